Context: an optimization exercise on an open-source flow, tuned for small area and a short achievable clock period. The choices shown serve that exercise and are no tape-out recipe. At most, simulation tests tie the RTL to the original design; equivalence was not proved. Order is by start time. A run may have started before the one above it ended, and the first run may already hold edits. Some runs may be left out. An edit can pass the tests and still lose a function that they never use. The RTL of runs 4 to 8, 13 to 16, 18, 21 to 24, 33, 34, 40, 43 and 44 was laid out without a check of its function. The clock port is modelled as an ideal driver, which makes a skipped or thinned clock tree look cheaper than it is; a real chip needs a root buffer or a tree. Power and IR drop assume default switching activity.

## design.v

```verilog
 module ADDER_TREE#(parameter DATA_IN_WIDTH = 8,DATA_OUT_WIDTH = 16)
							(clk,rst_n,ena,data_in1,data_in2,data_out,done,	pipe
							);
 input clk,rst_n,ena;
 input [DATA_IN_WIDTH - 1:0] data_in1,data_in2;
 output [DATA_OUT_WIDTH:0] data_out;
 output done;
 reg signed done;
 reg signed [DATA_OUT_WIDTH:0] data_out;
output [6:0] pipe;
reg signed [6:0] pipe;
wire data_in2_b0,data_in2_b1,data_in2_b2,data_in2_b3,data_in2_b4,data_in2_b5,data_in2_b6,data_in2_b7;
wire [DATA_IN_WIDTH - 1:0] M_wire0,M_wire1,M_wire2,M_wire3,M_wire4,M_wire5,M_wire6,M_wire7;
reg signed  [DATA_IN_WIDTH - 1:0] M_reg0,M_reg1,M_reg2,M_reg3,M_reg4,M_reg5,M_reg6,M_reg7;
reg signed  [DATA_IN_WIDTH:0] M_reg_ls1_0,M_reg_ls1_1,M_reg_ls1_2,M_reg_ls1_3,M_reg_ls1_4,M_reg_ls1_5,M_reg_ls1_6,M_reg_ls1_7;
reg signed  [DATA_IN_WIDTH + 1:0] Adder_reg1_0,Adder_reg1_1,Adder_reg1_2,Adder_reg1_3;
reg signed  [DATA_IN_WIDTH + 3:0] Adder_reg1_ls2_0,Adder_reg1_ls2_1,Adder_reg1_ls2_2,Adder_reg1_ls2_3,Adder_reg2_0,Adder_reg2_1;
reg signed  [DATA_IN_WIDTH + DATA_IN_WIDTH - 1:0] Adder_reg2_ls4_0,Adder_reg2_ls4_1;
reg signed  [DATA_IN_WIDTH + DATA_IN_WIDTH - 1:0] Adder_reg3_1;
assign data_in2_b0 = data_in2[0];
assign data_in2_b1 = data_in2[1];
assign data_in2_b2 = data_in2[2];
assign data_in2_b3 = data_in2[3];
assign data_in2_b4 = data_in2[4];
assign data_in2_b5 = data_in2[5];
assign data_in2_b6 = data_in2[6];
assign data_in2_b7 = data_in2[7];
assign M_wire0 = data_in2_b0 ? data_in1 : 0;
assign M_wire1 = data_in2_b1 ? data_in1 : 0;
assign M_wire2 = data_in2_b2 ? data_in1 : 0;
assign M_wire3 = data_in2_b3 ? data_in1 : 0;
assign M_wire4 = data_in2_b4 ? data_in1 : 0;
assign M_wire5 = data_in2_b5 ? data_in1 : 0;
assign M_wire6 = data_in2_b6 ? data_in1 : 0;
assign M_wire7 = data_in2_b7 ? data_in1 : 0;
always @(posedge clk or negedge rst_n)
  begin
    if(!rst_n)
	   begin
		   M_reg0 <= 0;
			M_reg1 <= 0;
			M_reg2 <= 0;
			M_reg3 <= 0;
			M_reg4 <= 0;
			M_reg5 <= 0;
			M_reg6 <= 0;
			M_reg7 <= 0;
			pipe[0] <= 0;
		end
	 else
	   begin
		  if(ena)
		    begin
			   M_reg0 <= M_wire0;
				M_reg1 <= M_wire1;
				M_reg2 <= M_wire2;
				M_reg3 <= M_wire3;
				M_reg4 <= M_wire4;
				M_reg5 <= M_wire5;
				M_reg6 <= M_wire6;
				M_reg7 <= M_wire7;
				pipe[0] <= 1;
			 end
		end
  end
always @(posedge clk or negedge rst_n)
  begin
    if(!rst_n)
	   begin
		   M_reg_ls1_0 <= 0;
			M_reg_ls1_1 <= 0;
			M_reg_ls1_2 <= 0;
			M_reg_ls1_3 <= 0;
			M_reg_ls1_4 <= 0;
			M_reg_ls1_5 <= 0;
			M_reg_ls1_6 <= 0;
			M_reg_ls1_7 <= 0;
			pipe[1] <= 0;
		end
	 else
	   begin
		  if(pipe[0])
		    begin
			   M_reg_ls1_0 <= M_reg0;
				M_reg_ls1_1 <= {M_reg1[7:0],1'b0};
				M_reg_ls1_2 <= M_reg2;
				M_reg_ls1_3 <= {M_reg3[7:0],1'b0};
				M_reg_ls1_4 <= M_reg4;
				M_reg_ls1_5 <= {M_reg5[7:0],1'b0};
				M_reg_ls1_6 <= M_reg6;
				M_reg_ls1_7 <= {M_reg7[7:0],1'b0};
				pipe[1] <= 1;
			 end
		end
  end
always @(posedge clk or negedge rst_n)
  begin
    if(!rst_n)
	   begin
		   Adder_reg1_0 <= 0;
			Adder_reg1_1 <= 0;
			Adder_reg1_2 <= 0;
			Adder_reg1_3 <= 0;
			pipe[2] <= 0;
		end
	 else
	   begin
		  if(pipe[1])
		    begin
			   Adder_reg1_0 <= M_reg_ls1_0 + M_reg_ls1_1;
				Adder_reg1_1 <= M_reg_ls1_2 + M_reg_ls1_3;
				Adder_reg1_2 <= M_reg_ls1_4 + M_reg_ls1_5;
				Adder_reg1_3 <= M_reg_ls1_6 + M_reg_ls1_7;
				pipe[2] <= 1;
			 end
		end
  end
always @(posedge clk or negedge rst_n)
  begin
    if(!rst_n)
	   begin
		   Adder_reg1_ls2_0 <= 0;
			Adder_reg1_ls2_1 <= 0;
			Adder_reg1_ls2_2 <= 0;
			Adder_reg1_ls2_3 <= 0;
			pipe[3] <= 0;
		end
	 else
	   begin
		  if(pipe[2])
		    begin
			   Adder_reg1_ls2_0 <= Adder_reg1_0;
				Adder_reg1_ls2_1 <= {Adder_reg1_1[9:0],2'b0};
				Adder_reg1_ls2_2 <= Adder_reg1_2;
				Adder_reg1_ls2_3 <= {Adder_reg1_3[9:0],2'b0};
				pipe[3] <= 1;
			 end
		end
  end
 always @(posedge clk or negedge rst_n)
  begin
    if(!rst_n)
	   begin
		   Adder_reg2_0 <= 0;
			Adder_reg2_1 <= 0;
			pipe[4] <= 0;
		end
	 else
	   begin
		  if(pipe[3])
		    begin
			   Adder_reg2_0 <= Adder_reg1_ls2_0 + Adder_reg1_ls2_1;
				Adder_reg2_1 <= Adder_reg1_ls2_2 + Adder_reg1_ls2_3;
				pipe[4] <= 1;
			 end
		end
  end
  always @(posedge clk or negedge rst_n)
  begin
    if(!rst_n)
	   begin
		   Adder_reg2_ls4_0 <= 0;
		   Adder_reg2_ls4_1 <= 0;
			pipe[5] <= 0;
		end
	 else
	   begin
		  if(pipe[4])
		    begin
				Adder_reg2_ls4_0 <= Adder_reg2_0;
				Adder_reg2_ls4_1 <= {Adder_reg2_1[11:0],4'b0};
				pipe[5] <= 1;
			 end
		end
  end
 always @(posedge clk or negedge rst_n)
  begin
    if(!rst_n)
	   begin
		   Adder_reg3_1 <= 0;
			pipe[6] <= 0;
		end
	 else
	   begin
		  if(pipe[5])
		    begin
			   Adder_reg3_1 <= Adder_reg2_ls4_0 + Adder_reg2_ls4_1;
				pipe[6] <= 1;
			 end
		end
  end
always @(posedge clk or negedge rst_n)
  begin
    if(!rst_n)
	   begin
		  data_out <= 0;
		  done <= 0; 
		end
	 else
	   begin
		  if(pipe[6])
		    begin
			  data_out <= Adder_reg3_1;
			  done <= 1'b1;
			 end
		end
  end
 endmodule 
```

## constraint.sdc

```tcl
create_clock -name core_clock -period 4.0 [get_ports {clk}]
set_input_delay 0.8000 -clock core_clock [delete_from_list [all_inputs] [get_ports {clk}]]
set_output_delay 0.8000 -clock core_clock [all_outputs]
set_load 0.01 [all_outputs]
```

## config.mk

```make
export PLATFORM = sky130hd
export DESIGN_NAME = ADDER_TREE
export DESIGN_NICKNAME = ADDER_TREE
export VERILOG_FILES = /design/flow/design.v
export SDC_FILE = /design/flow/constraint.sdc
export NUM_CORES = 4
export LEC_CHECK = 0
export CAP_MARGIN = 20
export CORE_MARGIN = 2
export CORE_UTILIZATION = 40
export SLEW_MARGIN = 20
```

## run.sh

```bash
#!/bin/bash
# synth_recipe.tcl (not shown) runs the flow's synth.tcl, then flattens the netlist and writes it again
# the make line also repeats each setting of config.mk as NAME=value (left out here)
make -C /OpenROAD-flow-scripts/flow DESIGN_CONFIG=/design/flow/config.mk WORK_HOME=/design/flow/orfs CLKGATE_MAP_FILE= SYNTH_SCRIPT=/design/flow/synth_recipe.tcl finish
```

==> flow_summary.html, run 1 <==
<table>
<tr><th>Metric</th><th>Value</th></tr>
<tr><th colspan="2">Yosys</th></tr>
<tr><td>Post-synthesis average cell area</td><td>12.0 sq um</td></tr>
<tr><td>Syn nets</td><td>1211</td></tr>
<tr><td>Post-Syn Instances</td><td>1124</td></tr>
<tr><td>Warning count from the yosys run</td><td>1</td></tr>
<tr><td>Count of flip-flops with a built-in enable after synthesis</td><td>0</td></tr>
<tr><td>Share of flip-flops with an asynchronous set or reset</td><td>100%</td></tr>
<tr><td>Primary flip-flop cell chosen by synthesis mapping</td><td>sky130_fd_sc_hd__dfrtp_1</td></tr>
<tr><td>Synth Register Bits</td><td>296</td></tr>
<tr><td>Portion of the post-synthesis area used by sequential elements</td><td>54.8%</td></tr>
<tr><td>Combined area of all synthesized cells</td><td>0.0135 sq mm</td></tr>
<tr><td>Synth cell types</td><td>50</td></tr>
<tr><th colspan="2">Clock network</th></tr>
<tr><td>CTS sink cnt</td><td>296</td></tr>
<tr><td>Total clock buffers created by CTS</td><td>34</td></tr>
<tr><td>Hold bufs inserted after CTS</td><td>0</td></tr>
<tr><td>Post-CTS setup buffers</td><td>0</td></tr>
<tr><td>Buffer type at the clock tree root</td><td>sky130_fd_sc_hd__clkbuf_16</td></tr>
<tr><td>Clock Pin Slew Worst Setup and Hold Paths</td><td>60 ps</td></tr>
<tr><td>TritonCTS clock tree</td><td>done</td></tr>
<tr><td>Maximum root-to-sink buffer count</td><td>3</td></tr>
<tr><td>Post-cts sizing count</td><td>0</td></tr>
<tr><td>Number of H-tree levels</td><td>2</td></tr>
<tr><td>Clock latency on the worst-skew pair</td><td>510 ps</td></tr>
<tr><th colspan="2">Drt</th></tr>
<tr><td>Final routed DRC violation total</td><td>0</td></tr>
<tr><td>Via count</td><td>8130</td></tr>
<tr><td>Final wirelength</td><td>25000 um</td></tr>
<tr><td>Average wire length per cell after detail routing</td><td>15.4 um</td></tr>
<tr><td>Number of optimization iterations in the first detailed-route pass</td><td>6</td></tr>
<tr><td>Per-cell via count in the routed design</td><td>5.01</td></tr>
<tr><td>Number of routed nets with antenna violations</td><td>0</td></tr>
<tr><td>Iteration-0 DRC Markers</td><td>351</td></tr>
<tr><th colspan="2">Finish</th></tr>
<tr><td>Final std cell area, no fill</td><td>0.0155 sq mm</td></tr>
<tr><td>Number of nets in the layout</td><td>1239</td></tr>
<tr><td>N_diodes</td><td>0</td></tr>
<tr><td>Post-Layout Cell Count</td><td>1624</td></tr>
<tr><td>Share of layout cells above drive strength 1</td><td>24.1%</td></tr>
<tr><td>Fill cell count</td><td>3048</td></tr>
<tr><td>Post-synthesis to final-layout area growth</td><td>14.6%</td></tr>
<tr><td>Core Util, Final</td><td>46.3%</td></tr>
<tr><th colspan="2">Floorplanning</th></tr>
<tr><td>Chip Width</td><td>188 um</td></tr>
<tr><td>Placement Rows</td><td>67</td></tr>
<tr><td>Initial Utilization</td><td>40.4%</td></tr>
<tr><td>Die boundary height</td><td>188 um</td></tr>
<tr><td>Top-Level Pins</td><td>44</td></tr>
<tr><td>Area enclosed by the die boundary</td><td>0.0353 sq mm</td></tr>
<tr><td>Area of the core</td><td>0.0334 sq mm</td></tr>
<tr><th colspan="2">Timing</th></tr>
<tr><td>Max Clock Skew</td><td>14.2 ps</td></tr>
<tr><td>Finish-stage setup viols</td><td>0</td></tr>
<tr><td>Final critical delay including setup and external delays</td><td>3020 ps</td></tr>
<tr><td>Final critical-path share of the clock period</td><td>75.6%</td></tr>
<tr><td>Measured slew at the worst slew-check pin</td><td>1020 ps</td></tr>
<tr><td>Setup repair after global routing missed its margin</td><td>no</td></tr>
<tr><td>Max Clk Rate</td><td>0.331 GHz</td></tr>
<tr><td>Final max-slew violation count</td><td>0</td></tr>
<tr><td>Slew headroom</td><td>32.2%</td></tr>
<tr><td>Final sum of negative setup slack</td><td>0 ps</td></tr>
<tr><td>Hold violation count in the final report</td><td>0</td></tr>
<tr><th colspan="2">Placed design</th></tr>
<tr><td>Port Buffers</td><td>43</td></tr>
<tr><td>Half-perimeter wire length of the detailed placement result</td><td>16900 um</td></tr>
<tr><td>Final Wtd Congestion</td><td>0.773</td></tr>
<tr><td>Cell count after placement</td><td>1564</td></tr>
<tr><td>Placed Area</td><td>0.0144 sq mm</td></tr>
<tr><th colspan="2">Setup path</th></tr>
<tr><td>Critical register-to-register path startpoint</td><td>M_reg_ls1_4[1]</td></tr>
<tr><td>Data arrival time at the worst-slack endpoint</td><td>2220 ps</td></tr>
<tr><td>Worst setup EP type</td><td>primary output</td></tr>
<tr><td>Worst setup path start</td><td>pipe[4]</td></tr>
<tr><td>Total buffers and inverters traversed by the critical path</td><td>1</td></tr>
<tr><td>Cell family with most CP delay</td><td>flip-flops</td></tr>
<tr><td>Worst setup path category</td><td>reg2out</td></tr>
<tr><td>Worst path cell trace</td><td>clkdlybuf4s50_1</td></tr>
<tr><td>Biggest cell delay along the critical path</td><td>1010 ps</td></tr>
<tr><td>Slowest stage cell, crit path</td><td>sky130_fd_sc_hd__dfrtp_1</td></tr>
<tr><td>Critical path launch point type</td><td>flop</td></tr>
<tr><td>Required time at the endpoint of the critical path</td><td>3200 ps</td></tr>
<tr><td>Critical path fanouts, max</td><td>27</td></tr>
<tr><th colspan="2">Power</th></tr>
<tr><td>Total power density per cell area</td><td>604 mW/mm^2</td></tr>
<tr><td>Tot Pwr</td><td>9.36 mW</td></tr>
<tr><td>Worst IR Drop VDD</td><td>0.350 mV</td></tr>
<tr><td>Static Leakage</td><td>7.06 nW</td></tr>
<tr><th colspan="2">GRT</th></tr>
<tr><td>First-pass GRT wire length</td><td>42900 um</td></tr>
<tr><td>Initial antenna violation count</td><td>0</td></tr>
<tr><td>Vias in the first global route</td><td>8303</td></tr>
<tr><td>All-Layer GR Usage</td><td>14.7%</td></tr>
<tr><td>Congestion Overflow GR</td><td>0</td></tr>
<tr><td>Pin count of the biggest net entering global routing</td><td>96</td></tr>
<tr><th colspan="2">Status</th></tr>
<tr><td>Run status</td><td>no timing/DRC/antenna violations</td></tr>
<tr><th colspan="2">Run</th></tr>
<tr><td>Reported max-cap violation count</td><td>0</td></tr>
<tr><th colspan="2">Hold path</th></tr>
<tr><td>Hold Path Class</td><td>in2async</td></tr>
</table>
cell type report:
| type | count | area, sq um | area share, % |
|---|---|---|---|
| multi-input cells | 690 | 5570 | 36.0 |
| well taps | 448 | 561 | 3.62 |
| flip-flops and latches | 296 | 7410 | 47.8 |
| inverters | 78 | 293 | 1.89 |
| clock buffers | 49 | 1010 | 6.51 |
| clock inverters | 11 | 123 | 0.791 |
| repair buffers | 52 | 526 | 3.39 |
cells in the mapped netlist, drive strengths merged, types with 9 or more instances:
master / n / area share [%]
xnor2: 24 / 1.6
nor2b: 13 / 0.60
mux2: 188 / 16
buf: 22 / 0.77
o21ai: 103 / 3.8
nor2: 39 / 1.1
o31ai: 9 / 0.54
nand2: 27 / 0.75
a21o: 16 / 0.89
a21oi: 39 / 1.5
nor3: 10 / 0.37
inv: 78 / 2.2
ha: 61 / 5.6
nand3: 67 / 2.5
dfrtp: 296 / 55
clkbuf: 38 / 1.1
a31oi: 9 / 0.46
a211oi: 14 / 0.93
flip-flops by register name (all words and copies together), names as in the netlist, 10 cells and up:
name and flops:
Adder_reg2_1 12, Adder_reg1_3 10, Adder_reg1_2 10, Adder_reg1_ls2_0 10, Adder_reg3_1 16, Adder_reg1_ls2_2 10
Adder_reg1_ls2_1 10, Adder_reg2_ls4_0 12, Adder_reg1_ls2_3 10, Adder_reg2_0 12, data_out 16, Adder_reg2_ls4_1 12
Adder_reg1_0 10, Adder_reg1_1 10
stage by stage:
step / hold slack [ps] / setup WS (ps)
2_1_floorplan: 443 / 1930
3_3_place_gp: 456 / 1470
3_5_place_dp: 466 / 1470
4_1_cts: 336 / 931
5_1_grt: 362 / 844
6_report: 289 / 976
metal layers:
layer,track usage (%),routed length (um)
met1,21.6,12800
met2,22.3,10800
met3,2.70,957
met4,4.30,495
met5,0,0
kinds of logic (layout without fill, tap and decap cells):
group                      Yosys count  in the layout  share of synthesized area, %
DFF                                296            296                          54.8
AOI/OAI and AO/OA                  216            216                          9.94
muxes                              188            188                          15.7
and+or+nand+nor                    186            186                          6.85
buffers and inverters              138            190                          3.99
adders and majority gates           68             68                          6.68
xor gates and xnor gates            32             32                          2.07
path summary, 6_finish.rpt:
check	endpoint	slack [ps]	cells past startpoint
setup / recovery	pipe[4]	980	1
hold / removal	Adder_reg2_ls4_0[1]	290	1
setup reg to reg	Adder_reg1_2[7]	1760	7
hold reg to reg	done	470	1
max in group asynchronous	pipe[0]	2820	2
min in group core_clock	done	470	1
cell usage in the layout, fill, tap and decap left out, types with 4 or more instances in the layout:
master	Yosys	routed
sky130_fd_sc_hd__a21o_1	16	16
sky130_fd_sc_hd__a211oi_2	4	4
sky130_fd_sc_hd__o31ai_1	8	8
sky130_fd_sc_hd__clkbuf_16	0	35
sky130_fd_sc_hd__o21a_1	6	6
sky130_fd_sc_hd__clkbuf_8	0	8
sky130_fd_sc_hd__nand2_1	27	27
sky130_fd_sc_hd__buf_4	1	8
sky130_fd_sc_hd__nor2_1	39	39
sky130_fd_sc_hd__clkdlybuf4s50_1	0	41
sky130_fd_sc_hd__nor3b_1	4	4
sky130_fd_sc_hd__fa_1	7	7
sky130_fd_sc_hd__a31oi_1	8	8
sky130_fd_sc_hd__xnor2_1	24	24
sky130_fd_sc_hd__nor2b_1	13	13
sky130_fd_sc_hd__nand3_1	67	67
sky130_fd_sc_hd__a211oi_1	10	10
sky130_fd_sc_hd__nand2b_1	4	4
sky130_fd_sc_hd__nor3_1	10	10
sky130_fd_sc_hd__mux2_2	187	187
sky130_fd_sc_hd__or2_2	8	8
sky130_fd_sc_hd__ha_1	61	61
sky130_fd_sc_hd__xor2_1	8	8
sky130_fd_sc_hd__dfrtp_1	296	293
sky130_fd_sc_hd__clkinvlp_4	0	4
sky130_fd_sc_hd__inv_1	78	78
sky130_fd_sc_hd__a21oi_1	37	37
sky130_fd_sc_hd__o21ai_0	99	99
sky130_fd_sc_hd__a31o_2	4	4
sky130_fd_sc_hd__clkbuf_1	38	6
power breakdown:
group          internal [mW]  switching (mW)
clock                   1.89            1.22
sequential              3.62           0.362
combinational           1.20            1.08
total                   6.71            2.66
==> run 2, diff against run 1 <==
==> design.v (replaced) <==
module ADDER_TREE #(parameter DATA_IN_WIDTH = 8, DATA_OUT_WIDTH = 16)
  (clk, rst_n, ena, data_in1, data_in2, data_out, done, pipe);
  input clk, rst_n, ena;
  input [DATA_IN_WIDTH - 1:0] data_in1, data_in2;
  output [DATA_OUT_WIDTH:0] data_out;
  output done;
  output [6:0] pipe;
  reg        done;
  reg [6:0]  pipe;
  reg [7:0]  a1, b1;
  reg [7:0]  a2;
  reg [3:0]  bh2;
  reg [11:0] x2;
  reg [15:0] p3, p4, p5, p6, p7;
  reg [15:0] p8;
  wire [11:0] x = {{4{a1[7]}}, a1} * {8'b0, b1[3:0]};
  wire [11:0] y = {{4{a2[7]}}, a2} * {8'b0, bh2};
  wire [15:0] p = {{4{x2[11]}}, x2} + {y, 4'b0};
  always @(posedge clk) begin
    if (ena) begin
      a1 <= data_in1;
      b1 <= data_in2;
    end
    a2  <= a1;
    bh2 <= b1[7:4];
    x2  <= x;
    p3  <= p;
    p4  <= p3;
    p5  <= p4;
    p6  <= p5;
    p7  <= p6;
  end
  always @(posedge clk or negedge rst_n) begin
    if (!rst_n) begin
      pipe <= 7'b0;
      done <= 1'b0;
      p8   <= 16'b0;
    end else begin
      pipe <= {pipe[5:0], pipe[0] | ena};
      done <= pipe[6];
      p8   <= pipe[6] ? p7 : 16'b0;
    end
  end
  assign data_out = {p8[15], p8};
endmodule
==> run 2 against run 1 <==
Power fell by 36%. Core utilization rose by 5.1 points. Combinational power fell by 5%. Setup slack got worse by 910 ps. Clock skew fell by 8.2 ps. Flip-flop and latch count fell by 152. Clock power fell by 46%. First-iteration DRC count fell by 69%. Still clean. Global-route usage fell by 2.1 points. Critical endpoint is now p3[15]. Wire length fell by 64%.
==> flow_summary.html, run 2 <==
<table>
<tr><th>Metric</th><th>Value</th></tr>
<tr><th colspan="2">Status</th></tr>
<tr><td>Run status</td><td>no timing/DRC/antenna violations</td></tr>
<tr><th colspan="2">Floorplanning</th></tr>
<tr><td>Initial Utilization</td><td>41.2%</td></tr>
<tr><td>Area enclosed by the die boundary</td><td>0.0161 sq mm</td></tr>
<tr><td>Chip Width</td><td>127 um</td></tr>
<tr><td>Die boundary height</td><td>127 um</td></tr>
<tr><td>Top-Level Pins</td><td>44</td></tr>
<tr><th colspan="2">Clock network</th></tr>
<tr><td>Hold bufs inserted after CTS</td><td>0</td></tr>
<tr><td>Clock Pin Slew Worst Setup and Hold Paths</td><td>60 ps</td></tr>
<tr><td>Buffer type at the clock tree root</td><td>sky130_fd_sc_hd__clkbuf_16</td></tr>
<tr><td>TritonCTS clock tree</td><td>done</td></tr>
<tr><th colspan="2">Yosys</th></tr>
<tr><td>Count of flip-flops with a built-in enable after synthesis</td><td>16</td></tr>
<tr><td>Warning count from the yosys run</td><td>1</td></tr>
<tr><td>Combined area of all synthesized cells</td><td>0.00603 sq mm</td></tr>
<tr><td>Cell type with the highest aggregate area in the netlist</td><td>sky130_fd_sc_hd__dfxtp_1</td></tr>
<tr><td>Proportion of netlist area held by the largest area contributor</td><td>34.5%</td></tr>
<tr><td>Portion of the post-synthesis area used by sequential elements</td><td>52.4%</td></tr>
<tr><td>Syn nets</td><td>608</td></tr>
<tr><td>Top-count cell post-synth</td><td>sky130_fd_sc_hd__dfxtp_1</td></tr>
<tr><th colspan="2">Setup path</th></tr>
<tr><td>Biggest cell delay along the critical path</td><td>510 ps</td></tr>
<tr><td>Critical path fanouts, max</td><td>8</td></tr>
<tr><td>Data arrival time at the worst-slack endpoint</td><td>4220 ps</td></tr>
<tr><td>Critical path launch point type</td><td>flop</td></tr>
<tr><td>Worst setup path category</td><td>reg2reg</td></tr>
<tr><td>Slowest stage cell, crit path</td><td>sky130_fd_sc_hd__fa_1</td></tr>
<tr><td>Cell family with most CP delay</td><td>adder cells</td></tr>
<tr><td>Required time at the endpoint of the critical path</td><td>4290 ps</td></tr>
<tr><th colspan="2">Drt</th></tr>
<tr><td>Final wirelength</td><td>8910 um</td></tr>
<tr><td>Number of routed nets with antenna violations</td><td>0</td></tr>
<tr><td>Iteration-0 DRC Markers</td><td>109</td></tr>
<tr><th colspan="2">GRT</th></tr>
<tr><td>Pin count of the biggest net entering global routing</td><td>25</td></tr>
<tr><td>Congestion Overflow GR</td><td>0</td></tr>
<tr><td>Initial antenna violation count</td><td>0</td></tr>
<tr><td>Vias in the first global route</td><td>3558</td></tr>
<tr><td>All-Layer GR Usage</td><td>12.6%</td></tr>
<tr><th colspan="2">Timing</th></tr>
<tr><td>Measured slew at the worst slew-check pin</td><td>792 ps</td></tr>
<tr><td>Max Clk Rate</td><td>0.254 GHz</td></tr>
<tr><td>Worst Slack Setup Final</td><td>68.7 ps</td></tr>
<tr><td>Finish-stage setup viols</td><td>0</td></tr>
<tr><td>Final critical-path share of the clock period</td><td>98.3%</td></tr>
<tr><th colspan="2">Placed design</th></tr>
<tr><td>Half-perimeter wire length of the detailed placement result</td><td>6700 um</td></tr>
<tr><td>Port Buffers</td><td>43</td></tr>
<tr><th colspan="2">Power</th></tr>
<tr><td>Static Leakage</td><td>3.36 nW</td></tr>
<tr><td>Net switching component of the power</td><td>1.76 mW</td></tr>
<tr><th colspan="2">Finish</th></tr>
<tr><td>Share of layout cells above drive strength 1</td><td>12.4%</td></tr>
<tr><td>Fill cell count</td><td>1275</td></tr>
<tr><td>Most common cell after layout, fill and taps aside</td><td>sky130_fd_sc_hd__dfxtp_1</td></tr>
<tr><td>Number of nets in the layout</td><td>681</td></tr>
<tr><th colspan="2">Hold path</th></tr>
<tr><td>Hold Path Class</td><td>reg2reg</td></tr>
<tr><th colspan="2">Run</th></tr>
<tr><td>Reported max-cap violation count</td><td>0</td></tr>
</table>
-- run 2: power groups by stage --
stage	clock, mW	combinational (mW)	sequential, mW
finish	1.67	2.16	2.15
global route	1.80	2.42	2.21
CTS	1.72	2.10	2.16
detailed placement	0	1.99	2.19
global placement	0	1.95	2.17
floorplan	0	1.45	2.18
-- run 2: per-stage QoR --
step	util [%]	hold slack [ps]	cells	instance area [sq um]	total power, mW
3_5_place_dp	46.0	312	730	6730	4.18
6_report	51.4	319	772	7530	5.98
5_1_grt	51.4	320	772	7530	6.43
2_1_floorplan	-	310	502	6060	3.63
4_1_cts	51.1	320	768	7480	5.98
3_3_place_gp	46.0	310	730	6730	4.12
-- run 2: cells by family (layout without fill, tap and decap cells) --
group / after synthesis / count (layout) / synth area share (%)
XOR/XNOR: 31 / 31 / 4.73
buffers and inverters: 68 / 154 / 4.29
adder cells (fa/ha/maj): 87 / 87 / 22.2
AO/OA/AOI/OAI: 47 / 47 / 5.35
AND/OR/NAND/NOR: 124 / 124 / 10.9
multiplexers: 1 / 1 / 0.166
flip-flops: 144 / 144 / 52.4
-- run 2: final timing paths --
| check | startpoint | end | slack [ps] | cells past startpoint |
|---|---|---|---|---|
| worst max-delay path | bh2[2] | p3[15] | 70 | 18 |
| min in group asynchronous | rst_n | p8[0] | 350 | 1 |
| worst min register to register | p6[1] | p7[1] | 320 | 0 |
| worst max register to register | bh2[2] | p3[15] | 70 | 18 |
| max in group asynchronous | rst_n | pipe[0] | 3300 | 1 |
| worst min-delay path | p6[1] | p7[1] | 320 | 0 |
-- run 2: area by class of cell --
class                      count  area, sq um  share of cell area (%)
clock inverter                13          198                    2.63
timing repair buffer          56          523                    6.94
inverter                      66          248                    3.29
clock buffer                  19          443                    5.88
tap                          184          230                    3.06
multi-input combinational    290         2720                    36.1
sequential                   144         3170                    42.1
-- run 2: metal layers --
metal / share of wire, % / up-vias / GRT usage, %
met5: 0 / - / 0
met4: 2.9 / 0 / 5.82
met3: 4.3 / 25 / 5.06
met2: 49 / 68 / 20.8
met1: 44 / 1614 / 14.5
li1: - / 1753 / -
-- run 2: repair_timing --
action | CTS | global route
gates resized for setup | 15 | 7
setup buffers | 6 | 4
setup endpoints to repair | 2 | 2
pin swaps | 22 | 20
==> run 3, diff against run 2 <==
--- a/config.mk
+++ b/config.mk
@@ -6,6 +6,9 @@
 export NUM_CORES = 4
 export LEC_CHECK = 0
+export ABC_CLOCK_PERIOD_IN_PS = 2000
 export CAP_MARGIN = 20
 export CORE_MARGIN = 2
 export CORE_UTILIZATION = 40
+export CTS_BUF_LIST = sky130_fd_sc_hd__clkbuf_4 sky130_fd_sc_hd__clkbuf_8
+export SETUP_SLACK_MARGIN = 1.5
 export SLEW_MARGIN = 20
==> run 3 against run 2 <==
Now fails the layout checks on setup timing. Count of clock-buffer cells in the layout fell by 1. Clock power shrank 34%. Critical path depth unchanged. Clock skew about the same. Synthesized area stayed put. Die area unchanged.
==> flow_summary.html, run 3 <==
<table>
<tr><th>Metric</th><th>Value</th></tr>
<tr><th colspan="2">Clock network</th></tr>
<tr><td>Clock latency on the worst-skew pair</td><td>440 ps</td></tr>
<tr><td>Maximum root-to-sink buffer count</td><td>2</td></tr>
<tr><td>Clock Pin Slew Worst Setup and Hold Paths</td><td>80 ps</td></tr>
<tr><td>Total clock buffers created by CTS</td><td>17</td></tr>
<tr><td>Hold bufs inserted after CTS</td><td>0</td></tr>
<tr><td>TritonCTS clock tree</td><td>done</td></tr>
<tr><th colspan="2">Placed design</th></tr>
<tr><td>Half-perimeter wire length of the detailed placement result</td><td>6730 um</td></tr>
<tr><td>Port Buffers</td><td>43</td></tr>
<tr><th colspan="2">Status</th></tr>
<tr><td>Layout violations</td><td>setup timing</td></tr>
<tr><td>Run status</td><td>complete, but fails checks</td></tr>
<tr><th colspan="2">GRT</th></tr>
<tr><td>Congestion Overflow GR</td><td>0</td></tr>
<tr><td>All-Layer GR Usage</td><td>12.5%</td></tr>
<tr><th colspan="2">Drt</th></tr>
<tr><td>Final routed DRC violation total</td><td>0</td></tr>
<tr><td>Via count</td><td>3580</td></tr>
<tr><td>Number of routed nets with antenna violations</td><td>0</td></tr>
<tr><td>Average wire length per cell after detail routing</td><td>12.1 um</td></tr>
<tr><td>Number of optimization iterations in the first detailed-route pass</td><td>4</td></tr>
<tr><th colspan="2">Floorplanning</th></tr>
<tr><td>Placement Rows</td><td>44</td></tr>
<tr><td>Die boundary height</td><td>127 um</td></tr>
<tr><td>Initial Utilization</td><td>41.2%</td></tr>
<tr><th colspan="2">Timing</th></tr>
<tr><td>Setup repair after global routing missed its margin</td><td>yes</td></tr>
<tr><td>Finish-stage setup viols</td><td>1</td></tr>
<tr><td>Max Clock Skew</td><td>5.57 ps</td></tr>
<tr><td>Measured slew at the worst slew-check pin</td><td>770 ps</td></tr>
<tr><td>Max Clk Rate</td><td>0.249 GHz</td></tr>
<tr><td>Final critical-path share of the clock period</td><td>100%</td></tr>
<tr><td>Final max-slew violation count</td><td>0</td></tr>
<tr><td>Worst Slack Setup Final</td><td>-14.8 ps</td></tr>
<tr><td>Final critical delay including setup and external delays</td><td>4010 ps</td></tr>
<tr><th colspan="2">Yosys</th></tr>
<tr><td>Syn nets</td><td>608</td></tr>
<tr><td>Combined area of all synthesized cells</td><td>0.00603 sq mm</td></tr>
<tr><td>Primary flip-flop cell chosen by synthesis mapping</td><td>sky130_fd_sc_hd__dfxtp_1</td></tr>
<tr><td>Warning count from the yosys run</td><td>1</td></tr>
<tr><td>Post-synthesis average cell area</td><td>12.0 sq um</td></tr>
<tr><td>Post-synthesis share of cell area spent on full adders, half adders and majority gates</td><td>22.2%</td></tr>
<tr><td>Area contributors post-synth</td><td>sky130_fd_sc_hd__dfxtp_1 (35%), sky130_fd_sc_hd__ha_1 (11%), sky130_fd_sc_hd__fa_1 (11%)</td></tr>
<tr><td>Synth cell types</td><td>39</td></tr>
<tr><td>Top cells by count, synth</td><td>sky130_fd_sc_hd__dfxtp_1 (104), sky130_fd_sc_hd__inv_1 (66), sky130_fd_sc_hd__and2_1 (64), sky130_fd_sc_hd__ha_1 (54), sky130_fd_sc_hd__fa_1 (33)</td></tr>
<tr><td>Multiplexer share of the synthesized area</td><td>0.166%</td></tr>
<tr><td>Combinational family with the most area after synthesis</td><td>adder cells</td></tr>
<tr><th colspan="2">Run</th></tr>
<tr><td>Reported max-cap violation count</td><td>0</td></tr>
<tr><th colspan="2">Power</th></tr>
<tr><td>Static Leakage</td><td>3.43 nW</td></tr>
<tr><td>Tot Pwr</td><td>5.89 mW</td></tr>
<tr><th colspan="2">Setup path</th></tr>
<tr><td>Data arrival time at the worst-slack endpoint</td><td>4330 ps</td></tr>
<tr><td>Critical path launch point type</td><td>flop</td></tr>
<tr><td>Worst setup path start</td><td>bh2[2]</td></tr>
<tr><th colspan="2">Finish</th></tr>
<tr><td>Most common cell after layout, fill and taps aside</td><td>sky130_fd_sc_hd__dfxtp_1</td></tr>
<tr><td>Leading cell types in the layout, fill and taps excluded</td><td>sky130_fd_sc_hd__dfxtp_1 (102), sky130_fd_sc_hd__inv_1 (55), sky130_fd_sc_hd__and2_1 (54)</td></tr>
<tr><td>Core Util, Final</td><td>53.7%</td></tr>
</table>
[run 3: critical path: stages, from the launching register on]
cell and delay (ps):
sky130_fd_sc_hd__dfxtp_4 370, sky130_fd_sc_hd__and2_4 150, sky130_fd_sc_hd__ha_4 250, sky130_fd_sc_hd__inv_2 30, sky130_fd_sc_hd__fa_1 450, sky130_fd_sc_hd__fa_1 520
sky130_fd_sc_hd__inv_2 50, sky130_fd_sc_hd__ha_4 220, sky130_fd_sc_hd__a21o_1 190, sky130_fd_sc_hd__a21oi_2 170, sky130_fd_sc_hd__o21ai_2 90, sky130_fd_sc_hd__nor2_1 110
sky130_fd_sc_hd__xnor2_1 90, sky130_fd_sc_hd__ha_1 320, sky130_fd_sc_hd__nand2_1 70, sky130_fd_sc_hd__a211oi_2 220, sky130_fd_sc_hd__o41ai_2 120, sky130_fd_sc_hd__a32oi_1 230
sky130_fd_sc_hd__xnor3_1 250
[run 3: report_power, final]
group | internal [mW] | switching (mW)
Combinational | 1.41 | 1.22
Sequential | 2.01 | 0.144
Clock | 0.528 | 0.576
Total | 3.95 | 1.94
[run 3: final cells by class]
| class | instances | area, sq um |
|---|---|---|
| fillers | 1269 | 6780 |
| flip-flops and latches | 144 | 3170 |
| multi-input cells | 290 | 3080 |
| repair buffers | 81 | 744 |
| clock buffers | 18 | 248 |
| inverters | 66 | 248 |
| well taps | 184 | 230 |
| clock inverters | 14 | 150 |
[run 3: repair_timing]
action / CTS / global route
resized for setup: 25 / 49
pin swaps: 24 / 36
hold endpoints to repair: 0 / 0
setup buffers: 19 / 18
setup endpoints to repair: 18 / 17
[run 3: how the worst min path moves through the flow]
| stage | endpoint | cells after the start | slack (ps) | start |
|---|---|---|---|---|
| finish | p8[7] | 1 | 320 | rst_n |
| global route | p6[9] | 0 | 320 | p5[9] |
| CTS | p6[4] | 0 | 330 | p5[4] |
| detailed placement | p4[13] | 0 | 310 | p3[13] |
| global placement | p5[8] | 0 | 310 | p4[8] |
| floorplan | p3[0] | 0 | 310 | x2[0] |
[run 3: per-stage QoR]
stage | instances | worst slack, ps | TNS (ps) | instance area, sq um | hold WS [ps]
after floorplan | 502 | 165 | 0 | 6190 | 310
after global routing | 797 | -172 | -294 | 7870 | 321
after detailed placement | 728 | -13.5 | -13.5 | 6840 | 312
final | 797 | -14.8 | -14.8 | 7870 | 318
after global placement | 728 | 74.4 | 0 | 6840 | 310
after CTS | 779 | 39.8 | 0 | 7480 | 326
[run 3: layer usage]
layer / part of all wire (%) / up-vias / wire length (um) / track usage [%]
met5: 0 / - / 0 / 0
met4: 1.5 / 0 / 144 / 4.27
met3: 4.2 / 12 / 407 / 4.56
met2: 50 / 68 / 4830 / 21.7
met1: 44 / 1696 / 4230 / 14.2
li1: - / 1804 / - / -
==> run 4, diff against run 3 <==
==> design.v (replaced) <==
module ADDER_TREE #(parameter DATA_IN_WIDTH = 8, DATA_OUT_WIDTH = 16)
  (clk, rst_n, ena, data_in1, data_in2, data_out, done, pipe);
  input clk, rst_n, ena;
  input [DATA_IN_WIDTH - 1:0] data_in1, data_in2;
  output [DATA_OUT_WIDTH:0] data_out;
  output done;
  output [6:0] pipe;
  reg        done;
  reg [6:0]  pipe;
  reg [7:0]  a1, b1;
  always @(posedge clk)
    if (ena) begin
      a1 <= data_in1;
      b1 <= data_in2;
    end
  wire [9:0] s2 = {{2{a1[7] & b1[0]}}, a1 & {8{b1[0]}}}
      + {{1{a1[7] & b1[1]}}, a1 & {8{b1[1]}}, 1'b0};
  reg  [9:0] x2;
  reg  [7:0] a2;
  reg  [7:2] b2;
  always @(posedge clk) begin
    x2 <= s2;
    a2 <= a1;
    b2 <= b1[7:2];
  end
  wire [11:0] s3 = {{2{x2[9]}}, x2}
      + {{2{a2[7] & b2[2]}}, a2 & {8{b2[2]}}, 2'b0}
      + {{1{a2[7] & b2[3]}}, a2 & {8{b2[3]}}, 3'b0};
  reg  [11:0] x3;
  reg  [7:0] a3;
  reg  [7:4] b3;
  always @(posedge clk) begin
    x3 <= s3;
    a3 <= a2;
    b3 <= b2[7:4];
  end
  wire [13:0] s4 = {{2{x3[11]}}, x3}
      + {{2{a3[7] & b3[4]}}, a3 & {8{b3[4]}}, 4'b0}
      + {{1{a3[7] & b3[5]}}, a3 & {8{b3[5]}}, 5'b0};
  reg  [13:0] x4;
  reg  [7:0] a4;
  reg  [7:6] b4;
  always @(posedge clk) begin
    x4 <= s4;
    a4 <= a3;
    b4 <= b3[7:6];
  end
  wire [15:0] s5 = {{2{x4[13]}}, x4}
      + {{2{a4[7] & b4[6]}}, a4 & {8{b4[6]}}, 6'b0}
      + {{1{a4[7] & b4[7]}}, a4 & {8{b4[7]}}, 7'b0};
  reg  [15:0] x5;
  always @(posedge clk) begin
    x5 <= s5;
  end
  reg  [15:0] x6;
  always @(posedge clk) x6 <= x5;
  reg  [15:0] x7;
  always @(posedge clk) x7 <= x6;
  reg [15:0] p8;
  always @(posedge clk or negedge rst_n) begin
    if (!rst_n) begin
      pipe <= 7'b0;
      done <= 1'b0;
      p8   <= 16'b0;
    end else begin
      pipe <= {pipe[5:0], pipe[0] | ena};
      done <= pipe[6];
      p8   <= x7 & {16{pipe[6]}};
    end
  end
  assign data_out = {p8[15], p8};
endmodule
==> run 4 against run 3 <==
Now clean on timing, DRC and antenna. Sequential power increased by 6%. Synthesized area decreased by 2.4%. Wire length decreased by 12%. Highest routed layer unchanged. Global-route usage decreased by 0.56 points.
==> flow_summary.html, run 4 <==
<table>
<tr><th>Metric</th><th>Value</th></tr>
<tr><th colspan="2">Placed design</th></tr>
<tr><td>Final Wtd Congestion</td><td>0.806</td></tr>
<tr><td>DP Worst Slack</td><td>1390 ps</td></tr>
<tr><td>Half-perimeter wire length of the detailed placement result</td><td>6400 um</td></tr>
<tr><td>Port Buffers</td><td>43</td></tr>
<tr><th colspan="2">Timing</th></tr>
<tr><td>Setup repair after global routing missed its margin</td><td>yes</td></tr>
<tr><td>Final sum of negative setup slack</td><td>0 ps</td></tr>
<tr><td>Final critical-path share of the clock period</td><td>59.2%</td></tr>
<tr><td>Final max-slew violation count</td><td>0</td></tr>
<tr><td>Final critical delay including setup and external delays</td><td>2370 ps</td></tr>
<tr><td>Measured slew at the worst slew-check pin</td><td>833 ps</td></tr>
<tr><td>Hold violation count in the final report</td><td>0</td></tr>
<tr><td>Max Clock Skew</td><td>9.35 ps</td></tr>
<tr><td>Worst Slack Setup Final</td><td>1630 ps</td></tr>
<tr><td>Finish-stage setup viols</td><td>0</td></tr>
<tr><td>Slew headroom</td><td>44.3%</td></tr>
<tr><th colspan="2">Finish</th></tr>
<tr><td>Leading cell types in the layout, fill and taps excluded</td><td>sky130_fd_sc_hd__dfxtp_1 (114), sky130_fd_sc_hd__and2_1 (74), sky130_fd_sc_hd__clkdlybuf4s50_1 (42)</td></tr>
<tr><td>Post-synthesis to final-layout area growth</td><td>19.1%</td></tr>
<tr><td>Share of layout cells above drive strength 1</td><td>9.56%</td></tr>
<tr><td>Combined area of the multi-input logic cells</td><td>0.00235 sq mm</td></tr>
<tr><td>Final std cell area, no fill</td><td>0.00701 sq mm</td></tr>
<tr><td>N_diodes</td><td>0</td></tr>
<tr><td>Fill cell count</td><td>1298</td></tr>
<tr><td>Number of nets in the layout</td><td>592</td></tr>
<tr><th colspan="2">Clock network</th></tr>
<tr><td>Number of H-tree levels</td><td>4</td></tr>
<tr><td>TritonCTS clock tree</td><td>done</td></tr>
<tr><td>CTS sink cnt</td><td>160</td></tr>
<tr><td>Maximum root-to-sink buffer count</td><td>2</td></tr>
<tr><td>Buffer type at the clock tree root</td><td>sky130_fd_sc_hd__clkbuf_8</td></tr>
<tr><td>Clock Pin Slew Worst Setup and Hold Paths</td><td>80 ps</td></tr>
<tr><td>Hold bufs inserted after CTS</td><td>0</td></tr>
<tr><th colspan="2">Setup path</th></tr>
<tr><td>Biggest cell delay along the critical path</td><td>500 ps</td></tr>
<tr><td>Critical path launch point type</td><td>flop</td></tr>
<tr><td>Data arrival time at the worst-slack endpoint</td><td>2740 ps</td></tr>
<tr><td>Required time at the endpoint of the critical path</td><td>4370 ps</td></tr>
<tr><td>Depth of the worst register-to-register path</td><td>9</td></tr>
<tr><td>Cell family with most CP delay</td><td>adder cells</td></tr>
<tr><td>Worst-case register-to-register setup slack</td><td>1630 ps</td></tr>
<tr><td>Crit path depth</td><td>9</td></tr>
<tr><td>Total buffers and inverters traversed by the critical path</td><td>1</td></tr>
<tr><td>Crit Reg-Reg Endpoint</td><td>x4[13]</td></tr>
<tr><td>Slowest stage cell, crit path</td><td>sky130_fd_sc_hd__fa_1</td></tr>
<tr><th colspan="2">Yosys</th></tr>
<tr><td>Combined area of all synthesized cells</td><td>0.00589 sq mm</td></tr>
<tr><td>Proportion of netlist area held by the largest area contributor</td><td>40.8%</td></tr>
<tr><td>Portion of the post-synthesis area used by sequential elements</td><td>59.2%</td></tr>
<tr><td>Count of flip-flops with a built-in enable after synthesis</td><td>16</td></tr>
<tr><td>Synth cell types</td><td>41</td></tr>
<tr><td>Top cells by count, synth</td><td>sky130_fd_sc_hd__dfxtp_1 (120), sky130_fd_sc_hd__and2_1 (74), sky130_fd_sc_hd__ha_1 (35), sky130_fd_sc_hd__fa_1 (28), sky130_fd_sc_hd__dfrtp_1 (24)</td></tr>
<tr><td>Primary flip-flop cell chosen by synthesis mapping</td><td>sky130_fd_sc_hd__dfxtp_1</td></tr>
<tr><td>Share of flip-flops with an asynchronous set or reset</td><td>15.0%</td></tr>
<tr><td>Synth Register Bits</td><td>160</td></tr>
<tr><td>Post-Syn Instances</td><td>449</td></tr>
<tr><td>Cell type with the highest aggregate area in the netlist</td><td>sky130_fd_sc_hd__dfxtp_1</td></tr>
<tr><td>Syn nets</td><td>531</td></tr>
<tr><th colspan="2">GRT</th></tr>
<tr><td>Vias in the first global route</td><td>3464</td></tr>
<tr><td>First-pass GRT wire length</td><td>14800 um</td></tr>
<tr><td>Initial antenna violation count</td><td>0</td></tr>
<tr><td>Congestion Overflow GR</td><td>0</td></tr>
<tr><td>Pin count of the biggest net entering global routing</td><td>25</td></tr>
<tr><th colspan="2">Floorplanning</th></tr>
<tr><td>Area of the core</td><td>0.0145 sq mm</td></tr>
<tr><td>Placement Rows</td><td>44</td></tr>
<tr><td>Die boundary height</td><td>125 um</td></tr>
<tr><td>Chip Width</td><td>125 um</td></tr>
<tr><th colspan="2">Status</th></tr>
<tr><td>Run status</td><td>no timing/DRC/antenna violations</td></tr>
<tr><th colspan="2">Drt</th></tr>
<tr><td>Number of routed nets with antenna violations</td><td>0</td></tr>
<tr><td>Number of optimization iterations in the first detailed-route pass</td><td>4</td></tr>
<tr><td>Iteration-0 DRC Markers</td><td>149</td></tr>
<tr><td>Final wirelength</td><td>8460 um</td></tr>
<tr><td>Final routed DRC violation total</td><td>0</td></tr>
<tr><th colspan="2">Hold path</th></tr>
<tr><td>Hold Path Class</td><td>in2async</td></tr>
<tr><th colspan="2">Run</th></tr>
<tr><td>Reported max-cap violation count</td><td>0</td></tr>
<tr><th colspan="2">Power</th></tr>
<tr><td>Total power density per cell area</td><td>732 mW/mm^2</td></tr>
</table>
[run 4: changes by cell type in the layout (fill, tap and decap cells not counted), moves of 9 or more]
cell / change
sky130_fd_sc_hd__inv_1: -40
sky130_fd_sc_hd__buf_4: -28
sky130_fd_sc_hd__and2_1: +20
sky130_fd_sc_hd__ha_4: -19
sky130_fd_sc_hd__a21oi_1: +14
sky130_fd_sc_hd__dfxtp_1: +12
sky130_fd_sc_hd__inv_2: -11
sky130_fd_sc_hd__and2_4: -10
sky130_fd_sc_hd__nor2_1: -10
sky130_fd_sc_hd__buf_6: -9
[run 4: what timing repair did]
item / 4_1_cts / 5_1_grt
resized for setup: 7 / 8
buffers inserted: 0 / 1
endpoints found under the setup margin: 5 / 7
pin swaps: 0 / 3
[run 4: final cells by class]
| class | count | share of cell area, % |
|---|---|---|
| timing repair buffer | 44 | 6.18 |
| multi-input combinational | 272 | 33.5 |
| clock buffer | 19 | 3.73 |
| inverter | 15 | 0.803 |
| sequential | 160 | 49.9 |
| clock inverter | 13 | 2.61 |
| tap | 184 | 3.28 |
[run 4: cells by family (layout without fill, tap and decap cells)]
family	after synthesis	in the layout	share of synthesized area, %
AOI/OAI and AO/OA	58	58	6.70
muxes	3	3	0.510
xor gates and xnor gates	23	23	3.42
buffers and inverters	17	91	1.15
and+or+nand+nor	125	125	12.1
DFF	160	160	59.2
adders and majority gates	63	63	17.0
[run 4: power breakdown]
group	switching (mW)	internal, mW
Sequential	0.161	2.12
Combinational	0.792	0.797
Clock	0.548	0.715
Total	1.50	3.63
[run 4: layer usage]
layer | part of all wire, % | vias to the layer above | GRT usage, %
li1 | - | 1637 | -
met3 | 4.5 | 14 | 4.58
met4 | 1.9 | 0 | 5.75
met2 | 53 | 62 | 21.2
met5 | 0 | - | 0
met1 | 41 | 1596 | 12.2
[run 4: worst max-delay path by stage]
stage,startpoint,to
2_1_floorplan,b2[2],x3[9]
3_3_place_gp,b4[6],x5[13]
3_5_place_dp,b2[2],x3[9]
4_1_cts,b2[2],x3[9]
5_1_grt,b3[4],x4[13]
6_report,b3[4],x4[13]
[run 4: stage by stage]
stage	total power, mW	instances	hold slack (ps)
2_1_floorplan	3.44	449	310
4_1_cts	5.19	706	325
3_3_place_gp	3.84	674	310
6_report	5.13	707	327
5_1_grt	5.52	707	330
3_5_place_dp	3.89	674	312
==> run 5, diff against run 4 <==
==> design.v (replaced) <==
module ADDER_TREE #(parameter DATA_IN_WIDTH = 8, DATA_OUT_WIDTH = 16)
  (clk, rst_n, ena, data_in1, data_in2, data_out, done, pipe);
  input clk, rst_n, ena;
  input [DATA_IN_WIDTH - 1:0] data_in1, data_in2;
  output [DATA_OUT_WIDTH:0] data_out;
  output done;
  output [6:0] pipe;
  reg        done;
  reg [6:0]  pipe;
  function [8:0] bpp;
    input [7:0] a;
    input [2:0] bits;    
    reg one, two;
    begin
      one = bits[1] ^ bits[0];
      two = (bits[2] & ~bits[1] & ~bits[0]) | (~bits[2] & bits[1] & bits[0]);
      bpp = (({9{one}} & {a[7], a}) | ({9{two}} & {a, 1'b0})) ^ {9{bits[2]}};
    end
  endfunction
  reg [7:0] a1, b1;
  always @(posedge clk)
    if (ena) begin
      a1 <= data_in1;
      b1 <= data_in2;
    end
  wire [8:0]  pp0 = bpp(a1, {b1[1:0], 1'b0});
  wire [8:0]  pp1 = bpp(a1, b1[3:1]);
  wire [11:0] s2  = {{3{pp0[8]}}, pp0} + {{1{pp1[8]}}, pp1, 1'b0, b1[1]};
  reg  [11:0] x2;
  reg  [7:0]  a2;
  reg  [7:3]  b2;
  always @(posedge clk) begin
    x2 <= s2;
    a2 <= a1;
    b2 <= b1[7:3];
  end
  wire [8:0]  pp2 = bpp(a2, b2[5:3]);
  wire [13:0] s3  = {{2{x2[11]}}, x2} + {{{1{pp2[8]}}, pp2, 1'b0, b2[3]}, 2'b0};
  reg  [13:0] x3;
  reg  [7:0]  a3;
  reg  [7:5]  b3;
  always @(posedge clk) begin
    x3 <= s3;
    a3 <= a2;
    b3 <= b2[7:5];
  end
  wire [8:0]  pp3 = bpp(a3, b3[7:5]);
  wire [15:0] s4  = {{2{x3[13]}}, x3} + {{{1{pp3[8]}}, pp3, 1'b0, b3[5]}, 4'b0};
  reg  [15:0] x4;
  reg  [7:0]  a4;
  reg         b4;
  always @(posedge clk) begin
    x4 <= s4;
    a4 <= a3;
    b4 <= b3[7];
  end
  wire [15:0] s5 = x4 + {a4 & {8{b4}}, 1'b0, b4, 6'b0};
  reg  [15:0] x5, x6, x7;
  always @(posedge clk) begin
    x5 <= s5;
    x6 <= x5;
    x7 <= x6;
  end
  reg [15:0] p8;
  always @(posedge clk or negedge rst_n) begin
    if (!rst_n) begin
      pipe <= 7'b0;
      done <= 1'b0;
      p8   <= 16'b0;
    end else begin
      pipe <= {pipe[5:0], pipe[0] | ena};
      done <= pipe[6];
      p8   <= x7 & {16{pipe[6]}};
    end
  end
  assign data_out = {p8[15], p8};
endmodule
--- a/config.mk
+++ b/config.mk
@@ -6,9 +6,7 @@
 export NUM_CORES = 4
 export LEC_CHECK = 0
-export ABC_CLOCK_PERIOD_IN_PS = 2000
 export CAP_MARGIN = 20
 export CORE_MARGIN = 2
 export CORE_UTILIZATION = 40
 export CTS_BUF_LIST = sky130_fd_sc_hd__clkbuf_4 sky130_fd_sc_hd__clkbuf_8
-export SETUP_SLACK_MARGIN = 1.5
 export SLEW_MARGIN = 20
==> run 5 against run 4 <==
First-iteration DRC count up 98%. Flip-flop and latch count grew 3. Still clean. Setup slack lost 640 ps. Maximum frequency is 21% lower. Cell count up 31%. Non-clock buffer count is 1 higher. Global-route usage rose by 2.2 points. Power is 7.0% higher. Sequential share of layout area shrank 4.2 points. Critical endpoint is now x2[10].
==> flow_summary.html, run 5 <==
<table>
<tr><th>Metric</th><th>Value</th></tr>
<tr><th colspan="2">Drt</th></tr>
<tr><td>Final routed DRC violation total</td><td>0</td></tr>
<tr><td>Via count</td><td>4676</td></tr>
<tr><td>Number of optimization iterations in the first detailed-route pass</td><td>4</td></tr>
<tr><td>Number of routed nets with antenna violations</td><td>0</td></tr>
<tr><td>Average wire length per cell after detail routing</td><td>12.9 um</td></tr>
<tr><th colspan="2">Yosys</th></tr>
<tr><td>Portion of the post-synthesis area used by sequential elements</td><td>52.4%</td></tr>
<tr><td>Synth cell types</td><td>56</td></tr>
<tr><td>Top cells by count, synth</td><td>sky130_fd_sc_hd__dfxtp_1 (123), sky130_fd_sc_hd__nand2_1 (71), sky130_fd_sc_hd__a21oi_1 (53), sky130_fd_sc_hd__o21ai_0 (48), sky130_fd_sc_hd__ha_1 (42)</td></tr>
<tr><td>Warning count from the yosys run</td><td>1</td></tr>
<tr><td>Cell type with the highest aggregate area in the netlist</td><td>sky130_fd_sc_hd__dfxtp_1</td></tr>
<tr><td>Combined area of all synthesized cells</td><td>0.00677 sq mm</td></tr>
<tr><td>Top-count cell post-synth</td><td>sky130_fd_sc_hd__dfxtp_1</td></tr>
<tr><td>Share of flip-flops with an asynchronous set or reset</td><td>14.7%</td></tr>
<tr><td>Synth Register Bits</td><td>163</td></tr>
<tr><th colspan="2">Finish</th></tr>
<tr><td>Post-synthesis to final-layout area growth</td><td>14.6%</td></tr>
<tr><td>Share of layout cells above drive strength 1</td><td>7.08%</td></tr>
<tr><td>Most common cell after layout, fill and taps aside</td><td>sky130_fd_sc_hd__dfxtp_1</td></tr>
<tr><td>Number of nets in the layout</td><td>754</td></tr>
<tr><th colspan="2">Status</th></tr>
<tr><td>Run status</td><td>no timing/DRC/antenna violations</td></tr>
<tr><th colspan="2">Setup path</th></tr>
<tr><td>Worst setup EP type</td><td>flop</td></tr>
<tr><td>Worst-case register-to-register setup slack</td><td>990 ps</td></tr>
<tr><td>Critical path launch point type</td><td>flop</td></tr>
<tr><td>Data arrival time at the worst-slack endpoint</td><td>3320 ps</td></tr>
<tr><th colspan="2">Clock network</th></tr>
<tr><td>TritonCTS clock tree</td><td>done</td></tr>
<tr><td>Post-cts sizing count</td><td>0</td></tr>
<tr><td>CTS sink cnt</td><td>163</td></tr>
<tr><td>Buffer type at the clock tree root</td><td>sky130_fd_sc_hd__clkbuf_8</td></tr>
<tr><td>Post-CTS setup buffers</td><td>0</td></tr>
<tr><th colspan="2">Power</th></tr>
<tr><td>Net switching share of the total power</td><td>31.7%</td></tr>
<tr><td>Cell-internal power</td><td>3.75 mW</td></tr>
<tr><td>Static Leakage</td><td>3.18 nW</td></tr>
<tr><td>Sequential group share of total power</td><td>44.9%</td></tr>
<tr><td>Total power density per cell area</td><td>708 mW/mm^2</td></tr>
<tr><th colspan="2">Timing</th></tr>
<tr><td>Slew headroom</td><td>29.4%</td></tr>
<tr><td>Final critical-path share of the clock period</td><td>75.2%</td></tr>
<tr><td>Final sum of negative setup slack</td><td>0 ps</td></tr>
<tr><td>Finish-stage setup viols</td><td>0</td></tr>
<tr><td>Final critical delay including setup and external delays</td><td>3010 ps</td></tr>
<tr><td>Hold violation count in the final report</td><td>0</td></tr>
<tr><th colspan="2">Floorplanning</th></tr>
<tr><td>Initial Utilization</td><td>40.8%</td></tr>
<tr><td>Area of the core</td><td>0.0166 sq mm</td></tr>
<tr><th colspan="2">Hold path</th></tr>
<tr><td>Hold Path Class</td><td>in2async</td></tr>
<tr><th colspan="2">Placed design</th></tr>
<tr><td>Final Wtd Congestion</td><td>0.794</td></tr>
<tr><td>Port Buffers</td><td>43</td></tr>
<tr><th colspan="2">GRT</th></tr>
<tr><td>All-Layer GR Usage</td><td>14.1%</td></tr>
<tr><td>Initial antenna violation count</td><td>0</td></tr>
<tr><td>Vias in the first global route</td><td>4393</td></tr>
<tr><td>First-pass GRT wire length</td><td>20300 um</td></tr>
<tr><th colspan="2">Run</th></tr>
<tr><td>Reported max-cap violation count</td><td>0</td></tr>
</table>
==> run 5: logic make-up after synthesis <==
logic type	Yosys count	synth area share [%]
flops	163	52.4
mux	1	0.148
simple gates	161	10.8
compound gates	179	16.5
buf+inv	47	2.90
xor+xnor	47	6.08
fa+ha+maj	65	11.2
==> run 5: final cells by class <==
type | count | area (sq um) | share of cell area, %
clock buffer | 19 | 255 | 3.29
clock inverter | 13 | 160 | 2.07
inverter | 13 | 48.8 | 0.630
multi-input combinational | 453 | 3030 | 39.0
sequential | 163 | 3540 | 45.7
tap | 220 | 275 | 3.55
timing repair buffer | 45 | 440 | 5.68
==> run 5: critical path, stage by stage (launching register included) <==
cell and delay [ps]:
sky130_fd_sc_hd__edfxtp_1 660, sky130_fd_sc_hd__buf_4 340, sky130_fd_sc_hd__maj3_1 360, sky130_fd_sc_hd__o22ai_1 150, sky130_fd_sc_hd__a21oi_1 60, sky130_fd_sc_hd__ha_1 400, sky130_fd_sc_hd__a21o_1 220, sky130_fd_sc_hd__a21o_1 200
sky130_fd_sc_hd__a221oi_1 320, sky130_fd_sc_hd__o311ai_1 150
==> run 5: power by group through the flow <==
stage / clock [mW] / combinational [mW] / sequential (mW)
after floorplan: 0 / 1.37 / 2.44
after global placement: 0 / 1.75 / 2.49
after detailed placement: 0 / 1.80 / 2.51
after CTS: 1.28 / 1.81 / 2.48
after global routing: 1.34 / 2.03 / 2.54
final: 1.22 / 1.80 / 2.47
==> run 5: path summary, 6_finish.rpt <==
kind,from,endpoint,cells after the start
max,b1[1],x2[10],9
min,rst_n,p8[2],1
max reg2reg,b1[1],x2[10],9
min reg2reg,x6[3],x7[3],0
max in group asynchronous,rst_n,p8[11],1
min in group core_clock,x6[3],x7[3],0
==> run 5: metrics by stage <==
step / setup slack, ps / total power, mW / hold WS, ps / instance area, sq um / cells
2_1_floorplan: 1510 / 3.81 / 310 / 6770 / 663
3_3_place_gp: 1090 / 4.25 / 310 / 7340 / 894
3_5_place_dp: 1030 / 4.31 / 312 / 7340 / 894
4_1_cts: 998 / 5.56 / 329 / 7750 / 926
5_1_grt: 753 / 5.91 / 323 / 7750 / 926
6_report: 993 / 5.49 / 325 / 7750 / 926
==> run 5: layer usage <==
metal,up-vias,part of all wire [%],global-route usage (%),wire length (um)
li1,2381,-,-,-
met1,2179,44,16.3,5220
met2,93,50,24.9,6040
met3,23,3.7,3.40,446
met4,0,2.3,6.26,274
met5,-,0,0,0
==> run 6, diff against run 5 <==
==> flow/run.sh (new file) <==
#!/bin/bash
# The standard layout (standard.sh), with plain buffers on the ports instead
# of the delay cells buffer_ports picks by default.
set -euo pipefail
export BUFFER_PORTS_ARGS="-buffer_cell sky130_fd_sc_hd__buf_2"
bash standard.sh > standard_make.log 2>&1
==> standard.sh (new file) <==
#!/bin/bash
# synth_recipe.tcl (not shown) runs the flow's synth.tcl, then flattens the netlist and writes it again
# the make line also repeats each setting of config.mk as NAME=value (left out here)
make -C /OpenROAD-flow-scripts/flow DESIGN_CONFIG=/design/flow/config.mk WORK_HOME=/design/flow/orfs CLKGATE_MAP_FILE= SYNTH_SCRIPT=/design/flow/synth_recipe.tcl "${@:-finish}"
removed: run.sh
==> run 6 against run 5 <==
Sequential share of layout area rose by 1.4 points. Non-clock buffer count decreased by 1. Synthesized area is the same. Still clean. Largest cell class unchanged. Clock power about the same. Synthesized cell count unchanged. Power is 2.3% lower. Count of clock-buffer cells in the layout down 1. Clock skew down 3.0 ps.
==> flow_summary.html, run 6 <==
<table>
<tr><th>Metric</th><th>Value</th></tr>
<tr><th colspan="2">Status</th></tr>
<tr><td>Run status</td><td>no timing/DRC/antenna violations</td></tr>
<tr><th colspan="2">Yosys</th></tr>
<tr><td>Top-count cell post-synth</td><td>sky130_fd_sc_hd__dfxtp_1</td></tr>
<tr><td>Count of flip-flops with a built-in enable after synthesis</td><td>16</td></tr>
<tr><td>Proportion of netlist area held by the largest area contributor</td><td>36.4%</td></tr>
<tr><td>Portion of the post-synthesis area used by sequential elements</td><td>52.4%</td></tr>
<tr><td>Cell type with the highest aggregate area in the netlist</td><td>sky130_fd_sc_hd__dfxtp_1</td></tr>
<tr><td>Share of flip-flops with an asynchronous set or reset</td><td>14.7%</td></tr>
<tr><td>Area contributors post-synth</td><td>sky130_fd_sc_hd__dfxtp_1 (36%), sky130_fd_sc_hd__dfrtp_1 (8.9%), sky130_fd_sc_hd__ha_1 (7.8%)</td></tr>
<tr><td>Combined area of all synthesized cells</td><td>0.00677 sq mm</td></tr>
<tr><td>Primary flip-flop cell chosen by synthesis mapping</td><td>sky130_fd_sc_hd__dfxtp_1</td></tr>
<tr><td>Warning count from the yosys run</td><td>1</td></tr>
<tr><th colspan="2">Finish</th></tr>
<tr><td>Most common cell after layout, fill and taps aside</td><td>sky130_fd_sc_hd__dfxtp_1</td></tr>
<tr><td>Number of nets in the layout</td><td>753</td></tr>
<tr><td>Fill cell count</td><td>1581</td></tr>
<tr><td>Core Util, Final</td><td>45.4%</td></tr>
<tr><th colspan="2">Placed design</th></tr>
<tr><td>Half-perimeter wire length of the detailed placement result</td><td>8480 um</td></tr>
<tr><td>Final Wtd Congestion</td><td>0.788</td></tr>
<tr><th colspan="2">Drt</th></tr>
<tr><td>Final wirelength</td><td>11700 um</td></tr>
<tr><td>Via count</td><td>4648</td></tr>
<tr><td>WL met2</td><td>5830 um</td></tr>
<tr><td>M1 WL</td><td>5250 um</td></tr>
<tr><th colspan="2">Timing</th></tr>
<tr><td>Measured slew at the worst slew-check pin</td><td>1070 ps</td></tr>
<tr><td>Final sum of negative setup slack</td><td>0 ps</td></tr>
<tr><td>Hold slack final</td><td>306 ps</td></tr>
<tr><td>Hold violation count in the final report</td><td>0</td></tr>
<tr><td>Worst Slack Setup Final</td><td>867 ps</td></tr>
<tr><td>Slew headroom</td><td>28.8%</td></tr>
<tr><td>Finish-stage setup viols</td><td>0</td></tr>
<tr><th colspan="2">Setup path</th></tr>
<tr><td>Worst path cell trace</td><td>buf_4 -&gt; xnor2_1 -&gt; a21oi_1 -&gt; ha_1 -&gt; a211o_1 -&gt; a21oi_2 -&gt; nor2b_1 -&gt; o41a_1 -&gt; xor2_1</td></tr>
<tr><td>Biggest cell delay along the critical path</td><td>960 ps</td></tr>
<tr><td>Slowest stage cell, crit path</td><td>sky130_fd_sc_hd__edfxtp_1</td></tr>
<tr><td>Critical path launch point type</td><td>flop</td></tr>
<tr><td>Worst setup path category</td><td>reg2reg</td></tr>
<tr><td>Data arrival time at the worst-slack endpoint</td><td>3460 ps</td></tr>
<tr><td>Total buffers and inverters traversed by the critical path</td><td>1</td></tr>
<tr><th colspan="2">Clock network</th></tr>
<tr><td>Total clock buffers created by CTS</td><td>17</td></tr>
<tr><td>Post-cts sizing count</td><td>0</td></tr>
<tr><td>CTS sink cnt</td><td>163</td></tr>
<tr><td>Hold bufs inserted after CTS</td><td>0</td></tr>
<tr><th colspan="2">GRT</th></tr>
<tr><td>Pin count of the biggest net entering global routing</td><td>39</td></tr>
<tr><td>First-pass GRT wire length</td><td>20400 um</td></tr>
<tr><td>Vias in the first global route</td><td>4468</td></tr>
<tr><th colspan="2">Power</th></tr>
<tr><td>Static Leakage</td><td>3.15 nW</td></tr>
<tr><td>Cell-internal power</td><td>3.64 mW</td></tr>
<tr><th colspan="2">Floorplanning</th></tr>
<tr><td>Area of the core</td><td>0.0166 sq mm</td></tr>
<tr><td>Top-Level Pins</td><td>44</td></tr>
<tr><td>Die boundary height</td><td>134 um</td></tr>
<tr><td>Placement Rows</td><td>47</td></tr>
<tr><th colspan="2">Run</th></tr>
<tr><td>Reported max-cap violation count</td><td>0</td></tr>
</table>
run 6: changes by cell type in the layout (fill, tap and decap cells not counted):
cell                              previous run  this run
sky130_fd_sc_hd__buf_4                       2         1
sky130_fd_sc_hd__clkinv_2                    0         1
sky130_fd_sc_hd__clkinv_4                    1         2
sky130_fd_sc_hd__clkdlybuf4s50_1            42         0
sky130_fd_sc_hd__inv_6                       5         4
sky130_fd_sc_hd__clkbuf_8                   18        17
sky130_fd_sc_hd__buf_2                       1        43
run 6: logic make-up (layout without fill, tap and decap cells):
family / count (synthesis) / count (layout) / share of synthesized area [%]
simple gates: 161 / 161 / 10.8
mux: 1 / 1 / 0.148
flops: 163 / 163 / 52.4
compound gates: 179 / 179 / 16.5
fa+ha+maj: 65 / 65 / 11.2
xor+xnor: 47 / 47 / 6.08
buf+inv: 47 / 89 / 2.90
run 6: final timing paths:
check	startpoint	end	slack, ps	cells after the start
max in group asynchronous	rst_n	p8[15]	3350	1
hold reg to reg	x6[2]	x7[2]	320	0
hold / removal	rst_n	p8[2]	310	1
min in group core_clock	x6[2]	x7[2]	320	0
setup / recovery	b1[1]	x2[8]	870	9
setup reg to reg	b1[1]	x2[8]	870	9
run 6: final cells by class:
type / instances / area (sq um) / share of cell area, %
flip-flops and latches: 163 / 3540 / 47.1
clock buffers: 18 / 241 / 3.21
repair buffers: 44 / 223 / 2.96
inverters: 13 / 48.8 / 0.648
well taps: 220 / 275 / 3.66
clock inverters: 14 / 165 / 2.19
multi-input cells: 453 / 3030 / 40.2
run 6: power by group through the flow:
stage / clock network (mW) / logic, mW / registers [mW]
CTS: 1.27 / 1.70 / 2.46
detailed placement: 0 / 1.69 / 2.50
global route: 1.34 / 1.93 / 2.53
global placement: 0 / 1.66 / 2.49
floorplan: 0 / 1.37 / 2.44
finish: 1.21 / 1.69 / 2.46
run 6: metrics by stage:
step,cell area [sq um],cells
2_1_floorplan,6770,663
3_3_place_gp,7120,893
3_5_place_dp,7120,893
4_1_cts,7520,925
5_1_grt,7520,925
6_report,7520,925
run 6: layer usage:
| metal | vias to the layer above | GRT usage [%] |
|---|---|---|
| met5 | - | 0 |
| li1 | 2383 | - |
| met1 | 2162 | 16.5 |
| met4 | 0 | 5.50 |
| met3 | 12 | 4.57 |
| met2 | 91 | 24.4 |
==> run 7, diff against run 6 <==
--- a/config.mk
+++ b/config.mk
@@ -6,4 +6,5 @@
 export NUM_CORES = 4
 export LEC_CHECK = 0
+export ABC_CLOCK_PERIOD_IN_PS = 1500
 export CAP_MARGIN = 20
 export CORE_MARGIN = 2
==> run 7 against run 6 <==
Power did not move. Via count did not move. First-iteration DRC count did not move. Largest cell class unchanged. Combinational power barely moved. Critical path type unchanged. Synthesized cell count did not move. Clock skew did not move. Sequential share of layout area did not move. Setup slack did not move. Critical path depth did not move. Non-clock buffer count did not move. Flip-flop and latch count did not move.
==> flow_summary.html, run 7 <==
<table>
<tr><th>Metric</th><th>Value</th></tr>
<tr><th colspan="2">Clock network</th></tr>
<tr><td>TritonCTS clock tree</td><td>done</td></tr>
<tr><td>Maximum root-to-sink buffer count</td><td>2</td></tr>
<tr><td>Total clock buffers created by CTS</td><td>17</td></tr>
<tr><td>Number of H-tree levels</td><td>4</td></tr>
<tr><td>Clock latency on the worst-skew pair</td><td>450 ps</td></tr>
<tr><td>Post-cts sizing count</td><td>0</td></tr>
<tr><td>Clock Pin Slew Worst Setup and Hold Paths</td><td>90 ps</td></tr>
<tr><td>Post-CTS setup buffers</td><td>0</td></tr>
<tr><th colspan="2">Finish</th></tr>
<tr><td>Number of nets in the layout</td><td>753</td></tr>
<tr><td>Share of layout cells above drive strength 1</td><td>12.9%</td></tr>
<tr><td>Post-synthesis to final-layout area growth</td><td>11.2%</td></tr>
<tr><td>Leading cell types in the layout, fill and taps excluded</td><td>sky130_fd_sc_hd__dfxtp_1 (122), sky130_fd_sc_hd__nand2_1 (71), sky130_fd_sc_hd__a21oi_1 (53)</td></tr>
<tr><td>Fill cell count</td><td>1581</td></tr>
<tr><td>N_diodes</td><td>0</td></tr>
<tr><td>Core Util, Final</td><td>45.4%</td></tr>
<tr><th colspan="2">Yosys</th></tr>
<tr><td>Top-count cell post-synth</td><td>sky130_fd_sc_hd__dfxtp_1</td></tr>
<tr><td>Post-synthesis average cell area</td><td>10.2 sq um</td></tr>
<tr><td>Proportion of netlist area held by the largest area contributor</td><td>36.4%</td></tr>
<tr><td>Top cells by count, synth</td><td>sky130_fd_sc_hd__dfxtp_1 (123), sky130_fd_sc_hd__nand2_1 (71), sky130_fd_sc_hd__a21oi_1 (53), sky130_fd_sc_hd__o21ai_0 (48), sky130_fd_sc_hd__ha_1 (42)</td></tr>
<tr><td>Portion of the post-synthesis area used by sequential elements</td><td>52.4%</td></tr>
<tr><td>Post-synthesis share of cell area spent on full adders, half adders and majority gates</td><td>11.2%</td></tr>
<tr><td>Combined area of all synthesized cells</td><td>0.00677 sq mm</td></tr>
<tr><td>Syn nets</td><td>724</td></tr>
<tr><td>Post-Syn Instances</td><td>663</td></tr>
<tr><td>Count of flip-flops with a built-in enable after synthesis</td><td>16</td></tr>
<tr><td>Primary flip-flop cell chosen by synthesis mapping</td><td>sky130_fd_sc_hd__dfxtp_1</td></tr>
<tr><td>Combinational family with the most area after synthesis</td><td>compound AO/OA/AOI/OAI gates</td></tr>
<tr><th colspan="2">Setup path</th></tr>
<tr><td>Worst setup path category</td><td>reg2reg</td></tr>
<tr><td>Worst setup EP type</td><td>flop</td></tr>
<tr><td>Slowest stage cell, crit path</td><td>sky130_fd_sc_hd__edfxtp_1</td></tr>
<tr><td>Required time at the endpoint of the critical path</td><td>4330 ps</td></tr>
<tr><td>Data arrival time at the worst-slack endpoint</td><td>3460 ps</td></tr>
<tr><td>Worst path cell trace</td><td>buf_4 -&gt; xnor2_1 -&gt; a21oi_1 -&gt; ha_1 -&gt; a211o_1 -&gt; a21oi_2 -&gt; nor2b_1 -&gt; o41a_1 -&gt; xor2_1</td></tr>
<tr><td>Depth of the worst register-to-register path</td><td>9</td></tr>
<tr><td>Critical register-to-register path startpoint</td><td>b1[1]</td></tr>
<tr><td>Crit Reg-Reg Endpoint</td><td>x2[8]</td></tr>
<tr><td>Critical path launch point type</td><td>flop</td></tr>
<tr><td>Worst-case register-to-register setup slack</td><td>870 ps</td></tr>
<tr><th colspan="2">Drt</th></tr>
<tr><td>Number of optimization iterations in the first detailed-route pass</td><td>5</td></tr>
<tr><td>Final routed DRC violation total</td><td>0</td></tr>
<tr><td>Via count</td><td>4648</td></tr>
<tr><td>Average wire length per cell after detail routing</td><td>12.7 um</td></tr>
<tr><td>Iteration-0 DRC Markers</td><td>196</td></tr>
<tr><td>Number of routed nets with antenna violations</td><td>0</td></tr>
<tr><td>Per-cell via count in the routed design</td><td>5.02</td></tr>
<tr><th colspan="2">GRT</th></tr>
<tr><td>Pin count of the biggest net entering global routing</td><td>39</td></tr>
<tr><td>All-Layer GR Usage</td><td>14.2%</td></tr>
<tr><td>Vias in the first global route</td><td>4468</td></tr>
<tr><td>Congestion Overflow GR</td><td>0</td></tr>
<tr><th colspan="2">Run</th></tr>
<tr><td>Reported max-cap violation count</td><td>0</td></tr>
<tr><th colspan="2">Timing</th></tr>
<tr><td>Finish-stage setup viols</td><td>0</td></tr>
<tr><td>Max Clk Rate</td><td>0.319 GHz</td></tr>
<tr><td>Final sum of negative setup slack</td><td>0 ps</td></tr>
<tr><td>Measured slew at the worst slew-check pin</td><td>1070 ps</td></tr>
<tr><td>Max Clock Skew</td><td>13.9 ps</td></tr>
<tr><td>Final max-slew violation count</td><td>0</td></tr>
<tr><td>Final critical delay including setup and external delays</td><td>3130 ps</td></tr>
<tr><td>Hold violation count in the final report</td><td>0</td></tr>
<tr><td>Slew headroom</td><td>28.8%</td></tr>
<tr><td>Setup repair after global routing missed its margin</td><td>no</td></tr>
<tr><th colspan="2">Floorplanning</th></tr>
<tr><td>Area enclosed by the die boundary</td><td>0.0180 sq mm</td></tr>
<tr><td>Initial Utilization</td><td>40.8%</td></tr>
<tr><td>Die boundary height</td><td>134 um</td></tr>
<tr><td>Area of the core</td><td>0.0166 sq mm</td></tr>
<tr><td>Top-Level Pins</td><td>44</td></tr>
<tr><td>Placement Rows</td><td>47</td></tr>
<tr><th colspan="2">Placed design</th></tr>
<tr><td>Port Buffers</td><td>43</td></tr>
<tr><td>Final Wtd Congestion</td><td>0.788</td></tr>
<tr><td>Half-perimeter wire length of the detailed placement result</td><td>8480 um</td></tr>
<tr><th colspan="2">Power</th></tr>
<tr><td>Total power density per cell area</td><td>713 mW/mm^2</td></tr>
<tr><th colspan="2">Status</th></tr>
<tr><td>Run status</td><td>no timing/DRC/antenna violations</td></tr>
</table>
==> run 7: layout make-up <==
type	instances	area [sq um]	share of cell area (%)
clock inverter	14	165	2.19
sequential	163	3540	47.1
tap	220	275	3.66
timing repair buffer	44	223	2.96
inverter	13	48.8	0.648
clock buffer	18	241	3.21
multi-input combinational	453	3030	40.2
==> run 7: worst max-delay path by stage <==
stage / end / slack [ps] / cells after the start
global route: x2[8] / 700 / 9
CTS: x2[8] / 900 / 9
global placement: x2[8] / 1030 / 9
detailed placement: x2[8] / 930 / 9
floorplan: x2[8] / 1510 / 10
finish: x2[8] / 870 / 9
==> run 7: metal layers <==
layer  up-vias  share of wire (%)  GRT usage, %
met3        12                4.2          4.57
li1       2383                  -             -
met2        91                 50          24.4
met4         0                1.4          5.50
met1      2162                 45          16.5
met5         -                  0             0
==> run 7: through the flow <==
step | hold WS (ps) | worst slack (ps) | instance area (sq um)
finish | 306 | 867 | 7520
global route | 297 | 696 | 7520
CTS | 291 | 899 | 7520
detailed placement | 312 | 931 | 7120
global placement | 309 | 1030 | 7120
floorplan | 310 | 1510 | 6770
==> run 7: where the power goes <==
group / total (mW) / internal (mW) / switching (mW) / leakage (nW)
clock: 1.21 / 0.583 / 0.631 / 0.208
combinational: 1.69 / 0.822 / 0.870 / 1.49
sequential: 2.46 / 2.23 / 0.223 / 1.45
==> run 7: logic make-up (layout without fill, tap and decap cells) <==
group / after synthesis / after routing
AOI/OAI and AO/OA: 179 / 179
muxes: 1 / 1
xor gates and xnor gates: 47 / 47
DFF: 163 / 163
and+or+nand+nor: 161 / 161
buffers and inverters: 47 / 89
adders and majority gates: 65 / 65
==> run 7: worst max-delay path: cells and delay by family (launching register included) <==
family	cells	cell delay, ps
DFF	1	960
buffers and inverters	1	360
adders and majority gates	1	400
AOI/OAI and AO/OA	4	920
and+or+nand+nor	1	70
xor gates and xnor gates	2	310
==> run 8, diff against run 7 <==
--- a/config.mk
+++ b/config.mk
@@ -11,3 +11,4 @@
 export CORE_UTILIZATION = 40
 export CTS_BUF_LIST = sky130_fd_sc_hd__clkbuf_4 sky130_fd_sc_hd__clkbuf_8
+export SETUP_SLACK_MARGIN = 2.2
 export SLEW_MARGIN = 20
==> run 8 against run 7 <==
Still clean. Clock skew up 1.3 ps. Flip-flop and latch count unchanged. Clock power down 8%. Combinational power up 58%. Register-to-register slack better by 610 ps. Critical endpoint unchanged. Highest routed layer unchanged.
==> flow_summary.html, run 8 <==
<table>
<tr><th>Metric</th><th>Value</th></tr>
<tr><th colspan="2">Status</th></tr>
<tr><td>Run status</td><td>no timing/DRC/antenna violations</td></tr>
<tr><th colspan="2">Placed design</th></tr>
<tr><td>Half-perimeter wire length of the detailed placement result</td><td>8560 um</td></tr>
<tr><td>Port Buffers</td><td>43</td></tr>
<tr><td>Final Wtd Congestion</td><td>0.779</td></tr>
<tr><td>Cell count after placement</td><td>895</td></tr>
<tr><th colspan="2">Finish</th></tr>
<tr><td>Number of nets in the layout</td><td>843</td></tr>
<tr><td>Leading cell types in the layout, fill and taps excluded</td><td>sky130_fd_sc_hd__dfxtp_1 (116), sky130_fd_sc_hd__nand2_1 (69), sky130_fd_sc_hd__buf_4 (69)</td></tr>
<tr><th colspan="2">Setup path</th></tr>
<tr><td>Slowest stage cell, crit path</td><td>sky130_fd_sc_hd__edfxtp_1</td></tr>
<tr><td>Biggest cell delay along the critical path</td><td>460 ps</td></tr>
<tr><td>Worst-case register-to-register setup slack</td><td>1480 ps</td></tr>
<tr><td>Critical register-to-register path startpoint</td><td>b1[1]</td></tr>
<tr><td>Worst path cell trace</td><td>buf_4 -&gt; xor2_2 -&gt; nand2_1 -&gt; xnor2_1 -&gt; ha_1 -&gt; a211o_1 -&gt; a21oi_2 -&gt; nor2b_1 -&gt; o41a_1 -&gt; xor2_1</td></tr>
<tr><th colspan="2">Clock network</th></tr>
<tr><td>Hold bufs inserted after CTS</td><td>0</td></tr>
<tr><td>Clock latency on the worst-skew pair</td><td>450 ps</td></tr>
<tr><td>TritonCTS clock tree</td><td>done</td></tr>
<tr><th colspan="2">Power</th></tr>
<tr><td>Clock group share of total power</td><td>17.7%</td></tr>
<tr><td>Net switching component of the power</td><td>2.09 mW</td></tr>
<tr><td>Worst IR Drop VDD</td><td>0.314 mV</td></tr>
<tr><td>Static Leakage</td><td>3.70 nW</td></tr>
<tr><th colspan="2">Timing</th></tr>
<tr><td>Measured slew at the worst slew-check pin</td><td>516 ps</td></tr>
<tr><td>Final sum of negative setup slack</td><td>0 ps</td></tr>
<tr><td>Max Clock Skew</td><td>15.2 ps</td></tr>
<tr><td>Hold violation count in the final report</td><td>0</td></tr>
<tr><td>Final max-slew violation count</td><td>0</td></tr>
<tr><td>Slew headroom</td><td>65.6%</td></tr>
<tr><td>Finish-stage setup viols</td><td>0</td></tr>
<tr><th colspan="2">Drt</th></tr>
<tr><td>Average wire length per cell after detail routing</td><td>14.3 um</td></tr>
<tr><td>Iteration-0 DRC Markers</td><td>195</td></tr>
<tr><td>Per-cell via count in the routed design</td><td>5.03</td></tr>
<tr><th colspan="2">GRT</th></tr>
<tr><td>First-pass GRT wire length</td><td>23100 um</td></tr>
<tr><td>Pin count of the biggest net entering global routing</td><td>25</td></tr>
<tr><td>Vias in the first global route</td><td>5051</td></tr>
<tr><td>All-Layer GR Usage</td><td>16.2%</td></tr>
<tr><th colspan="2">Yosys</th></tr>
<tr><td>Combinational family with the most area after synthesis</td><td>compound AO/OA/AOI/OAI gates</td></tr>
<tr><td>Cell type with the highest aggregate area in the netlist</td><td>sky130_fd_sc_hd__dfxtp_1</td></tr>
<tr><td>Synth Register Bits</td><td>163</td></tr>
<tr><td>Synth cell types</td><td>56</td></tr>
<tr><td>Warning count from the yosys run</td><td>1</td></tr>
<tr><td>Top cells by count, synth</td><td>sky130_fd_sc_hd__dfxtp_1 (123), sky130_fd_sc_hd__nand2_1 (71), sky130_fd_sc_hd__a21oi_1 (53), sky130_fd_sc_hd__o21ai_0 (48), sky130_fd_sc_hd__ha_1 (42)</td></tr>
<tr><td>Share of flip-flops with an asynchronous set or reset</td><td>14.7%</td></tr>
<tr><td>Portion of the post-synthesis area used by sequential elements</td><td>52.4%</td></tr>
<tr><td>Post-Syn Instances</td><td>663</td></tr>
<tr><td>Combined area of all synthesized cells</td><td>0.00677 sq mm</td></tr>
<tr><td>Post-synthesis share of cell area spent on xor and xnor gates</td><td>6.08%</td></tr>
<tr><td>Multiplexer share of the synthesized area</td><td>0.148%</td></tr>
<tr><th colspan="2">Floorplanning</th></tr>
<tr><td>Initial Utilization</td><td>40.8%</td></tr>
<tr><td>Chip Width</td><td>134 um</td></tr>
<tr><td>Die boundary height</td><td>134 um</td></tr>
<tr><th colspan="2">Run</th></tr>
<tr><td>Reported max-cap violation count</td><td>0</td></tr>
</table>
-- run 8: cell counts after synthesis --
No cell type changed its count.
-- run 8: power by group through the flow --
stage | sequential, mW | combinational, mW | clock, mW
floorplan | 2.44 | 1.50 | 0
global placement | 2.49 | 1.76 | 0
detailed placement | 2.50 | 1.81 | 0
CTS | 2.45 | 2.35 | 1.15
global route | 2.52 | 2.91 | 1.22
finish | 2.45 | 2.67 | 1.11
-- run 8: repair_timing --
item / in CTS / in global routing
gates resized for setup: 85 / 53
buffers inserted: 68 / 19
pin swaps: 52 / 42
endpoints found under the hold margin: 0 / 0
setup endpoints to repair: 41 / 55
cloned: 1 / 0
-- run 8: worst max path at each step --
stage	from	to	slack [ps]	cells past startpoint
CTS	b1[1]	x2[8]	1550	10
global route	b1[1]	x2[8]	1410	10
global placement	b1[2]	x2[8]	1100	9
floorplan	b1[1]	x2[10]	1630	10
finish	b1[1]	x2[8]	1480	10
detailed placement	b1[2]	x2[8]	1020	9
-- run 8: logic make-up after synthesis --
family                   after synthesis
XOR/XNOR                              47
flip-flops                           163
adder cells (fa/ha/maj)               65
AND/OR/NAND/NOR                      161
multiplexers                           1
AO/OA/AOI/OAI                        179
buffers and inverters                 47
-- run 8: cell type report --
cell class / instances / area (sq um)
inverters: 13 / 48.8
repair buffers: 134 / 1020
well taps: 220 / 275
flip-flops and latches: 163 / 3570
multi-input cells: 453 / 3560
clock buffers: 21 / 277
clock inverters: 11 / 90.1
fillers: 1476 / 7730
-- run 8: routing by layer --
layer | routed length (um) | share of wire (%) | track usage [%]
met5 | 0 | 0 | 0
met3 | 509 | 3.5 | 4.61
met2 | 7970 | 55 | 30.7
met4 | 352 | 2.4 | 7.08
met1 | 5660 | 39 | 16.6
-- run 8: metrics by stage --
step / util (%) / setup WS [ps] / power (mW) / instance area [sq um]
after global placement: 43.6 / 1100 / 4.25 / 7240
after detailed placement: 43.6 / 1020 / 4.31 / 7240
after global routing: 53.4 / 1410 / 6.65 / 8850
after CTS: 51.2 / 1550 / 5.95 / 8490
final: 53.4 / 1480 / 6.23 / 8850
after floorplan: - / 1630 / 3.94 / 6970
==> run 9, diff against run 8 <==
==> design.v (replaced) <==
module ADDER_TREE #(parameter DATA_IN_WIDTH = 8, DATA_OUT_WIDTH = 16)
  (clk, rst_n, ena, data_in1, data_in2, data_out, done, pipe);
  input clk, rst_n, ena;
  input [DATA_IN_WIDTH - 1:0] data_in1, data_in2;
  output [DATA_OUT_WIDTH:0] data_out;
  output done;
  output [6:0] pipe;
  reg        done;
  reg [6:0]  pipe;
  reg [7:0] a1, b1;
  always @(posedge clk)
    if (ena) begin
      a1 <= data_in1;
      b1 <= data_in2;
    end
  wire [8:0] r0 = {a1[7], a1} & {9{b1[0]}};
  wire [8:0] r1 = {a1[7], a1} & {9{b1[1]}};
  reg  [9:0]  x2;
  reg  [7:0]  a2;
  reg  [7:2]  b2;
  always @(posedge clk) begin
    x2 <= {r0[8], r0} + {r1, 1'b0};
    a2 <= a1;
    b2 <= b1[7:2];
  end
  wire [8:0] r2 = {a2[7], a2} & {9{b2[2]}};
  reg  [10:0] x3;
  reg  [7:0]  a3;
  reg  [7:3]  b3;
  always @(posedge clk) begin
    x3 <= {x2[9], x2} + {r2, 2'b0};
    a3 <= a2;
    b3 <= b2[7:3];
  end
  wire [8:0] r3 = {a3[7], a3} & {9{b3[3]}};
  reg  [11:0] x4;
  reg  [7:0]  a4;
  reg  [7:4]  b4;
  always @(posedge clk) begin
    x4 <= {x3[10], x3} + {r3, 3'b0};
    a4 <= a3;
    b4 <= b3[7:4];
  end
  wire [8:0] r4 = {a4[7], a4} & {9{b4[4]}};
  reg  [12:0] x5;
  reg  [7:0]  a5;
  reg  [7:5]  b5;
  always @(posedge clk) begin
    x5 <= {x4[11], x4} + {r4, 4'b0};
    a5 <= a4;
    b5 <= b4[7:5];
  end
  wire [8:0] r5 = {a5[7], a5} & {9{b5[5]}};
  reg  [13:0] x6;
  reg  [7:0]  a6;
  reg  [7:6]  b6;
  always @(posedge clk) begin
    x6 <= {x5[12], x5} + {r5, 5'b0};
    a6 <= a5;
    b6 <= b5[7:6];
  end
  wire [8:0] r6 = {a6[7], a6} & {9{b6[6]}};
  reg  [14:0] x7;
  reg  [7:0]  a7;
  reg         b7;
  always @(posedge clk) begin
    x7 <= {x6[13], x6} + {r6, 6'b0};
    a7 <= a6;
    b7 <= b6[7];
  end
  wire [15:0] x8 = {x7[14], x7} + {a7[7] & b7, a7 & {8{b7}}, 7'b0};
  reg [15:0] p8;
  always @(posedge clk or negedge rst_n) begin
    if (!rst_n) begin
      pipe <= 7'b0;
      done <= 1'b0;
      p8   <= 16'b0;
    end else begin
      pipe <= {pipe[5:0], pipe[0] | ena};
      done <= pipe[6];
      p8   <= x8 & {16{pipe[6]}};
    end
  end
  assign data_out = {p8[15], p8};
endmodule
--- a/config.mk
+++ b/config.mk
@@ -6,9 +6,7 @@
 export NUM_CORES = 4
 export LEC_CHECK = 0
-export ABC_CLOCK_PERIOD_IN_PS = 1500
 export CAP_MARGIN = 20
 export CORE_MARGIN = 2
 export CORE_UTILIZATION = 40
 export CTS_BUF_LIST = sky130_fd_sc_hd__clkbuf_4 sky130_fd_sc_hd__clkbuf_8
-export SETUP_SLACK_MARGIN = 2.2
 export SLEW_MARGIN = 20
==> run 9 against run 8 <==
Design area is 15% lower. Hold slack improved by 6.6 ps. Sequential share of layout area up 12 points. Core utilization is 7.4 points lower. Clock power rose by 14%. Sequential power hardly changed. Largest cell class unchanged. Wire length down 27%. Setup slack improved by 210 ps. Cell count decreased by 18%. Register-to-register slack better by 470 ps. Global-route usage down 3.0 points. Critical path depth fell by 9.
==> flow_summary.html, run 9 <==
<table>
<tr><th>Metric</th><th>Value</th></tr>
<tr><th colspan="2">Finish</th></tr>
<tr><td>Post-synthesis to final-layout area growth</td><td>13.4%</td></tr>
<tr><td>Reg with most FFs</td><td>p8</td></tr>
<tr><td>N_diodes</td><td>0</td></tr>
<tr><td>Post-Layout Cell Count</td><td>828</td></tr>
<tr><td>Largest registers</td><td>p8 x16, x7 x15, x6 x14</td></tr>
<tr><td>Flip-flop count of the largest register after layout</td><td>16</td></tr>
<tr><td>Combined area of the multi-input logic cells</td><td>0.00264 sq mm</td></tr>
<tr><td>Most common cell after layout, fill and taps aside</td><td>sky130_fd_sc_hd__dfxtp_1</td></tr>
<tr><td>Area occupied by registers</td><td>0.00396 sq mm</td></tr>
<tr><td>Number of nets in the layout</td><td>677</td></tr>
<tr><th colspan="2">Setup path</th></tr>
<tr><td>Cell family with most CP delay</td><td>flip-flops</td></tr>
<tr><td>Critical path launch point type</td><td>flop</td></tr>
<tr><td>Total buffers and inverters traversed by the critical path</td><td>1</td></tr>
<tr><td>Data arrival time at the worst-slack endpoint</td><td>1510 ps</td></tr>
<tr><td>Worst path cell trace</td><td>buf_2</td></tr>
<tr><th colspan="2">Yosys</th></tr>
<tr><td>Synth cell types</td><td>39</td></tr>
<tr><td>Top cells by count, synth</td><td>sky130_fd_sc_hd__dfxtp_1 (144), sky130_fd_sc_hd__and2_1 (82), sky130_fd_sc_hd__ha_1 (56), sky130_fd_sc_hd__a21oi_1 (32), sky130_fd_sc_hd__dfrtp_1 (24)</td></tr>
<tr><td>Cell type with the highest aggregate area in the netlist</td><td>sky130_fd_sc_hd__dfxtp_1</td></tr>
<tr><td>Share of flip-flops with an asynchronous set or reset</td><td>13.0%</td></tr>
<tr><td>Synth Register Bits</td><td>184</td></tr>
<tr><td>Area contributors post-synth</td><td>sky130_fd_sc_hd__dfxtp_1 (43%), sky130_fd_sc_hd__ha_1 (11%), sky130_fd_sc_hd__dfrtp_1 (9.0%)</td></tr>
<tr><th colspan="2">Hold path</th></tr>
<tr><td>Hold Path Class</td><td>in2async</td></tr>
<tr><th colspan="2">Timing</th></tr>
<tr><td>Final critical-path share of the clock period</td><td>57.8%</td></tr>
<tr><td>Finish-stage setup viols</td><td>0</td></tr>
<tr><td>Final max-slew violation count</td><td>0</td></tr>
<tr><td>Max Clk Rate</td><td>0.432 GHz</td></tr>
<tr><td>Measured slew at the worst slew-check pin</td><td>717 ps</td></tr>
<tr><td>Final critical delay including setup and external delays</td><td>2310 ps</td></tr>
<tr><td>Final sum of negative setup slack</td><td>0 ps</td></tr>
<tr><th colspan="2">GRT</th></tr>
<tr><td>Vias in the first global route</td><td>4102</td></tr>
<tr><td>First-pass GRT wire length</td><td>18300 um</td></tr>
<tr><td>All-Layer GR Usage</td><td>13.2%</td></tr>
<tr><th colspan="2">Drt</th></tr>
<tr><td>Final routed DRC violation total</td><td>0</td></tr>
<tr><td>Per-cell via count in the routed design</td><td>4.79</td></tr>
<tr><td>Average wire length per cell after detail routing</td><td>12.8 um</td></tr>
<tr><td>Number of routed nets with antenna violations</td><td>0</td></tr>
<tr><td>Via count</td><td>3970</td></tr>
<tr><th colspan="2">Placed design</th></tr>
<tr><td>Port Buffers</td><td>43</td></tr>
<tr><td>Cell count after placement</td><td>796</td></tr>
<tr><th colspan="2">Clock network</th></tr>
<tr><td>Total clock buffers created by CTS</td><td>17</td></tr>
<tr><td>Clock Pin Slew Worst Setup and Hold Paths</td><td>90 ps</td></tr>
<tr><td>CTS sink cnt</td><td>184</td></tr>
<tr><td>Post-cts sizing count</td><td>0</td></tr>
<tr><th colspan="2">Floorplanning</th></tr>
<tr><td>Placement Rows</td><td>47</td></tr>
<tr><td>Chip Width</td><td>133 um</td></tr>
<tr><td>Die boundary height</td><td>133 um</td></tr>
<tr><th colspan="2">Run</th></tr>
<tr><td>Reported max-cap violation count</td><td>0</td></tr>
<tr><th colspan="2">Status</th></tr>
<tr><td>Run status</td><td>no timing/DRC/antenna violations</td></tr>
<tr><th colspan="2">Power</th></tr>
<tr><td>Worst IR Drop VDD</td><td>0.402 mV</td></tr>
</table>
## run 9: changes by cell type after synthesis, moves of 14 or more
cell / previous run / this run
sky130_fd_sc_hd__nor2_1: 34 / 13
sky130_fd_sc_hd__maj3_1: 23 / 0
sky130_fd_sc_hd__o22ai_1: 20 / 6
sky130_fd_sc_hd__a21oi_1: 53 / 32
sky130_fd_sc_hd__dfxtp_1: 123 / 144
sky130_fd_sc_hd__ha_1: 42 / 56
sky130_fd_sc_hd__o21ai_0: 48 / 20
sky130_fd_sc_hd__nand2_1: 71 / 12
sky130_fd_sc_hd__xnor2_1: 32 / 18
sky130_fd_sc_hd__and2_1: 23 / 82
sky130_fd_sc_hd__clkbuf_1: 19 / 2
## run 9: worst reg2reg max path: cells and delay by family (launching register included)
family	cells	cell delay, ps
adder cells (fa/ha/maj)	2	660
AO/OA/AOI/OAI	3	450
AND/OR/NAND/NOR	2	380
flip-flops	1	480
## run 9: cell type report
cell class,instances,area share (%)
Multi-Input combinational cell,340,35.0
Inverter,9,0.448
Clock buffer,20,3.49
Clock inverter,12,2.01
Tap cell,220,3.65
Sequential cell,184,52.6
Timing Repair Buffer,43,2.85
## run 9: cell families (layout without fill, tap and decap cells)
family | Yosys count | after routing | synth area share, %
adders and majority gates | 63 | 63 | 12.6
and+or+nand+nor | 126 | 126 | 10.9
xor gates and xnor gates | 31 | 31 | 4.08
DFF | 184 | 184 | 59.6
buffers and inverters | 12 | 84 | 0.734
AOI/OAI and AO/OA | 120 | 120 | 12.0
## run 9: power breakdown
part	internal (mW)	switching, mW	total, mW
registers	2.32	0.159	2.48
logic	0.687	0.774	1.46
clock network	0.647	0.625	1.27
## run 9: final timing paths
kind,endpoint,slack (ps),cells past startpoint
setup / recovery,pipe[6],1690,1
hold reg to reg,x4[1],330,0
setup reg to reg,x2[9],1950,7
min in group core_clock,x4[1],330,0
max in group asynchronous,p8[12],3330,1
hold / removal,pipe[6],320,1
## run 9: per-stage QoR
step	power (mW)	instance area (sq um)	hold WS, ps	worst slack [ps]
6_report	5.21	7540	319	1690
4_1_cts	5.29	7540	308	1640
5_1_grt	5.60	7540	334	1570
3_3_place_gp	3.96	7120	311	2000
2_1_floorplan	3.63	6650	310	2160
3_5_place_dp	3.99	7120	312	1950
## run 9: per-layer routing
| layer | global-route usage [%] | vias to the layer above | wire [um] |
|---|---|---|---|
| met5 | 0 | - | 0 |
| met4 | 7.95 | 0 | 484 |
| met3 | 4.29 | 33 | 416 |
| met2 | 24.1 | 81 | 5580 |
| met1 | 13.0 | 1851 | 4100 |
| li1 | - | 2005 | - |
==> run 10, diff against run 9 <==
--- a/config.mk
+++ b/config.mk
@@ -10,3 +10,4 @@
 export CORE_UTILIZATION = 40
 export CTS_BUF_LIST = sky130_fd_sc_hd__clkbuf_4 sky130_fd_sc_hd__clkbuf_8
+export SETUP_SLACK_MARGIN = 2.2
 export SLEW_MARGIN = 20
==> run 10 against run 9 <==
Critical path depth increased by 6. Non-clock buffer count increased by 17. Die area did not move. Critical endpoint is now x2[7]. Still clean. Synthesized area did not move. Maximum frequency is 24% higher. Register-to-register slack better by 180 ps. Clock skew is essentially flat.
==> flow_summary.html, run 10 <==
<table>
<tr><th>Metric</th><th>Value</th></tr>
<tr><th colspan="2">Timing</th></tr>
<tr><td>Max Clk Rate</td><td>0.534 GHz</td></tr>
<tr><td>Hold violation count in the final report</td><td>0</td></tr>
<tr><td>Finish-stage setup viols</td><td>0</td></tr>
<tr><td>Final max-slew violation count</td><td>0</td></tr>
<tr><td>Final critical delay including setup and external delays</td><td>1870 ps</td></tr>
<tr><td>Slew headroom</td><td>65.5%</td></tr>
<tr><td>Setup repair after global routing missed its margin</td><td>yes</td></tr>
<tr><td>Final critical-path share of the clock period</td><td>46.8%</td></tr>
<tr><th colspan="2">Drt</th></tr>
<tr><td>Number of optimization iterations in the first detailed-route pass</td><td>4</td></tr>
<tr><td>Final routed DRC violation total</td><td>0</td></tr>
<tr><th colspan="2">Setup path</th></tr>
<tr><td>Critical path launch point type</td><td>flop</td></tr>
<tr><td>Critical path fanouts, max</td><td>4</td></tr>
<tr><td>Required time at the endpoint of the critical path</td><td>4340 ps</td></tr>
<tr><td>Crit Reg-Reg Endpoint</td><td>x2[7]</td></tr>
<tr><td>Worst setup path category</td><td>reg2reg</td></tr>
<tr><th colspan="2">Power</th></tr>
<tr><td>Clock group share of total power</td><td>24.5%</td></tr>
<tr><td>Net switching component of the power</td><td>1.66 mW</td></tr>
<tr><td>Net switching share of the total power</td><td>30.3%</td></tr>
<tr><td>Static Leakage</td><td>3.39 nW</td></tr>
<tr><td>Combinational power share</td><td>30.1%</td></tr>
<tr><th colspan="2">GRT</th></tr>
<tr><td>First-pass GRT wire length</td><td>18200 um</td></tr>
<tr><td>Congestion Overflow GR</td><td>0</td></tr>
<tr><td>Initial antenna violation count</td><td>0</td></tr>
<tr><th colspan="2">Floorplanning</th></tr>
<tr><td>Chip Width</td><td>133 um</td></tr>
<tr><td>Placement Rows</td><td>47</td></tr>
<tr><td>Area of the core</td><td>0.0164 sq mm</td></tr>
<tr><td>Area enclosed by the die boundary</td><td>0.0177 sq mm</td></tr>
<tr><th colspan="2">Placed design</th></tr>
<tr><td>Placed Area</td><td>0.00713 sq mm</td></tr>
<tr><td>Cell count after placement</td><td>796</td></tr>
<tr><td>Port Buffers</td><td>43</td></tr>
<tr><th colspan="2">Yosys</th></tr>
<tr><td>Proportion of netlist area held by the largest area contributor</td><td>43.4%</td></tr>
<tr><td>Share of flip-flops with an asynchronous set or reset</td><td>13.0%</td></tr>
<tr><td>Post-Syn Instances</td><td>536</td></tr>
<tr><td>Area contributors post-synth</td><td>sky130_fd_sc_hd__dfxtp_1 (43%), sky130_fd_sc_hd__ha_1 (11%), sky130_fd_sc_hd__dfrtp_1 (9.0%)</td></tr>
<tr><td>Cell type with the highest aggregate area in the netlist</td><td>sky130_fd_sc_hd__dfxtp_1</td></tr>
<tr><th colspan="2">Finish</th></tr>
<tr><td>Post-synthesis to final-layout area growth</td><td>20.3%</td></tr>
<tr><td>Leading cell types in the layout, fill and taps excluded</td><td>sky130_fd_sc_hd__dfxtp_1 (138), sky130_fd_sc_hd__and2_1 (70), sky130_fd_sc_hd__ha_1 (46)</td></tr>
<tr><td>Fill cell count</td><td>1482</td></tr>
<tr><td>Flip-flop count of the largest register after layout</td><td>16</td></tr>
<tr><td>Largest registers</td><td>p8 x16, x7 x15, x6 x14</td></tr>
<tr><td>Share of layout cells above drive strength 1</td><td>25.6%</td></tr>
<tr><td>Number of nets in the layout</td><td>694</td></tr>
<tr><th colspan="2">Clock network</th></tr>
<tr><td>Buffer type at the clock tree root</td><td>sky130_fd_sc_hd__clkbuf_8</td></tr>
<tr><td>Clock Pin Slew Worst Setup and Hold Paths</td><td>90 ps</td></tr>
<tr><td>Clock latency on the worst-skew pair</td><td>450 ps</td></tr>
<tr><td>Total clock buffers created by CTS</td><td>17</td></tr>
<tr><th colspan="2">Hold path</th></tr>
<tr><td>Hold Path Class</td><td>in2async</td></tr>
<tr><th colspan="2">Status</th></tr>
<tr><td>Run status</td><td>no timing/DRC/antenna violations</td></tr>
<tr><th colspan="2">Run</th></tr>
<tr><td>Reported max-cap violation count</td><td>0</td></tr>
</table>
-- run 10: cell counts after synthesis --
No cell type changed its count.
-- run 10: cells by family (layout without fill, tap and decap cells) --
kind of cell | count (synthesis) | count (layout) | share of synthesized area (%)
compound gates | 120 | 120 | 12.0
xor+xnor | 31 | 31 | 4.08
fa+ha+maj | 63 | 63 | 12.6
buf+inv | 12 | 101 | 0.734
flops | 184 | 184 | 59.6
simple gates | 126 | 126 | 10.9
-- run 10: per-layer routing --
metal / track usage (%) / routed length [um] / share of wire, %
met1: 12.4 / 4170 / 38
met5: 0 / 0 / 0
met2: 25.2 / 6090 / 56
met3: 3.98 / 358 / 3.3
met4: 5.68 / 221 / 2.0
-- run 10: per-stage QoR --
stage	hold slack (ps)	setup slack, ps	power, mW
after floorplan	310	2210	3.63
after detailed placement	312	1940	3.98
after global placement	311	2010	3.94
after global routing	322	2090	5.85
final	317	2130	5.48
after CTS	309	2110	5.40
-- run 10: how the worst max path moves through the flow --
stage | end | cells after the start | start | slack [ps]
2_1_floorplan | p8[11] | 6 | b7 | 2210
3_3_place_gp | p8[13] | 7 | b7 | 2010
3_5_place_dp | p8[13] | 7 | b7 | 1940
4_1_cts | pipe[6] | 1 | pipe[6] | 2110
5_1_grt | x2[7] | 7 | b1[0] | 2090
6_report | x2[7] | 7 | b1[0] | 2130
-- run 10: area by class of cell --
class	count	area [sq um]	area share [%]
Multi-Input combinational cell	340	2900	36.3
Clock buffer	18	248	3.10
Timing Repair Buffer	60	357	4.46
Inverter	9	33.8	0.422
Sequential cell	184	3990	49.9
Tap cell	220	275	3.44
Clock inverter	14	193	2.41
-- run 10: what timing repair did --
item / CTS / global route
gates resized for setup: 37 / 45
pin swaps: 14 / 36
setup buffers: 8 / 9
endpoints found under the setup margin: 25 / 44
-- run 10: power groups by stage --
stage	registers, mW	clock network [mW]	logic [mW]
floorplan	2.52	0	1.11
global placement	2.52	0	1.43
detailed placement	2.52	0	1.46
CTS	2.48	1.39	1.53
global route	2.53	1.46	1.85
finish	2.49	1.34	1.65
-- run 10: worst max-delay path, cell delays in order (launching register included) --
cell                       delay, ps
sky130_fd_sc_hd__edfxtp_1        450
sky130_fd_sc_hd__and2_4          200
sky130_fd_sc_hd__ha_4            170
sky130_fd_sc_hd__fa_2            410
sky130_fd_sc_hd__a21oi_2         160
sky130_fd_sc_hd__o21ai_1          80
sky130_fd_sc_hd__a211oi_1        240
sky130_fd_sc_hd__nor2_1           60
==> run 11, diff against run 10 <==
--- a/config.mk
+++ b/config.mk
@@ -10,4 +10,4 @@
 export CORE_UTILIZATION = 40
 export CTS_BUF_LIST = sky130_fd_sc_hd__clkbuf_4 sky130_fd_sc_hd__clkbuf_8
-export SETUP_SLACK_MARGIN = 2.2
+export SETUP_SLACK_MARGIN = 1.9
 export SLEW_MARGIN = 20
==> run 11 against run 10 <==
Cell count is 1.7% lower. Core utilization is 2.5 points lower. Critical path depth is 6 lower. Hold slack better by 6.2 ps. Wire length is 1.1% lower. Synthesized cell count stayed put. Setup slack worse by 100 ps. Highest routed layer unchanged.
==> flow_summary.html, run 11 <==
<table>
<tr><th>Metric</th><th>Value</th></tr>
<tr><th colspan="2">Floorplanning</th></tr>
<tr><td>Placement Rows</td><td>47</td></tr>
<tr><td>Top-Level Pins</td><td>44</td></tr>
<tr><th colspan="2">Power</th></tr>
<tr><td>Net switching share of the total power</td><td>30.0%</td></tr>
<tr><td>Sequential group share of total power</td><td>47.4%</td></tr>
<tr><td>Net switching component of the power</td><td>1.57 mW</td></tr>
<tr><td>Cell-internal power</td><td>3.66 mW</td></tr>
<tr><td>Static Leakage</td><td>3.27 nW</td></tr>
<tr><th colspan="2">Setup path</th></tr>
<tr><td>Worst path cell trace</td><td>buf_2</td></tr>
<tr><td>Critical register-to-register path startpoint</td><td>b7</td></tr>
<tr><td>Slowest stage cell, crit path</td><td>sky130_fd_sc_hd__dfrtp_4</td></tr>
<tr><td>Cell family with most CP delay</td><td>flip-flops</td></tr>
<tr><td>Critical path launch point type</td><td>flop</td></tr>
<tr><th colspan="2">GRT</th></tr>
<tr><td>Initial antenna violation count</td><td>0</td></tr>
<tr><td>Vias in the first global route</td><td>4111</td></tr>
<tr><td>Congestion Overflow GR</td><td>0</td></tr>
<tr><th colspan="2">Timing</th></tr>
<tr><td>Final critical delay including setup and external delays</td><td>1970 ps</td></tr>
<tr><td>Max Clock Skew</td><td>9.93 ps</td></tr>
<tr><td>Final critical-path share of the clock period</td><td>49.4%</td></tr>
<tr><td>Hold slack final</td><td>323 ps</td></tr>
<tr><td>Slew headroom</td><td>64.1%</td></tr>
<tr><th colspan="2">Yosys</th></tr>
<tr><td>Top-count cell post-synth</td><td>sky130_fd_sc_hd__dfxtp_1</td></tr>
<tr><td>Cell type with the highest aggregate area in the netlist</td><td>sky130_fd_sc_hd__dfxtp_1</td></tr>
<tr><td>Synth cell types</td><td>39</td></tr>
<tr><td>Portion of the post-synthesis area used by sequential elements</td><td>59.6%</td></tr>
<tr><td>Synth Register Bits</td><td>184</td></tr>
<tr><td>Warning count from the yosys run</td><td>1</td></tr>
<tr><td>Share of flip-flops with an asynchronous set or reset</td><td>13.0%</td></tr>
<tr><td>Post-Syn Instances</td><td>536</td></tr>
<tr><td>Proportion of netlist area held by the largest area contributor</td><td>43.4%</td></tr>
<tr><td>Syn nets</td><td>618</td></tr>
<tr><td>Count of flip-flops with a built-in enable after synthesis</td><td>16</td></tr>
<tr><th colspan="2">Drt</th></tr>
<tr><td>Per-cell via count in the routed design</td><td>4.85</td></tr>
<tr><td>Final routed DRC violation total</td><td>0</td></tr>
<tr><td>Via count</td><td>4027</td></tr>
<tr><td>Number of routed nets with antenna violations</td><td>0</td></tr>
<tr><td>Final wirelength</td><td>10700 um</td></tr>
<tr><th colspan="2">Finish</th></tr>
<tr><td>Leading cell types in the layout, fill and taps excluded</td><td>sky130_fd_sc_hd__dfxtp_1 (144), sky130_fd_sc_hd__and2_1 (82), sky130_fd_sc_hd__ha_1 (56)</td></tr>
<tr><td>Post-Layout Cell Count</td><td>831</td></tr>
<tr><td>Reg with most FFs</td><td>p8</td></tr>
<tr><td>Most common cell after layout, fill and taps aside</td><td>sky130_fd_sc_hd__dfxtp_1</td></tr>
<tr><td>Core Util, Final</td><td>46.2%</td></tr>
<tr><th colspan="2">Clock network</th></tr>
<tr><td>Hold bufs inserted after CTS</td><td>0</td></tr>
<tr><td>Total clock buffers created by CTS</td><td>17</td></tr>
<tr><td>CTS sink cnt</td><td>184</td></tr>
<tr><td>Number of H-tree levels</td><td>4</td></tr>
<tr><td>Clock Pin Slew Worst Setup and Hold Paths</td><td>90 ps</td></tr>
<tr><th colspan="2">Status</th></tr>
<tr><td>Run status</td><td>no timing/DRC/antenna violations</td></tr>
<tr><th colspan="2">Hold path</th></tr>
<tr><td>Hold Path Class</td><td>in2async</td></tr>
<tr><th colspan="2">Run</th></tr>
<tr><td>Reported max-cap violation count</td><td>0</td></tr>
</table>
-- run 11: changes by cell type in the layout (fill, tap and decap cells not counted), moves of 6 or more --
cell / delta
sky130_fd_sc_hd__a21oi_1: +6
sky130_fd_sc_hd__ha_1: +10
sky130_fd_sc_hd__o21ai_0: +8
sky130_fd_sc_hd__ha_4: -8
sky130_fd_sc_hd__o21ai_1: -6
sky130_fd_sc_hd__and2_1: +12
sky130_fd_sc_hd__dfxtp_1: +6
sky130_fd_sc_hd__and2_4: -12
sky130_fd_sc_hd__buf_4: -12
sky130_fd_sc_hd__fa_1: +6
sky130_fd_sc_hd__dfxtp_4: -6
sky130_fd_sc_hd__fa_2: -6
-- run 11: cells by family after synthesis --
group	Yosys count	synth area share, %
AOI/OAI and AO/OA	120	12.0
xor gates and xnor gates	31	4.08
adders and majority gates	63	12.6
buffers and inverters	12	0.734
DFF	184	59.6
and+or+nand+nor	126	10.9
-- run 11: layer usage --
metal / GRT usage, % / share of wire [%] / vias to the layer above / wire length [um]
met5: 0 / 0 / - / 0
met4: 8.06 / 4.4 / 0 / 474
met3: 4.29 / 3.8 / 31 / 409
met2: 24.1 / 53 / 93 / 5650
met1: 13.0 / 39 / 1893 / 4190
li1: - / - / 2010 / -
-- run 11: repair_timing --
item	in CTS	in global routing
buffers inserted	0	3
setup endpoints to repair	1	7
gates resized for setup	2	4
-- run 11: per-stage QoR --
stage	power (mW)	setup slack, ps	area [sq um]
2_1_floorplan	3.63	2160	6650
3_3_place_gp	3.96	2000	7120
3_5_place_dp	3.99	1950	7120
4_1_cts	5.29	1930	7540
5_1_grt	5.61	1890	7580
6_report	5.23	2030	7580
-- run 11: area by class of cell --
cell class              instances  area (sq um)  share of cell area [%]
clock buffers                  20           263                    3.47
clock inverters                12           151                    2.00
inverters                       9          33.8                   0.446
multi-input cells             340          2650                    35.0
flip-flops and latches        184          3970                    52.3
well taps                     220           275                    3.63
repair buffers                 46           238                    3.14
-- run 11: power groups by stage --
stage | sequential [mW] | combinational [mW] | clock (mW)
2_1_floorplan | 2.52 | 1.11 | 0
3_3_place_gp | 2.52 | 1.43 | 0
3_5_place_dp | 2.53 | 1.46 | 0
4_1_cts | 2.49 | 1.48 | 1.32
5_1_grt | 2.53 | 1.69 | 1.40
6_report | 2.48 | 1.48 | 1.28
-- run 11: path summary, 6_finish.rpt --
check / endpoint / slack [ps] / cells after the start
min in group core_clock: b6[7] / 330 / 0
hold / removal: pipe[0] / 320 / 1
max in group asynchronous: pipe[6] / 3280 / 1
setup reg to reg: p8[13] / 2050 / 7
hold reg to reg: b6[7] / 330 / 0
setup / recovery: pipe[6] / 2030 / 1
==> run 12, diff against run 11 <==
==> flow/run.sh (replaced) <==
#!/bin/bash
# The standard layout (standard.sh) with three changes to how it is made:
# plain buffers on the ports instead of the delay cells buffer_ports picks
# by default, and clock tree synthesis with larger sink clusters and without
# dummy loads.
set -euo pipefail
export BUFFER_PORTS_ARGS="-buffer_cell sky130_fd_sc_hd__buf_1"
export CTS_ARGS="-sink_clustering_enable -repair_clock_nets -dont_use_dummy_load -buf_list {sky130_fd_sc_hd__clkbuf_8 sky130_fd_sc_hd__clkbuf_16} -sink_clustering_size 30 -sink_clustering_max_diameter 100"
bash standard.sh > standard_make.log 2>&1
==> run 12 against run 11 <==
Still clean on timing, DRC and antenna. Maximum frequency down 1.8%. Hold slack worse by 9.5 ps. Count of clock-buffer cells in the layout fell by 3. First-iteration DRC count decreased by 4.1%. Highest routed layer unchanged.
==> flow_summary.html, run 12 <==
<table>
<tr><th>Metric</th><th>Value</th></tr>
<tr><th colspan="2">Finish</th></tr>
<tr><td>Area occupied by registers</td><td>0.00397 sq mm</td></tr>
<tr><td>Number of nets in the layout</td><td>680</td></tr>
<tr><td>Largest registers</td><td>p8 x16, x7 x15, x6 x14</td></tr>
<tr><td>Reg with most FFs</td><td>p8</td></tr>
<tr><td>Combined area of the multi-input logic cells</td><td>0.00267 sq mm</td></tr>
<tr><th colspan="2">Yosys</th></tr>
<tr><td>Synth cell types</td><td>39</td></tr>
<tr><td>Primary flip-flop cell chosen by synthesis mapping</td><td>sky130_fd_sc_hd__dfxtp_1</td></tr>
<tr><td>Combined area of all synthesized cells</td><td>0.00665 sq mm</td></tr>
<tr><td>Post-synthesis average cell area</td><td>12.4 sq um</td></tr>
<tr><td>Warning count from the yosys run</td><td>1</td></tr>
<tr><td>Count of flip-flops with a built-in enable after synthesis</td><td>16</td></tr>
<tr><td>Synth Register Bits</td><td>184</td></tr>
<tr><td>Top-count cell post-synth</td><td>sky130_fd_sc_hd__dfxtp_1</td></tr>
<tr><td>Portion of the post-synthesis area used by sequential elements</td><td>59.6%</td></tr>
<tr><th colspan="2">Status</th></tr>
<tr><td>Run status</td><td>no timing/DRC/antenna violations</td></tr>
<tr><th colspan="2">Setup path</th></tr>
<tr><td>Critical register-to-register path startpoint</td><td>b1[1]</td></tr>
<tr><td>Worst-case register-to-register setup slack</td><td>1990 ps</td></tr>
<tr><td>Worst setup EP type</td><td>flop</td></tr>
<tr><td>Data arrival time at the worst-slack endpoint</td><td>2350 ps</td></tr>
<tr><th colspan="2">Hold path</th></tr>
<tr><td>Hold Path Class</td><td>reg2reg</td></tr>
<tr><td>Hold Crit Depth</td><td>0</td></tr>
<tr><td>Source of the worst hold timing path</td><td>x6[3]</td></tr>
<tr><th colspan="2">Drt</th></tr>
<tr><td>Final wirelength</td><td>10100 um</td></tr>
<tr><td>Per-cell via count in the routed design</td><td>4.82</td></tr>
<tr><td>Number of routed nets with antenna violations</td><td>0</td></tr>
<tr><td>Iteration-0 DRC Markers</td><td>141</td></tr>
<tr><th colspan="2">Clock network</th></tr>
<tr><td>Maximum root-to-sink buffer count</td><td>2</td></tr>
<tr><td>Number of H-tree levels</td><td>4</td></tr>
<tr><td>TritonCTS clock tree</td><td>done</td></tr>
<tr><td>Hold bufs inserted after CTS</td><td>0</td></tr>
<tr><td>Clock Pin Slew Worst Setup and Hold Paths</td><td>70 ps</td></tr>
<tr><th colspan="2">Timing</th></tr>
<tr><td>Final critical-path share of the clock period</td><td>50.3%</td></tr>
<tr><td>Slew headroom</td><td>33.1%</td></tr>
<tr><td>Hold violation count in the final report</td><td>0</td></tr>
<tr><td>Worst Slack Setup Final</td><td>1990 ps</td></tr>
<tr><td>Final max-slew violation count</td><td>0</td></tr>
<tr><td>Max Clk Rate</td><td>0.497 GHz</td></tr>
<tr><th colspan="2">Floorplanning</th></tr>
<tr><td>Placement Rows</td><td>47</td></tr>
<tr><td>Initial Utilization</td><td>40.5%</td></tr>
<tr><td>Die boundary height</td><td>133 um</td></tr>
<tr><td>Area enclosed by the die boundary</td><td>0.0177 sq mm</td></tr>
<tr><th colspan="2">Power</th></tr>
<tr><td>Total power density per cell area</td><td>694 mW/mm^2</td></tr>
<tr><td>Static Leakage</td><td>3.18 nW</td></tr>
<tr><th colspan="2">GRT</th></tr>
<tr><td>Vias in the first global route</td><td>4067</td></tr>
<tr><td>All-Layer GR Usage</td><td>12.5%</td></tr>
<tr><td>Pin count of the biggest net entering global routing</td><td>28</td></tr>
<tr><td>Initial antenna violation count</td><td>0</td></tr>
<tr><th colspan="2">Run</th></tr>
<tr><td>Reported max-cap violation count</td><td>0</td></tr>
<tr><th colspan="2">Placed design</th></tr>
<tr><td>Half-perimeter wire length of the detailed placement result</td><td>7600 um</td></tr>
</table>
[run 12: changes by cell type in the layout (fill, tap and decap cells not counted), sizes merged]
cell	change
clkinvlp	-4
clkinv	-3
inv	-2
bufinv	-3
clkbuf	-3
[run 12: critical path: stages (launching register included)]
cell and delay [ps]:
sky130_fd_sc_hd__edfxtp_1 420, sky130_fd_sc_hd__buf_4 160, sky130_fd_sc_hd__and2_1 180, sky130_fd_sc_hd__ha_1 320, sky130_fd_sc_hd__a211oi_1 390, sky130_fd_sc_hd__o21ai_1 130
sky130_fd_sc_hd__a21oi_1 190, sky130_fd_sc_hd__xnor2_1 140
[run 12: repair_timing]
action	4_1_cts	5_1_grt
pin swaps	0	1
resized for setup	1	8
endpoints found under the setup margin	1	9
setup buffers	0	2
[run 12: cell type report]
cell class                 instances  area share, %
inverter                           9          0.447
tap                              220           3.65
multi-input combinational        340           35.3
clock buffer                      17           5.63
sequential                       184           52.5
timing repair buffer              46           2.44
[run 12: how the worst max path moves through the flow]
stage,start,end,slack [ps],depth (start not counted)
after CTS,b1[1],x2[9],1920,7
after detailed placement,b1[1],x2[9],1940,7
after global placement,b1[0],x2[9],2010,7
after floorplan,b1[0],x2[7],2160,7
final,b1[1],x2[8],1990,7
after global routing,b1[0],x2[7],1870,7
[run 12: logic make-up after synthesis]
group	Yosys count	share of synthesized area, %
simple gates	126	10.9
fa+ha+maj	63	12.6
buf+inv	12	0.734
flops	184	59.6
compound gates	120	12.0
xor+xnor	31	4.08
[run 12: metrics by stage]
| stage | instance area [sq um] | instances | utilization, % |
|---|---|---|---|
| floorplan | 6650 | 536 | - |
| global placement | 7080 | 797 | 43.1 |
| detailed placement | 7080 | 797 | 43.1 |
| CTS | 7500 | 814 | 45.7 |
| global route | 7550 | 816 | 46.0 |
| finish | 7550 | 816 | 46.0 |
[run 12: layer usage]
layer  track usage, %  up-vias  part of all wire, %  wire length, um
met5                0        -                    0                0
li1                 -     1996                    -                -
met1             12.2     1842                   39             3970
met2             23.1       71                   54             5420
met3             4.14       25                  3.6              369
met4             6.63        0                  3.5              356
[run 12: power breakdown]
part	leakage (nW)	total (mW)	internal, mW	switching [mW]
Clock	0.209	1.31	0.738	0.573
Combinational	1.34	1.45	0.670	0.776
Sequential	1.63	2.48	2.33	0.153
==> run 13, diff against run 12 <==
==> design.v (replaced) <==
module ADDER_TREE #(parameter DATA_IN_WIDTH = 8, DATA_OUT_WIDTH = 16)
  (clk, rst_n, ena, data_in1, data_in2, data_out, done, pipe);
  input clk, rst_n, ena;
  input [DATA_IN_WIDTH - 1:0] data_in1, data_in2;
  output [DATA_OUT_WIDTH:0] data_out;
  output done;
  output [6:0] pipe;
  reg        done;
  reg [6:0]  pipe;
  reg [7:0] a1, b1;
  always @(posedge clk)
    if (ena) begin
      a1 <= data_in1;
      b1 <= data_in2;
    end
  wire       s0 = a1[7] & b1[0];
  wire       s1 = a1[7] & b1[1];
  reg  [9:0] x2;
  reg  [7:0] a2;
  reg  [7:2] b2;
  always @(posedge clk) begin
    x2 <= {1'b0, ~s0, s0, a1[6:0] & {7{b1[0]}}}
        + {~s1, a1[6:0] & {7{b1[1]}}, 1'b0};
    a2 <= a1;
    b2 <= b1[7:2];
  end
  reg  [10:0] x3;
  reg  [7:0]  a3;
  reg  [7:3]  b3;
  always @(posedge clk) begin
    x3 <= {1'b0, x2} + {~(a2[7] & b2[2]), a2[6:0] & {7{b2[2]}}, 2'b0};
    a3 <= a2;
    b3 <= b2[7:3];
  end
  reg  [11:0] x4;
  reg  [7:0]  a4;
  reg  [7:4]  b4;
  always @(posedge clk) begin
    x4 <= {1'b0, x3} + {~(a3[7] & b3[3]), a3[6:0] & {7{b3[3]}}, 3'b0};
    a4 <= a3;
    b4 <= b3[7:4];
  end
  reg  [12:0] x5;
  reg  [7:0]  a5;
  reg  [7:5]  b5;
  always @(posedge clk) begin
    x5 <= {1'b0, x4} + {~(a4[7] & b4[4]), a4[6:0] & {7{b4[4]}}, 4'b0};
    a5 <= a4;
    b5 <= b4[7:5];
  end
  reg  [13:0] x6;
  reg  [7:0]  a6;
  reg  [7:6]  b6;
  always @(posedge clk) begin
    x6 <= {1'b0, x5} + {~(a5[7] & b5[5]), a5[6:0] & {7{b5[5]}}, 5'b0};
    a6 <= a5;
    b6 <= b5[7:6];
  end
  reg  [14:0] x7;
  reg  [7:0]  a7;
  reg         b7;
  always @(posedge clk) begin
    x7 <= {1'b0, x6} + {~(a6[7] & b6[6]), a6[6:0] & {7{b6[6]}}, 6'b0};
    a7 <= a6;
    b7 <= b6[7];
  end
  wire [15:0] x8 = ({1'b0, x7} + {~(a7[7] & b7), a7[6:0] & {7{b7}}, 7'b0})
                   ^ 16'h8000;
  reg  [15:0] p8;
  always @(posedge clk or negedge rst_n) begin
    if (!rst_n) begin
      pipe <= 7'b0;
      done <= 1'b0;
      p8   <= 16'b0;
    end else begin
      pipe <= {pipe[5:0], pipe[0] | ena};
      done <= pipe[6];
      p8   <= x8 & {16{pipe[6]}};
    end
  end
  assign data_out = {p8[15], p8};
endmodule
==> run 13 against run 12 <==
Non-clock buffer count up 2. Setup slack got worse by 52 ps. Power down 0.41%. Maximum frequency shrank 2.5%. Hold slack about the same. Largest power group unchanged.
==> flow_summary.html, run 13 <==
<table>
<tr><th>Metric</th><th>Value</th></tr>
<tr><th colspan="2">Drt</th></tr>
<tr><td>Final wirelength</td><td>9840 um</td></tr>
<tr><td>Number of routed nets with antenna violations</td><td>0</td></tr>
<tr><td>Iteration-0 DRC Markers</td><td>149</td></tr>
<tr><td>Via count</td><td>3744</td></tr>
<tr><td>Number of optimization iterations in the first detailed-route pass</td><td>4</td></tr>
<tr><th colspan="2">Finish</th></tr>
<tr><td>Post-synthesis to final-layout area growth</td><td>15.1%</td></tr>
<tr><td>Number of nets in the layout</td><td>664</td></tr>
<tr><td>Leading cell types in the layout, fill and taps excluded</td><td>sky130_fd_sc_hd__dfxtp_1 (139), sky130_fd_sc_hd__and2_1 (66), sky130_fd_sc_hd__ha_1 (55)</td></tr>
<tr><td>Largest registers</td><td>p8 x16, x7 x15, x6 x14</td></tr>
<tr><td>Area occupied by registers</td><td>0.00397 sq mm</td></tr>
<tr><td>Most common cell after layout, fill and taps aside</td><td>sky130_fd_sc_hd__dfxtp_1</td></tr>
<tr><th colspan="2">Power</th></tr>
<tr><td>Cell-internal power</td><td>3.72 mW</td></tr>
<tr><td>Clock group share of total power</td><td>25.2%</td></tr>
<tr><td>Static Leakage</td><td>3.16 nW</td></tr>
<tr><td>Net switching component of the power</td><td>1.49 mW</td></tr>
<tr><td>Tot Pwr</td><td>5.22 mW</td></tr>
<tr><th colspan="2">Setup path</th></tr>
<tr><td>Required time at the endpoint of the critical path</td><td>4290 ps</td></tr>
<tr><td>Data arrival time at the worst-slack endpoint</td><td>2350 ps</td></tr>
<tr><td>Worst setup path category</td><td>reg2reg</td></tr>
<tr><th colspan="2">Run</th></tr>
<tr><td>Reported max-cap violation count</td><td>0</td></tr>
<tr><th colspan="2">Clock network</th></tr>
<tr><td>Clock Pin Slew Worst Setup and Hold Paths</td><td>60 ps</td></tr>
<tr><td>CTS sink cnt</td><td>184</td></tr>
<tr><td>Total clock buffers created by CTS</td><td>17</td></tr>
<tr><td>Number of H-tree levels</td><td>4</td></tr>
<tr><td>Hold bufs inserted after CTS</td><td>0</td></tr>
<tr><th colspan="2">Timing</th></tr>
<tr><td>Final sum of negative setup slack</td><td>0 ps</td></tr>
<tr><td>Final max-slew violation count</td><td>0</td></tr>
<tr><td>Final critical delay including setup and external delays</td><td>2060 ps</td></tr>
<tr><td>Max Clk Rate</td><td>0.485 GHz</td></tr>
<tr><td>Setup repair after global routing missed its margin</td><td>yes</td></tr>
<tr><td>Hold violation count in the final report</td><td>0</td></tr>
<tr><td>Worst Slack Setup Final</td><td>1940 ps</td></tr>
<tr><th colspan="2">GRT</th></tr>
<tr><td>Vias in the first global route</td><td>4048</td></tr>
<tr><td>First-pass GRT wire length</td><td>17300 um</td></tr>
<tr><th colspan="2">Floorplanning</th></tr>
<tr><td>Area enclosed by the die boundary</td><td>0.0173 sq mm</td></tr>
<tr><td>Area of the core</td><td>0.0159 sq mm</td></tr>
<tr><td>Die boundary height</td><td>131 um</td></tr>
<tr><td>Chip Width</td><td>131 um</td></tr>
<tr><th colspan="2">Placed design</th></tr>
<tr><td>Final Wtd Congestion</td><td>0.849</td></tr>
<tr><td>Half-perimeter wire length of the detailed placement result</td><td>7360 um</td></tr>
<tr><th colspan="2">Hold path</th></tr>
<tr><td>Hold Crit Depth</td><td>0</td></tr>
<tr><td>Hold Path Class</td><td>reg2reg</td></tr>
<tr><th colspan="2">Yosys</th></tr>
<tr><td>Portion of the post-synthesis area used by sequential elements</td><td>61.0%</td></tr>
<tr><td>Proportion of netlist area held by the largest area contributor</td><td>44.4%</td></tr>
<tr><td>Share of flip-flops with an asynchronous set or reset</td><td>13.0%</td></tr>
<tr><td>Count of flip-flops with a built-in enable after synthesis</td><td>16</td></tr>
<tr><td>Area contributors post-synth</td><td>sky130_fd_sc_hd__dfxtp_1 (44%), sky130_fd_sc_hd__ha_1 (11%), sky130_fd_sc_hd__dfrtp_1 (9.2%)</td></tr>
<tr><td>Syn nets</td><td>600</td></tr>
<tr><th colspan="2">Status</th></tr>
<tr><td>Run status</td><td>no timing/DRC/antenna violations</td></tr>
</table>
## run 13: worst max-delay path: stages, from the launching register on
cell and delay (ps):
sky130_fd_sc_hd__edfxtp_1 400, sky130_fd_sc_hd__and2_1 180, sky130_fd_sc_hd__ha_1 220, sky130_fd_sc_hd__fa_2 370, sky130_fd_sc_hd__a21oi_2 180, sky130_fd_sc_hd__o21ai_1 120, sky130_fd_sc_hd__a2111oi_2 380, sky130_fd_sc_hd__a21oi_1 70
## run 13: metrics by stage
| stage | hold slack, ps | cells | area, sq um |
|---|---|---|---|
| 2_1_floorplan | 310 | 518 | 6500 |
| 3_3_place_gp | 312 | 775 | 6910 |
| 3_5_place_dp | 312 | 775 | 6910 |
| 4_1_cts | 313 | 793 | 7380 |
| 5_1_grt | 318 | 796 | 7480 |
| 6_report | 313 | 796 | 7480 |
## run 13: worst paths after layout
| kind | slack (ps) | from | endpoint |
|---|---|---|---|
| worst max-delay path | 1940 | a1[1] | x2[9] |
| worst min-delay path | 310 | x3[2] | x4[2] |
| worst max register to register | 1940 | a1[1] | x2[9] |
| worst min register to register | 310 | x3[2] | x4[2] |
| max in group asynchronous | 3390 | rst_n | pipe[6] |
| min in group asynchronous | 350 | rst_n | pipe[4] |
## run 13: repair_timing
action                     CTS  global route
pin swaps                    6            10
setup endpoints to repair    7            10
gates resized for setup     14            27
buffers inserted             1             3
## run 13: cell families after synthesis
logic type	share of synthesized area, %
AND/OR/NAND/NOR	9.42
buffers and inverters	1.27
adder cells (fa/ha/maj)	12.9
XOR/XNOR	4.99
AO/OA/AOI/OAI	10.4
flip-flops	61.0
## run 13: cell type report
class | instances | share of cell area (%)
clock buffer | 17 | 5.69
inverter | 16 | 0.803
multi-input combinational | 315 | 34.1
sequential | 184 | 53.1
tap | 216 | 3.61
timing repair buffer | 48 | 2.66
## run 13: power by group through the flow
stage	clock network (mW)	registers (mW)	logic (mW)
2_1_floorplan	0	2.51	1.01
6_report	1.32	2.48	1.42
3_3_place_gp	0	2.51	1.28
3_5_place_dp	0	2.51	1.33
5_1_grt	1.44	2.52	1.62
4_1_cts	1.37	2.48	1.37
## run 13: per-layer routing
metal / global-route usage, % / vias to the layer above / wire, um
li1: - / 1906 / -
met1: 11.5 / 1764 / 3770
met2: 24.0 / 56 / 5420
met3: 4.13 / 18 / 360
met4: 7.49 / 0 / 283
met5: 0 / - / 0
==> run 14, diff against run 13 <==
==> flow/run.sh (replaced) <==
#!/bin/bash
# The standard layout (standard.sh) with three changes to how it is made:
# plain buffers on the ports instead of the delay cells buffer_ports picks
# by default, and clock tree synthesis with larger sink clusters and without
# dummy loads.
set -euo pipefail
export BUFFER_PORTS_ARGS="-buffer_cell sky130_fd_sc_hd__buf_1"
export CTS_ARGS="-sink_clustering_enable -repair_clock_nets -dont_use_dummy_load -buf_list {sky130_fd_sc_hd__clkbuf_8}"
bash standard.sh > standard_make.log 2>&1
--- a/config.mk
+++ b/config.mk
@@ -8,6 +8,5 @@
 export CAP_MARGIN = 20
 export CORE_MARGIN = 2
-export CORE_UTILIZATION = 40
-export CTS_BUF_LIST = sky130_fd_sc_hd__clkbuf_4 sky130_fd_sc_hd__clkbuf_8
+export CORE_UTILIZATION = 60
 export SETUP_SLACK_MARGIN = 1.9
 export SLEW_MARGIN = 20
==> run 14 against run 13 <==
Still clean on timing, DRC and antenna. Hold slack better by 6.9 ps. Critical path depth unchanged. Combinational power about the same. Cell count down 10%. Clock power down 33%. Maximum frequency up 3.1%. Core utilization up 22 points. Global-route usage up 5.1 points. Via count down 0.51%. Largest cell class unchanged.
==> flow_summary.html, run 14 <==
<table>
<tr><th>Metric</th><th>Value</th></tr>
<tr><th colspan="2">Hold path</th></tr>
<tr><td>Source of the worst hold timing path</td><td>x6[3]</td></tr>
<tr><td>Hold Path Class</td><td>reg2reg</td></tr>
<tr><th colspan="2">Floorplanning</th></tr>
<tr><td>Initial Utilization</td><td>62.4%</td></tr>
<tr><td>Top-Level Pins</td><td>44</td></tr>
<tr><td>Area enclosed by the die boundary</td><td>0.0117 sq mm</td></tr>
<tr><td>Die boundary height</td><td>108 um</td></tr>
<tr><td>Chip Width</td><td>108 um</td></tr>
<tr><th colspan="2">Finish</th></tr>
<tr><td>Most common cell after layout, fill and taps aside</td><td>sky130_fd_sc_hd__dfxtp_1</td></tr>
<tr><td>Largest registers</td><td>p8 x16, x7 x15, x6 x14</td></tr>
<tr><td>Share of layout cells above drive strength 1</td><td>10.0%</td></tr>
<tr><td>Leading cell types in the layout, fill and taps excluded</td><td>sky130_fd_sc_hd__dfxtp_1 (139), sky130_fd_sc_hd__and2_1 (66), sky130_fd_sc_hd__ha_1 (56)</td></tr>
<tr><td>N_diodes</td><td>0</td></tr>
<tr><td>Post-synthesis to final-layout area growth</td><td>11.1%</td></tr>
<tr><td>Fill cell count</td><td>777</td></tr>
<tr><th colspan="2">Clock network</th></tr>
<tr><td>TritonCTS clock tree</td><td>done</td></tr>
<tr><td>Maximum root-to-sink buffer count</td><td>2</td></tr>
<tr><td>Clock latency on the worst-skew pair</td><td>430 ps</td></tr>
<tr><th colspan="2">Drt</th></tr>
<tr><td>Via count</td><td>3725</td></tr>
<tr><td>Average wire length per cell after detail routing</td><td>13.5 um</td></tr>
<tr><td>Per-cell via count in the routed design</td><td>5.20</td></tr>
<tr><td>Number of optimization iterations in the first detailed-route pass</td><td>4</td></tr>
<tr><td>Number of routed nets with antenna violations</td><td>0</td></tr>
<tr><td>Final routed DRC violation total</td><td>0</td></tr>
<tr><th colspan="2">Timing</th></tr>
<tr><td>Hold violation count in the final report</td><td>0</td></tr>
<tr><td>Slew headroom</td><td>71.0%</td></tr>
<tr><td>Setup repair after global routing missed its margin</td><td>no</td></tr>
<tr><td>Final max-slew violation count</td><td>0</td></tr>
<tr><td>Measured slew at the worst slew-check pin</td><td>431 ps</td></tr>
<tr><td>Final critical-path share of the clock period</td><td>50.0%</td></tr>
<tr><td>Max Clk Rate</td><td>0.500 GHz</td></tr>
<tr><td>Max Clock Skew</td><td>9.49 ps</td></tr>
<tr><td>Final sum of negative setup slack</td><td>0 ps</td></tr>
<tr><th colspan="2">Placed design</th></tr>
<tr><td>Port Buffers</td><td>43</td></tr>
<tr><td>DP Worst Slack</td><td>1720 ps</td></tr>
<tr><td>Placed Area</td><td>0.00681 sq mm</td></tr>
<tr><td>Half-perimeter wire length of the detailed placement result</td><td>7200 um</td></tr>
<tr><td>Final Wtd Congestion</td><td>0.758</td></tr>
<tr><td>Cell count after placement</td><td>695</td></tr>
<tr><th colspan="2">Power</th></tr>
<tr><td>Tot Pwr</td><td>4.79 mW</td></tr>
<tr><td>Static Leakage</td><td>3.08 nW</td></tr>
<tr><td>Worst IR Drop VDD</td><td>0.352 mV</td></tr>
<tr><th colspan="2">Yosys</th></tr>
<tr><td>Top cells by count, synth</td><td>sky130_fd_sc_hd__dfxtp_1 (144), sky130_fd_sc_hd__and2_1 (66), sky130_fd_sc_hd__ha_1 (56), sky130_fd_sc_hd__a21oi_1 (33), sky130_fd_sc_hd__dfrtp_1 (24)</td></tr>
<tr><td>Simple-Gate Fraction of Synth Area</td><td>9.42%</td></tr>
<tr><td>Primary flip-flop cell chosen by synthesis mapping</td><td>sky130_fd_sc_hd__dfxtp_1</td></tr>
<tr><td>Synth Register Bits</td><td>184</td></tr>
<tr><td>Share of flip-flops with an asynchronous set or reset</td><td>13.0%</td></tr>
<tr><td>Top-count cell post-synth</td><td>sky130_fd_sc_hd__dfxtp_1</td></tr>
<tr><td>Synth cell types</td><td>37</td></tr>
<tr><td>Combined area of all synthesized cells</td><td>0.00650 sq mm</td></tr>
<tr><td>Post-synthesis share of cell area spent on full adders, half adders and majority gates</td><td>12.9%</td></tr>
<tr><td>Portion of the post-synthesis area used by sequential elements</td><td>61.0%</td></tr>
<tr><td>Cell type with the highest aggregate area in the netlist</td><td>sky130_fd_sc_hd__dfxtp_1</td></tr>
<tr><td>Warning count from the yosys run</td><td>1</td></tr>
<tr><td>Post-synthesis average cell area</td><td>12.5 sq um</td></tr>
<tr><td>Post-synthesis share of cell area spent on xor and xnor gates</td><td>4.99%</td></tr>
<tr><td>Count of flip-flops with a built-in enable after synthesis</td><td>16</td></tr>
<tr><td>Combinational family with the most area after synthesis</td><td>adder cells</td></tr>
<tr><th colspan="2">GRT</th></tr>
<tr><td>Vias in the first global route</td><td>3726</td></tr>
<tr><td>First-pass GRT wire length</td><td>15400 um</td></tr>
<tr><td>Initial antenna violation count</td><td>0</td></tr>
<tr><td>All-Layer GR Usage</td><td>17.7%</td></tr>
<tr><td>Congestion Overflow GR</td><td>0</td></tr>
<tr><th colspan="2">Run</th></tr>
<tr><td>Reported max-cap violation count</td><td>0</td></tr>
<tr><th colspan="2">Status</th></tr>
<tr><td>Run status</td><td>no timing/DRC/antenna violations</td></tr>
<tr><th colspan="2">Setup path</th></tr>
<tr><td>Slowest stage cell, crit path</td><td>sky130_fd_sc_hd__edfxtp_1</td></tr>
<tr><td>Worst path cell trace</td><td>and2_1 -&gt; ha_1 -&gt; fa_2 -&gt; a21oi_2 -&gt; o21ai_1 -&gt; a2111oi_2 -&gt; a21oi_1</td></tr>
<tr><td>Critical register-to-register path startpoint</td><td>b1[1]</td></tr>
<tr><td>Worst setup EP type</td><td>flop</td></tr>
<tr><td>Critical path launch point type</td><td>flop</td></tr>
<tr><td>Worst setup path category</td><td>reg2reg</td></tr>
<tr><td>Required time at the endpoint of the critical path</td><td>4310 ps</td></tr>
</table>
## run 14: cell counts after synthesis
No cell type changed its count.
## run 14: stage by stage
step | util [%] | hold WS [ps]
finish | 69.3 | 320
global route | 69.3 | 320
CTS | 68.1 | 318
detailed placement | 65.4 | 312
global placement | 65.4 | 310
floorplan | - | 310
## run 14: timing repair
item                       CTS  global route
pin swaps                    5             8
hold buffers                 0             0
setup buffers                1             2
setup endpoints to repair    8            11
gates resized for setup     16            30
## run 14: logic make-up (layout without fill, tap and decap cells)
group / Yosys count / count (layout)
flops: 184 / 184
buf+inv: 19 / 81
fa+ha+maj: 63 / 63
compound gates: 107 / 107
xor+xnor: 37 / 37
simple gates: 108 / 108
## run 14: worst max-delay path: cells and delay by family, from the launching register on
kind / cells / cell delay, ps
DFF: 1 / 390
and+or+nand+nor: 1 / 180
AOI/OAI and AO/OA: 4 / 680
adders and majority gates: 2 / 620
## run 14: final cells by class
cell class,instances,area [sq um],area share [%]
inverters,16,60.1,0.832
repair buffers,48,206,2.86
flip-flops and latches,184,3970,55.1
clock buffers,17,234,3.24
well taps,136,170,2.36
multi-input cells,315,2570,35.6
## run 14: worst paths after layout
kind	endpoint	slack, ps	depth (start not counted)
worst max-delay path	x2[9]	2000	7
worst min-delay path	x7[3]	320	0
worst max register to register	x2[9]	2000	7
worst min register to register	x7[3]	320	0
max in group asynchronous	pipe[6]	3400	2
min in group asynchronous	p8[9]	340	2
## run 14: where the power goes
group | internal, mW | switching (mW)
Sequential | 2.32 | 0.156
Combinational | 0.666 | 0.768
Clock | 0.376 | 0.507
Total | 3.36 | 1.43
## run 14: metal layers
layer	vias to the layer above	wire length (um)	track usage [%]
met5	-	0	0
met1	1736	3710	16.0
met3	17	287	5.73
met2	55	5430	34.6
met4	0	218	9.16
li1	1917	-	-
==> run 15, diff against run 14 <==
--- a/config.mk
+++ b/config.mk
@@ -8,5 +8,5 @@
 export CAP_MARGIN = 20
 export CORE_MARGIN = 2
-export CORE_UTILIZATION = 60
+export CORE_UTILIZATION = 40
 export SETUP_SLACK_MARGIN = 1.9
 export SLEW_MARGIN = 20
==> run 15 against run 14 <==
Clock skew increased by 15 ps. Setup slack got worse by 55 ps. Via count grew 0.54%. Largest power group unchanged.
==> flow_summary.html, run 15 <==
<table>
<tr><th>Metric</th><th>Value</th></tr>
<tr><th colspan="2">GRT</th></tr>
<tr><td>All-Layer GR Usage</td><td>12.3%</td></tr>
<tr><td>First-pass GRT wire length</td><td>16900 um</td></tr>
<tr><td>Vias in the first global route</td><td>4026</td></tr>
<tr><td>Pin count of the biggest net entering global routing</td><td>26</td></tr>
<tr><td>Congestion Overflow GR</td><td>0</td></tr>
<tr><td>Initial antenna violation count</td><td>0</td></tr>
<tr><th colspan="2">Yosys</th></tr>
<tr><td>Primary flip-flop cell chosen by synthesis mapping</td><td>sky130_fd_sc_hd__dfxtp_1</td></tr>
<tr><td>Cell type with the highest aggregate area in the netlist</td><td>sky130_fd_sc_hd__dfxtp_1</td></tr>
<tr><td>Combined area of all synthesized cells</td><td>0.00650 sq mm</td></tr>
<tr><td>Synth cell types</td><td>37</td></tr>
<tr><td>Share of flip-flops with an asynchronous set or reset</td><td>13.0%</td></tr>
<tr><td>Warning count from the yosys run</td><td>1</td></tr>
<tr><td>Post-synthesis average cell area</td><td>12.5 sq um</td></tr>
<tr><td>Post-Syn Instances</td><td>518</td></tr>
<tr><td>Synth Register Bits</td><td>184</td></tr>
<tr><td>Portion of the post-synthesis area used by sequential elements</td><td>61.0%</td></tr>
<tr><td>Count of flip-flops with a built-in enable after synthesis</td><td>16</td></tr>
<tr><td>Syn nets</td><td>600</td></tr>
<tr><th colspan="2">Placed design</th></tr>
<tr><td>Cell count after placement</td><td>775</td></tr>
<tr><td>DP Worst Slack</td><td>1690 ps</td></tr>
<tr><td>Final Wtd Congestion</td><td>0.849</td></tr>
<tr><td>Port Buffers</td><td>43</td></tr>
<tr><th colspan="2">Finish</th></tr>
<tr><td>N_diodes</td><td>0</td></tr>
<tr><td>Flip-flop count of the largest register after layout</td><td>16</td></tr>
<tr><td>Number of nets in the layout</td><td>663</td></tr>
<tr><td>Final std cell area, no fill</td><td>0.00729 sq mm</td></tr>
<tr><td>Reg with most FFs</td><td>p8</td></tr>
<tr><td>Largest registers</td><td>p8 x16, x7 x15, x6 x14</td></tr>
<tr><td>Combined area of the multi-input logic cells</td><td>0.00256 sq mm</td></tr>
<tr><td>Leading cell types in the layout, fill and taps excluded</td><td>sky130_fd_sc_hd__dfxtp_1 (139), sky130_fd_sc_hd__and2_1 (66), sky130_fd_sc_hd__ha_1 (53)</td></tr>
<tr><td>Post-Layout Cell Count</td><td>795</td></tr>
<tr><td>Share of layout cells above drive strength 1</td><td>9.50%</td></tr>
<tr><td>Area occupied by registers</td><td>0.00398 sq mm</td></tr>
<tr><th colspan="2">Setup path</th></tr>
<tr><td>Worst path cell trace</td><td>and2_1 -&gt; ha_2 -&gt; fa_2 -&gt; a21oi_2 -&gt; o21ai_1 -&gt; a2111oi_2 -&gt; a21oi_1</td></tr>
<tr><td>Slowest stage cell, crit path</td><td>sky130_fd_sc_hd__edfxtp_1</td></tr>
<tr><td>Worst setup path category</td><td>reg2reg</td></tr>
<tr><td>Critical path fanouts, max</td><td>5</td></tr>
<tr><td>Crit path depth</td><td>7</td></tr>
<tr><td>Cell family with most CP delay</td><td>compound AO/OA/AOI/OAI gates</td></tr>
<tr><td>Data arrival time at the worst-slack endpoint</td><td>2370 ps</td></tr>
<tr><td>Total buffers and inverters traversed by the critical path</td><td>0</td></tr>
<tr><th colspan="2">Timing</th></tr>
<tr><td>Setup repair after global routing missed its margin</td><td>yes</td></tr>
<tr><td>Final critical-path share of the clock period</td><td>51.4%</td></tr>
<tr><td>Max Clock Skew</td><td>24.0 ps</td></tr>
<tr><td>Measured slew at the worst slew-check pin</td><td>1010 ps</td></tr>
<tr><td>Slew headroom</td><td>32.6%</td></tr>
<tr><td>Max Clk Rate</td><td>0.486 GHz</td></tr>
<tr><td>Final critical delay including setup and external delays</td><td>2060 ps</td></tr>
<tr><td>Hold violation count in the final report</td><td>0</td></tr>
<tr><th colspan="2">Run</th></tr>
<tr><td>Reported max-cap violation count</td><td>0</td></tr>
<tr><th colspan="2">Clock network</th></tr>
<tr><td>Maximum root-to-sink buffer count</td><td>2</td></tr>
<tr><td>Clock latency on the worst-skew pair</td><td>460 ps</td></tr>
<tr><td>Number of H-tree levels</td><td>4</td></tr>
<tr><td>Hold bufs inserted after CTS</td><td>0</td></tr>
<tr><td>TritonCTS clock tree</td><td>done</td></tr>
<tr><td>Buffer type at the clock tree root</td><td>sky130_fd_sc_hd__clkbuf_8</td></tr>
<tr><th colspan="2">Floorplanning</th></tr>
<tr><td>Area enclosed by the die boundary</td><td>0.0173 sq mm</td></tr>
<tr><td>Area of the core</td><td>0.0159 sq mm</td></tr>
<tr><td>Top-Level Pins</td><td>44</td></tr>
<tr><td>Chip Width</td><td>131 um</td></tr>
<tr><td>Placement Rows</td><td>46</td></tr>
<tr><td>Initial Utilization</td><td>40.9%</td></tr>
<tr><th colspan="2">Drt</th></tr>
<tr><td>Number of optimization iterations in the first detailed-route pass</td><td>4</td></tr>
<tr><td>Final routed DRC violation total</td><td>0</td></tr>
<tr><td>Number of routed nets with antenna violations</td><td>0</td></tr>
<tr><td>Average wire length per cell after detail routing</td><td>12.3 um</td></tr>
<tr><td>Per-cell via count in the routed design</td><td>4.71</td></tr>
<tr><td>Final wirelength</td><td>9750 um</td></tr>
<tr><th colspan="2">Power</th></tr>
<tr><td>Worst IR Drop VDD</td><td>0.240 mV</td></tr>
<tr><th colspan="2">Status</th></tr>
<tr><td>Run status</td><td>no timing/DRC/antenna violations</td></tr>
<tr><th colspan="2">Hold path</th></tr>
<tr><td>Hold Path Class</td><td>in2async</td></tr>
</table>
## run 15: cell counts after synthesis
Identical to the previous run, type by type.
## run 15: through the flow
stage          util [%]  hold WS (ps)  power (mW)
3_5_place_dp       43.5           312        3.84
2_1_floorplan         -           310        3.52
5_1_grt            45.9           314        5.16
6_report           45.9           310        4.80
3_3_place_gp       43.5           312        3.79
4_1_cts            45.2           286        4.80
## run 15: path summary, 6_finish.rpt
check | start | endpoint | slack [ps]
min in group core_clock | x4[1] | x5[1] | 310
setup / recovery | b1[1] | x2[9] | 1940
max in group asynchronous | rst_n | pipe[6] | 3400
hold / removal | rst_n | pipe[4] | 310
hold reg to reg | x4[1] | x5[1] | 310
setup reg to reg | b1[1] | x2[9] | 1940
## run 15: area by class of cell
cell class,count,share of cell area (%)
repair buffers,47,2.63
clock buffers,17,3.21
inverters,16,0.824
well taps,216,3.71
multi-input cells,315,35.1
flip-flops and latches,184,54.5
## run 15: routing by layer
| metal | vias up | track usage [%] | wire length (um) |
|---|---|---|---|
| met2 | 60 | 23.7 | 5400 |
| met5 | - | 0 | 0 |
| li1 | 1900 | - | - |
| met4 | 0 | 6.40 | 265 |
| met1 | 1764 | 11.2 | 3720 |
| met3 | 21 | 4.48 | 368 |
## run 15: timing repair
item | CTS | global route
pin swaps | 6 | 11
resized for setup | 17 | 28
setup endpoints to repair | 7 | 10
setup buffers | 0 | 3
## run 15: logic make-up (layout without fill, tap and decap cells)
kind of cell | after synthesis | count (layout) | synth area share [%]
buffers and inverters | 19 | 80 | 1.27
XOR/XNOR | 37 | 37 | 4.99
adder cells (fa/ha/maj) | 63 | 63 | 12.9
AO/OA/AOI/OAI | 107 | 107 | 10.4
AND/OR/NAND/NOR | 108 | 108 | 9.42
flip-flops | 184 | 184 | 61.0
## run 15: where the power goes
part	switching (mW)	total [mW]	internal (mW)
clock	0.527	0.903	0.375
combinational	0.760	1.42	0.664
sequential	0.153	2.47	2.32
total	1.44	4.80	3.36
==> run 16, diff against run 15 <==
--- a/design.v
+++ b/design.v
@@ -8,4 +8,24 @@
   reg        done;
   reg [6:0]  pipe;
+  function [8:0] addrow;
+    input [7:0] x;
+    input [7:0] a;
+    input       bk;
+    reg   [7:0] r, p, g;
+    reg   [8:0] c;
+    integer i;
+    begin
+      r = a & {8{bk}};
+      r[7] = ~r[7];
+      for (i = 0; i < 7; i = i + 1)
+        g[i] = (x[i] & a[i]) & bk;
+      g[7] = x[7] & r[7];
+      p = x ^ r;
+      c[0] = 1'b0;
+      for (i = 0; i < 8; i = i + 1)
+        c[i+1] = g[i] | (p[i] & c[i]);
+      addrow = {c[8], p ^ c[7:0]};
+    end
+  endfunction
   reg [7:0] a1, b1;
   always @(posedge clk)
@@ -29,5 +49,5 @@
   reg  [7:3]  b3;
   always @(posedge clk) begin
-    x3 <= {1'b0, x2} + {~(a2[7] & b2[2]), a2[6:0] & {7{b2[2]}}, 2'b0};
+    x3 <= {addrow(x2[9:2], a2, b2[2]), x2[1:0]};
     a3 <= a2;
     b3 <= b2[7:3];
@@ -37,5 +57,5 @@
   reg  [7:4]  b4;
   always @(posedge clk) begin
-    x4 <= {1'b0, x3} + {~(a3[7] & b3[3]), a3[6:0] & {7{b3[3]}}, 3'b0};
+    x4 <= {addrow(x3[10:3], a3, b3[3]), x3[2:0]};
     a4 <= a3;
     b4 <= b3[7:4];
@@ -45,5 +65,5 @@
   reg  [7:5]  b5;
   always @(posedge clk) begin
-    x5 <= {1'b0, x4} + {~(a4[7] & b4[4]), a4[6:0] & {7{b4[4]}}, 4'b0};
+    x5 <= {addrow(x4[11:4], a4, b4[4]), x4[3:0]};
     a5 <= a4;
     b5 <= b4[7:5];
@@ -53,5 +73,5 @@
   reg  [7:6]  b6;
   always @(posedge clk) begin
-    x6 <= {1'b0, x5} + {~(a5[7] & b5[5]), a5[6:0] & {7{b5[5]}}, 5'b0};
+    x6 <= {addrow(x5[12:5], a5, b5[5]), x5[4:0]};
     a6 <= a5;
     b6 <= b5[7:6];
@@ -61,10 +81,9 @@
   reg         b7;
   always @(posedge clk) begin
-    x7 <= {1'b0, x6} + {~(a6[7] & b6[6]), a6[6:0] & {7{b6[6]}}, 6'b0};
+    x7 <= {addrow(x6[13:6], a6, b6[6]), x6[5:0]};
     a7 <= a6;
     b7 <= b6[7];
   end
-  wire [15:0] x8 = ({1'b0, x7} + {~(a7[7] & b7), a7[6:0] & {7{b7}}, 7'b0})
-                   ^ 16'h8000;
+  wire [15:0] x8 = {addrow(x7[14:7], a7, b7), x7[6:0]} ^ 16'h8000;
   reg  [15:0] p8;
   always @(posedge clk or negedge rst_n) begin
--- a/config.mk
+++ b/config.mk
@@ -8,5 +8,5 @@
 export CAP_MARGIN = 20
 export CORE_MARGIN = 2
-export CORE_UTILIZATION = 40
+export CORE_UTILIZATION = 60
 export SETUP_SLACK_MARGIN = 1.9
 export SLEW_MARGIN = 20
==> run 16 against run 15 <==
Cell count down 19%. Highest routed layer unchanged. Still clean on timing, DRC and antenna. Count of clock-buffer cells in the layout unchanged. Global-route usage up 5.8 points. Synthesized cell count down 14%. Sequential share of layout area down 1.9 points. Critical endpoint is now x7[13]. Maximum frequency down 38%. Flip-flop and latch count unchanged. Clock skew down 6.6 ps. Wire length down 12%.
==> flow_summary.html, run 16 <==
<table>
<tr><th>Metric</th><th>Value</th></tr>
<tr><th colspan="2">Timing</th></tr>
<tr><td>Slew headroom</td><td>31.6%</td></tr>
<tr><td>Setup repair after global routing missed its margin</td><td>yes</td></tr>
<tr><td>Hold violation count in the final report</td><td>0</td></tr>
<tr><td>Max Clk Rate</td><td>0.300 GHz</td></tr>
<tr><td>Final critical delay including setup and external delays</td><td>3340 ps</td></tr>
<tr><td>Hold slack final</td><td>320 ps</td></tr>
<tr><td>Final critical-path share of the clock period</td><td>83.4%</td></tr>
<tr><td>Final sum of negative setup slack</td><td>0 ps</td></tr>
<tr><th colspan="2">Power</th></tr>
<tr><td>Cell-internal power</td><td>3.51 mW</td></tr>
<tr><td>Net switching component of the power</td><td>1.36 mW</td></tr>
<tr><td>Tot Pwr</td><td>4.87 mW</td></tr>
<tr><td>Combinational power share</td><td>28.4%</td></tr>
<tr><td>Sequential group share of total power</td><td>53.5%</td></tr>
<tr><th colspan="2">Floorplanning</th></tr>
<tr><td>Area enclosed by the die boundary</td><td>0.0108 sq mm</td></tr>
<tr><td>Area of the core</td><td>0.00973 sq mm</td></tr>
<tr><td>Initial Utilization</td><td>61.5%</td></tr>
<tr><th colspan="2">Placed design</th></tr>
<tr><td>Final Wtd Congestion</td><td>0.658</td></tr>
<tr><td>Port Buffers</td><td>43</td></tr>
<tr><td>Cell count after placement</td><td>616</td></tr>
<tr><td>Half-perimeter wire length of the detailed placement result</td><td>5870 um</td></tr>
<tr><th colspan="2">Setup path</th></tr>
<tr><td>Cell family with most CP delay</td><td>adder cells</td></tr>
<tr><td>Critical register-to-register path startpoint</td><td>b6[6]</td></tr>
<tr><td>Slowest stage cell, crit path</td><td>sky130_fd_sc_hd__fa_2</td></tr>
<tr><td>Crit path depth</td><td>15</td></tr>
<tr><td>Worst-case register-to-register setup slack</td><td>660 ps</td></tr>
<tr><td>Biggest cell delay along the critical path</td><td>510 ps</td></tr>
<tr><td>Worst setup path start</td><td>b6[6]</td></tr>
<tr><td>Depth of the worst register-to-register path</td><td>15</td></tr>
<tr><td>Worst setup path category</td><td>reg2reg</td></tr>
<tr><td>Critical path fanouts, max</td><td>2</td></tr>
<tr><td>Worst setup EP type</td><td>flop</td></tr>
<tr><td>Total buffers and inverters traversed by the critical path</td><td>1</td></tr>
<tr><td>Required time at the endpoint of the critical path</td><td>4370 ps</td></tr>
<tr><td>Data arrival time at the worst-slack endpoint</td><td>3710 ps</td></tr>
<tr><td>Crit Reg-Reg Endpoint</td><td>x7[13]</td></tr>
<tr><th colspan="2">Drt</th></tr>
<tr><td>Iteration-0 DRC Markers</td><td>64</td></tr>
<tr><td>Final routed DRC violation total</td><td>0</td></tr>
<tr><td>Average wire length per cell after detail routing</td><td>13.3 um</td></tr>
<tr><td>Number of routed nets with antenna violations</td><td>0</td></tr>
<tr><td>Per-cell via count in the routed design</td><td>4.94</td></tr>
<tr><td>Final wirelength</td><td>8600 um</td></tr>
<tr><th colspan="2">Yosys</th></tr>
<tr><td>Portion of the post-synthesis area used by sequential elements</td><td>66.2%</td></tr>
<tr><td>Cell type with the highest aggregate area in the netlist</td><td>sky130_fd_sc_hd__dfxtp_1</td></tr>
<tr><td>Combined area of all synthesized cells</td><td>0.00598 sq mm</td></tr>
<tr><td>Syn nets</td><td>513</td></tr>
<tr><td>Share of flip-flops with an asynchronous set or reset</td><td>13.0%</td></tr>
<tr><td>Warning count from the yosys run</td><td>1</td></tr>
<tr><td>Synth Register Bits</td><td>184</td></tr>
<tr><td>Primary flip-flop cell chosen by synthesis mapping</td><td>sky130_fd_sc_hd__dfxtp_1</td></tr>
<tr><th colspan="2">Finish</th></tr>
<tr><td>Number of nets in the layout</td><td>584</td></tr>
<tr><td>Largest registers</td><td>p8 x16, x7 x15, x6 x14</td></tr>
<tr><td>Most common cell after layout, fill and taps aside</td><td>sky130_fd_sc_hd__dfxtp_1</td></tr>
<tr><td>N_diodes</td><td>0</td></tr>
<tr><td>Leading cell types in the layout, fill and taps excluded</td><td>sky130_fd_sc_hd__dfxtp_1 (132), sky130_fd_sc_hd__nand2_1 (45), sky130_fd_sc_hd__buf_1 (43)</td></tr>
<tr><td>Reg with most FFs</td><td>p8</td></tr>
<tr><td>Fill cell count</td><td>606</td></tr>
<tr><th colspan="2">Status</th></tr>
<tr><td>Run status</td><td>no timing/DRC/antenna violations</td></tr>
<tr><th colspan="2">Clock network</th></tr>
<tr><td>Clock Pin Slew Worst Setup and Hold Paths</td><td>80 ps</td></tr>
<tr><td>Buffer type at the clock tree root</td><td>sky130_fd_sc_hd__clkbuf_8</td></tr>
<tr><td>CTS sink cnt</td><td>184</td></tr>
<tr><td>Clock latency on the worst-skew pair</td><td>440 ps</td></tr>
<tr><td>TritonCTS clock tree</td><td>done</td></tr>
<tr><td>Number of H-tree levels</td><td>4</td></tr>
<tr><td>Total clock buffers created by CTS</td><td>17</td></tr>
<tr><th colspan="2">Run</th></tr>
<tr><td>Reported max-cap violation count</td><td>0</td></tr>
<tr><th colspan="2">GRT</th></tr>
<tr><td>Pin count of the biggest net entering global routing</td><td>25</td></tr>
<tr><td>First-pass GRT wire length</td><td>14700 um</td></tr>
<tr><td>Vias in the first global route</td><td>3308</td></tr>
<tr><td>All-Layer GR Usage</td><td>18.1%</td></tr>
<tr><td>Congestion Overflow GR</td><td>0</td></tr>
<tr><th colspan="2">Hold path</th></tr>
<tr><td>Hold Path Class</td><td>reg2reg</td></tr>
</table>
## run 16: changes by cell type in the layout (fill, tap and decap cells not counted), sizes merged, moves of 8 or more
cell | before | now
xor2 | 19 | 1
buf | 47 | 60
o31ai | 13 | 0
a31o | 1 | 35
ha | 56 | 44
xnor2 | 18 | 45
a21o | 8 | 0
a21oi | 33 | 6
o21bai | 8 | 0
inv | 16 | 8
nand2 | 16 | 51
a211oi | 10 | 0
o21ai | 24 | 2
and2 | 66 | 28
## run 16: cells by family after synthesis
kind of cell	Yosys count	share of synthesized area (%)
DFF	184	66.2
and+or+nand+nor	98	7.80
adders and majority gates	51	11.5
AOI/OAI and AO/OA	48	6.61
xor gates and xnor gates	46	6.73
buffers and inverters	16	1.07
## run 16: power by group through the flow
stage               sequential [mW]  combinational (mW)  clock [mW]
floorplan                      2.63                1.03           0
global placement               2.63                1.27           0
detailed placement             2.64                1.31           0
CTS                            2.60                1.39       0.922
global route                   2.65                1.58       0.989
finish                         2.61                1.38       0.881
## run 16: metrics by stage
stage / instance area, sq um / setup WS (ps)
after floorplan: 6840 / 658
after global placement: 7110 / 535
after detailed placement: 7110 / 485
after CTS: 7550 / 655
after global routing: 7590 / 612
final: 7590 / 662
## run 16: per-layer routing
| metal | vias to the layer above | global-route usage [%] | wire (um) | share of wire, % |
|---|---|---|---|---|
| li1 | 1621 | - | - | - |
| met1 | 1497 | 16.9 | 3070 | 36 |
| met2 | 58 | 34.3 | 5040 | 59 |
| met3 | 13 | 6.20 | 277 | 3.2 |
| met4 | 0 | 9.75 | 210 | 2.4 |
| met5 | - | 0 | 0 | 0 |
## run 16: timing repair
item / 4_1_cts / 5_1_grt
setup buffers: 12 / 0
cloned: 0 / 0
setup endpoints to repair: 29 / 28
pin swaps: 5 / 8
gates resized for setup: 32 / 12
## run 16: worst min path at each step
stage | from | to | cells after the start
after floorplan | b2[3] | b3[3] | 0
after global placement | x3[1] | x4[1] | 0
after detailed placement | b2[3] | b3[3] | 0
after CTS | rst_n | p8[0] | 2
after global routing | rst_n | pipe[5] | 2
final | x6[4] | x7[4] | 0
## run 16: layout make-up
class	instances	area, sq um	share of cell area [%]
sequential	184	4000	52.6
multi-input combinational	243	2840	37.4
tap	133	166	2.19
timing repair buffer	60	330	4.35
clock buffer	17	234	3.08
inverter	8	30.0	0.395
==> run 17, diff against run 16 <==
==> design.v (replaced) <==
module ADDER_TREE #(parameter DATA_IN_WIDTH = 8, DATA_OUT_WIDTH = 16)
  (clk, rst_n, ena, data_in1, data_in2, data_out, done, pipe);
  input clk, rst_n, ena;
  input [DATA_IN_WIDTH - 1:0] data_in1, data_in2;
  output [DATA_OUT_WIDTH:0] data_out;
  output done;
  output [6:0] pipe;
  reg        done;
  reg [6:0]  pipe;
  reg [7:0] a1, b1;
  always @(posedge clk)
    if (ena) begin
      a1 <= data_in1;
      b1 <= data_in2;
    end
  wire hs1 = (a1[3] & b1[0]) ^ (a1[2] & b1[1]);
  wire hc2 = (a1[3] & b1[0]) & (a1[2] & b1[1]);
  wire fs3 = (a1[4] & b1[0]) ^ (a1[3] & b1[1]) ^ (a1[2] & b1[2]);
  wire fc4 = ((a1[4] & b1[0]) & (a1[3] & b1[1])) | ((a1[4] & b1[0]) & (a1[2] & b1[2])) | ((a1[3] & b1[1]) & (a1[2] & b1[2]));
  wire fs5 = (a1[5] & b1[0]) ^ (a1[4] & b1[1]) ^ (a1[3] & b1[2]);
  wire fc6 = ((a1[5] & b1[0]) & (a1[4] & b1[1])) | ((a1[5] & b1[0]) & (a1[3] & b1[2])) | ((a1[4] & b1[1]) & (a1[3] & b1[2]));
  wire fs7 = (a1[6] & b1[0]) ^ (a1[5] & b1[1]) ^ (a1[4] & b1[2]);
  wire fc8 = ((a1[6] & b1[0]) & (a1[5] & b1[1])) | ((a1[6] & b1[0]) & (a1[4] & b1[2])) | ((a1[5] & b1[1]) & (a1[4] & b1[2]));
  wire fs9 = (a1[7] & b1[0]) ^ (a1[6] & b1[1]) ^ (a1[5] & b1[2]);
  wire fc10 = ((a1[7] & b1[0]) & (a1[6] & b1[1])) | ((a1[7] & b1[0]) & (a1[5] & b1[2])) | ((a1[6] & b1[1]) & (a1[5] & b1[2]));
  wire fs11 = ~(a1[7] & b1[0]) ^ ~(a1[7] & b1[1]) ^ (a1[6] & b1[2]);
  wire fc12 = (~(a1[7] & b1[0]) & ~(a1[7] & b1[1])) | (~(a1[7] & b1[0]) & (a1[6] & b1[2])) | (~(a1[7] & b1[1]) & (a1[6] & b1[2]));
  wire hs13 = (a1[2] & b1[0]) ^ (a1[1] & b1[1]);
  wire hc14 = (a1[2] & b1[0]) & (a1[1] & b1[1]);
  wire fs15 = hs1 ^ (a1[1] & b1[2]) ^ (a1[0] & b1[3]);
  wire fc16 = (hs1 & (a1[1] & b1[2])) | (hs1 & (a1[0] & b1[3])) | ((a1[1] & b1[2]) & (a1[0] & b1[3]));
  wire fs17 = hc2 ^ fs3 ^ (a1[1] & b1[3]);
  wire fc18 = (hc2 & fs3) | (hc2 & (a1[1] & b1[3])) | (fs3 & (a1[1] & b1[3]));
  wire fs19 = fc4 ^ fs5 ^ (a1[2] & b1[3]);
  wire fc20 = (fc4 & fs5) | (fc4 & (a1[2] & b1[3])) | (fs5 & (a1[2] & b1[3]));
  wire fs21 = fc6 ^ fs7 ^ (a1[3] & b1[3]);
  wire fc22 = (fc6 & fs7) | (fc6 & (a1[3] & b1[3])) | (fs7 & (a1[3] & b1[3]));
  wire fs23 = fc8 ^ fs9 ^ (a1[4] & b1[3]);
  wire fc24 = (fc8 & fs9) | (fc8 & (a1[4] & b1[3])) | (fs9 & (a1[4] & b1[3]));
  wire fs25 = fc10 ^ fs11 ^ (a1[5] & b1[3]);
  wire fc26 = (fc10 & fs11) | (fc10 & (a1[5] & b1[3])) | (fs11 & (a1[5] & b1[3]));
  wire fs27 = fc12 ^ ~(a1[7] & b1[2]) ^ (a1[6] & b1[3]);
  wire fc28 = (fc12 & ~(a1[7] & b1[2])) | (fc12 & (a1[6] & b1[3])) | (~(a1[7] & b1[2]) & (a1[6] & b1[3]));
  reg [20:0] t2;
  reg [7:0] a2;
  reg [7:4] b2;
  always @(posedge clk) begin
    t2[0] <= (a1[0] & b1[0]);    
    t2[1] <= (a1[1] & b1[0]);    
    t2[2] <= (a1[0] & b1[1]);    
    t2[3] <= hs13;    
    t2[4] <= (a1[0] & b1[2]);    
    t2[5] <= hc14;    
    t2[6] <= fs15;    
    t2[7] <= fc16;    
    t2[8] <= fs17;    
    t2[9] <= fc18;    
    t2[10] <= fs19;    
    t2[11] <= fc20;    
    t2[12] <= fs21;    
    t2[13] <= fc22;    
    t2[14] <= fs23;    
    t2[15] <= fc24;    
    t2[16] <= fs25;    
    t2[17] <= fc26;    
    t2[18] <= fs27;    
    t2[19] <= fc28;    
    t2[20] <= ~(a1[7] & b1[3]);    
    a2 <= a1;
    b2 <= b1[7:4];
  end
  wire hs29 = t2[9] ^ t2[10];
  wire hc30 = t2[9] & t2[10];
  wire fs31 = t2[11] ^ t2[12] ^ (a2[2] & b2[4]);
  wire fc32 = (t2[11] & t2[12]) | (t2[11] & (a2[2] & b2[4])) | (t2[12] & (a2[2] & b2[4]));
  wire fs33 = t2[13] ^ t2[14] ^ (a2[3] & b2[4]);
  wire fc34 = (t2[13] & t2[14]) | (t2[13] & (a2[3] & b2[4])) | (t2[14] & (a2[3] & b2[4]));
  wire fs35 = t2[15] ^ t2[16] ^ (a2[4] & b2[4]);
  wire fc36 = (t2[15] & t2[16]) | (t2[15] & (a2[4] & b2[4])) | (t2[16] & (a2[4] & b2[4]));
  wire fs37 = t2[17] ^ t2[18] ^ (a2[5] & b2[4]);
  wire fc38 = (t2[17] & t2[18]) | (t2[17] & (a2[5] & b2[4])) | (t2[18] & (a2[5] & b2[4]));
  wire fs39 = t2[19] ^ t2[20] ^ (a2[6] & b2[4]);
  wire fc40 = (t2[19] & t2[20]) | (t2[19] & (a2[6] & b2[4])) | (t2[20] & (a2[6] & b2[4]));
  wire hs41 = t2[7] ^ t2[8];
  wire hc42 = t2[7] & t2[8];
  wire fs43 = hs29 ^ (a2[1] & b2[4]) ^ (a2[0] & b2[5]);
  wire fc44 = (hs29 & (a2[1] & b2[4])) | (hs29 & (a2[0] & b2[5])) | ((a2[1] & b2[4]) & (a2[0] & b2[5]));
  wire fs45 = hc30 ^ fs31 ^ (a2[1] & b2[5]);
  wire fc46 = (hc30 & fs31) | (hc30 & (a2[1] & b2[5])) | (fs31 & (a2[1] & b2[5]));
  wire fs47 = fc32 ^ fs33 ^ (a2[2] & b2[5]);
  wire fc48 = (fc32 & fs33) | (fc32 & (a2[2] & b2[5])) | (fs33 & (a2[2] & b2[5]));
  wire fs49 = fc34 ^ fs35 ^ (a2[3] & b2[5]);
  wire fc50 = (fc34 & fs35) | (fc34 & (a2[3] & b2[5])) | (fs35 & (a2[3] & b2[5]));
  wire fs51 = fc36 ^ fs37 ^ (a2[4] & b2[5]);
  wire fc52 = (fc36 & fs37) | (fc36 & (a2[4] & b2[5])) | (fs37 & (a2[4] & b2[5]));
  wire fs53 = fc38 ^ fs39 ^ (a2[5] & b2[5]);
  wire fc54 = (fc38 & fs39) | (fc38 & (a2[5] & b2[5])) | (fs39 & (a2[5] & b2[5]));
  wire fs55 = fc40 ^ ~(a2[7] & b2[4]) ^ (a2[6] & b2[5]);
  wire fc56 = (fc40 & ~(a2[7] & b2[4])) | (fc40 & (a2[6] & b2[5])) | (~(a2[7] & b2[4]) & (a2[6] & b2[5]));
  reg [24:0] t3;
  reg [7:0] a3;
  reg [7:6] b3;
  always @(posedge clk) begin
    t3[0] <= t2[0];    
    t3[1] <= t2[1];    
    t3[2] <= t2[2];    
    t3[3] <= t2[3];    
    t3[4] <= t2[4];    
    t3[5] <= t2[5];    
    t3[6] <= t2[6];    
    t3[7] <= hs41;    
    t3[8] <= (a2[0] & b2[4]);    
    t3[9] <= hc42;    
    t3[10] <= fs43;    
    t3[11] <= fc44;    
    t3[12] <= fs45;    
    t3[13] <= fc46;    
    t3[14] <= fs47;    
    t3[15] <= fc48;    
    t3[16] <= fs49;    
    t3[17] <= fc50;    
    t3[18] <= fs51;    
    t3[19] <= fc52;    
    t3[20] <= fs53;    
    t3[21] <= fc54;    
    t3[22] <= fs55;    
    t3[23] <= fc56;    
    t3[24] <= ~(a2[7] & b2[5]);    
    a3 <= a2;
    b3 <= b2[7:6];
  end
  wire hs57 = t3[13] ^ t3[14];
  wire hc58 = t3[13] & t3[14];
  wire fs59 = t3[15] ^ t3[16] ^ (a3[2] & b3[6]);
  wire fc60 = (t3[15] & t3[16]) | (t3[15] & (a3[2] & b3[6])) | (t3[16] & (a3[2] & b3[6]));
  wire fs61 = t3[17] ^ t3[18] ^ (a3[3] & b3[6]);
  wire fc62 = (t3[17] & t3[18]) | (t3[17] & (a3[3] & b3[6])) | (t3[18] & (a3[3] & b3[6]));
  wire fs63 = t3[19] ^ t3[20] ^ (a3[4] & b3[6]);
  wire fc64 = (t3[19] & t3[20]) | (t3[19] & (a3[4] & b3[6])) | (t3[20] & (a3[4] & b3[6]));
  wire fs65 = t3[21] ^ t3[22] ^ (a3[5] & b3[6]);
  wire fc66 = (t3[21] & t3[22]) | (t3[21] & (a3[5] & b3[6])) | (t3[22] & (a3[5] & b3[6]));
  wire fs67 = t3[23] ^ t3[24] ^ (a3[6] & b3[6]);
  wire fc68 = (t3[23] & t3[24]) | (t3[23] & (a3[6] & b3[6])) | (t3[24] & (a3[6] & b3[6]));
  wire hs69 = t3[11] ^ t3[12];
  wire hc70 = t3[11] & t3[12];
  wire fs71 = hs57 ^ (a3[1] & b3[6]) ^ (a3[0] & b3[7]);
  wire fc72 = (hs57 & (a3[1] & b3[6])) | (hs57 & (a3[0] & b3[7])) | ((a3[1] & b3[6]) & (a3[0] & b3[7]));
  wire fs73 = hc58 ^ fs59 ^ (a3[1] & b3[7]);
  wire fc74 = (hc58 & fs59) | (hc58 & (a3[1] & b3[7])) | (fs59 & (a3[1] & b3[7]));
  wire fs75 = fc60 ^ fs61 ^ (a3[2] & b3[7]);
  wire fc76 = (fc60 & fs61) | (fc60 & (a3[2] & b3[7])) | (fs61 & (a3[2] & b3[7]));
  wire fs77 = fc62 ^ fs63 ^ (a3[3] & b3[7]);
  wire fc78 = (fc62 & fs63) | (fc62 & (a3[3] & b3[7])) | (fs63 & (a3[3] & b3[7]));
  wire fs79 = fc64 ^ fs65 ^ (a3[4] & b3[7]);
  wire fc80 = (fc64 & fs65) | (fc64 & (a3[4] & b3[7])) | (fs65 & (a3[4] & b3[7]));
  wire fs81 = fc66 ^ fs67 ^ (a3[5] & b3[7]);
  wire fc82 = (fc66 & fs67) | (fc66 & (a3[5] & b3[7])) | (fs67 & (a3[5] & b3[7]));
  wire fs83 = fc68 ^ ~(a3[7] & b3[6]) ^ (a3[6] & b3[7]);
  wire fc84 = (fc68 & ~(a3[7] & b3[6])) | (fc68 & (a3[6] & b3[7])) | (~(a3[7] & b3[6]) & (a3[6] & b3[7]));
  reg [28:0] t4;
  always @(posedge clk) begin
    t4[0] <= t3[0];    
    t4[1] <= t3[1];    
    t4[2] <= t3[2];    
    t4[3] <= t3[3];    
    t4[4] <= t3[4];    
    t4[5] <= t3[5];    
    t4[6] <= t3[6];    
    t4[7] <= t3[7];    
    t4[8] <= t3[8];    
    t4[9] <= t3[9];    
    t4[10] <= t3[10];    
    t4[11] <= hs69;    
    t4[12] <= (a3[0] & b3[6]);    
    t4[13] <= hc70;    
    t4[14] <= fs71;    
    t4[15] <= fc72;    
    t4[16] <= fs73;    
    t4[17] <= fc74;    
    t4[18] <= fs75;    
    t4[19] <= fc76;    
    t4[20] <= fs77;    
    t4[21] <= fc78;    
    t4[22] <= fs79;    
    t4[23] <= fc80;    
    t4[24] <= fs81;    
    t4[25] <= fc82;    
    t4[26] <= fs83;    
    t4[27] <= fc84;    
    t4[28] <= ~(a3[7] & b3[7]);    
  end
  wire [8:0] sum85 = {1'b0, t4[13], t4[11], t4[9], t4[7], t4[5], t4[3], t4[1], t4[0]} + {1'b0, t4[14], t4[12], t4[10], t4[8], t4[6], t4[4], t4[2], 1'b0} + 1'b0;
  reg [7:0] t5;
  reg [13:0] u5;
  reg cy5;
  always @(posedge clk) begin
    t5[0] <= sum85[0];    
    t5[1] <= sum85[1];    
    t5[2] <= sum85[2];    
    t5[3] <= sum85[3];    
    t5[4] <= sum85[4];    
    t5[5] <= sum85[5];    
    t5[6] <= sum85[6];    
    t5[7] <= sum85[7];    
    cy5 <= sum85[8];
    u5[0] <= t4[15];    
    u5[1] <= t4[16];    
    u5[2] <= t4[17];    
    u5[3] <= t4[18];    
    u5[4] <= t4[19];    
    u5[5] <= t4[20];    
    u5[6] <= t4[21];    
    u5[7] <= t4[22];    
    u5[8] <= t4[23];    
    u5[9] <= t4[24];    
    u5[10] <= t4[25];    
    u5[11] <= t4[26];    
    u5[12] <= t4[27];    
    u5[13] <= t4[28];    
  end
  wire [7:0] sum86 = {1'b0, u5[12], u5[10], u5[8], u5[6], u5[4], u5[2], u5[0]} + {1'b0, u5[13], u5[11], u5[9], u5[7], u5[5], u5[3], u5[1]} + cy5;
  reg [15:0] t6;
  always @(posedge clk) begin
    t6[0] <= t5[0];    
    t6[1] <= t5[1];    
    t6[2] <= t5[2];    
    t6[3] <= t5[3];    
    t6[4] <= t5[4];    
    t6[5] <= t5[5];    
    t6[6] <= t5[6];    
    t6[7] <= t5[7];    
    t6[8] <= sum86[0];    
    t6[9] <= sum86[1];    
    t6[10] <= sum86[2];    
    t6[11] <= sum86[3];    
    t6[12] <= sum86[4];    
    t6[13] <= sum86[5];    
    t6[14] <= sum86[6];    
    t6[15] <= sum86[7];    
  end
  wire [15:0] prod = {t6[15], t6[14], t6[13], t6[12], t6[11], t6[10], t6[9], t6[8], t6[7], t6[6], t6[5], t6[4], t6[3], t6[2], t6[1], t6[0]} ^ 16'h8000;
  reg [15:0] x7;
  always @(posedge clk) x7 <= prod;
  reg [15:0] p8;
  always @(posedge clk or negedge rst_n) begin
    if (!rst_n) begin
      pipe <= 7'b0;
      done <= 1'b0;
      p8   <= 16'b0;
    end else begin
      pipe <= {pipe[5:0], pipe[0] | ena};
      done <= pipe[6];
      p8   <= x7 & {16{pipe[6]}};
    end
  end
  assign data_out = {p8[15], p8};
endmodule
==> run 17 against run 16 <==
Largest power group unchanged. Hold slack lost 7.8 ps. Combinational power decreased by 35%. Maximum frequency is 75% higher. Via count is 14% lower. Non-clock buffer count fell by 16. Wire length fell by 21%. Critical path depth fell by 10. Count of clock-buffer cells in the layout stayed put. Power down 8.5%. Sequential share of layout area rose by 10 points. Still clean on timing, DRC and antenna.
==> flow_summary.html, run 17 <==
<table>
<tr><th>Metric</th><th>Value</th></tr>
<tr><th colspan="2">Status</th></tr>
<tr><td>Run status</td><td>no timing/DRC/antenna violations</td></tr>
<tr><th colspan="2">Timing</th></tr>
<tr><td>Measured slew at the worst slew-check pin</td><td>839 ps</td></tr>
<tr><td>Max Clock Skew</td><td>26.6 ps</td></tr>
<tr><td>Hold violation count in the final report</td><td>0</td></tr>
<tr><td>Max Clk Rate</td><td>0.525 GHz</td></tr>
<tr><td>Final critical delay including setup and external delays</td><td>1900 ps</td></tr>
<tr><td>Finish-stage setup viols</td><td>0</td></tr>
<tr><td>Final sum of negative setup slack</td><td>0 ps</td></tr>
<tr><td>Setup repair after global routing missed its margin</td><td>no</td></tr>
<tr><td>Slew headroom</td><td>44.1%</td></tr>
<tr><th colspan="2">Finish</th></tr>
<tr><td>Largest registers</td><td>t4 x29, t3 x25, t2 x21</td></tr>
<tr><td>N_diodes</td><td>0</td></tr>
<tr><td>Reg with most FFs</td><td>t4</td></tr>
<tr><td>Most common cell after layout, fill and taps aside</td><td>sky130_fd_sc_hd__dfxtp_1</td></tr>
<tr><td>Fill cell count</td><td>735</td></tr>
<tr><td>Flip-flop count of the largest register after layout</td><td>29</td></tr>
<tr><td>Core Util, Final</td><td>67.3%</td></tr>
<tr><td>Share of layout cells above drive strength 1</td><td>4.72%</td></tr>
<tr><td>Post-synthesis to final-layout area growth</td><td>9.30%</td></tr>
<tr><th colspan="2">Power</th></tr>
<tr><td>Worst IR Drop VDD</td><td>0.245 mV</td></tr>
<tr><td>Total power density per cell area</td><td>678 mW/mm^2</td></tr>
<tr><td>Static Leakage</td><td>2.76 nW</td></tr>
<tr><th colspan="2">Clock network</th></tr>
<tr><td>Clock Pin Slew Worst Setup and Hold Paths</td><td>90 ps</td></tr>
<tr><td>Maximum root-to-sink buffer count</td><td>2</td></tr>
<tr><td>Post-cts sizing count</td><td>0</td></tr>
<tr><td>Hold bufs inserted after CTS</td><td>0</td></tr>
<tr><td>Buffer type at the clock tree root</td><td>sky130_fd_sc_hd__clkbuf_8</td></tr>
<tr><th colspan="2">Yosys</th></tr>
<tr><td>Warning count from the yosys run</td><td>1</td></tr>
<tr><td>Post-Syn Instances</td><td>407</td></tr>
<tr><td>Area contributors post-synth</td><td>sky130_fd_sc_hd__dfxtp_1 (51%), sky130_fd_sc_hd__fa_1 (13%), sky130_fd_sc_hd__dfrtp_1 (10%)</td></tr>
<tr><td>Synth cell types</td><td>25</td></tr>
<tr><td>Count of flip-flops with a built-in enable after synthesis</td><td>16</td></tr>
<tr><td>Top cells by count, synth</td><td>sky130_fd_sc_hd__dfxtp_1 (152), sky130_fd_sc_hd__and2_1 (60), sky130_fd_sc_hd__fa_1 (39), sky130_fd_sc_hd__inv_1 (25), sky130_fd_sc_hd__nand2_1 (25)</td></tr>
<tr><td>Synth Register Bits</td><td>192</td></tr>
<tr><td>Primary flip-flop cell chosen by synthesis mapping</td><td>sky130_fd_sc_hd__dfxtp_1</td></tr>
<tr><td>Share of flip-flops with an asynchronous set or reset</td><td>12.5%</td></tr>
<tr><td>Post-synthesis average cell area</td><td>14.8 sq um</td></tr>
<tr><th colspan="2">Floorplanning</th></tr>
<tr><td>Die boundary height</td><td>104 um</td></tr>
<tr><td>Chip Width</td><td>104 um</td></tr>
<tr><td>Top-Level Pins</td><td>44</td></tr>
<tr><td>Initial Utilization</td><td>61.5%</td></tr>
<tr><td>Area of the core</td><td>0.00977 sq mm</td></tr>
<tr><td>Area enclosed by the die boundary</td><td>0.0108 sq mm</td></tr>
<tr><th colspan="2">Placed design</th></tr>
<tr><td>Half-perimeter wire length of the detailed placement result</td><td>5120 um</td></tr>
<tr><td>Final Wtd Congestion</td><td>0.760</td></tr>
<tr><td>Port Buffers</td><td>43</td></tr>
<tr><th colspan="2">Run</th></tr>
<tr><td>Reported max-cap violation count</td><td>0</td></tr>
<tr><th colspan="2">Setup path</th></tr>
<tr><td>Biggest cell delay along the critical path</td><td>540 ps</td></tr>
<tr><td>Critical path fanouts, max</td><td>8</td></tr>
<tr><td>Required time at the endpoint of the critical path</td><td>4310 ps</td></tr>
<tr><td>Slowest stage cell, crit path</td><td>sky130_fd_sc_hd__fa_1</td></tr>
<tr><td>Data arrival time at the worst-slack endpoint</td><td>2210 ps</td></tr>
<tr><td>Critical path launch point type</td><td>flop</td></tr>
<tr><td>Worst setup path category</td><td>reg2reg</td></tr>
<tr><td>Total buffers and inverters traversed by the critical path</td><td>2</td></tr>
<tr><td>Worst path cell trace</td><td>and2_1 -&gt; inv_1 -&gt; fa_1 -&gt; inv_1 -&gt; fa_1</td></tr>
<tr><td>Worst setup EP type</td><td>flop</td></tr>
<tr><th colspan="2">Drt</th></tr>
<tr><td>Final wirelength</td><td>6770 um</td></tr>
<tr><td>Number of routed nets with antenna violations</td><td>0</td></tr>
<tr><td>Iteration-0 DRC Markers</td><td>70</td></tr>
<tr><td>WL met3</td><td>286 um</td></tr>
<tr><td>WL met2</td><td>3370 um</td></tr>
<tr><td>Number of optimization iterations in the first detailed-route pass</td><td>4</td></tr>
<tr><td>Top layer in use</td><td>met4</td></tr>
<tr><td>M1 WL</td><td>2990 um</td></tr>
<tr><th colspan="2">GRT</th></tr>
<tr><td>Pin count of the biggest net entering global routing</td><td>25</td></tr>
<tr><td>All-Layer GR Usage</td><td>14.4%</td></tr>
<tr><td>Initial antenna violation count</td><td>0</td></tr>
<tr><td>First-pass GRT wire length</td><td>12100 um</td></tr>
<tr><td>Vias in the first global route</td><td>2830</td></tr>
<tr><th colspan="2">Hold path</th></tr>
<tr><td>Hold Path Class</td><td>reg2reg</td></tr>
</table>
==> run 17: routing by layer <==
metal,global-route usage [%],up-vias
li1,-,1391
met1,16.0,1284
met2,24.3,55
met3,5.39,10
met4,7.05,0
met5,0,-
==> run 17: area by class of cell <==
class / count / area, sq um / share of cell area [%]
clock buffers: 17 / 234 / 3.56
inverters: 25 / 93.8 / 1.43
multi-input cells: 188 / 1790 / 27.2
flip-flops and latches: 192 / 4130 / 62.8
well taps: 133 / 166 / 2.53
repair buffers: 44 / 169 / 2.57
==> run 17: power breakdown <==
group / switching [mW] / internal (mW) / total [mW]
combinational: 0.465 / 0.433 / 0.899
sequential: 0.166 / 2.51 / 2.68
clock: 0.505 / 0.376 / 0.881
==> run 17: final timing paths <==
path / endpoint / cells past startpoint / start / slack [ps]
worst min register to register: x7[2] / 0 / t6[2] / 310
max in group asynchronous: pipe[6] / 2 / rst_n / 3400
worst min-delay path: x7[2] / 0 / t6[2] / 310
worst max-delay path: t2[14] / 5 / b1[0] / 2100
min in group asynchronous: pipe[0] / 2 / rst_n / 330
worst max register to register: t2[14] / 5 / b1[0] / 2100
==> run 17: kinds of logic after synthesis <==
family          after synthesis  synth area share, %
compound gates               20                 2.25
xor+xnor                      6                0.874
fa+ha+maj                    58                 16.9
buf+inv                      27                 1.75
flops                       192                 68.6
mux                           2                0.333
simple gates                102                 9.30
==> run 17: per-stage QoR <==
| step | setup WS [ps] | cells | hold slack, ps | total power [mW] | area, sq um |
|---|---|---|---|---|---|
| after floorplan | 2230 | 407 | 310 | 3.39 | 6010 |
| after global placement | 2160 | 582 | 310 | 3.59 | 6340 |
| after detailed placement | 2110 | 582 | 312 | 3.64 | 6340 |
| after CTS | 1910 | 599 | 309 | 4.53 | 6570 |
| after global routing | 1990 | 599 | 312 | 4.78 | 6570 |
| final | 2100 | 599 | 312 | 4.45 | 6570 |
==> run 18, diff against run 17 <==
--- a/design.v
+++ b/design.v
@@ -190,7 +190,7 @@
     t4[28] <= ~(a3[7] & b3[7]);    
   end
-  wire [8:0] sum85 = {1'b0, t4[13], t4[11], t4[9], t4[7], t4[5], t4[3], t4[1], t4[0]} + {1'b0, t4[14], t4[12], t4[10], t4[8], t4[6], t4[4], t4[2], 1'b0} + 1'b0;
-  reg [7:0] t5;
-  reg [13:0] u5;
+  wire [6:0] sum85 = {1'b0, t4[9], t4[7], t4[5], t4[3], t4[1], t4[0]} + {1'b0, t4[10], t4[8], t4[6], t4[4], t4[2], 1'b0} + 1'b0;
+  reg [5:0] t5;
+  reg [17:0] u5;
   reg cy5;
   always @(posedge clk) begin
@@ -201,24 +201,28 @@
     t5[4] <= sum85[4];    
     t5[5] <= sum85[5];    
-    t5[6] <= sum85[6];    
-    t5[7] <= sum85[7];    
-    cy5 <= sum85[8];
-    u5[0] <= t4[15];    
-    u5[1] <= t4[16];    
-    u5[2] <= t4[17];    
-    u5[3] <= t4[18];    
-    u5[4] <= t4[19];    
-    u5[5] <= t4[20];    
-    u5[6] <= t4[21];    
-    u5[7] <= t4[22];    
-    u5[8] <= t4[23];    
-    u5[9] <= t4[24];    
-    u5[10] <= t4[25];    
-    u5[11] <= t4[26];    
-    u5[12] <= t4[27];    
-    u5[13] <= t4[28];    
-  end
-  wire [7:0] sum86 = {1'b0, u5[12], u5[10], u5[8], u5[6], u5[4], u5[2], u5[0]} + {1'b0, u5[13], u5[11], u5[9], u5[7], u5[5], u5[3], u5[1]} + cy5;
-  reg [15:0] t6;
+    cy5 <= sum85[6];
+    u5[0] <= t4[11];    
+    u5[1] <= t4[12];    
+    u5[2] <= t4[13];    
+    u5[3] <= t4[14];    
+    u5[4] <= t4[15];    
+    u5[5] <= t4[16];    
+    u5[6] <= t4[17];    
+    u5[7] <= t4[18];    
+    u5[8] <= t4[19];    
+    u5[9] <= t4[20];    
+    u5[10] <= t4[21];    
+    u5[11] <= t4[22];    
+    u5[12] <= t4[23];    
+    u5[13] <= t4[24];    
+    u5[14] <= t4[25];    
+    u5[15] <= t4[26];    
+    u5[16] <= t4[27];    
+    u5[17] <= t4[28];    
+  end
+  wire [5:0] sum86 = {1'b0, u5[8], u5[6], u5[4], u5[2], u5[0]} + {1'b0, u5[9], u5[7], u5[5], u5[3], u5[1]} + cy5;
+  reg [10:0] t6;
+  reg [7:0] u6;
+  reg cy6;
   always @(posedge clk) begin
     t6[0] <= t5[0];    
@@ -228,18 +232,40 @@
     t6[4] <= t5[4];    
     t6[5] <= t5[5];    
-    t6[6] <= t5[6];    
-    t6[7] <= t5[7];    
-    t6[8] <= sum86[0];    
-    t6[9] <= sum86[1];    
-    t6[10] <= sum86[2];    
-    t6[11] <= sum86[3];    
-    t6[12] <= sum86[4];    
-    t6[13] <= sum86[5];    
-    t6[14] <= sum86[6];    
-    t6[15] <= sum86[7];    
-  end
-  wire [15:0] prod = {t6[15], t6[14], t6[13], t6[12], t6[11], t6[10], t6[9], t6[8], t6[7], t6[6], t6[5], t6[4], t6[3], t6[2], t6[1], t6[0]} ^ 16'h8000;
-  reg [15:0] x7;
-  always @(posedge clk) x7 <= prod;
+    t6[6] <= sum86[0];    
+    t6[7] <= sum86[1];    
+    t6[8] <= sum86[2];    
+    t6[9] <= sum86[3];    
+    t6[10] <= sum86[4];    
+    cy6 <= sum86[5];
+    u6[0] <= u5[10];    
+    u6[1] <= u5[11];    
+    u6[2] <= u5[12];    
+    u6[3] <= u5[13];    
+    u6[4] <= u5[14];    
+    u6[5] <= u5[15];    
+    u6[6] <= u5[16];    
+    u6[7] <= u5[17];    
+  end
+  wire [4:0] sum87 = {1'b0, u6[6], u6[4], u6[2], u6[0]} + {1'b0, u6[7], u6[5], u6[3], u6[1]} + cy6;
+  reg [15:0] t7;
+  always @(posedge clk) begin
+    t7[0] <= t6[0];    
+    t7[1] <= t6[1];    
+    t7[2] <= t6[2];    
+    t7[3] <= t6[3];    
+    t7[4] <= t6[4];    
+    t7[5] <= t6[5];    
+    t7[6] <= t6[6];    
+    t7[7] <= t6[7];    
+    t7[8] <= t6[8];    
+    t7[9] <= t6[9];    
+    t7[10] <= t6[10];    
+    t7[11] <= sum87[0];    
+    t7[12] <= sum87[1];    
+    t7[13] <= sum87[2];    
+    t7[14] <= sum87[3];    
+    t7[15] <= sum87[4];    
+  end
+  wire [15:0] prod = {t7[15], t7[14], t7[13], t7[12], t7[11], t7[10], t7[9], t7[8], t7[7], t7[6], t7[5], t7[4], t7[3], t7[2], t7[1], t7[0]} ^ 16'h8000;
   reg [15:0] p8;
   always @(posedge clk or negedge rst_n) begin
@@ -251,5 +277,5 @@
       pipe <= {pipe[5:0], pipe[0] | ena};
       done <= pipe[6];
-      p8   <= x7 & {16{pipe[6]}};
+      p8   <= prod & {16{pipe[6]}};
     end
   end
==> run 18 against run 17 <==
Clock skew grew 2.7 ps. Via count shrank 3.0%. Sequential power grew 3%. First-iteration DRC count shrank 37%. Design area grew 0.80%. Wire length shrank 3.1%. Still clean. Critical endpoint is now pipe[6]. Synthesized area grew 0.87%. Cell count shrank 1.8%. Power shrank 0.20%. Flip-flop and latch count grew 6.
==> flow_summary.html, run 18 <==
<table>
<tr><th>Metric</th><th>Value</th></tr>
<tr><th colspan="2">Yosys</th></tr>
<tr><td>Top-count cell post-synth</td><td>sky130_fd_sc_hd__dfxtp_1</td></tr>
<tr><td>Synth Register Bits</td><td>198</td></tr>
<tr><td>Post-synthesis average cell area</td><td>15.3 sq um</td></tr>
<tr><td>Post-Syn Instances</td><td>396</td></tr>
<tr><td>Top cells by count, synth</td><td>sky130_fd_sc_hd__dfxtp_1 (158), sky130_fd_sc_hd__and2_1 (59), sky130_fd_sc_hd__fa_1 (41), sky130_fd_sc_hd__inv_1 (25), sky130_fd_sc_hd__dfrtp_1 (24)</td></tr>
<tr><td>Warning count from the yosys run</td><td>1</td></tr>
<tr><td>Syn nets</td><td>474</td></tr>
<tr><td>Synth cell types</td><td>24</td></tr>
<tr><td>Portion of the post-synthesis area used by sequential elements</td><td>70.0%</td></tr>
<tr><td>Proportion of netlist area held by the largest area contributor</td><td>52.1%</td></tr>
<tr><td>Primary flip-flop cell chosen by synthesis mapping</td><td>sky130_fd_sc_hd__dfxtp_1</td></tr>
<tr><td>Count of flip-flops with a built-in enable after synthesis</td><td>16</td></tr>
<tr><th colspan="2">Setup path</th></tr>
<tr><td>Slowest stage cell, crit path</td><td>sky130_fd_sc_hd__dfrtp_2</td></tr>
<tr><td>Data arrival time at the worst-slack endpoint</td><td>1100 ps</td></tr>
<tr><td>Biggest cell delay along the critical path</td><td>490 ps</td></tr>
<tr><td>Critical path launch point type</td><td>flop</td></tr>
<tr><td>Required time at the endpoint of the critical path</td><td>3200 ps</td></tr>
<tr><td>Cell family with most CP delay</td><td>flip-flops</td></tr>
<tr><td>Worst path cell trace</td><td>buf_1</td></tr>
<tr><th colspan="2">Timing</th></tr>
<tr><td>Worst Slack Setup Final</td><td>2100 ps</td></tr>
<tr><td>Measured slew at the worst slew-check pin</td><td>814 ps</td></tr>
<tr><td>Hold slack final</td><td>323 ps</td></tr>
<tr><td>Hold violation count in the final report</td><td>0</td></tr>
<tr><td>Setup repair after global routing missed its margin</td><td>no</td></tr>
<tr><td>Slew headroom</td><td>45.7%</td></tr>
<tr><td>Final max-slew violation count</td><td>0</td></tr>
<tr><td>Max Clock Skew</td><td>29.2 ps</td></tr>
<tr><td>Max Clk Rate</td><td>0.526 GHz</td></tr>
<tr><td>Finish-stage setup viols</td><td>0</td></tr>
<tr><th colspan="2">Drt</th></tr>
<tr><td>Average wire length per cell after detail routing</td><td>11.1 um</td></tr>
<tr><td>Via count</td><td>2657</td></tr>
<tr><td>Per-cell via count in the routed design</td><td>4.52</td></tr>
<tr><td>Number of optimization iterations in the first detailed-route pass</td><td>4</td></tr>
<tr><td>Iteration-0 DRC Markers</td><td>44</td></tr>
<tr><td>Final wirelength</td><td>6560 um</td></tr>
<tr><td>Final routed DRC violation total</td><td>0</td></tr>
<tr><td>Number of routed nets with antenna violations</td><td>0</td></tr>
<tr><th colspan="2">Clock network</th></tr>
<tr><td>Total clock buffers created by CTS</td><td>17</td></tr>
<tr><td>Clock latency on the worst-skew pair</td><td>450 ps</td></tr>
<tr><td>Number of H-tree levels</td><td>4</td></tr>
<tr><td>Maximum root-to-sink buffer count</td><td>2</td></tr>
<tr><td>TritonCTS clock tree</td><td>done</td></tr>
<tr><td>Clock Pin Slew Worst Setup and Hold Paths</td><td>80 ps</td></tr>
<tr><th colspan="2">Hold path</th></tr>
<tr><td>Hold Path Class</td><td>reg2reg</td></tr>
<tr><th colspan="2">Finish</th></tr>
<tr><td>Fill cell count</td><td>703</td></tr>
<tr><td>Share of layout cells above drive strength 1</td><td>4.84%</td></tr>
<tr><td>Reg with most FFs</td><td>t4</td></tr>
<tr><td>Final std cell area, no fill</td><td>0.00663 sq mm</td></tr>
<tr><td>Leading cell types in the layout, fill and taps excluded</td><td>sky130_fd_sc_hd__dfxtp_1 (158), sky130_fd_sc_hd__and2_1 (59), sky130_fd_sc_hd__buf_1 (43)</td></tr>
<tr><td>Largest registers</td><td>t4 x29, t3 x25, t2 x21</td></tr>
<tr><td>Number of nets in the layout</td><td>535</td></tr>
<tr><td>Area occupied by registers</td><td>0.00425 sq mm</td></tr>
<tr><td>Post-Layout Cell Count</td><td>588</td></tr>
<tr><td>Most common cell after layout, fill and taps aside</td><td>sky130_fd_sc_hd__dfxtp_1</td></tr>
<tr><td>Core Util, Final</td><td>67.8%</td></tr>
<tr><th colspan="2">GRT</th></tr>
<tr><td>Initial antenna violation count</td><td>0</td></tr>
<tr><td>First-pass GRT wire length</td><td>11600 um</td></tr>
<tr><td>All-Layer GR Usage</td><td>14.2%</td></tr>
<tr><td>Vias in the first global route</td><td>2691</td></tr>
<tr><td>Congestion Overflow GR</td><td>0</td></tr>
<tr><th colspan="2">Floorplanning</th></tr>
<tr><td>Placement Rows</td><td>36</td></tr>
<tr><td>Area of the core</td><td>0.00977 sq mm</td></tr>
<tr><td>Die boundary height</td><td>105 um</td></tr>
<tr><td>Area enclosed by the die boundary</td><td>0.0109 sq mm</td></tr>
<tr><td>Top-Level Pins</td><td>44</td></tr>
<tr><th colspan="2">Placed design</th></tr>
<tr><td>Final Wtd Congestion</td><td>0.781</td></tr>
<tr><td>Port Buffers</td><td>43</td></tr>
<tr><td>DP Worst Slack</td><td>2110 ps</td></tr>
<tr><td>Cell count after placement</td><td>571</td></tr>
<tr><th colspan="2">Power</th></tr>
<tr><td>Tot Pwr</td><td>4.45 mW</td></tr>
<tr><th colspan="2">Status</th></tr>
<tr><td>Run status</td><td>no timing/DRC/antenna violations</td></tr>
</table>
-- run 18: cell types whose count changed after synthesis, sizes merged, moves of 2 or more --
cell,change
a21oi,-4
dfxtp,+6
nor3,-4
nor2,+2
o21a,-2
nor2b,-4
nand2,-5
mux2i,-2
nand2b,+2
fa,+2
a211o,+2
o211ai,+2
o31a,-2
xor2,+2
-- run 18: layout make-up --
class / count / area share, %
Sequential cell: 198 / 64.1
Multi-Input combinational cell: 171 / 25.9
Clock buffer: 17 / 3.53
Timing Repair Buffer: 44 / 2.55
Tap cell: 133 / 2.51
Inverter: 25 / 1.42
-- run 18: kinds of logic after synthesis --
logic type / after synthesis / share of synthesized area (%)
DFF: 198 / 70.0
and+or+nand+nor: 91 / 8.43
adders and majority gates: 59 / 17.2
buffers and inverters: 27 / 1.73
AOI/OAI and AO/OA: 13 / 1.48
xor gates and xnor gates: 8 / 1.15
-- run 18: report_power, final --
part	switching, mW	internal [mW]	total (mW)	leakage (nW)
combinational	0.410	0.391	0.802	0.958
sequential	0.170	2.58	2.75	1.74
clock	0.522	0.376	0.897	0.122
-- run 18: per-layer routing --
layer	wire (um)	up-vias	track usage, %	share of wire (%)
met1	2890	1234	15.9	44
li1	-	1334	-	-
met5	0	-	0	0
met4	135	0	8.01	2.1
met2	3150	73	22.4	48
met3	378	16	6.80	5.8
-- run 18: worst paths after layout --
check | startpoint | end | slack (ps) | cells after the start
worst max-delay path | pipe[6] | pipe[6] | 2100 | 1
worst max register to register | b1[0] | t2[16] | 2100 | 4
min in group asynchronous | rst_n | p8[1] | 330 | 2
max in group asynchronous | rst_n | pipe[6] | 3400 | 2
worst min-delay path | t4[26] | u5[15] | 320 | 0
worst min register to register | t4[26] | u5[15] | 320 | 0
-- run 18: what timing repair did --
| action | 4_1_cts | 5_1_grt |
|---|---|---|
| hold endpoints to repair | 0 | 0 |
| resized for setup | 0 | 1 |
| endpoints found under the setup margin | 0 | 1 |
| hold buffers | 0 | 0 |
==> run 19, diff against run 18 <==
==> design.v: back to that of run 17 <==
--- a/config.mk
+++ b/config.mk
@@ -9,4 +9,4 @@
 export CORE_MARGIN = 2
 export CORE_UTILIZATION = 60
-export SETUP_SLACK_MARGIN = 1.9
+export SETUP_SLACK_MARGIN = 2.4
 export SLEW_MARGIN = 20
==> run 19 against run 18 <==
Sequential power decreased by 2%. Hold slack got worse by 12 ps. Design area up 2.0%. Power is 2.2% higher. Critical path depth rose by 4. First-iteration DRC count is 73% higher. Highest routed layer unchanged. Combinational power is 21% higher. Count of clock-buffer cells in the layout is the same. Clock skew is 3.5 ps lower.
==> flow_summary.html, run 19 <==
<table>
<tr><th>Metric</th><th>Value</th></tr>
<tr><th colspan="2">Setup path</th></tr>
<tr><td>Required time at the endpoint of the critical path</td><td>4370 ps</td></tr>
<tr><td>Critical path launch point type</td><td>flop</td></tr>
<tr><td>Worst setup EP type</td><td>flop</td></tr>
<tr><td>Critical path fanouts, max</td><td>8</td></tr>
<tr><td>Worst setup path start</td><td>b1[0]</td></tr>
<tr><td>Slowest stage cell, crit path</td><td>sky130_fd_sc_hd__fa_2</td></tr>
<tr><td>Cell family with most CP delay</td><td>adder cells</td></tr>
<tr><th colspan="2">Clock network</th></tr>
<tr><td>Number of H-tree levels</td><td>4</td></tr>
<tr><td>Buffer type at the clock tree root</td><td>sky130_fd_sc_hd__clkbuf_8</td></tr>
<tr><td>Clock Pin Slew Worst Setup and Hold Paths</td><td>80 ps</td></tr>
<tr><th colspan="2">Finish</th></tr>
<tr><td>Post-synthesis to final-layout area growth</td><td>12.4%</td></tr>
<tr><td>Largest registers</td><td>t4 x29, t3 x25, t2 x21</td></tr>
<tr><td>Leading cell types in the layout, fill and taps excluded</td><td>sky130_fd_sc_hd__dfxtp_1 (145), sky130_fd_sc_hd__and2_1 (54), sky130_fd_sc_hd__fa_1 (33)</td></tr>
<tr><td>Flip-flop count of the largest register after layout</td><td>29</td></tr>
<tr><td>Final std cell area, no fill</td><td>0.00676 sq mm</td></tr>
<tr><td>Post-Layout Cell Count</td><td>611</td></tr>
<tr><td>Core Util, Final</td><td>69.2%</td></tr>
<tr><th colspan="2">Timing</th></tr>
<tr><td>Slew headroom</td><td>45.7%</td></tr>
<tr><td>Final sum of negative setup slack</td><td>0 ps</td></tr>
<tr><td>Max Clock Skew</td><td>25.8 ps</td></tr>
<tr><td>Max Clk Rate</td><td>0.550 GHz</td></tr>
<tr><td>Final critical delay including setup and external delays</td><td>1820 ps</td></tr>
<tr><td>Final max-slew violation count</td><td>0</td></tr>
<tr><th colspan="2">Drt</th></tr>
<tr><td>Per-cell via count in the routed design</td><td>4.62</td></tr>
<tr><td>Final routed DRC violation total</td><td>0</td></tr>
<tr><td>Number of routed nets with antenna violations</td><td>0</td></tr>
<tr><td>Iteration-0 DRC Markers</td><td>76</td></tr>
<tr><th colspan="2">Power</th></tr>
<tr><td>Tot Pwr</td><td>4.54 mW</td></tr>
<tr><td>Total power density per cell area</td><td>672 mW/mm^2</td></tr>
<tr><th colspan="2">Yosys</th></tr>
<tr><td>Synth cell types</td><td>25</td></tr>
<tr><td>Combined area of all synthesized cells</td><td>0.00601 sq mm</td></tr>
<tr><td>Post-synthesis average cell area</td><td>14.8 sq um</td></tr>
<tr><td>Top-count cell post-synth</td><td>sky130_fd_sc_hd__dfxtp_1</td></tr>
<tr><td>Cell type with the highest aggregate area in the netlist</td><td>sky130_fd_sc_hd__dfxtp_1</td></tr>
<tr><td>Count of flip-flops with a built-in enable after synthesis</td><td>16</td></tr>
<tr><td>Portion of the post-synthesis area used by sequential elements</td><td>68.6%</td></tr>
<tr><th colspan="2">Floorplanning</th></tr>
<tr><td>Area of the core</td><td>0.00977 sq mm</td></tr>
<tr><td>Placement Rows</td><td>36</td></tr>
<tr><td>Area enclosed by the die boundary</td><td>0.0108 sq mm</td></tr>
<tr><td>Die boundary height</td><td>104 um</td></tr>
<tr><th colspan="2">Placed design</th></tr>
<tr><td>Cell count after placement</td><td>582</td></tr>
<tr><td>Placed Area</td><td>0.00634 sq mm</td></tr>
<tr><td>Final Wtd Congestion</td><td>0.756</td></tr>
<tr><th colspan="2">Hold path</th></tr>
<tr><td>Source of the worst hold timing path</td><td>t5[7]</td></tr>
<tr><th colspan="2">Status</th></tr>
<tr><td>Run status</td><td>no timing/DRC/antenna violations</td></tr>
<tr><th colspan="2">GRT</th></tr>
<tr><td>First-pass GRT wire length</td><td>12400 um</td></tr>
<tr><td>Pin count of the biggest net entering global routing</td><td>25</td></tr>
<tr><td>Vias in the first global route</td><td>2915</td></tr>
<tr><th colspan="2">Run</th></tr>
<tr><td>Reported max-cap violation count</td><td>0</td></tr>
</table>
## run 19: cell count changes after synthesis, sizes merged, moves of 2 or more
cell / before / now
nor2: 6 / 4
dfxtp: 158 / 152
a211o: 2 / 0
xor2: 2 / 0
mux2i: 0 / 2
nand2: 20 / 25
a21oi: 4 / 8
o31a: 0 / 2
nand2b: 2 / 0
o211ai: 2 / 0
o21a: 0 / 2
nor3: 0 / 4
fa: 41 / 39
nor2b: 3 / 7
## run 19: repair_timing
action                                  CTS  global route
buffers inserted                          6             6
endpoints found under the setup margin   60            50
cloned                                    0             0
gates resized for setup                  20            32
hold endpoints to repair                  0             0
pin swaps                                14            18
## run 19: power by group
group	leakage, nW	total (mW)	internal, mW	switching, mW
Combinational	1.07	0.970	0.488	0.482
Sequential	1.69	2.69	2.51	0.175
Clock	0.122	0.886	0.376	0.510
Total	2.88	4.54	3.38	1.17
## run 19: per-stage QoR
step | setup slack (ps) | hold slack (ps)
6_report | 2180 | 311
5_1_grt | 2110 | 312
4_1_cts | 2170 | 313
3_5_place_dp | 2180 | 312
3_3_place_gp | 2210 | 310
2_1_floorplan | 2310 | 310
## run 19: path summary, 6_finish.rpt
| path | cells after the start | endpoint | slack [ps] |
|---|---|---|---|
| hold reg to reg | 0 | t6[7] | 310 |
| setup reg to reg | 5 | t2[14] | 2180 |
| max in group asynchronous | 2 | pipe[6] | 3380 |
| setup / recovery | 5 | t2[14] | 2180 |
| hold / removal | 0 | t6[7] | 310 |
| min in group asynchronous | 2 | p8[6] | 340 |
## run 19: final cells by class
class,instances,area (sq um)
Timing Repair Buffer,56,292
Multi-Input combinational cell,188,1840
Clock buffer,17,234
Fill cell,710,3010
Tap cell,133,166
Inverter,25,93.8
Sequential cell,192,4140
## run 19: layer usage
metal / wire length [um] / vias up / track usage, %
met2: 3580 / 67 / 25.1
met5: 0 / - / 0
met3: 359 / 8 / 6.64
li1: - / 1414 / -
met4: 91 / 0 / 6.08
met1: 3160 / 1333 / 17.0
## run 19: cells by family after synthesis
group | count (synthesis) | share of synthesized area (%)
adder cells (fa/ha/maj) | 58 | 16.9
AO/OA/AOI/OAI | 20 | 2.25
AND/OR/NAND/NOR | 102 | 9.30
multiplexers | 2 | 0.333
XOR/XNOR | 6 | 0.874
buffers and inverters | 27 | 1.75
flip-flops | 192 | 68.6
==> run 20, diff against run 19 <==
--- a/config.mk
+++ b/config.mk
@@ -9,4 +9,4 @@
 export CORE_MARGIN = 2
 export CORE_UTILIZATION = 60
-export SETUP_SLACK_MARGIN = 2.4
+export SETUP_SLACK_MARGIN = 2.2
 export SLEW_MARGIN = 20
==> run 20 against run 19 <==
Setup slack improved by 28 ps. Sequential power about the same. First-iteration DRC count decreased by 2.6%. Power decreased by 1.5%. Combinational power decreased by 5.4%. Still clean on timing, DRC and antenna.
==> flow_summary.html, run 20 <==
<table>
<tr><th>Metric</th><th>Value</th></tr>
<tr><th colspan="2">Drt</th></tr>
<tr><td>Number of routed nets with antenna violations</td><td>0</td></tr>
<tr><td>Final wirelength</td><td>6910 um</td></tr>
<tr><td>Per-cell via count in the routed design</td><td>4.55</td></tr>
<tr><td>Via count</td><td>2762</td></tr>
<tr><td>Number of optimization iterations in the first detailed-route pass</td><td>4</td></tr>
<tr><th colspan="2">Clock network</th></tr>
<tr><td>TritonCTS clock tree</td><td>done</td></tr>
<tr><td>Buffer type at the clock tree root</td><td>sky130_fd_sc_hd__clkbuf_8</td></tr>
<tr><td>CTS sink cnt</td><td>192</td></tr>
<tr><td>Clock Pin Slew Worst Setup and Hold Paths</td><td>90 ps</td></tr>
<tr><td>Maximum root-to-sink buffer count</td><td>2</td></tr>
<tr><td>Number of H-tree levels</td><td>4</td></tr>
<tr><th colspan="2">Placed design</th></tr>
<tr><td>Cell count after placement</td><td>582</td></tr>
<tr><td>Placed Area</td><td>0.00634 sq mm</td></tr>
<tr><td>DP Worst Slack</td><td>2110 ps</td></tr>
<tr><td>Port Buffers</td><td>43</td></tr>
<tr><td>Half-perimeter wire length of the detailed placement result</td><td>5120 um</td></tr>
<tr><th colspan="2">Power</th></tr>
<tr><td>Cell-internal power</td><td>3.33 mW</td></tr>
<tr><td>Worst IR Drop VDD</td><td>0.245 mV</td></tr>
<tr><td>Combinational power share</td><td>20.5%</td></tr>
<tr><td>Total power density per cell area</td><td>671 mW/mm^2</td></tr>
<tr><th colspan="2">Timing</th></tr>
<tr><td>Max Clock Skew</td><td>26.0 ps</td></tr>
<tr><td>Final critical delay including setup and external delays</td><td>1790 ps</td></tr>
<tr><td>Max Clk Rate</td><td>0.559 GHz</td></tr>
<tr><td>Worst Slack Setup Final</td><td>2210 ps</td></tr>
<tr><td>Setup repair after global routing missed its margin</td><td>yes</td></tr>
<tr><td>Finish-stage setup viols</td><td>0</td></tr>
<tr><td>Hold violation count in the final report</td><td>0</td></tr>
<tr><td>Final critical-path share of the clock period</td><td>44.8%</td></tr>
<tr><td>Slew headroom</td><td>44.1%</td></tr>
<tr><th colspan="2">Setup path</th></tr>
<tr><td>Data arrival time at the worst-slack endpoint</td><td>990 ps</td></tr>
<tr><td>Slowest stage cell, crit path</td><td>sky130_fd_sc_hd__dfrtp_1</td></tr>
<tr><td>Critical path launch point type</td><td>flop</td></tr>
<tr><td>Cell family with most CP delay</td><td>flip-flops</td></tr>
<tr><td>Required time at the endpoint of the critical path</td><td>3200 ps</td></tr>
<tr><td>Worst path cell trace</td><td>clkbuf_2</td></tr>
<tr><td>Critical path fanouts, max</td><td>2</td></tr>
<tr><td>Crit path depth</td><td>1</td></tr>
<tr><td>Worst setup EP type</td><td>primary output</td></tr>
<tr><td>Worst setup path category</td><td>reg2out</td></tr>
<tr><td>Total buffers and inverters traversed by the critical path</td><td>1</td></tr>
<tr><th colspan="2">Yosys</th></tr>
<tr><td>Syn nets</td><td>484</td></tr>
<tr><td>Synth cell types</td><td>25</td></tr>
<tr><td>Post-Syn Instances</td><td>407</td></tr>
<tr><td>Post-synthesis average cell area</td><td>14.8 sq um</td></tr>
<tr><td>Area contributors post-synth</td><td>sky130_fd_sc_hd__dfxtp_1 (51%), sky130_fd_sc_hd__fa_1 (13%), sky130_fd_sc_hd__dfrtp_1 (10%)</td></tr>
<tr><td>Top-count cell post-synth</td><td>sky130_fd_sc_hd__dfxtp_1</td></tr>
<tr><td>Share of flip-flops with an asynchronous set or reset</td><td>12.5%</td></tr>
<tr><td>Cell type with the highest aggregate area in the netlist</td><td>sky130_fd_sc_hd__dfxtp_1</td></tr>
<tr><td>Synth Register Bits</td><td>192</td></tr>
<tr><td>Proportion of netlist area held by the largest area contributor</td><td>50.6%</td></tr>
<tr><td>Portion of the post-synthesis area used by sequential elements</td><td>68.6%</td></tr>
<tr><th colspan="2">Floorplanning</th></tr>
<tr><td>Area enclosed by the die boundary</td><td>0.0108 sq mm</td></tr>
<tr><td>Die boundary height</td><td>104 um</td></tr>
<tr><td>Chip Width</td><td>104 um</td></tr>
<tr><th colspan="2">Finish</th></tr>
<tr><td>Core Util, Final</td><td>68.3%</td></tr>
<tr><td>Post-synthesis to final-layout area growth</td><td>10.9%</td></tr>
<tr><td>Post-Layout Cell Count</td><td>607</td></tr>
<tr><td>Flip-flop count of the largest register after layout</td><td>29</td></tr>
<tr><td>Share of layout cells above drive strength 1</td><td>9.07%</td></tr>
<tr><td>Final std cell area, no fill</td><td>0.00667 sq mm</td></tr>
<tr><td>Leading cell types in the layout, fill and taps excluded</td><td>sky130_fd_sc_hd__dfxtp_1 (151), sky130_fd_sc_hd__and2_1 (58), sky130_fd_sc_hd__buf_1 (41)</td></tr>
<tr><td>Number of nets in the layout</td><td>553</td></tr>
<tr><td>Reg with most FFs</td><td>t4</td></tr>
<tr><th colspan="2">Hold path</th></tr>
<tr><td>Hold Path Class</td><td>reg2reg</td></tr>
<tr><td>Hold Crit Depth</td><td>0</td></tr>
<tr><th colspan="2">GRT</th></tr>
<tr><td>All-Layer GR Usage</td><td>14.6%</td></tr>
<tr><td>Initial antenna violation count</td><td>0</td></tr>
<tr><td>First-pass GRT wire length</td><td>12200 um</td></tr>
<tr><td>Pin count of the biggest net entering global routing</td><td>25</td></tr>
<tr><th colspan="2">Run</th></tr>
<tr><td>Reported max-cap violation count</td><td>0</td></tr>
<tr><th colspan="2">Status</th></tr>
<tr><td>Run status</td><td>no timing/DRC/antenna violations</td></tr>
</table>
## run 20: cell counts after synthesis
Identical to the previous run, type by type.
## run 20: power by group through the flow
stage | clock network (mW) | logic (mW) | registers (mW)
6_report | 0.881 | 0.918 | 2.68
5_1_grt | 0.987 | 1.08 | 2.73
4_1_cts | 0.923 | 0.928 | 2.68
3_5_place_dp | 0 | 0.913 | 2.73
3_3_place_gp | 0 | 0.879 | 2.71
2_1_floorplan | 0 | 0.674 | 2.72
## run 20: layout make-up
type,count,area (sq um)
Inverter,25,93.8
Tap cell,133,166
Timing Repair Buffer,52,239
Fill cell,713,3100
Multi-Input combinational cell,188,1810
Sequential cell,192,4130
Clock buffer,17,234
## run 20: repair_timing
action | in CTS | in global routing
pin swaps | 3 | 10
endpoints found under the setup margin | 6 | 18
setup buffers | 6 | 2
resized for setup | 3 | 14
endpoints found under the hold margin | 0 | 0
## run 20: worst paths after layout
path | to | slack, ps | startpoint
worst max-delay path | pipe[0] | 2210 | pipe[0]
worst min-delay path | x7[2] | 310 | t6[2]
worst max register to register | t2[16] | 2240 | b1[1]
worst min register to register | x7[2] | 310 | t6[2]
max in group asynchronous | pipe[6] | 3400 | rst_n
min in group asynchronous | pipe[0] | 330 | rst_n
## run 20: logic make-up after synthesis
group / count (synthesis) / share of synthesized area (%)
multiplexers: 2 / 0.333
XOR/XNOR: 6 / 0.874
flip-flops: 192 / 68.6
AO/OA/AOI/OAI: 20 / 2.25
buffers and inverters: 27 / 1.75
adder cells (fa/ha/maj): 58 / 16.9
AND/OR/NAND/NOR: 102 / 9.30
## run 20: per-layer routing
layer	vias to the layer above	global-route usage, %	routed length, um
met2	57	24.7	3450
met5	-	0	0
li1	1406	-	-
met3	11	5.39	284
met1	1288	16.3	3040
met4	0	7.34	130
==> run 21, diff against run 20 <==
==> design.v (replaced) <==
module ADDER_TREE #(parameter DATA_IN_WIDTH = 8, DATA_OUT_WIDTH = 16)
  (clk, rst_n, ena, data_in1, data_in2, data_out, done, pipe);
  input clk, rst_n, ena;
  input [DATA_IN_WIDTH - 1:0] data_in1, data_in2;
  output [DATA_OUT_WIDTH:0] data_out;
  output done;
  output [6:0] pipe;
  reg        done;
  reg [6:0]  pipe;
  reg [7:0] a1, b1;
  always @(posedge clk)
    if (ena) begin
      a1 <= data_in1;
      b1 <= data_in2;
    end
  wire hs1 = (a1[3] & b1[0]) ^ (a1[2] & b1[1]);
  wire hc2 = (a1[3] & b1[0]) & (a1[2] & b1[1]);
  wire fs3 = (a1[4] & b1[0]) ^ (a1[3] & b1[1]) ^ (a1[2] & b1[2]);
  wire fc4 = ((a1[4] & b1[0]) & (a1[3] & b1[1])) | ((a1[4] & b1[0]) & (a1[2] & b1[2])) | ((a1[3] & b1[1]) & (a1[2] & b1[2]));
  wire fs5 = (a1[5] & b1[0]) ^ (a1[4] & b1[1]) ^ (a1[3] & b1[2]);
  wire fc6 = ((a1[5] & b1[0]) & (a1[4] & b1[1])) | ((a1[5] & b1[0]) & (a1[3] & b1[2])) | ((a1[4] & b1[1]) & (a1[3] & b1[2]));
  wire fs7 = (a1[6] & b1[0]) ^ (a1[5] & b1[1]) ^ (a1[4] & b1[2]);
  wire fc8 = ((a1[6] & b1[0]) & (a1[5] & b1[1])) | ((a1[6] & b1[0]) & (a1[4] & b1[2])) | ((a1[5] & b1[1]) & (a1[4] & b1[2]));
  wire fs9 = (a1[7] & b1[0]) ^ (a1[6] & b1[1]) ^ (a1[5] & b1[2]);
  wire fc10 = ((a1[7] & b1[0]) & (a1[6] & b1[1])) | ((a1[7] & b1[0]) & (a1[5] & b1[2])) | ((a1[6] & b1[1]) & (a1[5] & b1[2]));
  wire fs11 = ~(a1[7] & b1[0]) ^ ~(a1[7] & b1[1]) ^ (a1[6] & b1[2]);
  wire fc12 = (~(a1[7] & b1[0]) & ~(a1[7] & b1[1])) | (~(a1[7] & b1[0]) & (a1[6] & b1[2])) | (~(a1[7] & b1[1]) & (a1[6] & b1[2]));
  wire hs13 = (a1[2] & b1[0]) ^ (a1[1] & b1[1]);
  wire hc14 = (a1[2] & b1[0]) & (a1[1] & b1[1]);
  wire fs15 = hs1 ^ (a1[1] & b1[2]) ^ (a1[0] & b1[3]);
  wire fc16 = (hs1 & (a1[1] & b1[2])) | (hs1 & (a1[0] & b1[3])) | ((a1[1] & b1[2]) & (a1[0] & b1[3]));
  wire fs17 = hc2 ^ fs3 ^ (a1[1] & b1[3]);
  wire fc18 = (hc2 & fs3) | (hc2 & (a1[1] & b1[3])) | (fs3 & (a1[1] & b1[3]));
  wire fs19 = fc4 ^ fs5 ^ (a1[2] & b1[3]);
  wire fc20 = (fc4 & fs5) | (fc4 & (a1[2] & b1[3])) | (fs5 & (a1[2] & b1[3]));
  wire fs21 = fc6 ^ fs7 ^ (a1[3] & b1[3]);
  wire fc22 = (fc6 & fs7) | (fc6 & (a1[3] & b1[3])) | (fs7 & (a1[3] & b1[3]));
  wire fs23 = fc8 ^ fs9 ^ (a1[4] & b1[3]);
  wire fc24 = (fc8 & fs9) | (fc8 & (a1[4] & b1[3])) | (fs9 & (a1[4] & b1[3]));
  wire fs25 = fc10 ^ fs11 ^ (a1[5] & b1[3]);
  wire fc26 = (fc10 & fs11) | (fc10 & (a1[5] & b1[3])) | (fs11 & (a1[5] & b1[3]));
  wire fs27 = fc12 ^ ~(a1[7] & b1[2]) ^ (a1[6] & b1[3]);
  wire fc28 = (fc12 & ~(a1[7] & b1[2])) | (fc12 & (a1[6] & b1[3])) | (~(a1[7] & b1[2]) & (a1[6] & b1[3]));
  reg [20:0] t2;
  reg [7:0] a2;
  reg [7:4] b2;
  always @(posedge clk) begin
    t2[0] <= (a1[0] & b1[0]);    
    t2[1] <= (a1[1] & b1[0]);    
    t2[2] <= (a1[0] & b1[1]);    
    t2[3] <= hs13;    
    t2[4] <= (a1[0] & b1[2]);    
    t2[5] <= hc14;    
    t2[6] <= fs15;    
    t2[7] <= fc16;    
    t2[8] <= fs17;    
    t2[9] <= fc18;    
    t2[10] <= fs19;    
    t2[11] <= fc20;    
    t2[12] <= fs21;    
    t2[13] <= fc22;    
    t2[14] <= fs23;    
    t2[15] <= fc24;    
    t2[16] <= fs25;    
    t2[17] <= fc26;    
    t2[18] <= fs27;    
    t2[19] <= fc28;    
    t2[20] <= ~(a1[7] & b1[3]);    
    a2 <= a1;
    b2 <= b1[7:4];
  end
  wire [4:0] sum29 = {1'b0, t2[5], t2[3], t2[1], t2[0]} + {1'b0, t2[6], t2[4], t2[2], 1'b0} + 1'b0;
  wire hs30 = t2[9] ^ t2[10];
  wire hc31 = t2[9] & t2[10];
  wire fs32 = t2[11] ^ t2[12] ^ (a2[2] & b2[4]);
  wire fc33 = (t2[11] & t2[12]) | (t2[11] & (a2[2] & b2[4])) | (t2[12] & (a2[2] & b2[4]));
  wire fs34 = t2[13] ^ t2[14] ^ (a2[3] & b2[4]);
  wire fc35 = (t2[13] & t2[14]) | (t2[13] & (a2[3] & b2[4])) | (t2[14] & (a2[3] & b2[4]));
  wire fs36 = t2[15] ^ t2[16] ^ (a2[4] & b2[4]);
  wire fc37 = (t2[15] & t2[16]) | (t2[15] & (a2[4] & b2[4])) | (t2[16] & (a2[4] & b2[4]));
  wire fs38 = t2[17] ^ t2[18] ^ (a2[5] & b2[4]);
  wire fc39 = (t2[17] & t2[18]) | (t2[17] & (a2[5] & b2[4])) | (t2[18] & (a2[5] & b2[4]));
  wire fs40 = t2[19] ^ t2[20] ^ (a2[6] & b2[4]);
  wire fc41 = (t2[19] & t2[20]) | (t2[19] & (a2[6] & b2[4])) | (t2[20] & (a2[6] & b2[4]));
  wire hs42 = t2[7] ^ t2[8];
  wire hc43 = t2[7] & t2[8];
  wire fs44 = hs30 ^ (a2[1] & b2[4]) ^ (a2[0] & b2[5]);
  wire fc45 = (hs30 & (a2[1] & b2[4])) | (hs30 & (a2[0] & b2[5])) | ((a2[1] & b2[4]) & (a2[0] & b2[5]));
  wire fs46 = hc31 ^ fs32 ^ (a2[1] & b2[5]);
  wire fc47 = (hc31 & fs32) | (hc31 & (a2[1] & b2[5])) | (fs32 & (a2[1] & b2[5]));
  wire fs48 = fc33 ^ fs34 ^ (a2[2] & b2[5]);
  wire fc49 = (fc33 & fs34) | (fc33 & (a2[2] & b2[5])) | (fs34 & (a2[2] & b2[5]));
  wire fs50 = fc35 ^ fs36 ^ (a2[3] & b2[5]);
  wire fc51 = (fc35 & fs36) | (fc35 & (a2[3] & b2[5])) | (fs36 & (a2[3] & b2[5]));
  wire fs52 = fc37 ^ fs38 ^ (a2[4] & b2[5]);
  wire fc53 = (fc37 & fs38) | (fc37 & (a2[4] & b2[5])) | (fs38 & (a2[4] & b2[5]));
  wire fs54 = fc39 ^ fs40 ^ (a2[5] & b2[5]);
  wire fc55 = (fc39 & fs40) | (fc39 & (a2[5] & b2[5])) | (fs40 & (a2[5] & b2[5]));
  wire fs56 = fc41 ^ ~(a2[7] & b2[4]) ^ (a2[6] & b2[5]);
  wire fc57 = (fc41 & ~(a2[7] & b2[4])) | (fc41 & (a2[6] & b2[5])) | (~(a2[7] & b2[4]) & (a2[6] & b2[5]));
  reg [21:0] t3;
  reg cy3;
  reg [7:0] a3;
  reg [7:6] b3;
  always @(posedge clk) begin
    t3[0] <= sum29[0];    
    t3[1] <= sum29[1];    
    t3[2] <= sum29[2];    
    t3[3] <= sum29[3];    
    t3[4] <= hs42;    
    t3[5] <= (a2[0] & b2[4]);    
    t3[6] <= hc43;    
    t3[7] <= fs44;    
    t3[8] <= fc45;    
    t3[9] <= fs46;    
    t3[10] <= fc47;    
    t3[11] <= fs48;    
    t3[12] <= fc49;    
    t3[13] <= fs50;    
    t3[14] <= fc51;    
    t3[15] <= fs52;    
    t3[16] <= fc53;    
    t3[17] <= fs54;    
    t3[18] <= fc55;    
    t3[19] <= fs56;    
    t3[20] <= fc57;    
    t3[21] <= ~(a2[7] & b2[5]);    
    cy3 <= sum29[4];    
    a3 <= a2;
    b3 <= b2[7:6];
  end
  wire [2:0] sum58 = {1'b0, t3[6], t3[4]} + {1'b0, t3[7], t3[5]} + cy3;
  wire hs59 = t3[10] ^ t3[11];
  wire hc60 = t3[10] & t3[11];
  wire fs61 = t3[12] ^ t3[13] ^ (a3[2] & b3[6]);
  wire fc62 = (t3[12] & t3[13]) | (t3[12] & (a3[2] & b3[6])) | (t3[13] & (a3[2] & b3[6]));
  wire fs63 = t3[14] ^ t3[15] ^ (a3[3] & b3[6]);
  wire fc64 = (t3[14] & t3[15]) | (t3[14] & (a3[3] & b3[6])) | (t3[15] & (a3[3] & b3[6]));
  wire fs65 = t3[16] ^ t3[17] ^ (a3[4] & b3[6]);
  wire fc66 = (t3[16] & t3[17]) | (t3[16] & (a3[4] & b3[6])) | (t3[17] & (a3[4] & b3[6]));
  wire fs67 = t3[18] ^ t3[19] ^ (a3[5] & b3[6]);
  wire fc68 = (t3[18] & t3[19]) | (t3[18] & (a3[5] & b3[6])) | (t3[19] & (a3[5] & b3[6]));
  wire fs69 = t3[20] ^ t3[21] ^ (a3[6] & b3[6]);
  wire fc70 = (t3[20] & t3[21]) | (t3[20] & (a3[6] & b3[6])) | (t3[21] & (a3[6] & b3[6]));
  wire hs71 = t3[8] ^ t3[9];
  wire hc72 = t3[8] & t3[9];
  wire fs73 = hs59 ^ (a3[1] & b3[6]) ^ (a3[0] & b3[7]);
  wire fc74 = (hs59 & (a3[1] & b3[6])) | (hs59 & (a3[0] & b3[7])) | ((a3[1] & b3[6]) & (a3[0] & b3[7]));
  wire fs75 = hc60 ^ fs61 ^ (a3[1] & b3[7]);
  wire fc76 = (hc60 & fs61) | (hc60 & (a3[1] & b3[7])) | (fs61 & (a3[1] & b3[7]));
  wire fs77 = fc62 ^ fs63 ^ (a3[2] & b3[7]);
  wire fc78 = (fc62 & fs63) | (fc62 & (a3[2] & b3[7])) | (fs63 & (a3[2] & b3[7]));
  wire fs79 = fc64 ^ fs65 ^ (a3[3] & b3[7]);
  wire fc80 = (fc64 & fs65) | (fc64 & (a3[3] & b3[7])) | (fs65 & (a3[3] & b3[7]));
  wire fs81 = fc66 ^ fs67 ^ (a3[4] & b3[7]);
  wire fc82 = (fc66 & fs67) | (fc66 & (a3[4] & b3[7])) | (fs67 & (a3[4] & b3[7]));
  wire fs83 = fc68 ^ fs69 ^ (a3[5] & b3[7]);
  wire fc84 = (fc68 & fs69) | (fc68 & (a3[5] & b3[7])) | (fs69 & (a3[5] & b3[7]));
  wire fs85 = fc70 ^ ~(a3[7] & b3[6]) ^ (a3[6] & b3[7]);
  wire fc86 = (fc70 & ~(a3[7] & b3[6])) | (fc70 & (a3[6] & b3[7])) | (~(a3[7] & b3[6]) & (a3[6] & b3[7]));
  reg [23:0] t4;
  reg cy4;
  always @(posedge clk) begin
    t4[0] <= t3[0];    
    t4[1] <= t3[1];    
    t4[2] <= t3[2];    
    t4[3] <= t3[3];    
    t4[4] <= sum58[0];    
    t4[5] <= sum58[1];    
    t4[6] <= hs71;    
    t4[7] <= (a3[0] & b3[6]);    
    t4[8] <= hc72;    
    t4[9] <= fs73;    
    t4[10] <= fc74;    
    t4[11] <= fs75;    
    t4[12] <= fc76;    
    t4[13] <= fs77;    
    t4[14] <= fc78;    
    t4[15] <= fs79;    
    t4[16] <= fc80;    
    t4[17] <= fs81;    
    t4[18] <= fc82;    
    t4[19] <= fs83;    
    t4[20] <= fc84;    
    t4[21] <= fs85;    
    t4[22] <= fc86;    
    t4[23] <= ~(a3[7] & b3[7]);    
    cy4 <= sum58[2];    
  end
  wire [5:0] sum87 = {1'b0, t4[14], t4[12], t4[10], t4[8], t4[6]} + {1'b0, t4[15], t4[13], t4[11], t4[9], t4[7]} + cy4;
  reg [18:0] t5;
  reg cy5;
  always @(posedge clk) begin
    t5[0] <= t4[0];    
    t5[1] <= t4[1];    
    t5[2] <= t4[2];    
    t5[3] <= t4[3];    
    t5[4] <= t4[4];    
    t5[5] <= t4[5];    
    t5[6] <= sum87[0];    
    t5[7] <= sum87[1];    
    t5[8] <= sum87[2];    
    t5[9] <= sum87[3];    
    t5[10] <= sum87[4];    
    t5[11] <= t4[16];    
    t5[12] <= t4[17];    
    t5[13] <= t4[18];    
    t5[14] <= t4[19];    
    t5[15] <= t4[20];    
    t5[16] <= t4[21];    
    t5[17] <= t4[22];    
    t5[18] <= t4[23];    
    cy5 <= sum87[5];    
  end
  wire [4:0] sum88 = {1'b0, t5[17], t5[15], t5[13], t5[11]} + {1'b0, t5[18], t5[16], t5[14], t5[12]} + cy5;
  reg [15:0] t6;
  always @(posedge clk) begin
    t6[0] <= t5[0];    
    t6[1] <= t5[1];    
    t6[2] <= t5[2];    
    t6[3] <= t5[3];    
    t6[4] <= t5[4];    
    t6[5] <= t5[5];    
    t6[6] <= t5[6];    
    t6[7] <= t5[7];    
    t6[8] <= t5[8];    
    t6[9] <= t5[9];    
    t6[10] <= t5[10];    
    t6[11] <= sum88[0];    
    t6[12] <= sum88[1];    
    t6[13] <= sum88[2];    
    t6[14] <= sum88[3];    
    t6[15] <= sum88[4];    
  end
  wire [15:0] prod = {t6[15], t6[14], t6[13], t6[12], t6[11], t6[10], t6[9], t6[8], t6[7], t6[6], t6[5], t6[4], t6[3], t6[2], t6[1], t6[0]} ^ 16'h8000;
  reg [15:0] x7;
  always @(posedge clk) x7 <= prod;
  reg [15:0] p8;
  reg        pipe0;
  always @(posedge clk or negedge rst_n) begin
    if (!rst_n) begin
      pipe  <= 7'b0;
      pipe0 <= 1'b0;
      done  <= 1'b0;
      p8    <= 16'b0;
    end else begin
      pipe  <= {pipe[5:1], pipe0, pipe[0] | ena};
      pipe0 <= pipe0 | ena;
      done  <= pipe[6];
      p8    <= x7 & {16{pipe[6]}};
    end
  end
  assign data_out = {p8[15], p8};
endmodule
==> run 21 against run 20 <==
Wire length is 7.6% lower. Sequential share of layout area is 0.26 points lower. Flip-flop and latch count is 8 lower. Global-route usage is 0.22 points lower. Combinational power is 12% lower. Synthesized cell count is 5.7% lower. Setup slack worse by 2.1 ps. Core utilization is 0.87 points higher. Cell count is 4.4% lower. Synthesized area is 3.6% lower.
==> flow_summary.html, run 21 <==
<table>
<tr><th>Metric</th><th>Value</th></tr>
<tr><th colspan="2">Yosys</th></tr>
<tr><td>Warning count from the yosys run</td><td>1</td></tr>
<tr><td>Post-synthesis average cell area</td><td>15.1 sq um</td></tr>
<tr><td>Proportion of netlist area held by the largest area contributor</td><td>49.4%</td></tr>
<tr><td>Synth cell types</td><td>24</td></tr>
<tr><td>Cell type with the highest aggregate area in the netlist</td><td>sky130_fd_sc_hd__dfxtp_1</td></tr>
<tr><td>Primary flip-flop cell chosen by synthesis mapping</td><td>sky130_fd_sc_hd__dfxtp_1</td></tr>
<tr><td>Synth Register Bits</td><td>184</td></tr>
<tr><td>Portion of the post-synthesis area used by sequential elements</td><td>68.5%</td></tr>
<tr><td>Syn nets</td><td>462</td></tr>
<tr><td>Post-Syn Instances</td><td>384</td></tr>
<tr><td>Top-count cell post-synth</td><td>sky130_fd_sc_hd__dfxtp_1</td></tr>
<tr><td>Top cells by count, synth</td><td>sky130_fd_sc_hd__dfxtp_1 (143), sky130_fd_sc_hd__and2_1 (60), sky130_fd_sc_hd__fa_1 (43), sky130_fd_sc_hd__inv_1 (34), sky130_fd_sc_hd__dfrtp_1 (25)</td></tr>
<tr><th colspan="2">Drt</th></tr>
<tr><td>Iteration-0 DRC Markers</td><td>33</td></tr>
<tr><td>Number of routed nets with antenna violations</td><td>0</td></tr>
<tr><td>Per-cell via count in the routed design</td><td>4.50</td></tr>
<tr><td>Number of optimization iterations in the first detailed-route pass</td><td>4</td></tr>
<tr><td>Final wirelength</td><td>6390 um</td></tr>
<tr><td>Final routed DRC violation total</td><td>0</td></tr>
<tr><th colspan="2">Finish</th></tr>
<tr><td>Post-synthesis to final-layout area growth</td><td>11.2%</td></tr>
<tr><td>Largest registers</td><td>t4 x24, t3 x22, t2 x21</td></tr>
<tr><td>Leading cell types in the layout, fill and taps excluded</td><td>sky130_fd_sc_hd__dfxtp_1 (142), sky130_fd_sc_hd__and2_1 (58), sky130_fd_sc_hd__fa_1 (43)</td></tr>
<tr><td>Reg with most FFs</td><td>t4</td></tr>
<tr><td>Share of layout cells above drive strength 1</td><td>10.2%</td></tr>
<tr><th colspan="2">GRT</th></tr>
<tr><td>Congestion Overflow GR</td><td>0</td></tr>
<tr><td>Vias in the first global route</td><td>2644</td></tr>
<tr><td>First-pass GRT wire length</td><td>11300 um</td></tr>
<tr><td>Pin count of the biggest net entering global routing</td><td>22</td></tr>
<tr><td>Initial antenna violation count</td><td>0</td></tr>
<tr><th colspan="2">Power</th></tr>
<tr><td>Static Leakage</td><td>2.80 nW</td></tr>
<tr><td>Tot Pwr</td><td>4.25 mW</td></tr>
<tr><td>Worst IR Drop VDD</td><td>0.330 mV</td></tr>
<tr><th colspan="2">Clock network</th></tr>
<tr><td>Number of H-tree levels</td><td>4</td></tr>
<tr><td>Clock Pin Slew Worst Setup and Hold Paths</td><td>110 ps</td></tr>
<tr><td>Buffer type at the clock tree root</td><td>sky130_fd_sc_hd__clkbuf_8</td></tr>
<tr><td>Maximum root-to-sink buffer count</td><td>2</td></tr>
<tr><td>Total clock buffers created by CTS</td><td>17</td></tr>
<tr><td>Clock latency on the worst-skew pair</td><td>440 ps</td></tr>
<tr><td>TritonCTS clock tree</td><td>done</td></tr>
<tr><td>CTS sink cnt</td><td>184</td></tr>
<tr><th colspan="2">Floorplanning</th></tr>
<tr><td>Placement Rows</td><td>35</td></tr>
<tr><td>Die boundary height</td><td>102 um</td></tr>
<tr><td>Chip Width</td><td>102 um</td></tr>
<tr><td>Area enclosed by the die boundary</td><td>0.0105 sq mm</td></tr>
<tr><td>Area of the core</td><td>0.00933 sq mm</td></tr>
<tr><td>Top-Level Pins</td><td>44</td></tr>
<tr><td>Initial Utilization</td><td>62.2%</td></tr>
<tr><th colspan="2">Timing</th></tr>
<tr><td>Worst Slack Setup Final</td><td>2210 ps</td></tr>
<tr><td>Max Clock Skew</td><td>42.5 ps</td></tr>
<tr><td>Measured slew at the worst slew-check pin</td><td>836 ps</td></tr>
<tr><td>Finish-stage setup viols</td><td>0</td></tr>
<tr><td>Final max-slew violation count</td><td>0</td></tr>
<tr><td>Final critical delay including setup and external delays</td><td>1790 ps</td></tr>
<tr><td>Max Clk Rate</td><td>0.558 GHz</td></tr>
<tr><td>Final critical-path share of the clock period</td><td>44.8%</td></tr>
<tr><td>Setup repair after global routing missed its margin</td><td>yes</td></tr>
<tr><th colspan="2">Setup path</th></tr>
<tr><td>Biggest cell delay along the critical path</td><td>430 ps</td></tr>
<tr><td>Crit Reg-Reg Endpoint</td><td>t2[16]</td></tr>
<tr><td>Cell family with most CP delay</td><td>flip-flops</td></tr>
<tr><td>Worst setup path start</td><td>pipe[6]</td></tr>
<tr><td>Worst-case register-to-register setup slack</td><td>2220 ps</td></tr>
<tr><td>Depth of the worst register-to-register path</td><td>4</td></tr>
<tr><td>Worst setup path category</td><td>reg2out</td></tr>
<tr><td>Critical path fanouts, max</td><td>2</td></tr>
<tr><th colspan="2">Hold path</th></tr>
<tr><td>Source of the worst hold timing path</td><td>t4[0]</td></tr>
<tr><td>Worst Hold Path EP</td><td>t5[0]</td></tr>
<tr><td>Hold Path Class</td><td>reg2reg</td></tr>
<tr><th colspan="2">Run</th></tr>
<tr><td>Reported max-cap violation count</td><td>0</td></tr>
<tr><th colspan="2">Placed design</th></tr>
<tr><td>Half-perimeter wire length of the detailed placement result</td><td>4790 um</td></tr>
<tr><td>Port Buffers</td><td>43</td></tr>
<tr><td>DP Worst Slack</td><td>2100 ps</td></tr>
<tr><th colspan="2">Status</th></tr>
<tr><td>Run status</td><td>no timing/DRC/antenna violations</td></tr>
</table>
run 21: metrics by stage:
stage / hold WS (ps) / instances / utilization [%] / instance area, sq um
floorplan: 310 / 384 / - / 5800
global placement: 310 / 555 / 65.6 / 6120
detailed placement: 312 / 555 / 65.6 / 6120
CTS: 281 / 578 / 68.6 / 6400
global route: 283 / 580 / 69.1 / 6450
finish: 276 / 580 / 69.1 / 6450
run 21: cell families after synthesis:
group                    synth area share (%)
adder cells (fa/ha/maj)                  18.3
flip-flops                               68.5
XOR/XNOR                                0.906
buffers and inverters                    2.40
AND/OR/NAND/NOR                          8.80
AO/OA/AOI/OAI                            1.14
run 21: metal layers:
metal  vias up  track usage [%]  part of all wire [%]
met3         8             4.99                   4.8
met4         0             7.28                   1.6
met5         -                0                     0
met2        66             23.9                    48
met1      1232             16.7                    45
li1       1303                -                     -
run 21: report_power, final:
part	leakage, nW	switching (mW)	internal, mW
registers	1.62	0.164	2.42
clock network	0.122	0.486	0.376
logic	1.06	0.405	0.399
run 21: how the worst max path moves through the flow:
stage / cells after the start / to / slack [ps]
final: 1 / pipe[6] / 2210
after global routing: 1 / pipe[6] / 2140
after CTS: 1 / pipe[6] / 2180
after detailed placement: 4 / t2[16] / 2100
after global placement: 5 / t2[14] / 2170
after floorplan: 5 / t2[14] / 2230
run 21: area by class of cell:
| cell class | count | area (sq um) |
|---|---|---|
| timing repair buffer | 52 | 259 |
| sequential | 184 | 3970 |
| clock buffer | 17 | 234 |
| inverter | 34 | 128 |
| fill | 676 | 2880 |
| multi-input combinational | 164 | 1700 |
| tap | 129 | 161 |
run 21: repair_timing:
| item | CTS | global route |
|---|---|---|
| setup endpoints to repair | 6 | 17 |
| buffers inserted | 6 | 2 |
| pin swaps | 0 | 6 |
| gates resized for setup | 2 | 19 |
| hold buffers | 0 | 0 |
==> run 22, diff against run 21 <==
--- a/design.v
+++ b/design.v
@@ -9,9 +9,8 @@
   reg [6:0]  pipe;
   reg [7:0] a1, b1;
-  always @(posedge clk)
-    if (ena) begin
-      a1 <= data_in1;
-      b1 <= data_in2;
-    end
+  always @(posedge clk) begin
+    a1 <= (data_in1 & {8{ena}}) | (a1 & {8{~ena}});
+    b1 <= (data_in2 & {8{ena}}) | (b1 & {8{~ena}});
+  end
   wire hs1 = (a1[3] & b1[0]) ^ (a1[2] & b1[1]);
   wire hc2 = (a1[3] & b1[0]) & (a1[2] & b1[1]);
@@ -237,9 +236,10 @@
   always @(posedge clk) x7 <= prod;
   reg [15:0] p8;
-  reg        pipe0;
+  reg        pipe0, valid;
   always @(posedge clk or negedge rst_n) begin
     if (!rst_n) begin
       pipe  <= 7'b0;
       pipe0 <= 1'b0;
+      valid <= 1'b0;
       done  <= 1'b0;
       p8    <= 16'b0;
@@ -247,6 +247,7 @@
       pipe  <= {pipe[5:1], pipe0, pipe[0] | ena};
       pipe0 <= pipe0 | ena;
-      done  <= pipe[6];
-      p8    <= x7 & {16{pipe[6]}};
+      valid <= valid | pipe[5];
+      done  <= valid;
+      p8    <= x7 & {16{valid}};
     end
   end
==> flow/run.sh (replaced) <==
#!/bin/bash
# The standard layout (standard.sh) with these changes to how it is made:
# - plain buffers on the ports instead of the delay cells buffer_ports picks
#   by default;
# - after clock tree synthesis, flow/clock_tree.tcl replaces the clock tree
#   with a balanced two-level tree: four root buffers fed by the clock port,
#   each driving the leaf buffers of one region; every register sees one root
#   and one leaf buffer.
set -euo pipefail
export BUFFER_PORTS_ARGS="-buffer_cell sky130_fd_sc_hd__buf_1"
export CTS_ARGS="-sink_clustering_enable -repair_clock_nets -dont_use_dummy_load -buf_list {sky130_fd_sc_hd__clkbuf_8}"
export POST_CTS_TCL="$PWD/flow/clock_tree.tcl"
export CLOCK_TREE_ROOTS=4
export CLOCK_TREE_LEAVES=12
export CLOCK_TREE_ROOT_CELL=sky130_fd_sc_hd__clkbuf_8
export CLOCK_TREE_LEAF_CELL=sky130_fd_sc_hd__clkbuf_8
bash standard.sh > standard_make.log 2>&1
==> flow/clock_tree.tcl (new file) <==
set nroot 4
set nleaf 8
set rootmaster sky130_fd_sc_hd__clkbuf_8
set leafmaster sky130_fd_sc_hd__clkbuf_16
foreach {v e} {nroot CLOCK_TREE_ROOTS nleaf CLOCK_TREE_LEAVES rootmaster CLOCK_TREE_ROOT_CELL leafmaster CLOCK_TREE_LEAF_CELL} {
  if {[info exists ::env($e)]} { set $v $::env($e) }
}

set block [ord::get_db_block]
set db [ord::get_db]
set port_net [$block findNet clk]

# walk the clock network from the port: buffers/inverters of the tree, sinks
set tree_insts {}
set tree_nets {}
set sinks {}
set todo [list $port_net]
while {[llength $todo]} {
  set net [lindex $todo 0]
  set todo [lrange $todo 1 end]
  foreach it [$net getITerms] {
    if {![$it isInputSignal]} { continue }
    set inst [$it getInst]
    set m [[$inst getMaster] getName]
    if {[string match "*clkbuf*" $m] || [string match "*clkinv*" $m] || [string match "sky130_fd_sc_hd__buf_*" $m] || [string match "*clkdlybuf*" $m] || [string match "*bufinv*" $m]} {
      lappend tree_insts $inst
      foreach ot [$inst getITerms] {
        if {[$ot isOutputSignal] && [$ot getNet] ne "NULL"} {
          lappend todo [$ot getNet]
          lappend tree_nets [$ot getNet]
        }
      }
    } else {
      lappend sinks $it
    }
  }
}
puts "clock_tree: [llength $tree_insts] tree cells, [llength $sinks] sinks"

# disconnect sinks, delete old tree
foreach it $sinks { $it disconnect }
foreach inst $tree_insts { odb::dbInst_destroy $inst }
foreach net $tree_nets { odb::dbNet_destroy $net }

# group sinks by location: recursive bisection along the longer side
proc sink_xy {it} {
  set inst [$it getInst]
  set b [$inst getBBox]
  return [list [expr {([$b xMin] + [$b xMax]) / 2}] [expr {([$b yMin] + [$b yMax]) / 2}]]
}
proc bisect {items n} {
  if {$n <= 1 || [llength $items] < 2} { return [list $items] }
  set xs {}; set ys {}
  foreach it $items { lassign [sink_xy $it] x y; lappend xs $x; lappend ys $y }
  set xs [lsort -integer $xs]; set ys [lsort -integer $ys]
  set dx [expr {[lindex $xs end] - [lindex $xs 0]}]
  set dy [expr {[lindex $ys end] - [lindex $ys 0]}]
  set axis [expr {$dx >= $dy ? 0 : 1}]
  set keyed {}
  foreach it $items { lappend keyed [list [lindex [sink_xy $it] $axis] $it] }
  set keyed [lsort -integer -index 0 $keyed]
  set n1 [expr {$n / 2}]
  set cut [expr {[llength $keyed] * $n1 / $n}]
  set a {}; set b {}
  set i 0
  foreach k $keyed { if {$i < $cut} { lappend a [lindex $k 1] } else { lappend b [lindex $k 1] }; incr i }
  return [concat [bisect $a $n1] [bisect $b [expr {$n - $n1}]]]
}
proc new_buffer {block master name in_net loads x y} {
  set net [odb::dbNet_create $block "${name}_net"]
  $net setSigType CLOCK
  set inst [odb::dbInst_create $block $master $name]
  $inst setSourceType TIMING
  $inst setLocation $x $y
  $inst setPlacementStatus PLACED
  [$inst findITerm A] connect $in_net
  [$inst findITerm X] connect $net
  foreach it $loads { $it connect $net }
  return $inst
}
proc centroid {items} {
  set sx 0; set sy 0
  foreach it $items { lassign [sink_xy $it] x y; incr sx $x; incr sy $y }
  return [list [expr {$sx / [llength $items]}] [expr {$sy / [llength $items]}]]
}
proc bisect_groups {groups n} {
  if {$n <= 1 || [llength $groups] < 2} { return [list $groups] }
  set xs {}; set ys {}
  foreach g $groups { lassign [centroid $g] x y; lappend xs $x; lappend ys $y }
  set xs [lsort -integer $xs]; set ys [lsort -integer $ys]
  set axis [expr {([lindex $xs end] - [lindex $xs 0]) >= ([lindex $ys end] - [lindex $ys 0]) ? 0 : 1}]
  set keyed {}
  foreach g $groups { lappend keyed [list [lindex [centroid $g] $axis] $g] }
  set keyed [lsort -integer -index 0 $keyed]
  set n1 [expr {$n / 2}]
  set cut [expr {[llength $keyed] * $n1 / $n}]
  set a {}; set b {}
  set i 0
  foreach k $keyed { if {$i < $cut} { lappend a [lindex $k 1] } else { lappend b [lindex $k 1] }; incr i }
  return [concat [bisect_groups $a $n1] [bisect_groups $b [expr {$n - $n1}]]]
}
set groups [bisect $sinks $nleaf]
if {$nroot == 0} {
  # one level: the port drives the leaf buffers directly
  set lmaster [$db findMaster $leafmaster]
  set l 0
  foreach g $groups {
    lassign [centroid $g] cx cy
    new_buffer $block $lmaster "clkbuf_leaf$l" $port_net $g $cx $cy
    puts "clock_tree: leaf $l drives [llength $g] sinks at ($cx, $cy)"
    incr l
  }
  set rootgroups {}
} else {
set rootgroups [bisect_groups $groups $nroot]
set rmaster [$db findMaster $rootmaster]
set lmaster [$db findMaster $leafmaster]
set r 0
set l 0
foreach rg $rootgroups {
  set all {}
  foreach g $rg { set all [concat $all $g] }
  lassign [centroid $all] rx ry
  set rnet [odb::dbNet_create $block "clknet_root$r"]
  $rnet setSigType CLOCK
  set rinst [odb::dbInst_create $block $rmaster "clkbuf_root$r"]
  $rinst setSourceType TIMING
  $rinst setLocation $rx $ry
  $rinst setPlacementStatus PLACED
  [$rinst findITerm A] connect $port_net
  [$rinst findITerm X] connect $rnet
  foreach g $rg {
    lassign [centroid $g] cx cy
    new_buffer $block $lmaster "clkbuf_leaf$l" $rnet $g $cx $cy
    puts "clock_tree: root $r leaf $l drives [llength $g] sinks at ($cx, $cy)"
    incr l
  }
  incr r
}
}
$port_net setSigType CLOCK
detailed_placement
check_placement
estimate_parasitics -placement
--- a/config.mk
+++ b/config.mk
@@ -9,4 +9,4 @@
 export CORE_MARGIN = 2
 export CORE_UTILIZATION = 60
-export SETUP_SLACK_MARGIN = 2.2
+export SETUP_SLACK_MARGIN = 2.45
 export SLEW_MARGIN = 20
==> run 22 against run 21 <==
Wire length up 6.9%. Setup slack lost 13 ps. Core utilization is 2.2 points higher. Die area is 0.52% higher. Power grew 1.1%. Critical path depth up 3. Combinational power is 7.2% higher. Register-to-register slack worse by 30 ps. Synthesized cell count up 0.52%. Sequential power about the same. Largest cell class unchanged.
==> flow_summary.html, run 22 <==
<table>
<tr><th>Metric</th><th>Value</th></tr>
<tr><th colspan="2">Status</th></tr>
<tr><td>Run status</td><td>no timing/DRC/antenna violations</td></tr>
<tr><th colspan="2">GRT</th></tr>
<tr><td>Initial antenna violation count</td><td>0</td></tr>
<tr><td>Vias in the first global route</td><td>2811</td></tr>
<tr><td>All-Layer GR Usage</td><td>14.5%</td></tr>
<tr><td>First-pass GRT wire length</td><td>11800 um</td></tr>
<tr><th colspan="2">Timing</th></tr>
<tr><td>Slew headroom</td><td>73.9%</td></tr>
<tr><td>Measured slew at the worst slew-check pin</td><td>392 ps</td></tr>
<tr><td>Finish-stage setup viols</td><td>0</td></tr>
<tr><td>Max Clk Rate</td><td>0.554 GHz</td></tr>
<tr><td>Worst Slack Setup Final</td><td>2190 ps</td></tr>
<tr><td>Max Clock Skew</td><td>12.0 ps</td></tr>
<tr><td>Setup repair after global routing missed its margin</td><td>yes</td></tr>
<tr><td>Final critical delay including setup and external delays</td><td>1810 ps</td></tr>
<tr><td>Final max-slew violation count</td><td>0</td></tr>
<tr><td>Final sum of negative setup slack</td><td>0 ps</td></tr>
<tr><th colspan="2">Floorplanning</th></tr>
<tr><td>Chip Width</td><td>103 um</td></tr>
<tr><td>Die boundary height</td><td>103 um</td></tr>
<tr><td>Area enclosed by the die boundary</td><td>0.0105 sq mm</td></tr>
<tr><td>Initial Utilization</td><td>62.5%</td></tr>
<tr><td>Top-Level Pins</td><td>44</td></tr>
<tr><th colspan="2">Drt</th></tr>
<tr><td>Via count</td><td>2661</td></tr>
<tr><td>Final wirelength</td><td>6830 um</td></tr>
<tr><td>Number of optimization iterations in the first detailed-route pass</td><td>4</td></tr>
<tr><td>Average wire length per cell after detail routing</td><td>11.6 um</td></tr>
<tr><td>Number of routed nets with antenna violations</td><td>0</td></tr>
<tr><td>Iteration-0 DRC Markers</td><td>32</td></tr>
<tr><th colspan="2">Placed design</th></tr>
<tr><td>Final Wtd Congestion</td><td>0.804</td></tr>
<tr><td>Half-perimeter wire length of the detailed placement result</td><td>4890 um</td></tr>
<tr><td>Cell count after placement</td><td>557</td></tr>
<tr><td>Port Buffers</td><td>43</td></tr>
<tr><th colspan="2">Yosys</th></tr>
<tr><td>Share of flip-flops with an asynchronous set or reset</td><td>14.1%</td></tr>
<tr><td>Proportion of netlist area held by the largest area contributor</td><td>49.1%</td></tr>
<tr><td>Post-synthesis average cell area</td><td>15.1 sq um</td></tr>
<tr><td>Post-Syn Instances</td><td>386</td></tr>
<tr><td>Synth cell types</td><td>24</td></tr>
<tr><td>Warning count from the yosys run</td><td>1</td></tr>
<tr><td>Syn nets</td><td>464</td></tr>
<tr><td>Combined area of all synthesized cells</td><td>0.00583 sq mm</td></tr>
<tr><td>Count of flip-flops with a built-in enable after synthesis</td><td>16</td></tr>
<tr><td>Area contributors post-synth</td><td>sky130_fd_sc_hd__dfxtp_1 (49%), sky130_fd_sc_hd__fa_1 (15%), sky130_fd_sc_hd__dfrtp_1 (11%)</td></tr>
<tr><td>Top-count cell post-synth</td><td>sky130_fd_sc_hd__dfxtp_1</td></tr>
<tr><td>Top cells by count, synth</td><td>sky130_fd_sc_hd__dfxtp_1 (143), sky130_fd_sc_hd__and2_1 (60), sky130_fd_sc_hd__fa_1 (43), sky130_fd_sc_hd__inv_1 (34), sky130_fd_sc_hd__dfrtp_1 (26)</td></tr>
<tr><th colspan="2">Clock network</th></tr>
<tr><td>Clock Pin Slew Worst Setup and Hold Paths</td><td>90 ps</td></tr>
<tr><td>Clock latency on the worst-skew pair</td><td>290 ps</td></tr>
<tr><th colspan="2">Run</th></tr>
<tr><td>Reported max-cap violation count</td><td>0</td></tr>
<tr><th colspan="2">Power</th></tr>
<tr><td>Worst IR Drop VDD</td><td>0.395 mV</td></tr>
<tr><td>Sequential group share of total power</td><td>60.6%</td></tr>
<tr><td>Cell-internal power</td><td>3.23 mW</td></tr>
<tr><td>Combinational power share</td><td>20.0%</td></tr>
<tr><td>Net switching component of the power</td><td>1.06 mW</td></tr>
<tr><td>Static Leakage</td><td>2.91 nW</td></tr>
<tr><td>Tot Pwr</td><td>4.30 mW</td></tr>
<tr><td>Clock group share of total power</td><td>19.4%</td></tr>
<tr><th colspan="2">Hold path</th></tr>
<tr><td>Hold Path Class</td><td>reg2reg</td></tr>
<tr><td>Source of the worst hold timing path</td><td>b2[6]</td></tr>
<tr><td>Hold Crit Depth</td><td>0</td></tr>
<tr><th colspan="2">Finish</th></tr>
<tr><td>N_diodes</td><td>0</td></tr>
<tr><td>Fill cell count</td><td>631</td></tr>
<tr><td>Post-synthesis to final-layout area growth</td><td>14.2%</td></tr>
<tr><td>Flip-flop count of the largest register after layout</td><td>24</td></tr>
<tr><td>Number of nets in the layout</td><td>539</td></tr>
<tr><td>Largest registers</td><td>t4 x24, t3 x22, t2 x21</td></tr>
<tr><th colspan="2">Setup path</th></tr>
<tr><td>Critical path launch point type</td><td>flop</td></tr>
<tr><td>Biggest cell delay along the critical path</td><td>540 ps</td></tr>
<tr><td>Worst-case register-to-register setup slack</td><td>2190 ps</td></tr>
<tr><td>Slowest stage cell, crit path</td><td>sky130_fd_sc_hd__fa_2</td></tr>
<tr><td>Dominant cell type by count on the critical path</td><td>sky130_fd_sc_hd__fa_2</td></tr>
<tr><td>Required time at the endpoint of the critical path</td><td>4230 ps</td></tr>
<tr><td>Crit Reg-Reg Endpoint</td><td>t2[16]</td></tr>
<tr><td>Worst setup path category</td><td>reg2reg</td></tr>
<tr><td>Critical path fanouts, max</td><td>5</td></tr>
</table>
## run 22: cell count changes after synthesis
cell                      previous run  this run
sky130_fd_sc_hd__or2_2               2         3
sky130_fd_sc_hd__dfrtp_1            25        26
## run 22: worst register-to-register path: stages, from the launching register on
cell and delay, ps:
sky130_fd_sc_hd__edfxtp_1 470, sky130_fd_sc_hd__and2_4 200, sky130_fd_sc_hd__fa_2 540, sky130_fd_sc_hd__inv_2 40
sky130_fd_sc_hd__fa_2 500
## run 22: cell families after synthesis
group | Yosys count | share of synthesized area (%)
XOR/XNOR | 6 | 0.901
adder cells (fa/ha/maj) | 59 | 18.2
AO/OA/AOI/OAI | 9 | 1.14
flip-flops | 185 | 68.5
AND/OR/NAND/NOR | 91 | 8.86
buffers and inverters | 36 | 2.38
## run 22: cell type report, clock buffers not listed
class	count	share of cell area [%]
inverter	34	1.92
multi-input combinational	165	26.9
tap	129	2.42
sequential	185	60.2
timing repair buffer	59	5.30
## run 22: how the worst max path moves through the flow
stage | start | endpoint | depth (start not counted)
2_1_floorplan | flop | t2[16] | 4
5_1_grt | flop | t2[14] | 5
3_5_place_dp | ena | flop | 1
6_report | flop | t2[16] | 4
3_3_place_gp | ena | flop | 1
## run 22: through the flow
stage / hold slack, ps / util [%] / cell area, sq um
2_1_floorplan: 310 / - / 5840
3_3_place_gp: 310 / 66.0 / 6160
3_5_place_dp: 312 / 66.0 / 6160
5_1_grt: 317 / 71.4 / 6660
6_report: 322 / 71.4 / 6660
## run 22: routing by layer
metal | track usage (%) | wire, um
met3 | 3.19 | 305
met4 | 7.69 | 238
met1 | 16.5 | 2860
met5 | 0 | 0
met2 | 25.6 | 3430
## run 22: power by group through the flow
stage	Clock [mW]	Sequential, mW	Combinational [mW]
after global placement	0	2.63	0.782
after detailed placement	0	2.65	0.820
after global routing	0.937	2.67	1.04
after floorplan	0	2.64	0.583
final	0.834	2.60	0.862
==> run 23, diff against run 22 <==
--- a/flow/run.sh
+++ b/flow/run.sh
@@ -12,6 +12,6 @@
 export POST_CTS_TCL="$PWD/flow/clock_tree.tcl"
 export CLOCK_TREE_ROOTS=4
-export CLOCK_TREE_LEAVES=12
+export CLOCK_TREE_LEAVES=8
 export CLOCK_TREE_ROOT_CELL=sky130_fd_sc_hd__clkbuf_8
-export CLOCK_TREE_LEAF_CELL=sky130_fd_sc_hd__clkbuf_8
+export CLOCK_TREE_LEAF_CELL=sky130_fd_sc_hd__clkbuf_16
 bash standard.sh > standard_make.log 2>&1
==> run 23 against run 22 <==
Global-route usage shrank 0.24 points. Clock skew down 2.4 ps. Sequential power is essentially flat. Register-to-register slack is essentially flat. Cell count shrank 1.0%. First-iteration DRC count up 3.1%. Flip-flop and latch count stayed put.
==> flow_summary.html, run 23 <==
<table>
<tr><th>Metric</th><th>Value</th></tr>
<tr><th colspan="2">Status</th></tr>
<tr><td>Run status</td><td>no timing/DRC/antenna violations</td></tr>
<tr><th colspan="2">Drt</th></tr>
<tr><td>Average wire length per cell after detail routing</td><td>11.6 um</td></tr>
<tr><td>Final routed DRC violation total</td><td>0</td></tr>
<tr><td>Number of optimization iterations in the first detailed-route pass</td><td>4</td></tr>
<tr><td>Final wirelength</td><td>6760 um</td></tr>
<tr><td>Number of routed nets with antenna violations</td><td>0</td></tr>
<tr><td>Per-cell via count in the routed design</td><td>4.52</td></tr>
<tr><td>Iteration-0 DRC Markers</td><td>33</td></tr>
<tr><th colspan="2">Clock network</th></tr>
<tr><td>Clock Pin Slew Worst Setup and Hold Paths</td><td>80 ps</td></tr>
<tr><td>Clock latency on the worst-skew pair</td><td>280 ps</td></tr>
<tr><th colspan="2">Yosys</th></tr>
<tr><td>Area contributors post-synth</td><td>sky130_fd_sc_hd__dfxtp_1 (49%), sky130_fd_sc_hd__fa_1 (15%), sky130_fd_sc_hd__dfrtp_1 (11%)</td></tr>
<tr><td>Warning count from the yosys run</td><td>1</td></tr>
<tr><td>Share of flip-flops with an asynchronous set or reset</td><td>14.1%</td></tr>
<tr><td>Post-synthesis average cell area</td><td>15.1 sq um</td></tr>
<tr><td>Portion of the post-synthesis area used by sequential elements</td><td>68.5%</td></tr>
<tr><td>Primary flip-flop cell chosen by synthesis mapping</td><td>sky130_fd_sc_hd__dfxtp_1</td></tr>
<tr><td>Combined area of all synthesized cells</td><td>0.00583 sq mm</td></tr>
<tr><td>Top cells by count, synth</td><td>sky130_fd_sc_hd__dfxtp_1 (143), sky130_fd_sc_hd__and2_1 (60), sky130_fd_sc_hd__fa_1 (43), sky130_fd_sc_hd__inv_1 (34), sky130_fd_sc_hd__dfrtp_1 (26)</td></tr>
<tr><td>Proportion of netlist area held by the largest area contributor</td><td>49.1%</td></tr>
<tr><td>Post-Syn Instances</td><td>386</td></tr>
<tr><td>Cell type with the highest aggregate area in the netlist</td><td>sky130_fd_sc_hd__dfxtp_1</td></tr>
<tr><th colspan="2">Finish</th></tr>
<tr><td>Largest registers</td><td>t4 x24, t3 x22, t2 x21</td></tr>
<tr><td>Number of nets in the layout</td><td>533</td></tr>
<tr><td>Leading cell types in the layout, fill and taps excluded</td><td>sky130_fd_sc_hd__dfxtp_1 (139), sky130_fd_sc_hd__and2_1 (48), sky130_fd_sc_hd__fa_1 (31)</td></tr>
<tr><td>Flip-flop count of the largest register after layout</td><td>24</td></tr>
<tr><td>Fill cell count</td><td>625</td></tr>
<tr><td>Core Util, Final</td><td>71.6%</td></tr>
<tr><td>Reg with most FFs</td><td>t4</td></tr>
<tr><td>Post-synthesis to final-layout area growth</td><td>14.5%</td></tr>
<tr><td>Most common cell after layout, fill and taps aside</td><td>sky130_fd_sc_hd__dfxtp_1</td></tr>
<tr><th colspan="2">Setup path</th></tr>
<tr><td>Biggest cell delay along the critical path</td><td>550 ps</td></tr>
<tr><td>Cell family with most CP delay</td><td>adder cells</td></tr>
<tr><td>Crit path depth</td><td>4</td></tr>
<tr><td>Total buffers and inverters traversed by the critical path</td><td>1</td></tr>
<tr><td>Worst-case register-to-register setup slack</td><td>2210 ps</td></tr>
<tr><td>Depth of the worst register-to-register path</td><td>4</td></tr>
<tr><td>Worst path cell trace</td><td>and2_4 -&gt; fa_2 -&gt; inv_2 -&gt; fa_2</td></tr>
<tr><td>Worst setup path category</td><td>reg2reg</td></tr>
<tr><td>Crit Reg-Reg Endpoint</td><td>t2[16]</td></tr>
<tr><td>Critical path fanouts, max</td><td>3</td></tr>
<tr><td>Data arrival time at the worst-slack endpoint</td><td>2030 ps</td></tr>
<tr><td>Dominant cell type by count on the critical path</td><td>sky130_fd_sc_hd__fa_2</td></tr>
<tr><td>Last element of the critical path</td><td>t2[16]</td></tr>
<tr><td>Slowest stage cell, crit path</td><td>sky130_fd_sc_hd__fa_2</td></tr>
<tr><th colspan="2">Timing</th></tr>
<tr><td>Final critical delay including setup and external delays</td><td>1790 ps</td></tr>
<tr><td>Final critical-path share of the clock period</td><td>44.8%</td></tr>
<tr><td>Final sum of negative setup slack</td><td>0 ps</td></tr>
<tr><td>Finish-stage setup viols</td><td>0</td></tr>
<tr><td>Worst Slack Setup Final</td><td>2210 ps</td></tr>
<tr><td>Hold violation count in the final report</td><td>0</td></tr>
<tr><td>Setup repair after global routing missed its margin</td><td>yes</td></tr>
<tr><th colspan="2">Floorplanning</th></tr>
<tr><td>Area enclosed by the die boundary</td><td>0.0105 sq mm</td></tr>
<tr><td>Placement Rows</td><td>35</td></tr>
<tr><td>Top-Level Pins</td><td>44</td></tr>
<tr><td>Chip Width</td><td>103 um</td></tr>
<tr><td>Initial Utilization</td><td>62.5%</td></tr>
<tr><td>Die boundary height</td><td>103 um</td></tr>
<tr><th colspan="2">Placed design</th></tr>
<tr><td>DP Worst Slack</td><td>2170 ps</td></tr>
<tr><td>Final Wtd Congestion</td><td>0.804</td></tr>
<tr><td>Port Buffers</td><td>43</td></tr>
<tr><td>Half-perimeter wire length of the detailed placement result</td><td>4890 um</td></tr>
<tr><th colspan="2">GRT</th></tr>
<tr><td>Vias in the first global route</td><td>2772</td></tr>
<tr><td>Initial antenna violation count</td><td>0</td></tr>
<tr><td>All-Layer GR Usage</td><td>14.3%</td></tr>
<tr><td>First-pass GRT wire length</td><td>11600 um</td></tr>
<tr><td>Pin count of the biggest net entering global routing</td><td>27</td></tr>
<tr><th colspan="2">Hold path</th></tr>
<tr><td>Hold Crit Depth</td><td>0</td></tr>
<tr><td>Hold Path Class</td><td>reg2reg</td></tr>
<tr><th colspan="2">Power</th></tr>
<tr><td>Static Leakage</td><td>2.91 nW</td></tr>
<tr><td>Worst IR Drop VDD</td><td>0.331 mV</td></tr>
<tr><th colspan="2">Run</th></tr>
<tr><td>Reported max-cap violation count</td><td>0</td></tr>
</table>
==> run 23: cell count changes in the layout (fill, tap and decap cells not counted), sizes merged <==
| cell | change |
|---|---|
| buf | -2 |
| clkbuf | -4 |
==> run 23: cell type report, clock buffers not listed <==
cell class	instances	area, sq um	share of cell area, %
flip-flops and latches	185	4000	60.0
repair buffers	57	342	5.12
inverters	34	128	1.91
multi-input cells	165	1790	26.7
well taps	129	161	2.42
==> run 23: worst min-delay path by stage <==
| stage | start | to |
|---|---|---|
| 2_1_floorplan | b2[6] | b3[6] |
| 3_3_place_gp | t5[6] | t6[6] |
| 3_5_place_dp | t4[22] | t5[17] |
| 5_1_grt | b2[6] | b3[6] |
| 6_report | b2[6] | b3[6] |
==> run 23: where the power goes <==
part           internal (mW)  total (mW)  switching [mW]
registers               2.43        2.60           0.173
clock network          0.449       0.916           0.466
logic                  0.441       0.861           0.420
total                   3.32        4.38            1.06
==> run 23: routing by layer <==
| metal | wire, um | share of wire (%) | global-route usage [%] | vias to the layer above |
|---|---|---|---|---|
| met5 | 0 | 0 | 0 | - |
| met4 | 152 | 2.2 | 5.03 | 0 |
| met3 | 282 | 4.2 | 3.80 | 13 |
| met2 | 3430 | 51 | 25.5 | 56 |
| met1 | 2890 | 43 | 16.6 | 1249 |
| li1 | - | - | - | 1312 |
==> run 23: logic make-up after synthesis <==
family | Yosys count | synth area share, %
DFF | 185 | 68.5
and+or+nand+nor | 91 | 8.86
adders and majority gates | 59 | 18.2
buffers and inverters | 36 | 2.38
AOI/OAI and AO/OA | 9 | 1.14
xor gates and xnor gates | 6 | 0.901
==> run 23: metrics by stage <==
step / area, sq um / cells / hold WS (ps) / power [mW]
finish: 6680 / 582 / 329 / 4.38
global route: 6680 / 582 / 334 / 4.72
detailed placement: 6160 / 557 / 312 / 3.47
global placement: 6160 / 557 / 310 / 3.41
floorplan: 5840 / 386 / 310 / 3.22
## Run 24: large edit since run 23, in outline
design.v: 255 -> 281 lines; modules unchanged: 0
  ADDER_TREE: edited, 255 -> 281 lines, shown in part
==> module ADDER_TREE as of run 24, first 19 of 281 lines <==
module ADDER_TREE #(parameter DATA_IN_WIDTH = 8, DATA_OUT_WIDTH = 16)
  (clk, rst_n, ena, data_in1, data_in2, data_out, done, pipe);
  input clk, rst_n, ena;
  input [DATA_IN_WIDTH - 1:0] data_in1, data_in2;
  output [DATA_OUT_WIDTH:0] data_out;
  output done;
  output [6:0] pipe;
  reg        done;
  reg [6:0]  pipe;
  reg [7:0] a1, b1;
  always @(posedge clk) begin
    a1 <= (data_in1 & {8{ena}}) | (a1 & {8{~ena}});
    b1 <= (data_in2 & {8{ena}}) | (b1 & {8{~ena}});
  end
  wire hs1 = (a1[2] & b1[0]) ^ (a1[1] & b1[1]);
  wire hc2 = (a1[2] & b1[0]) & (a1[1] & b1[1]);
  wire fs3 = (a1[3] & b1[0]) ^ (a1[2] & b1[1]) ^ (a1[1] & b1[2]);
  wire fc4 = ((a1[3] & b1[0]) & (a1[2] & b1[1])) | ((a1[3] & b1[0]) & (a1[1] & b1[2])) | ((a1[2] & b1[1]) & (a1[1] & b1[2]));
  wire fs5 = (a1[4] & b1[0]) ^ (a1[3] & b1[1]) ^ (a1[2] & b1[2]);
==> run 24 against run 23 <==
Hold slack improved by 2.5 ps. Synthesized cell count is 7.0% higher. Power up 2.0%. First-iteration DRC count up 58%. Critical path type is now reg2out. Largest cell class unchanged.
==> flow_summary.html, run 24 <==
<table>
<tr><th>Metric</th><th>Value</th></tr>
<tr><th colspan="2">Status</th></tr>
<tr><td>Run status</td><td>no timing/DRC/antenna violations</td></tr>
<tr><th colspan="2">Power</th></tr>
<tr><td>Static Leakage</td><td>3.02 nW</td></tr>
<tr><td>Sequential group share of total power</td><td>60.8%</td></tr>
<tr><td>Net switching share of the total power</td><td>24.0%</td></tr>
<tr><td>Combinational power share</td><td>17.8%</td></tr>
<tr><td>Total power density per cell area</td><td>652 mW/mm^2</td></tr>
<tr><td>Worst IR Drop VDD</td><td>0.274 mV</td></tr>
<tr><td>Clock group share of total power</td><td>21.4%</td></tr>
<tr><td>Net switching component of the power</td><td>1.07 mW</td></tr>
<tr><td>Tot Pwr</td><td>4.47 mW</td></tr>
<tr><th colspan="2">Setup path</th></tr>
<tr><td>Slowest stage cell, crit path</td><td>sky130_fd_sc_hd__dfrtp_1</td></tr>
<tr><td>Required time at the endpoint of the critical path</td><td>3200 ps</td></tr>
<tr><td>Worst setup EP type</td><td>primary output</td></tr>
<tr><td>Total buffers and inverters traversed by the critical path</td><td>1</td></tr>
<tr><td>Critical path fanouts, max</td><td>2</td></tr>
<tr><td>Biggest cell delay along the critical path</td><td>430 ps</td></tr>
<tr><td>Critical path launch point type</td><td>flop</td></tr>
<tr><td>Data arrival time at the worst-slack endpoint</td><td>880 ps</td></tr>
<tr><td>Worst path cell trace</td><td>buf_2</td></tr>
<tr><th colspan="2">Finish</th></tr>
<tr><td>N_diodes</td><td>0</td></tr>
<tr><td>Number of nets in the layout</td><td>554</td></tr>
<tr><td>Share of layout cells above drive strength 1</td><td>14.5%</td></tr>
<tr><td>Final std cell area, no fill</td><td>0.00686 sq mm</td></tr>
<tr><td>Leading cell types in the layout, fill and taps excluded</td><td>sky130_fd_sc_hd__dfxtp_1 (154), sky130_fd_sc_hd__and2_1 (54), sky130_fd_sc_hd__inv_1 (50)</td></tr>
<tr><td>Post-synthesis to final-layout area growth</td><td>11.6%</td></tr>
<tr><td>Most common cell after layout, fill and taps aside</td><td>sky130_fd_sc_hd__dfxtp_1</td></tr>
<tr><th colspan="2">Yosys</th></tr>
<tr><td>Synth cell types</td><td>21</td></tr>
<tr><td>Warning count from the yosys run</td><td>1</td></tr>
<tr><td>Proportion of netlist area held by the largest area contributor</td><td>51.2%</td></tr>
<tr><td>Top cells by count, synth</td><td>sky130_fd_sc_hd__dfxtp_1 (157), sky130_fd_sc_hd__and2_1 (63), sky130_fd_sc_hd__inv_1 (54), sky130_fd_sc_hd__fa_1 (45), sky130_fd_sc_hd__dfrtp_1 (26)</td></tr>
<tr><td>Cell type with the highest aggregate area in the netlist</td><td>sky130_fd_sc_hd__dfxtp_1</td></tr>
<tr><td>Portion of the post-synthesis area used by sequential elements</td><td>69.6%</td></tr>
<tr><td>Primary flip-flop cell chosen by synthesis mapping</td><td>sky130_fd_sc_hd__dfxtp_1</td></tr>
<tr><td>Area contributors post-synth</td><td>sky130_fd_sc_hd__dfxtp_1 (51%), sky130_fd_sc_hd__fa_1 (15%), sky130_fd_sc_hd__dfrtp_1 (11%)</td></tr>
<tr><td>Top-count cell post-synth</td><td>sky130_fd_sc_hd__dfxtp_1</td></tr>
<tr><td>Syn nets</td><td>490</td></tr>
<tr><td>Count of flip-flops with a built-in enable after synthesis</td><td>16</td></tr>
<tr><td>Synth Register Bits</td><td>199</td></tr>
<tr><td>Post-Syn Instances</td><td>413</td></tr>
<tr><td>Post-synthesis average cell area</td><td>14.9 sq um</td></tr>
<tr><th colspan="2">GRT</th></tr>
<tr><td>Congestion Overflow GR</td><td>0</td></tr>
<tr><td>All-Layer GR Usage</td><td>13.0%</td></tr>
<tr><td>Pin count of the biggest net entering global routing</td><td>27</td></tr>
<tr><th colspan="2">Floorplanning</th></tr>
<tr><td>Top-Level Pins</td><td>44</td></tr>
<tr><td>Area enclosed by the die boundary</td><td>0.0111 sq mm</td></tr>
<tr><td>Die boundary height</td><td>105 um</td></tr>
<tr><td>Initial Utilization</td><td>62.3%</td></tr>
<tr><td>Placement Rows</td><td>36</td></tr>
<tr><th colspan="2">Timing</th></tr>
<tr><td>Max Clock Skew</td><td>8.42 ps</td></tr>
<tr><td>Hold violation count in the final report</td><td>0</td></tr>
<tr><td>Max Clk Rate</td><td>0.595 GHz</td></tr>
<tr><td>Measured slew at the worst slew-check pin</td><td>391 ps</td></tr>
<tr><td>Final sum of negative setup slack</td><td>0 ps</td></tr>
<tr><td>Finish-stage setup viols</td><td>0</td></tr>
<tr><td>Setup repair after global routing missed its margin</td><td>yes</td></tr>
<tr><td>Slew headroom</td><td>73.9%</td></tr>
<tr><th colspan="2">Run</th></tr>
<tr><td>Reported max-cap violation count</td><td>0</td></tr>
<tr><th colspan="2">Hold path</th></tr>
<tr><td>Hold Path Class</td><td>reg2reg</td></tr>
<tr><th colspan="2">Drt</th></tr>
<tr><td>Number of optimization iterations in the first detailed-route pass</td><td>4</td></tr>
<tr><td>Iteration-0 DRC Markers</td><td>52</td></tr>
<tr><td>Number of routed nets with antenna violations</td><td>0</td></tr>
<tr><td>Final routed DRC violation total</td><td>0</td></tr>
<tr><td>Per-cell via count in the routed design</td><td>4.38</td></tr>
<tr><td>Final wirelength</td><td>6560 um</td></tr>
<tr><td>Via count</td><td>2664</td></tr>
<tr><th colspan="2">Placed design</th></tr>
<tr><td>Half-perimeter wire length of the detailed placement result</td><td>4920 um</td></tr>
<tr><td>Placed Area</td><td>0.00647 sq mm</td></tr>
<tr><td>Port Buffers</td><td>43</td></tr>
<tr><td>Final Wtd Congestion</td><td>0.730</td></tr>
<tr><th colspan="2">Clock network</th></tr>
<tr><td>Clock latency on the worst-skew pair</td><td>290 ps</td></tr>
<tr><td>CTS sink cnt</td><td>199</td></tr>
</table>
## run 24: cell count changes in the layout (fill, tap and decap cells not counted), sizes merged, moves of 2 or more
cell	delta
xnor2	-2
fa	+2
ha	-3
and2	+3
buf	-6
inv	+20
dfxtp	+14
nand2	-4
nor2	-2
## run 24: final timing paths
kind                         start  endpoint  depth (start not counted)
hold reg to reg              t5[5]     t6[5]                          0
hold / removal               t5[5]     t6[5]                          0
setup reg to reg             b2[3]     t3[8]                          3
min in group asynchronous    rst_n   pipe[4]                          2
max in group asynchronous    rst_n    p8[11]                          2
setup / recovery           pipe[0]   pipe[0]                          1
## run 24: logic make-up (layout without fill, tap and decap cells)
family	Yosys count	count (layout)	synth area share [%]
fa+ha+maj	58	58	17.3
xor+xnor	4	4	0.570
compound gates	7	7	0.733
buf+inv	56	118	3.50
simple gates	89	89	8.33
flops	199	199	69.6
## run 24: final cells by class, clock buffers not listed
type	count	area, sq um	area share [%]
Inverter	54	203	2.96
Timing Repair Buffer	52	255	3.72
Tap cell	133	166	2.43
Sequential cell	199	4280	62.5
Multi-Input combinational cell	158	1690	24.7
## run 24: power by group through the flow
| stage | clock network [mW] | registers, mW | logic (mW) |
|---|---|---|---|
| 6_report | 0.956 | 2.72 | 0.796 |
| 5_1_grt | 1.06 | 2.77 | 0.962 |
| 3_5_place_dp | 0 | 2.77 | 0.792 |
| 3_3_place_gp | 0 | 2.75 | 0.753 |
| 2_1_floorplan | 0 | 2.76 | 0.567 |
## run 24: metal layers
metal | GRT usage [%] | vias up | wire [um]
met5 | 0 | - | 0
met4 | 4.38 | 0 | 101
met3 | 3.68 | 9 | 258
met2 | 22.2 | 50 | 3260
met1 | 15.8 | 1255 | 2940
li1 | - | 1350 | -
## run 24: metrics by stage
stage          cells  hold slack (ps)  setup WS, ps  utilization [%]
2_1_floorplan    413              310          2490                -
5_1_grt          608              339          2280             69.5
6_report         608              332          2320             69.5
3_5_place_dp     588              312          2170             65.6
3_3_place_gp     588              310          2190             65.6
==> run 25, diff against run 24 <==
--- a/design.v
+++ b/design.v
@@ -9,8 +9,9 @@
   reg [6:0]  pipe;
   reg [7:0] a1, b1;
-  always @(posedge clk) begin
-    a1 <= (data_in1 & {8{ena}}) | (a1 & {8{~ena}});
-    b1 <= (data_in2 & {8{ena}}) | (b1 & {8{~ena}});
-  end
+  always @(posedge clk)
+    if (ena) begin
+      a1 <= data_in1;
+      b1 <= data_in2;
+    end
   wire hs1 = (a1[2] & b1[0]) ^ (a1[1] & b1[1]);
   wire hc2 = (a1[2] & b1[0]) & (a1[1] & b1[1]);
@@ -271,6 +272,6 @@
       p8    <= 16'b0;
     end else begin
-      pipe  <= {pipe[5:1], pipe0, pipe[0] | ena};
-      pipe0 <= pipe0 | ena;
+      pipe  <= {pipe[5:1], pipe0, pipe0 | ena};
+      if (ena) pipe0 <= 1'b1;
       valid <= valid | pipe[5];
       done  <= valid;
==> run 25 against run 24 <==
Combinational power grew 0.9%. Power grew 0.53%. Synthesized cell count shrank 1.2%. Synthesized area shrank 0.37%. Sequential power is essentially flat. First-iteration DRC count shrank 17%. Register-to-register slack is essentially flat. Clock power grew 1%. Wire length grew 0.79%. Largest cell class unchanged.
==> flow_summary.html, run 25 <==
<table>
<tr><th>Metric</th><th>Value</th></tr>
<tr><th colspan="2">Power</th></tr>
<tr><td>Worst IR Drop VDD</td><td>0.340 mV</td></tr>
<tr><td>Cell-internal power</td><td>3.40 mW</td></tr>
<tr><td>Net switching component of the power</td><td>1.09 mW</td></tr>
<tr><td>Net switching share of the total power</td><td>24.3%</td></tr>
<tr><td>Clock group share of total power</td><td>21.6%</td></tr>
<tr><td>Combinational power share</td><td>17.9%</td></tr>
<tr><td>Static Leakage</td><td>3.01 nW</td></tr>
<tr><td>Total power density per cell area</td><td>658 mW/mm^2</td></tr>
<tr><th colspan="2">Hold path</th></tr>
<tr><td>Hold Path Class</td><td>reg2reg</td></tr>
<tr><th colspan="2">Placed design</th></tr>
<tr><td>Cell count after placement</td><td>583</td></tr>
<tr><td>DP Worst Slack</td><td>2160 ps</td></tr>
<tr><td>Half-perimeter wire length of the detailed placement result</td><td>4970 um</td></tr>
<tr><td>Port Buffers</td><td>43</td></tr>
<tr><th colspan="2">Drt</th></tr>
<tr><td>Number of optimization iterations in the first detailed-route pass</td><td>4</td></tr>
<tr><td>Final routed DRC violation total</td><td>0</td></tr>
<tr><td>Via count</td><td>2664</td></tr>
<tr><td>Number of routed nets with antenna violations</td><td>0</td></tr>
<tr><td>Final wirelength</td><td>6620 um</td></tr>
<tr><td>Per-cell via count in the routed design</td><td>4.43</td></tr>
<tr><td>Average wire length per cell after detail routing</td><td>11.0 um</td></tr>
<tr><th colspan="2">Timing</th></tr>
<tr><td>Final critical delay including setup and external delays</td><td>1680 ps</td></tr>
<tr><td>Setup repair after global routing missed its margin</td><td>yes</td></tr>
<tr><td>Slew headroom</td><td>74.2%</td></tr>
<tr><td>Max Clock Skew</td><td>16.0 ps</td></tr>
<tr><td>Final max-slew violation count</td><td>0</td></tr>
<tr><td>Final critical-path share of the clock period</td><td>42.1%</td></tr>
<tr><td>Hold violation count in the final report</td><td>0</td></tr>
<tr><td>Finish-stage setup viols</td><td>0</td></tr>
<tr><th colspan="2">Yosys</th></tr>
<tr><td>Post-synthesis average cell area</td><td>15.0 sq um</td></tr>
<tr><td>Syn nets</td><td>485</td></tr>
<tr><td>Synth cell types</td><td>21</td></tr>
<tr><td>Warning count from the yosys run</td><td>1</td></tr>
<tr><td>Synth Register Bits</td><td>199</td></tr>
<tr><td>Primary flip-flop cell chosen by synthesis mapping</td><td>sky130_fd_sc_hd__dfxtp_1</td></tr>
<tr><td>Share of flip-flops with an asynchronous set or reset</td><td>13.1%</td></tr>
<tr><td>Cell type with the highest aggregate area in the netlist</td><td>sky130_fd_sc_hd__dfxtp_1</td></tr>
<tr><td>Proportion of netlist area held by the largest area contributor</td><td>51.3%</td></tr>
<tr><td>Post-Syn Instances</td><td>408</td></tr>
<tr><td>Area contributors post-synth</td><td>sky130_fd_sc_hd__dfxtp_1 (51%), sky130_fd_sc_hd__fa_1 (15%), sky130_fd_sc_hd__dfrtp_1 (11%)</td></tr>
<tr><td>Count of flip-flops with a built-in enable after synthesis</td><td>16</td></tr>
<tr><td>Top cells by count, synth</td><td>sky130_fd_sc_hd__dfxtp_1 (157), sky130_fd_sc_hd__and2_1 (63), sky130_fd_sc_hd__inv_1 (50), sky130_fd_sc_hd__fa_1 (45), sky130_fd_sc_hd__dfrtp_1 (26)</td></tr>
<tr><td>Top-count cell post-synth</td><td>sky130_fd_sc_hd__dfxtp_1</td></tr>
<tr><th colspan="2">Finish</th></tr>
<tr><td>Fill cell count</td><td>701</td></tr>
<tr><td>N_diodes</td><td>0</td></tr>
<tr><td>Post-Layout Cell Count</td><td>602</td></tr>
<tr><td>Leading cell types in the layout, fill and taps excluded</td><td>sky130_fd_sc_hd__dfxtp_1 (152), sky130_fd_sc_hd__and2_1 (56), sky130_fd_sc_hd__inv_1 (50)</td></tr>
<tr><td>Most common cell after layout, fill and taps aside</td><td>sky130_fd_sc_hd__dfxtp_1</td></tr>
<tr><td>Share of layout cells above drive strength 1</td><td>13.6%</td></tr>
<tr><td>Number of nets in the layout</td><td>548</td></tr>
<tr><td>Largest registers</td><td>t4 x23, t5 x23, t3 x21</td></tr>
<tr><th colspan="2">GRT</th></tr>
<tr><td>Initial antenna violation count</td><td>0</td></tr>
<tr><td>Pin count of the biggest net entering global routing</td><td>27</td></tr>
<tr><td>Vias in the first global route</td><td>2730</td></tr>
<tr><td>All-Layer GR Usage</td><td>13.1%</td></tr>
<tr><th colspan="2">Setup path</th></tr>
<tr><td>Biggest cell delay along the critical path</td><td>430 ps</td></tr>
<tr><td>Data arrival time at the worst-slack endpoint</td><td>880 ps</td></tr>
<tr><td>Critical path fanouts, max</td><td>1</td></tr>
<tr><td>Critical path launch point type</td><td>flop</td></tr>
<tr><td>Total buffers and inverters traversed by the critical path</td><td>1</td></tr>
<tr><td>Worst setup EP type</td><td>primary output</td></tr>
<tr><td>Cell family with most CP delay</td><td>flip-flops</td></tr>
<tr><th colspan="2">Floorplanning</th></tr>
<tr><td>Area enclosed by the die boundary</td><td>0.0110 sq mm</td></tr>
<tr><td>Initial Utilization</td><td>62.3%</td></tr>
<tr><td>Top-Level Pins</td><td>44</td></tr>
<tr><td>Die boundary height</td><td>105 um</td></tr>
<tr><td>Chip Width</td><td>105 um</td></tr>
<tr><td>Area of the core</td><td>0.00982 sq mm</td></tr>
<tr><th colspan="2">Status</th></tr>
<tr><td>Run status</td><td>no timing/DRC/antenna violations</td></tr>
<tr><th colspan="2">Clock network</th></tr>
<tr><td>Clock latency on the worst-skew pair</td><td>300 ps</td></tr>
<tr><td>Clock Pin Slew Worst Setup and Hold Paths</td><td>90 ps</td></tr>
<tr><td>CTS sink cnt</td><td>199</td></tr>
</table>
-- run 25: metal layers --
layer	GRT usage (%)	part of all wire (%)
met5	0	0
met4	5.43	2.2
met3	3.68	4.5
met2	22.5	50
met1	15.4	43
-- run 25: logic make-up (layout without fill, tap and decap cells) --
logic type	count (synthesis)	count (layout)	synth area share, %
AOI/OAI and AO/OA	7	7	0.818
xor gates and xnor gates	4	4	0.572
adders and majority gates	58	58	17.4
buffers and inverters	52	113	3.25
DFF	199	199	69.8
and+or+nand+nor	88	88	8.18
-- run 25: layout make-up, clock buffers not listed --
| class | count | area [sq um] | area share (%) |
|---|---|---|---|
| sequential | 199 | 4290 | 62.7 |
| multi-input combinational | 157 | 1690 | 24.7 |
| timing repair buffer | 51 | 249 | 3.64 |
| inverter | 50 | 188 | 2.75 |
| tap | 133 | 166 | 2.44 |
-- run 25: final timing paths --
| check | start | endpoint | depth (start not counted) | slack, ps |
|---|---|---|---|---|
| max | pipe[0] | pipe[0] | 1 | 2320 |
| min | t6[7] | t7[7] | 0 | 330 |
| max reg2reg | b2[3] | t3[10] | 3 | 2440 |
| min reg2reg | t6[7] | t7[7] | 0 | 330 |
| max in group asynchronous | rst_n | p8[15] | 2 | 3260 |
| min in group asynchronous | rst_n | p8[12] | 2 | 490 |
-- run 25: power by group through the flow --
stage | combinational (mW) | clock, mW | sequential, mW
global route | 0.958 | 1.06 | 2.78
finish | 0.803 | 0.969 | 2.72
detailed placement | 0.789 | 0 | 2.77
floorplan | 0.563 | 0 | 2.77
global placement | 0.748 | 0 | 2.76
-- run 25: through the flow --
stage	total power, mW	instance area [sq um]	util [%]	hold WS (ps)
after detailed placement	3.56	6450	65.6	312
after global routing	4.80	6830	69.6	337
after global placement	3.51	6450	65.6	310
after floorplan	3.33	6120	-	310
final	4.49	6830	69.6	332
==> run 26, diff against run 25 <==
--- a/config.mk
+++ b/config.mk
@@ -9,4 +9,4 @@
 export CORE_MARGIN = 2
 export CORE_UTILIZATION = 60
-export SETUP_SLACK_MARGIN = 2.45
+export SETUP_SLACK_MARGIN = 2.35
 export SLEW_MARGIN = 20
==> run 26 against run 25 <==
Critical path depth unchanged. Largest power group unchanged. Sequential share of layout area up 0.76 points. Synthesized cell count unchanged. Still clean on timing, DRC and antenna. Global-route usage down 0.058 points. Hold slack about the same. Core utilization down 0.96 points. Setup slack better by 2.2 ps. Synthesized area unchanged. Clock skew down 3.8 ps. Sequential power about the same. Highest routed layer unchanged. Register-to-register slack about the same. Wire length down 1.0%.
==> flow_summary.html, run 26 <==
<table>
<tr><th>Metric</th><th>Value</th></tr>
<tr><th colspan="2">Yosys</th></tr>
<tr><td>Multiplexer share of the synthesized area</td><td>0%</td></tr>
<tr><td>Synth cell types</td><td>21</td></tr>
<tr><td>Top-count cell post-synth</td><td>sky130_fd_sc_hd__dfxtp_1</td></tr>
<tr><td>Top cells by count, synth</td><td>sky130_fd_sc_hd__dfxtp_1 (157), sky130_fd_sc_hd__and2_1 (63), sky130_fd_sc_hd__inv_1 (50), sky130_fd_sc_hd__fa_1 (45), sky130_fd_sc_hd__dfrtp_1 (26)</td></tr>
<tr><td>Post-synthesis share of cell area spent on full adders, half adders and majority gates</td><td>17.4%</td></tr>
<tr><td>Cell type with the highest aggregate area in the netlist</td><td>sky130_fd_sc_hd__dfxtp_1</td></tr>
<tr><td>Compound-Gate Fraction of Synth Area</td><td>0.817%</td></tr>
<tr><td>Primary flip-flop cell chosen by synthesis mapping</td><td>sky130_fd_sc_hd__dfxtp_1</td></tr>
<tr><td>Synth Register Bits</td><td>199</td></tr>
<tr><td>Post-synthesis average cell area</td><td>15.0 sq um</td></tr>
<tr><td>Post-Syn Instances</td><td>408</td></tr>
<tr><td>Combined area of all synthesized cells</td><td>0.00612 sq mm</td></tr>
<tr><td>Post-synthesis share of cell area spent on xor and xnor gates</td><td>0.572%</td></tr>
<tr><td>Syn nets</td><td>485</td></tr>
<tr><th colspan="2">Drt</th></tr>
<tr><td>Iteration-0 DRC Markers</td><td>30</td></tr>
<tr><td>Number of routed nets with antenna violations</td><td>0</td></tr>
<tr><td>Final wirelength</td><td>6550 um</td></tr>
<tr><td>Final routed DRC violation total</td><td>0</td></tr>
<tr><td>Per-cell via count in the routed design</td><td>4.39</td></tr>
<tr><td>Average wire length per cell after detail routing</td><td>10.9 um</td></tr>
<tr><td>Via count</td><td>2623</td></tr>
<tr><th colspan="2">Floorplanning</th></tr>
<tr><td>Placement Rows</td><td>36</td></tr>
<tr><td>Chip Width</td><td>105 um</td></tr>
<tr><td>Die boundary height</td><td>105 um</td></tr>
<tr><td>Area of the core</td><td>0.00982 sq mm</td></tr>
<tr><td>Initial Utilization</td><td>62.3%</td></tr>
<tr><td>Area enclosed by the die boundary</td><td>0.0110 sq mm</td></tr>
<tr><td>Top-Level Pins</td><td>44</td></tr>
<tr><th colspan="2">Status</th></tr>
<tr><td>Run status</td><td>no timing/DRC/antenna violations</td></tr>
<tr><th colspan="2">GRT</th></tr>
<tr><td>Congestion Overflow GR</td><td>0</td></tr>
<tr><td>Vias in the first global route</td><td>2724</td></tr>
<tr><th colspan="2">Finish</th></tr>
<tr><td>Core Util, Final</td><td>68.6%</td></tr>
<tr><td>Post-Layout Cell Count</td><td>598</td></tr>
<tr><td>Number of nets in the layout</td><td>544</td></tr>
<tr><td>Largest registers</td><td>t4 x23, t5 x23, t3 x21</td></tr>
<tr><td>Most common cell after layout, fill and taps aside</td><td>sky130_fd_sc_hd__dfxtp_1</td></tr>
<tr><td>Leading cell types in the layout, fill and taps excluded</td><td>sky130_fd_sc_hd__dfxtp_1 (154), sky130_fd_sc_hd__and2_1 (63), sky130_fd_sc_hd__inv_1 (50)</td></tr>
<tr><td>N_diodes</td><td>0</td></tr>
<tr><td>Area occupied by registers</td><td>0.00428 sq mm</td></tr>
<tr><th colspan="2">Run</th></tr>
<tr><td>Reported max-cap violation count</td><td>0</td></tr>
<tr><th colspan="2">Setup path</th></tr>
<tr><td>Biggest cell delay along the critical path</td><td>430 ps</td></tr>
<tr><td>Data arrival time at the worst-slack endpoint</td><td>880 ps</td></tr>
<tr><td>Worst setup EP type</td><td>primary output</td></tr>
<tr><td>Depth of the worst register-to-register path</td><td>3</td></tr>
<tr><td>Required time at the endpoint of the critical path</td><td>3200 ps</td></tr>
<tr><td>Slowest stage cell, crit path</td><td>sky130_fd_sc_hd__dfrtp_1</td></tr>
<tr><td>Crit Reg-Reg Endpoint</td><td>t3[10]</td></tr>
<tr><td>Worst setup path category</td><td>reg2out</td></tr>
<tr><td>Critical path launch point type</td><td>flop</td></tr>
<tr><th colspan="2">Placed design</th></tr>
<tr><td>Cell count after placement</td><td>583</td></tr>
<tr><td>Final Wtd Congestion</td><td>0.732</td></tr>
<tr><td>DP Worst Slack</td><td>2160 ps</td></tr>
<tr><td>Port Buffers</td><td>43</td></tr>
<tr><th colspan="2">Power</th></tr>
<tr><td>Cell-internal power</td><td>3.37 mW</td></tr>
<tr><td>Static Leakage</td><td>2.91 nW</td></tr>
<tr><td>Clock group share of total power</td><td>21.7%</td></tr>
<tr><td>Combinational power share</td><td>17.4%</td></tr>
<tr><td>Tot Pwr</td><td>4.46 mW</td></tr>
<tr><td>Net switching share of the total power</td><td>24.5%</td></tr>
<tr><td>Net switching component of the power</td><td>1.09 mW</td></tr>
<tr><th colspan="2">Timing</th></tr>
<tr><td>Final critical-path share of the clock period</td><td>42.0%</td></tr>
<tr><td>Hold violation count in the final report</td><td>0</td></tr>
<tr><td>Final critical delay including setup and external delays</td><td>1680 ps</td></tr>
<tr><td>Slew headroom</td><td>45.0%</td></tr>
<tr><td>Final sum of negative setup slack</td><td>0 ps</td></tr>
<tr><th colspan="2">Hold path</th></tr>
<tr><td>Worst Hold Path EP</td><td>t7[7]</td></tr>
<tr><td>Hold Crit Depth</td><td>0</td></tr>
<tr><td>Hold Path Class</td><td>reg2reg</td></tr>
<tr><th colspan="2">Clock network</th></tr>
<tr><td>CTS sink cnt</td><td>199</td></tr>
<tr><td>Clock Pin Slew Worst Setup and Hold Paths</td><td>90 ps</td></tr>
<tr><td>Clock latency on the worst-skew pair</td><td>290 ps</td></tr>
</table>
[run 26: stage by stage]
| stage | area (sq um) | hold WS (ps) |
|---|---|---|
| 2_1_floorplan | 6120 | 310 |
| 3_3_place_gp | 6450 | 310 |
| 3_5_place_dp | 6450 | 312 |
| 5_1_grt | 6740 | 337 |
| 6_report | 6740 | 332 |
[run 26: area by class of cell, clock buffers not listed]
cell class              count  area share, %
inverters                  50           2.79
multi-input cells         157           24.6
flip-flops and latches    199           63.5
well taps                 133           2.47
repair buffers             47           2.86
[run 26: how the worst max path moves through the flow]
stage	from	endpoint	depth (start not counted)
after global routing	pipe[0]	pipe[0]	1
final	pipe[0]	pipe[0]	1
after global placement	ena	a1[0]	1
after floorplan	b3[5]	t4[16]	3
after detailed placement	ena	a1[1]	1
[run 26: cells by family (layout without fill, tap and decap cells)]
group | Yosys count | after routing
DFF | 199 | 199
and+or+nand+nor | 88 | 88
adders and majority gates | 58 | 58
buffers and inverters | 52 | 109
AOI/OAI and AO/OA | 7 | 7
xor gates and xnor gates | 4 | 4
[run 26: layer usage]
metal | vias to the layer above | share of wire [%] | track usage [%]
met5 | - | 0 | 0
met2 | 55 | 50 | 22.5
li1 | 1329 | - | -
met1 | 1229 | 44 | 15.2
met3 | 10 | 3.8 | 2.56
met4 | 0 | 2.5 | 7.14
[run 26: power groups by stage]
stage | Clock [mW] | Combinational [mW] | Sequential [mW]
after floorplan | 0 | 0.563 | 2.77
after global placement | 0 | 0.748 | 2.76
after detailed placement | 0 | 0.789 | 2.77
after global routing | 1.06 | 0.936 | 2.78
final | 0.969 | 0.777 | 2.72
[run 26: worst register-to-register path, delay by kind of cell, from the launching register on]
family	cells	cell delay (ps)
adders and majority gates	2	950
DFF	1	360
and+or+nand+nor	1	150
==> run 27, diff against run 26 <==
--- a/config.mk
+++ b/config.mk
@@ -9,4 +9,5 @@
 export CORE_MARGIN = 2
 export CORE_UTILIZATION = 60
+export GPL_TIMING_DRIVEN = 1
 export SETUP_SLACK_MARGIN = 2.35
 export SLEW_MARGIN = 20
==> run 27 against run 26 <==
Register-to-register slack is essentially flat. Core utilization is the same. Sequential power is essentially flat. Synthesized cell count is the same. Critical path depth is the same. Cell count is the same. Still clean. Largest power group unchanged. Wire length is the same. Setup slack is the same. Clock power is essentially flat.
==> flow_summary.html, run 27 <==
<table>
<tr><th>Metric</th><th>Value</th></tr>
<tr><th colspan="2">Yosys</th></tr>
<tr><td>Share of flip-flops with an asynchronous set or reset</td><td>13.1%</td></tr>
<tr><td>Post-Syn Instances</td><td>408</td></tr>
<tr><td>Area contributors post-synth</td><td>sky130_fd_sc_hd__dfxtp_1 (51%), sky130_fd_sc_hd__fa_1 (15%), sky130_fd_sc_hd__dfrtp_1 (11%)</td></tr>
<tr><td>Post-synthesis share of cell area spent on full adders, half adders and majority gates</td><td>17.4%</td></tr>
<tr><td>Compound-Gate Fraction of Synth Area</td><td>0.817%</td></tr>
<tr><td>Proportion of netlist area held by the largest area contributor</td><td>51.3%</td></tr>
<tr><td>Count of flip-flops with a built-in enable after synthesis</td><td>16</td></tr>
<tr><td>Post-synthesis average cell area</td><td>15.0 sq um</td></tr>
<tr><td>Top cells by count, synth</td><td>sky130_fd_sc_hd__dfxtp_1 (157), sky130_fd_sc_hd__and2_1 (63), sky130_fd_sc_hd__inv_1 (50), sky130_fd_sc_hd__fa_1 (45), sky130_fd_sc_hd__dfrtp_1 (26)</td></tr>
<tr><td>Portion of the post-synthesis area used by sequential elements</td><td>69.8%</td></tr>
<tr><td>Primary flip-flop cell chosen by synthesis mapping</td><td>sky130_fd_sc_hd__dfxtp_1</td></tr>
<tr><td>Combined area of all synthesized cells</td><td>0.00612 sq mm</td></tr>
<tr><td>Cell type with the highest aggregate area in the netlist</td><td>sky130_fd_sc_hd__dfxtp_1</td></tr>
<tr><td>Synth Register Bits</td><td>199</td></tr>
<tr><td>Multiplexer share of the synthesized area</td><td>0%</td></tr>
<tr><td>Synth cell types</td><td>21</td></tr>
<tr><td>Warning count from the yosys run</td><td>1</td></tr>
<tr><td>Simple-Gate Fraction of Synth Area</td><td>8.17%</td></tr>
<tr><td>Post-synthesis share of cell area spent on xor and xnor gates</td><td>0.572%</td></tr>
<tr><td>Syn nets</td><td>485</td></tr>
<tr><th colspan="2">Clock network</th></tr>
<tr><td>CTS sink cnt</td><td>199</td></tr>
<tr><td>Clock latency on the worst-skew pair</td><td>290 ps</td></tr>
<tr><td>Clock Pin Slew Worst Setup and Hold Paths</td><td>90 ps</td></tr>
<tr><th colspan="2">Setup path</th></tr>
<tr><td>Total buffers and inverters traversed by the critical path</td><td>1</td></tr>
<tr><td>Slowest stage cell, crit path</td><td>sky130_fd_sc_hd__dfrtp_1</td></tr>
<tr><td>Cell family with most CP delay</td><td>flip-flops</td></tr>
<tr><td>Biggest cell delay along the critical path</td><td>430 ps</td></tr>
<tr><td>Worst setup path category</td><td>reg2out</td></tr>
<tr><td>Worst path cell trace</td><td>buf_2</td></tr>
<tr><td>Critical path fanouts, max</td><td>1</td></tr>
<tr><td>Worst setup EP type</td><td>primary output</td></tr>
<tr><td>Critical path launch point type</td><td>flop</td></tr>
<tr><th colspan="2">Timing</th></tr>
<tr><td>Finish-stage setup viols</td><td>0</td></tr>
<tr><td>Final critical-path share of the clock period</td><td>42.0%</td></tr>
<tr><td>Measured slew at the worst slew-check pin</td><td>826 ps</td></tr>
<tr><td>Final critical delay including setup and external delays</td><td>1680 ps</td></tr>
<tr><td>Hold violation count in the final report</td><td>0</td></tr>
<tr><td>Slew headroom</td><td>45.0%</td></tr>
<tr><td>Final sum of negative setup slack</td><td>0 ps</td></tr>
<tr><th colspan="2">Finish</th></tr>
<tr><td>N_diodes</td><td>0</td></tr>
<tr><td>Share of layout cells above drive strength 1</td><td>5.81%</td></tr>
<tr><td>Fill cell count</td><td>713</td></tr>
<tr><td>Largest registers</td><td>t4 x23, t5 x23, t3 x21</td></tr>
<tr><td>Post-synthesis to final-layout area growth</td><td>10.1%</td></tr>
<tr><td>Number of nets in the layout</td><td>544</td></tr>
<tr><td>Most common cell after layout, fill and taps aside</td><td>sky130_fd_sc_hd__dfxtp_1</td></tr>
<tr><th colspan="2">Floorplanning</th></tr>
<tr><td>Initial Utilization</td><td>62.3%</td></tr>
<tr><td>Area enclosed by the die boundary</td><td>0.0110 sq mm</td></tr>
<tr><td>Die boundary height</td><td>105 um</td></tr>
<tr><th colspan="2">Placed design</th></tr>
<tr><td>Placed Area</td><td>0.00645 sq mm</td></tr>
<tr><td>Final Wtd Congestion</td><td>0.732</td></tr>
<tr><td>Port Buffers</td><td>43</td></tr>
<tr><td>Half-perimeter wire length of the detailed placement result</td><td>4970 um</td></tr>
<tr><th colspan="2">GRT</th></tr>
<tr><td>Congestion Overflow GR</td><td>0</td></tr>
<tr><td>Initial antenna violation count</td><td>0</td></tr>
<tr><td>Pin count of the biggest net entering global routing</td><td>27</td></tr>
<tr><th colspan="2">Drt</th></tr>
<tr><td>Number of routed nets with antenna violations</td><td>0</td></tr>
<tr><td>Per-cell via count in the routed design</td><td>4.39</td></tr>
<tr><td>Average wire length per cell after detail routing</td><td>10.9 um</td></tr>
<tr><td>Final wirelength</td><td>6550 um</td></tr>
<tr><td>Via count</td><td>2623</td></tr>
<tr><td>Final routed DRC violation total</td><td>0</td></tr>
<tr><td>Iteration-0 DRC Markers</td><td>30</td></tr>
<tr><th colspan="2">Power</th></tr>
<tr><td>Net switching share of the total power</td><td>24.5%</td></tr>
<tr><td>Total power density per cell area</td><td>662 mW/mm^2</td></tr>
<tr><td>Clock group share of total power</td><td>21.7%</td></tr>
<tr><td>Static Leakage</td><td>2.91 nW</td></tr>
<tr><td>Sequential group share of total power</td><td>60.9%</td></tr>
<tr><th colspan="2">Hold path</th></tr>
<tr><td>Hold Path Class</td><td>reg2reg</td></tr>
<tr><th colspan="2">Run</th></tr>
<tr><td>Reported max-cap violation count</td><td>0</td></tr>
<tr><th colspan="2">Status</th></tr>
<tr><td>Run status</td><td>no timing/DRC/antenna violations</td></tr>
</table>
-- run 27: per-layer routing --
metal / GRT usage, % / wire length (um) / vias up
li1: - / - / 1329
met1: 15.2 / 2860 / 1229
met2: 22.5 / 3270 / 55
met3: 2.56 / 252 / 10
met4: 7.14 / 163 / 0
met5: 0 / 0 / -
-- run 27: cells by family (layout without fill, tap and decap cells) --
group	count (synthesis)	count (layout)
flip-flops	199	199
AND/OR/NAND/NOR	88	88
adder cells (fa/ha/maj)	58	58
buffers and inverters	52	109
AO/OA/AOI/OAI	7	7
XOR/XNOR	4	4
-- run 27: power by group through the flow --
stage | combinational [mW] | clock [mW] | sequential, mW
finish | 0.777 | 0.969 | 2.72
floorplan | 0.563 | 0 | 2.77
detailed placement | 0.789 | 0 | 2.77
global route | 0.936 | 1.06 | 2.78
global placement | 0.748 | 0 | 2.76
-- run 27: worst paths after layout --
path	slack [ps]	start	to	cells past startpoint
max	2320	pipe[0]	pipe[0]	1
min	330	t6[7]	t7[7]	0
max reg2reg	2430	b2[3]	t3[10]	3
min reg2reg	330	t6[7]	t7[7]	0
max in group asynchronous	3260	rst_n	p8[5]	2
min in group asynchronous	480	rst_n	p8[12]	2
-- run 27: layout make-up, clock buffers not listed --
| class | count | area (sq um) | share of cell area [%] |
|---|---|---|---|
| multi-input cells | 157 | 1660 | 24.6 |
| repair buffers | 47 | 193 | 2.86 |
| inverters | 50 | 188 | 2.79 |
| well taps | 133 | 166 | 2.47 |
| flip-flops and latches | 199 | 4280 | 63.5 |
-- run 27: through the flow --
| step | worst slack, ps | hold slack [ps] | util (%) | std cells |
|---|---|---|---|---|
| after global placement | 2200 | 310 | 65.6 | 583 |
| final | 2320 | 332 | 68.6 | 598 |
| after detailed placement | 2160 | 312 | 65.6 | 583 |
| after floorplan | 2490 | 310 | - | 408 |
| after global routing | 2310 | 337 | 68.6 | 598 |
==> run 28, diff against run 27 <==
--- a/config.mk
+++ b/config.mk
@@ -8,6 +8,5 @@
 export CAP_MARGIN = 20
 export CORE_MARGIN = 2
-export CORE_UTILIZATION = 60
-export GPL_TIMING_DRIVEN = 1
+export CORE_UTILIZATION = 72
 export SETUP_SLACK_MARGIN = 2.35
 export SLEW_MARGIN = 20
==> run 28 against run 27 <==
Still clean on timing, DRC and antenna. Power increased by 1.2%. Sequential share of layout area rose by 0.36 points. Sequential power about the same. Maximum frequency rose by 1.4%. Combinational power increased by 4.6%. Wire length rose by 10%. Critical path depth is the same. Global-route usage grew 4.3 points. Flip-flop and latch count unchanged. Synthesized area did not move. Synthesized cell count is the same. Critical path type unchanged.
==> flow_summary.html, run 28 <==
<table>
<tr><th>Metric</th><th>Value</th></tr>
<tr><th colspan="2">Status</th></tr>
<tr><td>Run status</td><td>no timing/DRC/antenna violations</td></tr>
<tr><th colspan="2">GRT</th></tr>
<tr><td>Congestion Overflow GR</td><td>0</td></tr>
<tr><td>Initial antenna violation count</td><td>0</td></tr>
<tr><td>First-pass GRT wire length</td><td>12000 um</td></tr>
<tr><td>Pin count of the biggest net entering global routing</td><td>27</td></tr>
<tr><td>All-Layer GR Usage</td><td>17.3%</td></tr>
<tr><td>Vias in the first global route</td><td>2775</td></tr>
<tr><th colspan="2">Clock network</th></tr>
<tr><td>Clock Pin Slew Worst Setup and Hold Paths</td><td>90 ps</td></tr>
<tr><td>Clock latency on the worst-skew pair</td><td>290 ps</td></tr>
<tr><th colspan="2">Finish</th></tr>
<tr><td>Largest registers</td><td>t4 x23, t5 x23, t3 x21</td></tr>
<tr><td>Number of nets in the layout</td><td>542</td></tr>
<tr><td>Area occupied by registers</td><td>0.00428 sq mm</td></tr>
<tr><td>Post-Layout Cell Count</td><td>568</td></tr>
<tr><td>Most common cell after layout, fill and taps aside</td><td>sky130_fd_sc_hd__dfxtp_1</td></tr>
<tr><th colspan="2">Drt</th></tr>
<tr><td>Via count</td><td>2672</td></tr>
<tr><td>Average wire length per cell after detail routing</td><td>12.7 um</td></tr>
<tr><td>Final routed DRC violation total</td><td>0</td></tr>
<tr><td>WL met3</td><td>299 um</td></tr>
<tr><td>Number of routed nets with antenna violations</td><td>0</td></tr>
<tr><td>Iteration-0 DRC Markers</td><td>27</td></tr>
<tr><td>WL met2</td><td>3790 um</td></tr>
<tr><td>Number of optimization iterations in the first detailed-route pass</td><td>6</td></tr>
<tr><th colspan="2">Timing</th></tr>
<tr><td>Final sum of negative setup slack</td><td>0 ps</td></tr>
<tr><td>Measured slew at the worst slew-check pin</td><td>840 ps</td></tr>
<tr><td>Hold violation count in the final report</td><td>0</td></tr>
<tr><td>Final critical-path share of the clock period</td><td>41.4%</td></tr>
<tr><td>Max Clk Rate</td><td>0.603 GHz</td></tr>
<tr><td>Final max-slew violation count</td><td>0</td></tr>
<tr><th colspan="2">Setup path</th></tr>
<tr><td>Critical path fanouts, max</td><td>2</td></tr>
<tr><td>Critical path launch point type</td><td>flop</td></tr>
<tr><td>Required time at the endpoint of the critical path</td><td>3200 ps</td></tr>
<tr><td>Biggest cell delay along the critical path</td><td>420 ps</td></tr>
<tr><td>Worst path cell trace</td><td>clkbuf_2</td></tr>
<tr><td>Worst setup EP type</td><td>primary output</td></tr>
<tr><td>Worst setup path category</td><td>reg2out</td></tr>
<tr><td>Worst setup path start</td><td>pipe[1]</td></tr>
<tr><td>Crit Reg-Reg Endpoint</td><td>t4[14]</td></tr>
<tr><th colspan="2">Power</th></tr>
<tr><td>Worst IR Drop VDD</td><td>0.366 mV</td></tr>
<tr><td>Total power density per cell area</td><td>674 mW/mm^2</td></tr>
<tr><th colspan="2">Yosys</th></tr>
<tr><td>Area contributors post-synth</td><td>sky130_fd_sc_hd__dfxtp_1 (51%), sky130_fd_sc_hd__fa_1 (15%), sky130_fd_sc_hd__dfrtp_1 (11%)</td></tr>
<tr><td>Combined area of all synthesized cells</td><td>0.00612 sq mm</td></tr>
<tr><td>Top cells by count, synth</td><td>sky130_fd_sc_hd__dfxtp_1 (157), sky130_fd_sc_hd__and2_1 (63), sky130_fd_sc_hd__inv_1 (50), sky130_fd_sc_hd__fa_1 (45), sky130_fd_sc_hd__dfrtp_1 (26)</td></tr>
<tr><td>Warning count from the yosys run</td><td>1</td></tr>
<tr><td>Primary flip-flop cell chosen by synthesis mapping</td><td>sky130_fd_sc_hd__dfxtp_1</td></tr>
<tr><td>Syn nets</td><td>485</td></tr>
<tr><td>Synth Register Bits</td><td>199</td></tr>
<tr><th colspan="2">Placed design</th></tr>
<tr><td>Port Buffers</td><td>43</td></tr>
<tr><td>Half-perimeter wire length of the detailed placement result</td><td>4990 um</td></tr>
<tr><th colspan="2">Floorplanning</th></tr>
<tr><td>Initial Utilization</td><td>74.5%</td></tr>
</table>
[run 28: cell types whose count changed in the layout (fill, tap and decap cells not counted)]
| cell | delta |
|---|---|
| sky130_fd_sc_hd__buf_1 | -6 |
| sky130_fd_sc_hd__clkbuf_2 | +5 |
| sky130_fd_sc_hd__buf_4 | -2 |
| sky130_fd_sc_hd__buf_6 | +2 |
| sky130_fd_sc_hd__fa_1 | +2 |
| sky130_fd_sc_hd__fa_2 | -2 |
| sky130_fd_sc_hd__a21oi_1 | +1 |
| sky130_fd_sc_hd__a21oi_2 | -1 |
| sky130_fd_sc_hd__buf_2 | -1 |
| sky130_fd_sc_hd__dfxtp_1 | +1 |
| sky130_fd_sc_hd__dfxtp_2 | -1 |
[run 28: final cells by class, clock buffers not listed]
class / instances / area share, %
multi-input combinational: 157 / 24.6
sequential: 199 / 63.9
timing repair buffer: 45 / 2.95
tap: 105 / 1.96
inverter: 50 / 2.80
[run 28: how the worst min path moves through the flow]
stage / endpoint / slack (ps) / cells past startpoint
floorplan: b3[5] / 310 / 0
global placement: t7[9] / 310 / 0
detailed placement: t7[0] / 310 / 0
global route: b3[5] / 330 / 0
finish: b3[5] / 330 / 0
[run 28: report_power, final]
group | total [mW] | leakage, nW | switching [mW] | internal (mW)
Combinational | 0.813 | 1.05 | 0.437 | 0.376
Clock | 0.970 | 0.127 | 0.518 | 0.452
Sequential | 2.73 | 1.75 | 0.177 | 2.56
Total | 4.52 | 2.92 | 1.13 | 3.38
[run 28: layer usage]
| layer | vias to the layer above | global-route usage [%] |
|---|---|---|
| met3 | 9 | 4.39 |
| met2 | 58 | 31.8 |
| met5 | - | 0 |
| li1 | 1329 | - |
| met1 | 1276 | 19.2 |
| met4 | 0 | 6.07 |
[run 28: cell families after synthesis]
logic type               Yosys count  share of synthesized area (%)
flip-flops                       199                           69.8
AND/OR/NAND/NOR                   88                           8.18
adder cells (fa/ha/maj)           58                           17.4
buffers and inverters             52                           3.25
AO/OA/AOI/OAI                      7                          0.818
XOR/XNOR                           4                          0.572
[run 28: stage by stage]
step                area (sq um)  hold slack (ps)  worst slack (ps)  power, mW  utilization (%)
global route                6700              335              2320       4.81             81.5
finish                      6700              329              2340       4.52             81.5
global placement            6410              310              2200       3.49             78.0
floorplan                   6120              310              2490       3.33                -
detailed placement          6410              312              2180       3.58             78.0
==> run 29, diff against run 28 <==
--- a/config.mk
+++ b/config.mk
@@ -8,5 +8,5 @@
 export CAP_MARGIN = 20
 export CORE_MARGIN = 2
-export CORE_UTILIZATION = 72
+export CORE_UTILIZATION = 80
 export SETUP_SLACK_MARGIN = 2.35
 export SLEW_MARGIN = 20
==> run 29 against run 28 <==
Still clean. Combinational power up 14%. Sequential share of layout area grew 0.058 points. Synthesized area unchanged. Via count is 8.4% higher. Synthesized cell count unchanged. Setup slack improved by 29 ps. Critical path depth is 2 higher. Sequential power up 1%. Wire length up 39%. Cell count down 0.88%. Largest power group unchanged.
==> flow_summary.html, run 29 <==
<table>
<tr><th>Metric</th><th>Value</th></tr>
<tr><th colspan="2">Status</th></tr>
<tr><td>Run status</td><td>no timing/DRC/antenna violations</td></tr>
<tr><th colspan="2">GRT</th></tr>
<tr><td>Initial antenna violation count</td><td>0</td></tr>
<tr><td>Congestion Overflow GR</td><td>0</td></tr>
<tr><td>All-Layer GR Usage</td><td>26.6%</td></tr>
<tr><td>First-pass GRT wire length</td><td>16400 um</td></tr>
<tr><td>Vias in the first global route</td><td>3352</td></tr>
<tr><th colspan="2">Finish</th></tr>
<tr><td>N_diodes</td><td>0</td></tr>
<tr><td>Combined area of the multi-input logic cells</td><td>0.00167 sq mm</td></tr>
<tr><td>Largest registers</td><td>t4 x23, t5 x23, t3 x21</td></tr>
<tr><td>Most common cell after layout, fill and taps aside</td><td>sky130_fd_sc_hd__dfxtp_1</td></tr>
<tr><td>Area occupied by registers</td><td>0.00428 sq mm</td></tr>
<tr><td>Leading cell types in the layout, fill and taps excluded</td><td>sky130_fd_sc_hd__dfxtp_1 (154), sky130_fd_sc_hd__and2_1 (60), sky130_fd_sc_hd__inv_1 (50)</td></tr>
<tr><td>Share of layout cells above drive strength 1</td><td>6.47%</td></tr>
<tr><td>Number of nets in the layout</td><td>543</td></tr>
<tr><td>Core Util, Final</td><td>91.4%</td></tr>
<tr><td>Post-synthesis to final-layout area growth</td><td>9.46%</td></tr>
<tr><th colspan="2">Power</th></tr>
<tr><td>Total power density per cell area</td><td>696 mW/mm^2</td></tr>
<tr><td>Clock group share of total power</td><td>20.9%</td></tr>
<tr><td>Combinational power share</td><td>19.8%</td></tr>
<tr><td>Static Leakage</td><td>2.91 nW</td></tr>
<tr><td>Net switching component of the power</td><td>1.26 mW</td></tr>
<tr><td>Cell-internal power</td><td>3.41 mW</td></tr>
<tr><td>Tot Pwr</td><td>4.67 mW</td></tr>
<tr><td>Net switching share of the total power</td><td>26.9%</td></tr>
<tr><th colspan="2">Yosys</th></tr>
<tr><td>Synth Register Bits</td><td>199</td></tr>
<tr><td>Primary flip-flop cell chosen by synthesis mapping</td><td>sky130_fd_sc_hd__dfxtp_1</td></tr>
<tr><td>Portion of the post-synthesis area used by sequential elements</td><td>69.8%</td></tr>
<tr><td>Post-Syn Instances</td><td>408</td></tr>
<tr><td>Synth cell types</td><td>21</td></tr>
<tr><td>Proportion of netlist area held by the largest area contributor</td><td>51.3%</td></tr>
<tr><td>Post-synthesis average cell area</td><td>15.0 sq um</td></tr>
<tr><td>Share of flip-flops with an asynchronous set or reset</td><td>13.1%</td></tr>
<tr><td>Count of flip-flops with a built-in enable after synthesis</td><td>16</td></tr>
<tr><td>Top cells by count, synth</td><td>sky130_fd_sc_hd__dfxtp_1 (157), sky130_fd_sc_hd__and2_1 (63), sky130_fd_sc_hd__inv_1 (50), sky130_fd_sc_hd__fa_1 (45), sky130_fd_sc_hd__dfrtp_1 (26)</td></tr>
<tr><td>Area contributors post-synth</td><td>sky130_fd_sc_hd__dfxtp_1 (51%), sky130_fd_sc_hd__fa_1 (15%), sky130_fd_sc_hd__dfrtp_1 (11%)</td></tr>
<tr><th colspan="2">Setup path</th></tr>
<tr><td>Crit path depth</td><td>3</td></tr>
<tr><td>Depth of the worst register-to-register path</td><td>3</td></tr>
<tr><td>Worst setup EP type</td><td>flop</td></tr>
<tr><td>Critical path fanouts, max</td><td>7</td></tr>
<tr><td>Worst setup path start</td><td>b2[3]</td></tr>
<tr><td>Biggest cell delay along the critical path</td><td>540 ps</td></tr>
<tr><td>Critical path launch point type</td><td>flop</td></tr>
<tr><td>Cell family with most CP delay</td><td>adder cells</td></tr>
<tr><td>Crit Reg-Reg Endpoint</td><td>t3[10]</td></tr>
<tr><td>Slowest stage cell, crit path</td><td>sky130_fd_sc_hd__fa_1</td></tr>
<tr><td>Total buffers and inverters traversed by the critical path</td><td>0</td></tr>
<tr><td>Worst-case register-to-register setup slack</td><td>2370 ps</td></tr>
<tr><th colspan="2">Timing</th></tr>
<tr><td>Worst Slack Setup Final</td><td>2370 ps</td></tr>
<tr><td>Slew headroom</td><td>44.8%</td></tr>
<tr><td>Hold violation count in the final report</td><td>0</td></tr>
<tr><td>Final critical delay including setup and external delays</td><td>1630 ps</td></tr>
<tr><th colspan="2">Drt</th></tr>
<tr><td>Average wire length per cell after detail routing</td><td>17.8 um</td></tr>
<tr><td>Final routed DRC violation total</td><td>0</td></tr>
<tr><td>Via count</td><td>2897</td></tr>
<tr><td>Per-cell via count in the routed design</td><td>5.15</td></tr>
<tr><td>Number of routed nets with antenna violations</td><td>0</td></tr>
<tr><td>Final wirelength</td><td>10000 um</td></tr>
<tr><td>Iteration-0 DRC Markers</td><td>97</td></tr>
<tr><td>Number of optimization iterations in the first detailed-route pass</td><td>4</td></tr>
<tr><th colspan="2">Floorplanning</th></tr>
<tr><td>Die boundary height</td><td>91.5 um</td></tr>
<tr><td>Top-Level Pins</td><td>44</td></tr>
<tr><td>Initial Utilization</td><td>83.5%</td></tr>
<tr><td>Placement Rows</td><td>31</td></tr>
<tr><td>Area of the core</td><td>0.00733 sq mm</td></tr>
<tr><td>Chip Width</td><td>91.5 um</td></tr>
<tr><th colspan="2">Placed design</th></tr>
<tr><td>Port Buffers</td><td>43</td></tr>
<tr><td>Placed Area</td><td>0.00640 sq mm</td></tr>
<tr><td>Half-perimeter wire length of the detailed placement result</td><td>5990 um</td></tr>
<tr><td>Final Wtd Congestion</td><td>0.725</td></tr>
<tr><th colspan="2">Clock network</th></tr>
<tr><td>Clock latency on the worst-skew pair</td><td>300 ps</td></tr>
<tr><td>CTS sink cnt</td><td>199</td></tr>
</table>
==> run 29: kinds of logic (layout without fill, tap and decap cells) <==
group           count (synthesis)  after routing  synth area share (%)
simple gates                   88             88                  8.18
compound gates                  7              7                 0.818
flops                         199            199                  69.8
xor+xnor                        4              4                 0.572
buf+inv                        52            108                  3.25
fa+ha+maj                      58             58                  17.4
==> run 29: layer usage <==
layer | global-route usage [%] | share of wire (%) | up-vias
met1 | 27.2 | 36 | 1456
met3 | 5.15 | 3.5 | 29
met4 | 10.4 | 3.5 | 0
met5 | 0 | 0 | -
li1 | - | - | 1332
met2 | 52.2 | 57 | 80
==> run 29: worst min path at each step <==
stage,startpoint,end,slack (ps),cells past startpoint
floorplan,b2[5],b3[5],310,0
global placement,t6[9],t7[9],310,0
detailed placement,t3[1],t4[1],310,0
global route,t2[0],t3[0],340,0
finish,t6[9],t7[9],330,0
==> run 29: power by group through the flow <==
stage / combinational [mW] / clock (mW) / sequential (mW)
detailed placement: 0.831 / 0 / 2.79
finish: 0.924 / 0.976 / 2.77
global route: 1.07 / 1.05 / 2.82
floorplan: 0.563 / 0 / 2.77
global placement: 0.733 / 0 / 2.75
==> run 29: final cells by class, clock buffers not listed <==
cell class | count | share of cell area [%]
well taps | 99 | 1.85
repair buffers | 46 | 2.78
flip-flops and latches | 199 | 63.9
inverters | 50 | 2.80
multi-input cells | 157 | 24.9
==> run 29: worst register-to-register path, stage by stage, from the launching register on <==
cell and delay, ps:
sky130_fd_sc_hd__dfxtp_4 380, sky130_fd_sc_hd__and2_4 150, sky130_fd_sc_hd__fa_1 540, sky130_fd_sc_hd__fa_1 440
==> run 30, diff against run 29 <==
--- a/config.mk
+++ b/config.mk
@@ -8,5 +8,5 @@
 export CAP_MARGIN = 20
 export CORE_MARGIN = 2
-export CORE_UTILIZATION = 80
-export SETUP_SLACK_MARGIN = 2.35
+export CORE_UTILIZATION = 72
+export SETUP_SLACK_MARGIN = 2.45
 export SLEW_MARGIN = 20
==> run 30 against run 29 <==
Sequential power barely moved. Via count fell by 8.8%. Cell count rose by 1.2%. Synthesized cell count did not move. Sequential share of layout area fell by 1.1 points. Critical path depth fell by 2. Maximum frequency fell by 1.4%. Design area rose by 1.8%. First-iteration DRC count fell by 69%. Global-route usage fell by 9.0 points. Setup slack got worse by 23 ps. Still clean on timing, DRC and antenna. Combinational power fell by 5.2%.
==> flow_summary.html, run 30 <==
<table>
<tr><th>Metric</th><th>Value</th></tr>
<tr><th colspan="2">Status</th></tr>
<tr><td>Run status</td><td>no timing/DRC/antenna violations</td></tr>
<tr><th colspan="2">Timing</th></tr>
<tr><td>Finish-stage setup viols</td><td>0</td></tr>
<tr><td>Final critical delay including setup and external delays</td><td>1650 ps</td></tr>
<tr><td>Setup repair after global routing missed its margin</td><td>yes</td></tr>
<tr><td>Slew headroom</td><td>72.2%</td></tr>
<tr><td>Hold slack final</td><td>331 ps</td></tr>
<tr><td>Final max-slew violation count</td><td>0</td></tr>
<tr><td>Final sum of negative setup slack</td><td>0 ps</td></tr>
<tr><td>Measured slew at the worst slew-check pin</td><td>417 ps</td></tr>
<tr><td>Max Clock Skew</td><td>12.1 ps</td></tr>
<tr><td>Final critical-path share of the clock period</td><td>41.3%</td></tr>
<tr><td>Max Clk Rate</td><td>0.606 GHz</td></tr>
<tr><th colspan="2">Placed design</th></tr>
<tr><td>Port Buffers</td><td>43</td></tr>
<tr><td>Final Wtd Congestion</td><td>0.735</td></tr>
<tr><td>Half-perimeter wire length of the detailed placement result</td><td>4990 um</td></tr>
<tr><th colspan="2">Clock network</th></tr>
<tr><td>CTS sink cnt</td><td>199</td></tr>
<tr><td>Clock Pin Slew Worst Setup and Hold Paths</td><td>80 ps</td></tr>
<tr><th colspan="2">Floorplanning</th></tr>
<tr><td>Initial Utilization</td><td>74.5%</td></tr>
<tr><td>Area enclosed by the die boundary</td><td>0.00926 sq mm</td></tr>
<tr><td>Area of the core</td><td>0.00822 sq mm</td></tr>
<tr><td>Die boundary height</td><td>96.2 um</td></tr>
<tr><td>Placement Rows</td><td>33</td></tr>
<tr><th colspan="2">Drt</th></tr>
<tr><td>Number of optimization iterations in the first detailed-route pass</td><td>4</td></tr>
<tr><td>Final routed DRC violation total</td><td>0</td></tr>
<tr><td>Via count</td><td>2641</td></tr>
<tr><td>Per-cell via count in the routed design</td><td>4.63</td></tr>
<tr><td>Final wirelength</td><td>7330 um</td></tr>
<tr><td>Iteration-0 DRC Markers</td><td>30</td></tr>
<tr><th colspan="2">Setup path</th></tr>
<tr><td>Worst setup path category</td><td>reg2out</td></tr>
<tr><td>Critical path launch point type</td><td>flop</td></tr>
<tr><td>Data arrival time at the worst-slack endpoint</td><td>850 ps</td></tr>
<tr><td>Slowest stage cell, crit path</td><td>sky130_fd_sc_hd__dfrtp_1</td></tr>
<tr><td>Total buffers and inverters traversed by the critical path</td><td>1</td></tr>
<tr><td>Required time at the endpoint of the critical path</td><td>3200 ps</td></tr>
<tr><td>Biggest cell delay along the critical path</td><td>420 ps</td></tr>
<tr><td>Cell family with most CP delay</td><td>flip-flops</td></tr>
<tr><td>Worst setup EP type</td><td>primary output</td></tr>
<tr><td>Critical path fanouts, max</td><td>2</td></tr>
<tr><th colspan="2">Yosys</th></tr>
<tr><td>Post-synthesis average cell area</td><td>15.0 sq um</td></tr>
<tr><td>Area contributors post-synth</td><td>sky130_fd_sc_hd__dfxtp_1 (51%), sky130_fd_sc_hd__fa_1 (15%), sky130_fd_sc_hd__dfrtp_1 (11%)</td></tr>
<tr><td>Synth cell types</td><td>21</td></tr>
<tr><td>Syn nets</td><td>485</td></tr>
<tr><td>Top cells by count, synth</td><td>sky130_fd_sc_hd__dfxtp_1 (157), sky130_fd_sc_hd__and2_1 (63), sky130_fd_sc_hd__inv_1 (50), sky130_fd_sc_hd__fa_1 (45), sky130_fd_sc_hd__dfrtp_1 (26)</td></tr>
<tr><td>Proportion of netlist area held by the largest area contributor</td><td>51.3%</td></tr>
<tr><td>Warning count from the yosys run</td><td>1</td></tr>
<tr><td>Portion of the post-synthesis area used by sequential elements</td><td>69.8%</td></tr>
<tr><td>Synth Register Bits</td><td>199</td></tr>
<tr><td>Count of flip-flops with a built-in enable after synthesis</td><td>16</td></tr>
<tr><td>Post-Syn Instances</td><td>408</td></tr>
<tr><td>Share of flip-flops with an asynchronous set or reset</td><td>13.1%</td></tr>
<tr><td>Primary flip-flop cell chosen by synthesis mapping</td><td>sky130_fd_sc_hd__dfxtp_1</td></tr>
<tr><th colspan="2">GRT</th></tr>
<tr><td>Initial antenna violation count</td><td>0</td></tr>
<tr><td>First-pass GRT wire length</td><td>12200 um</td></tr>
<tr><td>Congestion Overflow GR</td><td>0</td></tr>
<tr><td>All-Layer GR Usage</td><td>17.6%</td></tr>
<tr><th colspan="2">Finish</th></tr>
<tr><td>Post-synthesis to final-layout area growth</td><td>11.4%</td></tr>
<tr><td>Leading cell types in the layout, fill and taps excluded</td><td>sky130_fd_sc_hd__dfxtp_1 (153), sky130_fd_sc_hd__and2_1 (53), sky130_fd_sc_hd__inv_1 (50)</td></tr>
<tr><td>Most common cell after layout, fill and taps aside</td><td>sky130_fd_sc_hd__dfxtp_1</td></tr>
<tr><td>Area occupied by registers</td><td>0.00428 sq mm</td></tr>
<tr><td>Fill cell count</td><td>419</td></tr>
<tr><td>N_diodes</td><td>0</td></tr>
<tr><td>Combined area of the multi-input logic cells</td><td>0.00169 sq mm</td></tr>
<tr><td>Largest registers</td><td>t4 x23, t5 x23, t3 x21</td></tr>
<tr><td>Number of nets in the layout</td><td>544</td></tr>
<tr><td>Share of layout cells above drive strength 1</td><td>14.0%</td></tr>
<tr><th colspan="2">Power</th></tr>
<tr><td>Worst IR Drop VDD</td><td>0.375 mV</td></tr>
<tr><td>Static Leakage</td><td>3.02 nW</td></tr>
<tr><td>Tot Pwr</td><td>4.58 mW</td></tr>
<tr><td>Total power density per cell area</td><td>672 mW/mm^2</td></tr>
<tr><th colspan="2">Run</th></tr>
<tr><td>Reported max-cap violation count</td><td>0</td></tr>
<tr><th colspan="2">Hold path</th></tr>
<tr><td>Hold Path Class</td><td>reg2reg</td></tr>
</table>
run 30: cell counts after synthesis:
Identical to the previous run, type by type.
run 30: routing by layer:
| layer | global-route usage, % | routed length (um) | vias to the layer above |
|---|---|---|---|
| met2 | 31.5 | 3810 | 52 |
| met4 | 6.07 | 129 | 0 |
| met3 | 4.31 | 282 | 11 |
| li1 | - | - | 1333 |
| met5 | 0 | 0 | - |
| met1 | 20.7 | 3110 | 1245 |
run 30: report_power, final:
group / switching, mW / internal [mW] / total (mW) / leakage [nW]
clock network: 0.511 / 0.451 / 0.962 / 0.127
logic: 0.452 / 0.425 / 0.876 / 1.15
registers: 0.186 / 2.56 / 2.74 / 1.75
run 30: cells by family (layout without fill, tap and decap cells):
family / Yosys count / in the layout / share of synthesized area (%)
simple gates: 88 / 88 / 8.18
xor+xnor: 4 / 4 / 0.572
flops: 199 / 199 / 69.8
compound gates: 7 / 7 / 0.818
fa+ha+maj: 58 / 58 / 17.4
buf+inv: 52 / 109 / 3.25
run 30: stage by stage:
| stage | utilization, % | area (sq um) | instances | setup slack (ps) |
|---|---|---|---|---|
| 3_3_place_gp | 78.0 | 6410 | 555 | 2200 |
| 5_1_grt | 83.0 | 6820 | 570 | 2320 |
| 2_1_floorplan | - | 6120 | 408 | 2490 |
| 3_5_place_dp | 78.0 | 6410 | 555 | 2180 |
| 6_report | 83.0 | 6820 | 570 | 2350 |
run 30: area by class of cell, clock buffers not listed:
type / instances / area share, %
Sequential cell: 199 / 62.8
Inverter: 50 / 2.75
Timing Repair Buffer: 47 / 3.93
Multi-Input combinational cell: 157 / 24.8
Tap cell: 105 / 1.93
run 30: final timing paths:
kind | cells after the start | from | endpoint | slack (ps)
hold reg to reg | 0 | b2[5] | b3[5] | 330
setup reg to reg | 3 | b3[5] | t4[12] | 2420
setup / recovery | 1 | pipe[1] | pipe[1] | 2350
hold / removal | 0 | b2[5] | b3[5] | 330
min in group asynchronous | 2 | rst_n | pipe[1] | 490
max in group asynchronous | 2 | rst_n | p8[15] | 3260
==> run 31, diff against run 30 <==
--- a/config.mk
+++ b/config.mk
@@ -9,4 +9,4 @@
 export CORE_MARGIN = 2
 export CORE_UTILIZATION = 72
-export SETUP_SLACK_MARGIN = 2.45
+export SETUP_SLACK_MARGIN = 2.25
 export SLEW_MARGIN = 20
==> run 31 against run 30 <==
Still clean on timing, DRC and antenna. Wire length fell by 3.4%. Synthesized area unchanged. Global-route usage decreased by 0.65 points. Hold slack better by 1.2 ps. Via count increased by 1.1%. Sequential share of layout area rose by 1.1 points. Design area down 2.0%. Maximum frequency shrank 1.4%. Register-to-register slack got worse by 80 ps. First-iteration DRC count is 13% lower. Die area unchanged. Critical endpoint unchanged. Highest routed layer unchanged.
==> flow_summary.html, run 31 <==
<table>
<tr><th>Metric</th><th>Value</th></tr>
<tr><th colspan="2">Status</th></tr>
<tr><td>Run status</td><td>no timing/DRC/antenna violations</td></tr>
<tr><th colspan="2">Finish</th></tr>
<tr><td>Post-synthesis to final-layout area growth</td><td>9.16%</td></tr>
<tr><td>Share of layout cells above drive strength 1</td><td>4.32%</td></tr>
<tr><td>Leading cell types in the layout, fill and taps excluded</td><td>sky130_fd_sc_hd__dfxtp_1 (157), sky130_fd_sc_hd__and2_1 (63), sky130_fd_sc_hd__inv_1 (50)</td></tr>
<tr><td>Number of nets in the layout</td><td>542</td></tr>
<tr><td>Most common cell after layout, fill and taps aside</td><td>sky130_fd_sc_hd__dfxtp_1</td></tr>
<tr><td>Final std cell area, no fill</td><td>0.00668 sq mm</td></tr>
<tr><th colspan="2">Placed design</th></tr>
<tr><td>Final Wtd Congestion</td><td>0.735</td></tr>
<tr><td>Placed Area</td><td>0.00641 sq mm</td></tr>
<tr><td>Port Buffers</td><td>43</td></tr>
<tr><th colspan="2">GRT</th></tr>
<tr><td>Pin count of the biggest net entering global routing</td><td>27</td></tr>
<tr><td>Vias in the first global route</td><td>2752</td></tr>
<tr><td>Initial antenna violation count</td><td>0</td></tr>
<tr><td>Congestion Overflow GR</td><td>0</td></tr>
<tr><th colspan="2">Yosys</th></tr>
<tr><td>Portion of the post-synthesis area used by sequential elements</td><td>69.8%</td></tr>
<tr><td>Area contributors post-synth</td><td>sky130_fd_sc_hd__dfxtp_1 (51%), sky130_fd_sc_hd__fa_1 (15%), sky130_fd_sc_hd__dfrtp_1 (11%)</td></tr>
<tr><td>Syn nets</td><td>485</td></tr>
<tr><td>Top-count cell post-synth</td><td>sky130_fd_sc_hd__dfxtp_1</td></tr>
<tr><td>Post-Syn Instances</td><td>408</td></tr>
<tr><td>Synth Register Bits</td><td>199</td></tr>
<tr><td>Top cells by count, synth</td><td>sky130_fd_sc_hd__dfxtp_1 (157), sky130_fd_sc_hd__and2_1 (63), sky130_fd_sc_hd__inv_1 (50), sky130_fd_sc_hd__fa_1 (45), sky130_fd_sc_hd__dfrtp_1 (26)</td></tr>
<tr><td>Synth cell types</td><td>21</td></tr>
<tr><td>Cell type with the highest aggregate area in the netlist</td><td>sky130_fd_sc_hd__dfxtp_1</td></tr>
<tr><td>Warning count from the yosys run</td><td>1</td></tr>
<tr><td>Count of flip-flops with a built-in enable after synthesis</td><td>16</td></tr>
<tr><td>Proportion of netlist area held by the largest area contributor</td><td>51.3%</td></tr>
<tr><td>Primary flip-flop cell chosen by synthesis mapping</td><td>sky130_fd_sc_hd__dfxtp_1</td></tr>
<tr><td>Combined area of all synthesized cells</td><td>0.00612 sq mm</td></tr>
<tr><th colspan="2">Power</th></tr>
<tr><td>Clock group share of total power</td><td>21.5%</td></tr>
<tr><td>Cell-internal power</td><td>3.38 mW</td></tr>
<tr><td>Tot Pwr</td><td>4.51 mW</td></tr>
<tr><td>Combinational power share</td><td>17.9%</td></tr>
<tr><td>Worst IR Drop VDD</td><td>0.366 mV</td></tr>
<tr><td>Net switching share of the total power</td><td>25.1%</td></tr>
<tr><td>Sequential group share of total power</td><td>60.6%</td></tr>
<tr><td>Total power density per cell area</td><td>675 mW/mm^2</td></tr>
<tr><th colspan="2">Floorplanning</th></tr>
<tr><td>Top-Level Pins</td><td>44</td></tr>
<tr><td>Die boundary height</td><td>96.2 um</td></tr>
<tr><td>Placement Rows</td><td>33</td></tr>
<tr><td>Area enclosed by the die boundary</td><td>0.00926 sq mm</td></tr>
<tr><td>Initial Utilization</td><td>74.5%</td></tr>
<tr><th colspan="2">Drt</th></tr>
<tr><td>Number of routed nets with antenna violations</td><td>0</td></tr>
<tr><td>Final wirelength</td><td>7080 um</td></tr>
<tr><td>Via count</td><td>2671</td></tr>
<tr><td>Iteration-0 DRC Markers</td><td>26</td></tr>
<tr><td>Final routed DRC violation total</td><td>0</td></tr>
<tr><td>Number of optimization iterations in the first detailed-route pass</td><td>4</td></tr>
<tr><td>Average wire length per cell after detail routing</td><td>12.5 um</td></tr>
<tr><th colspan="2">Timing</th></tr>
<tr><td>Final sum of negative setup slack</td><td>0 ps</td></tr>
<tr><td>Hold violation count in the final report</td><td>0</td></tr>
<tr><td>Max Clk Rate</td><td>0.597 GHz</td></tr>
<tr><td>Slew headroom</td><td>44.0%</td></tr>
<tr><td>Final critical delay including setup and external delays</td><td>1670 ps</td></tr>
<tr><td>Hold slack final</td><td>333 ps</td></tr>
<tr><td>Measured slew at the worst slew-check pin</td><td>840 ps</td></tr>
<tr><td>Setup repair after global routing missed its margin</td><td>no</td></tr>
<tr><td>Final max-slew violation count</td><td>0</td></tr>
<tr><th colspan="2">Setup path</th></tr>
<tr><td>Total buffers and inverters traversed by the critical path</td><td>1</td></tr>
<tr><td>Critical path fanouts, max</td><td>2</td></tr>
<tr><td>Worst setup path category</td><td>reg2out</td></tr>
<tr><td>Biggest cell delay along the critical path</td><td>400 ps</td></tr>
<tr><td>Data arrival time at the worst-slack endpoint</td><td>870 ps</td></tr>
<tr><td>Worst path cell trace</td><td>buf_1</td></tr>
<tr><td>Worst setup EP type</td><td>primary output</td></tr>
<tr><td>Required time at the endpoint of the critical path</td><td>3200 ps</td></tr>
<tr><td>Cell family with most CP delay</td><td>flip-flops</td></tr>
<tr><td>Worst-case register-to-register setup slack</td><td>2340 ps</td></tr>
<tr><th colspan="2">Clock network</th></tr>
<tr><td>CTS sink cnt</td><td>199</td></tr>
<tr><td>Clock latency on the worst-skew pair</td><td>290 ps</td></tr>
<tr><th colspan="2">Run</th></tr>
<tr><td>Reported max-cap violation count</td><td>0</td></tr>
<tr><th colspan="2">Hold path</th></tr>
<tr><td>Hold Path Class</td><td>reg2reg</td></tr>
</table>
[run 31: cell counts after synthesis]
No cell type changed its count.
[run 31: final cells by class, clock buffers not listed]
type / count / area (sq um)
fill: 442 / 1530
sequential: 199 / 4270
inverter: 50 / 188
tap: 105 / 131
timing repair buffer: 45 / 185
multi-input combinational: 157 / 1650
[run 31: path summary, 6_finish.rpt]
check | start | to | cells past startpoint
max reg2reg | b3[5] | t4[14] | 3
max | pipe[1] | pipe[1] | 1
max in group asynchronous | rst_n | p8[6] | 2
min | b2[5] | b3[5] | 0
min in group asynchronous | rst_n | pipe[1] | 2
min reg2reg | b2[5] | b3[5] | 0
[run 31: logic make-up (layout without fill, tap and decap cells)]
logic type	after synthesis	after routing	share of synthesized area [%]
fa+ha+maj	58	58	17.4
flops	199	199	69.8
simple gates	88	88	8.18
xor+xnor	4	4	0.572
buf+inv	52	107	3.25
compound gates	7	7	0.818
[run 31: per-stage QoR]
stage / util [%] / setup WS, ps / std cells
final: 81.3 / 2330 / 568
after global routing: 81.3 / 2250 / 568
after detailed placement: 78.0 / 2180 / 555
after global placement: 78.0 / 2200 / 555
after floorplan: - / 2490 / 408
[run 31: power by group through the flow]
stage               clock, mW  sequential (mW)  combinational, mW
floorplan                   0             2.77              0.563
global placement            0             2.75              0.739
detailed placement          0             2.78              0.806
global route             1.07             2.79              0.950
finish                  0.969             2.73              0.809
[run 31: routing by layer]
layer / global-route usage (%) / part of all wire [%]
met1: 19.0 / 43
met4: 6.07 / 1.5
met2: 31.0 / 52
met3: 4.39 / 4.2
met5: 0 / 0
==> run 32, diff against run 31 <==
--- a/config.mk
+++ b/config.mk
@@ -9,4 +9,5 @@
 export CORE_MARGIN = 2
 export CORE_UTILIZATION = 72
-export SETUP_SLACK_MARGIN = 2.25
+export PLACE_DENSITY = 0.8
+export SETUP_SLACK_MARGIN = 2.35
 export SLEW_MARGIN = 20
==> run 32 against run 31 <==
Still clean on timing, DRC and antenna. Hold slack about the same. Synthesized cell count unchanged. Setup slack improved by 16 ps. Critical path depth unchanged. Flip-flop and latch count unchanged. Largest cell class unchanged. Largest power group unchanged.
==> flow_summary.html, run 32 <==
<table>
<tr><th>Metric</th><th>Value</th></tr>
<tr><th colspan="2">Placed design</th></tr>
<tr><td>Final Wtd Congestion</td><td>0.756</td></tr>
<tr><td>Port Buffers</td><td>43</td></tr>
<tr><td>Half-perimeter wire length of the detailed placement result</td><td>4990 um</td></tr>
<tr><th colspan="2">Setup path</th></tr>
<tr><td>Cell family with most CP delay</td><td>flip-flops</td></tr>
<tr><td>Worst setup EP type</td><td>primary output</td></tr>
<tr><td>Biggest cell delay along the critical path</td><td>430 ps</td></tr>
<tr><td>Worst-case register-to-register setup slack</td><td>2380 ps</td></tr>
<tr><td>Critical path fanouts, max</td><td>1</td></tr>
<tr><td>Depth of the worst register-to-register path</td><td>6</td></tr>
<tr><td>Required time at the endpoint of the critical path</td><td>3200 ps</td></tr>
<tr><td>Critical register-to-register path startpoint</td><td>t5[7]</td></tr>
<tr><td>Worst setup path category</td><td>reg2out</td></tr>
<tr><th colspan="2">Clock network</th></tr>
<tr><td>Clock Pin Slew Worst Setup and Hold Paths</td><td>90 ps</td></tr>
<tr><td>Clock latency on the worst-skew pair</td><td>290 ps</td></tr>
<tr><th colspan="2">Yosys</th></tr>
<tr><td>Primary flip-flop cell chosen by synthesis mapping</td><td>sky130_fd_sc_hd__dfxtp_1</td></tr>
<tr><td>Post-synthesis share of cell area spent on full adders, half adders and majority gates</td><td>17.4%</td></tr>
<tr><td>Post-synthesis share of cell area spent on xor and xnor gates</td><td>0.572%</td></tr>
<tr><td>Synth Register Bits</td><td>199</td></tr>
<tr><td>Post-synthesis average cell area</td><td>15.0 sq um</td></tr>
<tr><td>Compound-Gate Fraction of Synth Area</td><td>0.817%</td></tr>
<tr><td>Share of flip-flops with an asynchronous set or reset</td><td>13.1%</td></tr>
<tr><td>Count of flip-flops with a built-in enable after synthesis</td><td>16</td></tr>
<tr><td>Proportion of netlist area held by the largest area contributor</td><td>51.3%</td></tr>
<tr><td>Synth cell types</td><td>21</td></tr>
<tr><td>Syn nets</td><td>485</td></tr>
<tr><td>Area contributors post-synth</td><td>sky130_fd_sc_hd__dfxtp_1 (51%), sky130_fd_sc_hd__fa_1 (15%), sky130_fd_sc_hd__dfrtp_1 (11%)</td></tr>
<tr><td>Combined area of all synthesized cells</td><td>0.00612 sq mm</td></tr>
<tr><td>Multiplexer share of the synthesized area</td><td>0%</td></tr>
<tr><td>Top cells by count, synth</td><td>sky130_fd_sc_hd__dfxtp_1 (157), sky130_fd_sc_hd__and2_1 (63), sky130_fd_sc_hd__inv_1 (50), sky130_fd_sc_hd__fa_1 (45), sky130_fd_sc_hd__dfrtp_1 (26)</td></tr>
<tr><td>Simple-Gate Fraction of Synth Area</td><td>8.17%</td></tr>
<tr><td>Combinational family with the most area after synthesis</td><td>adder cells</td></tr>
<tr><td>Cell type with the highest aggregate area in the netlist</td><td>sky130_fd_sc_hd__dfxtp_1</td></tr>
<tr><td>Warning count from the yosys run</td><td>1</td></tr>
<tr><th colspan="2">Floorplanning</th></tr>
<tr><td>Top-Level Pins</td><td>44</td></tr>
<tr><td>Area enclosed by the die boundary</td><td>0.00926 sq mm</td></tr>
<tr><td>Initial Utilization</td><td>74.5%</td></tr>
<tr><td>Die boundary height</td><td>96.2 um</td></tr>
<tr><td>Area of the core</td><td>0.00822 sq mm</td></tr>
<tr><td>Placement Rows</td><td>33</td></tr>
<tr><td>Chip Width</td><td>96.2 um</td></tr>
<tr><th colspan="2">Drt</th></tr>
<tr><td>Via count</td><td>2706</td></tr>
<tr><td>Final routed DRC violation total</td><td>0</td></tr>
<tr><td>Final wirelength</td><td>8300 um</td></tr>
<tr><td>Per-cell via count in the routed design</td><td>4.75</td></tr>
<tr><th colspan="2">GRT</th></tr>
<tr><td>Pin count of the biggest net entering global routing</td><td>27</td></tr>
<tr><td>Congestion Overflow GR</td><td>0</td></tr>
<tr><td>All-Layer GR Usage</td><td>19.9%</td></tr>
<tr><td>Vias in the first global route</td><td>2956</td></tr>
<tr><td>First-pass GRT wire length</td><td>13600 um</td></tr>
<tr><th colspan="2">Timing</th></tr>
<tr><td>Finish-stage setup viols</td><td>0</td></tr>
<tr><td>Final critical-path share of the clock period</td><td>41.4%</td></tr>
<tr><td>Final sum of negative setup slack</td><td>0 ps</td></tr>
<tr><td>Measured slew at the worst slew-check pin</td><td>816 ps</td></tr>
<tr><td>Max Clock Skew</td><td>7.17 ps</td></tr>
<tr><td>Final max-slew violation count</td><td>0</td></tr>
<tr><td>Final critical delay including setup and external delays</td><td>1660 ps</td></tr>
<tr><td>Setup repair after global routing missed its margin</td><td>yes</td></tr>
<tr><th colspan="2">Power</th></tr>
<tr><td>Net switching component of the power</td><td>1.18 mW</td></tr>
<tr><td>Clock group share of total power</td><td>21.1%</td></tr>
<tr><td>Sequential group share of total power</td><td>59.9%</td></tr>
<tr><td>Net switching share of the total power</td><td>25.8%</td></tr>
<tr><td>Cell-internal power</td><td>3.40 mW</td></tr>
<tr><td>Total power density per cell area</td><td>682 mW/mm^2</td></tr>
<tr><th colspan="2">Finish</th></tr>
<tr><td>Leading cell types in the layout, fill and taps excluded</td><td>sky130_fd_sc_hd__dfxtp_1 (155), sky130_fd_sc_hd__and2_1 (60), sky130_fd_sc_hd__inv_1 (50)</td></tr>
<tr><td>Most common cell after layout, fill and taps aside</td><td>sky130_fd_sc_hd__dfxtp_1</td></tr>
<tr><td>Number of nets in the layout</td><td>544</td></tr>
<tr><td>Share of layout cells above drive strength 1</td><td>6.67%</td></tr>
<tr><td>Post-synthesis to final-layout area growth</td><td>9.79%</td></tr>
<tr><th colspan="2">Hold path</th></tr>
<tr><td>Hold Path Class</td><td>reg2reg</td></tr>
<tr><td>Worst Hold Path EP</td><td>t6[3]</td></tr>
<tr><th colspan="2">Status</th></tr>
<tr><td>Run status</td><td>no timing/DRC/antenna violations</td></tr>
</table>
run 32: changes by cell type in the layout (fill, tap and decap cells not counted), sizes merged:
cell	before	now
clkbuf	12	15
buf	45	44
run 32: area by class of cell, clock buffers not listed:
class                   count  area, sq um
well taps                 105          131
flip-flops and latches    199         4280
inverters                  50          188
repair buffers             47          203
multi-input cells         157         1660
fillers                   434         1500
run 32: metrics by stage:
stage	instances	instance area, sq um	setup slack [ps]	power, mW	hold WS, ps
global placement	555	6410	2210	3.49	310
finish	570	6720	2340	4.58	333
global route	570	6720	2300	4.90	333
floorplan	408	6120	2490	3.33	310
detailed placement	555	6410	2180	3.58	312
run 32: worst max path at each step:
stage | start | to | depth (start not counted)
floorplan | b3[5] | t4[16] | 3
global placement | ena | a1[0] | 1
detailed placement | ena | a1[0] | 1
global route | t5[8] | t6[11] | 6
finish | pipe[0] | pipe[0] | 1
run 32: cells by family after synthesis:
group	count (synthesis)
AOI/OAI and AO/OA	7
xor gates and xnor gates	4
adders and majority gates	58
buffers and inverters	52
DFF	199
and+or+nand+nor	88
run 32: per-layer routing:
layer,GRT usage (%),vias up,routed length [um]
met5,0,-,0
met4,7.02,0,124
met3,3.21,10,316
met2,37.0,57,4500
met1,23.0,1311,3350
li1,-,1328,-
run 32: power by group through the flow:
stage | clock network, mW | logic (mW) | registers (mW)
finish | 0.966 | 0.871 | 2.75
detailed placement | 0 | 0.805 | 2.78
global route | 1.07 | 1.03 | 2.80
global placement | 0 | 0.738 | 2.75
floorplan | 0 | 0.563 | 2.77
==> run 33, diff against run 32 <==
--- a/design.v
+++ b/design.v
@@ -217,7 +217,6 @@
     cy5 <= sum73[2];    
   end
-  wire [5:0] sum88 = {1'b0, t5[15], t5[13], t5[11], t5[9], t5[7]} + {1'b0, t5[16], t5[14], t5[12], t5[10], t5[8]} + cy5;
-  reg [17:0] t6;
-  reg cy6;
+  wire [8:0] sum88 = {1'b0, t5[21], t5[19], t5[17], t5[15], t5[13], t5[11], t5[9], t5[7]} + {1'b0, t5[22], t5[20], t5[18], t5[16], t5[14], t5[12], t5[10], t5[8]} + cy5;
+  reg [15:0] t6;
   always @(posedge clk) begin
     t6[0] <= t5[0];    
@@ -233,33 +232,12 @@
     t6[10] <= sum88[3];    
     t6[11] <= sum88[4];    
-    t6[12] <= t5[17];    
-    t6[13] <= t5[18];    
-    t6[14] <= t5[19];    
-    t6[15] <= t5[20];    
-    t6[16] <= t5[21];    
-    t6[17] <= t5[22];    
-    cy6 <= sum88[5];    
-  end
-  wire [3:0] sum89 = {1'b0, t6[16], t6[14], t6[12]} + {1'b0, t6[17], t6[15], t6[13]} + cy6;
-  reg [15:0] t7;
-  always @(posedge clk) begin
-    t7[0] <= t6[0];    
-    t7[1] <= t6[1];    
-    t7[2] <= t6[2];    
-    t7[3] <= t6[3];    
-    t7[4] <= t6[4];    
-    t7[5] <= t6[5];    
-    t7[6] <= t6[6];    
-    t7[7] <= t6[7];    
-    t7[8] <= t6[8];    
-    t7[9] <= t6[9];    
-    t7[10] <= t6[10];    
-    t7[11] <= t6[11];    
-    t7[12] <= sum89[0];    
-    t7[13] <= sum89[1];    
-    t7[14] <= sum89[2];    
-    t7[15] <= sum89[3];    
-  end
-  wire [15:0] prod = {t7[15], t7[14], t7[13], t7[12], t7[11], t7[10], t7[9], t7[8], t7[7], t7[6], t7[5], t7[4], t7[3], t7[2], t7[1], t7[0]} ^ 16'h8000;
+    t6[12] <= sum88[5];    
+    t6[13] <= sum88[6];    
+    t6[14] <= sum88[7];    
+    t6[15] <= sum88[8];    
+  end
+  wire [15:0] prod = {t6[15], t6[14], t6[13], t6[12], t6[11], t6[10], t6[9], t6[8], t6[7], t6[6], t6[5], t6[4], t6[3], t6[2], t6[1], t6[0]} ^ 16'h8000;
+  reg [15:0] x7;
+  always @(posedge clk) x7 <= prod;
   reg [15:0] p8;
   reg        pipe0, valid;
@@ -276,5 +254,5 @@
       valid <= valid | pipe[5];
       done  <= valid;
-      p8    <= prod & {16{valid}};
+      p8    <= x7 & {16{valid}};
     end
   end
--- a/config.mk
+++ b/config.mk
@@ -8,6 +8,5 @@
 export CAP_MARGIN = 20
 export CORE_MARGIN = 2
-export CORE_UTILIZATION = 72
-export PLACE_DENSITY = 0.8
+export CORE_UTILIZATION = 88
 export SETUP_SLACK_MARGIN = 2.35
 export SLEW_MARGIN = 20
==> run 33 against run 32 <==
The flow now stops in clock tree synthesis (4_1_cts). Synthesized cell count increased by 3.7%. Synthesized area about the same.
==> flow_summary.html, run 33 <==
<table>
<tr><th>Metric</th><th>Value</th></tr>
<tr><th colspan="2">Status</th></tr>
<tr><td>Run status</td><td>did not finish</td></tr>
<tr><td>Last stage the flow got to</td><td>clock tree synthesis (4_1_cts)</td></tr>
<tr><td>Stop Error</td><td>[ERROR DPL-0033] detailed placement checks failed during check placement.</td></tr>
<tr><th colspan="2">Clock network</th></tr>
<tr><td>CTS sink cnt</td><td>196</td></tr>
<tr><th colspan="2">Floorplanning</th></tr>
<tr><td>Initial Utilization</td><td>90.5%</td></tr>
<tr><td>Die boundary height</td><td>87.4 um</td></tr>
<tr><td>Placement Rows</td><td>30</td></tr>
<tr><td>Chip Width</td><td>87.4 um</td></tr>
<tr><td>Top-Level Pins</td><td>44</td></tr>
<tr><th colspan="2">Yosys</th></tr>
<tr><td>Post-synthesis average cell area</td><td>14.5 sq um</td></tr>
<tr><td>Synth Register Bits</td><td>196</td></tr>
<tr><td>Warning count from the yosys run</td><td>1</td></tr>
<tr><td>Synth cell types</td><td>30</td></tr>
<tr><td>Syn nets</td><td>499</td></tr>
<tr><td>Proportion of netlist area held by the largest area contributor</td><td>50.4%</td></tr>
<tr><td>Primary flip-flop cell chosen by synthesis mapping</td><td>sky130_fd_sc_hd__dfxtp_1</td></tr>
<tr><td>Count of flip-flops with a built-in enable after synthesis</td><td>16</td></tr>
<tr><td>Area contributors post-synth</td><td>sky130_fd_sc_hd__dfxtp_1 (50%), sky130_fd_sc_hd__fa_1 (14%), sky130_fd_sc_hd__dfrtp_1 (11%)</td></tr>
<tr><td>Post-Syn Instances</td><td>423</td></tr>
<tr><td>Portion of the post-synthesis area used by sequential elements</td><td>68.9%</td></tr>
<tr><td>Share of flip-flops with an asynchronous set or reset</td><td>13.3%</td></tr>
<tr><td>Top cells by count, synth</td><td>sky130_fd_sc_hd__dfxtp_1 (154), sky130_fd_sc_hd__inv_1 (56), sky130_fd_sc_hd__and2_1 (52), sky130_fd_sc_hd__fa_1 (43), sky130_fd_sc_hd__nand2_1 (30)</td></tr>
<tr><td>Cell type with the highest aggregate area in the netlist</td><td>sky130_fd_sc_hd__dfxtp_1</td></tr>
<tr><td>Combined area of all synthesized cells</td><td>0.00612 sq mm</td></tr>
<tr><td>Top-count cell post-synth</td><td>sky130_fd_sc_hd__dfxtp_1</td></tr>
<tr><th colspan="2">Placed design</th></tr>
<tr><td>Port Buffers</td><td>43</td></tr>
<tr><td>Half-perimeter wire length of the detailed placement result</td><td>8970 um</td></tr>
<tr><td>Final Wtd Congestion</td><td>0.737</td></tr>
<tr><td>DP Worst Slack</td><td>2130 ps</td></tr>
</table>
## run 33: cell count changes after synthesis, sizes merged, moves of 3 or more
| cell | before | now |
|---|---|---|
| nor2 | 4 | 0 |
| dfxtp | 157 | 154 |
| a21oi | 2 | 5 |
| inv | 50 | 57 |
| and2 | 63 | 52 |
| nand2 | 16 | 30 |
## run 33: logic make-up after synthesis
logic type | count (synthesis) | share of synthesized area, %
and+or+nand+nor | 93 | 8.24
xor gates and xnor gates | 4 | 0.573
adders and majority gates | 57 | 16.9
AOI/OAI and AO/OA | 14 | 1.68
buffers and inverters | 59 | 3.68
DFF | 196 | 68.9
## run 33: stage by stage
stage	hold slack, ps	std cells	total power [mW]	area (sq um)
3_3_place_gp	310	545	3.56	6380
3_5_place_dp	312	545	3.88	6380
2_1_floorplan	310	423	3.40	6120
## run 33: power by group through the flow
| stage | clock (mW) | combinational (mW) | sequential, mW |
|---|---|---|---|
| 3_3_place_gp | 0 | 0.839 | 2.72 |
| 3_5_place_dp | 0 | 1.10 | 2.78 |
| 2_1_floorplan | 0 | 0.662 | 2.73 |
## run 33: how the worst min path moves through the flow
| stage | end | startpoint | slack [ps] |
|---|---|---|---|
| after floorplan | b3[5] | b2[5] | 310 |
| after global placement | x7[9] | t6[9] | 310 |
| after detailed placement | b3[7] | b2[7] | 310 |
==> run 34, diff against run 33 <==
--- a/config.mk
+++ b/config.mk
@@ -8,5 +8,5 @@
 export CAP_MARGIN = 20
 export CORE_MARGIN = 2
-export CORE_UTILIZATION = 88
+export CORE_UTILIZATION = 80
 export SETUP_SLACK_MARGIN = 2.35
 export SLEW_MARGIN = 20
==> run 34 against run 33 <==
The run now finishes clean. Synthesized area is the same. Synthesized cell count unchanged.
==> flow_summary.html, run 34 <==
<table>
<tr><th>Metric</th><th>Value</th></tr>
<tr><th colspan="2">Status</th></tr>
<tr><td>Run status</td><td>no timing/DRC/antenna violations</td></tr>
<tr><th colspan="2">Yosys</th></tr>
<tr><td>Syn nets</td><td>499</td></tr>
<tr><td>Synth Register Bits</td><td>196</td></tr>
<tr><td>Share of flip-flops with an asynchronous set or reset</td><td>13.3%</td></tr>
<tr><td>Combined area of all synthesized cells</td><td>0.00612 sq mm</td></tr>
<tr><td>Synth cell types</td><td>30</td></tr>
<tr><td>Proportion of netlist area held by the largest area contributor</td><td>50.4%</td></tr>
<tr><td>Post-synthesis average cell area</td><td>14.5 sq um</td></tr>
<tr><td>Primary flip-flop cell chosen by synthesis mapping</td><td>sky130_fd_sc_hd__dfxtp_1</td></tr>
<tr><td>Area contributors post-synth</td><td>sky130_fd_sc_hd__dfxtp_1 (50%), sky130_fd_sc_hd__fa_1 (14%), sky130_fd_sc_hd__dfrtp_1 (11%)</td></tr>
<tr><td>Cell type with the highest aggregate area in the netlist</td><td>sky130_fd_sc_hd__dfxtp_1</td></tr>
<tr><td>Portion of the post-synthesis area used by sequential elements</td><td>68.9%</td></tr>
<tr><td>Top-count cell post-synth</td><td>sky130_fd_sc_hd__dfxtp_1</td></tr>
<tr><td>Post-Syn Instances</td><td>423</td></tr>
<tr><td>Warning count from the yosys run</td><td>1</td></tr>
<tr><th colspan="2">Timing</th></tr>
<tr><td>Slew headroom</td><td>42.7%</td></tr>
<tr><td>Finish-stage setup viols</td><td>0</td></tr>
<tr><td>Final sum of negative setup slack</td><td>0 ps</td></tr>
<tr><td>Measured slew at the worst slew-check pin</td><td>860 ps</td></tr>
<tr><td>Final critical-path share of the clock period</td><td>44.3%</td></tr>
<tr><td>Hold slack final</td><td>323 ps</td></tr>
<tr><td>Setup repair after global routing missed its margin</td><td>yes</td></tr>
<tr><td>Final critical delay including setup and external delays</td><td>1770 ps</td></tr>
<tr><td>Final max-slew violation count</td><td>0</td></tr>
<tr><th colspan="2">Finish</th></tr>
<tr><td>Combined area of the multi-input logic cells</td><td>0.00171 sq mm</td></tr>
<tr><td>Post-Layout Cell Count</td><td>582</td></tr>
<tr><td>Area occupied by registers</td><td>0.00423 sq mm</td></tr>
<tr><td>N_diodes</td><td>0</td></tr>
<tr><td>Post-synthesis to final-layout area growth</td><td>10.3%</td></tr>
<tr><td>Largest registers</td><td>t4 x23, t5 x23, t3 x21</td></tr>
<tr><td>Most common cell after layout, fill and taps aside</td><td>sky130_fd_sc_hd__dfxtp_1</td></tr>
<tr><td>Final std cell area, no fill</td><td>0.00675 sq mm</td></tr>
<tr><td>Number of nets in the layout</td><td>561</td></tr>
<tr><td>Share of layout cells above drive strength 1</td><td>8.90%</td></tr>
<tr><th colspan="2">Setup path</th></tr>
<tr><td>Depth of the worst register-to-register path</td><td>5</td></tr>
<tr><td>Worst-case register-to-register setup slack</td><td>2230 ps</td></tr>
<tr><td>Worst setup EP type</td><td>flop</td></tr>
<tr><td>Required time at the endpoint of the critical path</td><td>4220 ps</td></tr>
<tr><td>Critical path launch point type</td><td>flop</td></tr>
<tr><td>Critical path fanouts, max</td><td>2</td></tr>
<tr><td>Worst setup path category</td><td>reg2reg</td></tr>
<tr><td>Data arrival time at the worst-slack endpoint</td><td>2000 ps</td></tr>
<tr><th colspan="2">Placed design</th></tr>
<tr><td>Placed Area</td><td>0.00640 sq mm</td></tr>
<tr><td>Cell count after placement</td><td>564</td></tr>
<tr><td>Half-perimeter wire length of the detailed placement result</td><td>6190 um</td></tr>
<tr><td>Final Wtd Congestion</td><td>0.745</td></tr>
<tr><th colspan="2">Drt</th></tr>
<tr><td>Iteration-0 DRC Markers</td><td>138</td></tr>
<tr><td>Number of optimization iterations in the first detailed-route pass</td><td>4</td></tr>
<tr><td>WL met2</td><td>7160 um</td></tr>
<tr><td>WL met3</td><td>622 um</td></tr>
<tr><td>Number of routed nets with antenna violations</td><td>0</td></tr>
<tr><td>Via count</td><td>3237</td></tr>
<tr><td>Top layer in use</td><td>met4</td></tr>
<tr><td>Final wirelength</td><td>13000 um</td></tr>
<tr><td>Final routed DRC violation total</td><td>0</td></tr>
<tr><th colspan="2">GRT</th></tr>
<tr><td>Initial antenna violation count</td><td>0</td></tr>
<tr><td>First-pass GRT wire length</td><td>19400 um</td></tr>
<tr><td>All-Layer GR Usage</td><td>32.3%</td></tr>
<tr><td>Pin count of the biggest net entering global routing</td><td>27</td></tr>
<tr><th colspan="2">Floorplanning</th></tr>
<tr><td>Initial Utilization</td><td>83.4%</td></tr>
<tr><td>Area enclosed by the die boundary</td><td>0.00836 sq mm</td></tr>
<tr><td>Chip Width</td><td>91.4 um</td></tr>
<tr><td>Top-Level Pins</td><td>44</td></tr>
<tr><td>Die boundary height</td><td>91.4 um</td></tr>
<tr><td>Area of the core</td><td>0.00733 sq mm</td></tr>
<tr><th colspan="2">Power</th></tr>
<tr><td>Worst IR Drop VDD</td><td>0.427 mV</td></tr>
<tr><td>Static Leakage</td><td>2.97 nW</td></tr>
<tr><td>Total power density per cell area</td><td>739 mW/mm^2</td></tr>
<tr><th colspan="2">Hold path</th></tr>
<tr><td>Source of the worst hold timing path</td><td>t6[3]</td></tr>
<tr><td>Hold Crit Depth</td><td>0</td></tr>
<tr><th colspan="2">Clock network</th></tr>
<tr><td>CTS sink cnt</td><td>196</td></tr>
</table>
-- run 34: cell counts after synthesis --
Identical to the previous run, type by type.
-- run 34: cell type report, clock buffers not listed --
cell class	instances	share of cell area (%)
timing repair buffer	50	3.26
multi-input combinational	168	25.3
sequential	196	62.6
inverter	57	3.17
tap	99	1.84
-- run 34: worst max-delay path: stages (launching register included) --
cell	delay [ps]
sky130_fd_sc_hd__dfxtp_2	350
sky130_fd_sc_hd__fa_2	430
sky130_fd_sc_hd__fa_2	400
sky130_fd_sc_hd__a21oi_4	190
sky130_fd_sc_hd__o21a_1	200
sky130_fd_sc_hd__xnor2_1	140
-- run 34: where the power goes --
group | leakage [nW] | internal, mW | switching (mW) | total (mW)
clock network | 0.127 | 0.453 | 0.537 | 0.989
logic | 1.11 | 0.492 | 0.727 | 1.22
registers | 1.73 | 2.53 | 0.246 | 2.78
-- run 34: kinds of logic after synthesis --
kind of cell             count (synthesis)  share of synthesized area [%]
XOR/XNOR                                 4                          0.573
flip-flops                             196                           68.9
AND/OR/NAND/NOR                         93                           8.24
adder cells (fa/ha/maj)                 57                           16.9
AO/OA/AOI/OAI                           14                           1.68
buffers and inverters                   59                           3.68
-- run 34: routing by layer --
| metal | up-vias | global-route usage, % |
|---|---|---|
| met1 | 1598 | 32.8 |
| met3 | 64 | 6.14 |
| li1 | 1401 | - |
| met5 | - | 0 |
| met2 | 174 | 60.9 |
| met4 | 0 | 18.3 |
-- run 34: worst max path at each step --
stage	depth (start not counted)	slack, ps	end	startpoint
6_report	5	2230	t6[13]	t5[7]
5_1_grt	5	2210	t6[15]	t5[7]
3_5_place_dp	1	2180	a1[0]	ena
3_3_place_gp	1	2210	a1[0]	ena
2_1_floorplan	5	2350	t6[15]	t5[7]
-- run 34: metrics by stage --
step / power, mW / worst slack, ps
finish: 4.98 / 2230
detailed placement: 3.71 / 2180
floorplan: 3.40 / 2350
global placement: 3.56 / 2210
global route: 5.17 / 2210
==> run 35, diff against run 34 <==
--- a/design.v
+++ b/design.v
@@ -217,6 +217,7 @@
     cy5 <= sum73[2];    
   end
-  wire [8:0] sum88 = {1'b0, t5[21], t5[19], t5[17], t5[15], t5[13], t5[11], t5[9], t5[7]} + {1'b0, t5[22], t5[20], t5[18], t5[16], t5[14], t5[12], t5[10], t5[8]} + cy5;
-  reg [15:0] t6;
+  wire [5:0] sum88 = {1'b0, t5[15], t5[13], t5[11], t5[9], t5[7]} + {1'b0, t5[16], t5[14], t5[12], t5[10], t5[8]} + cy5;
+  reg [17:0] t6;
+  reg cy6;
   always @(posedge clk) begin
     t6[0] <= t5[0];    
@@ -232,12 +233,33 @@
     t6[10] <= sum88[3];    
     t6[11] <= sum88[4];    
-    t6[12] <= sum88[5];    
-    t6[13] <= sum88[6];    
-    t6[14] <= sum88[7];    
-    t6[15] <= sum88[8];    
-  end
-  wire [15:0] prod = {t6[15], t6[14], t6[13], t6[12], t6[11], t6[10], t6[9], t6[8], t6[7], t6[6], t6[5], t6[4], t6[3], t6[2], t6[1], t6[0]} ^ 16'h8000;
-  reg [15:0] x7;
-  always @(posedge clk) x7 <= prod;
+    t6[12] <= t5[17];    
+    t6[13] <= t5[18];    
+    t6[14] <= t5[19];    
+    t6[15] <= t5[20];    
+    t6[16] <= t5[21];    
+    t6[17] <= t5[22];    
+    cy6 <= sum88[5];    
+  end
+  wire [3:0] sum89 = {1'b0, t6[16], t6[14], t6[12]} + {1'b0, t6[17], t6[15], t6[13]} + cy6;
+  reg [15:0] t7;
+  always @(posedge clk) begin
+    t7[0] <= t6[0];    
+    t7[1] <= t6[1];    
+    t7[2] <= t6[2];    
+    t7[3] <= t6[3];    
+    t7[4] <= t6[4];    
+    t7[5] <= t6[5];    
+    t7[6] <= t6[6];    
+    t7[7] <= t6[7];    
+    t7[8] <= t6[8];    
+    t7[9] <= t6[9];    
+    t7[10] <= t6[10];    
+    t7[11] <= t6[11];    
+    t7[12] <= sum89[0];    
+    t7[13] <= sum89[1];    
+    t7[14] <= sum89[2];    
+    t7[15] <= sum89[3];    
+  end
+  wire [15:0] prod = {t7[15], t7[14], t7[13], t7[12], t7[11], t7[10], t7[9], t7[8], t7[7], t7[6], t7[5], t7[4], t7[3], t7[2], t7[1], t7[0]} ^ 16'h8000;
   reg [15:0] p8;
   reg        pipe0, valid;
@@ -254,5 +276,5 @@
       valid <= valid | pipe[5];
       done  <= valid;
-      p8    <= x7 & {16{valid}};
+      p8    <= prod & {16{valid}};
     end
   end
--- a/flow/run.sh
+++ b/flow/run.sh
@@ -13,5 +13,5 @@
 export CLOCK_TREE_ROOTS=4
 export CLOCK_TREE_LEAVES=8
-export CLOCK_TREE_ROOT_CELL=sky130_fd_sc_hd__clkbuf_8
+export CLOCK_TREE_ROOT_CELL=sky130_fd_sc_hd__clkbuf_16
 export CLOCK_TREE_LEAF_CELL=sky130_fd_sc_hd__clkbuf_16
 bash standard.sh > standard_make.log 2>&1
==> run 35 against run 34 <==
Setup slack better by 150 ps. Power is 4.4% lower. Design area hardly changed. First-iteration DRC count is 8.7% higher. Wire length is 18% lower. Largest power group unchanged. Maximum frequency is 9.2% higher. Via count is 9.6% lower. Largest cell class unchanged. Critical path type is now reg2out. Still clean on timing, DRC and antenna.
==> flow_summary.html, run 35 <==
<table>
<tr><th>Metric</th><th>Value</th></tr>
<tr><th colspan="2">Status</th></tr>
<tr><td>Run status</td><td>no timing/DRC/antenna violations</td></tr>
<tr><th colspan="2">GRT</th></tr>
<tr><td>Congestion Overflow GR</td><td>0</td></tr>
<tr><td>Pin count of the biggest net entering global routing</td><td>27</td></tr>
<tr><td>First-pass GRT wire length</td><td>17400 um</td></tr>
<tr><td>Initial antenna violation count</td><td>0</td></tr>
<tr><td>Vias in the first global route</td><td>3337</td></tr>
<tr><th colspan="2">Clock network</th></tr>
<tr><td>Clock latency on the worst-skew pair</td><td>280 ps</td></tr>
<tr><td>CTS sink cnt</td><td>199</td></tr>
<tr><td>Clock Pin Slew Worst Setup and Hold Paths</td><td>90 ps</td></tr>
<tr><th colspan="2">Finish</th></tr>
<tr><td>Final std cell area, no fill</td><td>0.00674 sq mm</td></tr>
<tr><td>Combined area of the multi-input logic cells</td><td>0.00167 sq mm</td></tr>
<tr><td>N_diodes</td><td>0</td></tr>
<tr><td>Fill cell count</td><td>226</td></tr>
<tr><td>Share of layout cells above drive strength 1</td><td>6.03%</td></tr>
<tr><td>Number of nets in the layout</td><td>543</td></tr>
<tr><td>Leading cell types in the layout, fill and taps excluded</td><td>sky130_fd_sc_hd__dfxtp_1 (154), sky130_fd_sc_hd__and2_1 (59), sky130_fd_sc_hd__inv_1 (50)</td></tr>
<tr><td>Area occupied by registers</td><td>0.00428 sq mm</td></tr>
<tr><td>Largest registers</td><td>t4 x23, t5 x23, t3 x21</td></tr>
<tr><td>Core Util, Final</td><td>92.0%</td></tr>
<tr><th colspan="2">Setup path</th></tr>
<tr><td>Crit Reg-Reg Endpoint</td><td>t3[10]</td></tr>
<tr><td>Last element of the critical path</td><td>pipe[0]</td></tr>
<tr><td>Worst setup path start</td><td>pipe[0]</td></tr>
<tr><td>Critical path launch point type</td><td>flop</td></tr>
<tr><td>Worst path cell trace</td><td>buf_1</td></tr>
<tr><td>Data arrival time at the worst-slack endpoint</td><td>820 ps</td></tr>
<tr><td>Cell family with most CP delay</td><td>flip-flops</td></tr>
<tr><td>Worst setup EP type</td><td>primary output</td></tr>
<tr><td>Total buffers and inverters traversed by the critical path</td><td>1</td></tr>
<tr><td>Slowest stage cell, crit path</td><td>sky130_fd_sc_hd__dfrtp_1</td></tr>
<tr><th colspan="2">Yosys</th></tr>
<tr><td>Synth cell types</td><td>21</td></tr>
<tr><td>Portion of the post-synthesis area used by sequential elements</td><td>69.8%</td></tr>
<tr><td>Proportion of netlist area held by the largest area contributor</td><td>51.3%</td></tr>
<tr><td>Post-Syn Instances</td><td>408</td></tr>
<tr><td>Area contributors post-synth</td><td>sky130_fd_sc_hd__dfxtp_1 (51%), sky130_fd_sc_hd__fa_1 (15%), sky130_fd_sc_hd__dfrtp_1 (11%)</td></tr>
<tr><td>Warning count from the yosys run</td><td>1</td></tr>
<tr><td>Combined area of all synthesized cells</td><td>0.00612 sq mm</td></tr>
<tr><td>Post-synthesis average cell area</td><td>15.0 sq um</td></tr>
<tr><td>Primary flip-flop cell chosen by synthesis mapping</td><td>sky130_fd_sc_hd__dfxtp_1</td></tr>
<tr><td>Share of flip-flops with an asynchronous set or reset</td><td>13.1%</td></tr>
<tr><td>Cell type with the highest aggregate area in the netlist</td><td>sky130_fd_sc_hd__dfxtp_1</td></tr>
<tr><th colspan="2">Floorplanning</th></tr>
<tr><td>Initial Utilization</td><td>83.5%</td></tr>
<tr><td>Area enclosed by the die boundary</td><td>0.00837 sq mm</td></tr>
<tr><td>Area of the core</td><td>0.00733 sq mm</td></tr>
<tr><td>Top-Level Pins</td><td>44</td></tr>
<tr><td>Chip Width</td><td>91.5 um</td></tr>
<tr><td>Placement Rows</td><td>31</td></tr>
<tr><th colspan="2">Timing</th></tr>
<tr><td>Final sum of negative setup slack</td><td>0 ps</td></tr>
<tr><td>Max Clock Skew</td><td>8.13 ps</td></tr>
<tr><td>Measured slew at the worst slew-check pin</td><td>841 ps</td></tr>
<tr><td>Hold violation count in the final report</td><td>0</td></tr>
<tr><td>Final critical delay including setup and external delays</td><td>1620 ps</td></tr>
<tr><td>Setup repair after global routing missed its margin</td><td>yes</td></tr>
<tr><td>Final critical-path share of the clock period</td><td>40.6%</td></tr>
<tr><td>Max Clk Rate</td><td>0.616 GHz</td></tr>
<tr><td>Hold slack final</td><td>333 ps</td></tr>
<tr><td>Worst Slack Setup Final</td><td>2380 ps</td></tr>
<tr><td>Finish-stage setup viols</td><td>0</td></tr>
<tr><td>Slew headroom</td><td>43.9%</td></tr>
<tr><th colspan="2">Power</th></tr>
<tr><td>Static Leakage</td><td>2.93 nW</td></tr>
<tr><td>Worst IR Drop VDD</td><td>0.526 mV</td></tr>
<tr><th colspan="2">Drt</th></tr>
<tr><td>Average wire length per cell after detail routing</td><td>18.9 um</td></tr>
<tr><td>Number of optimization iterations in the first detailed-route pass</td><td>6</td></tr>
<tr><td>Final routed DRC violation total</td><td>0</td></tr>
<tr><td>Via count</td><td>2927</td></tr>
<tr><td>Per-cell via count in the routed design</td><td>5.20</td></tr>
<tr><th colspan="2">Placed design</th></tr>
<tr><td>Final Wtd Congestion</td><td>0.725</td></tr>
<tr><td>Half-perimeter wire length of the detailed placement result</td><td>5990 um</td></tr>
<tr><td>Port Buffers</td><td>43</td></tr>
<tr><td>Placed Area</td><td>0.00640 sq mm</td></tr>
<tr><th colspan="2">Hold path</th></tr>
<tr><td>Source of the worst hold timing path</td><td>t5[2]</td></tr>
<tr><th colspan="2">Run</th></tr>
<tr><td>Reported max-cap violation count</td><td>0</td></tr>
</table>
==> run 35: cell types whose count changed in the layout (fill, tap and decap cells not counted), moves of 5 or more <==
cell	before	now
sky130_fd_sc_hd__inv_1	56	50
sky130_fd_sc_hd__and2_1	51	59
sky130_fd_sc_hd__nand2_1	30	16
sky130_fd_sc_hd__dfxtp_1	149	154
sky130_fd_sc_hd__buf_1	38	43
==> run 35: logic make-up (layout without fill, tap and decap cells) <==
family | after synthesis | after routing | synth area share [%]
AND/OR/NAND/NOR | 88 | 88 | 8.18
AO/OA/AOI/OAI | 7 | 7 | 0.818
XOR/XNOR | 4 | 4 | 0.572
flip-flops | 199 | 199 | 69.8
adder cells (fa/ha/maj) | 58 | 58 | 17.4
buffers and inverters | 52 | 108 | 3.25
==> run 35: cell type report, clock buffers not listed <==
class	count	area share, %
Sequential cell	199	63.5
Multi-Input combinational cell	157	24.7
Inverter	50	2.78
Timing Repair Buffer	46	2.73
Tap cell	99	1.84
==> run 35: where the power goes <==
group	switching (mW)	internal [mW]	total [mW]
Clock	0.526	0.538	1.06
Sequential	0.220	2.56	2.78
Combinational	0.521	0.401	0.923
==> run 35: how the worst min path moves through the flow <==
stage                        to  depth (start not counted)
after floorplan           b3[5]                          0
after global placement    t7[9]                          0
after detailed placement  t4[1]                          0
after global routing      t6[0]                          0
final                     t6[2]                          0
==> run 35: routing by layer <==
metal  vias to the layer above  GRT usage (%)  wire length, um
met1                      1452           29.5             3720
li1                       1329              -                -
met4                         0           11.6              430
met2                       106           55.6             6050
met3                        40           5.56              413
met5                         -              0                0
==> run 35: through the flow <==
stage	total power, mW	std cells
6_report	4.76	563
5_1_grt	5.03	563
3_5_place_dp	3.62	549
3_3_place_gp	3.48	549
2_1_floorplan	3.33	408
==> run 36, diff against run 35 <==
--- a/flow/run.sh
+++ b/flow/run.sh
@@ -12,6 +12,6 @@
 export POST_CTS_TCL="$PWD/flow/clock_tree.tcl"
 export CLOCK_TREE_ROOTS=4
-export CLOCK_TREE_LEAVES=8
-export CLOCK_TREE_ROOT_CELL=sky130_fd_sc_hd__clkbuf_16
-export CLOCK_TREE_LEAF_CELL=sky130_fd_sc_hd__clkbuf_16
+export CLOCK_TREE_LEAVES=12
+export CLOCK_TREE_ROOT_CELL=sky130_fd_sc_hd__clkbuf_8
+export CLOCK_TREE_LEAF_CELL=sky130_fd_sc_hd__clkbuf_8
 bash standard.sh > standard_make.log 2>&1
==> run 36 against run 35 <==
Hold slack got worse by 5.5 ps. Global-route usage decreased by 0.90 points. Sequential power about the same. Wire length decreased by 0.65%. Power decreased by 3.2%. Sequential share of layout area increased by 0.78 points. Cell count increased by 0.53%. Synthesized area unchanged. Critical path depth unchanged. Critical path type unchanged. Critical endpoint is now data_out[1]. Largest cell class unchanged. Largest power group unchanged. Highest routed layer unchanged.
==> flow_summary.html, run 36 <==
<table>
<tr><th>Metric</th><th>Value</th></tr>
<tr><th colspan="2">Floorplanning</th></tr>
<tr><td>Die boundary height</td><td>91.5 um</td></tr>
<tr><td>Area of the core</td><td>0.00733 sq mm</td></tr>
<tr><td>Placement Rows</td><td>31</td></tr>
<tr><td>Area enclosed by the die boundary</td><td>0.00837 sq mm</td></tr>
<tr><td>Chip Width</td><td>91.5 um</td></tr>
<tr><td>Initial Utilization</td><td>83.5%</td></tr>
<tr><td>Top-Level Pins</td><td>44</td></tr>
<tr><th colspan="2">Timing</th></tr>
<tr><td>Hold violation count in the final report</td><td>0</td></tr>
<tr><td>Final critical delay including setup and external delays</td><td>1630 ps</td></tr>
<tr><td>Final sum of negative setup slack</td><td>0 ps</td></tr>
<tr><td>Finish-stage setup viols</td><td>0</td></tr>
<tr><td>Max Clk Rate</td><td>0.613 GHz</td></tr>
<tr><td>Final max-slew violation count</td><td>0</td></tr>
<tr><td>Max Clock Skew</td><td>13.6 ps</td></tr>
<tr><td>Measured slew at the worst slew-check pin</td><td>833 ps</td></tr>
<tr><td>Final critical-path share of the clock period</td><td>40.8%</td></tr>
<tr><th colspan="2">Setup path</th></tr>
<tr><td>Biggest cell delay along the critical path</td><td>410 ps</td></tr>
<tr><td>Cell family with most CP delay</td><td>flip-flops</td></tr>
<tr><td>Critical path launch point type</td><td>flop</td></tr>
<tr><td>Worst path cell trace</td><td>clkbuf_2</td></tr>
<tr><td>Critical path fanouts, max</td><td>1</td></tr>
<tr><td>Worst setup EP type</td><td>primary output</td></tr>
<tr><td>Required time at the endpoint of the critical path</td><td>3200 ps</td></tr>
<tr><td>Slowest stage cell, crit path</td><td>sky130_fd_sc_hd__dfrtp_1</td></tr>
<tr><td>Total buffers and inverters traversed by the critical path</td><td>1</td></tr>
<tr><th colspan="2">Yosys</th></tr>
<tr><td>Cell type with the highest aggregate area in the netlist</td><td>sky130_fd_sc_hd__dfxtp_1</td></tr>
<tr><td>Warning count from the yosys run</td><td>1</td></tr>
<tr><td>Portion of the post-synthesis area used by sequential elements</td><td>69.8%</td></tr>
<tr><td>Area contributors post-synth</td><td>sky130_fd_sc_hd__dfxtp_1 (51%), sky130_fd_sc_hd__fa_1 (15%), sky130_fd_sc_hd__dfrtp_1 (11%)</td></tr>
<tr><td>Synth Register Bits</td><td>199</td></tr>
<tr><td>Combined area of all synthesized cells</td><td>0.00612 sq mm</td></tr>
<tr><td>Post-Syn Instances</td><td>408</td></tr>
<tr><td>Proportion of netlist area held by the largest area contributor</td><td>51.3%</td></tr>
<tr><td>Share of flip-flops with an asynchronous set or reset</td><td>13.1%</td></tr>
<tr><td>Top-count cell post-synth</td><td>sky130_fd_sc_hd__dfxtp_1</td></tr>
<tr><td>Primary flip-flop cell chosen by synthesis mapping</td><td>sky130_fd_sc_hd__dfxtp_1</td></tr>
<tr><td>Synth cell types</td><td>21</td></tr>
<tr><td>Count of flip-flops with a built-in enable after synthesis</td><td>16</td></tr>
<tr><td>Syn nets</td><td>485</td></tr>
<tr><th colspan="2">Finish</th></tr>
<tr><td>Final std cell area, no fill</td><td>0.00666 sq mm</td></tr>
<tr><td>Most common cell after layout, fill and taps aside</td><td>sky130_fd_sc_hd__dfxtp_1</td></tr>
<tr><td>Number of nets in the layout</td><td>546</td></tr>
<tr><td>Post-synthesis to final-layout area growth</td><td>8.85%</td></tr>
<tr><td>Leading cell types in the layout, fill and taps excluded</td><td>sky130_fd_sc_hd__dfxtp_1 (153), sky130_fd_sc_hd__and2_1 (60), sky130_fd_sc_hd__inv_1 (50)</td></tr>
<tr><th colspan="2">Power</th></tr>
<tr><td>Sequential group share of total power</td><td>60.2%</td></tr>
<tr><td>Combinational power share</td><td>20.2%</td></tr>
<tr><td>Total power density per cell area</td><td>692 mW/mm^2</td></tr>
<tr><td>Worst IR Drop VDD</td><td>0.471 mV</td></tr>
<tr><td>Clock group share of total power</td><td>19.6%</td></tr>
<tr><td>Net switching component of the power</td><td>1.28 mW</td></tr>
<tr><td>Net switching share of the total power</td><td>27.9%</td></tr>
<tr><td>Tot Pwr</td><td>4.61 mW</td></tr>
<tr><th colspan="2">Run</th></tr>
<tr><td>Reported max-cap violation count</td><td>0</td></tr>
<tr><th colspan="2">Drt</th></tr>
<tr><td>Per-cell via count in the routed design</td><td>5.13</td></tr>
<tr><td>Final wirelength</td><td>10500 um</td></tr>
<tr><td>Number of routed nets with antenna violations</td><td>0</td></tr>
<tr><td>Average wire length per cell after detail routing</td><td>18.6 um</td></tr>
<tr><td>Number of optimization iterations in the first detailed-route pass</td><td>5</td></tr>
<tr><td>Via count</td><td>2906</td></tr>
<tr><td>Iteration-0 DRC Markers</td><td>107</td></tr>
<tr><th colspan="2">Placed design</th></tr>
<tr><td>Placed Area</td><td>0.00640 sq mm</td></tr>
<tr><td>Port Buffers</td><td>43</td></tr>
<tr><td>Final Wtd Congestion</td><td>0.725</td></tr>
<tr><th colspan="2">GRT</th></tr>
<tr><td>Vias in the first global route</td><td>3371</td></tr>
<tr><td>All-Layer GR Usage</td><td>27.7%</td></tr>
<tr><td>Initial antenna violation count</td><td>0</td></tr>
<tr><td>Congestion Overflow GR</td><td>0</td></tr>
<tr><td>First-pass GRT wire length</td><td>17000 um</td></tr>
<tr><th colspan="2">Hold path</th></tr>
<tr><td>Hold Path Class</td><td>reg2reg</td></tr>
<tr><th colspan="2">Status</th></tr>
<tr><td>Run status</td><td>no timing/DRC/antenna violations</td></tr>
<tr><th colspan="2">Clock network</th></tr>
<tr><td>CTS sink cnt</td><td>199</td></tr>
</table>
==> run 36: cell types whose count changed in the layout (fill, tap and decap cells not counted), sizes merged <==
cell | previous run | this run
buf | 46 | 40
clkbuf | 12 | 21
==> run 36: cell type report, clock buffers not listed <==
class / instances / area [sq um]
well taps: 99 / 124
repair buffers: 45 / 183
flip-flops and latches: 199 / 4280
multi-input cells: 157 / 1670
fillers: 255 / 667
inverters: 50 / 188
==> run 36: cell families (layout without fill, tap and decap cells) <==
logic type	count (synthesis)	after routing	synth area share [%]
AOI/OAI and AO/OA	7	7	0.818
xor gates and xnor gates	4	4	0.572
adders and majority gates	58	58	17.4
buffers and inverters	52	111	3.25
DFF	199	199	69.8
and+or+nand+nor	88	88	8.18
==> run 36: routing by layer <==
metal	track usage (%)	part of all wire, %
met1	29.1	37
met4	10.1	3.0
met2	53.7	57
met3	5.64	3.5
met5	0	0
==> run 36: metrics by stage <==
step / setup WS, ps / std cells / hold slack (ps) / utilization [%]
floorplan: 2490 / 408 / 310 / -
global placement: 2210 / 549 / 310 / 87.4
detailed placement: 2200 / 549 / 312 / 87.4
global route: 2330 / 566 / 335 / 90.9
finish: 2370 / 566 / 328 / 90.9
==> run 36: final timing paths <==
path	start	endpoint	slack [ps]	cells after the start
worst max-delay path	p8[1]	data_out[1]	2370	1
worst min-delay path	b2[6]	b3[6]	330	0
worst max register to register	b2[3]	t3[10]	2380	3
worst min register to register	b2[6]	b3[6]	330	0
max in group asynchronous	rst_n	p8[15]	3260	2
min in group asynchronous	rst_n	pipe[3]	480	2
==> run 36: power groups by stage <==
stage | sequential (mW) | combinational (mW) | clock, mW
2_1_floorplan | 2.77 | 0.563 | 0
3_3_place_gp | 2.75 | 0.733 | 0
3_5_place_dp | 2.79 | 0.831 | 0
5_1_grt | 2.82 | 1.05 | 0.982
6_report | 2.78 | 0.932 | 0.902
==> run 37, diff against run 36 <==
--- a/flow/run.sh
+++ b/flow/run.sh
@@ -11,7 +11,7 @@
 export CTS_ARGS="-sink_clustering_enable -repair_clock_nets -dont_use_dummy_load -buf_list {sky130_fd_sc_hd__clkbuf_8}"
 export POST_CTS_TCL="$PWD/flow/clock_tree.tcl"
-export CLOCK_TREE_ROOTS=4
-export CLOCK_TREE_LEAVES=12
+export CLOCK_TREE_ROOTS=0
+export CLOCK_TREE_LEAVES=4
 export CLOCK_TREE_ROOT_CELL=sky130_fd_sc_hd__clkbuf_8
-export CLOCK_TREE_LEAF_CELL=sky130_fd_sc_hd__clkbuf_8
+export CLOCK_TREE_LEAF_CELL=sky130_fd_sc_hd__clkbuf_16
 bash standard.sh > standard_make.log 2>&1
--- a/config.mk
+++ b/config.mk
@@ -8,5 +8,5 @@
 export CAP_MARGIN = 20
 export CORE_MARGIN = 2
-export CORE_UTILIZATION = 80
-export SETUP_SLACK_MARGIN = 2.35
+export CORE_UTILIZATION = 85
+export SETUP_SLACK_MARGIN = 2.4
 export SLEW_MARGIN = 20
==> run 37 against run 36 <==
The run now fails in clock tree synthesis (4_1_cts). Synthesized cell count is the same. Synthesized area is the same.
==> flow_summary.html, run 37 <==
<table>
<tr><th>Metric</th><th>Value</th></tr>
<tr><th colspan="2">Yosys</th></tr>
<tr><td>Portion of the post-synthesis area used by sequential elements</td><td>69.8%</td></tr>
<tr><td>Post-synthesis average cell area</td><td>15.0 sq um</td></tr>
<tr><td>Primary flip-flop cell chosen by synthesis mapping</td><td>sky130_fd_sc_hd__dfxtp_1</td></tr>
<tr><td>Share of flip-flops with an asynchronous set or reset</td><td>13.1%</td></tr>
<tr><td>Area contributors post-synth</td><td>sky130_fd_sc_hd__dfxtp_1 (51%), sky130_fd_sc_hd__fa_1 (15%), sky130_fd_sc_hd__dfrtp_1 (11%)</td></tr>
<tr><td>Syn nets</td><td>485</td></tr>
<tr><td>Combined area of all synthesized cells</td><td>0.00612 sq mm</td></tr>
<tr><td>Top cells by count, synth</td><td>sky130_fd_sc_hd__dfxtp_1 (157), sky130_fd_sc_hd__and2_1 (63), sky130_fd_sc_hd__inv_1 (50), sky130_fd_sc_hd__fa_1 (45), sky130_fd_sc_hd__dfrtp_1 (26)</td></tr>
<tr><td>Cell type with the highest aggregate area in the netlist</td><td>sky130_fd_sc_hd__dfxtp_1</td></tr>
<tr><td>Top-count cell post-synth</td><td>sky130_fd_sc_hd__dfxtp_1</td></tr>
<tr><td>Proportion of netlist area held by the largest area contributor</td><td>51.3%</td></tr>
<tr><td>Synth Register Bits</td><td>199</td></tr>
<tr><td>Count of flip-flops with a built-in enable after synthesis</td><td>16</td></tr>
<tr><td>Warning count from the yosys run</td><td>1</td></tr>
<tr><td>Post-Syn Instances</td><td>408</td></tr>
<tr><td>Synth cell types</td><td>21</td></tr>
<tr><th colspan="2">Placed design</th></tr>
<tr><td>Port Buffers</td><td>43</td></tr>
<tr><td>Half-perimeter wire length of the detailed placement result</td><td>7500 um</td></tr>
<tr><td>Cell count after placement</td><td>546</td></tr>
<tr><td>Final Wtd Congestion</td><td>0.722</td></tr>
<tr><td>Placed Area</td><td>0.00640 sq mm</td></tr>
<tr><th colspan="2">Status</th></tr>
<tr><td>Last stage the flow got to</td><td>clock tree synthesis (4_1_cts)</td></tr>
<tr><td>Stop Error</td><td>[ERROR DPL-0033] detailed placement checks failed during check placement.</td></tr>
<tr><td>Run status</td><td>did not finish</td></tr>
<tr><th colspan="2">Clock network</th></tr>
<tr><td>CTS sink cnt</td><td>199</td></tr>
<tr><th colspan="2">Floorplanning</th></tr>
<tr><td>Chip Width</td><td>88.9 um</td></tr>
<tr><td>Die boundary height</td><td>88.9 um</td></tr>
<tr><td>Placement Rows</td><td>30</td></tr>
<tr><td>Top-Level Pins</td><td>44</td></tr>
<tr><td>Initial Utilization</td><td>89.1%</td></tr>
</table>
-- run 37: how the worst max path moves through the flow --
stage | endpoint | start | depth (start not counted)
after floorplan | t4[16] | b3[5] | 3
after global placement | a1[0] | ena | 1
after detailed placement | a1[3] | ena | 1
-- run 37: logic make-up after synthesis --
logic type,share of synthesized area (%)
adders and majority gates,17.4
and+or+nand+nor,8.18
buffers and inverters,3.25
DFF,69.8
AOI/OAI and AO/OA,0.818
xor gates and xnor gates,0.572
-- run 37: stage by stage --
stage	setup slack (ps)	power, mW	util (%)
2_1_floorplan	2490	3.33	-
3_3_place_gp	2210	3.48	93.2
3_5_place_dp	2180	3.72	93.2
-- run 37: power by group through the flow --
| stage | Combinational, mW | Sequential [mW] | Clock (mW) |
|---|---|---|---|
| floorplan | 0.563 | 2.77 | 0 |
| global placement | 0.729 | 2.75 | 0 |
| detailed placement | 0.905 | 2.81 | 0 |
==> run 38, diff against run 37 <==
--- a/flow/run.sh
+++ b/flow/run.sh
@@ -11,7 +11,7 @@
 export CTS_ARGS="-sink_clustering_enable -repair_clock_nets -dont_use_dummy_load -buf_list {sky130_fd_sc_hd__clkbuf_8}"
 export POST_CTS_TCL="$PWD/flow/clock_tree.tcl"
-export CLOCK_TREE_ROOTS=0
-export CLOCK_TREE_LEAVES=4
+export CLOCK_TREE_ROOTS=4
+export CLOCK_TREE_LEAVES=12
 export CLOCK_TREE_ROOT_CELL=sky130_fd_sc_hd__clkbuf_8
-export CLOCK_TREE_LEAF_CELL=sky130_fd_sc_hd__clkbuf_16
+export CLOCK_TREE_LEAF_CELL=sky130_fd_sc_hd__clkbuf_8
 bash standard.sh > standard_make.log 2>&1
--- a/config.mk
+++ b/config.mk
@@ -8,5 +8,5 @@
 export CAP_MARGIN = 20
 export CORE_MARGIN = 2
-export CORE_UTILIZATION = 85
-export SETUP_SLACK_MARGIN = 2.4
+export CORE_UTILIZATION = 80
+export SETUP_SLACK_MARGIN = 2.45
 export SLEW_MARGIN = 20
==> run 38 against run 37 <==
Now clean on timing, DRC and antenna. Synthesized cell count is the same. Synthesized area did not move.
==> flow_summary.html, run 38 <==
<table>
<tr><th>Metric</th><th>Value</th></tr>
<tr><th colspan="2">Floorplanning</th></tr>
<tr><td>Chip Width</td><td>91.5 um</td></tr>
<tr><td>Area of the core</td><td>0.00733 sq mm</td></tr>
<tr><td>Die boundary height</td><td>91.5 um</td></tr>
<tr><td>Area enclosed by the die boundary</td><td>0.00837 sq mm</td></tr>
<tr><th colspan="2">Setup path</th></tr>
<tr><td>Worst path cell trace</td><td>clkbuf_2</td></tr>
<tr><td>Depth of the worst register-to-register path</td><td>3</td></tr>
<tr><td>Critical register-to-register path startpoint</td><td>b2[3]</td></tr>
<tr><td>Required time at the endpoint of the critical path</td><td>3200 ps</td></tr>
<tr><td>Crit Reg-Reg Endpoint</td><td>t3[10]</td></tr>
<tr><td>Worst setup EP type</td><td>primary output</td></tr>
<tr><td>Total buffers and inverters traversed by the critical path</td><td>1</td></tr>
<tr><td>Critical path launch point type</td><td>flop</td></tr>
<tr><td>Data arrival time at the worst-slack endpoint</td><td>850 ps</td></tr>
<tr><td>Biggest cell delay along the critical path</td><td>420 ps</td></tr>
<tr><td>Cell family with most CP delay</td><td>flip-flops</td></tr>
<tr><td>Worst setup path category</td><td>reg2out</td></tr>
<tr><td>Worst-case register-to-register setup slack</td><td>2370 ps</td></tr>
<tr><th colspan="2">Yosys</th></tr>
<tr><td>Portion of the post-synthesis area used by sequential elements</td><td>69.8%</td></tr>
<tr><td>Cell type with the highest aggregate area in the netlist</td><td>sky130_fd_sc_hd__dfxtp_1</td></tr>
<tr><td>Count of flip-flops with a built-in enable after synthesis</td><td>16</td></tr>
<tr><td>Warning count from the yosys run</td><td>1</td></tr>
<tr><td>Primary flip-flop cell chosen by synthesis mapping</td><td>sky130_fd_sc_hd__dfxtp_1</td></tr>
<tr><td>Synth cell types</td><td>21</td></tr>
<tr><td>Syn nets</td><td>485</td></tr>
<tr><td>Proportion of netlist area held by the largest area contributor</td><td>51.3%</td></tr>
<tr><td>Share of flip-flops with an asynchronous set or reset</td><td>13.1%</td></tr>
<tr><td>Top-count cell post-synth</td><td>sky130_fd_sc_hd__dfxtp_1</td></tr>
<tr><td>Area contributors post-synth</td><td>sky130_fd_sc_hd__dfxtp_1 (51%), sky130_fd_sc_hd__fa_1 (15%), sky130_fd_sc_hd__dfrtp_1 (11%)</td></tr>
<tr><td>Post-Syn Instances</td><td>408</td></tr>
<tr><td>Combined area of all synthesized cells</td><td>0.00612 sq mm</td></tr>
<tr><th colspan="2">GRT</th></tr>
<tr><td>Vias in the first global route</td><td>3472</td></tr>
<tr><td>Pin count of the biggest net entering global routing</td><td>27</td></tr>
<tr><td>Initial antenna violation count</td><td>0</td></tr>
<tr><td>All-Layer GR Usage</td><td>28.8%</td></tr>
<tr><td>First-pass GRT wire length</td><td>17600 um</td></tr>
<tr><th colspan="2">Power</th></tr>
<tr><td>Static Leakage</td><td>2.98 nW</td></tr>
<tr><td>Worst IR Drop VDD</td><td>0.422 mV</td></tr>
<tr><th colspan="2">Finish</th></tr>
<tr><td>Core Util, Final</td><td>92.0%</td></tr>
<tr><td>Post-synthesis to final-layout area growth</td><td>10.2%</td></tr>
<tr><td>Combined area of the multi-input logic cells</td><td>0.00171 sq mm</td></tr>
<tr><td>Leading cell types in the layout, fill and taps excluded</td><td>sky130_fd_sc_hd__dfxtp_1 (152), sky130_fd_sc_hd__and2_1 (53), sky130_fd_sc_hd__inv_1 (50)</td></tr>
<tr><td>Fill cell count</td><td>215</td></tr>
<tr><td>N_diodes</td><td>0</td></tr>
<tr><td>Largest registers</td><td>t4 x23, t5 x23, t3 x21</td></tr>
<tr><td>Most common cell after layout, fill and taps aside</td><td>sky130_fd_sc_hd__dfxtp_1</td></tr>
<tr><td>Area occupied by registers</td><td>0.00429 sq mm</td></tr>
<tr><td>Number of nets in the layout</td><td>547</td></tr>
<tr><td>Share of layout cells above drive strength 1</td><td>16.5%</td></tr>
<tr><th colspan="2">Run</th></tr>
<tr><td>Reported max-cap violation count</td><td>0</td></tr>
<tr><th colspan="2">Placed design</th></tr>
<tr><td>Port Buffers</td><td>43</td></tr>
<tr><td>DP Worst Slack</td><td>2200 ps</td></tr>
<tr><td>Final Wtd Congestion</td><td>0.725</td></tr>
<tr><th colspan="2">Drt</th></tr>
<tr><td>Per-cell via count in the routed design</td><td>5.14</td></tr>
<tr><td>Final routed DRC violation total</td><td>0</td></tr>
<tr><td>Final wirelength</td><td>11100 um</td></tr>
<tr><td>Via count</td><td>2912</td></tr>
<tr><td>Number of routed nets with antenna violations</td><td>0</td></tr>
<tr><td>Number of optimization iterations in the first detailed-route pass</td><td>4</td></tr>
<tr><th colspan="2">Hold path</th></tr>
<tr><td>Hold Path Class</td><td>reg2reg</td></tr>
<tr><td>Hold Crit Depth</td><td>0</td></tr>
<tr><td>Worst Hold Path EP</td><td>t6[0]</td></tr>
<tr><th colspan="2">Status</th></tr>
<tr><td>Run status</td><td>no timing/DRC/antenna violations</td></tr>
<tr><th colspan="2">Timing</th></tr>
<tr><td>Final sum of negative setup slack</td><td>0 ps</td></tr>
<tr><td>Worst Slack Setup Final</td><td>2350 ps</td></tr>
<tr><td>Max Clk Rate</td><td>0.607 GHz</td></tr>
<tr><td>Finish-stage setup viols</td><td>0</td></tr>
<tr><td>Measured slew at the worst slew-check pin</td><td>495 ps</td></tr>
<tr><td>Final critical-path share of the clock period</td><td>41.2%</td></tr>
<tr><td>Final critical delay including setup and external delays</td><td>1650 ps</td></tr>
<tr><td>Slew headroom</td><td>67.0%</td></tr>
<tr><th colspan="2">Clock network</th></tr>
<tr><td>Clock latency on the worst-skew pair</td><td>290 ps</td></tr>
</table>
==> run 38: cell counts after synthesis <==
Identical to the previous run, type by type.
==> run 38: cells by family (layout without fill, tap and decap cells) <==
kind of cell | count (synthesis) | in the layout | share of synthesized area, %
xor+xnor | 4 | 4 | 0.572
fa+ha+maj | 58 | 58 | 17.4
simple gates | 88 | 88 | 8.18
buf+inv | 52 | 112 | 3.25
compound gates | 7 | 7 | 0.818
flops | 199 | 199 | 69.8
==> run 38: cell type report, clock buffers not listed <==
cell class                 instances  area share, %
multi-input combinational        157           25.4
inverter                          50           2.78
sequential                       199           63.5
tap                               99           1.84
timing repair buffer              46           3.21
==> run 38: routing by layer <==
layer / routed length (um) / GRT usage (%) / vias to the layer above
li1: - / - / 1337
met1: 3870 / 29.9 / 1447
met2: 6440 / 57.3 / 95
met3: 379 / 4.56 / 33
met4: 393 / 10.5 / 0
met5: 0 / 0 / -
==> run 38: how the worst max path moves through the flow <==
stage	start	endpoint	slack, ps	cells past startpoint
floorplan	b3[5]	t4[16]	2490	3
global placement	ena	a1[1]	2210	1
detailed placement	ena	b1[1]	2200	1
global route	pipe[5]	pipe[5]	2320	1
finish	pipe[5]	pipe[5]	2350	1
==> run 38: power breakdown <==
part | internal (mW) | total, mW | switching [mW]
Sequential | 2.56 | 2.78 | 0.223
Clock | 0.364 | 0.885 | 0.521
Combinational | 0.443 | 0.998 | 0.555
==> run 38: through the flow <==
stage               std cells  instance area (sq um)  hold slack (ps)  power, mW
global route              567                   6750              338       4.90
global placement          549                   6400              310       3.48
detailed placement        549                   6400              312       3.62
finish                    567                   6750              332       4.66
floorplan                 408                   6120              310       3.33
==> run 39, diff against run 38 <==
--- a/config.mk
+++ b/config.mk
@@ -8,5 +8,5 @@
 export CAP_MARGIN = 20
 export CORE_MARGIN = 2
-export CORE_UTILIZATION = 80
-export SETUP_SLACK_MARGIN = 2.45
+export CORE_UTILIZATION = 75
+export SETUP_SLACK_MARGIN = 2.42
 export SLEW_MARGIN = 20
==> run 39 against run 38 <==
Setup slack got worse by 11 ps. Hold slack lost 13 ps. Via count fell by 5.1%. Still clean.
==> flow_summary.html, run 39 <==
<table>
<tr><th>Metric</th><th>Value</th></tr>
<tr><th colspan="2">Clock network</th></tr>
<tr><td>Clock Pin Slew Worst Setup and Hold Paths</td><td>90 ps</td></tr>
<tr><td>Clock latency on the worst-skew pair</td><td>300 ps</td></tr>
<tr><th colspan="2">Yosys</th></tr>
<tr><td>Top-count cell post-synth</td><td>sky130_fd_sc_hd__dfxtp_1</td></tr>
<tr><td>Synth Register Bits</td><td>199</td></tr>
<tr><td>Share of flip-flops with an asynchronous set or reset</td><td>13.1%</td></tr>
<tr><td>Synth cell types</td><td>21</td></tr>
<tr><td>Syn nets</td><td>485</td></tr>
<tr><td>Portion of the post-synthesis area used by sequential elements</td><td>69.8%</td></tr>
<tr><td>Proportion of netlist area held by the largest area contributor</td><td>51.3%</td></tr>
<tr><td>Post-Syn Instances</td><td>408</td></tr>
<tr><td>Post-synthesis average cell area</td><td>15.0 sq um</td></tr>
<tr><td>Top cells by count, synth</td><td>sky130_fd_sc_hd__dfxtp_1 (157), sky130_fd_sc_hd__and2_1 (63), sky130_fd_sc_hd__inv_1 (50), sky130_fd_sc_hd__fa_1 (45), sky130_fd_sc_hd__dfrtp_1 (26)</td></tr>
<tr><td>Cell type with the highest aggregate area in the netlist</td><td>sky130_fd_sc_hd__dfxtp_1</td></tr>
<tr><td>Count of flip-flops with a built-in enable after synthesis</td><td>16</td></tr>
<tr><td>Area contributors post-synth</td><td>sky130_fd_sc_hd__dfxtp_1 (51%), sky130_fd_sc_hd__fa_1 (15%), sky130_fd_sc_hd__dfrtp_1 (11%)</td></tr>
<tr><td>Warning count from the yosys run</td><td>1</td></tr>
<tr><th colspan="2">Floorplanning</th></tr>
<tr><td>Chip Width</td><td>94.4 um</td></tr>
<tr><td>Area of the core</td><td>0.00781 sq mm</td></tr>
<tr><td>Placement Rows</td><td>32</td></tr>
<tr><td>Area enclosed by the die boundary</td><td>0.00890 sq mm</td></tr>
<tr><td>Die boundary height</td><td>94.4 um</td></tr>
<tr><td>Initial Utilization</td><td>78.4%</td></tr>
<tr><th colspan="2">Drt</th></tr>
<tr><td>Top layer in use</td><td>met4</td></tr>
<tr><td>Number of routed nets with antenna violations</td><td>0</td></tr>
<tr><td>WL met2</td><td>4180 um</td></tr>
<tr><td>Average wire length per cell after detail routing</td><td>13.4 um</td></tr>
<tr><td>Number of optimization iterations in the first detailed-route pass</td><td>4</td></tr>
<tr><td>Via count</td><td>2764</td></tr>
<tr><td>Final routed DRC violation total</td><td>0</td></tr>
<tr><td>Iteration-0 DRC Markers</td><td>63</td></tr>
<tr><td>Final wirelength</td><td>7700 um</td></tr>
<tr><td>M1 WL</td><td>2950 um</td></tr>
<tr><td>WL met3</td><td>316 um</td></tr>
<tr><th colspan="2">Timing</th></tr>
<tr><td>Hold violation count in the final report</td><td>0</td></tr>
<tr><td>Finish-stage setup viols</td><td>0</td></tr>
<tr><td>Worst Slack Setup Final</td><td>2340 ps</td></tr>
<tr><td>Max Clock Skew</td><td>16.4 ps</td></tr>
<tr><td>Slew headroom</td><td>45.4%</td></tr>
<tr><td>Final max-slew violation count</td><td>0</td></tr>
<tr><td>Max Clk Rate</td><td>0.603 GHz</td></tr>
<tr><td>Final sum of negative setup slack</td><td>0 ps</td></tr>
<tr><td>Final critical-path share of the clock period</td><td>41.5%</td></tr>
<tr><td>Measured slew at the worst slew-check pin</td><td>819 ps</td></tr>
<tr><th colspan="2">Status</th></tr>
<tr><td>Run status</td><td>no timing/DRC/antenna violations</td></tr>
<tr><th colspan="2">Placed design</th></tr>
<tr><td>Final Wtd Congestion</td><td>0.738</td></tr>
<tr><td>Half-perimeter wire length of the detailed placement result</td><td>5200 um</td></tr>
<tr><td>Port Buffers</td><td>43</td></tr>
<tr><th colspan="2">Setup path</th></tr>
<tr><td>Biggest cell delay along the critical path</td><td>430 ps</td></tr>
<tr><td>Worst setup EP type</td><td>primary output</td></tr>
<tr><td>Worst setup path start</td><td>pipe[1]</td></tr>
<tr><td>Required time at the endpoint of the critical path</td><td>3200 ps</td></tr>
<tr><td>Crit path depth</td><td>1</td></tr>
<tr><td>Total buffers and inverters traversed by the critical path</td><td>1</td></tr>
<tr><td>Last element of the critical path</td><td>pipe[1]</td></tr>
<tr><td>Crit Reg-Reg Endpoint</td><td>t4[14]</td></tr>
<tr><td>Critical path fanouts, max</td><td>2</td></tr>
<tr><td>Worst-case register-to-register setup slack</td><td>2420 ps</td></tr>
<tr><td>Worst path cell trace</td><td>clkbuf_2</td></tr>
<tr><th colspan="2">Run</th></tr>
<tr><td>Reported max-cap violation count</td><td>0</td></tr>
<tr><th colspan="2">GRT</th></tr>
<tr><td>All-Layer GR Usage</td><td>19.2%</td></tr>
<tr><td>First-pass GRT wire length</td><td>12900 um</td></tr>
<tr><td>Congestion Overflow GR</td><td>0</td></tr>
<tr><td>Vias in the first global route</td><td>2945</td></tr>
<tr><th colspan="2">Hold path</th></tr>
<tr><td>Hold Path Class</td><td>reg2reg</td></tr>
<tr><th colspan="2">Power</th></tr>
<tr><td>Worst IR Drop VDD</td><td>0.366 mV</td></tr>
<tr><td>Static Leakage</td><td>3.00 nW</td></tr>
<tr><td>Total power density per cell area</td><td>667 mW/mm^2</td></tr>
<tr><th colspan="2">Finish</th></tr>
<tr><td>Number of nets in the layout</td><td>550</td></tr>
<tr><td>Most common cell after layout, fill and taps aside</td><td>sky130_fd_sc_hd__dfxtp_1</td></tr>
<tr><td>Largest registers</td><td>t4 x23, t5 x23, t3 x21</td></tr>
<tr><td>N_diodes</td><td>0</td></tr>
</table>
-- run 39: worst min path at each step --
stage / endpoint / depth (start not counted) / start
2_1_floorplan: b3[5] / 0 / b2[5]
3_3_place_gp: t7[9] / 0 / t6[9]
3_5_place_dp: b4 / 0 / b3[7]
5_1_grt: t5[3] / 0 / t4[3]
6_report: t5[3] / 0 / t4[3]
-- run 39: final cells by class, clock buffers not listed --
cell class / instances / area [sq um]
Sequential cell: 199 / 4290
Multi-Input combinational cell: 157 / 1700
Fill cell: 369 / 1040
Timing Repair Buffer: 49 / 243
Inverter: 50 / 188
Tap cell: 102 / 128
-- run 39: per-stage QoR --
step	utilization [%]	cell area (sq um)	hold slack [ps]	cells
global placement	82.1	6410	310	552
global route	86.6	6760	335	573
floorplan	-	6120	310	408
finish	86.6	6760	319	573
detailed placement	82.1	6410	312	552
-- run 39: power by group --
part / switching (mW) / internal, mW
Clock: 0.516 / 0.364
Combinational: 0.470 / 0.419
Sequential: 0.182 / 2.56
-- run 39: kinds of logic (layout without fill, tap and decap cells) --
family                     after synthesis  count (layout)  share of synthesized area, %
buffers and inverters                   52             115                          3.25
DFF                                    199             199                          69.8
adders and majority gates               58              58                          17.4
AOI/OAI and AO/OA                        7               7                         0.818
xor gates and xnor gates                 4               4                         0.572
and+or+nand+nor                         88              88                          8.18
-- run 39: per-layer routing --
layer	GRT usage (%)	vias to the layer above
met5	0	-
met4	8.09	0
met3	3.67	23
met2	36.2	70
met1	21.2	1328
li1	-	1343
==> run 40, diff against run 39 <==
--- a/design.v
+++ b/design.v
@@ -263,18 +263,13 @@
   wire [15:0] prod = {t7[15], t7[14], t7[13], t7[12], t7[11], t7[10], t7[9], t7[8], t7[7], t7[6], t7[5], t7[4], t7[3], t7[2], t7[1], t7[0]} ^ 16'h8000;
   reg [15:0] p8;
-  reg        pipe0, valid;
   always @(posedge clk or negedge rst_n) begin
     if (!rst_n) begin
-      pipe  <= 7'b0;
-      pipe0 <= 1'b0;
-      valid <= 1'b0;
-      done  <= 1'b0;
-      p8    <= 16'b0;
+      pipe <= 7'b0;
+      done <= 1'b0;
+      p8   <= 16'b0;
     end else begin
-      pipe  <= {pipe[5:1], pipe0, pipe0 | ena};
-      if (ena) pipe0 <= 1'b1;
-      valid <= valid | pipe[5];
-      done  <= valid;
-      p8    <= prod & {16{valid}};
+      pipe <= {pipe[5:0], pipe[0] | ena};
+      done <= pipe[6];
+      p8   <= prod & {16{pipe[6]}};
     end
   end
--- a/config.mk
+++ b/config.mk
@@ -8,5 +8,5 @@
 export CAP_MARGIN = 20
 export CORE_MARGIN = 2
-export CORE_UTILIZATION = 75
-export SETUP_SLACK_MARGIN = 2.42
+export CORE_UTILIZATION = 80
+export SETUP_SLACK_MARGIN = 2.35
 export SLEW_MARGIN = 20
==> run 40 against run 39 <==
Maximum frequency decreased by 1.5%. Clock power increased by 2%. Largest cell class unchanged. Largest power group unchanged. Setup slack got worse by 26 ps. Flip-flop and latch count decreased by 2. Global-route usage increased by 12 points. Critical path type unchanged. Sequential power increased by 1%.
==> flow_summary.html, run 40 <==
<table>
<tr><th>Metric</th><th>Value</th></tr>
<tr><th colspan="2">Timing</th></tr>
<tr><td>Measured slew at the worst slew-check pin</td><td>884 ps</td></tr>
<tr><td>Slew headroom</td><td>41.0%</td></tr>
<tr><td>Hold violation count in the final report</td><td>0</td></tr>
<tr><td>Max Clk Rate</td><td>0.594 GHz</td></tr>
<tr><td>Setup repair after global routing missed its margin</td><td>yes</td></tr>
<tr><td>Final max-slew violation count</td><td>0</td></tr>
<tr><td>Final sum of negative setup slack</td><td>0 ps</td></tr>
<tr><td>Final critical-path share of the clock period</td><td>42.1%</td></tr>
<tr><th colspan="2">Floorplanning</th></tr>
<tr><td>Area enclosed by the die boundary</td><td>0.00832 sq mm</td></tr>
<tr><td>Die boundary height</td><td>91.2 um</td></tr>
<tr><td>Placement Rows</td><td>31</td></tr>
<tr><td>Initial Utilization</td><td>83.4%</td></tr>
<tr><td>Top-Level Pins</td><td>44</td></tr>
<tr><td>Chip Width</td><td>91.2 um</td></tr>
<tr><th colspan="2">Drt</th></tr>
<tr><td>Final routed DRC violation total</td><td>0</td></tr>
<tr><td>Average wire length per cell after detail routing</td><td>21.1 um</td></tr>
<tr><td>WL met2</td><td>6770 um</td></tr>
<tr><td>M1 WL</td><td>4250 um</td></tr>
<tr><td>Final wirelength</td><td>12200 um</td></tr>
<tr><td>Number of optimization iterations in the first detailed-route pass</td><td>4</td></tr>
<tr><td>Top layer in use</td><td>met4</td></tr>
<tr><td>Iteration-0 DRC Markers</td><td>113</td></tr>
<tr><td>Via count</td><td>3050</td></tr>
<tr><td>Number of routed nets with antenna violations</td><td>0</td></tr>
<tr><td>WL met3</td><td>517 um</td></tr>
<tr><th colspan="2">Power</th></tr>
<tr><td>Combinational power share</td><td>22.0%</td></tr>
<tr><td>Cell-internal power</td><td>3.34 mW</td></tr>
<tr><td>Static Leakage</td><td>2.96 nW</td></tr>
<tr><td>Worst IR Drop VDD</td><td>0.408 mV</td></tr>
<tr><td>Net switching share of the total power</td><td>29.1%</td></tr>
<tr><td>Clock group share of total power</td><td>19.1%</td></tr>
<tr><td>Net switching component of the power</td><td>1.37 mW</td></tr>
<tr><td>Total power density per cell area</td><td>701 mW/mm^2</td></tr>
<tr><th colspan="2">Yosys</th></tr>
<tr><td>Top-count cell post-synth</td><td>sky130_fd_sc_hd__dfxtp_1</td></tr>
<tr><td>Count of flip-flops with a built-in enable after synthesis</td><td>16</td></tr>
<tr><td>Syn nets</td><td>486</td></tr>
<tr><td>Primary flip-flop cell chosen by synthesis mapping</td><td>sky130_fd_sc_hd__dfxtp_1</td></tr>
<tr><td>Synth Register Bits</td><td>197</td></tr>
<tr><td>Area contributors post-synth</td><td>sky130_fd_sc_hd__dfxtp_1 (52%), sky130_fd_sc_hd__fa_1 (15%), sky130_fd_sc_hd__dfrtp_1 (9.9%)</td></tr>
<tr><td>Share of flip-flops with an asynchronous set or reset</td><td>12.2%</td></tr>
<tr><td>Cell type with the highest aggregate area in the netlist</td><td>sky130_fd_sc_hd__dfxtp_1</td></tr>
<tr><td>Synth cell types</td><td>21</td></tr>
<tr><td>Proportion of netlist area held by the largest area contributor</td><td>51.7%</td></tr>
<tr><th colspan="2">GRT</th></tr>
<tr><td>Congestion Overflow GR</td><td>0</td></tr>
<tr><td>All-Layer GR Usage</td><td>31.2%</td></tr>
<tr><td>Vias in the first global route</td><td>3557</td></tr>
<tr><td>First-pass GRT wire length</td><td>18700 um</td></tr>
<tr><td>Pin count of the biggest net entering global routing</td><td>25</td></tr>
<tr><td>Initial antenna violation count</td><td>0</td></tr>
<tr><th colspan="2">Finish</th></tr>
<tr><td>Post-synthesis to final-layout area growth</td><td>10.5%</td></tr>
<tr><td>Leading cell types in the layout, fill and taps excluded</td><td>sky130_fd_sc_hd__dfxtp_1 (155), sky130_fd_sc_hd__and2_1 (58), sky130_fd_sc_hd__inv_1 (50)</td></tr>
<tr><td>Largest registers</td><td>t4 x23, t5 x23, t3 x21</td></tr>
<tr><td>N_diodes</td><td>0</td></tr>
<tr><td>Most common cell after layout, fill and taps aside</td><td>sky130_fd_sc_hd__dfxtp_1</td></tr>
<tr><td>Share of layout cells above drive strength 1</td><td>10.7%</td></tr>
<tr><th colspan="2">Placed design</th></tr>
<tr><td>Half-perimeter wire length of the detailed placement result</td><td>5720 um</td></tr>
<tr><td>Port Buffers</td><td>43</td></tr>
<tr><td>Final Wtd Congestion</td><td>0.721</td></tr>
<tr><th colspan="2">Run</th></tr>
<tr><td>Reported max-cap violation count</td><td>0</td></tr>
<tr><th colspan="2">Clock network</th></tr>
<tr><td>CTS sink cnt</td><td>197</td></tr>
<tr><td>Clock Pin Slew Worst Setup and Hold Paths</td><td>100 ps</td></tr>
<tr><td>Clock latency on the worst-skew pair</td><td>300 ps</td></tr>
<tr><th colspan="2">Setup path</th></tr>
<tr><td>Worst path cell trace</td><td>buf_6</td></tr>
<tr><td>Data arrival time at the worst-slack endpoint</td><td>880 ps</td></tr>
<tr><td>Worst setup EP type</td><td>primary output</td></tr>
<tr><td>Cell family with most CP delay</td><td>flip-flops</td></tr>
<tr><td>Biggest cell delay along the critical path</td><td>450 ps</td></tr>
<tr><td>Required time at the endpoint of the critical path</td><td>3200 ps</td></tr>
<tr><td>Critical path launch point type</td><td>flop</td></tr>
<tr><td>Worst setup path category</td><td>reg2out</td></tr>
<tr><th colspan="2">Status</th></tr>
<tr><td>Run status</td><td>no timing/DRC/antenna violations</td></tr>
</table>
run 40: changes by cell type in the layout (fill, tap and decap cells not counted), moves of 3 or more:
cell                       delta
sky130_fd_sc_hd__dfrtp_1      -3
sky130_fd_sc_hd__clkbuf_2    -21
sky130_fd_sc_hd__buf_1       +18
sky130_fd_sc_hd__dfxtp_1      +4
sky130_fd_sc_hd__and2_4       -5
sky130_fd_sc_hd__dfxtp_2      -4
sky130_fd_sc_hd__and2_1       +5
sky130_fd_sc_hd__inv_2        +4
sky130_fd_sc_hd__buf_4        +6
run 40: worst paths after layout:
path / startpoint / endpoint / slack (ps) / depth (start not counted)
hold / removal: t4[0] / t5[0] / 320 / 0
setup / recovery: pipe[6] / pipe[6] / 2320 / 1
min in group asynchronous: rst_n / p8[1] / 480 / 2
setup reg to reg: b3[5] / t4[16] / 2340 / 3
max in group asynchronous: rst_n / pipe[6] / 3250 / 2
hold reg to reg: t4[0] / t5[0] / 320 / 0
run 40: metrics by stage:
stage	util [%]	hold WS, ps	setup WS (ps)	std cells	instance area (sq um)
final	92.1	315	2320	577	6720
after global routing	92.1	332	2300	577	6720
after detailed placement	87.3	312	2200	550	6360
after global placement	87.3	310	2220	550	6360
after floorplan	-	310	2490	409	6080
run 40: area by class of cell, clock buffers not listed:
| type | count | area (sq um) |
|---|---|---|
| Sequential cell | 197 | 4230 |
| Inverter | 54 | 203 |
| Fill cell | 230 | 574 |
| Tap cell | 99 | 124 |
| Timing Repair Buffer | 55 | 278 |
| Multi-Input combinational cell | 156 | 1660 |
run 40: cell families after synthesis:
logic type	count (synthesis)	synth area share, %
compound gates	7	0.741
xor+xnor	4	0.576
fa+ha+maj	58	17.5
buf+inv	56	3.54
flops	197	69.5
simple gates	87	8.21
run 40: power groups by stage:
stage / Clock, mW / Combinational, mW / Sequential [mW]
after global routing: 0.978 / 1.13 / 2.80
final: 0.900 / 1.04 / 2.78
after floorplan: 0 / 0.568 / 2.74
after detailed placement: 0 / 0.851 / 2.76
after global placement: 0 / 0.738 / 2.73
run 40: layer usage:
| layer | global-route usage (%) | vias up |
|---|---|---|
| met5 | 0 | - |
| met4 | 15.8 | 0 |
| met3 | 5.39 | 51 |
| met2 | 60.6 | 114 |
| met1 | 31.5 | 1527 |
| li1 | - | 1358 |
==> run 41, diff against run 40 <==
--- a/design.v
+++ b/design.v
@@ -144,6 +144,5 @@
   reg [22:0] t4;
   reg cy4;
-  reg [7:0] a4;
-  reg [7:7] b4;
+  reg [7:0] r4;
   always @(posedge clk) begin
     t4[0] <= t3[0];    
@@ -171,22 +170,28 @@
     t4[22] <= ~(a3[7] & b3[6]);    
     cy4 <= sum44[2];    
-    a4 <= a3;
-    b4 <= b3[7:7];
+    r4[0] <= (a3[0] & b3[7]);    
+    r4[1] <= (a3[1] & b3[7]);    
+    r4[2] <= (a3[2] & b3[7]);    
+    r4[3] <= (a3[3] & b3[7]);    
+    r4[4] <= (a3[4] & b3[7]);    
+    r4[5] <= (a3[5] & b3[7]);    
+    r4[6] <= (a3[6] & b3[7]);    
+    r4[7] <= ~(a3[7] & b3[7]);    
   end
   wire [2:0] sum73 = {1'b0, t4[7], t4[5]} + {1'b0, t4[8], t4[6]} + cy4;
   wire hs74 = t4[9] ^ t4[10];
   wire hc75 = t4[9] & t4[10];
-  wire fs76 = t4[11] ^ t4[12] ^ (a4[1] & b4[7]);
-  wire fc77 = (t4[11] & t4[12]) | (t4[11] & (a4[1] & b4[7])) | (t4[12] & (a4[1] & b4[7]));
-  wire fs78 = t4[13] ^ t4[14] ^ (a4[2] & b4[7]);
-  wire fc79 = (t4[13] & t4[14]) | (t4[13] & (a4[2] & b4[7])) | (t4[14] & (a4[2] & b4[7]));
-  wire fs80 = t4[15] ^ t4[16] ^ (a4[3] & b4[7]);
-  wire fc81 = (t4[15] & t4[16]) | (t4[15] & (a4[3] & b4[7])) | (t4[16] & (a4[3] & b4[7]));
-  wire fs82 = t4[17] ^ t4[18] ^ (a4[4] & b4[7]);
-  wire fc83 = (t4[17] & t4[18]) | (t4[17] & (a4[4] & b4[7])) | (t4[18] & (a4[4] & b4[7]));
-  wire fs84 = t4[19] ^ t4[20] ^ (a4[5] & b4[7]);
-  wire fc85 = (t4[19] & t4[20]) | (t4[19] & (a4[5] & b4[7])) | (t4[20] & (a4[5] & b4[7]));
-  wire fs86 = t4[21] ^ t4[22] ^ (a4[6] & b4[7]);
-  wire fc87 = (t4[21] & t4[22]) | (t4[21] & (a4[6] & b4[7])) | (t4[22] & (a4[6] & b4[7]));
+  wire fs76 = t4[11] ^ t4[12] ^ r4[1];
+  wire fc77 = (t4[11] & t4[12]) | (t4[11] & r4[1]) | (t4[12] & r4[1]);
+  wire fs78 = t4[13] ^ t4[14] ^ r4[2];
+  wire fc79 = (t4[13] & t4[14]) | (t4[13] & r4[2]) | (t4[14] & r4[2]);
+  wire fs80 = t4[15] ^ t4[16] ^ r4[3];
+  wire fc81 = (t4[15] & t4[16]) | (t4[15] & r4[3]) | (t4[16] & r4[3]);
+  wire fs82 = t4[17] ^ t4[18] ^ r4[4];
+  wire fc83 = (t4[17] & t4[18]) | (t4[17] & r4[4]) | (t4[18] & r4[4]);
+  wire fs84 = t4[19] ^ t4[20] ^ r4[5];
+  wire fc85 = (t4[19] & t4[20]) | (t4[19] & r4[5]) | (t4[20] & r4[5]);
+  wire fs86 = t4[21] ^ t4[22] ^ r4[6];
+  wire fc87 = (t4[21] & t4[22]) | (t4[21] & r4[6]) | (t4[22] & r4[6]);
   reg [22:0] t5;
   reg cy5;
@@ -200,5 +205,5 @@
     t5[6] <= sum73[1];    
     t5[7] <= hs74;    
-    t5[8] <= (a4[0] & b4[7]);    
+    t5[8] <= r4[0];    
     t5[9] <= hc75;    
     t5[10] <= fs76;    
@@ -214,5 +219,5 @@
     t5[20] <= fs86;    
     t5[21] <= fc87;    
-    t5[22] <= ~(a4[7] & b4[7]);    
+    t5[22] <= r4[7];    
     cy5 <= sum73[2];    
   end
@@ -263,13 +268,18 @@
   wire [15:0] prod = {t7[15], t7[14], t7[13], t7[12], t7[11], t7[10], t7[9], t7[8], t7[7], t7[6], t7[5], t7[4], t7[3], t7[2], t7[1], t7[0]} ^ 16'h8000;
   reg [15:0] p8;
+  reg        pipe0, valid;
   always @(posedge clk or negedge rst_n) begin
     if (!rst_n) begin
-      pipe <= 7'b0;
-      done <= 1'b0;
-      p8   <= 16'b0;
+      pipe  <= 7'b0;
+      pipe0 <= 1'b0;
+      valid <= 1'b0;
+      done  <= 1'b0;
+      p8    <= 16'b0;
     end else begin
-      pipe <= {pipe[5:0], pipe[0] | ena};
-      done <= pipe[6];
-      p8   <= prod & {16{pipe[6]}};
+      pipe  <= {pipe[5:1], pipe0, pipe0 | ena};
+      if (ena) pipe0 <= 1'b1;
+      valid <= valid | pipe[5];
+      done  <= valid;
+      p8    <= prod & {16{valid}};
     end
   end
==> run 41 against run 40 <==
Still clean. Maximum frequency is 2.5% higher. Wire length fell by 30%. Setup slack gained 41 ps. Design area shrank 2.3%. Synthesized cell count is 7.8% lower. Largest cell class unchanged. Largest power group unchanged.
==> flow_summary.html, run 41 <==
<table>
<tr><th>Metric</th><th>Value</th></tr>
<tr><th colspan="2">Status</th></tr>
<tr><td>Run status</td><td>no timing/DRC/antenna violations</td></tr>
<tr><th colspan="2">Floorplanning</th></tr>
<tr><td>Die boundary height</td><td>90.7 um</td></tr>
<tr><td>Placement Rows</td><td>31</td></tr>
<tr><td>Area enclosed by the die boundary</td><td>0.00822 sq mm</td></tr>
<tr><td>Area of the core</td><td>0.00725 sq mm</td></tr>
<tr><td>Chip Width</td><td>90.7 um</td></tr>
<tr><td>Initial Utilization</td><td>82.9%</td></tr>
<tr><td>Top-Level Pins</td><td>44</td></tr>
<tr><th colspan="2">Yosys</th></tr>
<tr><td>Combined area of all synthesized cells</td><td>0.00601 sq mm</td></tr>
<tr><td>Syn nets</td><td>454</td></tr>
<tr><td>Area contributors post-synth</td><td>sky130_fd_sc_hd__dfxtp_1 (52%), sky130_fd_sc_hd__fa_1 (15%), sky130_fd_sc_hd__dfrtp_1 (11%)</td></tr>
<tr><td>Post-Syn Instances</td><td>377</td></tr>
<tr><td>Top-count cell post-synth</td><td>sky130_fd_sc_hd__dfxtp_1</td></tr>
<tr><td>Cell type with the highest aggregate area in the netlist</td><td>sky130_fd_sc_hd__dfxtp_1</td></tr>
<tr><td>Primary flip-flop cell chosen by synthesis mapping</td><td>sky130_fd_sc_hd__dfxtp_1</td></tr>
<tr><td>Count of flip-flops with a built-in enable after synthesis</td><td>16</td></tr>
<tr><td>Synth Register Bits</td><td>198</td></tr>
<tr><td>Share of flip-flops with an asynchronous set or reset</td><td>13.1%</td></tr>
<tr><td>Warning count from the yosys run</td><td>1</td></tr>
<tr><td>Top cells by count, synth</td><td>sky130_fd_sc_hd__dfxtp_1 (156), sky130_fd_sc_hd__and2_1 (69), sky130_fd_sc_hd__fa_1 (45), sky130_fd_sc_hd__dfrtp_1 (26), sky130_fd_sc_hd__inv_1 (22)</td></tr>
<tr><td>Proportion of netlist area held by the largest area contributor</td><td>52.0%</td></tr>
<tr><td>Synth cell types</td><td>21</td></tr>
<tr><td>Portion of the post-synthesis area used by sequential elements</td><td>70.8%</td></tr>
<tr><th colspan="2">Setup path</th></tr>
<tr><td>Data arrival time at the worst-slack endpoint</td><td>1810 ps</td></tr>
<tr><td>Critical path launch point type</td><td>flop</td></tr>
<tr><td>Critical path fanouts, max</td><td>8</td></tr>
<tr><td>Required time at the endpoint of the critical path</td><td>4160 ps</td></tr>
<tr><td>Worst setup EP type</td><td>flop</td></tr>
<tr><td>Worst setup path category</td><td>reg2reg</td></tr>
<tr><th colspan="2">Clock network</th></tr>
<tr><td>Clock Pin Slew Worst Setup and Hold Paths</td><td>100 ps</td></tr>
<tr><td>CTS sink cnt</td><td>198</td></tr>
<tr><th colspan="2">GRT</th></tr>
<tr><td>Congestion Overflow GR</td><td>0</td></tr>
<tr><td>Initial antenna violation count</td><td>0</td></tr>
<tr><td>Pin count of the biggest net entering global routing</td><td>27</td></tr>
<tr><td>Vias in the first global route</td><td>3039</td></tr>
<tr><td>First-pass GRT wire length</td><td>14600 um</td></tr>
<tr><td>All-Layer GR Usage</td><td>23.3%</td></tr>
<tr><th colspan="2">Timing</th></tr>
<tr><td>Measured slew at the worst slew-check pin</td><td>848 ps</td></tr>
<tr><td>Max Clk Rate</td><td>0.609 GHz</td></tr>
<tr><td>Setup repair after global routing missed its margin</td><td>yes</td></tr>
<tr><td>Max Clock Skew</td><td>11.1 ps</td></tr>
<tr><td>Final critical delay including setup and external delays</td><td>1640 ps</td></tr>
<tr><td>Hold violation count in the final report</td><td>0</td></tr>
<tr><td>Slew headroom</td><td>43.5%</td></tr>
<tr><td>Final critical-path share of the clock period</td><td>41.1%</td></tr>
<tr><td>Final max-slew violation count</td><td>0</td></tr>
<tr><td>Hold slack final</td><td>330 ps</td></tr>
<tr><td>Final sum of negative setup slack</td><td>0 ps</td></tr>
<tr><th colspan="2">Drt</th></tr>
<tr><td>Number of optimization iterations in the first detailed-route pass</td><td>4</td></tr>
<tr><td>Number of routed nets with antenna violations</td><td>0</td></tr>
<tr><td>Average wire length per cell after detail routing</td><td>15.8 um</td></tr>
<tr><td>Via count</td><td>2701</td></tr>
<tr><td>Iteration-0 DRC Markers</td><td>50</td></tr>
<tr><td>Final routed DRC violation total</td><td>0</td></tr>
<tr><td>Final wirelength</td><td>8520 um</td></tr>
<tr><th colspan="2">Hold path</th></tr>
<tr><td>Hold Path Class</td><td>reg2reg</td></tr>
<tr><th colspan="2">Finish</th></tr>
<tr><td>Share of layout cells above drive strength 1</td><td>7.74%</td></tr>
<tr><td>Post-synthesis to final-layout area growth</td><td>9.14%</td></tr>
<tr><td>Number of nets in the layout</td><td>518</td></tr>
<tr><td>Final std cell area, no fill</td><td>0.00656 sq mm</td></tr>
<tr><td>Largest registers</td><td>t4 x23, t5 x23, t3 x21</td></tr>
<tr><td>Fill cell count</td><td>257</td></tr>
<tr><td>Core Util, Final</td><td>90.4%</td></tr>
<tr><td>N_diodes</td><td>0</td></tr>
<tr><td>Most common cell after layout, fill and taps aside</td><td>sky130_fd_sc_hd__dfxtp_1</td></tr>
<tr><td>Leading cell types in the layout, fill and taps excluded</td><td>sky130_fd_sc_hd__dfxtp_1 (154), sky130_fd_sc_hd__and2_1 (68), sky130_fd_sc_hd__fa_1 (43)</td></tr>
<tr><th colspan="2">Run</th></tr>
<tr><td>Reported max-cap violation count</td><td>0</td></tr>
<tr><th colspan="2">Placed design</th></tr>
<tr><td>Port Buffers</td><td>43</td></tr>
<tr><td>Half-perimeter wire length of the detailed placement result</td><td>5410 um</td></tr>
<tr><th colspan="2">Power</th></tr>
<tr><td>Worst IR Drop VDD</td><td>0.405 mV</td></tr>
<tr><td>Total power density per cell area</td><td>672 mW/mm^2</td></tr>
</table>
-- run 41: routing by layer --
layer | wire (um) | GRT usage (%) | vias up
li1 | - | - | 1276
met1 | 3260 | 25.5 | 1329
met2 | 4610 | 43.2 | 70
met3 | 303 | 4.17 | 26
met4 | 346 | 12.1 | 0
met5 | 0 | 0 | -
-- run 41: path summary, 6_finish.rpt --
kind,cells after the start,from,to,slack [ps]
hold / removal,0,t5[18],t6[13],330
min in group asynchronous,2,rst_n,pipe[2],490
hold reg to reg,0,t5[18],t6[13],330
max in group asynchronous,2,rst_n,p8[10],3270
setup / recovery,3,b3[5],t4[10],2360
setup reg to reg,3,b3[5],t4[10],2360
-- run 41: cell families (layout without fill, tap and decap cells) --
kind of cell / after synthesis / after routing / synth area share, %
buffers and inverters: 24 / 86 / 1.58
DFF: 198 / 198 / 70.8
xor gates and xnor gates: 4 / 4 / 0.583
and+or+nand+nor: 85 / 85 / 8.35
adders and majority gates: 58 / 58 / 17.7
AOI/OAI and AO/OA: 8 / 8 / 1.02
-- run 41: layout make-up, clock buffers not listed --
cell class / instances / area (sq um) / area share (%)
timing repair buffer: 48 / 203 / 3.09
inverter: 22 / 82.6 / 1.26
sequential: 198 / 4260 / 65.0
tap: 99 / 124 / 1.89
multi-input combinational: 155 / 1670 / 25.4
-- run 41: worst max-delay path, stage by stage (launching register included) --
cell and delay, ps:
sky130_fd_sc_hd__dfxtp_4 380, sky130_fd_sc_hd__and2_1 150, sky130_fd_sc_hd__fa_1 540, sky130_fd_sc_hd__fa_1 440
-- run 41: metrics by stage --
stage	setup WS [ps]	total power [mW]	instances
3_5_place_dp	2190	3.54	518
3_3_place_gp	2200	3.43	518
2_1_floorplan	2370	3.27	377
6_report	2360	4.41	538
5_1_grt	2320	4.67	538
-- run 41: where the power goes --
group | total [mW] | leakage [nW] | internal [mW] | switching, mW
sequential | 2.75 | 1.74 | 2.55 | 0.208
combinational | 0.776 | 0.924 | 0.365 | 0.411
clock | 0.877 | 0.115 | 0.364 | 0.513
==> run 42, diff against run 41 <==
--- a/config.mk
+++ b/config.mk
@@ -9,4 +9,4 @@
 export CORE_MARGIN = 2
 export CORE_UTILIZATION = 80
-export SETUP_SLACK_MARGIN = 2.35
+export SETUP_SLACK_MARGIN = 2.4
 export SLEW_MARGIN = 20
==> run 42 against run 41 <==
Still clean on timing, DRC and antenna. Clock power fell by 0.5%. Power rose by 1.8%. Clock skew rose by 2.9 ps. Critical path type is now reg2out. Hold slack barely moved. Highest routed layer unchanged. Synthesized cell count did not move. Cell count rose by 0.19%. Wire length rose by 7.9%. Design area rose by 0.67%. Maximum frequency rose by 0.64%. Largest power group unchanged.
==> flow_summary.html, run 42 <==
<table>
<tr><th>Metric</th><th>Value</th></tr>
<tr><th colspan="2">Status</th></tr>
<tr><td>Run status</td><td>no timing/DRC/antenna violations</td></tr>
<tr><th colspan="2">Setup path</th></tr>
<tr><td>Required time at the endpoint of the critical path</td><td>3200 ps</td></tr>
<tr><td>Worst setup path start</td><td>pipe[1]</td></tr>
<tr><td>Last element of the critical path</td><td>pipe[1]</td></tr>
<tr><td>Worst path cell trace</td><td>buf_2</td></tr>
<tr><td>Critical path launch point type</td><td>flop</td></tr>
<tr><td>Slowest stage cell, crit path</td><td>sky130_fd_sc_hd__dfrtp_1</td></tr>
<tr><td>Cell family with most CP delay</td><td>flip-flops</td></tr>
<tr><td>Total buffers and inverters traversed by the critical path</td><td>1</td></tr>
<tr><td>Biggest cell delay along the critical path</td><td>400 ps</td></tr>
<tr><td>Data arrival time at the worst-slack endpoint</td><td>830 ps</td></tr>
<tr><td>Critical path fanouts, max</td><td>2</td></tr>
<tr><td>Critical register-to-register path startpoint</td><td>cy5</td></tr>
<tr><th colspan="2">Yosys</th></tr>
<tr><td>Warning count from the yosys run</td><td>1</td></tr>
<tr><td>Synth cell types</td><td>21</td></tr>
<tr><td>Synth Register Bits</td><td>198</td></tr>
<tr><td>Cell type with the highest aggregate area in the netlist</td><td>sky130_fd_sc_hd__dfxtp_1</td></tr>
<tr><td>Proportion of netlist area held by the largest area contributor</td><td>52.0%</td></tr>
<tr><td>Portion of the post-synthesis area used by sequential elements</td><td>70.8%</td></tr>
<tr><td>Post-synthesis share of cell area spent on xor and xnor gates</td><td>0.583%</td></tr>
<tr><td>Post-Syn Instances</td><td>377</td></tr>
<tr><td>Combined area of all synthesized cells</td><td>0.00601 sq mm</td></tr>
<tr><td>Multiplexer share of the synthesized area</td><td>0%</td></tr>
<tr><td>Post-synthesis share of cell area spent on full adders, half adders and majority gates</td><td>17.7%</td></tr>
<tr><td>Area contributors post-synth</td><td>sky130_fd_sc_hd__dfxtp_1 (52%), sky130_fd_sc_hd__fa_1 (15%), sky130_fd_sc_hd__dfrtp_1 (11%)</td></tr>
<tr><td>Share of flip-flops with an asynchronous set or reset</td><td>13.1%</td></tr>
<tr><td>Simple-Gate Fraction of Synth Area</td><td>8.35%</td></tr>
<tr><td>Count of flip-flops with a built-in enable after synthesis</td><td>16</td></tr>
<tr><td>Post-synthesis average cell area</td><td>15.9 sq um</td></tr>
<tr><td>Combinational family with the most area after synthesis</td><td>adder cells</td></tr>
<tr><th colspan="2">Power</th></tr>
<tr><td>Combinational power share</td><td>18.7%</td></tr>
<tr><td>Net switching component of the power</td><td>1.17 mW</td></tr>
<tr><td>Static Leakage</td><td>2.84 nW</td></tr>
<tr><td>Tot Pwr</td><td>4.48 mW</td></tr>
<tr><td>Clock group share of total power</td><td>19.5%</td></tr>
<tr><td>Worst IR Drop VDD</td><td>0.487 mV</td></tr>
<tr><th colspan="2">Clock network</th></tr>
<tr><td>Clock Pin Slew Worst Setup and Hold Paths</td><td>90 ps</td></tr>
<tr><th colspan="2">GRT</th></tr>
<tr><td>Congestion Overflow GR</td><td>0</td></tr>
<tr><td>All-Layer GR Usage</td><td>24.0%</td></tr>
<tr><td>Pin count of the biggest net entering global routing</td><td>27</td></tr>
<tr><td>First-pass GRT wire length</td><td>14900 um</td></tr>
<tr><td>Initial antenna violation count</td><td>0</td></tr>
<tr><th colspan="2">Timing</th></tr>
<tr><td>Slew headroom</td><td>43.1%</td></tr>
<tr><td>Hold violation count in the final report</td><td>0</td></tr>
<tr><td>Setup repair after global routing missed its margin</td><td>yes</td></tr>
<tr><td>Final max-slew violation count</td><td>0</td></tr>
<tr><td>Max Clock Skew</td><td>14.0 ps</td></tr>
<tr><td>Finish-stage setup viols</td><td>0</td></tr>
<tr><td>Hold slack final</td><td>330 ps</td></tr>
<tr><td>Max Clk Rate</td><td>0.612 GHz</td></tr>
<tr><td>Final sum of negative setup slack</td><td>0 ps</td></tr>
<tr><th colspan="2">Floorplanning</th></tr>
<tr><td>Top-Level Pins</td><td>44</td></tr>
<tr><td>Die boundary height</td><td>90.7 um</td></tr>
<tr><td>Placement Rows</td><td>31</td></tr>
<tr><td>Area enclosed by the die boundary</td><td>0.00822 sq mm</td></tr>
<tr><td>Initial Utilization</td><td>82.9%</td></tr>
<tr><th colspan="2">Placed design</th></tr>
<tr><td>Final Wtd Congestion</td><td>0.697</td></tr>
<tr><td>Port Buffers</td><td>43</td></tr>
<tr><th colspan="2">Finish</th></tr>
<tr><td>Number of nets in the layout</td><td>519</td></tr>
<tr><td>Most common cell after layout, fill and taps aside</td><td>sky130_fd_sc_hd__dfxtp_1</td></tr>
<tr><td>Share of layout cells above drive strength 1</td><td>13.4%</td></tr>
<tr><td>Post-synthesis to final-layout area growth</td><td>9.87%</td></tr>
<tr><th colspan="2">Drt</th></tr>
<tr><td>Number of optimization iterations in the first detailed-route pass</td><td>6</td></tr>
<tr><td>Final wirelength</td><td>9190 um</td></tr>
<tr><td>Average wire length per cell after detail routing</td><td>17.0 um</td></tr>
<tr><td>Final routed DRC violation total</td><td>0</td></tr>
<tr><td>Number of routed nets with antenna violations</td><td>0</td></tr>
<tr><td>Iteration-0 DRC Markers</td><td>46</td></tr>
<tr><th colspan="2">Run</th></tr>
<tr><td>Reported max-cap violation count</td><td>0</td></tr>
<tr><th colspan="2">Hold path</th></tr>
<tr><td>Hold Path Class</td><td>reg2reg</td></tr>
<tr><td>Source of the worst hold timing path</td><td>t5[17]</td></tr>
</table>
run 42: cell count changes in the layout (fill, tap and decap cells not counted):
cell	before	now
sky130_fd_sc_hd__buf_1	40	23
sky130_fd_sc_hd__clkbuf_2	3	18
sky130_fd_sc_hd__and2_1	68	63
sky130_fd_sc_hd__and2_4	1	6
sky130_fd_sc_hd__buf_2	0	2
sky130_fd_sc_hd__dfxtp_1	154	152
sky130_fd_sc_hd__dfxtp_2	0	2
sky130_fd_sc_hd__buf_4	5	6
run 42: routing by layer:
| metal | part of all wire, % | vias up | routed length [um] | track usage [%] |
|---|---|---|---|---|
| met5 | 0 | - | 0 | 0 |
| met4 | 2.9 | 0 | 271 | 8.85 |
| met3 | 3.3 | 26 | 301 | 4.09 |
| met2 | 57 | 73 | 5220 | 47.5 |
| met1 | 37 | 1354 | 3400 | 25.1 |
| li1 | - | 1281 | - | - |
run 42: kinds of logic after synthesis:
logic type | Yosys count
AOI/OAI and AO/OA | 8
xor gates and xnor gates | 4
adders and majority gates | 58
buffers and inverters | 24
DFF | 198
and+or+nand+nor | 85
run 42: per-stage QoR:
stage | setup slack (ps) | instance area, sq um | utilization, %
3_5_place_dp | 2170 | 6290 | 86.8
2_1_floorplan | 2420 | 6010 | -
3_3_place_gp | 2210 | 6290 | 86.8
6_report | 2370 | 6600 | 91.0
5_1_grt | 2320 | 6600 | 91.0
run 42: final cells by class, clock buffers not listed:
type	instances	area, sq um
fillers	253	649
inverters	22	82.6
multi-input cells	155	1680
flip-flops and latches	198	4260
well taps	99	124
repair buffers	49	231
run 42: power groups by stage:
stage	Combinational (mW)	Clock (mW)	Sequential (mW)
detailed placement	0.760	0	2.79
global placement	0.672	0	2.76
global route	0.948	0.970	2.81
floorplan	0.497	0	2.77
finish	0.838	0.873	2.77
run 42: how the worst min path moves through the flow:
stage                  end  slack, ps  cells after the start
floorplan            b3[5]        310                      0
global placement     t6[4]        310                      0
detailed placement  t6[13]        310                      0
global route        t6[15]        330                      0
finish              t6[12]        330                      0
==> run 43, diff against run 42 <==
--- a/design.v
+++ b/design.v
@@ -179,20 +179,20 @@
     r4[7] <= ~(a3[7] & b3[7]);    
   end
-  wire [2:0] sum73 = {1'b0, t4[7], t4[5]} + {1'b0, t4[8], t4[6]} + cy4;
-  wire hs74 = t4[9] ^ t4[10];
-  wire hc75 = t4[9] & t4[10];
-  wire fs76 = t4[11] ^ t4[12] ^ r4[1];
-  wire fc77 = (t4[11] & t4[12]) | (t4[11] & r4[1]) | (t4[12] & r4[1]);
-  wire fs78 = t4[13] ^ t4[14] ^ r4[2];
-  wire fc79 = (t4[13] & t4[14]) | (t4[13] & r4[2]) | (t4[14] & r4[2]);
-  wire fs80 = t4[15] ^ t4[16] ^ r4[3];
-  wire fc81 = (t4[15] & t4[16]) | (t4[15] & r4[3]) | (t4[16] & r4[3]);
-  wire fs82 = t4[17] ^ t4[18] ^ r4[4];
-  wire fc83 = (t4[17] & t4[18]) | (t4[17] & r4[4]) | (t4[18] & r4[4]);
-  wire fs84 = t4[19] ^ t4[20] ^ r4[5];
-  wire fc85 = (t4[19] & t4[20]) | (t4[19] & r4[5]) | (t4[20] & r4[5]);
-  wire fs86 = t4[21] ^ t4[22] ^ r4[6];
-  wire fc87 = (t4[21] & t4[22]) | (t4[21] & r4[6]) | (t4[22] & r4[6]);
-  reg [22:0] t5;
+  wire hs73 = t4[9] ^ t4[10];
+  wire hc74 = t4[9] & t4[10];
+  wire fs75 = t4[11] ^ t4[12] ^ r4[1];
+  wire fc76 = (t4[11] & t4[12]) | (t4[11] & r4[1]) | (t4[12] & r4[1]);
+  wire fs77 = t4[13] ^ t4[14] ^ r4[2];
+  wire fc78 = (t4[13] & t4[14]) | (t4[13] & r4[2]) | (t4[14] & r4[2]);
+  wire fs79 = t4[15] ^ t4[16] ^ r4[3];
+  wire fc80 = (t4[15] & t4[16]) | (t4[15] & r4[3]) | (t4[16] & r4[3]);
+  wire fs81 = t4[17] ^ t4[18] ^ r4[4];
+  wire fc82 = (t4[17] & t4[18]) | (t4[17] & r4[4]) | (t4[18] & r4[4]);
+  wire fs83 = t4[19] ^ t4[20] ^ r4[5];
+  wire fc84 = (t4[19] & t4[20]) | (t4[19] & r4[5]) | (t4[20] & r4[5]);
+  wire fs85 = t4[21] ^ t4[22] ^ r4[6];
+  wire fc86 = (t4[21] & t4[22]) | (t4[21] & r4[6]) | (t4[22] & r4[6]);
+  wire [4:0] sum87 = {1'b0, hc74, hs73, t4[7], t4[5]} + {1'b0, fs75, r4[0], t4[8], t4[6]} + cy4;
+  reg [20:0] t5;
   reg cy5;
   always @(posedge clk) begin
@@ -202,25 +202,23 @@
     t5[3] <= t4[3];    
     t5[4] <= t4[4];    
-    t5[5] <= sum73[0];    
-    t5[6] <= sum73[1];    
-    t5[7] <= hs74;    
-    t5[8] <= r4[0];    
-    t5[9] <= hc75;    
-    t5[10] <= fs76;    
-    t5[11] <= fc77;    
-    t5[12] <= fs78;    
-    t5[13] <= fc79;    
-    t5[14] <= fs80;    
-    t5[15] <= fc81;    
-    t5[16] <= fs82;    
-    t5[17] <= fc83;    
-    t5[18] <= fs84;    
-    t5[19] <= fc85;    
-    t5[20] <= fs86;    
-    t5[21] <= fc87;    
-    t5[22] <= r4[7];    
-    cy5 <= sum73[2];    
-  end
-  wire [5:0] sum88 = {1'b0, t5[15], t5[13], t5[11], t5[9], t5[7]} + {1'b0, t5[16], t5[14], t5[12], t5[10], t5[8]} + cy5;
+    t5[5] <= sum87[0];    
+    t5[6] <= sum87[1];    
+    t5[7] <= sum87[2];    
+    t5[8] <= sum87[3];    
+    t5[9] <= fc76;    
+    t5[10] <= fs77;    
+    t5[11] <= fc78;    
+    t5[12] <= fs79;    
+    t5[13] <= fc80;    
+    t5[14] <= fs81;    
+    t5[15] <= fc82;    
+    t5[16] <= fs83;    
+    t5[17] <= fc84;    
+    t5[18] <= fs85;    
+    t5[19] <= fc86;    
+    t5[20] <= r4[7];    
+    cy5 <= sum87[4];    
+  end
+  wire [3:0] sum88 = {1'b0, t5[13], t5[11], t5[9]} + {1'b0, t5[14], t5[12], t5[10]} + cy5;
   reg [17:0] t6;
   reg cy6;
@@ -233,16 +231,16 @@
     t6[5] <= t5[5];    
     t6[6] <= t5[6];    
-    t6[7] <= sum88[0];    
-    t6[8] <= sum88[1];    
-    t6[9] <= sum88[2];    
-    t6[10] <= sum88[3];    
-    t6[11] <= sum88[4];    
-    t6[12] <= t5[17];    
-    t6[13] <= t5[18];    
-    t6[14] <= t5[19];    
-    t6[15] <= t5[20];    
-    t6[16] <= t5[21];    
-    t6[17] <= t5[22];    
-    cy6 <= sum88[5];    
+    t6[7] <= t5[7];    
+    t6[8] <= t5[8];    
+    t6[9] <= sum88[0];    
+    t6[10] <= sum88[1];    
+    t6[11] <= sum88[2];    
+    t6[12] <= t5[15];    
+    t6[13] <= t5[16];    
+    t6[14] <= t5[17];    
+    t6[15] <= t5[18];    
+    t6[16] <= t5[19];    
+    t6[17] <= t5[20];    
+    cy6 <= sum88[3];    
   end
   wire [3:0] sum89 = {1'b0, t6[16], t6[14], t6[12]} + {1'b0, t6[17], t6[15], t6[13]} + cy6;
==> run 43 against run 42 <==
Via count rose by 5.0%. Power rose by 1.4%. Wire length rose by 15%. Cell count rose by 1.5%. Critical path depth did not move. Setup slack got worse by 45 ps.
==> flow_summary.html, run 43 <==
<table>
<tr><th>Metric</th><th>Value</th></tr>
<tr><th colspan="2">GRT</th></tr>
<tr><td>Initial antenna violation count</td><td>0</td></tr>
<tr><td>Vias in the first global route</td><td>3319</td></tr>
<tr><td>Congestion Overflow GR</td><td>0</td></tr>
<tr><td>Pin count of the biggest net entering global routing</td><td>27</td></tr>
<tr><td>First-pass GRT wire length</td><td>16500 um</td></tr>
<tr><th colspan="2">Finish</th></tr>
<tr><td>Most common cell after layout, fill and taps aside</td><td>sky130_fd_sc_hd__dfxtp_1</td></tr>
<tr><td>Leading cell types in the layout, fill and taps excluded</td><td>sky130_fd_sc_hd__dfxtp_1 (150), sky130_fd_sc_hd__and2_1 (64), sky130_fd_sc_hd__fa_1 (43)</td></tr>
<tr><td>Core Util, Final</td><td>90.9%</td></tr>
<tr><td>Area occupied by registers</td><td>0.00422 sq mm</td></tr>
<tr><td>Largest registers</td><td>t4 x23, t3 x21, t5 x21</td></tr>
<tr><td>Fill cell count</td><td>272</td></tr>
<tr><td>Combined area of the multi-input logic cells</td><td>0.00172 sq mm</td></tr>
<tr><td>Final std cell area, no fill</td><td>0.00663 sq mm</td></tr>
<tr><td>Share of layout cells above drive strength 1</td><td>11.8%</td></tr>
<tr><td>Flip-flop count of the largest register after layout</td><td>23</td></tr>
<tr><td>Reg with most FFs</td><td>t4</td></tr>
<tr><td>N_diodes</td><td>0</td></tr>
<tr><th colspan="2">Hold path</th></tr>
<tr><td>Hold Crit Depth</td><td>0</td></tr>
<tr><td>Hold Path Class</td><td>reg2reg</td></tr>
<tr><td>Source of the worst hold timing path</td><td>t5[18]</td></tr>
<tr><td>Worst Hold Path EP</td><td>t6[15]</td></tr>
<tr><th colspan="2">Setup path</th></tr>
<tr><td>Worst setup EP type</td><td>primary output</td></tr>
<tr><td>Worst path cell trace</td><td>buf_2</td></tr>
<tr><td>Worst setup path category</td><td>reg2out</td></tr>
<tr><td>Critical register-to-register path startpoint</td><td>b2[3]</td></tr>
<tr><td>Biggest cell delay along the critical path</td><td>420 ps</td></tr>
<tr><td>Cell family with most CP delay</td><td>flip-flops</td></tr>
<tr><td>Data arrival time at the worst-slack endpoint</td><td>880 ps</td></tr>
<tr><td>Slowest stage cell, crit path</td><td>sky130_fd_sc_hd__dfrtp_1</td></tr>
<tr><td>Worst-case register-to-register setup slack</td><td>2390 ps</td></tr>
<tr><th colspan="2">Drt</th></tr>
<tr><td>Final routed DRC violation total</td><td>0</td></tr>
<tr><td>Via count</td><td>2871</td></tr>
<tr><td>Per-cell via count in the routed design</td><td>5.25</td></tr>
<tr><td>Average wire length per cell after detail routing</td><td>19.4 um</td></tr>
<tr><td>Number of routed nets with antenna violations</td><td>0</td></tr>
<tr><td>Final wirelength</td><td>10600 um</td></tr>
<tr><th colspan="2">Yosys</th></tr>
<tr><td>Synth Register Bits</td><td>196</td></tr>
<tr><td>Post-synthesis average cell area</td><td>15.6 sq um</td></tr>
<tr><td>Portion of the post-synthesis area used by sequential elements</td><td>69.7%</td></tr>
<tr><td>Top cells by count, synth</td><td>sky130_fd_sc_hd__dfxtp_1 (154), sky130_fd_sc_hd__and2_1 (72), sky130_fd_sc_hd__fa_1 (45), sky130_fd_sc_hd__inv_1 (34), sky130_fd_sc_hd__dfrtp_1 (26)</td></tr>
<tr><td>Syn nets</td><td>465</td></tr>
<tr><td>Combined area of all synthesized cells</td><td>0.00604 sq mm</td></tr>
<tr><td>Primary flip-flop cell chosen by synthesis mapping</td><td>sky130_fd_sc_hd__dfxtp_1</td></tr>
<tr><td>Cell type with the highest aggregate area in the netlist</td><td>sky130_fd_sc_hd__dfxtp_1</td></tr>
<tr><td>Share of flip-flops with an asynchronous set or reset</td><td>13.3%</td></tr>
<tr><td>Warning count from the yosys run</td><td>1</td></tr>
<tr><td>Count of flip-flops with a built-in enable after synthesis</td><td>16</td></tr>
<tr><th colspan="2">Clock network</th></tr>
<tr><td>Clock Pin Slew Worst Setup and Hold Paths</td><td>90 ps</td></tr>
<tr><td>Clock latency on the worst-skew pair</td><td>300 ps</td></tr>
<tr><td>CTS sink cnt</td><td>196</td></tr>
<tr><th colspan="2">Placed design</th></tr>
<tr><td>Final Wtd Congestion</td><td>0.733</td></tr>
<tr><td>Half-perimeter wire length of the detailed placement result</td><td>6100 um</td></tr>
<tr><td>Placed Area</td><td>0.00632 sq mm</td></tr>
<tr><td>Cell count after placement</td><td>528</td></tr>
<tr><th colspan="2">Timing</th></tr>
<tr><td>Finish-stage setup viols</td><td>0</td></tr>
<tr><td>Hold violation count in the final report</td><td>0</td></tr>
<tr><td>Final sum of negative setup slack</td><td>0 ps</td></tr>
<tr><td>Slew headroom</td><td>42.0%</td></tr>
<tr><td>Final critical delay including setup and external delays</td><td>1680 ps</td></tr>
<tr><td>Final critical-path share of the clock period</td><td>42.0%</td></tr>
<tr><th colspan="2">Power</th></tr>
<tr><td>Worst IR Drop VDD</td><td>0.403 mV</td></tr>
<tr><td>Total power density per cell area</td><td>686 mW/mm^2</td></tr>
<tr><td>Tot Pwr</td><td>4.55 mW</td></tr>
<tr><th colspan="2">Floorplanning</th></tr>
<tr><td>Placement Rows</td><td>31</td></tr>
<tr><td>Area of the core</td><td>0.00729 sq mm</td></tr>
<tr><td>Initial Utilization</td><td>82.9%</td></tr>
<tr><td>Chip Width</td><td>90.9 um</td></tr>
<tr><td>Top-Level Pins</td><td>44</td></tr>
<tr><td>Die boundary height</td><td>90.9 um</td></tr>
<tr><th colspan="2">Status</th></tr>
<tr><td>Run status</td><td>no timing/DRC/antenna violations</td></tr>
<tr><th colspan="2">Run</th></tr>
<tr><td>Reported max-cap violation count</td><td>0</td></tr>
</table>
-- run 43: power breakdown --
group	switching [mW]	internal, mW	total [mW]
combinational	0.483	0.428	0.911
sequential	0.233	2.52	2.76
clock	0.517	0.364	0.880
total	1.23	3.32	4.55
-- run 43: cell type report, clock buffers not listed --
| cell class | count | share of cell area (%) |
|---|---|---|
| tap | 99 | 1.87 |
| inverter | 34 | 1.93 |
| multi-input combinational | 155 | 25.9 |
| sequential | 196 | 63.7 |
| timing repair buffer | 47 | 3.23 |
-- run 43: cell families after synthesis --
| logic type | Yosys count | share of synthesized area [%] |
|---|---|---|
| DFF | 196 | 69.7 |
| AOI/OAI and AO/OA | 6 | 0.828 |
| adders and majority gates | 59 | 17.8 |
| and+or+nand+nor | 86 | 8.74 |
| xor gates and xnor gates | 4 | 0.580 |
| buffers and inverters | 36 | 2.30 |
-- run 43: through the flow --
step | hold slack [ps] | setup WS [ps]
after floorplan | 310 | 2490
after global placement | 310 | 2210
after detailed placement | 312 | 2170
after global routing | 343 | 2310
final | 330 | 2320
-- run 43: how the worst max path moves through the flow --
stage                    to     from  cells after the start  slack, ps
floorplan            t4[18]    b3[5]                      3       2490
global placement      a1[0]      ena                      1       2210
finish              pipe[1]  pipe[1]                      1       2320
detailed placement    a1[0]      ena                      1       2170
global route        pipe[1]  pipe[1]                      1       2310
-- run 43: per-layer routing --
layer	vias up	wire length [um]	GRT usage [%]
li1	1292	-	-
met1	1450	3920	29.0
met2	89	5800	52.0
met3	40	412	5.59
met4	0	469	11.5
met5	-	0	0
==> run 44, diff against run 43 <==
--- a/design.v
+++ b/design.v
@@ -193,6 +193,6 @@
   wire fs85 = t4[21] ^ t4[22] ^ r4[6];
   wire fc86 = (t4[21] & t4[22]) | (t4[21] & r4[6]) | (t4[22] & r4[6]);
-  wire [4:0] sum87 = {1'b0, hc74, hs73, t4[7], t4[5]} + {1'b0, fs75, r4[0], t4[8], t4[6]} + cy4;
-  reg [20:0] t5;
+  wire [5:0] sum87 = {1'b0, fc76, hc74, hs73, t4[7], t4[5]} + {1'b0, fs77, fs75, r4[0], t4[8], t4[6]} + cy4;
+  reg [19:0] t5;
   reg cy5;
   always @(posedge clk) begin
@@ -206,20 +206,19 @@
     t5[7] <= sum87[2];    
     t5[8] <= sum87[3];    
-    t5[9] <= fc76;    
-    t5[10] <= fs77;    
-    t5[11] <= fc78;    
-    t5[12] <= fs79;    
-    t5[13] <= fc80;    
-    t5[14] <= fs81;    
-    t5[15] <= fc82;    
-    t5[16] <= fs83;    
-    t5[17] <= fc84;    
-    t5[18] <= fs85;    
-    t5[19] <= fc86;    
-    t5[20] <= r4[7];    
-    cy5 <= sum87[4];    
-  end
-  wire [3:0] sum88 = {1'b0, t5[13], t5[11], t5[9]} + {1'b0, t5[14], t5[12], t5[10]} + cy5;
-  reg [17:0] t6;
+    t5[9] <= sum87[4];    
+    t5[10] <= fc78;    
+    t5[11] <= fs79;    
+    t5[12] <= fc80;    
+    t5[13] <= fs81;    
+    t5[14] <= fc82;    
+    t5[15] <= fs83;    
+    t5[16] <= fc84;    
+    t5[17] <= fs85;    
+    t5[18] <= fc86;    
+    t5[19] <= r4[7];    
+    cy5 <= sum87[5];    
+  end
+  wire [3:0] sum88 = {1'b0, t5[14], t5[12], t5[10]} + {1'b0, t5[15], t5[13], t5[11]} + cy5;
+  reg [16:0] t6;
   reg cy6;
   always @(posedge clk) begin
@@ -233,16 +232,15 @@
     t6[7] <= t5[7];    
     t6[8] <= t5[8];    
-    t6[9] <= sum88[0];    
-    t6[10] <= sum88[1];    
-    t6[11] <= sum88[2];    
-    t6[12] <= t5[15];    
+    t6[9] <= t5[9];    
+    t6[10] <= sum88[0];    
+    t6[11] <= sum88[1];    
+    t6[12] <= sum88[2];    
     t6[13] <= t5[16];    
     t6[14] <= t5[17];    
     t6[15] <= t5[18];    
     t6[16] <= t5[19];    
-    t6[17] <= t5[20];    
     cy6 <= sum88[3];    
   end
-  wire [3:0] sum89 = {1'b0, t6[16], t6[14], t6[12]} + {1'b0, t6[17], t6[15], t6[13]} + cy6;
+  wire [2:0] sum89 = {1'b0, t6[15], t6[13]} + {1'b0, t6[16], t6[14]} + cy6;
   reg [15:0] t7;
   always @(posedge clk) begin
@@ -259,8 +257,8 @@
     t7[10] <= t6[10];    
     t7[11] <= t6[11];    
-    t7[12] <= sum89[0];    
-    t7[13] <= sum89[1];    
-    t7[14] <= sum89[2];    
-    t7[15] <= sum89[3];    
+    t7[12] <= t6[12];    
+    t7[13] <= sum89[0];    
+    t7[14] <= sum89[1];    
+    t7[15] <= sum89[2];    
   end
   wire [15:0] prod = {t7[15], t7[14], t7[13], t7[12], t7[11], t7[10], t7[9], t7[8], t7[7], t7[6], t7[5], t7[4], t7[3], t7[2], t7[1], t7[0]} ^ 16'h8000;
==> run 44 against run 43 <==
Cell count up 1.5%. First-iteration DRC count shrank 3.6%. Maximum frequency hardly changed. Sequential power fell by 2%. Critical path depth unchanged. Global-route usage is 1.7 points lower. Synthesized cell count increased by 1.0%. Via count grew 0.70%. Clock power about the same. Largest cell class unchanged.
==> flow_summary.html, run 44 <==
<table>
<tr><th>Metric</th><th>Value</th></tr>
<tr><th colspan="2">Setup path</th></tr>
<tr><td>Critical path launch point type</td><td>flop</td></tr>
<tr><td>Slowest stage cell, crit path</td><td>sky130_fd_sc_hd__dfrtp_1</td></tr>
<tr><td>Critical register-to-register path startpoint</td><td>r4[2]</td></tr>
<tr><td>Worst path cell trace</td><td>buf_6</td></tr>
<tr><td>Data arrival time at the worst-slack endpoint</td><td>880 ps</td></tr>
<tr><td>Worst setup EP type</td><td>primary output</td></tr>
<tr><td>Cell family with most CP delay</td><td>flip-flops</td></tr>
<tr><td>Total buffers and inverters traversed by the critical path</td><td>1</td></tr>
<tr><td>Worst setup path start</td><td>pipe[0]</td></tr>
<tr><th colspan="2">GRT</th></tr>
<tr><td>Initial antenna violation count</td><td>0</td></tr>
<tr><td>Vias in the first global route</td><td>3283</td></tr>
<tr><td>First-pass GRT wire length</td><td>15700 um</td></tr>
<tr><td>Pin count of the biggest net entering global routing</td><td>27</td></tr>
<tr><td>Congestion Overflow GR</td><td>0</td></tr>
<tr><td>All-Layer GR Usage</td><td>25.5%</td></tr>
<tr><th colspan="2">Timing</th></tr>
<tr><td>Hold slack final</td><td>331 ps</td></tr>
<tr><td>Max Clk Rate</td><td>0.596 GHz</td></tr>
<tr><td>Finish-stage setup viols</td><td>0</td></tr>
<tr><td>Final critical delay including setup and external delays</td><td>1680 ps</td></tr>
<tr><td>Max Clock Skew</td><td>13.3 ps</td></tr>
<tr><td>Measured slew at the worst slew-check pin</td><td>845 ps</td></tr>
<tr><td>Final sum of negative setup slack</td><td>0 ps</td></tr>
<tr><td>Final critical-path share of the clock period</td><td>42.0%</td></tr>
<tr><th colspan="2">Drt</th></tr>
<tr><td>Average wire length per cell after detail routing</td><td>18.3 um</td></tr>
<tr><td>Via count</td><td>2891</td></tr>
<tr><td>Per-cell via count in the routed design</td><td>5.21</td></tr>
<tr><td>Final wirelength</td><td>10100 um</td></tr>
<tr><td>Iteration-0 DRC Markers</td><td>81</td></tr>
<tr><td>Final routed DRC violation total</td><td>0</td></tr>
<tr><td>Number of routed nets with antenna violations</td><td>0</td></tr>
<tr><th colspan="2">Yosys</th></tr>
<tr><td>Post-synthesis share of cell area spent on xor and xnor gates</td><td>0.584%</td></tr>
<tr><td>Post-synthesis share of cell area spent on full adders, half adders and majority gates</td><td>17.7%</td></tr>
<tr><td>Proportion of netlist area held by the largest area contributor</td><td>50.7%</td></tr>
<tr><td>Post-synthesis average cell area</td><td>15.3 sq um</td></tr>
<tr><td>Cell type with the highest aggregate area in the netlist</td><td>sky130_fd_sc_hd__dfxtp_1</td></tr>
<tr><td>Synth Register Bits</td><td>194</td></tr>
<tr><td>Post-Syn Instances</td><td>391</td></tr>
<tr><td>Compound-Gate Fraction of Synth Area</td><td>0.918%</td></tr>
<tr><td>Combined area of all synthesized cells</td><td>0.00600 sq mm</td></tr>
<tr><td>Multiplexer share of the synthesized area</td><td>0%</td></tr>
<tr><td>Synth cell types</td><td>21</td></tr>
<tr><td>Primary flip-flop cell chosen by synthesis mapping</td><td>sky130_fd_sc_hd__dfxtp_1</td></tr>
<tr><td>Portion of the post-synthesis area used by sequential elements</td><td>69.6%</td></tr>
<tr><td>Simple-Gate Fraction of Synth Area</td><td>8.58%</td></tr>
<tr><td>Combinational family with the most area after synthesis</td><td>adder cells</td></tr>
<tr><td>Count of flip-flops with a built-in enable after synthesis</td><td>16</td></tr>
<tr><th colspan="2">Placed design</th></tr>
<tr><td>Half-perimeter wire length of the detailed placement result</td><td>5770 um</td></tr>
<tr><td>Final Wtd Congestion</td><td>0.778</td></tr>
<tr><td>Placed Area</td><td>0.00628 sq mm</td></tr>
<tr><th colspan="2">Power</th></tr>
<tr><td>Worst IR Drop VDD</td><td>0.395 mV</td></tr>
<tr><td>Total power density per cell area</td><td>696 mW/mm^2</td></tr>
<tr><td>Static Leakage</td><td>2.91 nW</td></tr>
<tr><th colspan="2">Floorplanning</th></tr>
<tr><td>Top-Level Pins</td><td>44</td></tr>
<tr><td>Area enclosed by the die boundary</td><td>0.00820 sq mm</td></tr>
<tr><td>Chip Width</td><td>90.6 um</td></tr>
<tr><td>Die boundary height</td><td>90.6 um</td></tr>
<tr><td>Placement Rows</td><td>31</td></tr>
<tr><th colspan="2">Finish</th></tr>
<tr><td>Most common cell after layout, fill and taps aside</td><td>sky130_fd_sc_hd__dfxtp_1</td></tr>
<tr><td>Share of layout cells above drive strength 1</td><td>17.3%</td></tr>
<tr><td>Leading cell types in the layout, fill and taps excluded</td><td>sky130_fd_sc_hd__dfxtp_1 (145), sky130_fd_sc_hd__and2_1 (63), sky130_fd_sc_hd__fa_1 (43)</td></tr>
<tr><td>Flip-flop count of the largest register after layout</td><td>23</td></tr>
<tr><td>Largest registers</td><td>t4 x23, t3 x21, t5 x20</td></tr>
<tr><td>Post-synthesis to final-layout area growth</td><td>11.0%</td></tr>
<tr><td>Final std cell area, no fill</td><td>0.00666 sq mm</td></tr>
<tr><td>Reg with most FFs</td><td>t4</td></tr>
<tr><td>Number of nets in the layout</td><td>535</td></tr>
<tr><th colspan="2">Hold path</th></tr>
<tr><td>Hold Path Class</td><td>reg2reg</td></tr>
<tr><th colspan="2">Run</th></tr>
<tr><td>Reported max-cap violation count</td><td>0</td></tr>
<tr><th colspan="2">Clock network</th></tr>
<tr><td>CTS sink cnt</td><td>194</td></tr>
<tr><td>Clock Pin Slew Worst Setup and Hold Paths</td><td>90 ps</td></tr>
<tr><th colspan="2">Status</th></tr>
<tr><td>Run status</td><td>no timing/DRC/antenna violations</td></tr>
</table>
## run 44: report_power, final
part           switching [mW]  internal (mW)  total [mW]
clock                   0.519          0.364       0.883
combinational           0.543          0.506        1.05
sequential              0.210           2.49        2.70
total                    1.27           3.36        4.64
## run 44: routing by layer
layer	track usage [%]	vias to the layer above	share of wire, %
li1	-	1311	-
met2	47.1	104	56
met4	12.7	0	4.5
met5	0	-	0
met3	6.76	38	5.0
met1	26.6	1438	35
## run 44: cells by family (layout without fill, tap and decap cells)
group,after synthesis,count (layout)
flops,194,194
simple gates,87,87
fa+ha+maj,58,58
buf+inv,40,105
compound gates,8,8
xor+xnor,4,4
## run 44: worst paths after layout
check | cells past startpoint | slack, ps | end
max in group asynchronous | 2 | 3270 | p8[1]
min | 0 | 330 | t6[16]
max | 1 | 2320 | pipe[0]
min in group asynchronous | 2 | 480 | valid
min reg2reg | 0 | 330 | t6[16]
max reg2reg | 6 | 2330 | cy5
## run 44: per-stage QoR
step | cells | power, mW | setup WS (ps) | util (%)
6_report | 555 | 4.64 | 2320 | 91.8
5_1_grt | 555 | 4.88 | 2270 | 91.8
3_5_place_dp | 532 | 3.57 | 2190 | 86.6
3_3_place_gp | 532 | 3.43 | 2220 | 86.6
2_1_floorplan | 391 | 3.26 | 2410 | -
## run 44: final cells by class, clock buffers not listed
class                      instances  area (sq um)
inverter                          38           143
multi-input combinational        157          1730
timing repair buffer              51           259
sequential                       194          4190
fill                             241           594
tap                               99           124
==> run 45, diff against run 44 <==
==> design.v: back to that of run 41 <==
--- a/config.mk
+++ b/config.mk
@@ -8,5 +8,5 @@
 export CAP_MARGIN = 20
 export CORE_MARGIN = 2
-export CORE_UTILIZATION = 80
+export CORE_UTILIZATION = 76
 export SETUP_SLACK_MARGIN = 2.4
 export SLEW_MARGIN = 20
==> run 45 against run 44 <==
Still clean. Synthesized cell count down 3.6%. Hold slack worse by 7.9 ps. First-iteration DRC count down 47%. Core utilization down 5.5 points. Via count down 7.5%. Synthesized area up 0.23%. Design area down 0.34%. Setup slack better by 8.2 ps. Critical path depth unchanged. Critical path type unchanged. Highest routed layer unchanged.
==> flow_summary.html, run 45 <==
<table>
<tr><th>Metric</th><th>Value</th></tr>
<tr><th colspan="2">Status</th></tr>
<tr><td>Run status</td><td>no timing/DRC/antenna violations</td></tr>
<tr><th colspan="2">Placed design</th></tr>
<tr><td>Port Buffers</td><td>43</td></tr>
<tr><td>Final Wtd Congestion</td><td>0.722</td></tr>
<tr><td>Half-perimeter wire length of the detailed placement result</td><td>5210 um</td></tr>
<tr><th colspan="2">Hold path</th></tr>
<tr><td>Worst Hold Path EP</td><td>b3[5]</td></tr>
<tr><td>Hold Path Class</td><td>reg2reg</td></tr>
<tr><td>Hold Crit Depth</td><td>0</td></tr>
<tr><th colspan="2">Timing</th></tr>
<tr><td>Hold violation count in the final report</td><td>0</td></tr>
<tr><td>Final max-slew violation count</td><td>0</td></tr>
<tr><td>Max Clk Rate</td><td>0.598 GHz</td></tr>
<tr><td>Finish-stage setup viols</td><td>0</td></tr>
<tr><td>Final critical-path share of the clock period</td><td>41.8%</td></tr>
<tr><td>Slew headroom</td><td>45.4%</td></tr>
<tr><td>Final sum of negative setup slack</td><td>0 ps</td></tr>
<tr><td>Measured slew at the worst slew-check pin</td><td>819 ps</td></tr>
<tr><td>Setup repair after global routing missed its margin</td><td>yes</td></tr>
<tr><td>Final critical delay including setup and external delays</td><td>1670 ps</td></tr>
<tr><th colspan="2">Yosys</th></tr>
<tr><td>Share of flip-flops with an asynchronous set or reset</td><td>13.1%</td></tr>
<tr><td>Cell type with the highest aggregate area in the netlist</td><td>sky130_fd_sc_hd__dfxtp_1</td></tr>
<tr><td>Post-synthesis average cell area</td><td>15.9 sq um</td></tr>
<tr><td>Portion of the post-synthesis area used by sequential elements</td><td>70.8%</td></tr>
<tr><td>Count of flip-flops with a built-in enable after synthesis</td><td>16</td></tr>
<tr><td>Primary flip-flop cell chosen by synthesis mapping</td><td>sky130_fd_sc_hd__dfxtp_1</td></tr>
<tr><td>Synth cell types</td><td>21</td></tr>
<tr><td>Area contributors post-synth</td><td>sky130_fd_sc_hd__dfxtp_1 (52%), sky130_fd_sc_hd__fa_1 (15%), sky130_fd_sc_hd__dfrtp_1 (11%)</td></tr>
<tr><td>Top cells by count, synth</td><td>sky130_fd_sc_hd__dfxtp_1 (156), sky130_fd_sc_hd__and2_1 (69), sky130_fd_sc_hd__fa_1 (45), sky130_fd_sc_hd__dfrtp_1 (26), sky130_fd_sc_hd__inv_1 (22)</td></tr>
<tr><td>Syn nets</td><td>454</td></tr>
<tr><td>Warning count from the yosys run</td><td>1</td></tr>
<tr><th colspan="2">Setup path</th></tr>
<tr><td>Critical path fanouts, max</td><td>1</td></tr>
<tr><td>Required time at the endpoint of the critical path</td><td>3200 ps</td></tr>
<tr><td>Worst path cell trace</td><td>clkbuf_2</td></tr>
<tr><td>Worst-case register-to-register setup slack</td><td>2380 ps</td></tr>
<tr><td>Slowest stage cell, crit path</td><td>sky130_fd_sc_hd__dfrtp_1</td></tr>
<tr><td>Worst setup EP type</td><td>primary output</td></tr>
<tr><td>Cell family with most CP delay</td><td>flip-flops</td></tr>
<tr><td>Critical path launch point type</td><td>flop</td></tr>
<tr><td>Worst setup path category</td><td>reg2out</td></tr>
<tr><td>Biggest cell delay along the critical path</td><td>430 ps</td></tr>
<tr><td>Data arrival time at the worst-slack endpoint</td><td>870 ps</td></tr>
<tr><td>Total buffers and inverters traversed by the critical path</td><td>1</td></tr>
<tr><td>Critical register-to-register path startpoint</td><td>t5[7]</td></tr>
<tr><td>Crit Reg-Reg Endpoint</td><td>t6[11]</td></tr>
<tr><th colspan="2">Floorplanning</th></tr>
<tr><td>Area of the core</td><td>0.00769 sq mm</td></tr>
<tr><td>Chip Width</td><td>92.9 um</td></tr>
<tr><td>Area enclosed by the die boundary</td><td>0.00864 sq mm</td></tr>
<tr><td>Placement Rows</td><td>32</td></tr>
<tr><td>Top-Level Pins</td><td>44</td></tr>
<tr><td>Die boundary height</td><td>92.9 um</td></tr>
<tr><td>Initial Utilization</td><td>78.2%</td></tr>
<tr><th colspan="2">Finish</th></tr>
<tr><td>Fill cell count</td><td>335</td></tr>
<tr><td>Post-Layout Cell Count</td><td>546</td></tr>
<tr><td>Combined area of the multi-input logic cells</td><td>0.00168 sq mm</td></tr>
<tr><td>Post-synthesis to final-layout area growth</td><td>10.4%</td></tr>
<tr><td>Largest registers</td><td>t4 x23, t5 x23, t3 x21</td></tr>
<tr><td>Most common cell after layout, fill and taps aside</td><td>sky130_fd_sc_hd__dfxtp_1</td></tr>
<tr><td>Area occupied by registers</td><td>0.00426 sq mm</td></tr>
<tr><th colspan="2">Drt</th></tr>
<tr><td>Number of optimization iterations in the first detailed-route pass</td><td>4</td></tr>
<tr><td>Number of routed nets with antenna violations</td><td>0</td></tr>
<tr><td>Final wirelength</td><td>8320 um</td></tr>
<tr><td>Per-cell via count in the routed design</td><td>4.90</td></tr>
<tr><td>Via count</td><td>2675</td></tr>
<tr><th colspan="2">Clock network</th></tr>
<tr><td>Clock latency on the worst-skew pair</td><td>290 ps</td></tr>
<tr><td>Clock Pin Slew Worst Setup and Hold Paths</td><td>90 ps</td></tr>
<tr><th colspan="2">GRT</th></tr>
<tr><td>Vias in the first global route</td><td>2922</td></tr>
<tr><td>All-Layer GR Usage</td><td>21.3%</td></tr>
<tr><td>Initial antenna violation count</td><td>0</td></tr>
<tr><td>First-pass GRT wire length</td><td>13800 um</td></tr>
<tr><td>Pin count of the biggest net entering global routing</td><td>27</td></tr>
<tr><td>Congestion Overflow GR</td><td>0</td></tr>
<tr><th colspan="2">Run</th></tr>
<tr><td>Reported max-cap violation count</td><td>0</td></tr>
<tr><th colspan="2">Power</th></tr>
<tr><td>Static Leakage</td><td>2.86 nW</td></tr>
</table>
-- run 45: cell types whose count changed after synthesis, sizes merged, moves of 2 or more --
cell / delta
dfxtp: +4
inv: -16
xnor2: +2
xor2: -2
-- run 45: worst max-delay path by stage --
stage	startpoint	endpoint	slack, ps	cells after the start
floorplan	t5[7]	t6[11]	2420	5
global placement	ena	a1[0]	2210	1
detailed placement	ena	a1[1]	2180	1
global route	pipe[0]	pipe[0]	2300	1
finish	pipe[0]	pipe[0]	2330	1
-- run 45: power by group --
part,internal [mW],switching [mW]
Sequential,2.55,0.206
Combinational,0.402,0.408
Clock,0.364,0.517
Total,3.31,1.13
-- run 45: layer usage --
metal	global-route usage, %	vias up	wire length (um)
met2	38.6	73	4430
met1	25.5	1295	3370
met5	0	-	0
met3	3.91	20	302
met4	7.97	0	210
li1	-	1287	-
-- run 45: final cells by class, clock buffers not listed --
class	count	area share [%]
inverter	22	1.24
tap	102	1.92
timing repair buffer	53	3.92
multi-input combinational	155	25.3
sequential	198	64.3
-- run 45: through the flow --
stage | cell area (sq um) | utilization (%) | power [mW] | hold WS [ps] | setup WS [ps]
floorplan | 6010 | - | 3.27 | 310 | 2420
finish | 6640 | 86.3 | 4.44 | 323 | 2330
detailed placement | 6300 | 81.9 | 3.53 | 312 | 2180
global route | 6640 | 86.3 | 4.72 | 330 | 2300
global placement | 6300 | 81.9 | 3.43 | 310 | 2210
-- run 45: logic make-up after synthesis --
family                     share of synthesized area (%)
AOI/OAI and AO/OA                                   1.02
xor gates and xnor gates                           0.583
adders and majority gates                           17.7
buffers and inverters                               1.58
DFF                                                 70.8
and+or+nand+nor                                     8.35
==> run 46, diff against run 45 <==
--- a/config.mk
+++ b/config.mk
@@ -8,5 +8,5 @@
 export CAP_MARGIN = 20
 export CORE_MARGIN = 2
-export CORE_UTILIZATION = 76
+export CORE_UTILIZATION = 84
 export SETUP_SLACK_MARGIN = 2.4
 export SLEW_MARGIN = 20
==> run 46 against run 45 <==
Synthesized area is the same. Synthesized cell count unchanged. The flow now stops in global routing (5_1_grt).
==> flow_summary.html, run 46 <==
<table>
<tr><th>Metric</th><th>Value</th></tr>
<tr><th colspan="2">GRT</th></tr>
<tr><td>Pin count of the biggest net entering global routing</td><td>27</td></tr>
<tr><td>Initial antenna violation count</td><td>1</td></tr>
<tr><th colspan="2">Floorplanning</th></tr>
<tr><td>Top-Level Pins</td><td>44</td></tr>
<tr><td>Placement Rows</td><td>30</td></tr>
<tr><td>Initial Utilization</td><td>87.5%</td></tr>
<tr><td>Die boundary height</td><td>88.6 um</td></tr>
<tr><td>Chip Width</td><td>88.6 um</td></tr>
<tr><th colspan="2">Clock network</th></tr>
<tr><td>CTS sink cnt</td><td>198</td></tr>
<tr><th colspan="2">Status</th></tr>
<tr><td>Run status</td><td>did not finish</td></tr>
<tr><td>Stop Error</td><td>[ERROR DPL-0033] detailed placement checks failed during check placement.</td></tr>
<tr><td>Last stage the flow got to</td><td>global routing (5_1_grt)</td></tr>
<tr><th colspan="2">Yosys</th></tr>
<tr><td>Primary flip-flop cell chosen by synthesis mapping</td><td>sky130_fd_sc_hd__dfxtp_1</td></tr>
<tr><td>Combined area of all synthesized cells</td><td>0.00601 sq mm</td></tr>
<tr><td>Share of flip-flops with an asynchronous set or reset</td><td>13.1%</td></tr>
<tr><td>Post-synthesis average cell area</td><td>15.9 sq um</td></tr>
<tr><td>Proportion of netlist area held by the largest area contributor</td><td>52.0%</td></tr>
<tr><td>Synth Register Bits</td><td>198</td></tr>
<tr><td>Cell type with the highest aggregate area in the netlist</td><td>sky130_fd_sc_hd__dfxtp_1</td></tr>
<tr><td>Synth cell types</td><td>21</td></tr>
<tr><td>Area contributors post-synth</td><td>sky130_fd_sc_hd__dfxtp_1 (52%), sky130_fd_sc_hd__fa_1 (15%), sky130_fd_sc_hd__dfrtp_1 (11%)</td></tr>
<tr><td>Top-count cell post-synth</td><td>sky130_fd_sc_hd__dfxtp_1</td></tr>
<tr><td>Top cells by count, synth</td><td>sky130_fd_sc_hd__dfxtp_1 (156), sky130_fd_sc_hd__and2_1 (69), sky130_fd_sc_hd__fa_1 (45), sky130_fd_sc_hd__dfrtp_1 (26), sky130_fd_sc_hd__inv_1 (22)</td></tr>
<tr><td>Warning count from the yosys run</td><td>1</td></tr>
<tr><td>Syn nets</td><td>454</td></tr>
<tr><td>Count of flip-flops with a built-in enable after synthesis</td><td>16</td></tr>
<tr><td>Post-Syn Instances</td><td>377</td></tr>
<tr><td>Portion of the post-synthesis area used by sequential elements</td><td>70.8%</td></tr>
<tr><th colspan="2">Timing</th></tr>
<tr><td>Worst endpoint after global-route timing repair</td><td>t6[11]$_DFF_P_/D</td></tr>
<tr><td>Worst-path endpoint category</td><td>register data pin</td></tr>
<tr><th colspan="2">Placed design</th></tr>
<tr><td>Port Buffers</td><td>43</td></tr>
<tr><td>Final Wtd Congestion</td><td>0.716</td></tr>
<tr><td>Half-perimeter wire length of the detailed placement result</td><td>7100 um</td></tr>
<tr><td>DP Worst Slack</td><td>2180 ps</td></tr>
</table>
[run 46: cell counts after synthesis]
Identical to the previous run, type by type.
[run 46: worst max path at each step]
stage,slack (ps),endpoint,cells past startpoint
after detailed placement,2180,b1[1],1
after global placement,2210,a1[1],1
after floorplan,2420,t6[11],5
[run 46: kinds of logic after synthesis]
| family | synth area share, % |
|---|---|
| buffers and inverters | 1.58 |
| XOR/XNOR | 0.583 |
| flip-flops | 70.8 |
| AND/OR/NAND/NOR | 8.35 |
| adder cells (fa/ha/maj) | 17.7 |
| AO/OA/AOI/OAI | 1.02 |
[run 46: per-stage QoR]
| step | instances | area [sq um] | hold slack (ps) |
|---|---|---|---|
| floorplan | 377 | 6010 | 310 |
| global placement | 515 | 6290 | 310 |
| detailed placement | 515 | 6290 | 312 |
[run 46: power groups by stage]
stage               combinational [mW]  sequential [mW]  clock, mW
global placement                 0.669             2.76          0
floorplan                        0.497             2.77          0
detailed placement               0.836             2.82          0
==> run 47, diff against run 46 <==
--- a/config.mk
+++ b/config.mk
@@ -7,6 +7,7 @@
 export LEC_CHECK = 0
 export CAP_MARGIN = 20
+export CELL_PAD_IN_SITES_DETAIL_PLACEMENT = 0
 export CORE_MARGIN = 2
-export CORE_UTILIZATION = 84
-export SETUP_SLACK_MARGIN = 2.4
+export CORE_UTILIZATION = 80
+export SETUP_SLACK_MARGIN = 2.45
 export SLEW_MARGIN = 20
==> run 47 against run 46 <==
Now clean on timing, DRC and antenna. Synthesized cell count unchanged. Synthesized area unchanged.
==> flow_summary.html, run 47 <==
<table>
<tr><th>Metric</th><th>Value</th></tr>
<tr><th colspan="2">Yosys</th></tr>
<tr><td>Proportion of netlist area held by the largest area contributor</td><td>52.0%</td></tr>
<tr><td>Primary flip-flop cell chosen by synthesis mapping</td><td>sky130_fd_sc_hd__dfxtp_1</td></tr>
<tr><td>Synth Register Bits</td><td>198</td></tr>
<tr><td>Area contributors post-synth</td><td>sky130_fd_sc_hd__dfxtp_1 (52%), sky130_fd_sc_hd__fa_1 (15%), sky130_fd_sc_hd__dfrtp_1 (11%)</td></tr>
<tr><td>Syn nets</td><td>454</td></tr>
<tr><td>Portion of the post-synthesis area used by sequential elements</td><td>70.8%</td></tr>
<tr><td>Post-Syn Instances</td><td>377</td></tr>
<tr><td>Count of flip-flops with a built-in enable after synthesis</td><td>16</td></tr>
<tr><td>Combined area of all synthesized cells</td><td>0.00601 sq mm</td></tr>
<tr><td>Top cells by count, synth</td><td>sky130_fd_sc_hd__dfxtp_1 (156), sky130_fd_sc_hd__and2_1 (69), sky130_fd_sc_hd__fa_1 (45), sky130_fd_sc_hd__dfrtp_1 (26), sky130_fd_sc_hd__inv_1 (22)</td></tr>
<tr><td>Synth cell types</td><td>21</td></tr>
<tr><td>Warning count from the yosys run</td><td>1</td></tr>
<tr><td>Share of flip-flops with an asynchronous set or reset</td><td>13.1%</td></tr>
<tr><td>Top-count cell post-synth</td><td>sky130_fd_sc_hd__dfxtp_1</td></tr>
<tr><th colspan="2">Finish</th></tr>
<tr><td>Leading cell types in the layout, fill and taps excluded</td><td>sky130_fd_sc_hd__dfxtp_1 (153), sky130_fd_sc_hd__and2_1 (59), sky130_fd_sc_hd__fa_1 (37)</td></tr>
<tr><td>Post-synthesis to final-layout area growth</td><td>10.8%</td></tr>
<tr><td>Fill cell count</td><td>228</td></tr>
<tr><td>Most common cell after layout, fill and taps aside</td><td>sky130_fd_sc_hd__dfxtp_1</td></tr>
<tr><td>Number of nets in the layout</td><td>521</td></tr>
<tr><td>Largest registers</td><td>t4 x23, t5 x23, t3 x21</td></tr>
<tr><td>Share of layout cells above drive strength 1</td><td>17.0%</td></tr>
<tr><td>Combined area of the multi-input logic cells</td><td>0.00171 sq mm</td></tr>
<tr><td>N_diodes</td><td>0</td></tr>
<tr><th colspan="2">Floorplanning</th></tr>
<tr><td>Die boundary height</td><td>90.7 um</td></tr>
<tr><td>Area of the core</td><td>0.00725 sq mm</td></tr>
<tr><td>Area enclosed by the die boundary</td><td>0.00822 sq mm</td></tr>
<tr><td>Chip Width</td><td>90.7 um</td></tr>
<tr><td>Top-Level Pins</td><td>44</td></tr>
<tr><td>Initial Utilization</td><td>82.9%</td></tr>
<tr><th colspan="2">Setup path</th></tr>
<tr><td>Data arrival time at the worst-slack endpoint</td><td>1940 ps</td></tr>
<tr><td>Critical path launch point type</td><td>flop</td></tr>
<tr><td>Critical path fanouts, max</td><td>2</td></tr>
<tr><td>Worst setup path category</td><td>reg2reg</td></tr>
<tr><th colspan="2">Timing</th></tr>
<tr><td>Finish-stage setup viols</td><td>0</td></tr>
<tr><td>Setup repair after global routing missed its margin</td><td>yes</td></tr>
<tr><td>Max Clk Rate</td><td>0.584 GHz</td></tr>
<tr><td>Final critical-path share of the clock period</td><td>42.8%</td></tr>
<tr><td>Final critical delay including setup and external delays</td><td>1710 ps</td></tr>
<tr><td>Hold violation count in the final report</td><td>0</td></tr>
<tr><td>Final max-slew violation count</td><td>0</td></tr>
<tr><td>Slew headroom</td><td>72.1%</td></tr>
<tr><td>Max Clock Skew</td><td>11.1 ps</td></tr>
<tr><td>Final sum of negative setup slack</td><td>0 ps</td></tr>
<tr><th colspan="2">GRT</th></tr>
<tr><td>Pin count of the biggest net entering global routing</td><td>27</td></tr>
<tr><td>Initial antenna violation count</td><td>0</td></tr>
<tr><td>Congestion Overflow GR</td><td>0</td></tr>
<tr><td>Vias in the first global route</td><td>3217</td></tr>
<tr><td>First-pass GRT wire length</td><td>16200 um</td></tr>
<tr><td>All-Layer GR Usage</td><td>27.0%</td></tr>
<tr><th colspan="2">Drt</th></tr>
<tr><td>Per-cell via count in the routed design</td><td>5.24</td></tr>
<tr><td>Number of routed nets with antenna violations</td><td>0</td></tr>
<tr><td>Number of optimization iterations in the first detailed-route pass</td><td>4</td></tr>
<tr><td>Via count</td><td>2837</td></tr>
<tr><td>Average wire length per cell after detail routing</td><td>20.4 um</td></tr>
<tr><td>Final routed DRC violation total</td><td>0</td></tr>
<tr><td>Final wirelength</td><td>11000 um</td></tr>
<tr><th colspan="2">Clock network</th></tr>
<tr><td>CTS sink cnt</td><td>198</td></tr>
<tr><td>Clock latency on the worst-skew pair</td><td>290 ps</td></tr>
<tr><td>Clock Pin Slew Worst Setup and Hold Paths</td><td>100 ps</td></tr>
<tr><th colspan="2">Placed design</th></tr>
<tr><td>Final Wtd Congestion</td><td>0.721</td></tr>
<tr><td>Half-perimeter wire length of the detailed placement result</td><td>5890 um</td></tr>
<tr><td>Port Buffers</td><td>43</td></tr>
<tr><th colspan="2">Power</th></tr>
<tr><td>Static Leakage</td><td>2.87 nW</td></tr>
<tr><td>Cell-internal power</td><td>3.34 mW</td></tr>
<tr><td>Tot Pwr</td><td>4.59 mW</td></tr>
<tr><td>Net switching component of the power</td><td>1.25 mW</td></tr>
<tr><td>Combinational power share</td><td>19.8%</td></tr>
<tr><td>Clock group share of total power</td><td>19.4%</td></tr>
<tr><td>Net switching share of the total power</td><td>27.3%</td></tr>
<tr><td>Sequential group share of total power</td><td>60.8%</td></tr>
<tr><th colspan="2">Status</th></tr>
<tr><td>Run status</td><td>no timing/DRC/antenna violations</td></tr>
</table>
## run 47: cell counts after synthesis
No cell type changed its count.
## run 47: logic make-up after synthesis
kind of cell / share of synthesized area, %
compound gates: 1.02
simple gates: 8.35
flops: 70.8
xor+xnor: 0.583
fa+ha+maj: 17.7
buf+inv: 1.58
## run 47: worst paths after layout
path | from | end | slack [ps] | cells past startpoint
max reg2reg | t5[7] | t6[11] | 2290 | 5
min reg2reg | t6[5] | t7[5] | 330 | 0
min in group asynchronous | rst_n | pipe[5] | 540 | 2
min | t6[5] | t7[5] | 330 | 0
max in group asynchronous | rst_n | pipe[0] | 3210 | 2
max | t5[7] | t6[11] | 2290 | 5
## run 47: critical path, stage by stage (launching register included)
cell and delay (ps):
sky130_fd_sc_hd__dfxtp_1 340, sky130_fd_sc_hd__fa_2 420, sky130_fd_sc_hd__fa_2 390, sky130_fd_sc_hd__a21o_1 200
sky130_fd_sc_hd__a21oi_2 170, sky130_fd_sc_hd__xnor2_1 130
## run 47: layout make-up, clock buffers not listed
class / instances / area share, %
flip-flops and latches: 198 / 64.0
multi-input cells: 155 / 25.6
repair buffers: 51 / 3.98
well taps: 99 / 1.86
inverters: 22 / 1.24
## run 47: power by group through the flow
stage	Combinational, mW	Sequential (mW)	Clock, mW
floorplan	0.498	2.78	0
global placement	0.672	2.76	0
detailed placement	0.775	2.79	0
global route	0.998	2.84	0.970
finish	0.909	2.79	0.890
## run 47: routing by layer
metal | track usage (%) | vias up | share of wire (%) | wire (um)
met5 | 0 | - | 0 | 0
met4 | 12.7 | 0 | 4.7 | 521
met3 | 4.51 | 35 | 3.2 | 348
met2 | 54.2 | 88 | 59 | 6520
met1 | 26.3 | 1431 | 33 | 3620
li1 | - | 1283 | - | -
## run 47: stage by stage
stage                     std cells  util (%)  area (sq um)  hold WS, ps  setup slack (ps)
after global routing            541      91.8          6660          339              2260
after floorplan                 377         -          6020          310              2480
final                           541      91.8          6660          330              2290
after detailed placement        518      86.8          6300          312              2150
after global placement          518      86.8          6300          310              2210
==> run 48, diff against run 47 <==
--- a/config.mk
+++ b/config.mk
@@ -8,6 +8,7 @@
 export CAP_MARGIN = 20
 export CELL_PAD_IN_SITES_DETAIL_PLACEMENT = 0
+export CELL_PAD_IN_SITES_GLOBAL_PLACEMENT = 0
 export CORE_MARGIN = 2
 export CORE_UTILIZATION = 80
-export SETUP_SLACK_MARGIN = 2.45
+export SETUP_SLACK_MARGIN = 2.4
 export SLEW_MARGIN = 20
==> run 48 against run 47 <==
Still clean. Via count is 3.6% lower. Design area is 0.86% lower. Hold slack better by 0.61 ps. Maximum frequency is 4.8% higher. Critical path depth is 4 lower.
==> flow_summary.html, run 48 <==
<table>
<tr><th>Metric</th><th>Value</th></tr>
<tr><th colspan="2">Status</th></tr>
<tr><td>Run status</td><td>no timing/DRC/antenna violations</td></tr>
<tr><th colspan="2">Yosys</th></tr>
<tr><td>Post-synthesis share of cell area spent on xor and xnor gates</td><td>0.583%</td></tr>
<tr><td>Proportion of netlist area held by the largest area contributor</td><td>52.0%</td></tr>
<tr><td>Syn nets</td><td>454</td></tr>
<tr><td>Top-count cell post-synth</td><td>sky130_fd_sc_hd__dfxtp_1</td></tr>
<tr><td>Post-synthesis share of cell area spent on full adders, half adders and majority gates</td><td>17.7%</td></tr>
<tr><td>Combined area of all synthesized cells</td><td>0.00601 sq mm</td></tr>
<tr><td>Area contributors post-synth</td><td>sky130_fd_sc_hd__dfxtp_1 (52%), sky130_fd_sc_hd__fa_1 (15%), sky130_fd_sc_hd__dfrtp_1 (11%)</td></tr>
<tr><td>Combinational family with the most area after synthesis</td><td>adder cells</td></tr>
<tr><td>Multiplexer share of the synthesized area</td><td>0%</td></tr>
<tr><td>Portion of the post-synthesis area used by sequential elements</td><td>70.8%</td></tr>
<tr><th colspan="2">Timing</th></tr>
<tr><td>Finish-stage setup viols</td><td>0</td></tr>
<tr><td>Measured slew at the worst slew-check pin</td><td>853 ps</td></tr>
<tr><td>Final critical-path share of the clock period</td><td>40.8%</td></tr>
<tr><td>Worst Slack Setup Final</td><td>2370 ps</td></tr>
<tr><td>Slew headroom</td><td>43.1%</td></tr>
<tr><td>Max Clock Skew</td><td>14.0 ps</td></tr>
<tr><td>Hold violation count in the final report</td><td>0</td></tr>
<tr><td>Final max-slew violation count</td><td>0</td></tr>
<tr><td>Final critical delay including setup and external delays</td><td>1630 ps</td></tr>
<tr><td>Max Clk Rate</td><td>0.612 GHz</td></tr>
<tr><th colspan="2">Setup path</th></tr>
<tr><td>Slowest stage cell, crit path</td><td>sky130_fd_sc_hd__dfrtp_1</td></tr>
<tr><td>Data arrival time at the worst-slack endpoint</td><td>830 ps</td></tr>
<tr><td>Required time at the endpoint of the critical path</td><td>3200 ps</td></tr>
<tr><td>Depth of the worst register-to-register path</td><td>5</td></tr>
<tr><td>Critical path fanouts, max</td><td>2</td></tr>
<tr><td>Crit path depth</td><td>1</td></tr>
<tr><td>Total buffers and inverters traversed by the critical path</td><td>1</td></tr>
<tr><td>Worst-case register-to-register setup slack</td><td>2370 ps</td></tr>
<tr><td>Cell family with most CP delay</td><td>flip-flops</td></tr>
<tr><td>Worst setup path category</td><td>reg2out</td></tr>
<tr><th colspan="2">Placed design</th></tr>
<tr><td>Final Wtd Congestion</td><td>0.697</td></tr>
<tr><td>DP Worst Slack</td><td>2170 ps</td></tr>
<tr><td>Cell count after placement</td><td>518</td></tr>
<tr><td>Port Buffers</td><td>43</td></tr>
<tr><td>Half-perimeter wire length of the detailed placement result</td><td>5690 um</td></tr>
<tr><th colspan="2">Floorplanning</th></tr>
<tr><td>Top-Level Pins</td><td>44</td></tr>
<tr><td>Area enclosed by the die boundary</td><td>0.00822 sq mm</td></tr>
<tr><td>Placement Rows</td><td>31</td></tr>
<tr><td>Die boundary height</td><td>90.7 um</td></tr>
<tr><td>Area of the core</td><td>0.00725 sq mm</td></tr>
<tr><td>Initial Utilization</td><td>82.9%</td></tr>
<tr><th colspan="2">GRT</th></tr>
<tr><td>Initial antenna violation count</td><td>0</td></tr>
<tr><td>All-Layer GR Usage</td><td>24.0%</td></tr>
<tr><td>Vias in the first global route</td><td>3130</td></tr>
<tr><td>First-pass GRT wire length</td><td>14900 um</td></tr>
<tr><th colspan="2">Clock network</th></tr>
<tr><td>Clock Pin Slew Worst Setup and Hold Paths</td><td>90 ps</td></tr>
<tr><td>Clock latency on the worst-skew pair</td><td>290 ps</td></tr>
<tr><th colspan="2">Power</th></tr>
<tr><td>Static Leakage</td><td>2.84 nW</td></tr>
<tr><td>Net switching component of the power</td><td>1.17 mW</td></tr>
<tr><td>Sequential group share of total power</td><td>61.8%</td></tr>
<tr><td>Cell-internal power</td><td>3.31 mW</td></tr>
<tr><td>Clock group share of total power</td><td>19.5%</td></tr>
<tr><td>Combinational power share</td><td>18.7%</td></tr>
<tr><td>Worst IR Drop VDD</td><td>0.487 mV</td></tr>
<tr><th colspan="2">Drt</th></tr>
<tr><td>Final wirelength</td><td>9190 um</td></tr>
<tr><td>Per-cell via count in the routed design</td><td>5.07</td></tr>
<tr><td>Average wire length per cell after detail routing</td><td>17.0 um</td></tr>
<tr><td>Iteration-0 DRC Markers</td><td>46</td></tr>
<tr><td>Number of optimization iterations in the first detailed-route pass</td><td>6</td></tr>
<tr><th colspan="2">Finish</th></tr>
<tr><td>Post-Layout Cell Count</td><td>539</td></tr>
<tr><td>Most common cell after layout, fill and taps aside</td><td>sky130_fd_sc_hd__dfxtp_1</td></tr>
<tr><td>Core Util, Final</td><td>91.0%</td></tr>
<tr><td>N_diodes</td><td>0</td></tr>
<tr><td>Largest registers</td><td>t4 x23, t5 x23, t3 x21</td></tr>
<tr><td>Post-synthesis to final-layout area growth</td><td>9.87%</td></tr>
<tr><td>Number of nets in the layout</td><td>519</td></tr>
<tr><td>Fill cell count</td><td>253</td></tr>
<tr><td>Leading cell types in the layout, fill and taps excluded</td><td>sky130_fd_sc_hd__dfxtp_1 (152), sky130_fd_sc_hd__and2_1 (63), sky130_fd_sc_hd__fa_1 (43)</td></tr>
<tr><th colspan="2">Hold path</th></tr>
<tr><td>Hold Path Class</td><td>reg2reg</td></tr>
<tr><th colspan="2">Run</th></tr>
<tr><td>Reported max-cap violation count</td><td>0</td></tr>
</table>
run 48: layout make-up, clock buffers not listed:
| class | count | area [sq um] | area share, % |
|---|---|---|---|
| Sequential cell | 198 | 4260 | 64.6 |
| Multi-Input combinational cell | 155 | 1680 | 25.5 |
| Timing Repair Buffer | 49 | 231 | 3.51 |
| Tap cell | 99 | 124 | 1.88 |
| Inverter | 22 | 82.6 | 1.25 |
run 48: worst min path at each step:
stage | start | end | slack, ps | cells past startpoint
detailed placement | t5[18] | t6[13] | 310 | 0
global route | t5[20] | t6[15] | 330 | 0
finish | t5[17] | t6[12] | 330 | 0
floorplan | b2[5] | b3[5] | 310 | 0
global placement | t5[4] | t6[4] | 310 | 0
run 48: worst reg2reg max path, stage by stage (launching register included):
cell                      delay, ps
sky130_fd_sc_hd__dfxtp_2        340
sky130_fd_sc_hd__fa_2           410
sky130_fd_sc_hd__fa_2           380
sky130_fd_sc_hd__a21o_1         170
sky130_fd_sc_hd__a21oi_2        120
sky130_fd_sc_hd__xnor2_1        120
run 48: cells by family after synthesis:
family	after synthesis
compound gates	8
buf+inv	24
simple gates	85
xor+xnor	4
flops	198
fa+ha+maj	58
run 48: per-layer routing:
layer  global-route usage (%)  up-vias  part of all wire [%]
met3                     4.09       26                   3.3
li1                         -     1281                     -
met5                        0        -                     0
met1                     25.1     1354                    37
met2                     47.5       73                    57
met4                     8.85        0                   2.9
run 48: per-stage QoR:
step | area (sq um) | power (mW) | hold WS (ps)
after floorplan | 6010 | 3.27 | 310
final | 6600 | 4.48 | 330
after detailed placement | 6290 | 3.56 | 312
after global placement | 6290 | 3.43 | 310
after global routing | 6600 | 4.73 | 334
run 48: power groups by stage:
stage | Clock [mW] | Combinational, mW | Sequential [mW]
2_1_floorplan | 0 | 0.497 | 2.77
5_1_grt | 0.970 | 0.948 | 2.81
3_5_place_dp | 0 | 0.760 | 2.79
3_3_place_gp | 0 | 0.672 | 2.76
6_report | 0.873 | 0.838 | 2.77

-- afterwards: timing with drivers on the ports --
In the flow no input, the clock included, has a driving cell. The finished layouts below were timed again as built, in two steps.
Step 1, drivers: a clkbuf_16 drives clk and a buf_2 each remaining input, both assumed.
Step 2 adds t to the input delays and takes it off the output delays; t is the mean of the earliest and latest rising clock arrival at the registers after step 1. Input paths then give back, and output paths get back, about the clock's delay inside the block.
Three values: ideal ports, drivers, drivers and shift; two values: the first two.
run	t, ns	slack for setup (ns)	worst setup path after step 2
run 1	0.551	0.976 / 0.928 / 1.479	register to output
run 2	0.450	0.069 / 0.069 / 0.069	register to register
run 3	0.471	-0.015 / -0.015 / -0.015	register to register
run 4	0.463	1.630 / 1.617 / 1.630	register to register
run 5	0.479	0.993 / 0.993 / 0.993	register to register
run 6	0.481	0.867 / 0.867 / 0.867	register to register
run 7	0.481	0.867 / 0.867 / 0.867	register to register
run 8	0.481	1.481 / 1.481 / 1.481	register to register
run 9	0.478	1.688 / 1.653 / 1.953	register to register
run 10	0.475	2.128 / 2.116 / 2.128	register to register
run 11	0.477	2.026 / 1.991 / 2.050	register to register
run 12	0.446	1.989 / 1.989 / 1.989	register to register
run 13	0.458	1.937 / 1.937 / 1.937	register to register
run 14	0.466	1.999 / 1.987 / 1.999	register to register
run 15	0.481	1.944 / 1.944 / 1.944	register to register
run 16	0.464	0.662 / 0.662 / 0.662	register to register
run 17	0.454	2.095 / 2.065 / 2.095	register to register
run 18	0.471	2.099 / 2.067 / 2.101	register to register
run 19	0.459	2.182 / 2.165 / 2.182	register to register
run 20	0.453	2.210 / 2.175 / 2.189	input to register
run 21	0.451	2.208 / 2.176 / 2.166	input to register
run 22	0.344	2.195 / 2.195 / 2.195	register to register
run 23	0.341	2.208 / 2.208 / 2.208	register to register
run 24	0.348	2.320 / 2.255 / 2.434	register to register
run 25	0.354	2.317 / 2.252 / 2.440	register to register
run 26	0.353	2.319 / 2.253 / 2.206	input to register
run 27	0.353	2.319 / 2.253 / 2.206	input to register
run 28	0.348	2.343 / 2.282 / 2.194	input to register
run 29	0.350	2.372 / 2.318 / 2.194	input to register
run 30	0.347	2.349 / 2.287 / 2.423	register to register
run 31	0.348	2.326 / 2.265 / 2.194	input to register
run 32	0.349	2.342 / 2.276 / 2.209	input to register
run 34	0.353	2.227 / 2.227 / 2.174	input to register
run 35	0.358	2.377 / 2.297 / 2.190	input to register
run 36	0.353	2.369 / 2.305 / 2.192	input to register
run 38	0.347	2.352 / 2.289 / 2.368	register to register
run 39	0.346	2.341 / 2.282 / 2.207	input to register
run 40	0.355	2.315 / 2.250 / 2.157	input to register
run 41	0.352	2.357 / 2.305 / 2.184	input to register
run 42	0.346	2.367 / 2.306 / 2.179	input to register
run 43	0.356	2.322 / 2.258 / 2.161	input to register
run 44	0.358	2.321 / 2.254 / 2.183	input to register
run 45	0.349	2.329 / 2.267 / 2.208	input to register
run 47	0.357	2.288 / 2.241 / 2.288	register to register
run 48	0.346	2.367 / 2.306 / 2.179	input to register
